This is an optimization exercise on Yosys and OpenROAD, whose aim is small area and a short achievable clock period, not a production implementation.
Where RTL was checked, it was by simulation tests only, not by an equivalence proof against the original.
Runs are listed by start time; runs that overlapped did not see each other's results, and the first one shown may already differ from the original design.
The series may have gaps, and a smaller design here may also do less where the tests do not look.
Only the layout flow was run in runs 2 to 10, 13, 14, 21 to 24, 28 to 30 and 32 to 37; the RTL was not checked for function there.
No activity file was given, so power comes from the tool's default toggle rates.

--- flow/design.v ---
module half_adder(x,y,s,c);
   input x,y;
   output s,c;
   assign s=x^y;
   assign c=x&y;
endmodule  
module full_adder(x,y,c_in,s,c_out);
   input x,y,c_in;
   output s,c_out;
 assign s = (x^y) ^ c_in;
 assign c_out = (y&c_in)| (x&y) | (x&c_in);
endmodule  
module ha(a, b, sum, carry);
input a;
input b;
output sum;
output carry;
assign carry=a&b;
assign sum=a^b;
endmodule
module add_4_bit(input1,input2,answer);
parameter N=4;
input [N-1:0] input1,input2;
   output [N-1:0] answer;
   wire  carry_out;
  wire [N-1:0] carry;
   genvar i;
   generate 
   for(i=0;i<N;i=i+1)
     begin: generate_N_bit_Adder
   if(i==0) 
  half_adder f(input1[0],input2[0],answer[0],carry[0]);
   else
  full_adder f(input1[i],input2[i],carry[i-1],answer[i],carry[i]);
     end
  assign carry_out = carry[N-1];
   endgenerate
endmodule 
module add_6_bit(input1,input2,answer);
parameter N=6;
input [N-1:0] input1,input2;
   output [N-1:0] answer;
   wire  carry_out;
  wire [N-1:0] carry;
   genvar i;
   generate 
   for(i=0;i<N;i=i+1)
     begin: generate_N_bit_Adder
   if(i==0) 
  half_adder f(input1[0],input2[0],answer[0],carry[0]);
   else
  full_adder f(input1[i],input2[i],carry[i-1],answer[i],carry[i]);
     end
  assign carry_out = carry[N-1];
   endgenerate
endmodule 
module add_8_bit(input1,input2,answer);
parameter N=8;
input [N-1:0] input1,input2;
   output [N-1:0] answer;
   wire  carry_out;
  wire [N-1:0] carry;
   genvar i;
   generate 
   for(i=0;i<N;i=i+1)
     begin: generate_N_bit_Adder
   if(i==0) 
  half_adder f(input1[0],input2[0],answer[0],carry[0]);
   else
  full_adder f(input1[i],input2[i],carry[i-1],answer[i],carry[i]);
     end
  assign carry_out = carry[N-1];
   endgenerate
endmodule 
module add_12_bit(input1,input2,answer);
parameter N=12;
input [N-1:0] input1,input2;
   output [N-1:0] answer;
   wire  carry_out;
  wire [N-1:0] carry;
   genvar i;
   generate 
   for(i=0;i<N;i=i+1)
     begin: generate_N_bit_Adder
   if(i==0) 
  half_adder f(input1[0],input2[0],answer[0],carry[0]);
   else
  full_adder f(input1[i],input2[i],carry[i-1],answer[i],carry[i]);
     end
  assign carry_out = carry[N-1];
   endgenerate
endmodule 
module add_16_bit(input1,input2,answer);
parameter N=16;
input [N-1:0] input1,input2;
   output [N-1:0] answer;
   wire  carry_out;
  wire [N-1:0] carry;
   genvar i;
   generate 
   for(i=0;i<N;i=i+1)
     begin: generate_N_bit_Adder
   if(i==0) 
  half_adder f(input1[0],input2[0],answer[0],carry[0]);
   else
  full_adder f(input1[i],input2[i],carry[i-1],answer[i],carry[i]);
     end
  assign carry_out = carry[N-1];
   endgenerate
endmodule 
module sub_16_bit(input1,input2,answer);
parameter N=16;
input [N-1:0] input1,input2;
   output [N-1:0] answer;
   wire  carry_out;
   wire M;
   wire [N-1:0] temp;
  wire [N-1:0] carry;
   assign M = 1;
   genvar i;
   for(i=0; i<N; i=i+1)
   begin
       assign temp[i] = input2[i]^M; 
   end
   generate 
   for(i=0;i<N;i=i+1)
     begin: generate_N_bit_Adder
   if(i==0) 
        full_adder f(input1[0],temp[0],M,answer[0],carry[0]);
   else
        full_adder f(input1[i],temp[i],carry[i-1],answer[i],carry[i]);
     end
  assign carry_out = carry[N-1];
   endgenerate
endmodule 
module vedic_2x2(a,b,c);
input [1:0]a;
input [1:0]b;
output [3:0]c;
wire [3:0]c;
wire [3:0]temp;
assign c[0]=a[0]&b[0]; 
assign temp[0]=a[1]&b[0];
assign temp[1]=a[0]&b[1];
assign temp[2]=a[1]&b[1];
ha z1(temp[0],temp[1],c[1],temp[3]);
ha z2(temp[2],temp[3],c[2],c[3]);
endmodule
module vedic_4x4(a,b,c);
input [3:0]a;
input [3:0]b;
output [7:0]c;
wire [3:0]q0;	
wire [3:0]q1;	
wire [3:0]q2;
wire [3:0]q3;	
wire [7:0]c;
wire [3:0]temp1;
wire [5:0]temp2;
wire [5:0]temp3;
wire [5:0]temp4;
wire [3:0]q4;
wire [5:0]q5;
wire [5:0]q6;
vedic_2x2 z1(a[1:0],b[1:0],q0[3:0]);
vedic_2x2 z2(a[3:2],b[1:0],q1[3:0]);
vedic_2x2 z3(a[1:0],b[3:2],q2[3:0]);
vedic_2x2 z4(a[3:2],b[3:2],q3[3:0]);
assign temp1 ={2'b0,q0[3:2]};
add_4_bit z5(q1[3:0],temp1,q4);
assign temp2 ={2'b0,q2[3:0]};
assign temp3 ={q3[3:0],2'b0};
add_6_bit z6(temp2,temp3,q5);
assign temp4={2'b0,q4[3:0]};
add_6_bit z7(temp4,q5,q6);
assign c[1:0]=q0[1:0];
assign c[7:2]=q6[5:0];
endmodule
module vedic_8x8(a,b,c);
input [7:0]a;
input [7:0]b;
output [15:0]c;
wire [15:0]q0;	
wire [15:0]q1;	
wire [15:0]q2;
wire [15:0]q3;	
wire [15:0]c;
wire [7:0]temp1;
wire [11:0]temp2;
wire [11:0]temp3;
wire [11:0]temp4;
wire [7:0]q4;
wire [11:0]q5;
wire [11:0]q6;
vedic_4x4 z1(a[3:0],b[3:0],q0[7:0]);
vedic_4x4 z2(a[7:4],b[3:0],q1[7:0]);
vedic_4x4 z3(a[3:0],b[7:4],q2[7:0]);
vedic_4x4 z4(a[7:4],b[7:4],q3[7:0]);
assign temp1 ={4'b0,q0[7:4]};
add_8_bit z5(q1[7:0],temp1,q4);
assign temp2 ={4'b0,q2[7:0]};
assign temp3 ={q3[7:0],4'b0};
add_12_bit z6(temp2,temp3,q5);
assign temp4={4'b0,q4[7:0]};
add_12_bit z7(temp4,q5,q6);
assign c[3:0]=q0[3:0];
assign c[15:4]=q6[11:0];
endmodule
module complex(clk,a0,a1,b0,b1,im,re);
parameter N = 8;
input clk;
input [N-1:0] a0,a1,b0,b1;
output reg [15:0] im, re;
wire [15:0] im1, re1;
wire [15:0] q0, q1, q2, q3;
vedic_8x8 V1(a0,b0,q0);
vedic_8x8 V2(a1,b1,q1);
vedic_8x8 V3(a0,b1,q2);
vedic_8x8 V4(a1,b0,q3);
sub_16_bit A1(q0,q1,re1);
add_16_bit A2(q2,q3,im1);
always @(posedge clk) begin
    re <= re1;
    im <= im1;    
end
endmodule
--- flow/run.sh ---
#!/bin/bash
# synth_recipe.tcl (not shown) runs the flow's synth.tcl, then flattens the netlist and writes it again
# the make line also repeats each setting of config.mk as NAME=value (left out here)
make -C /OpenROAD-flow-scripts/flow DESIGN_CONFIG=/design/flow/config.mk WORK_HOME=/design/flow/orfs CLKGATE_MAP_FILE= SYNTH_SCRIPT=/design/flow/synth_recipe.tcl finish
--- flow/config.mk ---
export PLATFORM = sky130hd
export DESIGN_NAME = complex
export DESIGN_NICKNAME = complex
export VERILOG_FILES = /design/flow/design.v
export SDC_FILE = /design/flow/constraint.sdc
export NUM_CORES = 4
export LEC_CHECK = 0
export CAP_MARGIN = 20
export CORE_MARGIN = 2
export CORE_UTILIZATION = 40
export PLACE_DENSITY = 0.6
export SLEW_MARGIN = 20
--- flow/constraint.sdc ---
create_clock -name core_clock -period 10.0 [get_ports {clk}]
set_input_delay 2.0000 -clock core_clock [delete_from_list [all_inputs] [get_ports {clk}]]
set_output_delay 2.0000 -clock core_clock [all_outputs]
set_load 0.01 [all_outputs]
==> results.txt, run 1 <==
Avg Cell Area, Syn roughly 9.4 um^2; share of cells above drive strength 1 9.87%; slowest CP cell fa_2; die outline area 27300 um^2; Area contributors post-synth fa_1 (37%), ha_1 (25%), and2_1 (14%); Slew HR 50.8%; first-pass GRT wire length 36.3 mm; vias per cell 4.46; Num CTS Buffers 5; Least-Margin Pin Slew ~0.74 ns; Post-Synthesis Cells 1103; crit path max fanout 3; global-route usage over all layers 17.4%; crit end category flop; IO Pins 65; antenna violations before repair 0; Final WS setup 0.259 ns; core area 25300 um^2; Clock Sinks 32; First-pass DRT Iterations 4; routed vias 6761; status no timing/DRC/antenna violations; largest net degree at the start of global routing 17; fin area between 10000 and 15000 um^2; grt ovf 0; cell area after synthesis 10400 um^2; worst hold path type input pin to flop; Critical Path Max Stage Delay 0.53 ns; num rows 58; # DRC 0; die height 165 um; Yosys warnings 1; final setup fails 0; worst hold slack 2.12 ns; antenna-violating nets left 0; critical path class input pin to flop; Non-Filler Instances roughly 1500; vias in the first global route 7330; Crit path top cell by count fa_2; final cycle utilization of the critical path 97.4%; Pwr Total 2.30 mW; Die W roughly 170 um; Slew Viols, Final 0; Placer Congestion between 0.8 and 0.9; crit path DAT 9.93 ns; Initial DRC Count 182; DP Worst Slack -0.763 ns; leakage between 6 and 7 nW; CP required a little over 10 ns; DR WL/cell 14.0 um; pwr dens 192 nW/um^2; drt total wl between 20 and 25 mm; leading area contributor after synthesis fa_1; Yosys cell types 11; CTS tree yes; post-layout minimum cycle time 9.74 ns; Area Growth Syn to Fin 15.2%; maximum vdd drop approximately 0.00021 V; endpoints failing hold 0; PortBufs 64; achievable frequency between 0.1 and 0.15 GHz; Initial Utilization 41.0%; Post-DP Area 11700 um^2; Max-cap violations 0; unrepaired setup endpoints after global routing yes; Yosys top cell area share 37.0%; type of origin of the critical path input pin; # H-tree levels 2; fin nets 1621; diode count 0; sequential area share after synthesis 6.17%; post-synthesis register bit count 32; Clock Root Buffer clkbuf_16; dpl cells 1508; clk slew on worst S/H paths 0.06 ns; Clock Path Buffers 2; final HPWL from detailed placement 18.2 mm
Yosys cell counts:
master / number
and2_1: 225
xnor3_1: 2
nand2_1: 31
ha_1: 210
inv_1: 351
xor2_1: 13
dfxtp_1: 32
clkbuf_1: 32
xnor2_1: 13
xnor2_2: 2
fa_1: 192
worst paths after layout:
| path | startpoint | endpoint | cells past startpoint | slack, ns |
|---|---|---|---|---|
| max | a0[1] | im[15]$_DFF_P_ | 29 | 0.26 |
| min | b0[0] | re[0]$_DFF_P_ | 4 | 2.12 |
cell type report:
class | instances | area (um^2)
multi-input combinational | 688 | 8450
tap | 330 | 413
timing repair buffer | 108 | 981
clock buffer | 7 | 153
inverter | 351 | 1320
sequential | 32 | 641
fill | 2402 | 13400
flip-flops by register name (all words and copies together), names as in the netlist:
| name | flops |
|---|---|
| re | 16 |
| im | 16 |
layer usage:
metal	up-vias	part of all wire, %	wire [um]	GRT usage [%]
li1	3309	-	-	-
met4	0	0.88	187	2.92
met3	11	4.8	1020	1.67
met1	3334	48	10300	25.9
met2	107	46	9770	27.9
met5	-	0	0	0
per-stage QoR:
stage	setup TNS (ns)	util [%]
after detailed placement	-2.16	46.1
after floorplan	-0.0349	-
final	0	47.2
after CTS	-0.000289	46.9
after global routing	-0.00699	47.2
after global placement	-1.87	46.1
power by group:
| group | internal [mW] | switching (mW) | leakage [nW] | total (mW) |
|---|---|---|---|---|
| combinational | 0.905 | 0.963 | 5.88 | 1.87 |
| sequential | 0.236 | 0.0159 | 0.270 | 0.252 |
| clock | 0.105 | 0.0701 | 0.0760 | 0.175 |
| total | 1.25 | 1.05 | 6.22 | 2.30 |
worst max-delay path, delay by kind of cell:
family	cells	cell delay, ns
XOR/XNOR	3	0.51
adder cells (fa/ha/maj)	19	6.67
buffers and inverters	6	0.57
AND/OR/NAND/NOR	1	0.17
repair_timing:
item,CTS,global route
setup buffers,1,0
resized for setup,36,34
hold buffers,0,0
setup endpoints to repair,4,2
pin swaps,30,39
placed cells by master, fill, tap and decap left out, types with 13 or more instances in the layout:
cell	instances
xnor2_1	13
and2_1	221
inv_1	340
fa_2	43
nand2_1	31
xor2_1	13
ha_1	206
dfxtp_1	32
fa_1	149
clkdlybuf4s50_1	52
buf_4	42
logic make-up after synthesis:
family | after synthesis | share of synthesized area (%)
AND/OR/NAND/NOR | 256 | 14.7
buffers and inverters | 383 | 13.9
adder cells (fa/ha/maj) | 402 | 62.4
XOR/XNOR | 30 | 2.94
flip-flops | 32 | 6.17
--- run 2: outline of the changes from run 1 ---
flow/design.v: 226 -> 957 lines; modules unchanged: 0
  HA: new, 4 lines
  HAN: new, 4 lines
  FA: new, 4 lines
  FA1: new, 4 lines
  complex: edited, 18 -> 941 lines, not shown
  removed: half_adder, full_adder, ha, add_4_bit, add_6_bit, add_8_bit, add_12_bit, add_16_bit, sub_16_bit, vedic_2x2, vedic_4x4, vedic_8x8
==> module HA as of run 2 <==
module HA(input a, input b, output s, output co);
  assign s = a ^ b;
  assign co = a & b;
endmodule
==> module HAN as of run 2 <==
module HAN(input a, input b, output s, output co);
  assign s = ~(a ^ b);
  assign co = a | b;
endmodule
==> module FA as of run 2 <==
module FA(input a, input b, input c, output s, output co);
  assign s = a ^ b ^ c;
  assign co = (a & b) | (a & c) | (b & c);
endmodule
==> module FA1 as of run 2 <==
module FA1(input a, input b, output s, output co);
  assign s = ~(a ^ b);
  assign co = a | b;
endmodule
--- a/flow/config.mk
+++ b/flow/config.mk
@@ -10,3 +10,4 @@
 export CORE_UTILIZATION = 40
 export PLACE_DENSITY = 0.6
 export SLEW_MARGIN = 20
+export SYNTH_HIERARCHICAL = 1
==> run 2 against run 1 <==
Still clean on timing, DRC and antenna. Via count is 22% lower. Synthesized cell count shrank 30%. Clock power rose by 6%. Fmax increased by 37%. Worst hold slack gained 0.69 ns. First-iteration DRC count up 120%. Final area decreased by 29%. Sequential share of layout area increased by 2.2 points. Global-route usage increased by 0.84 points. Clock-buffer cell count fell by 1. Final cell count is 32% lower. Combinational power is 22% higher. Critical path type unchanged. Largest power group unchanged.
==> results.txt, run 2 <==
postcts setup bufs 0; XOR/XNOR share of the synthesized area under 10%; First-pass DRT Iterations 6; largest net degree at the start of global routing 17; Yosys cell types 28; Synth Area in Compound Gates 3.35%; routed vias about 5200; number of fillers in the final layout approximately 1800; Area Growth Syn to Fin 12.2%; antenna violations before repair 0; Clock Path Buffers 2; final HPWL from detailed placement 12.9 mm; largest family of logic cells by synthesized area adder cells; DP Worst Slack roughly 2.5 ns; Clock Root Buffer clkbuf_16; PortBufs 64; drt total wl 16.7 mm; first-pass GRT wire length ~29 mm; CTS tree yes; mux cell area share after synthesis 0%; die outline area 20000 um^2; most frequent cells in the layout nand2_1 (208), fa_1 (194), inv_1 (73); IO Pins 65; Yosys top cell area share 51.5%; Die W between 100 and 150 um; clk slew on worst S/H paths around 0.060 ns; type of origin of the critical path input pin; hold-fix buffers at CTS 0; leading area contributor after synthesis fa_1; final setup fails 0; setup tns final 0 ns; Clock Sinks 32; Slew HR 41.1%; unrepaired setup endpoints after global routing no; post-synthesis register bit count 32; status no timing/DRC/antenna violations; critical path class input pin to flop; crit path DAT 7.28 ns; maximum vdd drop about 0.00024 V; Post-CTS Resized 0; DR WL/cell 16.2 um; Max-cap violations 0; crit end category flop; Adder-Cell Fraction of Synth Area 62.9%; Post-synth EDFFs 0; Async SR Flop Fraction 0%; num rows 50; Pwr Total about 2.7 mW; Initial DRC Count 398; Yosys warnings 7; final core occ 45.5%; CP required 10.19 ns; Slew Viols, Final 0; # H-tree levels 2; post-layout minimum cycle time between 7 and 8 ns; Least-Margin Pin Slew 0.881 ns; vias per cell 5.11; endpoints failing hold 0; top-count cell post-synth nand2_1; sequential area share after synthesis approximately 8.5%; antenna-violating nets left 0; Most used DFF post-synth dfxtp_1; fin nets 1089; final cycle utilization of the critical path 71.0%; cell area after synthesis 7540 um^2; Synth top cells by count nand2_1 (208), fa_1 (194), inv_1 (73), ha_1 (69), and2_1 (64); share of cells above drive strength 1 1.89%; Placer Congestion 0.860; Area contributors post-synth fa_1 (51%), ha_1 (11%), nand2_1 (10%); global-route usage over all layers 18.2%; most common cell after layout, fill and taps aside nand2_1; crit path max fanout 16; largest registers im: 16 flops, re: 16 flops; vias in the first global route around 5700; leakage 3.54 nW; Avg Cell Area, Syn between 9 and 10 um^2; # DRC 0; grt ovf 0; Final WS setup a little under 3 ns; simple-gate share of the synthesized area 17.3%; Num CTS Buffers 5; die height 141 um; worst hold path type input pin to flop; Post-Synthesis Cells 770; core area 18600 um^2; Initial Utilization 40.6%; diode count 0; achievable frequency 0.141 GHz; pwr dens 324 nW/um^2
-- run 2: final timing paths --
| path | endpoint | cells past startpoint | start | slack, ns |
|---|---|---|---|---|
| hold / removal | im[0]$_DFF_P_ | 3 | a0[0] | 2.81 |
| setup / recovery | im[14]$_DFF_P_ | 16 | b1[4] | 2.90 |
-- run 2: per-module statistics from Yosys, one instance, submodules excluded --
module | cells | times used
complex | 461 | 1
FA1 | 5 | 6
HAN | 5 | 9
FA | 1 | 194
HA | 1 | 40
-- run 2: stage by stage --
stage	hold WS [ns]	cell area [um^2]	cells
after floorplan	2.30	7540	770
after global placement	2.73	8300	1020
after detailed placement	2.73	8300	1020
after CTS	2.83	8460	1028
after global routing	2.88	8460	1028
final	2.81	8460	1028
-- run 2: critical path: stages --
cell             delay (ns)
clkdlybuf4s50_1        0.93
nand2_1                0.17
fa_1                   0.48
fa_1                   0.47
fa_1                   0.46
fa_1                   0.39
fa_1                   0.51
fa_1                   0.41
ha_1                   0.33
inv_1                  0.05
o221ai_1               0.25
a21oi_1                0.11
o31ai_1                0.33
ha_1                   0.21
nor2_1                 0.05
xor2_1                 0.13
-- run 2: cell type report --
type / instances / area (um^2) / area share [%]
well taps: 234 / 293 / 3.46
multi-input cells: 616 / 6450 / 76.2
clock buffers: 6 / 129 / 1.52
flip-flops and latches: 32 / 641 / 7.57
inverters: 74 / 278 / 3.28
repair buffers: 64 / 641 / 7.57
clock inverters: 2 / 35.0 / 0.414
-- run 2: logic make-up (layout without fill, tap and decap cells) --
| group | after synthesis | count (layout) |
|---|---|---|
| flops | 32 | 32 |
| buf+inv | 122 | 146 |
| simple gates | 300 | 300 |
| fa+ha+maj | 263 | 263 |
| compound gates | 37 | 37 |
| xor+xnor | 16 | 16 |
-- run 2: report_power, final --
part	internal (mW)	leakage [nW]	switching, mW
clock	0.117	0.0808	0.0677
combinational	1.08	3.19	1.21
sequential	0.246	0.270	0.0140
total	1.45	3.54	1.29
-- run 2: routing by layer --
layer	wire, um	track usage [%]	vias up
li1	-	-	2361
met1	7340	25.5	2715
met2	8200	30.5	164
met3	997	2.97	9
met4	148	3.42	0
met5	0	0	-
## Run 3: large edit since run 2, in outline
flow/design.v: 957 -> 1005 lines; modules unchanged: 4
  complex: edited, 941 -> 989 lines, shown in part
==> module complex, changes in run 3, first 106 of 632 lines <==
@@ -278,38 +278,38 @@
   wire rap273;
   wire rag274;
   wire rag275;
-  wire rap276;
-  wire rag277;
-  wire rap278;
-  wire rag279;
-  wire rap280;
-  wire rag281;
+  wire rag276;
+  wire rap277;
+  wire rag278;
+  wire rap279;
+  wire rag280;
+  wire rap281;
   wire rag282;
   wire rap283;
   wire rag284;
-  wire rag285;
+  wire rap285;
   wire rag286;
-  wire rag287;
+  wire rap287;
   wire rag288;
   wire rag289;
   wire rag290;
   wire rag291;
   wire rag292;
-  wire rag293;
+  wire rap293;
   wire rag294;
-  wire rag295;
-  wire is296;
-  wire ic297;
-  wire is298;
-  wire ic299;
-  wire is300;
-  wire ic301;
-  wire is302;
-  wire ic303;
-  wire is304;
-  wire ic305;
-  wire is306;
-  wire ic307;
+  wire rap295;
+  wire rag296;
+  wire rap297;
+  wire rag298;
+  wire rap299;
+  wire rag300;
+  wire rag301;
+  wire rag302;
+  wire rag303;
+  wire rag304;
+  wire rag305;
+  wire rag306;
+  wire rag307;
   wire is308;
   wire ic309;
   wire is310;
@@ -508,18 +508,18 @@
   wire ic503;
   wire is504;
   wire ic505;
-  wire iahs506;
-  wire iahc507;
-  wire iahs508;
-  wire iahc509;
-  wire iahs510;
-  wire iahc511;
-  wire iahs512;
-  wire iahc513;
-  wire iahs514;
-  wire iahc515;
-  wire iahs516;
-  wire iahc517;
+  wire is506;
+  wire ic507;
+  wire is508;
+  wire ic509;
+  wire is510;
+  wire ic511;
+  wire is512;
+  wire ic513;
+  wire is514;
+  wire ic515;
+  wire is516;
+  wire ic517;
   wire iahs518;
   wire iahc519;
   wire iahs520;
@@ -540,43 +540,67 @@
   wire iahc535;
   wire iahs536;
   wire iahc537;
-  wire iag538;
-  wire iag539;
-  wire iap540;
-  wire iag541;
-  wire iap542;
-  wire iag543;
-  wire iap544;
-  wire iag545;
-  wire iap546;
-  wire iag547;
==> run 3 against run 2 <==
Routed wire length increased by 6.6%. Non-clock buffer count unchanged. Utilization increased by 0.25 points. First-iteration DRC count decreased by 30%. Worst hold slack improved by 0.089 ns. Final area increased by 1.6%. Final cell count increased by 2.7%. Largest cell class unchanged. Still clean.
==> results.txt, run 3 <==
final cycle utilization of the critical path 72.3%; worst path bufs/invs 2; Crit path top cell by count fa_1; postcts setup bufs 0; Yosys cell types 39; Num CTS Buffers 5; post-layout minimum cycle time 7.23 ns; Avg Cell Area, Syn a little under 10 um^2; met1 usage 27.2%; Post-CTS Resized 0; First-pass DRT Iterations 5; most frequent cells in the layout nand2_1 (204), fa_1 (194), inv_1 (73); Yosys warnings 7; die outline area 20400 um^2; crit path DAT ~7.4 ns; Die W 143 um; antenna violations before repair 0; routed vias 5500; Area contributors post-synth fa_1 (50%), nand2_1 (10%), ha_1 (9.9%); Initial Utilization 41.0%; drt total wl 17.8 mm; CP cell instances clkdlybuf4s50_1, nand2_1, fa_1, fa_1, fa_1, fa_1, fa_1, fa_1, ha_1, inv_1, o211ai_1, a211oi_1, o21ai_0, xnor2_1; Clock Root Buffer clkbuf_16; area of the multi-input gates approximately 6600 um^2; final HPWL from detailed placement 13.8 mm; DR WL/cell between 15 and 20 um; sequential area share after synthesis 8.33%; top-count cell post-synth nand2_1; type of origin of the critical path input pin; Slew Viols, Final 0; crit end category flop; Area Growth Syn to Fin 11.7%; vias in the first global route around 6000; critical path class input pin to flop; Clock Path Buffers 2; cell area after synthesis a little under 8000 um^2; PortBufs 64; final core occ 45.8%; slowest CP cell clkdlybuf4s50_1; global-route usage over all layers 19.3%; Critical Path Max Stage Delay 0.94 ns; CTS tree yes; worst hold path type input pin to flop; num rows 50; vias per cell 5.21; Post-synth EDFFs 0; antenna-violating nets left 0; crit path max fanout 16; achievable frequency approximately 0.14 GHz; Most used DFF post-synth dfxtp_1; Initial DRC Count 278; largest net degree at the start of global routing 17; Yosys top cell area share 50.5%; Placer Congestion 0.822; # DRC 0; DP Worst Slack 2.52 ns; most common cell after layout, fill and taps aside nand2_1; Max-cap violations 0; Top Usage Layer GRT met2; clk slew on worst S/H paths 0.05 ns; hold-fix buffers at CTS 0; share of cells above drive strength 1 between 1 and 1.5%; largest registers im: 16 flops, re: 16 flops; setup tns final 0 ns; unrepaired setup endpoints after global routing no; number of fillers in the final layout between 1500 and 2000; Post-Synthesis Cells 798; # H-tree levels 2; Synth top cells by count nand2_1 (204), fa_1 (194), inv_1 (73), and2_1 (63), ha_1 (61); diode count 0; Clock Sinks 32; worst hold slack 2.90 ns; endpoints failing hold 0; leading area contributor after synthesis fa_1; Async SR Flop Fraction 0%; final setup fails 0; post-synthesis register bit count 32; met3 Use GR 2.08%; Final WS setup 2.77 ns; Worst path top cell family by delay adder cells; core area 18800 um^2; die height 143 um; grt ovf 0; status no timing/DRC/antenna violations; met2 GRT Util 32.3%; Slew HR 46.8%; fin nets about 1100; IO Pins between 60 and 70; Least-Margin Pin Slew 0.796 ns; CP required 10.17 ns; first-pass GRT wire length 30.6 mm; Storage cell area 641 um^2
[run 3: Yosys stat by module, one instance, submodules excluded]
module | flops+latches | copies in the design
complex | 32 | 1
FA1 | 0 | 6
HAN | 0 | 9
FA | 0 | 194
HA | 0 | 40
[run 3: tightest hold or removal path: stages]
cell,delay (ns)
clkdlybuf4s50_1,0.74
nand2_1,0.19
ha_1,0.20
[run 3: per-stage QoR]
stage | instance area, um^2 | std cells
final | 8590 | 1056
after CTS | 8590 | 1056
after global placement | 8450 | 1048
after floorplan | 7690 | 798
after detailed placement | 8450 | 1048
after global routing | 8590 | 1056
[run 3: worst paths after layout]
check	startpoint	end	slack [ns]	cells past startpoint
setup / recovery	b1[1]	im[14]$_DFF_P_	2.77	14
hold / removal	a0[0]	im[0]$_DFF_P_	2.90	3
[run 3: cell type report]
class	count	share of cell area [%]
tap	234	3.41
sequential	32	7.45
timing repair buffer	64	7.45
multi-input combinational	645	76.8
clock buffer	8	1.70
inverter	73	3.19
[run 3: metal layers]
| layer | up-vias | part of all wire, % |
|---|---|---|
| li1 | 2495 | - |
| met1 | 2845 | 46 |
| met2 | 147 | 49 |
| met3 | 13 | 4.5 |
| met4 | 0 | 1.2 |
| met5 | - | 0 |
[run 3: cell families (layout without fill, tap and decap cells)]
logic type,count (synthesis),count (layout),synth area share [%]
and+or+nand+nor,317,317,18.3
adders and majority gates,255,255,60.4
buffers and inverters,121,145,5.90
AOI/OAI and AO/OA,55,55,5.06
DFF,32,32,8.33
xor gates and xnor gates,18,18,2.05
Power of run 3 is not shown: the default activity estimate is doubtful for this run.
--- run 4: outline of the changes from run 3 ---
flow/design.v: 1005 -> 960 lines; modules unchanged: 2
  HAN: edited, 4 -> 4 lines
  OR2: new, 3 lines
  FA1: edited, 4 -> 4 lines
  complex: edited, 989 -> 941 lines, shown in part
==> module HAN as of run 4 <==
module HAN(input a, input b, output s, output co);
  assign s = ~(a ^ b);
  OR2 o (a, b, co);
endmodule
==> module OR2 as of run 4 <==
module OR2(input a, input b, output y);
  assign y = a | b;
endmodule
==> module FA1 as of run 4 <==
module FA1(input a, input b, output s, output co);
  assign s = ~(a ^ b);
  OR2 o (a, b, co);
endmodule
==> module complex, changes in run 4, first 83 of 632 lines <==
@@ -278,38 +278,38 @@
   wire rap273;
   wire rag274;
   wire rag275;
-  wire rag276;
-  wire rap277;
-  wire rag278;
-  wire rap279;
-  wire rag280;
-  wire rap281;
+  wire rap276;
+  wire rag277;
+  wire rap278;
+  wire rag279;
+  wire rap280;
+  wire rag281;
   wire rag282;
   wire rap283;
   wire rag284;
-  wire rap285;
+  wire rag285;
   wire rag286;
-  wire rap287;
+  wire rag287;
   wire rag288;
   wire rag289;
   wire rag290;
   wire rag291;
   wire rag292;
-  wire rap293;
+  wire rag293;
   wire rag294;
-  wire rap295;
-  wire rag296;
-  wire rap297;
-  wire rag298;
-  wire rap299;
-  wire rag300;
-  wire rag301;
-  wire rag302;
-  wire rag303;
-  wire rag304;
-  wire rag305;
-  wire rag306;
-  wire rag307;
+  wire rag295;
+  wire is296;
+  wire ic297;
+  wire is298;
+  wire ic299;
+  wire is300;
+  wire ic301;
+  wire is302;
+  wire ic303;
+  wire is304;
+  wire ic305;
+  wire is306;
+  wire ic307;
   wire is308;
   wire ic309;
   wire is310;
@@ -508,18 +508,18 @@
   wire ic503;
   wire is504;
   wire ic505;
-  wire is506;
-  wire ic507;
-  wire is508;
-  wire ic509;
-  wire is510;
-  wire ic511;
-  wire is512;
-  wire ic513;
-  wire is514;
-  wire ic515;
-  wire is516;
-  wire ic517;
+  wire iahs506;
+  wire iahc507;
+  wire iahs508;
+  wire iahc509;
+  wire iahs510;
+  wire iahc511;
==> run 4 against run 3 <==
Synthesized cell count shrank 9.1%. Synthesized area is 4.4% lower. Sequential share of layout area up 0.33 points. Setup slack improved by 0.15 ns. Routed wire length is 5.3% lower. Worst hold slack lost 0.0089 ns. Final area shrank 4.3%. Critical path depth grew 2. Die area shrank 4.3%. Non-clock buffer count unchanged. First-iteration DRC count fell by 2.9%. Largest cell class unchanged.
==> results.txt, run 4 <==
maximum vdd drop around 0.00019 V; Slew Viols, Final 0; Most used DFF post-synth dfxtp_1; unrepaired setup endpoints after global routing no; vias in the first global route around 5900; # H-tree levels 2; leading area contributor after synthesis fa_1; num rows 49; number of fillers in the final layout roughly 1700; most common cell after layout, fill and taps aside nand2_1; final HPWL from detailed placement 13.3 mm; Critical Path Max Stage Delay 0.97 ns; First-pass DRT Iterations 4; post-layout minimum cycle time ~7 ns; sequential area share after synthesis 8.71%; # DRC 0; core area 18000 um^2; switching power of the nets 1.30 mW; vias per cell 5.26; die height 140 um; antenna-violating nets left 0; type of origin of the critical path input pin; grt ovf 0; clock group share of total power under 10%; Synth top cells by count nand2_1 (208), fa_1 (194), and2_1 (64), ha_1 (54), clkbuf_1 (48); status no timing/DRC/antenna violations; Placer Congestion 0.846; Area contributors post-synth fa_1 (53%), nand2_1 (11%), ha_1 (9.2%); Initial DRC Count 270; Final WS setup 2.92 ns; critical path class input pin to flop; Clock Sinks 32; area of the multi-input gates 6480 um^2; crit path DAT 7.30 ns; Worst path top cell family by delay adder cells; hold-fix buffers at CTS 0; Crit path top cell by count fa_1; Clock Path Buffers 2; crit end category flop; diode count 0; met1 wire length between 7 and 8 mm; Async SR Flop Fraction 0%; crit path max fanout 16; post-synthesis register bit count 32; top sig layer met4; IO Pins 65; Comb pwr share 85.0%; hold path depth 3; share of cells above drive strength 1 1.74%; Least-Margin Pin Slew 0.816 ns; DP Worst Slack about 2.6 ns; clk slew on worst S/H paths 0.05 ns; Clock Root Buffer clkbuf_16; DR WL met3 1.02 mm; DR WL/cell 17.3 um; dpl cells 970; met2 WL post-DR 8.56 mm; fin nets 1029; Yosys warnings 7; drt total wl 16.8 mm; Non-Filler Instances about 980; Num CTS Buffers 5; CTS tree yes; Post-synth EDFFs 0; leakage between 3 and 4 nW; slowest CP cell clkdlybuf4s50_1; worst hold slack between 2 and 3 ns; largest registers im: 16 flops, re: 16 flops; cell area after synthesis 7360 um^2; Yosys top cell area share 52.8%; P_int roughly 1.4 mW; Slew HR 45.4%; most frequent cells in the layout nand2_1 (208), fa_1 (194), and2_1 (64), clkdlybuf4s50_1 (64), ha_1 (54); CP cell instances clkdlybuf4s50_1, nand2_1, ha_1, fa_1, fa_1, fa_1, fa_1, fa_1, ha_1, a21oi_1, o221ai_1, nand2b_1, a41o_1, ha_1, nor2_1, xnor2_1; Post-Synthesis Cells roughly 730; antenna violations before repair 0; Area Growth Syn to Fin 11.9%; die outline area between 15000 and 20000 um^2; first-pass GRT wire length 29.3 mm; final setup fails 0; postcts setup bufs 0; Yosys cell types 29; global-route usage over all layers about a fifth; PortBufs 64; switch share between 40 and 50%; routed vias about 5100; Storage cell area 641 um^2; largest net degree at the start of global routing 17; worst hold path type input pin to flop; Reg power frac 9.6%; Post-CTS Resized 0; Avg Cell Area, Syn 10.1 um^2; crit path to re[14]$_DFF_P_; CP required 10.22 ns; Worst Setup SP a1[0]; Max-cap violations 0; Die W 140 um; final cycle utilization of the critical path 70.8%; achievable frequency 0.141 GHz; endpoints failing hold 0; Crit. path cell count 16; worst path bufs/invs 1; setup tns final 0 ns; pwr dens 330 nW/um^2; top-count cell post-synth nand2_1; Initial Utilization between 40 and 50%
[run 4: how the worst min path moves through the flow]
stage	start	endpoint
3_3_place_gp	re[4]$_DFF_P_	re[4]
3_5_place_dp	im[1]$_DFF_P_	im[1]
2_1_floorplan	im[0]$_DFF_P_	im[0]
6_report	b0[0]	im[0]$_DFF_P_
5_1_grt	b0[0]	im[0]$_DFF_P_
4_1_cts	b0[0]	im[0]$_DFF_P_
[run 4: area by class of cell]
| type | count | share of cell area, % |
|---|---|---|
| Inverter | 14 | 0.639 |
| Timing Repair Buffer | 64 | 7.78 |
| Multi-Input combinational cell | 631 | 78.8 |
| Sequential cell | 32 | 7.78 |
| Clock buffer | 5 | 1.52 |
| Tap cell | 229 | 3.48 |
[run 4: metal layers]
metal	vias up	track usage, %
li1	2274	-
met1	2678	25.3
met5	-	0
met2	165	32.6
met4	0	4.58
met3	12	2.92
[run 4: stage by stage]
step / instance area (um^2) / total power, mW / util [%]
floorplan: 7360 / 2.03 / -
global placement: 8100 / 2.58 / 45.0
detailed placement: 8100 / 2.62 / 45.0
CTS: 8230 / 2.79 / 45.7
global route: 8230 / 3.13 / 45.7
finish: 8230 / 2.72 / 45.7
[run 4: logic make-up after synthesis]
kind of cell | synth area share, %
fa+ha+maj | 62.0
buf+inv | 3.16
simple gates | 19.0
xor+xnor | 3.69
flops | 8.71
compound gates | 3.44
[run 4: per-module statistics from Yosys (local to each module, per instance)]
module,cell area (um^2),flops+latches
complex,2750,32
FA,20.0,0
HA,12.5,0
FA1,8.76,0
HAN,8.76,0
OR2,6.26,0
[run 4: power by group through the flow]
stage | Combinational [mW] | Sequential [mW] | Clock [mW]
2_1_floorplan | 1.73 | 0.299 | 0
3_3_place_gp | 2.32 | 0.266 | 0
3_5_place_dp | 2.36 | 0.265 | 0
4_1_cts | 2.37 | 0.263 | 0.153
5_1_grt | 2.71 | 0.267 | 0.158
6_report | 2.31 | 0.261 | 0.146
==> run 5, diff against run 4 <==
--- a/flow/config.mk
+++ b/flow/config.mk
@@ -9,5 +9,6 @@
 export CORE_MARGIN = 2
 export CORE_UTILIZATION = 40
 export PLACE_DENSITY = 0.6
+export SETUP_SLACK_MARGIN = 3.5
 export SLEW_MARGIN = 20
 export SYNTH_HIERARCHICAL = 1
==> run 5 against run 4 <==
Global-route usage hardly changed. Worst hold slack worse by 0.64 ns. Sequential share of layout area grew 0.099 points. Synthesized cell count did not move. Final area fell by 1.3%. Still clean. Sequential cell count stayed put. Critical endpoint unchanged. Clock-buffer cell count up 1. Final cell count increased by 0.31%.
==> results.txt, run 5 <==
status no timing/DRC/antenna violations; vias in the first global route 5807; Placer Congestion 0.832; IO Pins 65; Crit path top cell by count fa_1; crit path max fanout 16; post-synthesis register bit count 32; Area Growth Syn to Fin 10.4%; pwr dens between 300 and 400 nW/um^2; Yosys cell types 29; post-layout minimum cycle time 6.29 ns; Max-cap violations 0; share of cells above drive strength 1 around 6.3%; Most used DFF post-synth dfxtp_1; worst hold path type input pin to flop; achievable frequency between 0.15 and 0.2 GHz; maximum vdd drop 0.000232 V; # H-tree levels 2; grt ovf 0; fin nets 1029; global-route usage over all layers a little under a fifth; leakage between 3 and 4 nW; Post-DP Area 8100 um^2; number of fillers in the final layout roughly 1800; largest registers im: 16 flops, re: 16 flops; type of origin of the critical path input pin; First-pass DRT Iterations 4; postcts setup bufs 0; Area contributors post-synth fa_1 (53%), nand2_1 (11%), ha_1 (9.2%); vias per cell 5.32; most common cell after layout, fill and taps aside nand2_1; CP required 10.22 ns; Post-synth EDFFs 0; clock group share of total power 6.6%; Post-Synthesis Cells roughly 730; worst path bufs/invs 2; switch share 47.0%; antenna-violating nets left 0; slowest CP cell fa_1; clk slew on worst S/H paths 0.06 ns; switching power of the nets 1.29 mW; Initial DRC Count around 220; final core occ 45.1%; crit path DAT 6.51 ns; first-pass GRT wire length ~29 mm; Critical Path Max Stage Delay 0.50 ns; PortBufs 64; # DRC 0; Clock Root Buffer clkbuf_16; most frequent cells in the layout nand2_1 (208), fa_1 (194), and2_1 (64); core area approximately 18000 um^2; Clock Sinks 32; routed vias 5200; drt total wl 17.0 mm; critical path class input pin to flop; DR WL/cell 17.4 um; sequential area share after synthesis 8.71%; Clock Path Buffers 2; crit end category flop; P_int 1.45 mW; Initial Utilization 40.8%; cell area after synthesis around 7400 um^2; setup tns final 0 ns; Yosys warnings 7; final cycle utilization of the critical path a little over three fifths; Num CTS Buffers 5; die outline area between 15000 and 20000 um^2; largest net degree at the start of global routing 17; Slew Viols, Final 0; Synth top cells by count nand2_1 (208), fa_1 (194), and2_1 (64), ha_1 (54), clkbuf_1 (48); leading area contributor after synthesis fa_1; Least-Margin Pin Slew 0.424 ns; Die W approximately 140 um; Avg Cell Area, Syn 10.1 um^2; top-count cell post-synth nand2_1; diode count 0; Yosys top cell area share between 50% and 60%; final setup fails 0; CTS tree yes; CP cell instances buf_2, and2_1, fa_1, fa_1, fa_1, fa_1, fa_1, fa_1, ha_1, inv_1, o221ai_1, nand2b_1, a41o_1, ha_1, nor2_1, xnor2_1; unrepaired setup endpoints after global routing no; Comb pwr share 83.8%; Reg power frac 9.5%; antenna violations before repair 0; Async SR Flop Fraction 0%; Worst path top cell family by delay adder cells; Slew HR 71.7%; num rows 49; Post-CTS Resized 91; hold-fix buffers at CTS 0; endpoints failing hold 0; final HPWL from detailed placement roughly 13 mm; die height 140 um; fin area 8130 um^2
[run 5: cell counts after synthesis]
Identical to the previous run, type by type.
[run 5: layout make-up]
| cell class | instances | area (um^2) | share of cell area [%] |
|---|---|---|---|
| Clock buffer | 6 | 129 | 1.59 |
| Clock inverter | 2 | 35.0 | 0.431 |
| Inverter | 14 | 52.6 | 0.647 |
| Multi-Input combinational cell | 631 | 6480 | 79.8 |
| Sequential cell | 32 | 641 | 7.88 |
| Tap cell | 229 | 287 | 3.53 |
| Timing Repair Buffer | 64 | 498 | 6.13 |
[run 5: per-module statistics from Yosys (local to each module, per instance)]
module	times used	cells	area [um^2]	flops+latches
HAN	9	1	8.76	0
FA	194	1	20.0	0
OR2	15	1	6.26	0
HA	40	1	12.5	0
complex	1	461	2750	32
FA1	6	1	8.76	0
[run 5: cell families after synthesis]
family	synth area share (%)
xor gates and xnor gates	3.69
DFF	8.71
adders and majority gates	62.0
AOI/OAI and AO/OA	3.44
buffers and inverters	3.16
and+or+nand+nor	19.0
[run 5: power by group through the flow]
stage	logic, mW	clock network (mW)	registers [mW]
after floorplan	1.73	0	0.299
after global routing	2.68	0.193	0.267
after detailed placement	2.34	0	0.265
after global placement	2.31	0	0.266
after CTS	2.35	0.190	0.263
final	2.29	0.181	0.261
[run 5: path summary, 6_finish.rpt]
check	startpoint	endpoint	cells after the start
worst max-delay path	b0[4]	re[14]$_DFF_P_	16
worst min-delay path	b0[0]	im[0]$_DFF_P_	3
[run 5: metrics by stage]
step / hold WS [ns] / cells / total power [mW] / worst slack, ns
CTS: 2.41 / 978 / 2.80 / 3.50
floorplan: 2.30 / 725 / 2.03 / 3.52
finish: 2.25 / 978 / 2.74 / 3.71
detailed placement: 2.73 / 970 / 2.60 / 2.69
global placement: 2.74 / 970 / 2.58 / 2.79
global route: 2.28 / 978 / 3.14 / 3.50
[run 5: routing by layer]
layer / track usage [%] / wire (um) / share of wire (%) / up-vias
met3: 2.13 / 944 / 5.5 / 22
met4: 5.58 / 350 / 2.1 / 0
met2: 32.2 / 8410 / 49 / 169
li1: - / - / - / 2270
met5: 0 / 0 / 0 / -
met1: 25.9 / 7320 / 43 / 2739
==> run 6, diff against run 5 <==
--- a/flow/config.mk
+++ b/flow/config.mk
@@ -9,6 +9,6 @@
 export CORE_MARGIN = 2
 export CORE_UTILIZATION = 40
 export PLACE_DENSITY = 0.6
-export SETUP_SLACK_MARGIN = 3.5
+export SETUP_SLACK_MARGIN = 4.2
 export SLEW_MARGIN = 20
 export SYNTH_HIERARCHICAL = 1
==> run 6 against run 5 <==
Die area is the same. Synthesized area is the same. Synthesized cell count is the same. Final area grew 10%. Final cell count grew 1.7%. Critical endpoint unchanged. Largest cell class unchanged. Highest routed layer unchanged.
==> results.txt, run 6 <==
status no timing/DRC/antenna violations; setup tns final 0 ns; first-pass GRT wire length 30.6 mm; Avg Cell Area, Syn 10.1 um^2; sequential area share after synthesis 8.71%; final HPWL from detailed placement ~13 mm; area of the multi-input gates 6890 um^2; die height approximately 140 um; crit path DAT 6.06 ns; Placer Congestion 0.839; crit path max fanout 8; grt ovf 0; vias per cell 5.32; IO Pins 65; clk slew on worst S/H paths around 0.06 ns; PortBufs 64; Worst Setup SP b0[3]; number of fillers in the final layout 1636; unrepaired setup endpoints after global routing yes; Least-Margin Pin Slew 0.316 ns; die outline area 19500 um^2; Yosys top cell area share 52.8%; critical path class input pin to flop; Slew Viols, Final 0; endpoints failing hold 0; largest net degree at the start of global routing 17; fin nets 1046; global-route usage over all layers 19.8%; Most used DFF post-synth dfxtp_1; type of origin of the critical path input pin; Synth top cells by count nand2_1 (208), fa_1 (194), and2_1 (64), ha_1 (54), clkbuf_1 (48); slowest CP cell fa_1; cell area after synthesis ~7400 um^2; # DRC 0; most common cell after layout, fill and taps aside nand2_1; Num CTS Buffers 5; num rows 49; achievable frequency 0.171 GHz; Area Growth Syn to Fin 21.6%; core area 18000 um^2; Slew HR 78.9%; Initial Utilization 40.8%; Storage cell area about 640 um^2; post-layout minimum cycle time 5.83 ns; First-pass DRT Iterations 5; post-synthesis register bit count 32; final cycle utilization of the critical path 58.3%; Clock Path Buffers 2; crit path to re[14]$_DFF_P_; diode count 0; leading area contributor after synthesis fa_1; CTS tree yes; Post-synth EDFFs 0; hold-fix buffers at CTS 0; Clock Sinks 32; CP required 10.23 ns; share of cells above drive strength 1 a little under a fifth; Die W 140 um; # H-tree levels 2; Yosys warnings 7; drt total wl 18.0 mm; final setup fails 0; Max-cap violations 0; DR WL/cell 18.1 um; top-count cell post-synth nand2_1; largest registers im: 16 flops, re: 16 flops; CP cell instances buf_12, buf_4, and2_1, fa_1, fa_1, fa_1, fa_1, fa_1, ha_4, nor2_4, o221ai_4, nand2b_4, a41o_1, ha_4, nor2_2, xnor2_1; worst hold path type input pin to flop; Critical Path Max Stage Delay about 0.54 ns; Initial DRC Count 281; most frequent cells in the layout nand2_1 (201), fa_1 (164), and2_1 (50); routed vias 5296; Async SR Flop Fraction 0%; crit end category flop; Post-Synthesis Cells 725; vias in the first global route 6045; Yosys cell types 29; Crit path top cell by count fa_1; Clock Root Buffer clkbuf_16; antenna-violating nets left 0; Area contributors post-synth fa_1 (53%), nand2_1 (11%), ha_1 (9.2%); antenna violations before repair 0
-- run 6: metal layers --
layer	global-route usage (%)	wire length [um]
met1	26.5	7500
met2	34.1	9220
met3	2.89	1010
met4	5.11	226
met5	0	0
-- run 6: how the worst min path moves through the flow --
stage | from | depth (start not counted) | endpoint
finish | a1[0] | 3 | im[0]$_DFF_P_
global placement | re[1]$_DFF_P_ | 1 | re[1]
floorplan | im[0]$_DFF_P_ | 0 | im[0]
global route | a0[0] | 3 | im[0]$_DFF_P_
CTS | b1[0] | 3 | im[0]$_DFF_P_
detailed placement | re[11]$_DFF_P_ | 1 | re[11]
-- run 6: area by class of cell --
cell class,instances,share of cell area [%]
clock buffer,8,1.64
inverter,14,0.587
timing repair buffer,81,10.4
tap,229,3.20
multi-input combinational,631,77.0
sequential,32,7.16
-- run 6: modules after synthesis, one instance, submodules excluded --
module   flip-flops and latches  cell area, um^2  copies in the design
complex                      32             2750                     1
FA                            0             20.0                   194
HA                            0             12.5                    40
FA1                           0             8.76                     6
HAN                           0             8.76                     9
OR2                           0             6.26                    15
-- run 6: critical path: cells and delay by family --
family	cells	cell delay, ns
buf+inv	2	0.26
compound gates	2	0.32
simple gates	4	0.52
xor+xnor	1	0.11
fa+ha+maj	7	2.86
-- run 6: stage by stage --
stage	instance area, um^2	hold WS [ns]	util, %	setup slack (ns)	cells
floorplan	7910	2.30	-	3.93	725
global placement	8260	2.74	45.8	2.87	970
detailed placement	8260	2.74	45.8	2.76	970
CTS	8650	2.12	48.0	4.04	989
global route	8950	2.14	49.6	4.03	995
finish	8950	2.12	49.6	4.17	995
-- run 6: repair_timing --
action,CTS,global route
buffers inserted,11,6
pin swaps,17,30
endpoints found under the setup margin,19,13
hold endpoints to repair,0,0
gates resized for setup,250,56
-- run 6: cell families after synthesis --
| group | Yosys count | share of synthesized area, % |
|---|---|---|
| and+or+nand+nor | 315 | 19.0 |
| adders and majority gates | 248 | 62.0 |
| buffers and inverters | 62 | 3.16 |
| AOI/OAI and AO/OA | 37 | 3.44 |
| DFF | 32 | 8.71 |
| xor gates and xnor gates | 31 | 3.69 |
Power of run 6 is not shown: the default activity estimate is doubtful for this run.
==> run 7, diff against run 6 <==
--- a/flow/config.mk
+++ b/flow/config.mk
@@ -9,6 +9,6 @@
 export CORE_MARGIN = 2
 export CORE_UTILIZATION = 40
 export PLACE_DENSITY = 0.6
-export SETUP_SLACK_MARGIN = 4.2
+export SETUP_SLACK_MARGIN = 5.0
 export SLEW_MARGIN = 20
 export SYNTH_HIERARCHICAL = 1
==> run 7 against run 6 <==
Routed wire length is 6.8% higher. First-iteration DRC count decreased by 22%. Synthesized cell count unchanged. Worst hold slack gained 0.0060 ns. Clock-buffer cell count is the same. Via count up 3.5%. Fmax down 0.34%. Critical path depth is the same. Die area is the same. Final cell count up 3.6%. Global-route usage is 0.68 points higher. Non-clock buffer count increased by 36.
==> results.txt, run 7 <==
antenna violations before repair 0; dpl cells 970; unrepaired setup endpoints after global routing yes; Slew Viols, Final 0; IO Pins 65; Async SR Flop Fraction 0%; drt total wl around 19 mm; final cycle utilization of the critical path 58.5%; Max-cap violations 0; fin nets 1082; Critical Path Max Stage Delay 0.54 ns; Hold Path Origin b1[0]; DR WL/cell 18.6 um; Most used DFF post-synth dfxtp_1; vias in the first global route between 6000 and 7000; Slew HR roughly three quarters; CP cell instances buf_12, and2_4, fa_2, fa_2, fa_1, fa_2, fa_1, fa_1, ha_4, inv_2, o221ai_4, nand2b_4, a41o_1, ha_4, nor2_2, xnor2_1; vias per cell 5.32; antenna-violating nets left 0; hold-fix buffers at CTS 0; First-pass DRT Iterations 5; Area Growth Syn to Fin 32.8%; # H-tree levels 2; post-layout minimum cycle time 5.85 ns; Die W 140 um; Area contributors post-synth fa_1 (53%), nand2_1 (11%), ha_1 (9.2%); Least-Margin Pin Slew 0.367 ns; Synth top cells by count nand2_1 (208), fa_1 (194), and2_1 (64), ha_1 (54), clkbuf_1 (48); Min-Delay Endpoint im[0]$_DFF_P_; core area 18000 um^2; Yosys cell types 29; hold path depth 3; Clock Sinks 32; Num CTS Buffers 5; top-count cell post-synth nand2_1; Yosys warnings 7; Non-Filler Instances 1031; num rows just under 50; # DRC 0; largest net degree at the start of global routing 17; leading area contributor after synthesis fa_1; final setup fails 0; most frequent cells in the layout nand2_1 (179), fa_1 (142), and2_1 (53); status no timing/DRC/antenna violations; worst path bufs/invs 2; endpoints failing hold 0; CTS tree yes; largest registers im: 16 flops, re: 16 flops; Placer Congestion 0.849; final HPWL from detailed placement 13.5 mm; first-pass GRT wire length 31.4 mm; post-synthesis register bit count 32; cell area after synthesis 7360 um^2; achievable frequency 0.171 GHz; Clock Path Buffers 2; die outline area 19500 um^2; crit path DAT 6.07 ns; routed vias approximately 5500; Avg Cell Area, Syn 10.1 um^2; sequential area share after synthesis under 10%; type of origin of the critical path input pin; global-route usage over all layers 20.5%; Post-synth EDFFs 0; share of cells above drive strength 1 30.4%; Initial DRC Count 219; critical path class input pin to flop; die height 140 um; worst hold path type input pin to flop; Yosys top cell area share between 50% and 60%; Post-Synthesis Cells about 730; setup tns final 0 ns; crit path max fanout 9; clk slew on worst S/H paths ~0.050 ns; Clock Root Buffer clkbuf_16; CP required 10.22 ns; Initial Utilization ~41%; diode count 0; grt ovf 0; most common cell after layout, fill and taps aside nand2_1; slowest CP cell fa_1; PortBufs 64; Worst path top cell family by delay adder cells; crit end category flop
==> run 7: per-stage QoR <==
step           area, um^2  utilization (%)  setup WS (ns)  hold WS [ns]
6_report             9770             54.2           4.15          2.12
5_1_grt              9770             54.2           4.04          2.13
3_3_place_gp         8430             46.8           2.92          2.74
4_1_cts              9410             52.2           4.10          2.13
2_1_floorplan        8150                -           3.94          2.30
3_5_place_dp         8430             46.8           2.78          2.74
==> run 7: how the worst max path moves through the flow <==
stage | startpoint | end | slack [ns] | depth (start not counted)
2_1_floorplan | a1[0] | im[14]$_DFF_P_ | 3.94 | 17
3_3_place_gp | b1[3] | im[14]$_DFF_P_ | 2.92 | 16
3_5_place_dp | b1[4] | im[14]$_DFF_P_ | 2.78 | 16
4_1_cts | a0[6] | re[14]$_DFF_P_ | 4.10 | 16
5_1_grt | a0[6] | re[14]$_DFF_P_ | 4.04 | 16
6_report | a0[6] | re[14]$_DFF_P_ | 4.15 | 16
==> run 7: final cells by class <==
| cell class | count | area, um^2 |
|---|---|---|
| clock buffers | 8 | 146 |
| inverters | 14 | 56.3 |
| repair buffers | 117 | 1440 |
| well taps | 229 | 287 |
| multi-input cells | 631 | 7200 |
| flip-flops and latches | 32 | 641 |
| fillers | 1557 | 8250 |
==> run 7: cells by family after synthesis <==
family,after synthesis,share of synthesized area [%]
and+or+nand+nor,315,19.0
DFF,32,8.71
adders and majority gates,248,62.0
AOI/OAI and AO/OA,37,3.44
buffers and inverters,62,3.16
xor gates and xnor gates,31,3.69
==> run 7: per-module statistics from Yosys, one instance, submodules excluded <==
module | cell area, um^2 | flip-flops and latches | cells | copies in the design
HA | 12.5 | 0 | 1 | 40
FA | 20.0 | 0 | 1 | 194
FA1 | 8.76 | 0 | 1 | 6
complex | 2750 | 32 | 461 | 1
HAN | 8.76 | 0 | 1 | 9
OR2 | 6.26 | 0 | 1 | 15
==> run 7: what timing repair did <==
action / CTS / global route
resized for setup: 342 / 50
endpoints found under the setup margin: 25 / 19
buffers inserted: 36 / 17
pin swaps: 63 / 40
==> run 7: per-layer routing <==
metal / track usage (%) / wire [um] / vias up
met5: 0 / 0 / -
met4: 6.32 / 396 / 0
met3: 3.89 / 1280 / 25
met2: 35.4 / 9850 / 211
met1: 26.3 / 7660 / 2857
li1: - / - / 2388
Power of run 7 is not shown: the default activity estimate is doubtful for this run.
==> run 8, diff against run 7 <==
==> flow/flow/run.sh (new file) <==
#!/bin/bash
set -o pipefail
export BUFFER_PORTS_ARGS="-buffer_cell sky130_fd_sc_hd__buf_1"
cp standard.sh standard_sh.txt 2>/dev/null
bash standard.sh > standard.log 2>&1
==> flow/standard.sh (new file) <==
#!/bin/bash
# synth_recipe.tcl (not shown) runs the flow's synth.tcl, then flattens the netlist and writes it again
# the make line also repeats each setting of config.mk as NAME=value (left out here)
make -C /OpenROAD-flow-scripts/flow DESIGN_CONFIG=/design/flow/config.mk WORK_HOME=/design/flow/orfs CLKGATE_MAP_FILE= SYNTH_SCRIPT=/design/flow/synth_recipe.tcl "${@:-finish}"
--- a/flow/config.mk
+++ b/flow/config.mk
@@ -9,6 +9,6 @@
 export CORE_MARGIN = 2
 export CORE_UTILIZATION = 40
 export PLACE_DENSITY = 0.6
-export SETUP_SLACK_MARGIN = 5.0
+export SETUP_SLACK_MARGIN = 3.5
 export SLEW_MARGIN = 20
 export SYNTH_HIERARCHICAL = 1
removed: flow/run.sh
==> run 8 against run 7 <==
Still clean on timing, DRC and antenna. Setup slack got worse by 0.50 ns. Sequential cell count did not move. Final area is 19% lower. Clock-buffer cell count down 2. Final cell count is 4.8% lower. Die area unchanged. Utilization down 10 points. Sequential share of layout area up 1.5 points. Worst hold slack improved by 0.10 ns. First-iteration DRC count rose by 16%. Critical path type unchanged. Highest routed layer unchanged.
==> results.txt, run 8 <==
status no timing/DRC/antenna violations; vias in the first global route between 5000 and 6000; Die W 140 um; leading area contributor after synthesis fa_1; antenna-violating nets left 0; setup tns final 0 ns; Placer Congestion about 0.79; fin nets 1032; CP cell instances buf_2, nand2_1, fa_1, fa_1, fa_1, fa_1, fa_1, fa_1, ha_1, inv_1, o221ai_1, a21oi_1, o31ai_1, ha_1, nor2_1, xor2_1; worst path bufs/invs 2; Initial DRC Count 255; # H-tree levels 2; most frequent cells in the layout nand2_1 (208), fa_1 (194), and2_1 (64); # DRC 0; First-pass DRT Iterations 5; antenna violations before repair 0; top-count cell post-synth nand2_1; sequential area share after synthesis 8.71%; Clock Root Buffer clkbuf_16; Num CTS Buffers 5; post-layout minimum cycle time 6.36 ns; Worst path top cell family by delay adder cells; largest net degree at the start of global routing 17; Async SR Flop Fraction 0%; crit end category flop; clk slew on worst S/H paths 0.06 ns; final cycle utilization of the critical path 63.6%; critical path class input pin to flop; Storage cell area 641 um^2; final setup fails 0; Max-cap violations 0; final HPWL from detailed placement 12.7 mm; achievable frequency 0.157 GHz; area of the multi-input gates approximately 6500 um^2; Initial Utilization 40.8%; Synth top cells by count nand2_1 (208), fa_1 (194), and2_1 (64), ha_1 (54), clkbuf_1 (48); Post-Synthesis Cells 725; type of origin of the critical path input pin; worst hold path type input pin to flop; Crit path top cell by count fa_1; Slew HR 72.2%; core area between 15000 and 20000 um^2; routed vias 5079; Yosys cell types 29; DR WL/cell ~17 um; vias per cell slightly above 5; Post-synth EDFFs 0; diode count 0; die outline area 19500 um^2; grt ovf 0; Most used DFF post-synth dfxtp_1; cell area after synthesis around 7400 um^2; IO Pins 65; hold-fix buffers at CTS 0; Least-Margin Pin Slew 0.417 ns; Area Growth Syn to Fin 8.18%; num rows roughly 50; crit path DAT 6.54 ns; crit path max fanout 16; Avg Cell Area, Syn 10.1 um^2; slowest CP cell fa_1; post-synthesis register bit count 32; Clock Sinks 32; first-pass GRT wire length 28.1 mm; PortBufs 64; Clock Path Buffers 2; Area contributors post-synth fa_1 (53%), nand2_1 (11%), ha_1 (9.2%); die height about 140 um; CTS tree yes; number of fillers in the final layout 1781; largest registers im: 16 flops, re: 16 flops; Yosys top cell area share 52.8%; drt total wl 16.4 mm; global-route usage over all layers 18.1%; Critical Path Max Stage Delay 0.53 ns; CP required 10.18 ns; most common cell after layout, fill and taps aside nand2_1; Yosys warnings 7; share of cells above drive strength 1 6.25%; Slew Viols, Final 0; endpoints failing hold 0; unrepaired setup endpoints after global routing yes
[run 8: cell types whose count changed in the layout (fill, tap and decap cells not counted), sizes merged]
cell and change:
clkdlybuf4s18 +1, clkdlybuf4s50 -32, bufinv +1, clkinv +1
buf -32, clkbuf +11
[run 8: cell families (layout without fill, tap and decap cells)]
group,count (synthesis),count (layout),share of synthesized area (%)
flip-flops,32,32,8.71
buffers and inverters,62,89,3.16
adder cells (fa/ha/maj),248,248,62.0
AO/OA/AOI/OAI,37,37,3.44
XOR/XNOR,31,31,3.69
AND/OR/NAND/NOR,315,315,19.0
[run 8: per-stage QoR]
stage                     cell area [um^2]  worst slack [ns]  instances  hold slack [ns]  util, %
after CTS                             7960              3.50        981             2.20     44.1
after floorplan                       7360              3.52        725             2.30        -
final                                 7960              3.64        981             2.22     44.2
after detailed placement              7730              2.92        973             2.38     42.9
after global placement                7730              3.05        973             2.38     42.9
after global routing                  7960              3.38        981             2.24     44.2
[run 8: area by class of cell]
type                            count  area share [%]
Multi-Input combinational cell    631            81.5
Sequential cell                    32            8.05
Timing Repair Buffer               67            4.17
Tap cell                          229            3.60
Clock buffer                        6            1.62
Inverter                           14           0.660
Clock inverter                      2           0.440
[run 8: repair_timing]
item	4_1_cts	5_1_grt
cloned	0	0
resized for setup	32	22
endpoints found under the setup margin	7	7
setup buffers	0	0
[run 8: Yosys stat by module, one instance, submodules excluded]
module   copies in the design  area (um^2)  cells  flops+latches
OR2                        15         6.26      1              0
HA                         40         12.5      1              0
HAN                         9         8.76      1              0
FA1                         6         8.76      1              0
complex                     1         2750    461             32
FA                        194         20.0      1              0
[run 8: final timing paths]
check	startpoint	endpoint	slack [ns]	cells past startpoint
worst max-delay path	a0[4]	im[14]$_DFF_P_	3.64	16
worst min-delay path	b0[0]	im[0]$_DFF_P_	2.22	3
[run 8: per-layer routing]
metal  up-vias  global-route usage (%)  share of wire [%]
li1       2280                       -                  -
met2       135                    29.6                 49
met1      2657                    26.1                 45
met4         0                    3.95               0.91
met5         -                       0                  0
met3         7                    2.34                5.3
Power of run 8 is not shown: the default activity estimate is doubtful for this run.
==> run 9, diff against run 8 <==
==> flow/run.sh (new file) <==
#!/bin/bash
# synth_recipe.tcl (not shown) runs the flow's synth.tcl, then flattens the netlist and writes it again
# the make line also repeats each setting of config.mk as NAME=value (left out here)
make -C /OpenROAD-flow-scripts/flow DESIGN_CONFIG=/design/flow/config.mk WORK_HOME=/design/flow/orfs CLKGATE_MAP_FILE= SYNTH_SCRIPT=/design/flow/synth_recipe.tcl finish
--- a/flow/config.mk
+++ b/flow/config.mk
@@ -9,6 +9,6 @@
 export CORE_MARGIN = 2
 export CORE_UTILIZATION = 40
 export PLACE_DENSITY = 0.6
-export SETUP_SLACK_MARGIN = 3.5
+export SETUP_SLACK_MARGIN = 3.8
 export SLEW_MARGIN = 20
 export SYNTH_HIERARCHICAL = 1
removed: flow/flow/run.sh
removed: flow/standard.sh
==> run 9 against run 8 <==
Non-clock buffer count decreased by 3. Critical path depth unchanged. Fmax increased by 4.5%. Die area unchanged. Via count increased by 2.4%. Largest cell class unchanged. Synthesized cell count unchanged. Highest routed layer unchanged. First-iteration DRC count increased by 32%. Worst hold slack got worse by 0.071 ns. Synthesized area unchanged. Sequential share of layout area decreased by 0.30 points. Setup slack improved by 0.27 ns. Global-route usage increased by 0.95 points.
==> results.txt, run 9 <==
top-count cell post-synth nand2_1; First-pass DRT Iterations 5; IO Pins 65; Most used DFF post-synth dfxtp_1; Post-synth EDFFs 0; Synth top cells by count nand2_1 (208), fa_1 (194), and2_1 (64), ha_1 (54), clkbuf_1 (48); Max-cap violations 0; critical path class input pin to flop; Worst Setup SP b0[5]; type of origin of the critical path input pin; most common cell after layout, fill and taps aside nand2_1; setup tns final 0 ns; crit end category flop; unrepaired setup endpoints after global routing yes; most frequent cells in the layout nand2_1 (208), fa_1 (186), and2_1 (64); final HPWL from detailed placement between 10 and 15 mm; routed vias 5202; Yosys cell types 29; core area ~18000 um^2; crit path DAT 6.26 ns; Post-DP Area 8150 um^2; Least-Margin Pin Slew 0.331 ns; drt total wl 17.3 mm; fin nets 1029; cell area after synthesis 7360 um^2; CTS tree yes; die height 140 um; global-route usage over all layers 19.0%; diode count 0; antenna-violating nets left 0; Die W ~140 um; vias in the first global route 5740; Clock Path Buffers 2; Num CTS Buffers 5; crit path max fanout 16; # H-tree levels 2; clk slew on worst S/H paths 0.05 ns; Clock Root Buffer clkbuf_16; final cycle utilization of the critical path between 60% and 70%; num rows 49; final setup fails 0; status no timing/DRC/antenna violations; post-layout minimum cycle time 6.09 ns; post-synthesis register bit count 32; worst hold path type input pin to flop; Slew HR 77.9%; Slew Viols, Final 0; Yosys top cell area share about 53%; fin area 8270 um^2; share of cells above drive strength 1 8.42%; postcts setup bufs 0; Post-Synthesis Cells 725; largest net degree at the start of global routing 17; Placer Congestion 0.825; sequential area share after synthesis 8.71%; Yosys warnings 7; CP required approximately 10 ns; largest registers im: 16 flops, re: 16 flops; achievable frequency 0.164 GHz; Clock Sinks 32; vias per cell 5.32; antenna violations before repair 0; worst hold slack 2.15 ns; PortBufs 64; grt ovf 0; Hold Path Origin a0[0]; Area Growth Syn to Fin 12.4%; Initial DRC Count 336; DR WL/cell roughly 18 um; die outline area 19500 um^2; Area contributors post-synth fa_1 (53%), nand2_1 (11%), ha_1 (9.2%); Async SR Flop Fraction 0%; Avg Cell Area, Syn 10.1 um^2; first-pass GRT wire length around 29 mm; endpoints failing hold 0; # DRC 0; Initial Utilization 40.8%; leading area contributor after synthesis fa_1
-- run 9: area by class of cell --
| class | instances | area [um^2] |
|---|---|---|
| timing repair buffer | 64 | 582 |
| sequential | 32 | 641 |
| inverter | 14 | 52.6 |
| tap | 229 | 287 |
| fill | 1756 | 9750 |
| multi-input combinational | 631 | 6560 |
| clock buffer | 7 | 153 |
-- run 9: worst max-delay path: stages --
cell and delay, ns:
buf_2 0.26, nand2_1 0.13, fa_2 0.41, fa_1 0.40, fa_1 0.47, fa_2 0.35
fa_1 0.46, fa_1 0.51, ha_4 0.30, inv_1 0.05, o221ai_2 0.23, a21oi_2 0.09
o31ai_2 0.23, ha_2 0.21, nor2_1 0.05, xor2_1 0.13
-- run 9: cells by family after synthesis --
family | share of synthesized area, %
and+or+nand+nor | 19.0
adders and majority gates | 62.0
DFF | 8.71
AOI/OAI and AO/OA | 3.44
buffers and inverters | 3.16
xor gates and xnor gates | 3.69
-- run 9: final timing paths --
check        endpoint  slack (ns)  cells after the start
max    im[14]$_DFF_P_        3.91                     16
min     im[0]$_DFF_P_        2.15                      3
-- run 9: timing repair --
| item | in CTS | in global routing |
|---|---|---|
| pin swaps | 0 | 0 |
| resized for setup | 181 | 29 |
| endpoints found under the setup margin | 16 | 7 |
| hold buffers | 0 | 0 |
-- run 9: metal layers --
layer | part of all wire [%] | vias up | global-route usage, %
met5 | 0 | - | 0
met4 | 1.8 | 0 | 4.58
met3 | 6.2 | 19 | 2.96
met2 | 50 | 179 | 32.3
met1 | 42 | 2735 | 25.9
li1 | - | 2269 | -
-- run 9: metrics by stage --
step | std cells | setup WS, ns | utilization [%]
floorplan | 725 | 3.79 | -
global placement | 970 | 2.75 | 45.2
detailed placement | 970 | 2.68 | 45.2
CTS | 977 | 3.80 | 45.4
global route | 977 | 3.76 | 45.9
finish | 977 | 3.91 | 45.9
-- run 9: per-module statistics from Yosys (local to each module, per instance) --
module / cells / flip-flops and latches
complex: 461 / 32
OR2: 1 / 0
HAN: 1 / 0
FA: 1 / 0
FA1: 1 / 0
HA: 1 / 0
Power of run 9 is not shown: the default activity estimate is doubtful for this run.
## Run 10: large edit since run 9, in outline
flow/design.v: 960 -> 928 lines; modules unchanged: 5
  complex: edited, 941 -> 909 lines, shown in part
==> module complex, changes in run 10, first 57 of 608 lines <==
@@ -229,14 +229,14 @@
   wire rc224;
   wire rs225;
   wire rc226;
-  wire rahs227;
-  wire rahc228;
-  wire rahs229;
-  wire rahc230;
-  wire rahs231;
-  wire rahc232;
-  wire rahs233;
-  wire rahc234;
+  wire rars227;
+  wire rarc228;
+  wire rars229;
+  wire rarc230;
+  wire rars231;
+  wire rarc232;
+  wire rars233;
+  wire rarc234;
   wire rahs235;
   wire rahc236;
   wire rahs237;
@@ -273,31 +273,31 @@
   wire rag268;
   wire rap269;
   wire rag270;
-  wire rap271;
+  wire rag271;
   wire rag272;
   wire rap273;
   wire rag274;
-  wire rag275;
-  wire rap276;
-  wire rag277;
-  wire rap278;
-  wire rag279;
-  wire rap280;
+  wire rap275;
+  wire rag276;
+  wire rap277;
+  wire rag278;
+  wire rap279;
+  wire rag280;
   wire rag281;
   wire rag282;
-  wire rap283;
+  wire rag283;
   wire rag284;
   wire rag285;
   wire rag286;
   wire rag287;
-  wire rag288;
-  wire rag289;
-  wire rag290;
-  wire rag291;
-  wire rag292;
removed: flow/run.sh
==> flow/flow/run.sh (new file) <==
#!/bin/bash
set -o pipefail
export BUFFER_PORTS_ARGS="-buffer_cell sky130_fd_sc_hd__buf_1"
cp standard.sh standard_sh.txt 2>/dev/null
bash standard.sh > standard.log 2>&1
==> flow/standard.sh (new file) <==
#!/bin/bash
# synth_recipe.tcl (not shown) runs the flow's synth.tcl, then flattens the netlist and writes it again
# the make line also repeats each setting of config.mk as NAME=value (left out here)
make -C /OpenROAD-flow-scripts/flow DESIGN_CONFIG=/design/flow/config.mk WORK_HOME=/design/flow/orfs CLKGATE_MAP_FILE= SYNTH_SCRIPT=/design/flow/synth_recipe.tcl "${@:-finish}"
--- a/flow/config.mk
+++ b/flow/config.mk
@@ -9,6 +9,6 @@
 export CORE_MARGIN = 2
 export CORE_UTILIZATION = 40
 export PLACE_DENSITY = 0.6
-export SETUP_SLACK_MARGIN = 3.8
+export SETUP_SLACK_MARGIN = 3.5
 export SLEW_MARGIN = 20
 export SYNTH_HIERARCHICAL = 1
==> run 10 against run 9 <==
Still clean. Non-clock buffer count is 2 higher. Utilization decreased by 2.1 points. Synthesized area fell by 1.6%. Highest routed layer unchanged.
==> results.txt, run 10 <==
CP cell instances clkdlybuf4s15_2, nand2_1, fa_1, fa_1, fa_1, fa_1, fa_1, ha_1, a21o_1, a31o_2, a21oi_2, o21bai_1, ha_1, nor2_1, xor2_1; most common cell after layout, fill and taps aside fa_1; dpl cells 945; Num CTS Buffers 5; share of cells above drive strength 1 6.92%; Worst Setup SP a1[4]; met3 Use GR 2.87%; crit end category flop; die height roughly 140 um; most frequent cells in the layout fa_1 (202), nand2_1 (200), and2_1 (62); Placer Congestion approximately 0.8; grt ovf 0; vias per cell between 5 and 6; core area between 15000 and 20000 um^2; Die W 139 um; Post-Synthesis Cells 697; worst hold path type input pin to flop; Max-cap violations 0; die outline area about 19000 um^2; post-synthesis register bit count 32; crit path DAT 6.47 ns; antenna violations before repair 0; Avg Cell Area, Syn 10.4 um^2; fin nets 998; Clock Path Buffers 2; met1 usage about a quarter; sequential area share after synthesis 8.85%; routed vias just under 5000; Clock Sinks 32; # H-tree levels 2; Non-Filler Instances between 900 and 1000; cell area after synthesis 7240 um^2; # DRC 0; DR WL/cell 16.9 um; top-count cell post-synth fa_1; largest registers im: 16 flops, re: 16 flops; unrepaired setup endpoints after global routing yes; clk slew on worst S/H paths ~0.050 ns; met2 GRT Util 29.4%; Crit path top cell by count fa_1; IO Pins 65; global-route usage over all layers between 15 and 20%; maximum vdd drop around 0.00023 V; Area contributors post-synth fa_1 (56%), nand2_1 (10%), dfxtp_1 (8.8%); achievable frequency 0.160 GHz; final HPWL from detailed placement roughly 12 mm; PortBufs 64; diode count 0; Synth top cells by count fa_1 (202), nand2_1 (200), and2_1 (62), clkbuf_1 (48), ha_1 (40); first-pass GRT wire length 27.4 mm; Yosys top cell area share approximately 56%; Slew Viols, Final 0; final cycle utilization of the critical path around 62%; Top Usage Layer GRT met2; crit path to im[12]$_DFF_P_; crit path max fanout 16; slowest CP cell fa_1; num rows a little under 50; status no timing/DRC/antenna violations; Yosys warnings 7; Critical Path Max Stage Delay 0.50 ns; Clock Root Buffer clkbuf_16; type of origin of the critical path input pin; Post-synth EDFFs 0; CTS tree yes; Area Growth Syn to Fin 7.90%; drt total wl 16.1 mm; Async SR Flop Fraction 0%; postcts setup bufs 0; Most used DFF post-synth dfxtp_1; leading area contributor after synthesis fa_1; First-pass DRT Iterations 5; Yosys cell types 29; Initial Utilization around 41%; final setup fails 0; post-layout minimum cycle time 6.25 ns; critical path class input pin to flop; pwr dens around 330 nW/um^2; antenna-violating nets left 0; largest net degree at the start of global routing 17; vias in the first global route 5413; setup tns final 0 ns; Initial DRC Count around 350; leakage around 3 nW; CP required about 10 ns; endpoints failing hold 0
## run 10: changes by cell type after synthesis, moves of 3 or more
cell	change
xnor2_1	+3
nand3_1	+4
inv_1	+3
fa_1	+8
xor2_1	-3
a21oi_1	-5
nor3b_1	+4
nand2_1	-8
nor2_1	-11
ha_1	-14
nand2b_1	-4
## run 10: report_power, final
part           switching, mW  internal, mW
Combinational           1.14          1.01
Sequential            0.0144         0.246
Clock                 0.0584        0.0904
Total                   1.21          1.35
## run 10: kinds of logic after synthesis
kind of cell | count (synthesis) | synth area share [%]
simple gates | 301 | 18.8
other cells | 1 | 0.0518
flops | 32 | 8.85
fa+ha+maj | 242 | 62.8
compound gates | 26 | 2.47
buf+inv | 64 | 3.32
xor+xnor | 31 | 3.75
## run 10: repair_timing
item,in CTS,in global routing
resized for setup,16,33
endpoints found under the setup margin,6,10
hold buffers,0,0
## run 10: per-layer routing
| metal | part of all wire [%] | vias to the layer above |
|---|---|---|
| li1 | - | 2169 |
| met1 | 43 | 2622 |
| met2 | 49 | 157 |
| met3 | 6.6 | 13 |
| met4 | 1.4 | 0 |
| met5 | 0 | - |
## run 10: per-module statistics from Yosys, one instance, submodules excluded
module / cells / flops+latches / copies in the design / cell area (um^2)
complex: 433 / 32 / 1 / 2570
FA: 1 / 0 / 202 / 20.0
HA: 1 / 0 / 32 / 12.5
FA1: 1 / 0 / 6 / 8.76
HAN: 1 / 0 / 9 / 8.76
OR2: 1 / 0 / 15 / 6.26
## run 10: how the worst min path moves through the flow
stage,startpoint,endpoint,slack [ns],cells past startpoint
after floorplan,im[0]$_DFF_P_,im[0],2.30,0
after global placement,re[4]$_DFF_P_,re[4],2.39,1
after detailed placement,re[1]$_DFF_P_,re[1],2.38,1
after CTS,a1[0],re[0]$_DFF_P_,2.24,3
after global routing,a1[0],re[0]$_DFF_P_,2.30,3
final,a1[0],re[0]$_DFF_P_,2.25,3
## run 10: per-stage QoR
stage	setup WS [ns]	hold WS (ns)	instance area [um^2]	total power [mW]	utilization [%]
after floorplan	3.59	2.30	7240	2.02	-
after global placement	3.10	2.39	7600	2.43	42.6
after detailed placement	3.04	2.38	7600	2.45	42.6
after CTS	3.49	2.24	7780	2.61	43.6
after global routing	3.46	2.30	7810	2.93	43.8
final	3.75	2.25	7810	2.56	43.8
## run 10: worst max-delay path: cells and delay by family
kind / cells / cell delay, ns
compound gates: 4 / 0.72
buf+inv: 1 / 0.48
xor+xnor: 1 / 0.15
fa+ha+maj: 7 / 2.83
simple gates: 2 / 0.27
## run 10: final cells by class
type,instances,area (um^2)
multi-input cells,602,6370
clock inverters,1,5.00
clock buffers,6,129
repair buffers,66,318
inverters,16,60.1
well taps,229,287
flip-flops and latches,32,641
fillers,1713,10000
==> run 11, diff against run 10 <==
--- a/flow/design.v
+++ b/flow/design.v
@@ -256,10 +256,10 @@
   wire rarc232;
   wire rars233;
   wire rarc234;
-  wire rahs235;
-  wire rahc236;
-  wire rahs237;
-  wire rahc238;
+  wire rars235;
+  wire rarc236;
+  wire rars237;
+  wire rarc238;
   wire rahs239;
   wire rahc240;
   wire rahs241;
@@ -290,25 +290,25 @@
   wire rag266;
   wire rap267;
   wire rag268;
-  wire rap269;
-  wire rag270;
+  wire rag269;
+  wire rap270;
   wire rag271;
   wire rag272;
-  wire rap273;
+  wire rag273;
   wire rag274;
-  wire rap275;
+  wire rag275;
   wire rag276;
-  wire rap277;
-  wire rag278;
-  wire rap279;
-  wire rag280;
-  wire rag281;
-  wire rag282;
-  wire rag283;
-  wire rag284;
-  wire rag285;
-  wire rag286;
-  wire rag287;
+  wire rag277;
+  wire is278;
+  wire ic279;
+  wire is280;
+  wire ic281;
+  wire is282;
+  wire ic283;
+  wire is284;
+  wire ic285;
+  wire is286;
+  wire ic287;
   wire is288;
   wire ic289;
   wire is290;
@@ -509,24 +509,24 @@
   wire ic485;
   wire is486;
   wire ic487;
-  wire is488;
-  wire ic489;
-  wire is490;
-  wire ic491;
-  wire is492;
-  wire ic493;
-  wire is494;
-  wire ic495;
-  wire is496;
-  wire ic497;
+  wire iars488;
+  wire iarc489;
+  wire iars490;
+  wire iarc491;
+  wire iars492;
+  wire iarc493;
+  wire iars494;
+  wire iarc495;
+  wire iars496;
+  wire iarc497;
   wire iars498;
   wire iarc499;
-  wire iars500;
-  wire iarc501;
-  wire iars502;
-  wire iarc503;
-  wire iars504;
-  wire iarc505;
+  wire iahs500;
+  wire iahc501;
+  wire iahs502;
+  wire iahc503;
+  wire iahs504;
+  wire iahc505;
   wire iahs506;
   wire iahc507;
   wire iahs508;
@@ -541,45 +541,25 @@
   wire iahc517;
   wire iahs518;
   wire iahc519;
-  wire iahs520;
-  wire iahc521;
-  wire iahs522;
-  wire iahc523;
-  wire iahs524;
-  wire iahc525;
-  wire iahs526;
-  wire iahc527;
-  wire iahs528;
-  wire iahc529;
+  wire iag520;
+  wire iag521;
+  wire iap522;
+  wire iag523;
+  wire iap524;
+  wire iag525;
+  wire iap526;
+  wire iag527;
+  wire iap528;
+  wire iag529;
   wire iag530;
-  wire iag531;
-  wire iap532;
+  wire iap531;
+  wire iag532;
   wire iag533;
-  wire iap534;
+  wire iag534;
   wire iag535;
-  wire iap536;
+  wire iag536;
   wire iag537;
-  wire iap538;
-  wire iag539;
-  wire iap540;
-  wire iag541;
-  wire iag542;
-  wire iag543;
-  wire iap544;
-  wire iag545;
-  wire iap546;
-  wire iag547;
-  wire iap548;
-  wire iag549;
-  wire iap550;
-  wire iag551;
-  wire iag552;
-  wire iag553;
-  wire iag554;
-  wire iag555;
-  wire iag556;
-  wire iag557;
-  wire iag558;
+  wire iag538;
   FA1 ru2 ((a0[0] & b0[6]), (a0[1] & b0[5]), rs1, rc2);
   FA1 ru4 ((a0[0] & b0[7]), (a0[1] & b0[6]), rs3, rc4);
   FA ru6 ((a0[2] & b0[5]), (a0[3] & b0[4]), (a0[4] & b0[3]), rs5, rc6);
@@ -698,8 +678,8 @@
   FA raru230 (rs171, rs199, rarc228, rars229, rarc230);
   FA raru232 (rs173, rs201, rarc230, rars231, rarc232);
   FA raru234 (rs175, rs203, rarc232, rars233, rarc234);
-  HA rahu236 (rc204, rs205, rahs235, rahc236);
-  HA rahu238 (rc206, rs207, rahs237, rahc238);
+  FA raru236 (rc204, rs205, rarc234, rars235, rarc236);
+  FA raru238 (rc206, rs207, rarc236, rars237, rarc238);
   HA rahu240 (rc208, rs209, rahs239, rahc240);
   HA rahu242 (rc210, rs211, rahs241, rahc242);
   HA rahu244 (rc212, rs213, rahs243, rahc244);
@@ -710,217 +690,197 @@
   HA rahu254 (rc222, rs223, rahs253, rahc254);
   HA rahu256 (rc224, rs225, rahs255, rahc256);
   HA rahu258 (rc198, rc226, rahs257, rahc258);
-  assign rag259 = rahc236 | (rahs235 & rarc234);
-  assign rag260 = rahc240 | (rahs239 & rahc238);
-  assign rap261 = rahs239 & rahs237;
-  assign rag262 = rahc244 | (rahs243 & rahc242);
-  assign rap263 = rahs243 & rahs241;
-  assign rag264 = rahc248 | (rahs247 & rahc246);
-  assign rap265 = rahs247 & rahs245;
-  assign rag266 = rahc252 | (rahs251 & rahc250);
-  assign rap267 = rahs251 & rahs249;
-  assign rag268 = rahc256 | (rahs255 & rahc254);
-  assign rap269 = rahs255 & rahs253;
-  assign rag270 = rahc238 | (rahs237 & rag259);
-  assign rag271 = rag260 | (rap261 & rag259);
-  assign rag272 = rahc246 | (rahs245 & rag262);
-  assign rap273 = rahs245 & rap263;
-  assign rag274 = rag264 | (rap265 & rag262);
-  assign rap275 = rap265 & rap263;
-  assign rag276 = rahc254 | (rahs253 & rag266);
-  assign rap277 = rahs253 & rap267;
-  assign rag278 = rag268 | (rap269 & rag266);
-  assign rap279 = rap269 & rap267;
-  assign rag280 = rahc242 | (rahs241 & rag271);
-  assign rag281 = rag262 | (rap263 & rag271);
-  assign rag282 = rag272 | (rap273 & rag271);
-  assign rag283 = rag274 | (rap275 & rag271);
-  assign rag284 = rahc250 | (rahs249 & rag283);
-  assign rag285 = rag266 | (rap267 & rag283);
-  assign rag286 = rag276 | (rap277 & rag283);
-  assign rag287 = rag278 | (rap279 & rag283);
-  HAN iu289 (~(a0[0] & b1[6]), ~(a0[1] & b1[5]), is288, ic289);
-  FA iu291 (~(a0[0] & b1[7]), ~(a0[1] & b1[6]), ~(a0[2] & b1[5]), is290, ic291);
-  FA iu293 (~(a0[3] & b1[4]), ~(a0[4] & b1[3]), ~(a0[5] & b1[2]), is292, ic293);
-  FA iu295 (~(a0[1] & b1[7]), ~(a0[2] & b1[6]), ~(a0[3] & b1[5]), is294, ic295);
-  HAN iu297 (~(a0[4] & b1[4]), ~(a0[5] & b1[3]), is296, ic297);
-  HAN iu299 (~(a0[2] & b1[7]), ~(a0[3] & b1[6]), is298, ic299);
-  HAN iu301 (~(a0[0] & b1[4]), ~(a0[1] & b1[3]), is300, ic301);
-  FA iu303 (~(a0[0] & b1[5]), ~(a0[1] & b1[4]), ~(a0[2] & b1[3]), is302, ic303);
-  FA iu305 (~(a0[3] & b1[2]), ~(a0[4] & b1[1]), ~(a0[5] & b1[0]), is304, ic305);
-  FA iu307 (~(a0[2] & b1[4]), ~(a0[3] & b1[3]), ~(a0[4] & b1[2]), is306, ic307);
-  FA iu309 (~(a0[5] & b1[1]), ~(a0[6] & b1[0]), ~(a1[0] & b0[6]), is308, ic309);
-  FA iu311 (~(a1[1] & b0[5]), ~(a1[2] & b0[4]), ~(a1[3] & b0[3]), is310, ic311);
-  FA iu313 (~(a0[6] & b1[1]), ~(a0[7] & b1[0]), ~(a1[0] & b0[7]), is312, ic313);
-  FA iu315 (~(a1[1] & b0[6]), ~(a1[2] & b0[5]), ~(a1[3] & b0[4]), is314, ic315);
-  FA iu317 (~(a1[4] & b0[3]), ~(a1[5] & b0[2]), ~(a1[6] & b0[1]), is316, ic317);
-  HAN iu319 (~(a1[7] & b0[0]), ic289, is318, ic319);
-  FA iu321 (~(a0[6] & b1[2]), ~(a0[7] & b1[1]), ~(a1[1] & b0[7]), is320, ic321);
-  FA iu323 (~(a1[2] & b0[6]), ~(a1[3] & b0[5]), ~(a1[4] & b0[4]), is322, ic323);
-  FA iu325 (~(a1[5] & b0[3]), ~(a1[6] & b0[2]), ~(a1[7] & b0[1]), is324, ic325);
-  FA iu327 (is296, ic291, ic293, is326, ic327);
-  FA iu329 (~(a0[4] & b1[5]), ~(a0[5] & b1[4]), ~(a0[6] & b1[3]), is328, ic329);
-  FA iu331 (~(a0[7] & b1[2]), ~(a1[2] & b0[7]), ~(a1[3] & b0[6]), is330, ic331);
-  FA iu333 (~(a1[4] & b0[5]), ~(a1[5] & b0[4]), ~(a1[6] & b0[3]), is332, ic333);
-  FA iu335 (~(a1[7] & b0[2]), ic297, is298, is334, ic335);
-  FA iu337 (~(a0[3] & b1[7]), ~(a0[4] & b1[6]), ~(a0[5] & b1[5]), is336, ic337);
-  FA iu339 (~(a0[6] & b1[4]), ~(a0[7] & b1[3]), ~(a1[3] & b0[7]), is338, ic339);
-  FA iu341 (~(a1[4] & b0[6]), ~(a1[5] & b0[5]), ~(a1[6] & b0[4]), is340, ic341);
-  FA iu343 (~(a0[4] & b1[7]), ~(a0[5] & b1[6]), ~(a0[6] & b1[5]), is342, ic343);
-  FA iu345 (~(a0[0] & b1[3]), ~(a0[1] & b1[2]), ~(a0[2] & b1[1]), is344, ic345);
-  FA iu347 (~(a0[2] & b1[2]), ~(a0[3] & b1[1]), ~(a0[4] & b1[0]), is346, ic347);
-  FA iu349 (~(a1[0] & b0[4]), ~(a1[1] & b0[3]), ~(a1[2] & b0[2]), is348, ic349);
-  FA iu351 (~(a1[0] & b0[5]), ~(a1[1] & b0[4]), ~(a1[2] & b0[3]), is350, ic351);
-  FA iu353 (~(a1[3] & b0[2]), ~(a1[4] & b0[1]), ~(a1[5] & b0[0]), is352, ic353);
-  HAN iu355 (ic301, ic347, is354, ic355);
-  FA iu357 (~(a1[4] & b0[2]), ~(a1[5] & b0[1]), ~(a1[6] & b0[0]), is356, ic357);
-  FA iu359 (is288, ic303, ic305, is358, ic359);
-  FA iu361 (ic351, ic353, is306, is360, ic361);
-  FA iu363 (ic307, ic309, ic311, is362, ic363);
-  FA iu365 (ic357, is290, is292, is364, ic365);
-  FA iu367 (is312, is314, is316, is366, ic367);
-  FA iu369 (ic313, ic315, ic317, is368, ic369);
-  FA iu371 (is294, is320, is322, is370, ic371);
-  FA iu373 (is324, ic319, ic363, is372, ic373);
-  FA iu375 (ic295, ic321, ic323, is374, ic375);
-  FA iu377 (ic325, is328, is330, is376, ic377);
-  FA iu379 (is332, is334, ic327, is378, ic379);
-  FA iu381 (~(a1[7] & b0[3]), ic299, ic329, is380, ic381);
-  FA iu383 (ic331, ic333, is336, is382, ic383);
-  FA iu385 (is338, is340, ic335, is384, ic385);
-  FA iu387 (~(a0[7] & b1[4]), ~(a1[4] & b0[7]), ~(a1[5] & b0[6]), is386, ic387);
-  FA iu389 (~(a1[6] & b0[5]), ~(a1[7] & b0[4]), ic337, is388, ic389);
-  FA iu391 (ic339, ic341, is342, is390, ic391);
-  FA iu393 (~(a0[5] & b1[7]), ~(a0[6] & b1[6]), ~(a0[7] & b1[5]), is392, ic393);
-  FA iu395 (~(a1[5] & b0[7]), ~(a1[6] & b0[6]), ~(a1[7] & b0[5]), is394, ic395);
-  FA iu397 (~(a0[0] & b1[2]), ~(a0[1] & b1[1]), ~(a0[2] & b1[0]), is396, ic397);
-  FA iu399 (~(a0[3] & b1[0]), ~(a1[0] & b0[3]), ~(a1[1] & b0[2]), is398, ic399);
-  HAN iu401 (~(a1[2] & b0[1]), ~(a1[3] & b0[0]), is400, ic401);
-  FA iu403 (~(a1[3] & b0[1]), ~(a1[4] & b0[0]), is300, is402, ic403);
-  FA iu405 (ic401, ic345, ic399, is404, ic405);
-  FA iu407 (ic349, is302, is304, is406, ic407);
-  FA iu409 (is350, is352, is354, is408, ic409);
-  FA iu411 (is308, is310, is356, is410, ic411);
-  FA iu413 (ic355, is358, ic407, is412, ic413);
-  FA iu415 (is318, ic359, ic361, is414, ic415);
-  FA iu417 (is362, ic411, is364, is416, ic417);
-  FA iu419 (is326, ic365, ic367, is418, ic419);
-  FA iu421 (is368, is370, is372, is420, ic421);
-  FA iu423 (ic369, ic371, is374, is422, ic423);
-  FA iu425 (is376, ic373, is378, is424, ic425);
-  FA iu427 (ic375, ic377, is380, is426, ic427);
-  FA iu429 (is382, is384, ic379, is428, ic429);
-  FA iu431 (is386, ic381, ic383, is430, ic431);
-  FA iu433 (is388, is390, ic385, is432, ic433);
-  FA iu435 (ic343, ic387, is392, is434, ic435);
-  FA iu437 (is394, ic389, ic391, is436, ic437);
-  FA iu439 (~(a0[6] & b1[7]), ~(a0[7] & b1[6]), ~(a1[6] & b0[7]), is438, ic439);
-  FA iu441 (~(a1[7] & b0[6]), ic393, ic395, is440, ic441);
-  HAN iu443 (~(a0[0] & b1[1]), ~(a0[1] & b1[0]), is442, ic443);
-  FA iu445 (~(a1[0] & b0[2]), ~(a1[1] & b0[1]), ~(a1[2] & b0[0]), is444, ic445);
-  FA iu447 (is400, ic397, ic445, is446, ic447);
-  FA iu449 (is346, is348, is402, is448, ic449);
-  FA iu451 (ic403, ic405, is406, is450, ic451);
-  FA iu453 (is360, is410, ic409, is452, ic453);
-  FA iu455 (is366, ic413, is414, is454, ic455);
-  FA iu457 (ic415, ic417, is418, is456, ic457);
-  FA iu459 (ic419, is422, ic421, is458, ic459);
-  FA iu461 (ic423, is426, ic425, is460, ic461);
-  FA iu463 (ic427, is430, is432, is462, ic463);
-  FA iu465 (is434, ic431, is436, is464, ic465);
-  FA iu467 (is438, ic435, is440, is466, ic467);
-  FA iu469 (~(a0[7] & b1[7]), ~(a1[7] & b0[7]), ic439, is468, ic469);
-  HAN iu471 (~(a1[0] & b0[1]), ~(a1[1] & b0[0]), is470, ic471);
-  FA iu473 (ic443, ic471, is396, is472, ic473);
-  FA iu475 (is344, is398, is446, is474, ic475);
-  FA iu477 (ic447, is404, is448, is476, ic477);
-  FA iu479 (is408, ic449, is450, is478, ic479);
-  FA iu481 (is412, ic451, is452, is480, ic481);
-  FA iu483 (is416, ic453, is454, is482, ic483);
-  FA iu485 (is420, ic455, is456, is484, ic485);
-  FA iu487 (is424, ic457, is458, is486, ic487);
-  FA iu489 (is428, ic459, is460, is488, ic489);
-  FA iu491 (ic429, is462, ic461, is490, ic491);
-  FA iu493 (ic433, is464, ic463, is492, ic493);
-  FA iu495 (ic437, is466, ic465, is494, ic495);
-  FA iu497 (ic441, is468, ic467, is496, ic497);
-  FA iaru499 (~(a0[0] & b1[0]), ~(a1[0] & b0[0]), 1'b1, iars498, iarc499);
-  FA iaru501 (is442, is470, iarc499, iars500, iarc501);
-  FA iaru503 (is444, is472, iarc501, iars502, iarc503);
-  FA iaru505 (ic473, is474, iarc503, iars504, iarc505);
+  assign rag259 = rahc240 | (rahs239 & rarc238);
+  assign rag260 = rahc244 | (rahs243 & rahc242);
+  assign rap261 = rahs243 & rahs241;
+  assign rag262 = rahc248 | (rahs247 & rahc246);
+  assign rap263 = rahs247 & rahs245;
+  assign rag264 = rahc252 | (rahs251 & rahc250);
+  assign rap265 = rahs251 & rahs249;
+  assign rag266 = rahc256 | (rahs255 & rahc254);
+  assign rap267 = rahs255 & rahs253;
+  assign rag268 = rag260 | (rap261 & rag259);
+  assign rag269 = rag264 | (rap265 & rag262);
+  assign rap270 = rap265 & rap263;
+  assign rag271 = rag269 | (rap270 & rag268);
+  assign rag272 = rag262 | (rap263 & rag268);
+  assign rag273 = rag266 | (rap267 & rag271);
+  assign rag274 = rahc242 | (rahs241 & rag259);
+  assign rag275 = rahc246 | (rahs245 & rag268);
+  assign rag276 = rahc250 | (rahs249 & rag272);
+  assign rag277 = rahc254 | (rahs253 & rag271);
+  HAN iu279 (~(a0[0] & b1[6]), ~(a0[1] & b1[5]), is278, ic279);
+  FA iu281 (~(a0[0] & b1[7]), ~(a0[1] & b1[6]), ~(a0[2] & b1[5]), is280, ic281);
+  FA iu283 (~(a0[3] & b1[4]), ~(a0[4] & b1[3]), ~(a0[5] & b1[2]), is282, ic283);
+  FA iu285 (~(a0[1] & b1[7]), ~(a0[2] & b1[6]), ~(a0[3] & b1[5]), is284, ic285);
+  HAN iu287 (~(a0[4] & b1[4]), ~(a0[5] & b1[3]), is286, ic287);
+  HAN iu289 (~(a0[2] & b1[7]), ~(a0[3] & b1[6]), is288, ic289);
+  HAN iu291 (~(a0[0] & b1[4]), ~(a0[1] & b1[3]), is290, ic291);
+  FA iu293 (~(a0[0] & b1[5]), ~(a0[1] & b1[4]), ~(a0[2] & b1[3]), is292, ic293);
+  FA iu295 (~(a0[3] & b1[2]), ~(a0[4] & b1[1]), ~(a0[5] & b1[0]), is294, ic295);
+  FA iu297 (~(a0[2] & b1[4]), ~(a0[3] & b1[3]), ~(a0[4] & b1[2]), is296, ic297);
+  FA iu299 (~(a0[5] & b1[1]), ~(a0[6] & b1[0]), ~(a1[0] & b0[6]), is298, ic299);
+  FA iu301 (~(a1[1] & b0[5]), ~(a1[2] & b0[4]), ~(a1[3] & b0[3]), is300, ic301);
+  FA iu303 (~(a0[6] & b1[1]), ~(a0[7] & b1[0]), ~(a1[0] & b0[7]), is302, ic303);
+  FA iu305 (~(a1[1] & b0[6]), ~(a1[2] & b0[5]), ~(a1[3] & b0[4]), is304, ic305);
+  FA iu307 (~(a1[4] & b0[3]), ~(a1[5] & b0[2]), ~(a1[6] & b0[1]), is306, ic307);
+  HAN iu309 (~(a1[7] & b0[0]), ic279, is308, ic309);
+  FA iu311 (~(a0[6] & b1[2]), ~(a0[7] & b1[1]), ~(a1[1] & b0[7]), is310, ic311);
+  FA iu313 (~(a1[2] & b0[6]), ~(a1[3] & b0[5]), ~(a1[4] & b0[4]), is312, ic313);
+  FA iu315 (~(a1[5] & b0[3]), ~(a1[6] & b0[2]), ~(a1[7] & b0[1]), is314, ic315);
+  FA iu317 (is286, ic281, ic283, is316, ic317);
+  FA iu319 (~(a0[4] & b1[5]), ~(a0[5] & b1[4]), ~(a0[6] & b1[3]), is318, ic319);
+  FA iu321 (~(a0[7] & b1[2]), ~(a1[2] & b0[7]), ~(a1[3] & b0[6]), is320, ic321);
+  FA iu323 (~(a1[4] & b0[5]), ~(a1[5] & b0[4]), ~(a1[6] & b0[3]), is322, ic323);
+  FA iu325 (~(a1[7] & b0[2]), ic287, is288, is324, ic325);
+  FA iu327 (~(a0[3] & b1[7]), ~(a0[4] & b1[6]), ~(a0[5] & b1[5]), is326, ic327);
+  FA iu329 (~(a0[6] & b1[4]), ~(a0[7] & b1[3]), ~(a1[3] & b0[7]), is328, ic329);
+  FA iu331 (~(a1[4] & b0[6]), ~(a1[5] & b0[5]), ~(a1[6] & b0[4]), is330, ic331);
+  FA iu333 (~(a0[4] & b1[7]), ~(a0[5] & b1[6]), ~(a0[6] & b1[5]), is332, ic333);
+  FA iu335 (~(a0[0] & b1[3]), ~(a0[1] & b1[2]), ~(a0[2] & b1[1]), is334, ic335);
+  FA iu337 (~(a0[2] & b1[2]), ~(a0[3] & b1[1]), ~(a0[4] & b1[0]), is336, ic337);
+  FA iu339 (~(a1[0] & b0[4]), ~(a1[1] & b0[3]), ~(a1[2] & b0[2]), is338, ic339);
+  FA iu341 (~(a1[0] & b0[5]), ~(a1[1] & b0[4]), ~(a1[2] & b0[3]), is340, ic341);
+  FA iu343 (~(a1[3] & b0[2]), ~(a1[4] & b0[1]), ~(a1[5] & b0[0]), is342, ic343);
+  HAN iu345 (ic291, ic337, is344, ic345);
+  FA iu347 (~(a1[4] & b0[2]), ~(a1[5] & b0[1]), ~(a1[6] & b0[0]), is346, ic347);
+  FA iu349 (is278, ic293, ic295, is348, ic349);
+  FA iu351 (ic341, ic343, is296, is350, ic351);
+  FA iu353 (ic297, ic299, ic301, is352, ic353);
+  FA iu355 (ic347, is280, is282, is354, ic355);
+  FA iu357 (is302, is304, is306, is356, ic357);
+  FA iu359 (ic303, ic305, ic307, is358, ic359);
+  FA iu361 (is284, is310, is312, is360, ic361);
+  FA iu363 (is314, ic309, ic353, is362, ic363);
+  FA iu365 (ic285, ic311, ic313, is364, ic365);
+  FA iu367 (ic315, is318, is320, is366, ic367);
+  FA iu369 (is322, is324, ic317, is368, ic369);
+  FA iu371 (~(a1[7] & b0[3]), ic289, ic319, is370, ic371);
+  FA iu373 (ic321, ic323, is326, is372, ic373);
+  FA iu375 (is328, is330, ic325, is374, ic375);
+  FA iu377 (~(a0[7] & b1[4]), ~(a1[4] & b0[7]), ~(a1[5] & b0[6]), is376, ic377);
+  FA iu379 (~(a1[6] & b0[5]), ~(a1[7] & b0[4]), ic327, is378, ic379);
+  FA iu381 (ic329, ic331, is332, is380, ic381);
+  FA iu383 (~(a0[5] & b1[7]), ~(a0[6] & b1[6]), ~(a0[7] & b1[5]), is382, ic383);
+  FA iu385 (~(a1[5] & b0[7]), ~(a1[6] & b0[6]), ~(a1[7] & b0[5]), is384, ic385);
+  FA iu387 (~(a0[0] & b1[2]), ~(a0[1] & b1[1]), ~(a0[2] & b1[0]), is386, ic387);
+  FA iu389 (~(a0[3] & b1[0]), ~(a1[0] & b0[3]), ~(a1[1] & b0[2]), is388, ic389);
+  HAN iu391 (~(a1[2] & b0[1]), ~(a1[3] & b0[0]), is390, ic391);
+  FA iu393 (~(a1[3] & b0[1]), ~(a1[4] & b0[0]), is290, is392, ic393);
+  FA iu395 (ic391, ic335, ic389, is394, ic395);
+  FA iu397 (ic339, is292, is294, is396, ic397);
+  FA iu399 (is340, is342, is344, is398, ic399);
+  FA iu401 (is298, is300, is346, is400, ic401);
+  FA iu403 (ic345, is348, ic397, is402, ic403);
+  FA iu405 (is308, ic349, ic351, is404, ic405);
+  FA iu407 (is352, ic401, is354, is406, ic407);
+  FA iu409 (is316, ic355, ic357, is408, ic409);
+  FA iu411 (is358, is360, is362, is410, ic411);
+  FA iu413 (ic359, ic361, is364, is412, ic413);
+  FA iu415 (is366, ic363, is368, is414, ic415);
+  FA iu417 (ic365, ic367, is370, is416, ic417);
+  FA iu419 (is372, is374, ic369, is418, ic419);
+  FA iu421 (is376, ic371, ic373, is420, ic421);
+  FA iu423 (is378, is380, ic375, is422, ic423);
+  FA iu425 (ic333, ic377, is382, is424, ic425);
+  FA iu427 (is384, ic379, ic381, is426, ic427);
+  FA iu429 (~(a0[6] & b1[7]), ~(a0[7] & b1[6]), ~(a1[6] & b0[7]), is428, ic429);
+  FA iu431 (~(a1[7] & b0[6]), ic383, ic385, is430, ic431);
+  HAN iu433 (~(a0[0] & b1[1]), ~(a0[1] & b1[0]), is432, ic433);
+  FA iu435 (~(a1[0] & b0[2]), ~(a1[1] & b0[1]), ~(a1[2] & b0[0]), is434, ic435);
+  FA iu437 (is390, ic387, ic435, is436, ic437);
+  FA iu439 (is336, is338, is392, is438, ic439);
+  FA iu441 (ic393, ic395, is396, is440, ic441);
+  FA iu443 (is350, is400, ic399, is442, ic443);
+  FA iu445 (is356, ic403, is404, is444, ic445);
+  FA iu447 (ic405, ic407, is408, is446, ic447);
+  FA iu449 (ic409, is412, ic411, is448, ic449);
+  FA iu451 (ic413, is416, ic415, is450, ic451);
+  FA iu453 (ic417, is420, is422, is452, ic453);
+  FA iu455 (is424, ic421, is426, is454, ic455);
+  FA iu457 (is428, ic425, is430, is456, ic457);
+  FA iu459 (~(a0[7] & b1[7]), ~(a1[7] & b0[7]), ic429, is458, ic459);
+  HAN iu461 (~(a1[0] & b0[1]), ~(a1[1] & b0[0]), is460, ic461);
+  FA iu463 (ic433, ic461, is386, is462, ic463);
+  FA iu465 (is334, is388, is436, is464, ic465);
+  FA iu467 (ic437, is394, is438, is466, ic467);
+  FA iu469 (is398, ic439, is440, is468, ic469);
+  FA iu471 (is402, ic441, is442, is470, ic471);
+  FA iu473 (is406, ic443, is444, is472, ic473);
+  FA iu475 (is410, ic445, is446, is474, ic475);
+  FA iu477 (is414, ic447, is448, is476, ic477);
+  FA iu479 (is418, ic449, is450, is478, ic479);
+  FA iu481 (ic419, is452, ic451, is480, ic481);
+  FA iu483 (ic423, is454, ic453, is482, ic483);
+  FA iu485 (ic427, is456, ic455, is484, ic485);
+  FA iu487 (ic431, is458, ic457, is486, ic487);
+  FA iaru489 (~(a0[0] & b1[0]), ~(a1[0] & b0[0]), 1'b1, iars488, iarc489);
+  FA iaru491 (is432, is460, iarc489, iars490, iarc491);
+  FA iaru493 (is434, is462, iarc491, iars492, iarc493);
+  FA iaru495 (ic463, is464, iarc493, iars494, iarc495);
+  FA iaru497 (ic465, is466, iarc495, iars496, iarc497);
+  FA iaru499 (ic467, is468, iarc497, iars498, iarc499);
+  HA iahu501 (ic469, is470, iahs500, iahc501);
+  HA iahu503 (ic471, is472, iahs502, iahc503);
+  HA iahu505 (ic473, is474, iahs504, iahc505);
   HA iahu507 (ic475, is476, iahs506, iahc507);
   HA iahu509 (ic477, is478, iahs508, iahc509);
   HA iahu511 (ic479, is480, iahs510, iahc511);
   HA iahu513 (ic481, is482, iahs512, iahc513);
   HA iahu515 (ic483, is484, iahs514, iahc515);
   HA iahu517 (ic485, is486, iahs516, iahc517);
-  HA iahu519 (ic487, is488, iahs518, iahc519);
-  HA iahu521 (ic489, is490, iahs520, iahc521);
-  HA iahu523 (ic491, is492, iahs522, iahc523);
-  HA iahu525 (ic493, is494, iahs524, iahc525);
-  HA iahu527 (ic495, is496, iahs526, iahc527);
-  HA iahu529 (ic469, ic497, iahs528, iahc529);
-  assign iag530 = iahc507 | (iahs506 & iarc505);
-  assign iag531 = iahc511 | (iahs510 & iahc509);
-  assign iap532 = iahs510 & iahs508;
-  assign iag533 = iahc515 | (iahs514 & iahc513);
-  assign iap534 = iahs514 & iahs512;
-  assign iag535 = iahc519 | (iahs518 & iahc517);
-  assign iap536 = iahs518 & iahs516;
-  assign iag537 = iahc523 | (iahs522 & iahc521);
-  assign iap538 = iahs522 & iahs520;
-  assign iag539 = iahc527 | (iahs526 & iahc525);
-  assign iap540 = iahs526 & iahs524;
-  assign iag541 = iahc509 | (iahs508 & iag530);
-  assign iag542 = iag531 | (iap532 & iag530);
-  assign iag543 = iahc517 | (iahs516 & iag533);
-  assign iap544 = iahs516 & iap534;
-  assign iag545 = iag535 | (iap536 & iag533);
-  assign iap546 = iap536 & iap534;
-  assign iag547 = iahc525 | (iahs524 & iag537);
-  assign iap548 = iahs524 & iap538;
-  assign iag549 = iag539 | (iap540 & iag537);
-  assign iap550 = iap540 & iap538;
-  assign iag551 = iahc513 | (iahs512 & iag542);
-  assign iag552 = iag533 | (iap534 & iag542);
-  assign iag553 = iag543 | (iap544 & iag542);
-  assign iag554 = iag545 | (iap546 & iag542);
-  assign iag555 = iahc521 | (iahs520 & iag554);
-  assign iag556 = iag537 | (iap538 & iag554);
-  assign iag557 = iag547 | (iap548 & iag554);
-  assign iag558 = iag549 | (iap550 & iag554);
+  HA iahu519 (ic459, ic487, iahs518, iahc519);
+  assign iag520 = iahc501 | (iahs500 & iarc499);
+  assign iag521 = iahc505 | (iahs504 & iahc503);
+  assign iap522 = iahs504 & iahs502;
+  assign iag523 = iahc509 | (iahs508 & iahc507);
+  assign iap524 = iahs508 & iahs506;
+  assign iag525 = iahc513 | (iahs512 & iahc511);
+  assign iap526 = iahs512 & iahs510;
+  assign iag527 = iahc517 | (iahs516 & iahc515);
+  assign iap528 = iahs516 & iahs514;
+  assign iag529 = iag521 | (iap522 & iag520);
+  assign iag530 = iag525 | (iap526 & iag523);
+  assign iap531 = iap526 & iap524;
+  assign iag532 = iag530 | (iap531 & iag529);
+  assign iag533 = iag523 | (iap524 & iag529);
+  assign iag534 = iag527 | (iap528 & iag532);
+  assign iag535 = iahc503 | (iahs502 & iag520);
+  assign iag536 = iahc507 | (iahs506 & iag529);
+  assign iag537 = iahc511 | (iahs510 & iag533);
+  assign iag538 = iahc515 | (iahs514 & iag532);
   assign re_d[0] = rars227;
   assign re_d[1] = rars229;
   assign re_d[2] = rars231;
   assign re_d[3] = rars233;
-  assign re_d[4] = rahs235 ^ rarc234;
-  assign re_d[5] = rahs237 ^ rag259;
-  assign re_d[6] = rahs239 ^ rag270;
-  assign re_d[7] = rahs241 ^ rag271;
-  assign re_d[8] = rahs243 ^ rag280;
-  assign re_d[9] = rahs245 ^ rag281;
-  assign re_d[10] = rahs247 ^ rag282;
-  assign re_d[11] = rahs249 ^ rag283;
-  assign re_d[12] = rahs251 ^ rag284;
-  assign re_d[13] = rahs253 ^ rag285;
-  assign re_d[14] = rahs255 ^ rag286;
-  assign re_d[15] = rahs257 ^ rag287;
-  assign im_d[0] = ~(iars498);
-  assign im_d[1] = ~(iars500);
-  assign im_d[2] = ~(iars502);
-  assign im_d[3] = ~(iars504);
-  assign im_d[4] = ~(iahs506 ^ iarc505);
-  assign im_d[5] = ~(iahs508 ^ iag530);
-  assign im_d[6] = ~(iahs510 ^ iag541);
-  assign im_d[7] = ~(iahs512 ^ iag542);
-  assign im_d[8] = ~(iahs514 ^ iag551);
-  assign im_d[9] = ~(iahs516 ^ iag552);
-  assign im_d[10] = ~(iahs518 ^ iag553);
-  assign im_d[11] = ~(iahs520 ^ iag554);
-  assign im_d[12] = ~(iahs522 ^ iag555);
-  assign im_d[13] = ~(iahs524 ^ iag556);
-  assign im_d[14] = ~(iahs526 ^ iag557);
-  assign im_d[15] = ~(iahs528 ^ iag558);
+  assign re_d[4] = rars235;
+  assign re_d[5] = rars237;
+  assign re_d[6] = rahs239 ^ rarc238;
+  assign re_d[7] = rahs241 ^ rag259;
+  assign re_d[8] = rahs243 ^ rag274;
+  assign re_d[9] = rahs245 ^ rag268;
+  assign re_d[10] = rahs247 ^ rag275;
+  assign re_d[11] = rahs249 ^ rag272;
+  assign re_d[12] = rahs251 ^ rag276;
+  assign re_d[13] = rahs253 ^ rag271;
+  assign re_d[14] = rahs255 ^ rag277;
+  assign re_d[15] = rahs257 ^ rag273;
+  assign im_d[0] = ~(iars488);
+  assign im_d[1] = ~(iars490);
+  assign im_d[2] = ~(iars492);
+  assign im_d[3] = ~(iars494);
+  assign im_d[4] = ~(iars496);
+  assign im_d[5] = ~(iars498);
+  assign im_d[6] = ~(iahs500 ^ iarc499);
+  assign im_d[7] = ~(iahs502 ^ iag520);
+  assign im_d[8] = ~(iahs504 ^ iag535);
+  assign im_d[9] = ~(iahs506 ^ iag529);
+  assign im_d[10] = ~(iahs508 ^ iag536);
+  assign im_d[11] = ~(iahs510 ^ iag533);
+  assign im_d[12] = ~(iahs512 ^ iag537);
+  assign im_d[13] = ~(iahs514 ^ iag532);
+  assign im_d[14] = ~(iahs516 ^ iag538);
+  assign im_d[15] = ~(iahs518 ^ iag534);
   always @(posedge clk) begin
     re <= re_d;
     im <= im_d;
==> run 11 against run 10 <==
Clock power up 7%. Final cell count shrank 0.95%. Sequential cell count stayed put. Non-clock buffer count unchanged. Fmax hardly changed. Die area down 0.68%. Synthesized cell count shrank 1.3%. First-iteration DRC count is 3.2% lower. Synthesized area fell by 0.71%. Critical endpoint is now re[14]$_DFF_P_. Largest power group unchanged.
==> results.txt, run 11 <==
antenna violations before repair 0; pwr dens 303 nW/um^2; Post-synth EDFFs 0; die height 138 um; Final WS setup 3.75 ns; largest family of logic cells by synthesized area adder cells; CP cell instances buf_2, and2_1, fa_1, fa_1, fa_1, fa_1, fa_1, fa_1, ha_1, a21oi_2, o21ai_0, or2_1, ha_1, nor2_1, xnor2_1; endpoints failing hold 0; XOR/XNOR share of the synthesized area 2.92%; status no timing/DRC/antenna violations; Num CTS Buffers 5; critical path class input pin to flop; diode count 0; worst path bufs/invs 1; unrepaired setup endpoints after global routing no; clk slew on worst S/H paths about 0.050 ns; largest net degree at the start of global routing 17; crit end category flop; Crit path top cell by count fa_1; Area contributors post-synth fa_1 (57%), nand2_1 (11%), dfxtp_1 (8.9%); share of cells above drive strength 1 under 10%; Max-cap violations 0; maximum vdd drop between 0.0002 and 0.00025 V; type of origin of the critical path input pin; Yosys warnings 7; sequential area share after synthesis 8.91%; CTS tree yes; routed vias ~4900; post-layout minimum cycle time between 6 and 7 ns; final core occ around 44%; Adder-Cell Fraction of Synth Area a little under two thirds; Clock Path Buffers 2; Yosys cell types 27; # DRC 0; leakage 2.97 nW; setup tns final 0 ns; Critical Path Max Stage Delay 0.51 ns; IO Pins 65; post-synthesis register bit count 32; slowest CP cell fa_1; Pwr Total roughly 2.4 mW; vias in the first global route 5517; Placer Congestion 0.850; num rows 49; top-count cell post-synth fa_1; Synth Area in Compound Gates 1.93%; number of fillers in the final layout 1717; worst hold slack ~2.2 ns; drt total wl 15.9 mm; PortBufs 64; most common cell after layout, fill and taps aside fa_1; Clock Sinks 32; mux cell area share after synthesis 0.296%; DR WL/cell 16.8 um; achievable frequency 0.160 GHz; core area 17800 um^2; Die W 138 um; die outline area 19100 um^2; final cycle utilization of the critical path a little over three fifths; first-pass GRT wire length 27.7 mm; # H-tree levels 2; antenna-violating nets left 0; largest registers im: 16 flops, re: 16 flops; DP Worst Slack 2.95 ns; area of the multi-input gates ~6300 um^2; Slew Viols, Final 0; Yosys top cell area share 57.4%; cell area after synthesis between 7000 and 8000 um^2; final HPWL from detailed placement 12.2 mm; Area Growth Syn to Fin 7.95%; crit path DAT about 6.5 ns; worst hold path type input pin to flop; grt ovf 0; vias per cell roughly 5.1; Post-Synthesis Cells approximately 690; Most used DFF post-synth dfxtp_1; final setup fails 0; Initial Utilization 40.4%; CP required roughly 10 ns; Clock Root Buffer clkbuf_16; leading area contributor after synthesis fa_1; crit path max fanout 16; Synth top cells by count fa_1 (206), nand2_1 (205), and2_1 (62), clkbuf_1 (48), ha_1 (37); First-pass DRT Iterations 5; global-route usage over all layers 18.1%; Async SR Flop Fraction 0%; Avg Cell Area, Syn 10.4 um^2; Initial DRC Count 337; Storage cell area 641 um^2; simple-gate share of the synthesized area 18.7%; most frequent cells in the layout fa_1 (206), nand2_1 (205), and2_1 (62); Worst path top cell family by delay adder cells; fin nets 990
==> run 11: cells by family (layout without fill, tap and decap cells) <==
group,Yosys count,in the layout
buf+inv,64,89
other cells,1,2
fa+ha+maj,243,243
mux,2,2
compound gates,20,20
flops,32,32
simple gates,302,302
xor+xnor,24,24
==> run 11: Yosys stat by module (local to each module, per instance) <==
module,copies in the design,cells
complex,1,424
FA1,6,1
OR2,15,1
HA,28,1
FA,206,1
HAN,9,1
==> run 11: repair_timing <==
item,CTS,global route
hold buffers,0,0
gates resized for setup,32,24
gates cloned,0,0
buffers inserted,0,0
pin swaps,0,0
endpoints found under the setup margin,4,6
==> run 11: final timing paths <==
kind	cells after the start	slack, ns	endpoint	start
worst max-delay path	15	3.75	re[14]$_DFF_P_	b0[0]
worst min-delay path	3	2.25	re[0]$_DFF_P_	a1[0]
==> run 11: final cells by class <==
cell class	count	area share, %
clock buffer	7	1.97
sequential	32	8.26
timing repair buffer	66	3.93
inverter	16	0.774
tap	229	3.69
multi-input combinational	593	81.4
==> run 11: layer usage <==
metal | share of wire, % | up-vias | GRT usage, %
met5 | 0 | - | 0
met4 | 1.1 | 0 | 4.67
met3 | 7.6 | 8 | 3.64
met2 | 50 | 200 | 30.7
met1 | 41 | 2518 | 23.8
li1 | - | 2126 | -
==> run 11: where the power goes <==
group | total (mW) | leakage [nW] | internal [mW] | switching, mW
clock network | 0.160 | 0.0760 | 0.104 | 0.0555
logic | 1.93 | 2.62 | 0.894 | 1.04
registers | 0.259 | 0.270 | 0.245 | 0.0145
==> run 11: metrics by stage <==
stage	cell area [um^2]	instances
floorplan	7190	689
global placement	7550	936
detailed placement	7550	936
CTS	7780	943
global route	7760	943
finish	7760	943
==> run 12, diff against run 11 <==
--- a/flow/config.mk
+++ b/flow/config.mk
@@ -8,6 +8,7 @@
 export CAP_MARGIN = 20
 export CORE_MARGIN = 2
 export CORE_UTILIZATION = 40
+export CTS_BUF_LIST = sky130_fd_sc_hd__clkbuf_4
 export PLACE_DENSITY = 0.6
 export SETUP_SLACK_MARGIN = 3.5
 export SLEW_MARGIN = 20
==> run 12 against run 11 <==
Still clean on timing, DRC and antenna. Global-route usage about the same. Utilization decreased by 0.67 points. Worst hold slack got worse by 0.088 ns. Clock power down 55%. First-iteration DRC count decreased by 11%. Routed wire length fell by 0.32%. Die area is the same.
==> results.txt, run 12 <==
pwr dens 295 nW/um^2; worst hold path type input pin to flop; setup tns final 0 ns; Critical Path Max Stage Delay 0.51 ns; worst path bufs/invs 1; IO Pins 65; leakage 2.92 nW; switching power of the nets 1.10 mW; Clock Root Buffer clkbuf_4; status no timing/DRC/antenna violations; largest registers im: 16 flops, re: 16 flops; vias in the first global route approximately 5500; Final WS setup 3.76 ns; final setup fails 0; DR WL/cell 16.7 um; # DRC 0; most common cell after layout, fill and taps aside fa_1; Most used DFF post-synth dfxtp_1; type of origin of the critical path input pin; core area 17800 um^2; leading area contributor after synthesis fa_1; number of fillers in the final layout between 1500 and 2000; sequential area share after synthesis under 10%; crit path DAT 6.54 ns; Die W between 100 and 150 um; Post-synth EDFFs 0; PortBufs 64; Avg Cell Area, Syn between 10 and 15 um^2; Crit path top cell by count fa_1; final HPWL from detailed placement 12.2 mm; Initial Utilization 40.4%; Worst path top cell family by delay adder cells; unrepaired setup endpoints after global routing no; Worst Setup SP a0[2]; grt ovf 0; postcts setup bufs 0; crit path to re[14]$_DFF_P_; Yosys warnings 7; switch share 48.6%; Placer Congestion 0.850; vias per cell between 5 and 6; cell area after synthesis 7190 um^2; crit end category flop; CP required 10.30 ns; top-count cell post-synth fa_1; Num CTS Buffers 5; share of cells above drive strength 1 5.88%; crit path max fanout 16; CTS tree yes; Hold Path Origin a1[0]; Reg power frac roughly 12%; most frequent cells in the layout fa_1 (206), nand2_1 (205), and2_1 (62); slowest CP cell fa_1; post-layout minimum cycle time 6.24 ns; Clock Path Buffers 2; Clock Sinks 32; met1 usage roughly a quarter; num rows 49; Yosys top cell area share 57.4%; post-synthesis register bit count 32; global-route usage over all layers 18.0%; Async SR Flop Fraction 0%; clk slew on worst S/H paths 0.10 ns; fin nets approximately 1000; die height 138 um; critical path class input pin to flop; Comb pwr share between 80% and 90%; Area Growth Syn to Fin 6.30%; Crit. path cell count 15; achievable frequency approximately 0.16 GHz; routed vias 4836; antenna-violating nets left 0; endpoints failing hold 0; worst hold slack 2.16 ns; die outline area 19100 um^2; Max-cap violations 0; P_int 1.16 mW; First-pass DRT Iterations 7; Yosys cell types 27; Initial DRC Count 299; maximum vdd drop 0.000212 V; CP cell instances clkbuf_2, and2_1, fa_1, fa_1, fa_1, fa_1, fa_1, fa_1, ha_1, a21oi_1, o21ai_0, or2_1, ha_1, nor2_1, xnor2_1; drt total wl 15.8 mm; Post-Synthesis Cells 688; hold-fix buffers at CTS 0; clock group share of total power approximately 3.2%; largest net degree at the start of global routing 17; Slew Viols, Final 0; Synth top cells by count fa_1 (206), nand2_1 (205), and2_1 (62), clkbuf_1 (48), ha_1 (37); met2 GRT Util a little under a third; antenna violations before repair 1; Area contributors post-synth fa_1 (57%), nand2_1 (11%), dfxtp_1 (8.9%); DP Worst Slack roughly 3 ns; # H-tree levels 2; met3 Use GR between 3 and 4%; final cycle utilization of the critical path 62.4%; first-pass GRT wire length 27.6 mm; Top Usage Layer GRT met2
==> run 12: cell type report <==
type	count	area [um^2]	share of cell area [%]
Clock inverter	2	7.51	0.0982
Clock buffer	5	37.5	0.491
Tap cell	229	287	3.75
Timing Repair Buffer	66	295	3.86
Multi-Input combinational cell	593	6310	82.6
Inverter	16	60.1	0.786
Sequential cell	32	641	8.38
Antenna cell	1	2.50	0.0327
==> run 12: modules after synthesis, one instance, submodules excluded <==
module   area (um^2)  cells  flip-flops and latches
complex         2490    424                      32
FA              20.0      1                       0
HA              12.5      1                       0
FA1             8.76      1                       0
HAN             8.76      1                       0
OR2             6.26      1                       0
==> run 12: tightest hold or removal path: stages <==
cell and delay, ns:
clkbuf_4 0.22, nand2_1 0.13, fa_1 0.16
==> run 12: power groups by stage <==
stage          sequential (mW)  clock (mW)  combinational (mW)
2_1_floorplan            0.297           0                1.52
3_3_place_gp             0.263           0                1.96
3_5_place_dp             0.264           0                1.98
4_1_cts                  0.261      0.0785                1.99
5_1_grt                  0.264      0.0829                2.29
6_report                 0.259      0.0715                1.92
==> run 12: cell families after synthesis <==
kind of cell | Yosys count | synth area share, %
XOR/XNOR | 24 | 2.92
AO/OA/AOI/OAI | 20 | 1.93
buffers and inverters | 64 | 3.34
flip-flops | 32 | 8.91
other | 1 | 0.0522
multiplexers | 2 | 0.296
adder cells (fa/ha/maj) | 243 | 63.8
AND/OR/NAND/NOR | 302 | 18.7
==> run 12: per-layer routing <==
layer,part of all wire [%],vias to the layer above
li1,-,2127
met1,41,2522
met2,51,182
met3,6.8,5
met4,0.90,0
met5,0,-
==> run 12: worst min-delay path by stage <==
stage          slack (ns)  depth (start not counted)             to
6_report             2.16                          3  re[0]$_DFF_P_
2_1_floorplan        2.30                          0          im[0]
3_5_place_dp         2.39                          1          re[0]
4_1_cts              2.14                          3  re[0]$_DFF_P_
5_1_grt              2.18                          3  re[0]$_DFF_P_
3_3_place_gp         2.39                          1          re[4]
==> run 12: timing repair <==
| item | in CTS | in global routing |
|---|---|---|
| cloned | 0 | 0 |
| endpoints found under the setup margin | 3 | 8 |
| gates resized for setup | 16 | 42 |
==> run 12: per-stage QoR <==
step	power (mW)	cell area, um^2	cells	utilization, %
detailed placement	2.24	7550	936	42.5
CTS	2.33	7640	943	43.0
global placement	2.22	7550	936	42.5
floorplan	1.81	7190	689	-
finish	2.25	7640	944	43.0
global route	2.63	7640	944	43.0
==> run 13: too many edits to list; what changed since run 12 <==
flow/design.v: 888 -> 1101 lines; modules unchanged: 5
  G_NAND2: new, 3 lines
  G_NOR2: new, 3 lines
  G_XOR2: new, 3 lines
  G_XNOR2: new, 3 lines
  G_INV: new, 3 lines
  G_AOI21: new, 3 lines
  G_OAI21: new, 3 lines, not shown
  complex: edited, 869 -> 1061 lines, shown in part
==> module G_NAND2 as of run 13 <==
module G_NAND2(input a, input b, output y);
  assign y = ~(a & b);
endmodule
==> module G_NOR2 as of run 13 <==
module G_NOR2(input a, input b, output y);
  assign y = ~(a | b);
endmodule
==> module G_XOR2 as of run 13 <==
module G_XOR2(input a, input b, output y);
  assign y = a ^ b;
endmodule
==> module G_XNOR2 as of run 13 <==
module G_XNOR2(input a, input b, output y);
  assign y = ~(a ^ b);
endmodule
==> module G_INV as of run 13 <==
module G_INV(input a, output y);
  assign y = ~a;
endmodule
==> module G_AOI21 as of run 13 <==
module G_AOI21(input a1, input a2, input b1, output y);
  assign y = ~((a1 & a2) | b1);
endmodule
==> module complex as of run 13, first 41 of 1061 lines <==
module complex(clk, a0, a1, b0, b1, im, re);
  input clk;
  input [7:0] a0, a1, b0, b1;
  output reg [15:0] im, re;
  wire [15:0] re_d, im_d;
  wire rs1;
  wire rc2;
  wire rs3;
  wire rc4;
  wire rs5;
  wire rc6;
  wire rs7;
  wire rc8;
  wire rs9;
  wire rc10;
  wire rs11;
  wire rc12;
  wire rs13;
  wire rc14;
  wire rs15;
  wire rc16;
  wire rs17;
  wire rc18;
  wire rs19;
  wire rc20;
  wire rs21;
  wire rc22;
  wire rs23;
  wire rc24;
  wire rs25;
  wire rc26;
  wire rs27;
  wire rc28;
  wire rs29;
  wire rc30;
  wire rs31;
  wire rc32;
  wire rs33;
  wire rc34;
  wire rs35;
  wire rc36;
--- a/flow/config.mk
+++ b/flow/config.mk
@@ -8,8 +8,7 @@
 export CAP_MARGIN = 20
 export CORE_MARGIN = 2
 export CORE_UTILIZATION = 40
-export CTS_BUF_LIST = sky130_fd_sc_hd__clkbuf_4
 export PLACE_DENSITY = 0.6
-export SETUP_SLACK_MARGIN = 3.5
+export SETUP_SLACK_MARGIN = 4.1
 export SLEW_MARGIN = 20
 export SYNTH_HIERARCHICAL = 1
==> run 13 against run 12 <==
Global-route usage increased by 0.26 points. First-iteration DRC count shrank 4.3%. Synthesized cell count increased by 11%. Final area rose by 6.9%. Worst hold slack worse by 0.028 ns. Sequential cell count unchanged. Routed wire length increased by 6.9%. Largest cell class unchanged. Final cell count is 8.8% higher.
==> results.txt, run 13 <==
num rows 50; # DRC 0; area of the multi-input gates 6580 um^2; Max-cap violations 0; Critical Path Max Stage Delay 0.51 ns; top-count cell post-synth nand2_1; Slew HR 62.8%; Clock Path Buffers 2; unrepaired setup endpoints after global routing yes; crit end category flop; crit path max fanout 16; Synth top cells by count nand2_1 (224), fa_1 (204), and2_1 (64), nor2_1 (38); Post-synth EDFFs 0; First-pass DRT Iterations 5; Final WS setup roughly 4.2 ns; endpoints failing hold 0; final core occ 43.8%; DR WL/cell 16.4 um; final HPWL from detailed placement 13.1 mm; status no timing/DRC/antenna violations; post-layout minimum cycle time between 5 and 6 ns; worst hold path type input pin to flop; largest net degree at the start of global routing 19; worst hold slack 2.13 ns; grt ovf 0; fin nets 1037; worst path bufs/invs 2; DP Worst Slack 3.42 ns; Least-Margin Pin Slew 0.554 ns; sequential area share after synthesis around 8.4%; most common cell after layout, fill and taps aside nand2_1; core area 18600 um^2; final setup fails 0; Die W 142 um; Clock Sinks 32; drt total wl roughly 17 mm; type of origin of the critical path input pin; Clock Root Buffer clkbuf_16; crit path DAT 5.98 ns; cell area after synthesis 7590 um^2; Crit path top cell by count fa_1; antenna-violating nets left 0; most frequent cells in the layout nand2_1 (224), fa_1 (198), and2_1 (64); die outline area 20100 um^2; hold-fix buffers at CTS 0; Most used DFF post-synth dfxtp_1; Post-Synthesis Cells ~760; final cycle utilization of the critical path 57.9%; die height approximately 140 um; setup tns final 0 ns; vias per cell 5.13; critical path class input pin to flop; Yosys cell types 15; Worst path top cell family by delay adder cells; global-route usage over all layers a little under a fifth; Area Growth Syn to Fin 7.62%; largest registers im: 16 flops, re: 16 flops; Slew Viols, Final 0; Yosys top cell area share ~54%; Yosys warnings 7; Avg Cell Area, Syn 9.93 um^2; IO Pins 65; Placer Congestion 0.809; CP required 10.19 ns; number of fillers in the final layout 1826; vias in the first global route roughly 5700; post-synthesis register bit count 32; Initial DRC Count 286; Initial Utilization 40.7%; Area contributors post-synth fa_1 (54%), nand2_1 (11%), dfxtp_1 (8.4%); Storage cell area 641 um^2; achievable frequency around 0.17 GHz; share of cells above drive strength 1 a little over a tenth; leading area contributor after synthesis fa_1; # H-tree levels 2; PortBufs 64; antenna violations before repair 0; routed vias 5265; Async SR Flop Fraction 0%; diode count 0; clk slew on worst S/H paths approximately 0.05 ns; slowest CP cell fa_1; CTS tree yes; CP cell instances clkbuf_4, nand2_1, fa_1, fa_1, fa_1, fa_1, fa_1, fa_2, nor2_2, nor2_2, a21oi_2, o21ai_1, a21oi_2, xnor2_1, inv_1; first-pass GRT wire length between 20 and 30 mm; Num CTS Buffers 5
run 13: changes by cell type after synthesis, moves of 4 or more:
cell / before / now
clkbuf_1: 48 / 0
nand2_1: 205 / 224
xor2_1: 3 / 32
a21oi_1: 8 / 0
ha_1: 37 / 8
inv_1: 16 / 22
a21oi_2: 0 / 20
xnor2_1: 21 / 25
buf_4: 0 / 20
nor2_1: 13 / 38
clkbuf_2: 0 / 16
buf_6: 0 / 12
o21ai_1: 2 / 30
run 13: per-module statistics from Yosys (local to each module, per instance), a selection:
| module | cells inside | flip-flops and latches | copies in the design |
|---|---|---|---|
| G_OAI21 | 1 | 0 | 30 |
| G_XNOR2 | 1 | 0 | 8 |
| OR2 | 1 | 0 | 17 |
| FA | 1 | 0 | 204 |
| G_INV | 1 | 0 | 6 |
| G_NAND2 | 1 | 0 | 30 |
| complex | 354 | 32 | 1 |
| FA1 | 1 | 0 | 8 |
| G_XOR2 | 1 | 0 | 32 |
| HAN | 1 | 0 | 9 |
| G_NOR2 | 1 | 0 | 38 |
run 13: repair_timing:
| item | 4_1_cts | 5_1_grt |
|---|---|---|
| resized for setup | 33 | 67 |
| pin swaps | 0 | 4 |
| setup buffers | 0 | 0 |
| endpoints found under the setup margin | 15 | 11 |
run 13: layout make-up:
type                            count  area share (%)
Sequential cell                    32            7.85
Inverter                           22            1.01
Tap cell                          234            3.59
Clock buffer                        7            1.87
Clock inverter                      1           0.368
Timing Repair Buffer               69            4.70
Multi-Input combinational cell    662            80.6
run 13: kinds of logic after synthesis:
logic type / synth area share, %
xor+xnor: 6.58
buf+inv: 5.90
flops: 8.44
simple gates: 19.6
compound gates: 4.29
fa+ha+maj: 55.1
run 13: layer usage:
metal  GRT usage [%]  wire length [um]  vias up
li1                -                 -     2354
met1            26.1              7530     2733
met2            29.7              8200      163
met3            2.56               933       15
met4            4.53               225        0
met5               0                 0        -
run 13: path summary, 6_finish.rpt:
path | start | to | slack [ns] | cells past startpoint
worst max-delay path | a1[1] | im[15]$_DFF_P_ | 4.21 | 15
worst min-delay path | a0[0] | im[0]$_DFF_P_ | 2.13 | 4
run 13: per-stage QoR:
stage / instance area, um^2 / instances
2_1_floorplan: 7590 / 764
3_3_place_gp: 7790 / 1019
3_5_place_dp: 7790 / 1019
4_1_cts: 8020 / 1027
5_1_grt: 8170 / 1027
6_report: 8170 / 1027
Power of run 13 is not shown: the default activity estimate is doubtful for this run.
==> run 14, diff against run 13 <==
--- a/flow/design.v
+++ b/flow/design.v
@@ -573,100 +573,105 @@
   wire ic528;
   wire is529;
   wire ic530;
-  wire iars531;
-  wire iarc532;
+  wire iasw531;
+  wire iarw532;
   wire iars533;
   wire iarc534;
-  wire iars535;
-  wire iarc536;
-  wire iars537;
-  wire iarc538;
+  wire iaow535;
+  wire iars536;
+  wire iarc537;
+  wire iaow538;
   wire iars539;
   wire iarc540;
-  wire iars541;
-  wire iarc542;
-  wire iapw543;
-  wire iagw544;
-  wire iatw545;
-  wire iapw546;
-  wire iagw547;
-  wire iatw548;
-  wire iapw549;
-  wire iagw550;
-  wire iatw551;
-  wire iapw552;
-  wire iagw553;
-  wire iatw554;
-  wire iapw555;
-  wire iagw556;
-  wire iatw557;
-  wire iapw558;
-  wire iagw559;
-  wire iatw560;
-  wire iapw561;
-  wire iagw562;
-  wire iatw563;
-  wire iapw564;
-  wire iagw565;
-  wire iatw566;
-  wire iapw567;
-  wire iagw568;
-  wire iatw569;
-  wire iapw570;
-  wire iaiw571;
-  wire iaxw572;
-  wire iaxw573;
-  wire iayw574;
-  wire iaxw575;
-  wire iayw576;
+  wire iaow541;
+  wire iars542;
+  wire iarc543;
+  wire iaow544;
+  wire iars545;
+  wire iarc546;
+  wire iaow547;
+  wire iapw548;
+  wire iagw549;
+  wire iatw550;
+  wire iapw551;
+  wire iagw552;
+  wire iatw553;
+  wire iapw554;
+  wire iagw555;
+  wire iatw556;
+  wire iapw557;
+  wire iagw558;
+  wire iatw559;
+  wire iapw560;
+  wire iagw561;
+  wire iatw562;
+  wire iapw563;
+  wire iagw564;
+  wire iatw565;
+  wire iapw566;
+  wire iagw567;
+  wire iatw568;
+  wire iapw569;
+  wire iagw570;
+  wire iatw571;
+  wire iapw572;
+  wire iagw573;
+  wire iatw574;
+  wire iapw575;
+  wire iaiw576;
   wire iaxw577;
-  wire iayw578;
-  wire iaxw579;
-  wire iayw580;
-  wire iaxw581;
-  wire iayw582;
-  wire iaxw583;
-  wire iayw584;
-  wire iaxw585;
-  wire iayw586;
-  wire iaxw587;
-  wire iayw588;
-  wire iaxw589;
+  wire iaxw578;
+  wire iayw579;
+  wire iaxw580;
+  wire iayw581;
+  wire iaxw582;
+  wire iayw583;
+  wire iaxw584;
+  wire iayw585;
+  wire iaxw586;
+  wire iayw587;
+  wire iaxw588;
+  wire iayw589;
   wire iaxw590;
-  wire iaxw591;
-  wire iayw592;
-  wire iaxw593;
-  wire iayw594;
+  wire iayw591;
+  wire iaxw592;
+  wire iayw593;
+  wire iaxw594;
   wire iaxw595;
-  wire iayw596;
-  wire iaxw597;
-  wire iayw598;
-  wire iaxw599;
-  wire iayw600;
-  wire iaxw601;
-  wire iayw602;
-  wire iaiw603;
+  wire iaxw596;
+  wire iayw597;
+  wire iaxw598;
+  wire iayw599;
+  wire iaxw600;
+  wire iayw601;
+  wire iaxw602;
+  wire iayw603;
   wire iaxw604;
-  wire iaiw605;
+  wire iayw605;
   wire iaxw606;
-  wire iaxw607;
-  wire iaxw608;
+  wire iayw607;
+  wire iaiw608;
   wire iaxw609;
-  wire iayw610;
+  wire iaiw610;
   wire iaxw611;
-  wire iayw612;
+  wire iaxw612;
   wire iaxw613;
   wire iaxw614;
-  wire iasw615;
-  wire iasw616;
-  wire iasw617;
-  wire iasw618;
-  wire iasw619;
+  wire iayw615;
+  wire iaxw616;
+  wire iayw617;
+  wire iaxw618;
+  wire iaxw619;
   wire iasw620;
   wire iasw621;
   wire iasw622;
   wire iasw623;
   wire iasw624;
+  wire iasw625;
+  wire iasw626;
+  wire iasw627;
+  wire iasw628;
+  wire iasw629;
   FA1 ru2 ((a0[0] & b0[6]), (a0[1] & b0[5]), rs1, rc2);
   FA1 ru4 ((a0[0] & b0[7]), (a0[1] & b0[6]), rs3, rc4);
   FA ru6 ((a0[2] & b0[5]), (a0[3] & b0[4]), (a0[4] & b0[3]), rs5, rc6);
@@ -974,94 +979,100 @@
   FA iu526 (ic466, is497, ic496, is525, ic526);
   FA iu528 (ic470, is499, ic498, is527, ic528);
   FA iu530 (ic474, is501, ic500, is529, ic530);
-  FA1 iaru532 (~(a0[0] & b1[0]), ~(a1[0] & b0[0]), iars531, iarc532);
-  FA iaru534 (is475, is503, iarc532, iars533, iarc534);
-  FA iaru536 (is477, is505, iarc534, iars535, iarc536);
-  FA iaru538 (ic506, is507, iarc536, iars537, iarc538);
-  FA iaru540 (ic508, is509, iarc538, iars539, iarc540);
-  FA iaru542 (ic510, is511, iarc540, iars541, iarc542);
-  G_XOR2 iapu543 (ic512, is513, iapw543);
-  G_NAND2 iagu544 (ic512, is513, iagw544);
-  G_NOR2 iatu545 (ic512, is513, iatw545);
-  G_XOR2 iapu546 (ic514, is515, iapw546);
-  G_NAND2 iagu547 (ic514, is515, iagw547);
-  G_NOR2 iatu548 (ic514, is515, iatw548);
-  G_XOR2 iapu549 (ic516, is517, iapw549);
-  G_NAND2 iagu550 (ic516, is517, iagw550);
-  G_NOR2 iatu551 (ic516, is517, iatw551);
-  G_XOR2 iapu552 (ic518, is519, iapw552);
-  G_NAND2 iagu553 (ic518, is519, iagw553);
-  G_NOR2 iatu554 (ic518, is519, iatw554);
-  G_XOR2 iapu555 (ic520, is521, iapw555);
-  G_NAND2 iagu556 (ic520, is521, iagw556);
-  G_NOR2 iatu557 (ic520, is521, iatw557);
-  G_XOR2 iapu558 (ic522, is523, iapw558);
-  G_NAND2 iagu559 (ic522, is523, iagw559);
-  G_NOR2 iatu560 (ic522, is523, iatw560);
-  G_XOR2 iapu561 (ic524, is525, iapw561);
-  G_NAND2 iagu562 (ic524, is525, iagw562);
-  G_NOR2 iatu563 (ic524, is525, iatw563);
-  G_XOR2 iapu564 (ic526, is527, iapw564);
-  G_NAND2 iagu565 (ic526, is527, iagw565);
-  G_NOR2 iatu566 (ic526, is527, iatw566);
-  G_XOR2 iapu567 (ic528, is529, iapw567);
-  G_NAND2 iagu568 (ic528, is529, iagw568);
-  G_NOR2 iatu569 (ic528, is529, iatw569);
-  G_XOR2 iapu570 (ic502, ic530, iapw570);
-  G_INV iaiu571 (iarc542, iaiw571);
-  G_OAI21 iaxu572 (iatw545, iaiw571, iagw544, iaxw572);
-  G_OAI21 iaxu573 (iatw548, iagw544, iagw547, iaxw573);
-  G_NOR2 iayu574 (iatw548, iatw545, iayw574);
-  G_OAI21 iaxu575 (iatw551, iagw547, iagw550, iaxw575);
-  G_NOR2 iayu576 (iatw551, iatw548, iayw576);
-  G_OAI21 iaxu577 (iatw554, iagw550, iagw553, iaxw577);
-  G_NOR2 iayu578 (iatw554, iatw551, iayw578);
-  G_OAI21 iaxu579 (iatw557, iagw553, iagw556, iaxw579);
-  G_NOR2 iayu580 (iatw557, iatw554, iayw580);
-  G_OAI21 iaxu581 (iatw560, iagw556, iagw559, iaxw581);
-  G_NOR2 iayu582 (iatw560, iatw557, iayw582);
-  G_OAI21 iaxu583 (iatw563, iagw559, iagw562, iaxw583);
-  G_NOR2 iayu584 (iatw563, iatw560, iayw584);
-  G_OAI21 iaxu585 (iatw566, iagw562, iagw565, iaxw585);
-  G_NOR2 iayu586 (iatw566, iatw563, iayw586);
-  G_OAI21 iaxu587 (iatw569, iagw565, iagw568, iaxw587);
-  G_NOR2 iayu588 (iatw569, iatw566, iayw588);
-  G_AOI21 iaxu589 (iayw574, iarc542, iaxw573, iaxw589);
-  G_AOI21 iaxu590 (iayw576, iaxw572, iaxw575, iaxw590);
-  G_AOI21 iaxu591 (iayw578, iaxw573, iaxw577, iaxw591);
-  G_NAND2 iayu592 (iayw578, iayw574, iayw592);
-  G_AOI21 iaxu593 (iayw580, iaxw575, iaxw579, iaxw593);
-  G_NAND2 iayu594 (iayw580, iayw576, iayw594);
-  G_AOI21 iaxu595 (iayw582, iaxw577, iaxw581, iaxw595);
-  G_NAND2 iayu596 (iayw582, iayw578, iayw596);
-  G_AOI21 iaxu597 (iayw584, iaxw579, iaxw583, iaxw597);
-  G_NAND2 iayu598 (iayw584, iayw580, iayw598);
-  G_AOI21 iaxu599 (iayw586, iaxw581, iaxw585, iaxw599);
-  G_NAND2 iayu600 (iayw586, iayw582, iayw600);
-  G_AOI21 iaxu601 (iayw588, iaxw583, iaxw587, iaxw601);
-  G_NAND2 iayu602 (iayw588, iayw584, iayw602);
-  G_INV iaiu603 (iarc542, iaiw603);
-  G_OAI21 iaxu604 (iayw592, iaiw603, iaxw591, iaxw604);
-  G_INV iaiu605 (iaxw572, iaiw605);
-  G_OAI21 iaxu606 (iayw594, iaiw605, iaxw593, iaxw606);
-  G_OAI21 iaxu607 (iayw596, iaxw589, iaxw595, iaxw607);
-  G_OAI21 iaxu608 (iayw598, iaxw590, iaxw597, iaxw608);
-  G_OAI21 iaxu609 (iayw600, iaxw591, iaxw599, iaxw609);
-  G_NOR2 iayu610 (iayw600, iayw592, iayw610);
-  G_OAI21 iaxu611 (iayw602, iaxw593, iaxw601, iaxw611);
-  G_NOR2 iayu612 (iayw602, iayw594, iayw612);
-  G_AOI21 iaxu613 (iayw610, iarc542, iaxw609, iaxw613);
-  G_AOI21 iaxu614 (iayw612, iaxw572, iaxw611, iaxw614);
-  G_XOR2 iasu615 (iapw543, iarc542, iasw615);
-  G_XOR2 iasu616 (iapw546, iaxw572, iasw616);
-  G_XNOR2 iasu617 (iapw549, iaxw589, iasw617);
-  G_XNOR2 iasu618 (iapw552, iaxw590, iasw618);
-  G_XOR2 iasu619 (iapw555, iaxw604, iasw619);
-  G_XOR2 iasu620 (iapw558, iaxw606, iasw620);
-  G_XOR2 iasu621 (iapw561, iaxw607, iasw621);
-  G_XOR2 iasu622 (iapw564, iaxw608, iasw622);
-  G_XNOR2 iasu623 (iapw567, iaxw613, iasw623);
-  G_XNOR2 iasu624 (iapw570, iaxw614, iasw624);
+  G_XOR2 iasu531 (~(a0[0] & b1[0]), ~(a1[0] & b0[0]), iasw531);
+  OR2 iaru532 (~(a0[0] & b1[0]), ~(a1[0] & b0[0]), iarw532);
+  FA iaru534 (is475, is503, iarw532, iars533, iarc534);
+  G_INV iaou535 (iars533, iaow535);
+  FA iaru537 (is477, is505, iarc534, iars536, iarc537);
+  G_INV iaou538 (iars536, iaow538);
+  FA iaru540 (ic506, is507, iarc537, iars539, iarc540);
+  G_INV iaou541 (iars539, iaow541);
+  FA iaru543 (ic508, is509, iarc540, iars542, iarc543);
+  G_INV iaou544 (iars542, iaow544);
+  FA iaru546 (ic510, is511, iarc543, iars545, iarc546);
+  G_INV iaou547 (iars545, iaow547);
+  G_XOR2 iapu548 (ic512, is513, iapw548);
+  G_NAND2 iagu549 (ic512, is513, iagw549);
+  G_NOR2 iatu550 (ic512, is513, iatw550);
+  G_XOR2 iapu551 (ic514, is515, iapw551);
+  G_NAND2 iagu552 (ic514, is515, iagw552);
+  G_NOR2 iatu553 (ic514, is515, iatw553);
+  G_XOR2 iapu554 (ic516, is517, iapw554);
+  G_NAND2 iagu555 (ic516, is517, iagw555);
+  G_NOR2 iatu556 (ic516, is517, iatw556);
+  G_XOR2 iapu557 (ic518, is519, iapw557);
+  G_NAND2 iagu558 (ic518, is519, iagw558);
+  G_NOR2 iatu559 (ic518, is519, iatw559);
+  G_XOR2 iapu560 (ic520, is521, iapw560);
+  G_NAND2 iagu561 (ic520, is521, iagw561);
+  G_NOR2 iatu562 (ic520, is521, iatw562);
+  G_XOR2 iapu563 (ic522, is523, iapw563);
+  G_NAND2 iagu564 (ic522, is523, iagw564);
+  G_NOR2 iatu565 (ic522, is523, iatw565);
+  G_XOR2 iapu566 (ic524, is525, iapw566);
+  G_NAND2 iagu567 (ic524, is525, iagw567);
+  G_NOR2 iatu568 (ic524, is525, iatw568);
+  G_XOR2 iapu569 (ic526, is527, iapw569);
+  G_NAND2 iagu570 (ic526, is527, iagw570);
+  G_NOR2 iatu571 (ic526, is527, iatw571);
+  G_XOR2 iapu572 (ic528, is529, iapw572);
+  G_NAND2 iagu573 (ic528, is529, iagw573);
+  G_NOR2 iatu574 (ic528, is529, iatw574);
+  G_XOR2 iapu575 (ic502, ic530, iapw575);
+  G_INV iaiu576 (iarc546, iaiw576);
+  G_AOI21 iaxu577 (iagw549, iaiw576, iatw550, iaxw577);
+  G_AOI21 iaxu578 (iagw552, iatw550, iatw553, iaxw578);
+  G_NAND2 iayu579 (iagw552, iagw549, iayw579);
+  G_AOI21 iaxu580 (iagw555, iatw553, iatw556, iaxw580);
+  G_NAND2 iayu581 (iagw555, iagw552, iayw581);
+  G_AOI21 iaxu582 (iagw558, iatw556, iatw559, iaxw582);
+  G_NAND2 iayu583 (iagw558, iagw555, iayw583);
+  G_AOI21 iaxu584 (iagw561, iatw559, iatw562, iaxw584);
+  G_NAND2 iayu585 (iagw561, iagw558, iayw585);
+  G_AOI21 iaxu586 (iagw564, iatw562, iatw565, iaxw586);
+  G_NAND2 iayu587 (iagw564, iagw561, iayw587);
+  G_AOI21 iaxu588 (iagw567, iatw565, iatw568, iaxw588);
+  G_NAND2 iayu589 (iagw567, iagw564, iayw589);
+  G_AOI21 iaxu590 (iagw570, iatw568, iatw571, iaxw590);
+  G_NAND2 iayu591 (iagw570, iagw567, iayw591);
+  G_AOI21 iaxu592 (iagw573, iatw571, iatw574, iaxw592);
+  G_NAND2 iayu593 (iagw573, iagw570, iayw593);
+  G_OAI21 iaxu594 (iayw579, iarc546, iaxw578, iaxw594);
+  G_OAI21 iaxu595 (iayw581, iaxw577, iaxw580, iaxw595);
+  G_OAI21 iaxu596 (iayw583, iaxw578, iaxw582, iaxw596);
+  G_NOR2 iayu597 (iayw583, iayw579, iayw597);
+  G_OAI21 iaxu598 (iayw585, iaxw580, iaxw584, iaxw598);
+  G_NOR2 iayu599 (iayw585, iayw581, iayw599);
+  G_OAI21 iaxu600 (iayw587, iaxw582, iaxw586, iaxw600);
+  G_NOR2 iayu601 (iayw587, iayw583, iayw601);
+  G_OAI21 iaxu602 (iayw589, iaxw584, iaxw588, iaxw602);
+  G_NOR2 iayu603 (iayw589, iayw585, iayw603);
+  G_OAI21 iaxu604 (iayw591, iaxw586, iaxw590, iaxw604);
+  G_NOR2 iayu605 (iayw591, iayw587, iayw605);
+  G_OAI21 iaxu606 (iayw593, iaxw588, iaxw592, iaxw606);
+  G_NOR2 iayu607 (iayw593, iayw589, iayw607);
+  G_INV iaiu608 (iarc546, iaiw608);
+  G_AOI21 iaxu609 (iayw597, iaiw608, iaxw596, iaxw609);
+  G_INV iaiu610 (iaxw577, iaiw610);
+  G_AOI21 iaxu611 (iayw599, iaiw610, iaxw598, iaxw611);
+  G_AOI21 iaxu612 (iayw601, iaxw594, iaxw600, iaxw612);
+  G_AOI21 iaxu613 (iayw603, iaxw595, iaxw602, iaxw613);
+  G_AOI21 iaxu614 (iayw605, iaxw596, iaxw604, iaxw614);
+  G_NAND2 iayu615 (iayw605, iayw597, iayw615);
+  G_AOI21 iaxu616 (iayw607, iaxw598, iaxw606, iaxw616);
+  G_NAND2 iayu617 (iayw607, iayw599, iayw617);
+  G_OAI21 iaxu618 (iayw615, iarc546, iaxw614, iaxw618);
+  G_OAI21 iaxu619 (iayw617, iaxw577, iaxw616, iaxw619);
+  G_XNOR2 iasu620 (iapw548, iarc546, iasw620);
+  G_XNOR2 iasu621 (iapw551, iaxw577, iasw621);
+  G_XOR2 iasu622 (iapw554, iaxw594, iasw622);
+  G_XOR2 iasu623 (iapw557, iaxw595, iasw623);
+  G_XNOR2 iasu624 (iapw560, iaxw609, iasw624);
+  G_XNOR2 iasu625 (iapw563, iaxw611, iasw625);
+  G_XNOR2 iasu626 (iapw566, iaxw612, iasw626);
+  G_XNOR2 iasu627 (iapw569, iaxw613, iasw627);
+  G_XOR2 iasu628 (iapw572, iaxw618, iasw628);
+  G_XOR2 iasu629 (iapw575, iaxw619, iasw629);
   assign re_d[0] = rars227;
   assign re_d[1] = rars229;
   assign re_d[2] = rars231;
@@ -1078,22 +1089,22 @@
   assign re_d[13] = rasw318;
   assign re_d[14] = rasw319;
   assign re_d[15] = rasw320;
-  assign im_d[0] = ~iars531;
-  assign im_d[1] = ~iars533;
-  assign im_d[2] = ~iars535;
-  assign im_d[3] = ~iars537;
-  assign im_d[4] = ~iars539;
-  assign im_d[5] = ~iars541;
-  assign im_d[6] = ~iasw615;
-  assign im_d[7] = ~iasw616;
-  assign im_d[8] = ~iasw617;
-  assign im_d[9] = ~iasw618;
-  assign im_d[10] = ~iasw619;
-  assign im_d[11] = ~iasw620;
-  assign im_d[12] = ~iasw621;
-  assign im_d[13] = ~iasw622;
-  assign im_d[14] = ~iasw623;
-  assign im_d[15] = ~iasw624;
+  assign im_d[0] = iasw531;
+  assign im_d[1] = iaow535;
+  assign im_d[2] = iaow538;
+  assign im_d[3] = iaow541;
+  assign im_d[4] = iaow544;
+  assign im_d[5] = iaow547;
+  assign im_d[6] = iasw620;
+  assign im_d[7] = iasw621;
+  assign im_d[8] = iasw622;
+  assign im_d[9] = iasw623;
+  assign im_d[10] = iasw624;
+  assign im_d[11] = iasw625;
+  assign im_d[12] = iasw626;
+  assign im_d[13] = iasw627;
+  assign im_d[14] = iasw628;
+  assign im_d[15] = iasw629;
   always @(posedge clk) begin
     re <= re_d;
     im <= im_d;
==> run 14 against run 13 <==
Still clean on timing, DRC and antenna. Fmax increased by 0.49%. Sequential share of layout area about the same. Sequential cell count unchanged. Final cell count unchanged. Critical endpoint is now re[14]$_DFF_P_.
==> results.txt, run 14 <==
# H-tree levels 2; cell area after synthesis roughly 7600 um^2; Final WS setup 4.24 ns; Least-Margin Pin Slew 0.497 ns; Async SR Flop Fraction 0%; most common cell after layout, fill and taps aside nand2_1; vias in the first global route between 5000 and 6000; XOR/XNOR share of the synthesized area under 10%; crit path max fanout 17; Most used DFF post-synth dfxtp_1; setup tns final 0 ns; endpoints failing hold 0; Avg Cell Area, Syn 10.0 um^2; die height 142 um; critical path class input pin to flop; unrepaired setup endpoints after global routing yes; core area 18600 um^2; number of fillers in the final layout 1825; drt total wl 17.0 mm; achievable frequency 0.174 GHz; final setup fails 0; first-pass GRT wire length 28.5 mm; crit path DAT roughly 6 ns; Clock Root Buffer clkbuf_16; post-layout minimum cycle time 5.76 ns; Adder-Cell Fraction of Synth Area 55.3%; met3 Use GR 2.77%; Initial Utilization 40.6%; routed vias ~5300; met2 GRT Util 29.9%; clk slew on worst S/H paths 0.05 ns; final core occ between 40% and 50%; type of origin of the critical path input pin; Top Usage Layer GRT met2; IO Pins 65; Post-DP Area 7780 um^2; DP Worst Slack 3.48 ns; # DRC 0; Clock Path Buffers 2; Area Growth Syn to Fin 7.89%; antenna-violating nets left 0; final HPWL from detailed placement 12.9 mm; hold-fix buffers at CTS 0; Post-synth EDFFs 0; status no timing/DRC/antenna violations; final cycle utilization of the critical path 57.6%; worst hold path type input pin to flop; crit end category flop; Post-Synthesis Cells 753; PortBufs 64; DR WL/cell 16.6 um; largest registers im: 16 flops, re: 16 flops; met1 usage between 20 and 30%; Synth Area in Compound Gates around 4.5%; grt ovf 0; Yosys top cell area share 54.0%; Slew HR 66.6%; simple-gate share of the synthesized area 19.7%; Slew Viols, Final 0; CTS tree yes; Max-cap violations 0; Num CTS Buffers 5; CP required 10.18 ns; num rows 50; Synth top cells by count nand2_1 (228), fa_1 (204), and2_1 (64), nor2_1 (34), dfxtp_1 (32); Placer Congestion 0.847; Area contributors post-synth fa_1 (54%), nand2_1 (11%), dfxtp_1 (8.5%); fin area 8160 um^2; top-count cell post-synth nand2_1; most frequent cells in the layout nand2_1 (228), fa_1 (202), and2_1 (64); fin nets roughly 1000; First-pass DRT Iterations 5; die outline area 20000 um^2; post-synthesis register bit count 32; antenna violations before repair 0; Initial DRC Count 291; Clock Sinks 32; mux cell area share after synthesis 0%; largest family of logic cells by synthesized area adder cells; global-route usage over all layers 18.2%; Yosys cell types 15; leading area contributor after synthesis fa_1; Yosys warnings 7; share of cells above drive strength 1 10.5%; diode count 0; sequential area share after synthesis 8.47%; Die W about 140 um; vias per cell approximately 5.1; hold path depth 3; largest net degree at the start of global routing 19
run 14: changes by cell type after synthesis, sizes merged:
cell / before / now
nor2: 38 / 34
xor2: 32 / 31
inv: 22 / 11
nand2: 224 / 228
a21oi: 20 / 25
xnor2: 25 / 26
o21ai: 30 / 25
run 14: worst paths after layout:
kind / to / slack, ns / from
min: im[0]$_DFF_P_ / 2.06 / a0[0]
max: re[14]$_DFF_P_ / 4.24 / b0[1]
run 14: through the flow:
step,hold WS [ns],cells
6_report,2.06,1027
5_1_grt,2.07,1027
4_1_cts,2.15,1016
3_5_place_dp,2.38,1009
3_3_place_gp,2.39,1009
2_1_floorplan,2.23,753
run 14: Yosys stat by module, one instance, submodules excluded:
| module | cell area, um^2 | cells inside | times used | flip-flops and latches |
|---|---|---|---|---|
| G_OAI21 | 5.00 | 1 | 25 | 0 |
| HAN | 8.76 | 1 | 9 | 0 |
| OR2 | 6.26 | 1 | 17 | 0 |
| FA1 | 8.76 | 1 | 7 | 0 |
| FA | 20.0 | 1 | 204 | 0 |
| G_NOR2 | 3.75 | 1 | 34 | 0 |
| G_XNOR2 | 8.76 | 1 | 10 | 0 |
| G_XOR2 | 8.76 | 1 | 31 | 0 |
| G_INV | 3.75 | 1 | 11 | 0 |
| G_AOI21 | 8.76 | 1 | 25 | 0 |
| complex | 2130 | 338 | 1 | 32 |
| HA | 12.5 | 1 | 8 | 0 |
| G_NAND2 | 3.75 | 1 | 34 | 0 |
run 14: cells by family after synthesis:
logic type,count (synthesis)
DFF,32
and+or+nand+nor,343
xor gates and xnor gates,57
adders and majority gates,212
AOI/OAI and AO/OA,50
buffers and inverters,59
run 14: cell type report:
type,instances,area [um^2],share of cell area (%)
timing repair buffer,81,498,6.10
sequential,32,641,7.85
clock buffer,7,153,1.87
inverter,11,41.3,0.506
tap,234,293,3.59
multi-input combinational,662,6540,80.1
run 14: per-layer routing:
metal	share of wire [%]	vias up	routed length, um
met4	1.8	0	302
met5	0	-	0
met1	44	2714	7550
met3	6.0	20	1030
li1	-	2348	-
met2	48	173	8160
run 14: what timing repair did:
item,4_1_cts,5_1_grt
endpoints found under the hold margin,0,0
gates resized for setup,30,60
buffers inserted,0,10
endpoints found under the setup margin,14,11
pin swaps,0,1
cloned,0,1
run 14: critical path, stage by stage:
cell	delay, ns
buf_2	0.22
and2_1	0.23
fa_1	0.46
fa_1	0.41
fa_1	0.47
fa_1	0.39
fa_1	0.45
fa_1	0.56
nor2_2	0.08
nor2_1	0.20
nand2_1	0.12
nor2_1	0.15
a21oi_2	0.07
xnor2_1	0.12
Power of run 14 is not shown: the default activity estimate is doubtful for this run.
--- run 15: outline of the changes from run 14 ---
flow/design.v: 1112 -> 1048 lines; modules unchanged: 12
  complex: edited, 1072 -> 1008 lines, shown in part
==> module complex, changes in run 15, first 86 of 828 lines <==
@@ -279,50 +279,50 @@
   wire rayw274;
   wire raxw275;
   wire rayw276;
-  wire raxw277;
-  wire rayw278;
+  wire raiw277;
+  wire raxw278;
   wire raxw279;
-  wire rayw280;
-  wire raxw281;
-  wire rayw282;
-  wire raxw283;
-  wire rayw284;
-  wire raxw285;
+  wire raiw280;
+  wire raiw281;
+  wire raxw282;
+  wire rayw283;
+  wire raxw284;
+  wire rayw285;
   wire raxw286;
-  wire raxw287;
-  wire rayw288;
-  wire raxw289;
-  wire rayw290;
+  wire raiw287;
+  wire raxw288;
+  wire raiw289;
+  wire raxw290;
   wire raxw291;
-  wire rayw292;
+  wire raiw292;
   wire raxw293;
-  wire rayw294;
-  wire raxw295;
-  wire rayw296;
-  wire raxw297;
-  wire rayw298;
-  wire raiw299;
-  wire raxw300;
-  wire raiw301;
-  wire raxw302;
-  wire raxw303;
-  wire raxw304;
-  wire raxw305;
-  wire rayw306;
-  wire raxw307;
-  wire rayw308;
-  wire raxw309;
-  wire raxw310;
-  wire rasw311;
-  wire rasw312;
-  wire rasw313;
-  wire rasw314;
-  wire rasw315;
-  wire rasw316;
-  wire rasw317;
-  wire rasw318;
-  wire rasw319;
-  wire rasw320;
+  wire raxw294;
+  wire rasw295;
+  wire rasw296;
+  wire rasw297;
+  wire rasw298;
+  wire rasw299;
+  wire rasw300;
+  wire rasw301;
+  wire rasw302;
+  wire rasw303;
+  wire rasw304;
+  wire is305;
+  wire ic306;
+  wire is307;
+  wire ic308;
+  wire is309;
+  wire ic310;
+  wire is311;
+  wire ic312;
+  wire is313;
+  wire ic314;
+  wire is315;
+  wire ic316;
+  wire is317;
+  wire ic318;
--- a/flow/config.mk
+++ b/flow/config.mk
@@ -9,6 +9,6 @@
 export CORE_MARGIN = 2
 export CORE_UTILIZATION = 40
 export PLACE_DENSITY = 0.6
-export SETUP_SLACK_MARGIN = 4.1
+export SETUP_SLACK_MARGIN = 4.0
 export SLEW_MARGIN = 20
 export SYNTH_HIERARCHICAL = 1
==> run 15 against run 14 <==
Routed wire length shrank 9.6%. Utilization down 0.081 points. Highest routed layer unchanged. Via count shrank 7.6%. Final area fell by 3.5%. Die area decreased by 2.3%. Critical path type unchanged. Sequential share of layout area up 0.28 points.
==> results.txt, run 15 <==
Clock Sinks 32; worst path bufs/invs 2; hold-fix buffers at CTS 0; Crit path top cell by count fa_1; sequential area share after synthesis ~8.7%; met3 Use GR ~2.4%; CP required 10.18 ns; Critical Path Max Stage Delay 0.50 ns; setup tns final 0 ns; diode count 0; endpoints failing hold 0; antenna-violating nets left 0; Post-Synthesis Cells 721; Async SR Flop Fraction 0%; Area contributors post-synth fa_1 (55%), nand2_1 (11%), dfxtp_1 (8.7%); die height around 140 um; largest net degree at the start of global routing 19; Avg Cell Area, Syn 10.2 um^2; Area Growth Syn to Fin 6.69%; share of cells above drive strength 1 8.53%; First-pass DRT Iterations 5; routed vias 4857; slowest CP cell fa_1; Yosys warnings 7; leading area contributor after synthesis fa_1; Slew Viols, Final 0; Worst path top cell family by delay adder cells; Clock Root Buffer clkbuf_16; clk slew on worst S/H paths 0.06 ns; vias per cell 4.96; fin area 7880 um^2; # DRC 0; vias in the first global route 5355; Yosys cell types 15; top-count cell post-synth nand2_1; # H-tree levels 2; Post-DP Area 7570 um^2; crit end category flop; fin nets 994; post-synthesis register bit count 32; Initial DRC Count 226; achievable frequency 0.172 GHz; DR WL/cell roughly 16 um; Clock Path Buffers 2; largest registers im: 16 flops, re: 16 flops; status no timing/DRC/antenna violations; most common cell after layout, fill and taps aside nand2_1; unrepaired setup endpoints after global routing yes; met1 usage 24.3%; Least-Margin Pin Slew 0.391 ns; CP cell instances buf_2, and2_1, fa_1, fa_2, fa_1, fa_1, fa_1, fa_1, nor2_1, o21ai_4, a21oi_2, o21ai_2, buf_4, xor2_1; type of origin of the critical path input pin; Top Usage Layer GRT met2; crit path DAT 5.99 ns; Max-cap violations 0; Synth top cells by count nand2_1 (218), fa_1 (204), and2_1 (64), dfxtp_1 (32), xor2_1 (31); Die W between 100 and 150 um; critical path class input pin to flop; Num CTS Buffers 5; crit path max fanout 16; PortBufs 64; CTS tree yes; grt ovf 0; post-layout minimum cycle time 5.80 ns; Slew HR 73.9%; drt total wl 15.4 mm; Non-Filler Instances 979; Yosys top cell area share 55.3%; first-pass GRT wire length 26.9 mm; IO Pins 65; final core occ 43.7%; worst hold path type input pin to flop; Post-synth EDFFs 0; final cycle utilization of the critical path 58.0%; dpl cells 969; cell area after synthesis 7380 um^2; final setup fails 0; core area around 18000 um^2; met2 GRT Util around 29%; antenna violations before repair 0; die outline area 19600 um^2; num rows just under 50; final HPWL from detailed placement between 10 and 15 mm; most frequent cells in the layout nand2_1 (218), fa_1 (203), and2_1 (64); global-route usage over all layers 17.4%; Initial Utilization 41.0%; Placer Congestion approximately 0.80; Most used DFF post-synth dfxtp_1
-- run 15: changes by cell type after synthesis --
cell / change
inv_1: +8
nor2_1: -10
o21ai_1: -10
a21oi_2: -10
nand2_1: -10
-- run 15: timing repair --
action	4_1_cts	5_1_grt
hold endpoints to repair	0	0
pin swaps	0	2
buffers inserted	0	2
resized for setup	37	47
endpoints found under the setup margin	13	12
-- run 15: tightest hold or removal path, delay by kind of cell --
kind | cells | cell delay [ns]
XOR/XNOR | 1 | 0.06
AND/OR/NAND/NOR | 1 | 0.10
buffers and inverters | 1 | 0.18
-- run 15: per-module statistics from Yosys, one instance, submodules excluded, excerpt --
module	area, um^2	flip-flops and latches
G_NAND2	3.75	0
G_INV	3.75	0
HAN	8.76	0
G_XOR2	8.76	0
G_NOR2	3.75	0
FA	20.0	0
HA	12.5	0
OR2	6.26	0
complex	2130	32
G_XNOR2	8.76	0
G_OAI21	5.00	0
-- run 15: logic make-up (layout without fill, tap and decap cells) --
logic type	count (synthesis)	count (layout)	synth area share, %
AO/OA/AOI/OAI	30	30	2.80
buffers and inverters	67	96	5.92
adder cells (fa/ha/maj)	212	212	56.7
flip-flops	32	32	8.68
XOR/XNOR	57	57	6.76
AND/OR/NAND/NOR	323	323	19.2
-- run 15: metal layers --
| layer | part of all wire (%) | vias to the layer above |
|---|---|---|
| li1 | - | 2204 |
| met1 | 42 | 2489 |
| met2 | 51 | 151 |
| met3 | 6.3 | 13 |
| met4 | 1.4 | 0 |
| met5 | 0 | - |
-- run 15: worst paths after layout --
| check | start | endpoint | slack, ns | depth (start not counted) |
|---|---|---|---|---|
| min | a0[0] | im[0]$_DFF_P_ | 2.09 | 3 |
| max | a0[7] | re[13]$_DFF_P_ | 4.20 | 14 |
-- run 15: layout make-up --
class / instances / area [um^2]
clock buffers: 5 / 125
clock inverters: 3 / 42.5
fillers: 1758 / 10100
inverters: 19 / 71.3
multi-input cells: 622 / 6330
flip-flops and latches: 32 / 641
well taps: 229 / 287
repair buffers: 69 / 375
-- run 15: through the flow --
stage	worst slack, ns	hold slack (ns)
after CTS	3.96	2.14
after floorplan	4.02	2.23
final	4.20	2.09
after detailed placement	3.29	2.39
after global placement	3.40	2.39
after global routing	4.00	2.11
Power of run 15 is not shown: the default activity estimate is doubtful for this run.
==> run 16, diff against run 15 <==
--- a/flow/config.mk
+++ b/flow/config.mk
@@ -8,6 +8,9 @@
 export CAP_MARGIN = 20
 export CORE_MARGIN = 2
 export CORE_UTILIZATION = 40
+export CTS_BUF_LIST = sky130_fd_sc_hd__clkbuf_8
+export CTS_CLUSTER_DIAMETER = 200
+export CTS_CLUSTER_SIZE = 32
 export PLACE_DENSITY = 0.6
 export SETUP_SLACK_MARGIN = 4.0
 export SLEW_MARGIN = 20
==> run 16 against run 15 <==
Non-clock buffer count unchanged. Final cell count unchanged. Routed wire length decreased by 0.82%. Setup slack improved by 0.015 ns. Sequential share of layout area increased by 0.062 points. Utilization decreased by 0.33 points. Fmax increased by 0.26%. Sequential cell count unchanged. First-iteration DRC count increased by 2.7%. Clock-buffer cell count unchanged.
==> results.txt, run 16 <==
crit path DAT slightly above 6 ns; first-pass GRT wire length around 27 mm; post-layout minimum cycle time 5.79 ns; clk slew on worst S/H paths 0.08 ns; worst hold path type input pin to flop; critical path class input pin to flop; # H-tree levels 2; post-synthesis register bit count 32; Max-cap violations 0; leading area contributor after synthesis fa_1; final setup fails 0; num rows 49; sequential area share after synthesis between 8 and 9%; crit path max fanout 16; Post-synth EDFFs 0; top-count cell post-synth nand2_1; crit end category flop; CTS tree yes; PortBufs 64; die height around 140 um; unrepaired setup endpoints after global routing no; Async SR Flop Fraction 0%; Adder-Cell Fraction of Synth Area 56.7%; Area contributors post-synth fa_1 (55%), nand2_1 (11%), dfxtp_1 (8.7%); Placer Congestion 0.799; Most used DFF post-synth dfxtp_1; Initial Utilization 41.0%; IO Pins 65; Initial DRC Count 232; routed vias 4883; Slew Viols, Final 0; fin nets 994; share of cells above drive strength 1 8.53%; vias per cell 4.99; largest registers im: 16 flops, re: 16 flops; Yosys warnings 7; Post-Synthesis Cells 721; CP required 10.25 ns; global-route usage over all layers 17.5%; most common cell after layout, fill and taps aside nand2_1; largest family of logic cells by synthesized area adder cells; status no timing/DRC/antenna violations; antenna-violating nets left 0; Least-Margin Pin Slew approximately 0.41 ns; # DRC 0; type of origin of the critical path input pin; final HPWL from detailed placement 11.8 mm; simple-gate share of the synthesized area 19.2%; die outline area about 20000 um^2; Synth Area in Compound Gates around 2.8%; Slew HR 72.9%; mux cell area share after synthesis 0%; cell area after synthesis 7380 um^2; Yosys cell types 15; Yosys top cell area share 55.3%; Synth top cells by count nand2_1 (218), fa_1 (204), and2_1 (64), dfxtp_1 (32), xor2_1 (31); largest net degree at the start of global routing 19; Die W 140 um; Clock Path Buffers 2; vias in the first global route 5369; diode count 0; XOR/XNOR share of the synthesized area 6.76%; antenna violations before repair 0; final cycle utilization of the critical path 57.9%; most frequent cells in the layout nand2_1 (218), fa_1 (203), and2_1 (64); setup tns final 0 ns; Avg Cell Area, Syn ~10 um^2; Area Growth Syn to Fin 5.88%; Num CTS Buffers 5; First-pass DRT Iterations 5; drt total wl between 15 and 20 mm; core area 18000 um^2; Clock Root Buffer clkbuf_8; achievable frequency 0.173 GHz; number of fillers in the final layout 1767; Clock Sinks 32; endpoints failing hold 0; DR WL/cell 15.6 um; grt ovf 0
-- run 16: routing by layer --
metal	vias up	routed length, um	global-route usage (%)
li1	2201	-	-
met1	2522	6580	24.5
met2	152	7680	29.0
met3	8	867	2.34
met4	0	166	4.11
met5	-	0	0
-- run 16: worst max-delay path: stages --
cell and delay, ns:
clkbuf_4 0.24, nand2_1 0.11, fa_1 0.46, fa_1 0.47, fa_1 0.46, fa_1 0.40
fa_1 0.41, fa_1 0.57, nand2_1 0.10, a21oi_2 0.20, o21ai_1 0.10, a21oi_2 0.17
inv_1 0.07, a21oi_2 0.13, xnor2_1 0.12
-- run 16: cells by family after synthesis --
kind of cell | count (synthesis)
compound gates | 30
fa+ha+maj | 212
xor+xnor | 57
flops | 32
buf+inv | 67
simple gates | 323
-- run 16: repair_timing --
item | 4_1_cts | 5_1_grt
pin swaps | 0 | 2
resized for setup | 35 | 42
buffers inserted | 0 | 2
hold buffers | 0 | 0
hold endpoints to repair | 0 | 0
setup endpoints to repair | 10 | 12
cloned | 0 | 0
-- run 16: layout make-up --
type                    instances  area (um^2)  area share (%)
flip-flops and latches         32          641            8.20
clock inverters                 3         42.5           0.544
clock buffers                   5         68.8           0.880
multi-input cells             622         6330            81.0
well taps                     229          287            3.67
inverters                      19         71.3           0.912
repair buffers                 69          372            4.75
-- run 16: through the flow --
stage                     hold slack (ns)  cells  instance area (um^2)  setup WS [ns]  utilization (%)
after detailed placement             2.39    969                  7570           3.29             42.0
after global routing                 2.09    979                  7820           4.00             43.4
after floorplan                      2.23    721                  7380           4.02                -
after CTS                            2.10    977                  7730           3.94             42.9
final                                2.06    979                  7820           4.21             43.4
after global placement               2.39    969                  7570           3.40             42.0
-- run 16: modules after synthesis, one instance, submodules excluded, a selection --
module,times used,flops+latches,cell area [um^2],cells inside
FA,204,0,20.0,1
G_OAI21,15,0,5.00,1
HA,8,0,12.5,1
G_INV,19,0,3.75,1
complex,1,32,2130,338
FA1,7,0,8.76,1
G_NAND2,24,0,3.75,1
-- run 16: path summary, 6_finish.rpt --
| kind | start | to | slack [ns] | cells after the start |
|---|---|---|---|---|
| setup / recovery | b1[4] | im[14]$_DFF_P_ | 4.21 | 15 |
| hold / removal | b0[0] | im[0]$_DFF_P_ | 2.06 | 3 |
Power of run 16 is not shown: the default activity estimate is doubtful for this run.
==> run 17, diff against run 16 <==
--- a/flow/config.mk
+++ b/flow/config.mk
@@ -7,11 +7,11 @@
 export LEC_CHECK = 0
 export CAP_MARGIN = 20
 export CORE_MARGIN = 2
-export CORE_UTILIZATION = 40
+export CORE_UTILIZATION = 60
 export CTS_BUF_LIST = sky130_fd_sc_hd__clkbuf_8
 export CTS_CLUSTER_DIAMETER = 200
 export CTS_CLUSTER_SIZE = 32
-export PLACE_DENSITY = 0.6
+export PLACE_DENSITY = 0.75
 export SETUP_SLACK_MARGIN = 4.0
 export SLEW_MARGIN = 20
 export SYNTH_HIERARCHICAL = 1
==> run 17 against run 16 <==
First-iteration DRC count up 83%. Sequential share of layout area rose by 0.11 points. Sequential cell count did not move. Largest cell class unchanged. Highest routed layer unchanged.
==> results.txt, run 17 <==
routed vias 5054; status no timing/DRC/antenna violations; clk slew on worst S/H paths around 0.070 ns; IO Pins between 60 and 70; Synth top cells by count nand2_1 (218), fa_1 (204), and2_1 (64), dfxtp_1 (32), xor2_1 (31); unrepaired setup endpoints after global routing no; Avg Cell Area, Syn 10.2 um^2; Slew Viols, Final 0; Area Growth Syn to Fin 4.44%; Max-cap violations 0; Clock Root Buffer clkbuf_8; Post-Synthesis Cells 721; die height 115 um; leading area contributor after synthesis fa_1; final HPWL from detailed placement approximately 12 mm; largest net degree at the start of global routing 19; Non-Filler Instances 895; DR WL/cell 17.2 um; Most used DFF post-synth dfxtp_1; Die W 115 um; Async SR Flop Fraction 0%; fin area a little under 8000 um^2; dpl cells just under 900; top-count cell post-synth nand2_1; # H-tree levels 2; Num CTS Buffers 5; antenna-violating nets left 0; crit end category flop; Top Usage Layer GRT met2; Yosys top cell area share 55.3%; share of cells above drive strength 1 ~8.7%; antenna violations before repair 0; fin nets 992; CTS tree yes; Placer Congestion 0.888; most common cell after layout, fill and taps aside nand2_1; final cycle utilization of the critical path 59.2%; Clock Sinks 32; met3 Use GR 5.59%; most frequent cells in the layout nand2_1 (218), fa_1 (201), and2_1 (64); Area contributors post-synth fa_1 (55%), nand2_1 (11%), dfxtp_1 (8.7%); endpoints failing hold 0; drt total wl roughly 15 mm; cell area after synthesis 7380 um^2; hold-fix buffers at CTS 0; final setup fails 0; Post-DP Area roughly 7400 um^2; Initial DRC Count 424; vias per cell 5.65; First-pass DRT Iterations 5; grt ovf 0; crit path max fanout 16; PortBufs between 60 and 70; post-layout minimum cycle time between 5 and 6 ns; worst hold path type input pin to flop; met2 GRT Util 45.2%; # DRC 0; die outline area 13200 um^2; achievable frequency 0.169 GHz; sequential area share after synthesis 8.68%; Initial Utilization 61.5%; largest registers im: 16 flops, re: 16 flops; vias in the first global route 5751; post-synthesis register bit count 32; crit path DAT 6.16 ns; global-route usage over all layers 26.5%; type of origin of the critical path input pin; Yosys warnings 7; critical path class input pin to flop; met1 usage 34.1%; num rows 40; Yosys cell types 15; diode count 0; first-pass GRT wire length between 20 and 30 mm; Post-synth EDFFs 0; Least-Margin Pin Slew 0.382 ns; Slew HR approximately three quarters; setup tns final 0 ns; Clock Path Buffers 2; core area between 10000 and 15000 um^2; CP required just over 10 ns
-- run 17: cell count changes in the layout (fill, tap and decap cells not counted), moves of 2 or more --
cell	delta
buf_1	-3
clkbuf_4	+2
fa_1	-2
fa_2	+2
-- run 17: layout make-up --
type                       instances  area [um^2]
fill                            1002         4300
multi-input combinational        622         6340
tap                              147          184
clock buffer                       5         68.8
clock inverter                     3         38.8
sequential                        32          641
timing repair buffer              67          370
inverter                          19         71.3
-- run 17: Yosys stat by module (local to each module, per instance), excerpt --
module / cells / area (um^2)
HA: 1 / 12.5
G_INV: 1 / 3.75
G_OAI21: 1 / 5.00
FA1: 1 / 8.76
HAN: 1 / 8.76
G_NOR2: 1 / 3.75
G_XOR2: 1 / 8.76
-- run 17: kinds of logic after synthesis --
group           share of synthesized area (%)
flops                                    8.68
compound gates                           2.80
fa+ha+maj                                56.7
xor+xnor                                 6.76
buf+inv                                  5.92
simple gates                             19.2
-- run 17: what timing repair did --
item                       CTS  global route
pin swaps                    0             5
hold endpoints to repair     0             0
buffers inserted             0             3
setup endpoints to repair   12             6
gates resized for setup     34            39
-- run 17: metrics by stage --
step / hold WS [ns] / util [%] / setup WS, ns
final: 2.07 / 64.2 / 4.08
after global placement: 2.39 / 61.9 / 3.45
after global routing: 2.09 / 64.2 / 3.98
after detailed placement: 2.38 / 61.9 / 3.24
after floorplan: 2.23 / - / 4.02
after CTS: 2.11 / 63.2 / 4.07
-- run 17: worst paths after layout --
check	start	end	cells after the start
worst max-delay path	b0[5]	re[14]$_DFF_P_	15
worst min-delay path	b0[0]	im[0]$_DFF_P_	3
-- run 17: routing by layer --
metal / vias to the layer above / wire [um]
li1: 2197 / -
met1: 2598 / 5760
met2: 223 / 8160
met3: 36 / 1150
met4: 0 / 370
met5: - / 0
-- run 17: worst max-delay path, cell delays in order --
cell	delay (ns)
clkbuf_4	0.21
and2_1	0.19
fa_1	0.43
fa_1	0.38
fa_1	0.48
fa_2	0.36
fa_1	0.52
fa_2	0.61
nor2_1	0.08
nor2_2	0.17
nand2_1	0.10
o21ai_2	0.24
inv_1	0.06
o21ai_1	0.16
xor2_1	0.15
Power of run 17 is not shown: the default activity estimate is doubtful for this run.
==> run 18, diff against run 17 <==
--- a/flow/config.mk
+++ b/flow/config.mk
@@ -7,11 +7,11 @@
 export LEC_CHECK = 0
 export CAP_MARGIN = 20
 export CORE_MARGIN = 2
-export CORE_UTILIZATION = 60
+export CORE_UTILIZATION = 40
 export CTS_BUF_LIST = sky130_fd_sc_hd__clkbuf_8
 export CTS_CLUSTER_DIAMETER = 200
 export CTS_CLUSTER_SIZE = 32
-export PLACE_DENSITY = 0.75
-export SETUP_SLACK_MARGIN = 4.0
+export PLACE_DENSITY = 0.6
+export SETUP_SLACK_MARGIN = 4.7
 export SLEW_MARGIN = 20
 export SYNTH_HIERARCHICAL = 1
==> run 18 against run 17 <==
Still clean. Final cell count is 14% higher. Fmax is 6.8% higher. Setup slack better by 0.38 ns. Worst hold slack worse by 0.052 ns. Routed wire length is 11% higher. Synthesized cell count stayed put. Synthesized area stayed put. First-iteration DRC count is 39% lower. Utilization is 15 points lower. Sequential share of layout area is 1.0 points lower.
==> results.txt, run 18 <==
Die W 140 um; post-synthesis register bit count 32; Avg Cell Area, Syn 10.2 um^2; status no timing/DRC/antenna violations; clk slew on worst S/H paths approximately 0.070 ns; Post-synth EDFFs 0; CTS tree yes; final HPWL from detailed placement about 12 mm; sequential area share after synthesis 8.68%; Post-Synthesis Cells roughly 720; setup tns final 0 ns; Yosys warnings 7; vias in the first global route between 5000 and 6000; Num CTS Buffers 5; core area 18000 um^2; hold-fix buffers at CTS 0; largest family of logic cells by synthesized area adder cells; Clock Path Buffers 2; achievable frequency 0.181 GHz; first-pass GRT wire length ~29 mm; routed vias 5146; Yosys top cell area share 55.3%; Area contributors post-synth fa_1 (55%), nand2_1 (11%), dfxtp_1 (8.7%); leading area contributor after synthesis fa_1; worst hold path type input pin to flop; endpoints failing hold 0; Clock Root Buffer clkbuf_8; unrepaired setup endpoints after global routing yes; Async SR Flop Fraction 0%; final cycle utilization of the critical path a little under three fifths; top-count cell post-synth nand2_1; fin nets 1032; PortBufs 64; num rows 49; Area Growth Syn to Fin 19.5%; mux cell area share after synthesis 0%; global-route usage over all layers 18.8%; # DRC 0; die height 140 um; Min-Delay Endpoint re[0]$_DFF_P_; largest net degree at the start of global routing 19; Slew HR a little over four fifths; Synth top cells by count nand2_1 (218), fa_1 (204), and2_1 (64), dfxtp_1 (32), xor2_1 (31); DR WL/cell between 15 and 20 um; IO Pins 65; antenna-violating nets left 0; XOR/XNOR share of the synthesized area around 6.8%; crit end category flop; Most used DFF post-synth dfxtp_1; Synth Area in Compound Gates 2.80%; share of cells above drive strength 1 27.7%; die outline area a little under 20000 um^2; First-pass DRT Iterations 5; most frequent cells in the layout nand2_1 (198), fa_1 (141), fa_2 (63); crit path max fanout 6; Placer Congestion 0.785; largest registers im: 16 flops, re: 16 flops; Adder-Cell Fraction of Synth Area 56.7%; post-layout minimum cycle time 5.54 ns; vias per cell a little over 5; final setup fails 0; Hold Path Origin a1[0]; antenna violations before repair 0; Slew Viols, Final 0; hold path depth 3; Initial DRC Count 257; CP required 10.24 ns; # H-tree levels 2; diode count 0; simple-gate share of the synthesized area 19.2%; Least-Margin Pin Slew 0.244 ns; critical path class input pin to flop; grt ovf 0; most common cell after layout, fill and taps aside nand2_1; drt total wl 17.1 mm; crit path DAT 5.78 ns; Max-cap violations 0; cell area after synthesis 7380 um^2; Clock Sinks 32; type of origin of the critical path input pin; Initial Utilization just over 40%; Yosys cell types 15
## run 18: worst max path at each step
stage / from / end / cells after the start
global route: a0[6] / im[14]$_DFF_P_ / 17
CTS: b0[2] / re[14]$_DFF_P_ / 15
global placement: b1[4] / im[14]$_DFF_P_ / 15
floorplan: a1[0] / re[14]$_DFF_P_ / 16
finish: a0[6] / im[14]$_DFF_P_ / 17
detailed placement: a1[5] / re[14]$_DFF_P_ / 15
## run 18: routing by layer
layer	track usage [%]	routed length, um	vias up
li1	-	-	2280
met1	25.5	6930	2685
met2	31.8	8920	169
met3	3.54	1090	12
met4	3.95	190	0
met5	0	0	-
## run 18: final cells by class
cell class / instances / area (um^2)
Inverter: 19 / 71.3
Multi-Input combinational cell: 622 / 6700
Fill cell: 1696 / 9200
Clock inverter: 2 / 10.0
Clock buffer: 6 / 82.6
Sequential cell: 32 / 641
Timing Repair Buffer: 107 / 1030
Tap cell: 229 / 287
## run 18: worst max-delay path, stage by stage
cell	delay (ns)
buf_12	0.09
buf_8	0.11
buf_6	0.10
buf_8	0.12
nand2_4	0.05
fa_1	0.55
fa_2	0.46
fa_2	0.38
fa_1	0.50
fa_2	0.59
nand2_2	0.07
a21oi_2	0.17
o21ai_1	0.08
a21oi_2	0.16
inv_1	0.08
a21oi_2	0.14
xnor2_1	0.11
## run 18: through the flow
step	util, %	hold slack [ns]	worst slack [ns]	std cells	instance area, um^2
detailed placement	42.7	2.39	3.49	967	7690
finish	49.0	2.02	4.46	1017	8820
floorplan	-	2.23	4.26	721	7710
global route	49.0	2.02	4.29	1017	8820
global placement	42.7	2.39	3.52	967	7690
CTS	47.2	1.99	4.40	1004	8510
## run 18: timing repair
action                                  CTS  global route
gates cloned                              1             0
setup buffers                            28            13
pin swaps                                37            47
endpoints found under the setup margin   20            14
gates resized for setup                 198            64
## run 18: cell families (layout without fill, tap and decap cells)
group	after synthesis	after routing
flops	32	32
compound gates	30	30
fa+ha+maj	212	212
simple gates	323	323
xor+xnor	57	57
buf+inv	67	134
## run 18: Yosys stat by module (local to each module, per instance)
module   area, um^2  copies in the design
FA1            8.76                     7
complex        2130                     1
OR2            6.26                    17
G_XNOR2        8.76                    10
G_AOI21        8.76                    15
G_NOR2         3.75                    24
HAN            8.76                     9
G_INV          3.75                    19
G_XOR2         8.76                    31
HA             12.5                     8
FA             20.0                   204
G_NAND2        3.75                    24
G_OAI21        5.00                    15
Power of run 18 is not shown: the default activity estimate is doubtful for this run.
==> run 19, diff against run 18 <==
--- a/flow/config.mk
+++ b/flow/config.mk
@@ -12,6 +12,6 @@
 export CTS_CLUSTER_DIAMETER = 200
 export CTS_CLUSTER_SIZE = 32
 export PLACE_DENSITY = 0.6
-export SETUP_SLACK_MARGIN = 4.7
+export SETUP_SLACK_MARGIN = 5.0
 export SLEW_MARGIN = 20
 export SYNTH_HIERARCHICAL = 1
==> run 19 against run 18 <==
Largest cell class unchanged. Via count is essentially flat. Still clean. Clock-buffer cell count is the same. Fmax rose by 0.52%. Die area did not move.
==> results.txt, run 19 <==
die height 140 um; top-count cell post-synth nand2_1; final cycle utilization of the critical path between 50% and 60%; Max-cap violations 0; CP required approximately 10 ns; first-pass GRT wire length 28.4 mm; number of fillers in the final layout 1687; # H-tree levels 2; type of origin of the critical path input pin; Least-Margin Pin Slew 0.259 ns; Post-Synthesis Cells 721; status no timing/DRC/antenna violations; Yosys cell types 15; Most used DFF post-synth dfxtp_1; Final WS setup 4.49 ns; Placer Congestion roughly 0.8; Num CTS Buffers 5; vias per cell 5.02; most frequent cells in the layout nand2_1 (196), fa_1 (140), fa_2 (64); Synth top cells by count nand2_1 (218), fa_1 (204), and2_1 (64), dfxtp_1 (32), xor2_1 (31); sequential area share after synthesis 8.68%; worst hold slack about 2 ns; worst hold path type input pin to flop; critical path class input pin to flop; routed vias 5147; Slew Viols, Final 0; leading area contributor after synthesis fa_1; crit path DAT ~5.8 ns; hold-fix buffers at CTS 0; Clock Path Buffers 2; Yosys warnings 7; die outline area approximately 20000 um^2; Crit path top cell by count fa_2; share of cells above drive strength 1 28.9%; final core occ 49.2%; grt ovf 0; fin nets 1041; Initial Utilization about two fifths; unrepaired setup endpoints after global routing yes; area of the multi-input gates 6710 um^2; Clock Root Buffer clkbuf_8; Async SR Flop Fraction 0%; antenna-violating nets left 0; First-pass DRT Iterations 4; final setup fails 0; post-synthesis register bit count 32; Area Growth Syn to Fin 20.2%; Die W approximately 140 um; Area contributors post-synth fa_1 (55%), nand2_1 (11%), dfxtp_1 (8.7%); DP Worst Slack about 3.5 ns; CTS tree yes; core area between 15000 and 20000 um^2; Yosys top cell area share a little under three fifths; Avg Cell Area, Syn 10.2 um^2; crit end category flop; Initial DRC Count 300; CP cell instances buf_6, buf_6, buf_6, and2_4, fa_1, fa_2, fa_2, fa_2, fa_2, fa_2, inv_2, o21ai_4, a21oi_4, o21ai_2, buf_4, a21oi_2, xnor2_1; vias in the first global route 5656; diode count 0; PortBufs 64; largest registers im: 16 flops, re: 16 flops; achievable frequency between 0.15 and 0.2 GHz; final HPWL from detailed placement 12.2 mm; post-layout minimum cycle time about 5.5 ns; Clock Sinks 32; IO Pins 65; # DRC 0; global-route usage over all layers 18.4%; Storage cell area 641 um^2; drt total wl 17.1 mm; slowest CP cell fa_1; endpoints failing hold 0; setup tns final 0 ns; antenna violations before repair 0; DR WL/cell roughly 17 um; crit path max fanout 4; Critical Path Max Stage Delay around 0.53 ns; Post-synth EDFFs 0; most common cell after layout, fill and taps aside nand2_1; clk slew on worst S/H paths 0.07 ns; cell area after synthesis 7380 um^2; num rows 49; largest net degree at the start of global routing 18; Slew HR between 80% and 90%
-- run 19: cell counts after synthesis --
No cell type changed its count.
-- run 19: metrics by stage --
step                      cells  area, um^2
after detailed placement    970        7740
final                      1026        8870
after global routing       1026        8870
after CTS                  1007        8460
after global placement      970        7740
after floorplan             721        7740
-- run 19: kinds of logic (layout without fill, tap and decap cells) --
group / after synthesis / in the layout / synth area share, %
AND/OR/NAND/NOR: 323 / 323 / 19.2
XOR/XNOR: 57 / 57 / 6.76
AO/OA/AOI/OAI: 30 / 30 / 2.80
flip-flops: 32 / 32 / 8.68
buffers and inverters: 67 / 143 / 5.92
adder cells (fa/ha/maj): 212 / 212 / 56.7
-- run 19: worst paths after layout --
kind  start        endpoint  slack [ns]  cells after the start
max   b0[1]  re[15]$_DFF_P_        4.49                     17
min   b0[0]   im[0]$_DFF_P_        2.03                      3
-- run 19: repair_timing --
action,CTS,global route
gates cloned,3,2
endpoints found under the setup margin,22,18
pin swaps,57,41
gates resized for setup,172,63
buffers inserted,26,17
-- run 19: final cells by class --
| class | count | area share [%] |
|---|---|---|
| multi-input combinational | 622 | 75.6 |
| sequential | 32 | 7.22 |
| inverter | 19 | 0.804 |
| timing repair buffer | 116 | 12.1 |
| clock inverter | 2 | 0.113 |
| tap | 229 | 3.23 |
| clock buffer | 6 | 0.931 |
-- run 19: critical path, delay by kind of cell --
family | cells | cell delay (ns)
XOR/XNOR | 1 | 0.12
AND/OR/NAND/NOR | 1 | 0.15
adder cells (fa/ha/maj) | 6 | 2.41
buffers and inverters | 5 | 0.56
AO/OA/AOI/OAI | 4 | 0.53
-- run 19: per-module statistics from Yosys, one instance, submodules excluded, excerpt --
module	cells inside	flops+latches	times used	cell area (um^2)
HA	1	0	8	12.5
G_NOR2	1	0	24	3.75
G_OAI21	1	0	15	5.00
G_XNOR2	1	0	10	8.76
G_AOI21	1	0	15	8.76
G_INV	1	0	19	3.75
HAN	1	0	9	8.76
G_NAND2	1	0	24	3.75
OR2	1	0	17	6.26
G_XOR2	1	0	31	8.76
-- run 19: metal layers --
| metal | track usage, % | part of all wire, % | vias to the layer above |
|---|---|---|---|
| li1 | - | - | 2298 |
| met1 | 25.5 | 41 | 2649 |
| met2 | 31.1 | 51 | 180 |
| met3 | 2.44 | 6.7 | 20 |
| met4 | 4.00 | 1.5 | 0 |
| met5 | 0 | 0 | - |
Power of run 19 is not shown: the default activity estimate is doubtful for this run.
==> run 20, diff against run 19 <==
--- a/flow/config.mk
+++ b/flow/config.mk
@@ -12,6 +12,6 @@
 export CTS_CLUSTER_DIAMETER = 200
 export CTS_CLUSTER_SIZE = 32
 export PLACE_DENSITY = 0.6
-export SETUP_SLACK_MARGIN = 5.0
+export SETUP_SLACK_MARGIN = 4.4
 export SLEW_MARGIN = 20
 export SYNTH_HIERARCHICAL = 1
==> run 20 against run 19 <==
Still clean on timing, DRC and antenna. Clock-buffer cell count stayed put. Utilization is 4.1 points lower. First-iteration DRC count decreased by 34%. Setup slack got worse by 0.014 ns. Fmax down 0.25%. Synthesized cell count unchanged. Final area down 8.3%. Sequential cell count is the same. Critical path depth decreased by 2.
==> results.txt, run 20 <==
status no timing/DRC/antenna violations; post-layout minimum cycle time 5.52 ns; Initial DRC Count 197; crit path DAT 5.76 ns; fin nets approximately 1000; Async SR Flop Fraction 0%; crit end category flop; vias per cell 5.02; die outline area 19600 um^2; Worst Setup SP b0[4]; # H-tree levels 2; routed vias 4972; type of origin of the critical path input pin; critical path class input pin to flop; Yosys warnings 7; die height 140 um; PortBufs 64; Synth top cells by count nand2_1 (218), fa_1 (204), and2_1 (64), dfxtp_1 (32), xor2_1 (31); sequential area share after synthesis 8.68%; post-synthesis register bit count 32; worst hold path type input pin to flop; num rows 49; Critical Path Max Stage Delay 0.53 ns; cell area after synthesis 7380 um^2; Yosys cell types 15; drt total wl 16.4 mm; Max-cap violations 0; Clock Sinks 32; core area 18000 um^2; CP cell instances buf_6, and2_1, fa_2, fa_2, fa_1, fa_2, fa_1, fa_1, nor2_1, nor2_2, nand2_2, o21ai_4, inv_1, o21ai_1, xor2_1; Placer Congestion 0.786; area of the multi-input gates around 6500 um^2; endpoints failing hold 0; crit path max fanout 16; Area contributors post-synth fa_1 (55%), nand2_1 (11%), dfxtp_1 (8.7%); grt ovf 0; final setup fails 0; CP required approximately 10 ns; antenna violations before repair 0; IO Pins 65; Post-synth EDFFs 0; Yosys top cell area share 55.3%; most common cell after layout, fill and taps aside nand2_1; diode count 0; clk slew on worst S/H paths 0.07 ns; largest registers im: 16 flops, re: 16 flops; # DRC 0; final HPWL from detailed placement around 12 mm; Clock Path Buffers 2; Min-Delay Endpoint im[0]$_DFF_P_; Area Growth Syn to Fin 10.3%; achievable frequency 0.181 GHz; Clock Root Buffer clkbuf_8; setup tns final 0 ns; first-pass GRT wire length roughly 28 mm; global-route usage over all layers 18.1%; largest net degree at the start of global routing 19; worst path bufs/invs 2; Worst path top cell family by delay adder cells; Slew Viols, Final 0; unrepaired setup endpoints after global routing yes; Num CTS Buffers 5; DR WL/cell between 15 and 20 um; First-pass DRT Iterations 5; leading area contributor after synthesis fa_1; hold path depth 3; top-count cell post-synth nand2_1; vias in the first global route 5549; number of fillers in the final layout 1749; most frequent cells in the layout nand2_1 (214), fa_1 (175), and2_1 (61); Avg Cell Area, Syn 10.2 um^2; Storage cell area 641 um^2; antenna-violating nets left 0; final cycle utilization of the critical path 55.2%; CTS tree yes; Most used DFF post-synth dfxtp_1; Die W 140 um; Initial Utilization about two fifths; slowest CP cell fa_1; Hold Path Origin a0[0]; Slew HR slightly above 80%; Least-Margin Pin Slew between 0.2 and 0.3 ns; share of cells above drive strength 1 between 15 and 20%; Post-Synthesis Cells between 700 and 800
-- run 20: cell counts after synthesis --
Identical to the previous run, type by type.
-- run 20: cell type report --
class,count,area share [%]
clock inverter,2,0.123
inverter,19,0.876
timing repair buffer,80,7.29
multi-input combinational,622,79.3
clock buffer,6,1.01
sequential,32,7.87
tap,229,3.52
-- run 20: modules after synthesis (local to each module, per instance), excerpt --
module / flip-flops and latches / copies in the design
G_AOI21: 0 / 15
G_INV: 0 / 19
G_NOR2: 0 / 24
G_XOR2: 0 / 31
HA: 0 / 8
FA: 0 / 204
FA1: 0 / 7
OR2: 0 / 17
-- run 20: kinds of logic (layout without fill, tap and decap cells) --
group,after synthesis,after routing,synth area share [%]
compound gates,30,30,2.80
xor+xnor,57,57,6.76
fa+ha+maj,212,212,56.7
buf+inv,67,107,5.92
flops,32,32,8.68
simple gates,323,323,19.2
-- run 20: worst max path at each step --
stage                      to  slack (ns)  cells after the start
3_3_place_gp   im[14]$_DFF_P_        3.51                     15
5_1_grt        im[14]$_DFF_P_        4.32                     15
4_1_cts        re[14]$_DFF_P_        4.40                     15
6_report       re[14]$_DFF_P_        4.48                     15
3_5_place_dp   re[14]$_DFF_P_        3.45                     15
2_1_floorplan  re[14]$_DFF_P_        4.25                     16
-- run 20: layer usage --
layer / track usage, % / share of wire, %
met3: 3.10 / 7.0
met1: 24.8 / 41
met2: 30.4 / 51
met4: 3.74 / 1.0
met5: 0 / 0
-- run 20: timing repair --
action | 4_1_cts | 5_1_grt
hold buffers | 0 | 0
endpoints found under the hold margin | 0 | 0
pin swaps | 10 | 10
buffers inserted | 8 | 7
gates resized for setup | 105 | 39
cloned | 0 | 0
endpoints found under the setup margin | 16 | 12
-- run 20: metrics by stage --
step	worst slack [ns]	hold WS, ns	utilization, %	std cells	cell area, um^2
4_1_cts	4.40	2.06	44.1	983	7950
5_1_grt	4.32	2.04	45.2	990	8140
3_3_place_gp	3.51	2.39	42.3	967	7620
3_5_place_dp	3.45	2.39	42.3	967	7620
2_1_floorplan	4.25	2.23	-	721	7630
6_report	4.48	2.04	45.2	990	8140
Power of run 20 is not shown: the default activity estimate is doubtful for this run.
==> run 21: too many edits to list; what changed since run 20 <==
flow/design.v: 1048 -> 1113 lines; modules unchanged: 12
  G_AND2: new, 3 lines
  G_NAND2B: new, 3 lines
  G_NOR2B: new, 3 lines
  complex: edited, 1008 -> 1064 lines, shown in part
==> module G_AND2 as of run 21 <==
module G_AND2(input a, input b, output y);
  assign y = a & b;
endmodule
==> module G_NAND2B as of run 21 <==
module G_NAND2B(input a_n, input b, output y);
  assign y = ~(~a_n & b);
endmodule
==> module G_NOR2B as of run 21 <==
module G_NOR2B(input a, input b_n, output y);
  assign y = ~(a | ~b_n);
endmodule
==> module complex as of run 21, first 105 of 1064 lines <==
module complex(clk, a0, a1, b0, b1, im, re);
  input clk;
  input [7:0] a0, a1, b0, b1;
  output reg [15:0] im, re;
  wire [15:0] re_d, im_d;
  wire r1;
  wire r2;
  wire r3;
  wire r4;
  wire r5;
  wire r6;
  wire r7;
  wire r8;
  wire r9;
  wire r10;
  wire r11;
  wire r12;
  wire r13;
  wire r14;
  wire r15;
  wire r16;
  wire r17;
  wire r18;
  wire r19;
  wire r20;
  wire r21;
  wire r22;
  wire r23;
  wire r24;
  wire r25;
  wire r26;
  wire r27;
  wire r28;
  wire r29;
  wire r30;
  wire r31;
  wire r32;
  wire r33;
  wire r34;
  wire r35;
  wire r36;
  wire r37;
  wire r38;
  wire r39;
  wire r40;
  wire r41;
  wire r42;
  wire r43;
  wire r44;
  wire r45;
  wire r46;
  wire r47;
  wire r48;
  wire r49;
  wire r50;
  wire r51;
  wire r52;
  wire r53;
  wire r54;
  wire r55;
  wire r56;
  wire r57;
  wire r58;
  wire r59;
  wire r60;
  wire rn61;
  wire r62;
  wire r63;
  wire r64;
  wire r65;
  wire r66;
  wire r67;
  wire r68;
  wire r69;
  wire r70;
  wire r71;
  wire r72;
  wire r73;
  wire r74;
  wire r75;
  wire r76;
  wire r77;
  wire r78;
  wire r79;
  wire r80;
  wire r81;
  wire r82;
  wire r83;
  wire r84;
  wire r85;
  wire r86;
  wire r87;
  wire r88;
  wire r89;
  wire r90;
  wire r91;
  wire r92;
  wire r93;
  wire r94;
  wire r95;
  wire r96;
  wire r97;
  wire r98;
  wire r99;
  wire r100;
==> run 21 against run 20 <==
First-iteration DRC count is 71% higher. Final cell count is 11% higher. Critical path depth is 2 higher. Clock-buffer cell count unchanged. Largest cell class unchanged. Sequential cell count unchanged. Critical path type unchanged.
==> results.txt, run 21 <==
critical path class input pin to flop; most frequent cells in the layout nand2_1 (248), fa_1 (161), buf_4 (47); # DRC 0; Max-cap violations 0; type of origin of the critical path input pin; Avg Cell Area, Syn 10.2 um^2; global-route usage over all layers between 10% and 20%; Slew HR approximately four fifths; Clock Root Buffer clkbuf_8; post-layout minimum cycle time 5.78 ns; num rows 51; grt ovf 0; hold-fix buffers at CTS 0; Async SR Flop Fraction 0%; diode count 0; Area contributors post-synth fa_1 (52%), nand2_1 (13%), buf_6 (9.1%); Yosys warnings 7; final setup fails 0; first-pass GRT wire length 28.5 mm; Yosys top cell area share a little over half; Num CTS Buffers 5; status no timing/DRC/antenna violations; fin nets 1073; vias in the first global route 5842; setup tns final 0 ns; Clock Path Buffers 2; CP required 10.23 ns; core area 19300 um^2; Placer Congestion approximately 0.8; leading area contributor after synthesis fa_1; top-count cell post-synth nand2_1; most common cell after layout, fill and taps aside nand2_1; First-pass DRT Iterations 5; Area Growth Syn to Fin 14.7%; drt total wl about 17 mm; largest net degree at the start of global routing 17; Least-Margin Pin Slew 0.272 ns; cell area after synthesis 7810 um^2; crit path max fanout 16; worst hold path type input pin to flop; Initial DRC Count 337; Post-Synthesis Cells 769; vias per cell roughly 4.8; Synth top cells by count nand2_1 (266), fa_1 (204), buf_6 (63), inv_1 (49), xnor2_1 (41); Most used DFF post-synth dfxtp_1; crit path DAT approximately 6 ns; Clock Sinks 32; Die W 144 um; Worst Setup SP a1[4]; Post-synth EDFFs 0; final cycle utilization of the critical path 57.8%; IO Pins 65; met2 GRT Util 29.4%; achievable frequency 0.173 GHz; post-synthesis register bit count 32; antenna violations before repair 0; final HPWL from detailed placement 11.9 mm; die outline area a little over 20000 um^2; Crit path top cell by count fa_1; Initial Utilization approximately two fifths; Critical Path Max Stage Delay 0.57 ns; die height 144 um; Hold Path Origin b1[0]; PortBufs 64; Yosys cell types 16; routed vias 5304; clk slew on worst S/H paths 0.08 ns; crit end category flop; endpoints failing hold 0; DR WL/cell around 16 um; largest registers im: 16 flops, re: 16 flops; met3 Use GR 3.17%; Top Usage Layer GRT met2; slowest CP cell fa_2; share of cells above drive strength 1 25.5%; CTS tree yes; CP cell instances buf_12, nand2_1, fa_1, fa_1, inv_1, fa_1, fa_1, fa_2, fa_2, nor2b_4, nor2_4, inv_2, nor2_4, a21oi_4, inv_2, a21oi_2, xnor2_1; sequential area share after synthesis under 10%; met1 usage about 24%; number of fillers in the final layout 1807; unrepaired setup endpoints after global routing yes; Slew Viols, Final 0; # H-tree levels 2; antenna-violating nets left 0
==> run 21: logic make-up (layout without fill, tap and decap cells) <==
group | after synthesis | after routing | synth area share (%)
buf+inv | 113 | 177 | 11.7
xor+xnor | 61 | 61 | 6.84
flops | 32 | 32 | 8.20
fa+ha+maj | 208 | 208 | 52.9
simple gates | 325 | 325 | 17.6
compound gates | 30 | 30 | 2.74
==> run 21: Yosys stat by module, one instance, submodules excluded <==
module	cell area (um^2)	cells	flip-flops and latches	times used
HAN	8.76	1	0	14
G_AOI21	8.76	1	0	17
G_XNOR2	8.76	1	0	21
G_XOR2	8.76	1	0	20
G_NOR2B	13.8	1	0	7
G_OAI21	5.00	1	0	13
complex	2350	352	32	1
G_NAND2	3.75	1	0	17
HA	12.5	1	0	4
G_INV	3.75	1	0	49
OR2	6.26	1	0	21
FA	20.0	1	0	204
G_NOR2	3.75	1	0	17
G_NAND2B	6.26	1	0	7
FA1	8.76	1	0	6
==> run 21: per-layer routing <==
layer	share of wire, %	up-vias	wire length, um
met5	0	-	0
met4	1.5	0	255
met3	6.8	15	1170
met2	51	187	8800
met1	41	2744	6990
li1	-	2358	-
==> run 21: layout make-up <==
class	count	area [um^2]	share of cell area, %
clock buffers	6	82.6	0.921
clock inverters	2	10.0	0.112
inverters	49	184	2.05
multi-input cells	624	6590	73.6
flip-flops and latches	32	641	7.15
well taps	265	332	3.70
repair buffers	120	1120	12.5
==> run 21: timing repair <==
| action | in CTS | in global routing |
|---|---|---|
| pin swaps | 20 | 27 |
| endpoints found under the setup margin | 18 | 12 |
| resized for setup | 174 | 77 |
| buffers inserted | 34 | 18 |
==> run 21: worst max-delay path: cells and delay by family <==
kind            cells  cell delay (ns)
fa+ha+maj           6             2.88
simple gates        4             0.38
buf+inv             4             0.33
compound gates      2             0.29
xor+xnor            1             0.13
==> run 21: final timing paths <==
check | slack [ns] | end | cells after the start
setup / recovery | 4.22 | re[15]$_DFF_P_ | 17
hold / removal | 2.04 | im[0]$_DFF_P_ | 3
==> run 21: through the flow <==
step           area (um^2)  hold slack, ns  setup slack [ns]  std cells  utilization, %
2_1_floorplan         7900            2.29              3.95        769               -
6_report              8960            2.04              4.22       1098            46.4
4_1_cts               8540            2.00              4.23       1080            44.2
3_3_place_gp          7770            2.39              3.20       1038            40.2
5_1_grt               8960            2.05              4.09       1098            46.4
3_5_place_dp          7770            2.38              3.12       1038            40.2
Power of run 21 is not shown: the default activity estimate is doubtful for this run.
==> run 22: too many edits to list; what changed since run 21 <==
flow/design.v: 1113 -> 1085 lines; modules unchanged: 15
  complex: edited, 1064 -> 1036 lines, shown in part
==> module complex, changes in run 22, first 117 of 1267 lines <==
@@ -63,7 +63,7 @@
   wire r58;
   wire r59;
   wire r60;
-  wire rn61;
+  wire r61;
   wire r62;
   wire r63;
   wire r64;
@@ -148,7 +148,7 @@
   wire r143;
   wire r144;
   wire r145;
-  wire rn146;
+  wire r146;
   wire r147;
   wire r148;
   wire r149;
@@ -165,16 +165,16 @@
   wire r160;
   wire r161;
   wire r162;
-  wire rn163;
+  wire r163;
   wire r164;
   wire r165;
-  wire rn166;
+  wire r166;
   wire r167;
   wire r168;
-  wire rn169;
+  wire r169;
   wire r170;
   wire r171;
-  wire rn172;
+  wire r172;
   wire r173;
   wire r174;
   wire r175;
@@ -193,149 +193,149 @@
   wire r188;
   wire r189;
   wire r190;
-  wire r191;
+  wire rn191;
   wire r192;
   wire r193;
   wire r194;
-  wire rn195;
-  wire r196;
+  wire r195;
+  wire rn196;
   wire r197;
-  wire rn198;
+  wire r198;
   wire r199;
   wire r200;
-  wire rn201;
+  wire r201;
   wire r202;
   wire r203;
-  wire rn204;
+  wire r204;
   wire r205;
   wire r206;
   wire r207;
   wire r208;
-  wire r209;
+  wire rn209;
   wire r210;
   wire r211;
   wire r212;
   wire r213;
   wire r214;
   wire r215;
-  wire r216;
-  wire rn217;
+  wire rn216;
+  wire r217;
   wire r218;
   wire r219;
   wire r220;
   wire r221;
-  wire rn222;
-  wire r223;
+  wire r222;
+  wire rn223;
   wire r224;
   wire r225;
-  wire r226;
-  wire rn227;
+  wire rn226;
+  wire r227;
   wire r228;
-  wire r229;
-  wire rn230;
+  wire rn229;
+  wire r230;
   wire r231;
-  wire r232;
-  wire rn233;
-  wire r234;
-  wire r235;
-  wire rn236;
-  wire r237;
-  wire r238;
-  wire rn239;
-  wire r240;
-  wire r241;
-  wire ran242;
-  wire rar243;
-  wire rar244;
-  wire ran245;
-  wire ran246;
-  wire rar247;
-  wire rar248;
-  wire ran249;
==> run 22 against run 21 <==
Still clean on timing, DRC and antenna. Via count fell by 1.8%. Sequential share of layout area rose by 0.23 points. Utilization fell by 1.3 points.
==> results.txt, run 22 <==
unrepaired setup endpoints after global routing yes; top-count cell post-synth nand2_1; Min-Delay Endpoint im[0]$_DFF_P_; Post-Synthesis Cells 755; setup tns final 0 ns; fin nets 1049; leading area contributor after synthesis fa_1; # H-tree levels 2; Hold Path Origin a0[0]; Die W 143 um; Avg Cell Area, Syn 10.3 um^2; Least-Margin Pin Slew between 0.3 and 0.4 ns; vias in the first global route 5640; First-pass DRT Iterations 5; routed vias 5209; die outline area 20600 um^2; share of cells above drive strength 1 24.6%; Clock Sinks 32; Critical Path Max Stage Delay 0.56 ns; die height 143 um; final HPWL from detailed placement between 10 and 15 mm; sequential area share after synthesis 8.24%; Initial DRC Count roughly 220; post-synthesis register bit count 32; type of origin of the critical path input pin; DR WL/cell 15.2 um; first-pass GRT wire length 28.0 mm; hold-fix buffers at CTS 0; final cycle utilization of the critical path 62.8%; most frequent cells in the layout nand2_1 (244), fa_1 (156), fa_2 (48); Area contributors post-synth fa_1 (53%), nand2_1 (13%), buf_6 (9.1%); largest net degree at the start of global routing 17; global-route usage over all layers roughly 17%; Final WS setup between 3 and 4 ns; cell area after synthesis 7780 um^2; Clock Root Buffer clkbuf_8; dpl cells 1029; number of fillers in the final layout 1897; num rows 51; antenna-violating nets left 0; endpoints failing hold 0; worst hold path type input pin to flop; Initial Utilization between 40% and 50%; status no timing/DRC/antenna violations; Yosys warnings 7; Most used DFF post-synth dfxtp_1; drt total wl 16.3 mm; grt ovf 0; achievable frequency 0.159 GHz; final setup fails 0; Worst path top cell family by delay adder cells; worst path bufs/invs 3; CP cell instances buf_1, buf_6, nand2_4, fa_1, fa_1, fa_1, fa_2, fa_2, fa_2, fa_2, fa_2, nand2b_4, o21ai_1, a21oi_2, o21ai_2, buf_6, a21oi_4, xnor2_1; Yosys cell types 16; core area approximately 19000 um^2; CTS tree yes; diode count 0; Clock Path Buffers 2; clk slew on worst S/H paths 0.07 ns; critical path class input pin to flop; Slew Viols, Final 0; Num CTS Buffers 5; antenna violations before repair 0; crit path max fanout 5; hold path depth 3; Yosys top cell area share 52.5%; area of the multi-input gates roughly 6600 um^2; Placer Congestion 0.821; CP required 10.24 ns; vias per cell 4.85; Synth top cells by count nand2_1 (264), fa_1 (204), buf_6 (63), xnor2_1 (40), inv_1 (35); DP Worst Slack 2.67 ns; Storage cell area 641 um^2; Max-cap violations 0; Non-Filler Instances 1073; Area Growth Syn to Fin 11.6%; most common cell after layout, fill and taps aside nand2_1; post-layout minimum cycle time 6.28 ns; largest registers im: 16 flops, re: 16 flops; PortBufs 64; Crit path top cell by count fa_2; Post-synth EDFFs 0; crit end category flop; Async SR Flop Fraction 0%; slowest CP cell fa_2; Slew HR 74.7%; crit path DAT 6.52 ns; IO Pins 65; # DRC 0
==> run 22: cell types whose count changed after synthesis, sizes merged <==
cell / before / now
nand2: 273 / 271
inv: 49 / 35
nor2b: 7 / 9
nand2b: 7 / 9
nor2: 17 / 15
xnor2: 41 / 40
o21ai: 13 / 15
xor2: 20 / 21
a21oi: 17 / 15
==> run 22: cells by family after synthesis <==
kind of cell | count (synthesis) | synth area share, %
flip-flops | 32 | 8.24
XOR/XNOR | 61 | 6.87
AO/OA/AOI/OAI | 30 | 2.65
AND/OR/NAND/NOR | 325 | 18.0
buffers and inverters | 99 | 11.1
adder cells (fa/ha/maj) | 208 | 53.1
==> run 22: worst max path at each step <==
stage,cells past startpoint,slack [ns],from,to
final,18,3.72,b0[4],re[15]$_DFF_P_
after detailed placement,18,2.67,a0[3],re[14]$_DFF_P_
after global placement,18,2.75,a0[3],re[14]$_DFF_P_
after CTS,19,3.72,b0[4],re[15]$_DFF_P_
after floorplan,18,3.49,b0[4],re[14]$_DFF_P_
after global routing,19,3.57,b0[0],re[14]$_DFF_P_
==> run 22: modules after synthesis, one instance, submodules excluded, excerpt <==
module / flops+latches / cells / area (um^2) / copies in the design
complex: 32 / 352 / 2350 / 1
G_NOR2B: 0 / 1 / 13.8 / 9
HA: 0 / 1 / 12.5 / 4
G_XNOR2: 0 / 1 / 8.76 / 20
G_XOR2: 0 / 1 / 8.76 / 21
FA1: 0 / 1 / 8.76 / 6
G_NAND2B: 0 / 1 / 6.26 / 9
OR2: 0 / 1 / 6.26 / 21
G_OAI21: 0 / 1 / 5.00 / 15
G_NAND2: 0 / 1 / 3.75 / 15
G_NOR2: 0 / 1 / 3.75 / 15
==> run 22: layout make-up <==
class / count / share of cell area, %
Clock buffer: 7 / 1.11
Inverter: 35 / 1.51
Multi-Input combinational cell: 624 / 76.2
Sequential cell: 32 / 7.38
Tap cell: 265 / 3.82
Timing Repair Buffer: 110 / 10.0
==> run 22: stage by stage <==
step,area (um^2),utilization (%),hold WS (ns)
finish,8680,45.1,2.03
CTS,8470,43.9,2.01
global placement,7810,40.5,2.39
detailed placement,7810,40.5,2.39
floorplan,7910,-,2.29
global route,8680,45.1,2.03
==> run 22: per-layer routing <==
| layer | wire length (um) | up-vias | global-route usage [%] |
|---|---|---|---|
| met1 | 7230 | 2714 | 25.0 |
| met4 | 150 | 0 | 2.79 |
| li1 | - | 2315 | - |
| met2 | 7860 | 170 | 28.6 |
| met5 | 0 | - | 0 |
| met3 | 1030 | 10 | 2.90 |
==> run 22: repair_timing <==
item                                    4_1_cts  5_1_grt
endpoints found under the setup margin       18       15
pin swaps                                    30       29
buffers inserted                             31        6
endpoints found under the hold margin         0        0
resized for setup                           134       48
Power of run 22 is not shown: the default activity estimate is doubtful for this run.
==> run 23: too many edits to list; what changed since run 22 <==
flow/design.v: 1085 -> 1044 lines; modules unchanged: 12
  complex: edited, 1036 -> 1004 lines, shown in part
  removed: G_AND2, G_NAND2B, G_NOR2B
==> module complex as of run 23, first 124 of 1004 lines <==
module complex(clk, a0, a1, b0, b1, im, re);
  input clk;
  input [7:0] a0, a1, b0, b1;
  output reg [15:0] im, re;
  wire [15:0] re_d, im_d;
  wire rs1;
  wire rc2;
  wire rs3;
  wire rc4;
  wire rs5;
  wire rc6;
  wire rs7;
  wire rc8;
  wire rs9;
  wire rc10;
  wire rs11;
  wire rc12;
  wire rs13;
  wire rc14;
  wire rs15;
  wire rc16;
  wire rs17;
  wire rc18;
  wire rs19;
  wire rc20;
  wire rs21;
  wire rc22;
  wire rs23;
  wire rc24;
  wire rs25;
  wire rc26;
  wire rs27;
  wire rc28;
  wire rs29;
  wire rc30;
  wire rs31;
  wire rc32;
  wire rs33;
  wire rc34;
  wire rs35;
  wire rc36;
  wire rs37;
  wire rc38;
  wire rs39;
  wire rc40;
  wire rs41;
  wire rc42;
  wire rs43;
  wire rc44;
  wire rs45;
  wire rc46;
  wire rs47;
  wire rc48;
  wire rs49;
  wire rc50;
  wire rs51;
  wire rc52;
  wire rs53;
  wire rc54;
  wire rs55;
  wire rc56;
  wire rs57;
  wire rc58;
  wire rs59;
  wire rc60;
  wire rs61;
  wire rc62;
  wire rs63;
  wire rc64;
  wire rn65;
  wire rs66;
  wire rc67;
  wire rs68;
  wire rc69;
  wire rs70;
  wire rc71;
  wire rs72;
  wire rc73;
  wire rs74;
  wire rc75;
  wire rs76;
  wire rc77;
  wire rs78;
  wire rc79;
  wire rs80;
  wire rc81;
  wire rs82;
  wire rc83;
  wire rs84;
  wire rc85;
  wire rs86;
  wire rc87;
  wire rs88;
  wire rc89;
  wire rs90;
  wire rc91;
  wire rs92;
  wire rc93;
  wire rs94;
  wire rc95;
  wire rs96;
  wire rc97;
  wire rs98;
  wire rc99;
  wire rs100;
  wire rc101;
  wire rs102;
  wire rc103;
  wire rs104;
  wire rc105;
  wire rs106;
  wire rc107;
  wire rs108;
  wire rc109;
  wire rs110;
  wire rc111;
  wire rs112;
  wire rc113;
  wire rs114;
  wire rc115;
  wire rs116;
  wire rc117;
  wire rs118;
  wire rc119;
==> run 23 against run 22 <==
Still clean. First-iteration DRC count is 2.3% higher. Routed wire length grew 0.74%. Setup slack improved by 0.75 ns. Non-clock buffer count is 23 lower. Worst hold slack worse by 0.020 ns. Final cell count fell by 7.3%. Die area is 5.1% lower. Critical path depth fell by 2. Fmax is 14% higher. Final area is 3.7% lower.
==> results.txt, run 23 <==
PortBufs 64; Clock Root Buffer clkbuf_8; hold-fix buffers at CTS 0; met1 usage approximately a quarter; Least-Margin Pin Slew 0.259 ns; status no timing/DRC/antenna violations; Max-cap violations 0; top-count cell post-synth nand2_1; post-layout minimum cycle time 5.53 ns; CTS tree yes; worst path bufs/invs 3; Initial Utilization 40.9%; vias per cell 5.03; Initial DRC Count 227; Most used DFF post-synth dfxtp_1; most common cell after layout, fill and taps aside nand2_1; critical path class input pin to flop; first-pass GRT wire length between 20 and 30 mm; Post-synth EDFFs 0; slowest CP cell fa_2; met2 GRT Util 30.3%; met3 Use GR 2.79%; cell area after synthesis 7370 um^2; Num CTS Buffers 5; largest net degree at the start of global routing 19; First-pass DRT Iterations 5; unrepaired setup endpoints after global routing yes; IO Pins 65; crit end category flop; Yosys cell types 15; drt total wl 16.4 mm; Critical Path Max Stage Delay 0.59 ns; achievable frequency 0.181 GHz; most frequent cells in the layout nand2_1 (208), fa_1 (166), and2_1 (56); routed vias 5005; antenna violations before repair 0; Die W 140 um; largest registers im: 16 flops, re: 16 flops; antenna-violating nets left 0; num rows 49; leading area contributor after synthesis fa_1; Crit path top cell by count fa_2; diode count 0; Area contributors post-synth fa_1 (55%), nand2_1 (11%), dfxtp_1 (8.7%); die outline area 19500 um^2; endpoints failing hold 0; Slew HR between 80 and 90%; final cycle utilization of the critical path 55.3%; Placer Congestion 0.808; Slew Viols, Final 0; final HPWL from detailed placement 12.0 mm; clk slew on worst S/H paths 0.07 ns; worst hold path type input pin to flop; # DRC 0; core area 18000 um^2; Worst path top cell family by delay adder cells; Area Growth Syn to Fin 13.5%; global-route usage over all layers 17.9%; CP required 10.20 ns; setup tns final 0 ns; Synth top cells by count nand2_1 (218), fa_1 (204), and2_1 (64), dfxtp_1 (32), xor2_1 (31); type of origin of the critical path input pin; crit path max fanout 13; Avg Cell Area, Syn 10.3 um^2; Yosys warnings 7; vias in the first global route 5525; Async SR Flop Fraction 0%; Top Usage Layer GRT met2; Yosys top cell area share 55.4%; # H-tree levels 2; CP cell instances buf_12, buf_4, and2_1, fa_2, fa_2, fa_2, fa_2, fa_1, fa_2, nor2_2, nor2_2, nand2_1, o21ai_2, buf_4, a21oi_2, xnor2_1; die height 140 um; Post-Synthesis Cells roughly 700; DR WL/cell 16.5 um; crit path DAT 5.73 ns; post-synthesis register bit count 32; Clock Sinks 32; final setup fails 0; sequential area share after synthesis 8.69%; grt ovf 0; fin nets 1010; Clock Path Buffers 2; fin area 8370 um^2; Post-DP Area ~7600 um^2; share of cells above drive strength 1 19.3%
[run 23: cell count changes after synthesis, sizes merged]
cell    before  now
and2         0   64
nand2      271  218
buf         64   32
inv         35   17
clkbuf       0   16
xnor2       40   26
xor2        21   31
nand2b       9    0
nor2        15   24
nor2b        9    0
ha           4    8
or2         21   17
[run 23: worst paths after layout]
| check | from | to | slack (ns) | cells past startpoint |
|---|---|---|---|---|
| min | a0[0] | im[0]$_DFF_P_ | 2.01 | 3 |
| max | a0[4] | re[15]$_DFF_P_ | 4.47 | 16 |
[run 23: final cells by class]
cell class / instances / area (um^2)
fillers: 1748 / 9660
multi-input cells: 622 / 6520
repair buffers: 87 / 767
flip-flops and latches: 32 / 641
well taps: 229 / 287
clock buffers: 6 / 82.6
inverters: 17 / 63.8
clock inverters: 2 / 10.0
[run 23: kinds of logic after synthesis]
logic type                 synth area share, %
AOI/OAI and AO/OA                         2.80
xor gates and xnor gates                  6.77
adders and majority gates                 56.7
buffers and inverters                     5.82
DFF                                       8.69
and+or+nand+nor                           19.2
[run 23: per-layer routing]
| layer | vias up | wire length (um) |
|---|---|---|
| li1 | 2233 | - |
| met1 | 2598 | 6730 |
| met2 | 165 | 8420 |
| met3 | 9 | 1090 |
| met4 | 0 | 148 |
| met5 | - | 0 |
[run 23: timing repair]
item	4_1_cts	5_1_grt
pin swaps	18	32
setup buffers	6	16
setup endpoints to repair	17	11
resized for setup	132	71
[run 23: Yosys stat by module (local to each module, per instance), a selection]
module   area [um^2]  flops+latches
G_NAND2         3.75              0
G_OAI21         5.00              0
OR2             6.26              0
G_NOR2          3.75              0
FA              20.0              0
G_AOI21         8.76              0
G_INV           3.75              0
HAN             8.76              0
complex         2130             32
G_XNOR2         8.76              0
G_XOR2          8.76              0
HA              12.5              0
[run 23: metrics by stage]
stage / util, % / cells / hold slack [ns] / worst slack, ns
5_1_grt: 46.4 / 995 / 2.00 / 4.33
3_3_place_gp: 42.2 / 965 / 2.39 / 3.55
4_1_cts: 44.4 / 979 / 2.01 / 4.40
3_5_place_dp: 42.2 / 965 / 2.38 / 3.49
2_1_floorplan: - / 719 / 2.23 / 4.25
6_report: 46.4 / 995 / 2.01 / 4.47
Power of run 23 is not shown: the default activity estimate is doubtful for this run.
--- run 24: outline of the changes from run 23 ---
flow/design.v: 1044 -> 1072 lines; modules unchanged: 12
  complex: edited, 1004 -> 1032 lines, shown in part
==> module complex, changes in run 24, first 100 of 1298 lines <==
@@ -239,365 +239,378 @@
   wire rarc234;
   wire rars235;
   wire rarc236;
-  wire rars237;
-  wire rarc238;
-  wire rapw239;
-  wire ragw240;
-  wire ratw241;
-  wire rapw242;
-  wire ragw243;
-  wire ratw244;
-  wire rapw245;
-  wire ragw246;
-  wire ratw247;
-  wire rapw248;
-  wire ragw249;
-  wire ratw250;
-  wire rapw251;
-  wire ragw252;
-  wire ratw253;
-  wire rapw254;
-  wire ragw255;
-  wire ratw256;
-  wire rapw257;
-  wire ragw258;
-  wire ratw259;
-  wire rapw260;
-  wire ragw261;
-  wire ratw262;
-  wire rapw263;
-  wire ragw264;
-  wire ratw265;
-  wire rapw266;
-  wire raiw267;
-  wire raxw268;
+  wire rapw237;
+  wire ragw238;
+  wire ratw239;
+  wire rapw240;
+  wire ragw241;
+  wire ratw242;
+  wire rapw243;
+  wire ragw244;
+  wire ratw245;
+  wire rapw246;
+  wire ragw247;
+  wire ratw248;
+  wire rapw249;
+  wire ragw250;
+  wire ratw251;
+  wire rapw252;
+  wire ragw253;
+  wire ratw254;
+  wire rapw255;
+  wire ragw256;
+  wire ratw257;
+  wire rapw258;
+  wire ragw259;
+  wire ratw260;
+  wire rapw261;
+  wire ragw262;
+  wire ratw263;
+  wire rapw264;
+  wire ragw265;
+  wire ratw266;
+  wire rapw267;
+  wire raiw268;
   wire raxw269;
-  wire rayw270;
-  wire raxw271;
-  wire rayw272;
-  wire raxw273;
-  wire rayw274;
-  wire raxw275;
-  wire rayw276;
-  wire raiw277;
-  wire raxw278;
+  wire raxw270;
+  wire rayw271;
+  wire raxw272;
+  wire rayw273;
+  wire raxw274;
+  wire rayw275;
+  wire raxw276;
+  wire rayw277;
+  wire raiw278;
   wire raxw279;
-  wire raiw280;
+  wire raxw280;
   wire raiw281;
-  wire raxw282;
-  wire rayw283;
-  wire raxw284;
-  wire rayw285;
-  wire raxw286;
+  wire raiw282;
+  wire raxw283;
+  wire rayw284;
+  wire raxw285;
==> run 24 against run 23 <==
Still clean. Synthesized area increased by 0.76%. Clock-buffer cell count decreased by 1. Non-clock buffer count increased by 6. First-iteration DRC count increased by 22%. Fmax decreased by 1.3%. Critical path depth decreased by 1. Via count increased by 3.0%. Utilization increased by 1.3 points. Global-route usage decreased by 0.064 points. Highest routed layer unchanged.
==> results.txt, run 24 <==
Yosys warnings 7; Clock Sinks 32; antenna-violating nets left 0; endpoints failing hold 0; clk slew on worst S/H paths 0.07 ns; most common cell after layout, fill and taps aside nand2_1; Placer Congestion 0.806; Clock Root Buffer clkbuf_8; grt ovf 0; Hold Path Origin b1[0]; met1 usage around 24%; worst hold path type input pin to flop; Min-Delay Endpoint im[0]$_DFF_P_; vias per cell slightly above 5; critical path class input pin to flop; Avg Cell Area, Syn 10.1 um^2; First-pass DRT Iterations 5; Max-cap violations 0; Post-Synthesis Cells 734; Most used DFF post-synth dfxtp_1; largest net degree at the start of global routing 19; # H-tree levels 2; CTS tree yes; IO Pins 65; Area Growth Syn to Fin 16.2%; antenna violations before repair 0; Async SR Flop Fraction 0%; crit end category flop; crit path DAT slightly below 6 ns; Yosys cell types 15; Least-Margin Pin Slew 0.353 ns; leading area contributor after synthesis fa_1; share of cells above drive strength 1 18.4%; Slew Viols, Final 0; DR WL/cell 16.6 um; crit path max fanout 16; post-synthesis register bit count 32; drt total wl 16.9 mm; Initial DRC Count 278; most frequent cells in the layout nand2_1 (211), fa_1 (174), and2_1 (54); met3 Use GR under 10%; Num CTS Buffers 5; post-layout minimum cycle time 5.60 ns; hold path depth 3; achievable frequency 0.178 GHz; diode count 0; Slew HR 76.5%; final cycle utilization of the critical path 56.0%; CP required a little over 10 ns; PortBufs 64; Synth top cells by count nand2_1 (221), fa_1 (202), and2_1 (64), xor2_1 (34), dfxtp_1 (32); top-count cell post-synth nand2_1; num rows 49; status no timing/DRC/antenna violations; final setup fails 0; largest registers im: 16 flops, re: 16 flops; Clock Path Buffers 2; type of origin of the critical path input pin; final HPWL from detailed placement approximately 12 mm; # DRC 0; sequential area share after synthesis 8.62%; die outline area 19700 um^2; Initial Utilization 41.1%; first-pass GRT wire length 27.7 mm; Die W 140 um; die height 140 um; core area 18100 um^2; Post-synth EDFFs 0; setup tns final 0 ns; met2 GRT Util 29.9%; routed vias 5154; Top Usage Layer GRT met2; unrepaired setup endpoints after global routing yes; Yosys top cell area share roughly 54%; cell area after synthesis 7430 um^2; global-route usage over all layers 17.8%; vias in the first global route 5557; fin nets a little over 1000; Area contributors post-synth fa_1 (54%), nand2_1 (11%), dfxtp_1 (8.6%)
==> run 24: routing by layer <==
| metal | up-vias | part of all wire [%] |
|---|---|---|
| met2 | 183 | 52 |
| met3 | 12 | 6.7 |
| li1 | 2293 | - |
| met1 | 2666 | 40 |
| met4 | 0 | 1.0 |
| met5 | - | 0 |
==> run 24: worst max path at each step <==
| stage | startpoint | end | slack [ns] |
|---|---|---|---|
| finish | b0[5] | re[14]$_DFF_P_ | 4.40 |
| global route | b0[7] | re[13]$_DFF_P_ | 4.26 |
| CTS | b0[0] | re[13]$_DFF_P_ | 4.40 |
| detailed placement | a1[5] | re[13]$_DFF_P_ | 3.49 |
| global placement | a1[5] | re[13]$_DFF_P_ | 3.54 |
| floorplan | b0[5] | re[13]$_DFF_P_ | 4.25 |
==> run 24: modules after synthesis, one instance, submodules excluded <==
module / times used / flip-flops and latches / cell area, um^2
FA: 202 / 0 / 20.0
FA1: 7 / 0 / 8.76
G_AOI21: 17 / 0 / 8.76
G_INV: 20 / 0 / 3.75
G_NAND2: 27 / 0 / 3.75
G_NOR2: 27 / 0 / 3.75
G_OAI21: 17 / 0 / 5.00
G_XNOR2: 11 / 0 / 8.76
G_XOR2: 34 / 0 / 8.76
HA: 8 / 0 / 12.5
HAN: 9 / 0 / 8.76
OR2: 17 / 0 / 6.26
complex: 1 / 32 / 2130
==> run 24: through the flow <==
| step | cell area, um^2 | setup WS [ns] | utilization (%) | hold slack, ns | instances |
|---|---|---|---|---|---|
| global placement | 7670 | 3.54 | 42.4 | 2.39 | 979 |
| finish | 8640 | 4.40 | 47.8 | 2.01 | 1016 |
| global route | 8640 | 4.26 | 47.8 | 2.02 | 1016 |
| floorplan | 7690 | 4.25 | - | 2.23 | 734 |
| detailed placement | 7670 | 3.49 | 42.4 | 2.39 | 979 |
| CTS | 7940 | 4.40 | 43.9 | 2.06 | 990 |
==> run 24: logic make-up (layout without fill, tap and decap cells) <==
logic type	Yosys count	in the layout	synth area share (%)
flops	32	32	8.62
compound gates	34	34	3.15
simple gates	329	329	19.3
xor+xnor	61	61	7.19
buf+inv	68	121	5.93
fa+ha+maj	210	210	55.8
==> run 24: worst max-delay path, cell delays in order <==
cell and delay [ns]:
buf_6 0.14, and2_1 0.16, fa_1 0.44, fa_2 0.35, fa_1 0.46, fa_2 0.35, fa_1 0.50, fa_1 0.46
nor2_2 0.21, o21ai_1 0.10, a21oi_2 0.16, o21ai_4 0.11, buf_4 0.15, a21oi_2 0.13, xnor2_1 0.12
==> run 24: cell type report <==
cell class	count	area, um^2
fillers	1654	9450
well taps	229	287
multi-input cells	634	6550
flip-flops and latches	32	641
inverters	20	75.1
repair buffers	93	973
clock inverters	3	38.8
clock buffers	5	68.8
==> run 24: what timing repair did <==
action | 4_1_cts | 5_1_grt
setup endpoints to repair | 16 | 11
buffers inserted | 3 | 25
hold buffers | 0 | 0
gates cloned | 0 | 1
pin swaps | 5 | 38
gates resized for setup | 90 | 124
Power of run 24 is not shown: the default activity estimate is doubtful for this run.
==> run 25, diff against run 24 <==
==> flow/design.v: back to that of run 15 <==
--- a/flow/config.mk
+++ b/flow/config.mk
@@ -15,3 +15,4 @@
 export SETUP_SLACK_MARGIN = 4.4
 export SLEW_MARGIN = 20
 export SYNTH_HIERARCHICAL = 1
+export TNS_END_PERCENT = 0
==> run 25 against run 24 <==
Synthesized area fell by 0.66%. Via count fell by 3.8%. Die area shrank 0.64%. Worst hold slack better by 0.0064 ns. Critical endpoint unchanged.
==> results.txt, run 25 <==
cell area after synthesis 7380 um^2; Max-cap violations 0; # H-tree levels 2; final HPWL from detailed placement 11.9 mm; largest registers im: 16 flops, re: 16 flops; # DRC 0; top-count cell post-synth nand2_1; Placer Congestion 0.818; setup tns final 0 ns; CTS tree yes; type of origin of the critical path input pin; most common cell after layout, fill and taps aside nand2_1; endpoints failing hold 0; clk slew on worst S/H paths 0.08 ns; Clock Sinks 32; unrepaired setup endpoints after global routing yes; DR WL/cell 15.9 um; fin area 8190 um^2; post-synthesis register bit count 32; Yosys cell types 15; die height approximately 140 um; antenna violations before repair 0; fin nets 1000; IO Pins 65; number of fillers in the final layout between 1500 and 2000; diode count 0; PortBufs 64; status no timing/DRC/antenna violations; Avg Cell Area, Syn between 10 and 15 um^2; Most used DFF post-synth dfxtp_1; share of cells above drive strength 1 14.8%; worst hold path type input pin to flop; Post-Synthesis Cells 721; first-pass GRT wire length 26.8 mm; routed vias about 5000; leading area contributor after synthesis fa_1; achievable frequency between 0.15 and 0.2 GHz; Area Growth Syn to Fin 10.9%; core area 18000 um^2; vias per cell 5.03; final cycle utilization of the critical path between 50% and 60%; Initial DRC Count roughly 200; sequential area share after synthesis 8.68%; Initial Utilization 41.0%; Least-Margin Pin Slew 0.271 ns; Post-synth EDFFs 0; Synth top cells by count nand2_1 (218), fa_1 (204), and2_1 (64), dfxtp_1 (32), xor2_1 (31); area of the multi-input gates 6440 um^2; global-route usage over all layers 17.4%; Die W between 100 and 150 um; Num CTS Buffers 5; Clock Path Buffers 2; critical path class input pin to flop; largest net degree at the start of global routing 19; hold-fix buffers at CTS 0; vias in the first global route between 5000 and 6000; post-layout minimum cycle time 5.50 ns; Post-DP Area 7590 um^2; grt ovf 0; Async SR Flop Fraction 0%; Yosys top cell area share 55.3%; Clock Root Buffer clkbuf_8; CP required 10.25 ns; final setup fails 0; Area contributors post-synth fa_1 (55%), nand2_1 (11%), dfxtp_1 (8.7%); Storage cell area between 600 and 700 um^2; antenna-violating nets left 0; First-pass DRT Iterations 5; crit end category flop; crit path max fanout 16; final core occ 45.4%; most frequent cells in the layout nand2_1 (214), fa_1 (175), and2_1 (60); crit path DAT around 5.8 ns; die outline area between 15000 and 20000 um^2; num rows 49; Yosys warnings 7; Slew HR 81.8%; Slew Viols, Final 0; drt total wl 15.6 mm
## run 25: routing by layer
layer / share of wire, % / global-route usage [%] / up-vias
li1: - / - / 2207
met1: 42 / 24.1 / 2559
met2: 50 / 28.6 / 180
met3: 7.1 / 3.13 / 11
met4: 1.2 / 4.05 / 0
met5: 0 / 0 / -
## run 25: logic make-up after synthesis
family	synth area share (%)
xor+xnor	6.76
compound gates	2.80
simple gates	19.2
flops	8.68
buf+inv	5.92
fa+ha+maj	56.7
## run 25: timing repair
action                                  CTS  global route
resized for setup                        85            74
setup buffers                             6             5
endpoints found under the hold margin     0             0
endpoints found under the setup margin   16            12
pin swaps                                 8            22
## run 25: cell type report
class / count / share of cell area, %
clock inverter: 3 / 0.520
clock buffer: 5 / 0.841
tap: 229 / 3.50
inverter: 19 / 0.871
sequential: 32 / 7.83
timing repair buffer: 75 / 7.75
multi-input combinational: 622 / 78.7
## run 25: final timing paths
kind              start              to  slack, ns  cells after the start
setup / recovery  b0[0]  re[14]$_DFF_P_       4.50                     16
hold / removal    a1[0]   re[0]$_DFF_P_       2.02                      3
## run 25: through the flow
step           std cells  setup slack [ns]  hold slack (ns)
2_1_floorplan        721              4.24             2.23
3_3_place_gp         966              3.47             2.39
3_5_place_dp         966              3.40             2.39
4_1_cts              980              4.39             2.05
5_1_grt              985              4.33             2.04
6_report             985              4.50             2.02
## run 25: modules after synthesis, one instance, submodules excluded, excerpt
module   flip-flops and latches  cells inside  times used  area (um^2)
OR2                           0             1          17         6.26
HA                            0             1           8         12.5
FA                            0             1         204         20.0
HAN                           0             1           9         8.76
G_XOR2                        0             1          31         8.76
G_INV                         0             1          19         3.75
G_NOR2                        0             1          24         3.75
G_NAND2                       0             1          24         3.75
G_AOI21                       0             1          15         8.76
complex                      32           338           1         2130
G_XNOR2                       0             1          10         8.76
## run 25: worst max-delay path, stage by stage
cell and delay (ns):
buf_4 0.18, and2_1 0.17, ha_1 0.31, fa_2 0.37
fa_2 0.35, fa_2 0.38, fa_1 0.49, fa_1 0.61
nor2_1 0.08, o21ai_1 0.15, a21oi_2 0.05, buf_6 0.14
o21ai_4 0.16, inv_1 0.07, o21ai_2 0.12, xor2_1 0.13
Power of run 25 is not shown: the default activity estimate is doubtful for this run.
==> run 26, diff against run 25 <==
--- a/flow/config.mk
+++ b/flow/config.mk
@@ -15,4 +15,4 @@
 export SETUP_SLACK_MARGIN = 4.4
 export SLEW_MARGIN = 20
 export SYNTH_HIERARCHICAL = 1
-export TNS_END_PERCENT = 0
+export TNS_END_PERCENT = 20
==> run 26 against run 25 <==
Setup slack got worse by 0.029 ns. Sequential cell count unchanged. Final area up 0.40%. Critical path depth decreased by 1. Via count is 0.63% higher. First-iteration DRC count grew 5.0%. Sequential share of layout area hardly changed. Global-route usage up 0.57 points. Final cell count up 0.30%. Critical endpoint is now re[12]$_DFF_P_. Non-clock buffer count rose by 3. Worst hold slack lost 0.0067 ns. Utilization up 0.18 points.
==> results.txt, run 26 <==
Async SR Flop Fraction 0%; sequential area share after synthesis 8.68%; area of the multi-input gates 6490 um^2; Area Growth Syn to Fin 11.3%; crit path max fanout 16; Clock Root Buffer clkbuf_8; antenna-violating nets left 0; Area contributors post-synth fa_1 (55%), nand2_1 (11%), dfxtp_1 (8.7%); cell area after synthesis 7380 um^2; vias per cell between 5 and 6; Clock Sinks 32; Max-cap violations 0; largest net degree at the start of global routing 19; CTS tree yes; status no timing/DRC/antenna violations; achievable frequency about 0.18 GHz; Die W 140 um; IO Pins 65; worst hold path type input pin to flop; Yosys warnings 7; top-count cell post-synth nand2_1; crit path DAT 5.74 ns; Yosys cell types 15; Min-Delay Endpoint im[0]$_DFF_P_; DR WL/cell 16.2 um; Hold Path Origin a0[0]; Initial Utilization 41.0%; Initial DRC Count 209; Avg Cell Area, Syn about 10 um^2; antenna violations before repair 0; final HPWL from detailed placement 12.0 mm; Least-Margin Pin Slew 0.260 ns; post-layout minimum cycle time 5.53 ns; crit end category flop; most frequent cells in the layout nand2_1 (215), fa_1 (170), and2_1 (56); fin nets 1003; First-pass DRT Iterations 4; Placer Congestion 0.818; die outline area 19600 um^2; hold path depth 3; clk slew on worst S/H paths 0.07 ns; type of origin of the critical path input pin; unrepaired setup endpoints after global routing yes; core area about 18000 um^2; largest registers im: 16 flops, re: 16 flops; global-route usage over all layers 17.9%; # H-tree levels 2; Slew Viols, Final 0; number of fillers in the final layout 1725; Num CTS Buffers 5; Clock Path Buffers 2; Yosys top cell area share 55.3%; PortBufs 64; Post-synth EDFFs 0; Storage cell area around 640 um^2; drt total wl 16.0 mm; first-pass GRT wire length 27.8 mm; most common cell after layout, fill and taps aside nand2_1; share of cells above drive strength 1 17.0%; leading area contributor after synthesis fa_1; num rows 49; grt ovf 0; routed vias 4988; final cycle utilization of the critical path 55.3%; die height roughly 140 um; Post-Synthesis Cells 721; vias in the first global route 5460; hold-fix buffers at CTS 0; # DRC 0; Slew HR between 80 and 90%; setup tns final 0 ns; Most used DFF post-synth dfxtp_1; CP required 10.20 ns; diode count 0; endpoints failing hold 0; critical path class input pin to flop; post-synthesis register bit count 32; final setup fails 0; Synth top cells by count nand2_1 (218), fa_1 (204), and2_1 (64), dfxtp_1 (32), xor2_1 (31)
==> run 26: per-stage QoR <==
step / hold slack (ns) / instances / cell area, um^2 / util [%] / setup WS [ns]
5_1_grt: 2.04 / 988 / 8220 / 45.6 / 4.35
3_3_place_gp: 2.39 / 966 / 7600 / 42.1 / 3.51
6_report: 2.01 / 988 / 8220 / 45.6 / 4.47
3_5_place_dp: 2.38 / 966 / 7600 / 42.1 / 3.46
2_1_floorplan: 2.23 / 721 / 7610 / - / 4.24
4_1_cts: 2.00 / 981 / 7990 / 44.3 / 4.39
==> run 26: cell families after synthesis <==
logic type,synth area share [%]
simple gates,19.2
fa+ha+maj,56.7
buf+inv,5.92
xor+xnor,6.76
flops,8.68
compound gates,2.80
==> run 26: what timing repair did <==
action                     in CTS  in global routing
pin swaps                      20                 25
setup buffers                   7                  7
gates resized for setup       126                 50
setup endpoints to repair      16                 10
==> run 26: final cells by class <==
cell class / count / area share (%)
inverters: 19 / 0.868
well taps: 229 / 3.49
multi-input cells: 622 / 79.0
repair buffers: 78 / 7.70
flip-flops and latches: 32 / 7.80
clock inverters: 2 / 0.122
clock buffers: 6 / 1.00
==> run 26: how the worst max path moves through the flow <==
stage               startpoint              to
floorplan                a1[2]  re[14]$_DFF_P_
global placement         a1[2]  re[14]$_DFF_P_
detailed placement       a1[5]  re[14]$_DFF_P_
CTS                      b0[0]  re[12]$_DFF_P_
global route             b0[5]  re[13]$_DFF_P_
finish                   b0[3]  re[12]$_DFF_P_
==> run 26: critical path, cell delays in order <==
cell	delay, ns
buf_6	0.15
and2_4	0.18
fa_2	0.38
fa_2	0.39
fa_2	0.48
fa_2	0.35
fa_1	0.46
fa_2	0.57
nand2_1	0.09
o21ai_2	0.20
buf_4	0.15
inv_1	0.03
o21ai_1	0.13
a21oi_2	0.05
xnor2_1	0.12
==> run 26: per-module statistics from Yosys (local to each module, per instance), excerpt <==
| module | area [um^2] | times used |
|---|---|---|
| complex | 2130 | 1 |
| FA | 20.0 | 204 |
| HA | 12.5 | 8 |
| G_XNOR2 | 8.76 | 10 |
| G_AOI21 | 8.76 | 15 |
| FA1 | 8.76 | 7 |
| G_XOR2 | 8.76 | 31 |
| OR2 | 6.26 | 17 |
| G_NAND2 | 3.75 | 24 |
| G_NOR2 | 3.75 | 24 |
| G_INV | 3.75 | 19 |
==> run 26: layer usage <==
| metal | track usage (%) | vias up | part of all wire, % |
|---|---|---|---|
| li1 | - | 2222 | - |
| met1 | 25.7 | 2608 | 43 |
| met2 | 29.1 | 147 | 50 |
| met3 | 2.75 | 11 | 5.8 |
| met4 | 3.95 | 0 | 1.2 |
| met5 | 0 | - | 0 |
Power of run 26 is not shown: the default activity estimate is doubtful for this run.
==> run 27, diff against run 26 <==
==> flow/flow/run.sh (replaced) <==
#!/bin/bash
set -o pipefail
export BUFFER_PORTS_ARGS="-buffer_cell sky130_fd_sc_hd__buf_1"
export CTS_ARGS="-sink_clustering_enable -sink_clustering_size 32 -sink_clustering_max_diameter 200 -buf_list sky130_fd_sc_hd__clkbuf_8 -dont_use_dummy_load -repair_clock_nets"
cp standard.sh standard_sh.txt 2>/dev/null
bash standard.sh > standard.log 2>&1
--- a/flow/config.mk
+++ b/flow/config.mk
@@ -8,11 +8,8 @@
 export CAP_MARGIN = 20
 export CORE_MARGIN = 2
 export CORE_UTILIZATION = 40
-export CTS_BUF_LIST = sky130_fd_sc_hd__clkbuf_8
-export CTS_CLUSTER_DIAMETER = 200
-export CTS_CLUSTER_SIZE = 32
 export PLACE_DENSITY = 0.6
 export SETUP_SLACK_MARGIN = 4.4
 export SLEW_MARGIN = 20
 export SYNTH_HIERARCHICAL = 1
-export TNS_END_PERCENT = 20
+export TNS_END_PERCENT = 0
==> run 27 against run 26 <==
Global-route usage fell by 0.60 points. Sequential cell count stayed put. Synthesized cell count did not move. Fmax is 0.31% lower. Clock-buffer cell count is 1 lower. Utilization fell by 0.49 points. Critical path depth is the same. Final cell count is 0.61% lower. Final area is 1.1% lower. Highest routed layer unchanged.
==> results.txt, run 27 <==
share of cells above drive strength 1 approximately 14%; Placer Congestion 0.818; Area contributors post-synth fa_1 (55%), nand2_1 (11%), dfxtp_1 (8.7%); cell area after synthesis ~7400 um^2; type of origin of the critical path input pin; Post-DP Area 7590 um^2; core area 18000 um^2; met1 usage 24.1%; Most used DFF post-synth dfxtp_1; Top Usage Layer GRT met2; global-route usage over all layers 17.3%; Synth top cells by count nand2_1 (218), fa_1 (204), and2_1 (64), dfxtp_1 (32), xor2_1 (31); status no timing/DRC/antenna violations; met3 Use GR 3.13%; final core occ a little under half; Avg Cell Area, Syn 10.2 um^2; # DRC 0; antenna-violating nets left 0; post-synthesis register bit count 32; setup tns final 0 ns; routed vias 4942; unrepaired setup endpoints after global routing yes; final HPWL from detailed placement 11.9 mm; Hold Path Origin a1[0]; worst hold path type input pin to flop; achievable frequency 0.180 GHz; antenna violations before repair 0; vias in the first global route 5340; Clock Root Buffer clkbuf_8; crit path DAT roughly 5.8 ns; clk slew on worst S/H paths approximately 0.080 ns; first-pass GRT wire length 26.8 mm; Async SR Flop Fraction 0%; hold-fix buffers at CTS 0; dpl cells ~970; Least-Margin Pin Slew 0.270 ns; Clock Sinks 32; Initial Utilization 41.0%; Post-synth EDFFs 0; crit path max fanout 16; Area Growth Syn to Fin 10.1%; die outline area between 15000 and 20000 um^2; drt total wl 15.6 mm; sequential area share after synthesis 8.68%; DR WL/cell roughly 16 um; CTS tree yes; Post-Synthesis Cells 721; Num CTS Buffers 5; vias per cell 5.03; Slew Viols, Final 0; final cycle utilization of the critical path 55.5%; grt ovf 0; diode count 0; fin area 8130 um^2; met2 GRT Util between 20 and 30%; # H-tree levels 2; most frequent cells in the layout nand2_1 (215), fa_1 (177), and2_1 (60); First-pass DRT Iterations 4; largest net degree at the start of global routing 19; Max-cap violations 0; largest registers im: 16 flops, re: 16 flops; Worst Setup SP b0[0]; Non-Filler Instances 982; Initial DRC Count 230; critical path class input pin to flop; endpoints failing hold 0; leading area contributor after synthesis fa_1; crit path to re[14]$_DFF_P_; Slew HR around four fifths; Yosys cell types 15; top-count cell post-synth nand2_1; CP required 10.24 ns; post-layout minimum cycle time 5.55 ns; die height 140 um; final setup fails 0; Clock Path Buffers 2; Yosys top cell area share 55.3%; Die W approximately 140 um; most common cell after layout, fill and taps aside nand2_1; PortBufs between 60 and 70; IO Pins between 60 and 70; Yosys warnings 7; num rows 49; crit end category flop; fin nets 1000
-- run 27: cell counts after synthesis --
No cell type changed its count.
-- run 27: through the flow --
step	setup WS (ns)	hold slack [ns]
floorplan	4.24	2.23
global placement	3.47	2.39
detailed placement	3.40	2.39
CTS	4.38	2.05
global route	4.31	2.04
finish	4.45	2.02
-- run 27: routing by layer --
metal | share of wire, % | vias to the layer above
met4 | 1.2 | 0
met3 | 6.6 | 11
met5 | 0 | -
met1 | 42 | 2557
met2 | 50 | 169
li1 | - | 2205
-- run 27: how the worst min path moves through the flow --
| stage | depth (start not counted) | to | slack (ns) |
|---|---|---|---|
| 2_1_floorplan | 2 | re[0]$_DFF_P_ | 2.23 |
| 3_3_place_gp | 1 | re[8] | 2.39 |
| 3_5_place_dp | 1 | im[1] | 2.39 |
| 4_1_cts | 3 | im[0]$_DFF_P_ | 2.05 |
| 5_1_grt | 3 | re[0]$_DFF_P_ | 2.04 |
| 6_report | 3 | re[0]$_DFF_P_ | 2.02 |
-- run 27: Yosys stat by module, one instance, submodules excluded, a selection --
module   cell area (um^2)  cells inside
G_NAND2              3.75             1
FA                   20.0             1
complex              2130           338
HA                   12.5             1
G_XOR2               8.76             1
G_XNOR2              8.76             1
OR2                  6.26             1
-- run 27: final cells by class --
class                   count  area, um^2
clock buffers               5        68.8
well taps                 229         287
repair buffers             75         631
fillers                  1747        9900
multi-input cells         622        6430
inverters                  19        71.3
flip-flops and latches     32         641
-- run 27: what timing repair did --
| item | 4_1_cts | 5_1_grt |
|---|---|---|
| pin swaps | 8 | 17 |
| setup endpoints to repair | 16 | 12 |
| buffers inserted | 6 | 5 |
| gates resized for setup | 84 | 69 |
| gates cloned | 0 | 0 |
-- run 27: cell families (layout without fill, tap and decap cells) --
| group | count (synthesis) | after routing | synth area share [%] |
|---|---|---|---|
| buffers and inverters | 67 | 99 | 5.92 |
| DFF | 32 | 32 | 8.68 |
| adders and majority gates | 212 | 212 | 56.7 |
| AOI/OAI and AO/OA | 30 | 30 | 2.80 |
| and+or+nand+nor | 323 | 323 | 19.2 |
| xor gates and xnor gates | 57 | 57 | 6.76 |
-- run 27: worst max-delay path, cell delays in order --
cell,delay [ns]
buf_4,0.18
and2_1,0.19
fa_2,0.40
fa_2,0.40
fa_2,0.43
fa_2,0.34
fa_1,0.45
fa_2,0.57
nor2_2,0.06
nor2_2,0.13
nand2_1,0.11
o21ai_4,0.20
inv_1,0.07
o21ai_2,0.12
xor2_1,0.13
Power of run 27 is not shown: the default activity estimate is doubtful for this run.
==> run 28: too many edits to list; what changed since run 27 <==
flow/design.v: 1048 -> 1024 lines; modules unchanged: 12
  complex: edited, 1008 -> 984 lines, shown in part
==> module complex, changes in run 28, first 66 of 791 lines <==
@@ -241,72 +241,72 @@
   wire rarc236;
   wire rars237;
   wire rarc238;
-  wire rapw239;
-  wire ragw240;
-  wire ratw241;
-  wire rapw242;
-  wire ragw243;
-  wire ratw244;
-  wire rapw245;
-  wire ragw246;
-  wire ratw247;
-  wire rapw248;
-  wire ragw249;
-  wire ratw250;
-  wire rapw251;
-  wire ragw252;
-  wire ratw253;
-  wire rapw254;
-  wire ragw255;
-  wire ratw256;
-  wire rapw257;
-  wire ragw258;
-  wire ratw259;
-  wire rapw260;
-  wire ragw261;
-  wire ratw262;
-  wire rapw263;
-  wire ragw264;
-  wire ratw265;
-  wire rapw266;
-  wire raiw267;
+  wire rars239;
+  wire rarc240;
+  wire rapw241;
+  wire ragw242;
+  wire ratw243;
+  wire rapw244;
+  wire ragw245;
+  wire ratw246;
+  wire rapw247;
+  wire ragw248;
+  wire ratw249;
+  wire rapw250;
+  wire ragw251;
+  wire ratw252;
+  wire rapw253;
+  wire ragw254;
+  wire ratw255;
+  wire rapw256;
+  wire ragw257;
+  wire ratw258;
+  wire rapw259;
+  wire ragw260;
+  wire ratw261;
+  wire rapw262;
+  wire ragw263;
+  wire ratw264;
+  wire rapw265;
+  wire raiw266;
+  wire raxw267;
   wire raxw268;
-  wire raxw269;
-  wire rayw270;
-  wire raxw271;
==> flow/flow/run.sh (replaced) <==
#!/bin/bash
set -o pipefail
export BUFFER_PORTS_ARGS="-buffer_cell sky130_fd_sc_hd__buf_1"
cp standard.sh standard_sh.txt 2>/dev/null
bash standard.sh > standard.log 2>&1
--- a/flow/config.mk
+++ b/flow/config.mk
@@ -8,8 +8,10 @@
 export CAP_MARGIN = 20
 export CORE_MARGIN = 2
 export CORE_UTILIZATION = 40
+export CTS_BUF_LIST = sky130_fd_sc_hd__clkbuf_8
+export CTS_CLUSTER_DIAMETER = 200
+export CTS_CLUSTER_SIZE = 32
 export PLACE_DENSITY = 0.6
 export SETUP_SLACK_MARGIN = 4.4
 export SLEW_MARGIN = 20
 export SYNTH_HIERARCHICAL = 1
-export TNS_END_PERCENT = 0
==> run 28 against run 27 <==
Non-clock buffer count rose by 18. Critical path depth did not move. Worst hold slack improved by 0.020 ns. Final area rose by 2.7%. Synthesized area fell by 0.66%. Clock-buffer cell count rose by 1. Global-route usage rose by 0.70 points. Via count rose by 1.6%. Setup slack got worse by 0.084 ns. Final cell count rose by 0.81%. Critical path type unchanged. Critical endpoint is now re[15]$_DFF_P_. Highest routed layer unchanged.
==> results.txt, run 28 <==
achievable frequency 0.177 GHz; Post-synth EDFFs 0; Avg Cell Area, Syn 10.4 um^2; Clock Path Buffers 2; PortBufs 64; # DRC 0; Num CTS Buffers 5; most common cell after layout, fill and taps aside nand2_1; grt ovf 0; hold-fix buffers at CTS 0; share of cells above drive strength 1 between 10% and 20%; Slew HR 83.7%; routed vias approximately 5000; unrepaired setup endpoints after global routing yes; Synth top cells by count nand2_1 (215), fa_1 (206), and2_1 (64), dfxtp_1 (32), xor2_1 (28); Area Growth Syn to Fin 13.8%; largest net degree at the start of global routing 19; vias in the first global route 5406; sequential area share after synthesis 8.74%; critical path class input pin to flop; global-route usage over all layers 18.0%; Clock Sinks 32; setup tns final 0 ns; Most used DFF post-synth dfxtp_1; clk slew on worst S/H paths 0.07 ns; Die W ~140 um; Clock Root Buffer clkbuf_8; # H-tree levels 2; die outline area around 20000 um^2; Yosys warnings 7; Non-Filler Instances approximately 1000; Placer Congestion 0.776; dpl cells approximately 960; Yosys top cell area share 56.2%; worst hold path type input pin to flop; final HPWL from detailed placement 11.9 mm; endpoints failing hold 0; Post-Synthesis Cells 708; Initial DRC Count 212; drt total wl 16.2 mm; first-pass GRT wire length 27.8 mm; largest registers im: 16 flops, re: 16 flops; post-layout minimum cycle time between 5 and 6 ns; fin nets 1007; IO Pins 65; top-count cell post-synth nand2_1; crit path to re[15]$_DFF_P_; final cycle utilization of the critical path 56.3%; crit path DAT 5.88 ns; Least-Margin Pin Slew 0.243 ns; number of fillers in the final layout 1736; num rows 49; Yosys cell types 15; core area about 18000 um^2; Slew Viols, Final 0; leading area contributor after synthesis fa_1; Initial Utilization 40.8%; post-synthesis register bit count 32; crit path max fanout 16; Worst Setup SP b0[5]; First-pass DRT Iterations 5; diode count 0; antenna violations before repair 0; crit end category flop; vias per cell a little over 5; Storage cell area 641 um^2; CTS tree yes; status no timing/DRC/antenna violations; most frequent cells in the layout nand2_1 (208), fa_1 (173), and2_1 (53); die height 139 um; area of the multi-input gates 6500 um^2; DR WL/cell around 16 um; type of origin of the critical path input pin; Async SR Flop Fraction 0%; cell area after synthesis 7330 um^2; final setup fails 0; Area contributors post-synth fa_1 (56%), nand2_1 (11%), dfxtp_1 (8.7%); CP required approximately 10 ns; antenna-violating nets left 0; Max-cap violations 0
[run 28: cell types whose count changed in the layout (fill, tap and decap cells not counted), moves of 3 or more]
cell | before | now
nand2_1 | 215 | 208
buf_6 | 8 | 19
o21ai_1 | 10 | 6
a21oi_2 | 15 | 11
xor2_1 | 31 | 28
buf_12 | 6 | 2
buf_4 | 16 | 24
nor2_1 | 21 | 16
inv_2 | 0 | 4
inv_1 | 19 | 16
fa_2 | 27 | 33
and2_1 | 60 | 53
fa_1 | 177 | 173
and2_4 | 4 | 11
[run 28: area by class of cell]
class	instances	area share [%]
clock buffer	6	0.989
clock inverter	2	0.0899
inverter	18	0.809
multi-input combinational	610	77.8
sequential	32	7.68
tap	229	3.43
timing repair buffer	93	9.16
[run 28: how the worst min path moves through the flow]
stage	start	end	depth (start not counted)
global placement	re[3]$_DFF_P_	re[3]	1
finish	a0[0]	im[0]$_DFF_P_	3
floorplan	a0[0]	re[0]$_DFF_P_	2
CTS	b0[0]	im[0]$_DFF_P_	3
global route	a1[0]	re[0]$_DFF_P_	3
detailed placement	im[1]$_DFF_P_	im[1]	1
[run 28: cells by family after synthesis]
kind of cell,after synthesis,synth area share [%]
simple gates,317,19.0
buf+inv,66,5.90
xor+xnor,53,6.33
fa+ha+maj,214,57.6
compound gates,26,2.44
flops,32,8.74
[run 28: metrics by stage]
| stage | hold WS [ns] | instance area, um^2 | worst slack, ns | utilization [%] |
|---|---|---|---|---|
| final | 2.04 | 8350 | 4.37 | 46.5 |
| after global routing | 2.04 | 8350 | 4.24 | 46.5 |
| after CTS | 2.03 | 8070 | 4.34 | 44.9 |
| after detailed placement | 2.39 | 7660 | 3.36 | 42.7 |
| after global placement | 2.39 | 7660 | 3.45 | 42.7 |
| after floorplan | 2.23 | 7640 | 4.14 | - |
[run 28: timing repair]
action	CTS	global route
resized for setup	125	41
gates cloned	1	1
buffers inserted	7	16
endpoints found under the setup margin	20	10
pin swaps	24	18
[run 28: layer usage]
metal  GRT usage (%)  part of all wire (%)  vias up
met5               0                     0        -
met4            3.24                   1.1        0
met3            2.34                   5.3       15
met2            31.0                    51      153
met1            24.9                    42     2653
li1                -                     -     2201
[run 28: per-module statistics from Yosys (local to each module, per instance), excerpt]
module	cells	flip-flops and latches	copies in the design	cell area [um^2]
FA	1	0	206	20.0
G_AOI21	1	0	13	8.76
G_INV	1	0	18	3.75
G_NAND2	1	0	21	3.75
G_XOR2	1	0	28	8.76
HAN	1	0	9	8.76
OR2	1	0	17	6.26
[run 28: worst max-delay path, stage by stage]
cell	delay, ns
buf_4	0.19
and2_1	0.18
fa_1	0.44
fa_1	0.39
fa_1	0.46
fa_1	0.39
fa_1	0.46
fa_2	0.58
nor2_2	0.06
nor2_2	0.15
nand2_1	0.08
o21ai_2	0.14
inv_1	0.06
o21ai_1	0.15
xor2_1	0.14
Power of run 28 is not shown: the default activity estimate is doubtful for this run.
==> run 29: too many edits to list; what changed since run 28 <==
flow/design.v: 1024 -> 1108 lines; modules unchanged: 12
  complex: edited, 984 -> 1068 lines, shown in part
==> module complex, changes in run 29, first 100 of 1305 lines <==
@@ -241,314 +241,314 @@
   wire rarc236;
   wire rars237;
   wire rarc238;
-  wire rars239;
-  wire rarc240;
-  wire rapw241;
-  wire ragw242;
-  wire ratw243;
-  wire rapw244;
-  wire ragw245;
-  wire ratw246;
-  wire rapw247;
-  wire ragw248;
-  wire ratw249;
-  wire rapw250;
-  wire ragw251;
-  wire ratw252;
-  wire rapw253;
-  wire ragw254;
-  wire ratw255;
-  wire rapw256;
-  wire ragw257;
-  wire ratw258;
-  wire rapw259;
-  wire ragw260;
-  wire ratw261;
-  wire rapw262;
-  wire ragw263;
-  wire ratw264;
-  wire rapw265;
-  wire raiw266;
-  wire raxw267;
+  wire rapw239;
+  wire ragw240;
+  wire ratw241;
+  wire rapw242;
+  wire ragw243;
+  wire ratw244;
+  wire rapw245;
+  wire ragw246;
+  wire ratw247;
+  wire rapw248;
+  wire ragw249;
+  wire ratw250;
+  wire rapw251;
+  wire ragw252;
+  wire ratw253;
+  wire rapw254;
+  wire ragw255;
+  wire ratw256;
+  wire rapw257;
+  wire ragw258;
+  wire ratw259;
+  wire rapw260;
+  wire ragw261;
+  wire ratw262;
+  wire rapw263;
+  wire ragw264;
+  wire ratw265;
+  wire rapw266;
+  wire raiw267;
   wire raxw268;
-  wire rayw269;
-  wire raxw270;
-  wire rayw271;
-  wire raxw272;
-  wire rayw273;
-  wire raiw274;
+  wire raxw269;
+  wire rayw270;
+  wire raxw271;
+  wire rayw272;
+  wire raxw273;
+  wire rayw274;
   wire raxw275;
-  wire raxw276;
-  wire raiw277;
-  wire raiw278;
+  wire rayw276;
+  wire raxw277;
+  wire rayw278;
   wire raxw279;
   wire rayw280;
   wire raxw281;
   wire rayw282;
   wire raxw283;
-  wire raiw284;
+  wire rayw284;
   wire raxw285;
   wire raxw286;
   wire raxw287;
-  wire raiw288;
+  wire rayw288;
   wire raxw289;
-  wire rasw290;
-  wire rasw291;
-  wire rasw292;
-  wire rasw293;
-  wire rasw294;
==> run 29 against run 28 <==
Utilization shrank 0.089 points. Critical path depth unchanged. Die area rose by 3.0%. Sequential share of layout area fell by 0.27 points. Global-route usage up 0.85 points. Via count increased by 4.5%. Synthesized area rose by 3.1%. Critical path type unchanged.
==> results.txt, run 29 <==
status no timing/DRC/antenna violations; endpoints failing hold 0; type of origin of the critical path input pin; Async SR Flop Fraction 0%; sequential area share after synthesis between 8 and 9%; Yosys cell types 15; die outline area 20000 um^2; share of cells above drive strength 1 19.2%; leading area contributor after synthesis fa_1; Post-synth EDFFs 0; DR WL met3 919 um; Avg Cell Area, Syn 10.1 um^2; largest net degree at the start of global routing 19; CP cell instances buf_12, buf_4, nand2_1, fa_1, fa_2, fa_1, fa_2, fa_1, fa_2, nor2_2, a21oi_2, o21ai_2, a21oi_2, o21ai_1, xor2_1; Critical Path Max Stage Delay 0.59 ns; setup tns final 0 ns; Num CTS Buffers 5; Max-cap violations 0; worst hold path type input pin to flop; met2 WL post-DR ~8.6 mm; met1 wire length 7.69 mm; cell area after synthesis 7560 um^2; final HPWL from detailed placement 13.3 mm; grt ovf 0; DR WL/cell 16.8 um; # DRC 0; Worst path top cell family by delay adder cells; drt total wl 17.4 mm; die height 141 um; most common cell after layout, fill and taps aside nand2_1; Placer Congestion ~0.82; num rows 50; Die W 141 um; antenna-violating nets left 0; core area 18600 um^2; Synth top cells by count nand2_1 (228), fa_1 (204), and2_1 (64), nor2_1 (34), dfxtp_1 (32); hold-fix buffers at CTS 0; PortBufs 64; Yosys warnings 7; antenna violations before repair 0; crit path DAT 5.72 ns; top-count cell post-synth nand2_1; # H-tree levels 2; Storage cell area 641 um^2; first-pass GRT wire length between 20 and 30 mm; CTS tree yes; Yosys top cell area share about 54%; Area contributors post-synth fa_1 (54%), nand2_1 (11%), dfxtp_1 (8.5%); number of fillers in the final layout between 1500 and 2000; vias in the first global route about 5700; Clock Sinks 32; crit path max fanout 10; Initial DRC Count a little under 300; final cycle utilization of the critical path 55.3%; Clock Path Buffers 2; crit path to im[15]$_DFF_P_; clk slew on worst S/H paths around 0.070 ns; post-layout minimum cycle time 5.53 ns; IO Pins 65; First-pass DRT Iterations 5; final setup fails 0; worst path bufs/invs 2; routed vias 5249; Least-Margin Pin Slew roughly 0.33 ns; slowest CP cell fa_2; most frequent cells in the layout nand2_1 (219), fa_1 (176), and2_1 (59); Initial Utilization about two fifths; largest registers im: 16 flops, re: 16 flops; crit end category flop; Clock Root Buffer clkbuf_8; Most used DFF post-synth dfxtp_1; Worst Setup SP a0[4]; Crit. path cell count 15; CP required about 10 ns; critical path class input pin to flop; Slew HR 78.1%; unrepaired setup endpoints after global routing yes; vias per cell 5.07; Area Growth Syn to Fin 14.4%; diode count 0; area of the multi-input gates 6710 um^2; top sig layer met4; Post-Synthesis Cells 751; post-synthesis register bit count 32; global-route usage over all layers 18.9%; Slew Viols, Final 0; achievable frequency 0.181 GHz; fin nets 1047
[run 29: cell types whose count changed after synthesis, sizes merged]
cell   delta
nand2    +13
xor2      +3
o21ai    +12
nor2     +13
xnor2     +1
a21oi    +12
fa        -2
inv       -9
[run 29: logic make-up after synthesis]
logic type | Yosys count | synth area share, %
fa+ha+maj | 212 | 55.4
xor+xnor | 57 | 6.61
simple gates | 343 | 19.7
buf+inv | 57 | 5.28
flops | 32 | 8.48
compound gates | 50 | 4.55
[run 29: timing repair]
item                                    4_1_cts  5_1_grt
pin swaps                                     6       21
gates resized for setup                      82      114
hold endpoints to repair                      0        0
endpoints found under the setup margin       18       11
buffers inserted                              3       25
[run 29: modules after synthesis (local to each module, per instance), a selection]
module	area, um^2	flops+latches	cells	copies in the design
G_NAND2	3.75	0	1	34
HAN	8.76	0	1	9
G_OAI21	5.00	0	1	25
G_NOR2	3.75	0	1	34
FA1	8.76	0	1	7
G_XOR2	8.76	0	1	31
G_XNOR2	8.76	0	1	10
complex	2130	32	338	1
OR2	6.26	0	1	17
FA	20.0	0	1	204
[run 29: per-layer routing]
metal	up-vias	GRT usage (%)
met4	0	3.63
li1	2372	-
met2	158	30.7
met3	9	2.60
met5	-	0
met1	2710	27.4
[run 29: cell type report]
class	count	share of cell area [%]
clock buffers	7	1.11
well taps	234	3.39
repair buffers	92	10.1
inverters	9	0.391
flip-flops and latches	32	7.41
multi-input cells	662	77.6
[run 29: stage by stage]
stage / worst slack, ns / cells / util, % / hold WS (ns) / area, um^2
floorplan: 4.34 / 751 / - / 2.23 / 7830
global placement: 3.62 / 1001 / 42.0 / 2.39 / 7830
global route: 4.35 / 1036 / 46.4 / 2.00 / 8650
CTS: 4.40 / 1011 / 43.2 / 2.06 / 8060
finish: 4.47 / 1036 / 46.4 / 2.00 / 8650
detailed placement: 3.57 / 1001 / 42.0 / 2.38 / 7830
[run 29: how the worst min path moves through the flow]
stage | from | endpoint | slack [ns] | depth (start not counted)
after global routing | b1[0] | im[0]$_DFF_P_ | 2.00 | 3
after global placement | re[3]$_DFF_P_ | re[3] | 2.39 | 1
after floorplan | a0[0] | re[0]$_DFF_P_ | 2.23 | 2
after detailed placement | im[4]$_DFF_P_ | im[4] | 2.38 | 1
after CTS | a0[0] | im[0]$_DFF_P_ | 2.06 | 3
final | b1[0] | im[0]$_DFF_P_ | 2.00 | 3
Power of run 29 is not shown: the default activity estimate is doubtful for this run.
==> run 30: too many edits to list; what changed since run 29 <==
flow/design.v: 1108 -> 1048 lines; modules unchanged: 12
  complex: edited, 1068 -> 1008 lines, shown in part
==> module complex, changes in run 30, first 105 of 1391 lines <==
@@ -279,276 +279,276 @@
   wire rayw274;
   wire raxw275;
   wire rayw276;
-  wire raxw277;
-  wire rayw278;
+  wire raiw277;
+  wire raxw278;
   wire raxw279;
-  wire rayw280;
-  wire raxw281;
-  wire rayw282;
-  wire raxw283;
-  wire rayw284;
-  wire raxw285;
+  wire raiw280;
+  wire raiw281;
+  wire raxw282;
+  wire rayw283;
+  wire raxw284;
+  wire rayw285;
   wire raxw286;
-  wire raxw287;
-  wire rayw288;
-  wire raxw289;
-  wire rayw290;
+  wire raiw287;
+  wire raxw288;
+  wire raiw289;
+  wire raxw290;
   wire raxw291;
-  wire rayw292;
+  wire raiw292;
   wire raxw293;
-  wire rayw294;
-  wire raxw295;
-  wire rayw296;
-  wire raxw297;
-  wire rayw298;
-  wire raxw299;
-  wire raiw300;
-  wire raxw301;
-  wire raxw302;
-  wire raxw303;
-  wire raxw304;
-  wire rayw305;
-  wire raxw306;
-  wire rayw307;
-  wire raxw308;
-  wire raxw309;
-  wire rasw310;
-  wire rasw311;
-  wire rasw312;
-  wire rasw313;
-  wire rasw314;
-  wire rasw315;
-  wire rasw316;
-  wire rasw317;
-  wire rasw318;
-  wire rasw319;
-  wire is320;
-  wire ic321;
-  wire is322;
-  wire ic323;
-  wire is324;
-  wire ic325;
-  wire is326;
-  wire ic327;
-  wire is328;
-  wire ic329;
-  wire is330;
-  wire ic331;
-  wire is332;
-  wire ic333;
-  wire is334;
-  wire ic335;
-  wire is336;
-  wire ic337;
-  wire is338;
-  wire ic339;
-  wire is340;
-  wire ic341;
-  wire is342;
-  wire ic343;
-  wire is344;
-  wire ic345;
-  wire is346;
-  wire ic347;
-  wire is348;
-  wire ic349;
-  wire is350;
-  wire ic351;
-  wire is352;
-  wire ic353;
-  wire is354;
-  wire ic355;
-  wire is356;
-  wire ic357;
-  wire is358;
-  wire ic359;
-  wire is360;
-  wire ic361;
-  wire is362;
-  wire ic363;
-  wire is364;
==> run 30 against run 29 <==
Global-route usage decreased by 0.89 points. Die area down 1.2%. Synthesized cell count fell by 4.0%. Non-clock buffer count up 7. Clock-buffer cell count down 1. Final cell count fell by 2.6%. Critical path type unchanged. Largest cell class unchanged.
==> results.txt, run 30 <==
status no timing/DRC/antenna violations; Initial DRC Count 253; unrepaired setup endpoints after global routing yes; simple-gate share of the synthesized area 19.0%; num rows 49; drt total wl about 17 mm; DP Worst Slack 3.39 ns; routed vias just over 5000; final setup fails 0; worst hold path type input pin to flop; most frequent cells in the layout nand2_1 (204), fa_1 (165), and2_1 (66); Final WS setup between 4 and 5 ns; Synth Area in Compound Gates 2.77%; crit path max fanout 6; vias per cell between 5 and 6; Max-cap violations 0; antenna-violating nets left 0; post-layout minimum cycle time approximately 5.6 ns; Async SR Flop Fraction 0%; mux cell area share after synthesis 0%; # H-tree levels 2; IO Pins 65; PortBufs 64; Slew Viols, Final 0; endpoints failing hold 0; Least-Margin Pin Slew 0.336 ns; diode count 0; leading area contributor after synthesis fa_1; Adder-Cell Fraction of Synth Area 56.1%; core area 18100 um^2; largest registers im: 16 flops, re: 16 flops; clk slew on worst S/H paths roughly 0.07 ns; Area contributors post-synth fa_1 (55%), nand2_1 (11%), dfxtp_1 (8.6%); Placer Congestion about 0.77; Storage cell area about 640 um^2; Post-synth EDFFs 0; number of fillers in the final layout 1758; XOR/XNOR share of the synthesized area approximately 6.7%; Num CTS Buffers 5; area of the multi-input gates 6540 um^2; crit end category flop; global-route usage over all layers 18.0%; First-pass DRT Iterations 5; die outline area 19800 um^2; met3 Use GR 3.26%; final core occ 45.9%; final cycle utilization of the critical path a little under three fifths; vias in the first global route 5592; cell area after synthesis approximately 7500 um^2; Clock Sinks 32; CP required 10.20 ns; dpl cells 972; # DRC 0; antenna violations before repair 0; met2 GRT Util 30.1%; final HPWL from detailed placement between 10 and 15 mm; first-pass GRT wire length between 20 and 30 mm; Synth top cells by count nand2_1 (216), fa_1 (204), and2_1 (66), dfxtp_1 (32); sequential area share after synthesis between 8 and 9%; Clock Root Buffer clkbuf_8; crit path DAT a little under 6 ns; critical path class input pin to flop; Top Usage Layer GRT met2; Non-Filler Instances 1009; fin nets 1024; Area Growth Syn to Fin 11.8%; largest net degree at the start of global routing 18; met1 usage 24.8%; achievable frequency 0.177 GHz; type of origin of the critical path input pin; top-count cell post-synth nand2_1; largest family of logic cells by synthesized area adder cells; setup tns final 0 ns; Post-Synthesis Cells just over 700; grt ovf 0; CTS tree yes; Die W 141 um; Avg Cell Area, Syn 10.3 um^2; die height between 100 and 150 um; Yosys warnings 7; Slew HR 77.6%; Yosys cell types 16; Clock Path Buffers 2; most common cell after layout, fill and taps aside nand2_1; Yosys top cell area share 54.7%; share of cells above drive strength 1 19.5%; Initial Utilization between 40 and 50%; DR WL/cell between 15 and 20 um; post-synthesis register bit count 32; Most used DFF post-synth dfxtp_1
==> run 30: layout make-up <==
class	count	area share, %
Tap cell	229	3.44
Multi-Input combinational cell	622	78.4
Inverter	19	0.855
Clock buffer	6	0.990
Clock inverter	2	0.120
Sequential cell	32	7.68
Timing Repair Buffer	99	8.48
==> run 30: per-layer routing <==
layer,up-vias,wire length [um]
li1,2265,-
met2,172,8200
met3,19,1260
met4,0,259
met1,2614,6840
met5,-,0
==> run 30: what timing repair did <==
item,CTS,global route
endpoints found under the hold margin,0,0
pin swaps,14,20
gates cloned,0,2
resized for setup,92,54
setup endpoints to repair,17,11
hold buffers,0,0
setup buffers,21,6
==> run 30: kinds of logic after synthesis <==
| group | count (synthesis) |
|---|---|
| xor+xnor | 57 |
| compound gates | 30 |
| flops | 32 |
| fa+ha+maj | 212 |
| buf+inv | 67 |
| simple gates | 323 |
==> run 30: per-stage QoR <==
stage | cell area, um^2 | hold WS [ns]
global route | 8340 | 2.03
CTS | 8110 | 2.06
finish | 8340 | 2.03
floorplan | 7680 | 2.24
global placement | 7680 | 2.39
detailed placement | 7680 | 2.39
==> run 30: path summary, 6_finish.rpt <==
path	slack (ns)	cells past startpoint	start	end
worst max-delay path	4.36	16	a1[3]	im[12]$_DFF_P_
worst min-delay path	2.03	3	b1[0]	im[0]$_DFF_P_
==> run 30: critical path, stage by stage <==
cell and delay, ns:
buf_1 0.09, buf_6 0.16, buf_4 0.15, nand2_1 0.07, fa_2 0.36, fa_1 0.52, fa_1 0.61, fa_2 0.47
fa_2 0.65, nor2_4 0.05, a21oi_2 0.19, buf_4 0.14, inv_1 0.04, a21oi_2 0.12, o21ai_1 0.08, xor2_1 0.14
==> run 30: modules after synthesis (local to each module, per instance), a selection <==
module / flops+latches / cells inside / area [um^2] / copies in the design
G_NOR2: 0 / 1 / 3.75 / 24
FA1: 0 / 1 / 8.76 / 7
G_NAND2: 0 / 1 / 3.75 / 24
OR2: 0 / 1 / 6.26 / 17
G_AOI21: 0 / 1 / 8.76 / 15
G_INV: 0 / 1 / 3.75 / 19
HAN: 0 / 1 / 8.76 / 9
G_XNOR2: 0 / 1 / 8.76 / 10
FA: 0 / 1 / 20.0 / 204
G_OAI21: 0 / 1 / 5.00 / 15
Power of run 30 is not shown: the default activity estimate is doubtful for this run.
==> run 31, diff against run 30 <==
==> flow/design.v: back to that of run 15 <==
--- a/flow/config.mk
+++ b/flow/config.mk
@@ -12,6 +12,6 @@
 export CTS_CLUSTER_DIAMETER = 200
 export CTS_CLUSTER_SIZE = 32
 export PLACE_DENSITY = 0.6
-export SETUP_SLACK_MARGIN = 4.4
+export SETUP_SLACK_MARGIN = 4.2
 export SLEW_MARGIN = 20
 export SYNTH_HIERARCHICAL = 1
==> run 31 against run 30 <==
Sequential cell count unchanged. Final cell count down 2.5%. Critical path depth down 1. Via count down 2.2%. Global-route usage down 0.83 points. First-iteration DRC count down 5.5%. Routed wire length down 6.8%. Final area down 4.7%. Critical endpoint is now re[15]$_DFF_P_. Utilization down 1.9 points. Highest routed layer unchanged. Sequential share of layout area up 0.38 points. Non-clock buffer count down 25. Worst hold slack about the same.
==> results.txt, run 31 <==
status no timing/DRC/antenna violations; critical path class input pin to flop; top sig layer met4; CP required 10.20 ns; clk slew on worst S/H paths approximately 0.07 ns; Post-DP Area roughly 7600 um^2; Post-synth EDFFs 0; fin nets about 1000; Clock Root Buffer clkbuf_8; post-synthesis register bit count 32; setup tns final 0 ns; Yosys top cell area share between 50 and 60%; Post-Synthesis Cells 721; Yosys warnings 7; crit end category flop; die outline area 19600 um^2; Initial DRC Count 239; die height between 100 and 150 um; top-count cell post-synth nand2_1; Most used DFF post-synth dfxtp_1; antenna-violating nets left 0; Slew Viols, Final 0; fin area 7950 um^2; IO Pins 65; Min-Delay Endpoint im[0]$_DFF_P_; Clock Path Buffers 2; crit path DAT 5.90 ns; Worst path top cell family by delay adder cells; unrepaired setup endpoints after global routing no; first-pass GRT wire length 26.7 mm; num rows between 40 and 50; final cycle utilization of the critical path a little under three fifths; antenna violations before repair 0; type of origin of the critical path input pin; # H-tree levels 2; most common cell after layout, fill and taps aside nand2_1; final setup fails 0; achievable frequency around 0.18 GHz; Initial Utilization 41.0%; hold path depth 3; share of cells above drive strength 1 about an eighth; crit path max fanout 17; leading area contributor after synthesis fa_1; grt ovf 0; Area Growth Syn to Fin 7.64%; cell area after synthesis 7380 um^2; Least-Margin Pin Slew 0.253 ns; Async SR Flop Fraction 0%; Clock Sinks 32; met1 wire length 6.38 mm; core area between 15000 and 20000 um^2; Slew HR 83.0%; Yosys cell types 15; met2 WL post-DR 7.84 mm; global-route usage over all layers 17.2%; # DRC 0; post-layout minimum cycle time 5.70 ns; PortBufs 64; vias in the first global route between 5000 and 6000; CP cell instances buf_4, and2_4, fa_2, fa_2, fa_1, fa_2, fa_1, fa_1, nor2_1, nor2_2, nand2_1, o21ai_2, buf_4, a21oi_2, xnor2_1; Max-cap violations 0; Avg Cell Area, Syn 10.2 um^2; most frequent cells in the layout nand2_1 (218), fa_1 (189), and2_1 (61); CTS tree yes; worst path bufs/invs 2; largest net degree at the start of global routing 19; drt total wl 15.4 mm; routed vias 4960; hold-fix buffers at CTS 0; First-pass DRT Iterations 4; Area contributors post-synth fa_1 (55%), nand2_1 (11%), dfxtp_1 (8.7%); vias per cell between 5 and 6; Die W between 100 and 150 um; DR WL met3 1.04 mm; Critical Path Max Stage Delay 0.60 ns; worst hold path type input pin to flop; Placer Congestion ~0.82; Synth top cells by count nand2_1 (218), fa_1 (204), and2_1 (64), dfxtp_1 (32), xor2_1 (31); diode count 0; final HPWL from detailed placement around 12 mm; number of fillers in the final layout about 1800; DR WL/cell 15.7 um; Hold Path Origin a0[0]; slowest CP cell fa_1; endpoints failing hold 0; sequential area share after synthesis 8.68%; Num CTS Buffers 5; largest registers im: 16 flops, re: 16 flops
## run 31: cell count changes after synthesis, sizes merged
cell | before | now
nand2 | 216 | 218
clkbuf | 13 | 16
buf | 35 | 32
and2 | 66 | 64
## run 31: Yosys stat by module, one instance, submodules excluded
module	cell area [um^2]	cells
G_XOR2	8.76	1
G_NOR2	3.75	1
FA1	8.76	1
HAN	8.76	1
FA	20.0	1
HA	12.5	1
G_XNOR2	8.76	1
G_INV	3.75	1
G_NAND2	3.75	1
G_AOI21	8.76	1
complex	2130	338
OR2	6.26	1
G_OAI21	5.00	1
## run 31: cell families (layout without fill, tap and decap cells)
kind of cell	Yosys count	after routing	share of synthesized area, %
AOI/OAI and AO/OA	30	30	2.80
xor gates and xnor gates	57	57	6.76
adders and majority gates	212	212	56.7
buffers and inverters	67	101	5.92
DFF	32	32	8.68
and+or+nand+nor	323	323	19.2
## run 31: final cells by class
type	count	area, um^2	share of cell area (%)
well taps	229	287	3.61
flip-flops and latches	32	641	8.06
inverters	19	71.3	0.897
clock inverters	2	10.0	0.126
clock buffers	6	82.6	1.04
multi-input cells	622	6390	80.4
repair buffers	74	469	5.90
## run 31: metal layers
layer  vias up  global-route usage (%)
met3        10                    2.27
met1      2581                    24.5
met4         0                    3.32
met5         -                       0
met2       159                    28.4
li1       2210                       -
## run 31: stage by stage
step / utilization, % / hold WS (ns) / setup WS [ns] / cells
2_1_floorplan: - / 2.23 / 4.18 / 721
3_3_place_gp: 42.1 / 2.39 / 3.45 / 969
3_5_place_dp: 42.1 / 2.39 / 3.41 / 969
4_1_cts: 43.0 / 2.07 / 4.20 / 978
5_1_grt: 44.1 / 2.03 / 4.17 / 984
6_report: 44.1 / 2.03 / 4.30 / 984
## run 31: worst max path at each step
stage / startpoint / to / slack [ns] / cells after the start
after floorplan: a1[5] / re[14]$_DFF_P_ / 4.18 / 16
after global placement: b1[2] / im[15]$_DFF_P_ / 3.45 / 14
after detailed placement: b1[2] / im[15]$_DFF_P_ / 3.41 / 14
after CTS: a0[3] / im[15]$_DFF_P_ / 4.20 / 14
after global routing: b0[1] / re[14]$_DFF_P_ / 4.17 / 15
final: b0[1] / re[15]$_DFF_P_ / 4.30 / 15
## run 31: what timing repair did
item	in CTS	in global routing
setup endpoints to repair	14	8
setup buffers	1	6
pin swaps	2	9
gates resized for setup	47	69
## run 31: tightest hold or removal path: stages
cell and delay, ns:
buf_6 0.14, nand2_1 0.09, xor2_1 0.06
Power of run 31 is not shown: the default activity estimate is doubtful for this run.
--- run 32: outline of the changes from run 31 ---
flow/design.v: 1048 -> 1032 lines; modules unchanged: 12
  complex: edited, 1008 -> 992 lines, shown in part
==> module complex, changes in run 32, first 101 of 729 lines <==
@@ -273,19 +273,19 @@
   wire raxw268;
   wire raxw269;
   wire rayw270;
-  wire raxw271;
-  wire rayw272;
+  wire raiw271;
+  wire raxw272;
   wire raxw273;
-  wire rayw274;
+  wire raxw274;
   wire raxw275;
   wire rayw276;
-  wire raiw277;
-  wire raxw278;
-  wire raxw279;
-  wire raiw280;
-  wire raiw281;
-  wire raxw282;
-  wire rayw283;
+  wire raxw277;
+  wire rayw278;
+  wire raiw279;
+  wire raxw280;
+  wire raxw281;
+  wire raiw282;
+  wire raiw283;
   wire raxw284;
   wire rayw285;
   wire raxw286;
@@ -293,20 +293,20 @@
   wire raxw288;
   wire raiw289;
   wire raxw290;
-  wire raxw291;
-  wire raiw292;
-  wire raxw293;
-  wire raxw294;
+  wire rasw291;
+  wire rasw292;
+  wire rasw293;
+  wire rasw294;
   wire rasw295;
   wire rasw296;
   wire rasw297;
   wire rasw298;
   wire rasw299;
   wire rasw300;
-  wire rasw301;
-  wire rasw302;
-  wire rasw303;
-  wire rasw304;
+  wire is301;
+  wire ic302;
+  wire is303;
+  wire ic304;
   wire is305;
   wire ic306;
   wire is307;
@@ -513,93 +513,85 @@
   wire ic508;
   wire is509;
   wire ic510;
-  wire is511;
-  wire ic512;
-  wire is513;
-  wire ic514;
-  wire iasw515;
-  wire iarw516;
-  wire iars517;
-  wire iarc518;
-  wire iaow519;
-  wire iars520;
-  wire iarc521;
-  wire iaow522;
-  wire iars523;
-  wire iarc524;
-  wire iaow525;
-  wire iars526;
-  wire iarc527;
-  wire iaow528;
-  wire iars529;
-  wire iarc530;
-  wire iaow531;
-  wire iapw532;
-  wire iagw533;
-  wire iatw534;
-  wire iapw535;
-  wire iagw536;
-  wire iatw537;
-  wire iapw538;
-  wire iagw539;
-  wire iatw540;
-  wire iapw541;
-  wire iagw542;
-  wire iatw543;
-  wire iapw544;
-  wire iagw545;
-  wire iatw546;
-  wire iapw547;
-  wire iagw548;
==> run 32 against run 31 <==
Via count rose by 0.28%. Non-clock buffer count rose by 26. Setup slack improved by 0.033 ns. Die area fell by 0.56%. First-iteration DRC count rose by 18%. Clock-buffer cell count fell by 1. Utilization rose by 1.4 points. Fmax rose by 0.58%. Final cell count rose by 1.8%. Sequential share of layout area fell by 0.22 points. Sequential cell count did not move. Critical endpoint is now re[13]$_DFF_P_. Highest routed layer unchanged.
==> results.txt, run 32 <==
status no timing/DRC/antenna violations; Avg Cell Area, Syn around 10 um^2; pwr dens 325 nW/um^2; DR WL/cell around 16 um; maximum vdd drop approximately 0.00026 V; fin nets 1017; Yosys cell types 15; Clock Path Buffers 2; sequential area share after synthesis 8.73%; first-pass GRT wire length 27.1 mm; top-count cell post-synth nand2_1; DR WL met3 approximately 960 um; antenna violations before repair 0; top sig layer met4; Yosys warnings 7; Yosys top cell area share 55.6%; leakage roughly 3.1 nW; vias per cell 4.96; Initial DRC Count 283; Die W 139 um; crit path max fanout 16; Initial Utilization 40.9%; final setup fails 0; grt ovf 0; slowest CP cell fa_1; Area Growth Syn to Fin 11.3%; largest net degree at the start of global routing 19; CP cell instances buf_4, and2_1, fa_1, fa_1, fa_1, fa_1, fa_1, fa_1, nor2_1, o21ai_2, a21oi_4, o21ai_1, xor2_1; # H-tree levels 2; Placer Congestion 0.797; worst path bufs/invs 1; Num CTS Buffers 5; Most used DFF post-synth dfxtp_1; DP Worst Slack 3.43 ns; IO Pins 65; Post-synth EDFFs 0; number of fillers in the final layout 1723; Synth top cells by count nand2_1 (216), fa_1 (204), and2_1 (64), dfxtp_1 (32), xor2_1 (31); Async SR Flop Fraction 0%; vias in the first global route 5365; Clock Root Buffer clkbuf_8; drt total wl roughly 16 mm; # DRC 0; diode count 0; CTS tree yes; most frequent cells in the layout nand2_1 (216), fa_1 (196), and2_1 (64); First-pass DRT Iterations 4; Max-cap violations 0; Worst path top cell family by delay adder cells; worst hold slack 2.03 ns; Least-Margin Pin Slew 0.257 ns; antenna-violating nets left 0; cell area after synthesis 7340 um^2; num rows 49; Clock Sinks 32; crit end category flop; setup tns final 0 ns; most common cell after layout, fill and taps aside nand2_1; Area contributors post-synth fa_1 (56%), nand2_1 (11%), dfxtp_1 (8.7%); unrepaired setup endpoints after global routing no; Crit path top cell by count fa_1; post-layout minimum cycle time 5.67 ns; clk slew on worst S/H paths about 0.08 ns; routed vias 4974; met1 wire length 6.62 mm; CP required just over 10 ns; die outline area 19400 um^2; PortBufs 64; achievable frequency 0.176 GHz; Final WS setup roughly 4.3 ns; Crit. path cell count 13; Slew HR 82.8%; Critical Path Max Stage Delay around 0.55 ns; worst hold path type input pin to flop; crit path DAT 5.91 ns; met2 WL post-DR 8.37 mm; hold-fix buffers at CTS 0; endpoints failing hold 0; global-route usage over all layers 17.6%; leading area contributor after synthesis fa_1; hold path depth 3; type of origin of the critical path input pin; final HPWL from detailed placement 11.9 mm; core area 18000 um^2; Post-Synthesis Cells 713; share of cells above drive strength 1 12.8%; Slew Viols, Final 0; post-synthesis register bit count 32; final cycle utilization of the critical path between 50 and 60%; die height roughly 140 um; largest registers im: 16 flops, re: 16 flops; critical path class input pin to flop
-- run 32: logic make-up (layout without fill, tap and decap cells) --
kind of cell	count (synthesis)	count (layout)	synth area share, %
simple gates	319	319	19.1
buf+inv	67	127	5.95
flops	32	32	8.73
xor+xnor	57	57	6.80
compound gates	26	26	2.44
fa+ha+maj	212	212	57.0
-- run 32: worst paths after layout --
path	slack (ns)	startpoint	end
max	4.33	b0[4]	re[13]$_DFF_P_
min	2.03	a0[0]	im[0]$_DFF_P_
-- run 32: what timing repair did --
item,4_1_cts,5_1_grt
setup endpoints to repair,11,10
pin swaps,0,14
buffers inserted,0,29
gates resized for setup,48,73
-- run 32: power breakdown --
| part | internal, mW | total (mW) | leakage [nW] | switching [mW] |
|---|---|---|---|---|
| clock network | 0.0730 | 0.132 | 0.0593 | 0.0592 |
| logic | 1.07 | 2.27 | 2.78 | 1.20 |
| registers | 0.240 | 0.255 | 0.270 | 0.0145 |
-- run 32: modules after synthesis, one instance, submodules excluded, excerpt --
| module | flops+latches | copies in the design |
|---|---|---|
| G_AOI21 | 0 | 13 |
| FA | 0 | 204 |
| complex | 32 | 1 |
| G_XNOR2 | 0 | 10 |
| FA1 | 0 | 7 |
| G_NOR2 | 0 | 22 |
| G_XOR2 | 0 | 31 |
-- run 32: per-layer routing --
layer	global-route usage, %	vias up
met1	24.3	2576
met4	3.56	0
li1	-	2228
met2	29.9	153
met5	0	-
met3	2.51	17
-- run 32: through the flow --
step | instance area, um^2 | power (mW) | instances | util, %
5_1_grt | 8170 | 3.00 | 1002 | 45.5
3_5_place_dp | 7570 | 2.34 | 965 | 42.1
2_1_floorplan | 7370 | 2.02 | 713 | -
3_3_place_gp | 7570 | 2.30 | 965 | 42.1
6_report | 8170 | 2.66 | 1002 | 45.5
4_1_cts | 7740 | 2.49 | 973 | 43.1
-- run 32: layout make-up --
class                      instances  area (um^2)  share of cell area, %
inverter                          19         71.3                  0.873
tap                              229          287                   3.51
multi-input combinational        614         6340                   77.6
timing repair buffer             100          722                   8.84
clock buffer                       5         68.8                  0.842
clock inverter                     3         38.8                  0.475
sequential                        32          641                   7.84
## Run 33: large edit since run 32, in outline
flow/design.v: 1032 -> 1016 lines; modules unchanged: 12
  complex: edited, 992 -> 976 lines, shown in part
==> module complex, changes in run 33, first 101 of 670 lines <==
@@ -277,32 +277,32 @@
   wire raxw272;
   wire raxw273;
   wire raxw274;
-  wire raxw275;
-  wire rayw276;
+  wire raiw275;
+  wire raxw276;
   wire raxw277;
   wire rayw278;
-  wire raiw279;
-  wire raxw280;
-  wire raxw281;
-  wire raiw282;
-  wire raiw283;
+  wire raxw279;
+  wire rayw280;
+  wire raiw281;
+  wire raxw282;
+  wire raxw283;
   wire raxw284;
-  wire rayw285;
+  wire raiw285;
   wire raxw286;
-  wire raiw287;
-  wire raxw288;
-  wire raiw289;
-  wire raxw290;
+  wire rasw287;
+  wire rasw288;
+  wire rasw289;
+  wire rasw290;
   wire rasw291;
   wire rasw292;
   wire rasw293;
   wire rasw294;
   wire rasw295;
   wire rasw296;
-  wire rasw297;
-  wire rasw298;
-  wire rasw299;
-  wire rasw300;
+  wire is297;
+  wire ic298;
+  wire is299;
+  wire ic300;
   wire is301;
   wire ic302;
   wire is303;
@@ -509,89 +509,81 @@
   wire ic504;
   wire is505;
   wire ic506;
-  wire is507;
-  wire ic508;
-  wire is509;
-  wire ic510;
-  wire iasw511;
-  wire iarw512;
-  wire iars513;
-  wire iarc514;
-  wire iaow515;
-  wire iars516;
-  wire iarc517;
-  wire iaow518;
-  wire iars519;
-  wire iarc520;
-  wire iaow521;
-  wire iars522;
-  wire iarc523;
-  wire iaow524;
-  wire iars525;
-  wire iarc526;
-  wire iaow527;
-  wire iapw528;
-  wire iagw529;
-  wire iatw530;
-  wire iapw531;
-  wire iagw532;
-  wire iatw533;
-  wire iapw534;
-  wire iagw535;
-  wire iatw536;
-  wire iapw537;
-  wire iagw538;
-  wire iatw539;
-  wire iapw540;
-  wire iagw541;
-  wire iatw542;
-  wire iapw543;
-  wire iagw544;
-  wire iatw545;
-  wire iapw546;
-  wire iagw547;
-  wire iatw548;
-  wire iapw549;
-  wire iagw550;
-  wire iatw551;
-  wire iapw552;
-  wire iagw553;
-  wire iatw554;
==> run 33 against run 32 <==
Synthesized area fell by 0.49%. Clock power about the same. Utilization shrank 0.36 points. Fmax down 0.39%. Sequential cell count did not move. Clock-buffer cell count unchanged.
==> results.txt, run 33 <==
status no timing/DRC/antenna violations; worst hold slack 2.03 ns; critical path class input pin to flop; CP required 10.24 ns; PortBufs 64; type of origin of the critical path input pin; Post-DP Area between 7000 and 8000 um^2; Avg Cell Area, Syn 10.4 um^2; most common cell after layout, fill and taps aside nand2_1; Synth top cells by count nand2_1 (215), fa_1 (204), and2_1 (64), dfxtp_1 (32), xor2_1 (31); Placer Congestion 0.795; largest registers im: 16 flops, re: 16 flops; core area 18000 um^2; Area contributors post-synth fa_1 (56%), nand2_1 (11%), dfxtp_1 (8.8%); drt total wl 15.7 mm; First-pass DRT Iterations 5; Die W between 100 and 150 um; global-route usage over all layers 17.1%; Storage cell area 641 um^2; Yosys warnings 7; # H-tree levels 2; Num CTS Buffers 5; routed vias 4924; Pwr Total between 2 and 3 mW; switching power of the nets about 1.2 mW; Area Growth Syn to Fin 11.0%; vias per cell ~5; Post-synth EDFFs 0; Clock Sinks 32; final setup fails 0; P_int 1.41 mW; worst path bufs/invs 2; leakage 3.04 nW; num rows 49; diode count 0; Crit path top cell by count fa_1; DR WL/cell 16.0 um; die outline area 19400 um^2; maximum vdd drop 0.000364 V; grt ovf 0; share of cells above drive strength 1 around 15%; Yosys top cell area share 55.9%; Initial DRC Count 291; Post-Synthesis Cells 705; CTS tree yes; post-synthesis register bit count 32; achievable frequency 0.176 GHz; largest net degree at the start of global routing 19; vias in the first global route 5404; clock group share of total power 5.0%; switch share 46.5%; # DRC 0; number of fillers in the final layout approximately 1700; sequential area share after synthesis 8.77%; unrepaired setup endpoints after global routing yes; Initial Utilization 40.7%; Clock Root Buffer clkbuf_8; crit end category flop; most frequent cells in the layout nand2_1 (212), fa_1 (181), and2_1 (62); CP cell instances buf_6, and2_1, fa_1, fa_1, fa_1, fa_1, fa_2, nor2_4, o21ai_1, a21oi_2, o21ai_2, inv_1, o21ai_2, a21oi_2, o21ai_1, xor2_1; Slew Viols, Final 0; crit path DAT 5.93 ns; leading area contributor after synthesis fa_1; Comb pwr share 85.3%; area of the multi-input gates around 6400 um^2; Most used DFF post-synth dfxtp_1; Least-Margin Pin Slew roughly 0.25 ns; first-pass GRT wire length 26.2 mm; crit path max fanout 16; antenna violations before repair 0; Reg power frac approximately 9.7%; Critical Path Max Stage Delay 0.59 ns; Slew HR 83.2%; final HPWL from detailed placement between 10 and 15 mm; slowest CP cell fa_2; worst hold path type input pin to flop; Worst path top cell family by delay adder cells; cell area after synthesis 7300 um^2; fin nets 1000; fin area 8110 um^2; pwr dens between 300 and 400 nW/um^2; Yosys cell types 15; Async SR Flop Fraction 0%; antenna-violating nets left 0; setup tns final 0 ns; Clock Path Buffers 2; post-layout minimum cycle time 5.69 ns; final cycle utilization of the critical path around 57%; Max-cap violations 0; endpoints failing hold 0; clk slew on worst S/H paths 0.07 ns; top-count cell post-synth nand2_1; die height 139 um; IO Pins 65
[run 33: metrics by stage]
step	setup slack, ns	instances	utilization, %
finish	4.31	985	45.1
detailed placement	3.30	956	42.1
CTS	4.19	970	43.8
global placement	3.39	956	42.1
floorplan	4.10	705	-
global route	4.17	985	45.1
[run 33: cell families (layout without fill, tap and decap cells)]
group	count (synthesis)	count (layout)	synth area share, %
xor gates and xnor gates	57	57	6.84
and+or+nand+nor	317	317	19.1
DFF	32	32	8.77
adders and majority gates	212	212	57.3
buffers and inverters	63	114	5.77
AOI/OAI and AO/OA	24	24	2.26
[run 33: modules after synthesis, one instance, submodules excluded]
| module | flip-flops and latches | cell area (um^2) | cells | times used |
|---|---|---|---|---|
| complex | 32 | 2130 | 338 | 1 |
| FA | 0 | 20.0 | 1 | 204 |
| HA | 0 | 12.5 | 1 | 8 |
| FA1 | 0 | 8.76 | 1 | 7 |
| G_AOI21 | 0 | 8.76 | 1 | 12 |
| G_XNOR2 | 0 | 8.76 | 1 | 10 |
| G_XOR2 | 0 | 8.76 | 1 | 31 |
| HAN | 0 | 8.76 | 1 | 9 |
| OR2 | 0 | 6.26 | 1 | 17 |
| G_OAI21 | 0 | 5.00 | 1 | 12 |
| G_INV | 0 | 3.75 | 1 | 15 |
| G_NAND2 | 0 | 3.75 | 1 | 21 |
| G_NOR2 | 0 | 3.75 | 1 | 21 |
[run 33: metal layers]
metal  GRT usage (%)  part of all wire (%)
met4            4.31                   1.0
met5               0                     0
met2            28.4                    50
met1            23.1                    42
met3            3.49                   6.9
[run 33: what timing repair did]
action,4_1_cts,5_1_grt
pin swaps,4,22
gates cloned,0,2
hold buffers,0,0
buffers inserted,6,13
resized for setup,79,44
setup endpoints to repair,10,7
[run 33: area by class of cell]
cell class | count | area share, %
tap | 229 | 3.54
sequential | 32 | 7.90
clock inverter | 3 | 0.479
timing repair buffer | 91 | 8.06
inverter | 15 | 0.695
clock buffer | 5 | 0.849
multi-input combinational | 610 | 78.5
[run 33: final timing paths]
check | cells past startpoint | slack (ns) | from | end
worst max-delay path | 16 | 4.31 | a0[4] | re[14]$_DFF_P_
worst min-delay path | 3 | 2.03 | a0[0] | im[0]$_DFF_P_
[run 33: power groups by stage]
stage,Combinational [mW],Sequential (mW),Clock [mW]
3_5_place_dp,2.03,0.259,0
3_3_place_gp,2.00,0.261,0
6_report,2.25,0.255,0.132
4_1_cts,2.12,0.257,0.142
5_1_grt,2.54,0.261,0.144
2_1_floorplan,1.70,0.292,0
==> run 34, diff against run 33 <==
==> flow/design.v: back to that of run 32 <==
--- a/flow/config.mk
+++ b/flow/config.mk
@@ -12,6 +12,6 @@
 export CTS_CLUSTER_DIAMETER = 200
 export CTS_CLUSTER_SIZE = 32
 export PLACE_DENSITY = 0.6
-export SETUP_SLACK_MARGIN = 4.2
+export SETUP_SLACK_MARGIN = 4.4
 export SLEW_MARGIN = 20
 export SYNTH_HIERARCHICAL = 1
==> run 34 against run 33 <==
Still clean. Fmax up 3.0%. Critical path depth unchanged. Synthesized cell count grew 1.1%. Routed wire length rose by 6.5%. Clock power is essentially flat. Global-route usage is 1.5 points higher.
==> results.txt, run 34 <==
status no timing/DRC/antenna violations; Clock Path Buffers 2; crit path max fanout 16; share of cells above drive strength 1 23.8%; Post-DP Area 7640 um^2; Least-Margin Pin Slew 0.252 ns; First-pass DRT Iterations 5; crit path DAT 5.76 ns; worst hold slack 2.01 ns; CP required 10.24 ns; cell area after synthesis between 7000 and 8000 um^2; Post-Synthesis Cells 713; routed vias between 5000 and 6000; Yosys top cell area share between 50 and 60%; antenna violations before repair 0; clk slew on worst S/H paths around 0.08 ns; largest registers im: 16 flops, re: 16 flops; setup tns final 0 ns; Synth top cells by count nand2_1 (216), fa_1 (204), and2_1 (64), dfxtp_1 (32), xor2_1 (31); Min-Delay Endpoint im[0]$_DFF_P_; Pwr Total approximately 2.9 mW; global-route usage over all layers 18.5%; Slew Viols, Final 0; CP cell instances buf_8, nand2_2, ha_4, fa_1, fa_1, fa_1, fa_2, fa_2, inv_2, o21ai_4, a21oi_2, o21ai_2, a21oi_4, inv_2, a21oi_2, xnor2_1; Critical Path Max Stage Delay 0.57 ns; DR WL/cell 16.5 um; worst hold path type input pin to flop; first-pass GRT wire length about 28 mm; Final WS setup 4.48 ns; final core occ 48.2%; final setup fails 0; Most used DFF post-synth dfxtp_1; maximum vdd drop approximately 0.00030 V; Non-Filler Instances 1015; Hold Path Origin b0[0]; Slew HR between 80% and 90%; Max-cap violations 0; CTS tree yes; drt total wl 16.7 mm; Crit path top cell by count fa_1; leading area contributor after synthesis fa_1; Die W 139 um; Yosys cell types 15; PortBufs 64; DP Worst Slack between 3 and 4 ns; IO Pins 65; unrepaired setup endpoints after global routing yes; pwr dens 337 nW/um^2; Placer Congestion slightly above 0.8; Async SR Flop Fraction 0%; Initial Utilization 40.9%; Worst path top cell family by delay adder cells; dpl cells 965; slowest CP cell fa_1; Yosys warnings 7; worst path bufs/invs 3; die outline area slightly below 20000 um^2; grt ovf 0; die height 139 um; Initial DRC Count 264; vias in the first global route 5683; sequential area share after synthesis 8.73%; Storage cell area 641 um^2; post-synthesis register bit count 32; critical path class input pin to flop; post-layout minimum cycle time between 5 and 6 ns; vias per cell about 5.0; endpoints failing hold 0; most frequent cells in the layout nand2_1 (203), fa_1 (164), and2_1 (54); type of origin of the critical path input pin; Post-synth EDFFs 0; final cycle utilization of the critical path 55.2%; Area Growth Syn to Fin 18.0%; final HPWL from detailed placement ~12 mm; hold path depth 3; crit end category flop; Clock Sinks 32; diode count 0; Area contributors post-synth fa_1 (56%), nand2_1 (11%), dfxtp_1 (8.7%); Clock Root Buffer clkbuf_8; achievable frequency ~0.18 GHz; Avg Cell Area, Syn 10.3 um^2; core area 18000 um^2; fin nets 1030; fin area around 8700 um^2; # DRC 0; num rows between 40 and 50; leakage 3.27 nW; top-count cell post-synth nand2_1; most common cell after layout, fill and taps aside nand2_1; # H-tree levels 2; antenna-violating nets left 0; Num CTS Buffers 5; largest net degree at the start of global routing 19; area of the multi-input gates ~6600 um^2; number of fillers in the final layout 1668
[run 34: cell types whose count changed in the layout (fill, tap and decap cells not counted), moves of 7 or more]
cell,delta
and2_1,-8
and2_4,+8
buf_12,+9
buf_4,+17
buf_6,-19
buf_8,+14
fa_1,-17
fa_2,+17
nand2_1,-9
nand2_2,+7
[run 34: logic make-up after synthesis]
kind of cell,share of synthesized area (%)
simple gates,19.1
fa+ha+maj,57.0
buf+inv,5.95
xor+xnor,6.80
flops,8.73
compound gates,2.44
[run 34: where the power goes]
part,switching (mW),internal (mW)
registers,0.0140,0.240
logic,1.30,1.23
clock network,0.0577,0.0730
total,1.37,1.55
[run 34: timing repair]
item / 4_1_cts / 5_1_grt
resized for setup: 122 / 93
cloned: 2 / 0
hold buffers: 0 / 0
endpoints found under the setup margin: 14 / 9
pin swaps: 33 / 57
buffers inserted: 29 / 11
hold endpoints to repair: 0 / 0
[run 34: area by class of cell]
type / count / share of cell area (%)
clock inverters: 3 / 0.448
inverters: 19 / 0.823
repair buffers: 113 / 11.4
multi-input cells: 614 / 75.9
clock buffers: 5 / 0.794
flip-flops and latches: 32 / 7.40
well taps: 229 / 3.31
[run 34: worst max-delay path by stage]
stage / to / from / slack [ns] / cells past startpoint
finish: re[14]$_DFF_P_ / a1[3] / 4.48 / 16
global route: im[15]$_DFF_P_ / b1[7] / 4.34 / 16
CTS: im[14]$_DFF_P_ / a0[5] / 4.40 / 17
detailed placement: im[15]$_DFF_P_ / b1[2] / 3.45 / 16
global placement: im[14]$_DFF_P_ / b1[2] / 3.49 / 16
floorplan: im[15]$_DFF_P_ / a1[0] / 4.28 / 16
[run 34: Yosys stat by module, one instance, submodules excluded]
module / flip-flops and latches / copies in the design / cell area [um^2] / cells
HAN: 0 / 9 / 8.76 / 1
G_NAND2: 0 / 22 / 3.75 / 1
G_OAI21: 0 / 13 / 5.00 / 1
G_AOI21: 0 / 13 / 8.76 / 1
HA: 0 / 8 / 12.5 / 1
G_XOR2: 0 / 31 / 8.76 / 1
G_INV: 0 / 19 / 3.75 / 1
OR2: 0 / 17 / 6.26 / 1
complex: 32 / 1 / 2130 / 338
G_NOR2: 0 / 22 / 3.75 / 1
G_XNOR2: 0 / 10 / 8.76 / 1
FA1: 0 / 7 / 8.76 / 1
FA: 0 / 204 / 20.0 / 1
[run 34: metal layers]
metal | GRT usage, % | wire [um] | vias to the layer above
li1 | - | - | 2265
met2 | 32.2 | 8490 | 165
met3 | 3.06 | 1150 | 10
met5 | 0 | 0 | -
met4 | 3.67 | 155 | 0
met1 | 24.7 | 6930 | 2652
==> run 35, diff against run 34 <==
==> flow/design.v: back to that of run 33 <==
==> run 35 against run 34 <==
Sequential share of layout area down 0.15 points. Final cell count is 0.49% higher. Combinational power rose by 6%. Utilization grew 1.0 points. Synthesized area decreased by 0.49%. Sequential power about the same. Final area up 2.1%. Via count grew 1.8%. Routed wire length is 3.8% higher. Critical path type unchanged. Largest cell class unchanged. Largest power group unchanged.
==> results.txt, run 35 <==
Non-Filler Instances 1020; Yosys warnings 7; Initial Utilization 40.7%; Slew Viols, Final 0; Most used DFF post-synth dfxtp_1; cell area after synthesis 7300 um^2; pwr dens 347 nW/um^2; fin area 8840 um^2; CTS tree yes; top-count cell post-synth nand2_1; core area about 18000 um^2; hold path depth 3; die outline area a little under 20000 um^2; Post-DP Area between 7000 and 8000 um^2; routed vias 5185; # DRC 0; share of cells above drive strength 1 23.6%; Initial DRC Count 290; CP cell instances buf_1, buf_6, nand2_4, fa_1, fa_2, fa_1, fa_1, fa_2, nand2_2, a21oi_2, o21ai_2, a21oi_2, inv_2, a21oi_4, o21ai_4, buf_4, xor2_1; dpl cells 956; vias in the first global route 5693; Min-Delay Endpoint re[0]$_DFF_P_; DR WL/cell 17.0 um; Critical Path Max Stage Delay just over 0.6 ns; hold-fix buffers at CTS 0; Least-Margin Pin Slew roughly 0.28 ns; Final WS setup between 4 and 5 ns; slowest CP cell fa_2; leakage ~3.3 nW; top sig layer met4; Worst Setup SP b1[7]; Hold Path Origin a1[0]; drt total wl 17.4 mm; final core occ 49.2%; Synth top cells by count nand2_1 (215), fa_1 (204), and2_1 (64), dfxtp_1 (32), xor2_1 (31); Clock Sinks 32; DR WL met3 1.24 mm; vias per cell 5.08; num rows 49; Crit path top cell by count fa_1; Post-synth EDFFs 0; Clock Path Buffers 2; Max-cap violations 0; post-synthesis register bit count 32; Async SR Flop Fraction 0%; setup tns final 0 ns; leading area contributor after synthesis fa_1; worst hold path type input pin to flop; post-layout minimum cycle time 5.69 ns; type of origin of the critical path input pin; maximum vdd drop 0.000356 V; Num CTS Buffers 5; die height 139 um; Slew HR 81.4%; status no timing/DRC/antenna violations; worst path bufs/invs 4; crit path DAT between 5 and 6 ns; met1 wire length 7.23 mm; first-pass GRT wire length 27.9 mm; endpoints failing hold 0; Yosys cell types 15; achievable frequency 0.176 GHz; Area contributors post-synth fa_1 (56%), nand2_1 (11%), dfxtp_1 (8.8%); antenna-violating nets left 0; Pwr Total between 3 and 4 mW; DP Worst Slack 3.29 ns; fin nets 1035; largest registers im: 16 flops, re: 16 flops; Area Growth Syn to Fin 21.1%; met2 WL post-DR a little under 9 mm; unrepaired setup endpoints after global routing yes; PortBufs 64; Avg Cell Area, Syn between 10 and 15 um^2; clk slew on worst S/H paths ~0.080 ns; antenna violations before repair 0; grt ovf 0; critical path class input pin to flop; worst hold slack 2.02 ns; CP required 10.20 ns; final HPWL from detailed placement 11.7 mm; global-route usage over all layers 18.2%; IO Pins between 60 and 70; diode count 0; most common cell after layout, fill and taps aside nand2_1; First-pass DRT Iterations 5; final cycle utilization of the critical path 56.9%; Placer Congestion 0.799; Worst path top cell family by delay adder cells; crit path max fanout 6; Yosys top cell area share 55.9%; final setup fails 0; # H-tree levels 2; largest net degree at the start of global routing 19; crit end category flop; Clock Root Buffer clkbuf_8; most frequent cells in the layout nand2_1 (201), fa_1 (166), and2_1 (61); sequential area share after synthesis between 8 and 9%; Die W 139 um; Post-Synthesis Cells 705
## run 35: worst max path at each step
stage,to,cells past startpoint
floorplan,im[15]$_DFF_P_,18
global placement,im[15]$_DFF_P_,18
detailed placement,im[15]$_DFF_P_,18
CTS,im[15]$_DFF_P_,18
global route,im[13]$_DFF_P_,17
finish,im[13]$_DFF_P_,17
## run 35: per-layer routing
| layer | track usage (%) | up-vias |
|---|---|---|
| met4 | 4.63 | 0 |
| li1 | - | 2264 |
| met3 | 3.11 | 20 |
| met5 | 0 | - |
| met1 | 25.1 | 2704 |
| met2 | 30.3 | 197 |
## run 35: repair_timing
item                       4_1_cts  5_1_grt
setup buffers                   29       20
hold endpoints to repair         0        0
setup endpoints to repair       14       11
pin swaps                       34       36
resized for setup              129       74
cloned                           2        5
## run 35: where the power goes
group	switching [mW]	internal [mW]
registers	0.0147	0.240
logic	1.28	1.40
clock network	0.0595	0.0730
## run 35: cell families (layout without fill, tap and decap cells)
family,Yosys count,in the layout,share of synthesized area (%)
buf+inv,63,149,5.77
flops,32,32,8.77
simple gates,317,317,19.1
xor+xnor,57,57,6.84
compound gates,24,24,2.26
fa+ha+maj,212,212,57.3
## run 35: modules after synthesis, one instance, submodules excluded, a selection
module / flops+latches / times used / area, um^2 / cells inside
HA: 0 / 8 / 12.5 / 1
G_AOI21: 0 / 12 / 8.76 / 1
complex: 32 / 1 / 2130 / 338
FA1: 0 / 7 / 8.76 / 1
HAN: 0 / 9 / 8.76 / 1
G_INV: 0 / 15 / 3.75 / 1
G_OAI21: 0 / 12 / 5.00 / 1
## run 35: worst min-delay path, cell delays in order
cell,delay [ns]
buf_12,0.13
nand2_1,0.09
xnor2_1,0.07
## run 35: layout make-up
cell class,instances,area [um^2]
clock buffer,5,68.8
timing repair buffer,126,1220
tap,229,287
fill,1638,9120
sequential,32,641
multi-input combinational,610,6530
clock inverter,3,38.8
inverter,15,56.3
==> run 36, diff against run 35 <==
==> flow/design.v: back to that of run 32 <==
--- a/flow/config.mk
+++ b/flow/config.mk
@@ -12,6 +12,6 @@
 export CTS_CLUSTER_DIAMETER = 200
 export CTS_CLUSTER_SIZE = 32
 export PLACE_DENSITY = 0.6
-export SETUP_SLACK_MARGIN = 4.4
+export SETUP_SLACK_MARGIN = 4.6
 export SLEW_MARGIN = 20
 export SYNTH_HIERARCHICAL = 1
==> run 36 against run 35 <==
Via count increased by 0.42%. Non-clock buffer count unchanged. Final cell count increased by 0.78%. Worst hold slack got worse by 0.0014 ns. Clock-buffer cell count increased by 1. Global-route usage increased by 0.32 points. Sequential share of layout area increased by 0.068 points. Utilization decreased by 0.46 points. Setup slack improved by 0.11 ns. Sequential cell count unchanged. Critical path type unchanged.
==> results.txt, run 36 <==
status no timing/DRC/antenna violations; largest registers im: 16 flops, re: 16 flops; vias per cell 5.07; hold-fix buffers at CTS 0; Post-synth EDFFs 0; share of cells above drive strength 1 26.2%; unrepaired setup endpoints after global routing yes; most common cell after layout, fill and taps aside nand2_1; # H-tree levels 2; Slew Viols, Final 0; die height approximately 140 um; Post-Synthesis Cells 713; Yosys warnings 7; Async SR Flop Fraction 0%; Avg Cell Area, Syn around 10 um^2; leading area contributor after synthesis fa_1; fin area 8760 um^2; post-layout minimum cycle time 5.58 ns; crit path DAT 5.83 ns; die outline area 19400 um^2; antenna-violating nets left 0; CP required 10.25 ns; final setup fails 0; clk slew on worst S/H paths about 0.08 ns; DR WL/cell around 17 um; sequential area share after synthesis just under 9%; largest net degree at the start of global routing 19; Area Growth Syn to Fin 19.4%; CTS tree yes; top-count cell post-synth nand2_1; dpl cells between 900 and 1000; num rows 49; First-pass DRT Iterations 5; drt total wl roughly 17 mm; crit path max fanout 5; fin nets approximately 1000; crit path to re[14]$_DFF_P_; global-route usage over all layers 18.6%; Non-Filler Instances about 1000; IO Pins 65; crit end category flop; achievable frequency between 0.15 and 0.2 GHz; diode count 0; Slew HR 79.9%; Clock Root Buffer clkbuf_8; Most used DFF post-synth dfxtp_1; cell area after synthesis 7340 um^2; routed vias 5207; setup tns final 0 ns; Initial DRC Count 307; most frequent cells in the layout nand2_1 (203), fa_1 (156), and2_1 (57); antenna violations before repair 0; type of origin of the critical path input pin; Area contributors post-synth fa_1 (56%), nand2_1 (11%), dfxtp_1 (8.7%); grt ovf 0; Die W 139 um; number of fillers in the final layout 1663; # DRC 0; Synth top cells by count nand2_1 (216), fa_1 (204), and2_1 (64), dfxtp_1 (32), xor2_1 (31); final cycle utilization of the critical path 55.8%; Clock Path Buffers 2; Worst Setup SP a1[4]; critical path class input pin to flop; post-synthesis register bit count 32; Placer Congestion 0.807; Post-DP Area between 7000 and 8000 um^2; core area ~18000 um^2; Least-Margin Pin Slew ~0.3 ns; first-pass GRT wire length 28.4 mm; Clock Sinks 32; PortBufs 64; Max-cap violations 0; Initial Utilization 40.9%; Yosys top cell area share 55.6%; final HPWL from detailed placement 12.0 mm; vias in the first global route 5528; worst hold path type input pin to flop; Num CTS Buffers 5; Yosys cell types 15; endpoints failing hold 0
## run 36: critical path, stage by stage
cell and delay (ns):
buf_4 0.13, buf_8 0.13, buf_12 0.12, nand2_1 0.09
ha_4 0.21, fa_1 0.49, fa_1 0.44, fa_1 0.49
fa_2 0.35, fa_2 0.36, inv_2 0.08, o21ai_4 0.07
a21oi_2 0.23, o21ai_4 0.09, a21oi_4 0.21, inv_2 0.05
a21oi_2 0.14, xnor2_1 0.12
## run 36: worst min-delay path by stage
| stage | endpoint | depth (start not counted) | start | slack [ns] |
|---|---|---|---|---|
| 2_1_floorplan | re[0]$_DFF_P_ | 2 | a0[0] | 2.23 |
| 3_3_place_gp | re[3] | 1 | re[3]$_DFF_P_ | 2.39 |
| 3_5_place_dp | im[1] | 1 | im[1]$_DFF_P_ | 2.38 |
| 4_1_cts | re[0]$_DFF_P_ | 3 | a1[0] | 2.00 |
| 5_1_grt | im[0]$_DFF_P_ | 3 | a1[0] | 2.01 |
| 6_report | im[0]$_DFF_P_ | 3 | a1[0] | 2.02 |
## run 36: final cells by class
class / count / area, um^2 / area share, %
well taps: 229 / 287 / 3.27
multi-input cells: 614 / 6610 / 75.5
flip-flops and latches: 32 / 641 / 7.31
clock inverters: 2 / 10.0 / 0.114
inverters: 19 / 71.3 / 0.814
clock buffers: 6 / 82.6 / 0.942
repair buffers: 126 / 1060 / 12.1
## run 36: Yosys stat by module, one instance, submodules excluded, a selection
module,flip-flops and latches,cells inside
OR2,0,1
FA1,0,1
G_AOI21,0,1
HA,0,1
HAN,0,1
G_NOR2,0,1
G_OAI21,0,1
G_XNOR2,0,1
FA,0,1
G_INV,0,1
## run 36: layer usage
metal  up-vias  wire length, um  global-route usage (%)
met4         0              202                    3.62
met2       167             9010                    31.6
li1       2285                -                       -
met1      2744             7070                    24.9
met5         -                0                       0
met3        11             1090                    3.72
## run 36: kinds of logic (layout without fill, tap and decap cells)
logic type	Yosys count	count (layout)	synth area share, %
AOI/OAI and AO/OA	26	26	2.44
xor gates and xnor gates	57	57	6.80
adders and majority gates	212	212	57.0
buffers and inverters	67	153	5.95
DFF	32	32	8.73
and+or+nand+nor	319	319	19.1
## run 36: repair_timing
| item | CTS | global route |
|---|---|---|
| gates resized for setup | 132 | 80 |
| buffers inserted | 30 | 21 |
| setup endpoints to repair | 18 | 11 |
| pin swaps | 33 | 49 |
| gates cloned | 1 | 2 |
## run 36: stage by stage
| step | utilization (%) | setup slack [ns] | hold WS, ns |
|---|---|---|---|
| floorplan | - | 4.28 | 2.23 |
| global placement | 42.6 | 3.51 | 2.39 |
| detailed placement | 42.6 | 3.44 | 2.38 |
| CTS | 46.2 | 4.37 | 2.00 |
| global route | 48.8 | 4.25 | 2.01 |
| finish | 48.8 | 4.42 | 2.02 |
Power of run 36 is not shown: the default activity estimate is doubtful for this run.
==> run 37, diff against run 36 <==
==> flow/design.v: back to that of run 33 <==
==> run 37 against run 36 <==
Still clean on timing, DRC and antenna. Highest routed layer unchanged. Largest cell class unchanged. Critical endpoint is now im[15]$_DFF_P_. Worst hold slack improved by 0.012 ns. Fmax fell by 2.0%. Synthesized area fell by 0.49%. Critical path type unchanged.
==> results.txt, run 37 <==
status no timing/DRC/antenna violations; die outline area 19400 um^2; Worst Setup SP a0[6]; First-pass DRT Iterations 5; CTS tree yes; achievable frequency 0.176 GHz; Num CTS Buffers 5; Initial Utilization 40.7%; hold-fix buffers at CTS 0; Clock Sinks 32; Initial DRC Count 368; vias per cell ~5; Post-Synthesis Cells 705; # H-tree levels 2; crit path to im[15]$_DFF_P_; Most used DFF post-synth dfxtp_1; Slew Viols, Final 0; Critical Path Max Stage Delay 0.54 ns; CP required 10.20 ns; setup tns final 0 ns; Clock Path Buffers 2; endpoints failing hold 0; cell area after synthesis 7300 um^2; Area contributors post-synth fa_1 (56%), nand2_1 (11%), dfxtp_1 (8.8%); most frequent cells in the layout nand2_1 (205), fa_1 (171), and2_1 (55); core area ~18000 um^2; worst hold path type input pin to flop; final setup fails 0; IO Pins 65; vias in the first global route ~5600; crit path DAT 5.90 ns; final core occ a little under half; maximum vdd drop 0.000338 V; type of origin of the critical path input pin; share of cells above drive strength 1 21.6%; top-count cell post-synth nand2_1; Least-Margin Pin Slew 0.292 ns; DR WL/cell 16.7 um; Max-cap violations 0; Worst path top cell family by delay adder cells; global-route usage over all layers a little under a fifth; diode count 0; final cycle utilization of the critical path 56.9%; antenna-violating nets left 0; num rows 49; largest registers im: 16 flops, re: 16 flops; most common cell after layout, fill and taps aside nand2_1; leading area contributor after synthesis fa_1; Synth top cells by count nand2_1 (215), fa_1 (204), and2_1 (64), dfxtp_1 (32), xor2_1 (31); Clock Root Buffer clkbuf_8; die height between 100 and 150 um; DP Worst Slack 3.32 ns; Final WS setup 4.31 ns; Die W 139 um; CP cell instances buf_1, buf_6, buf_4, buf_4, nand2_1, fa_1, fa_1, fa_1, fa_1, fa_1, nand2_1, a21oi_2, inv_2, a21oi_4, o21ai_4, inv_2, o21ai_2, xor2_1; fin nets between 1000 and 1500; worst path bufs/invs 6; unrepaired setup endpoints after global routing yes; clk slew on worst S/H paths approximately 0.07 ns; Placer Congestion between 0.7 and 0.8; sequential area share after synthesis 8.77%; first-pass GRT wire length 28.1 mm; leakage 3.23 nW; grt ovf 0; Slew HR 80.4%; slowest CP cell fa_1; post-synthesis register bit count 32; crit end category flop; Crit. path cell count 18; critical path class input pin to flop; # DRC 0; post-layout minimum cycle time between 5 and 6 ns; Crit path top cell by count fa_1; pwr dens 327 nW/um^2; antenna violations before repair 0; Yosys cell types 15; PortBufs 64; Avg Cell Area, Syn around 10 um^2; largest net degree at the start of global routing 19; Area Growth Syn to Fin 17.4%; Yosys warnings 7; Post-synth EDFFs 0; drt total wl around 17 mm; Async SR Flop Fraction 0%; crit path max fanout 7; Yosys top cell area share 55.9%; routed vias slightly above 5000; final HPWL from detailed placement around 12 mm; worst hold slack ~2.0 ns
-- run 37: cell count changes in the layout (fill, tap and decap cells not counted), moves of 3 or more --
| cell | previous run | this run |
|---|---|---|
| nor2_2 | 7 | 4 |
| fa_2 | 48 | 33 |
| buf_6 | 26 | 21 |
| nor2_1 | 13 | 17 |
| nand2_2 | 11 | 7 |
| buf_4 | 42 | 36 |
| fa_1 | 156 | 171 |
-- run 37: cells by family (layout without fill, tap and decap cells) --
| group | after synthesis | in the layout | share of synthesized area [%] |
|---|---|---|---|
| xor gates and xnor gates | 57 | 57 | 6.84 |
| buffers and inverters | 63 | 137 | 5.77 |
| and+or+nand+nor | 317 | 317 | 19.1 |
| adders and majority gates | 212 | 212 | 57.3 |
| AOI/OAI and AO/OA | 24 | 24 | 2.26 |
| DFF | 32 | 32 | 8.77 |
-- run 37: final cells by class --
type,count,area [um^2]
fillers,1660,9390
multi-input cells,610,6500
repair buffers,114,983
flip-flops and latches,32,641
well taps,229,287
clock buffers,5,68.8
inverters,15,56.3
clock inverters,3,38.8
-- run 37: repair_timing --
action                     4_1_cts  5_1_grt
gates cloned                     1        0
resized for setup              143       28
setup endpoints to repair       17       11
setup buffers                   34        8
hold endpoints to repair         0        0
pin swaps                       52       37
-- run 37: tightest hold or removal path, delay by kind of cell --
family / cells / cell delay (ns)
XOR/XNOR: 1 / 0.07
buffers and inverters: 1 / 0.14
AND/OR/NAND/NOR: 1 / 0.09
-- run 37: stage by stage --
step,instance area (um^2),power (mW),instances
6_report,8570,2.80,1008
5_1_grt,8570,3.13,1008
4_1_cts,8380,2.71,1000
3_5_place_dp,7610,2.32,957
3_3_place_gp,7610,2.28,957
2_1_floorplan,7580,2.01,705
-- run 37: per-layer routing --
metal | track usage (%) | part of all wire [%] | wire, um | vias up
met4 | 3.30 | 0.93 | 157 | 0
met5 | 0 | 0 | 0 | -
met3 | 3.97 | 7.1 | 1200 | 13
met2 | 30.6 | 50 | 8450 | 148
met1 | 25.5 | 42 | 7050 | 2641
li1 | - | - | - | 2248
-- run 37: report_power, final --
group	internal (mW)	switching [mW]
clock	0.0730	0.0598
sequential	0.240	0.0148
combinational	1.19	1.22
total	1.50	1.30
-- run 37: how the worst min path moves through the flow --
stage | cells past startpoint | end | slack (ns) | start
global placement | 1 | re[1] | 2.39 | re[1]$_DFF_P_
detailed placement | 1 | im[2] | 2.38 | im[2]$_DFF_P_
finish | 3 | re[0]$_DFF_P_ | 2.03 | a1[0]
CTS | 3 | im[0]$_DFF_P_ | 1.99 | b0[0]
global route | 3 | re[0]$_DFF_P_ | 2.05 | a1[0]
floorplan | 2 | re[0]$_DFF_P_ | 2.23 | a0[0]
-- run 37: Yosys stat by module (local to each module, per instance), a selection --
module	cell area [um^2]	cells inside	flip-flops and latches
G_XNOR2	8.76	1	0
G_XOR2	8.76	1	0
G_INV	3.75	1	0
FA1	8.76	1	0
G_NOR2	3.75	1	0
complex	2130	338	32
HAN	8.76	1	0
G_AOI21	8.76	1	0
FA	20.0	1	0
OR2	6.26	1	0
HA	12.5	1	0
G_OAI21	5.00	1	0
==> run 38, diff against run 37 <==
==> flow/design.v: back to that of run 15 <==
==> run 38 against run 37 <==
Via count shrank 0.79%. Largest cell class unchanged. Routed wire length shrank 2.3%. Critical path type unchanged. Sequential cell count is the same. Synthesized area grew 1.1%. Clock-buffer cell count grew 1. Worst hold slack lost 0.014 ns. First-iteration DRC count shrank 17%. Global-route usage shrank 0.69 points. Utilization shrank 0.22 points. Die area grew 1.1%. Synthesized cell count grew 2.3%. Final area shrank 0.12%.
==> results.txt, run 38 <==
status no timing/DRC/antenna violations; crit path max fanout 16; Async SR Flop Fraction 0%; Crit path top cell by count fa_2; clk slew on worst S/H paths 0.07 ns; type of origin of the critical path input pin; PortBufs 64; fin nets around 1000; most frequent cells in the layout nand2_1 (203), fa_1 (156), and2_1 (57); Critical Path Max Stage Delay 0.50 ns; global-route usage over all layers 17.8%; Avg Cell Area, Syn 10.2 um^2; Hold Path Origin a0[0]; Area contributors post-synth fa_1 (55%), nand2_1 (11%), dfxtp_1 (8.7%); area of the multi-input gates 6640 um^2; First-pass DRT Iterations 4; die outline area between 15000 and 20000 um^2; Clock Root Buffer clkbuf_8; CP cell instances buf_8, nand2_1, fa_2, fa_2, fa_1, fa_2, fa_1, fa_2, nor2_4, o21ai_4, a21oi_2, o21ai_2, buf_4, a21oi_2, xnor2_1; Slew Viols, Final 0; Min-Delay Endpoint im[0]$_DFF_P_; final HPWL from detailed placement 11.9 mm; diode count 0; Area Growth Syn to Fin 16.0%; Yosys warnings 7; largest registers im: 16 flops, re: 16 flops; final cycle utilization of the critical path a little over half; Die W 140 um; post-synthesis register bit count 32; Slew HR 81.6%; Worst path top cell family by delay adder cells; share of cells above drive strength 1 22.6%; IO Pins 65; Num CTS Buffers 5; CP required 10.25 ns; Clock Sinks 32; Initial DRC Count 305; number of fillers in the final layout 1696; Storage cell area around 640 um^2; final setup fails 0; first-pass GRT wire length 27.4 mm; post-layout minimum cycle time approximately 5.5 ns; drt total wl 16.5 mm; achievable frequency 0.182 GHz; Least-Margin Pin Slew around 0.28 ns; antenna violations before repair 0; crit end category flop; Initial Utilization 41.0%; slowest CP cell fa_1; core area 18000 um^2; die height 140 um; DR WL/cell 16.5 um; unrepaired setup endpoints after global routing yes; Most used DFF post-synth dfxtp_1; antenna-violating nets left 0; endpoints failing hold 0; Max-cap violations 0; Yosys top cell area share a little under three fifths; leading area contributor after synthesis fa_1; top-count cell post-synth nand2_1; # DRC 0; Clock Path Buffers 2; routed vias 5010; crit path DAT between 5 and 6 ns; vias in the first global route approximately 5400; hold path depth 3; Post-synth EDFFs 0; Synth top cells by count nand2_1 (218), fa_1 (204), and2_1 (64), dfxtp_1 (32), xor2_1 (31); sequential area share after synthesis 8.68%; grt ovf 0; cell area after synthesis roughly 7400 um^2; Placer Congestion between 0.8 and 0.9; Post-Synthesis Cells approximately 720; # H-tree levels 2; worst hold path type input pin to flop; Yosys cell types 15; critical path class input pin to flop; num rows 49; largest net degree at the start of global routing 19; vias per cell about 5.0; CTS tree yes; worst path bufs/invs 2; most common cell after layout, fill and taps aside nand2_1; setup tns final 0 ns
-- run 38: changes by cell type after synthesis, sizes merged --
cell | before | now
a21oi | 12 | 15
nor2 | 21 | 24
nand2 | 215 | 218
inv | 15 | 19
o21ai | 12 | 15
-- run 38: how the worst max path moves through the flow --
stage,endpoint,depth (start not counted),startpoint,slack (ns)
after floorplan,re[14]$_DFF_P_,16,a1[0],4.26
after global placement,im[14]$_DFF_P_,15,b1[4],3.55
after detailed placement,im[15]$_DFF_P_,14,b1[4],3.51
after CTS,re[14]$_DFF_P_,15,a0[3],4.44
after global routing,im[14]$_DFF_P_,16,a0[3],4.38
final,re[15]$_DFF_P_,15,b1[2],4.50
-- run 38: cells by family (layout without fill, tap and decap cells) --
kind of cell / count (synthesis) / in the layout / share of synthesized area (%)
AO/OA/AOI/OAI: 30 / 30 / 2.80
XOR/XNOR: 57 / 57 / 6.76
adder cells (fa/ha/maj): 212 / 212 / 56.7
buffers and inverters: 67 / 115 / 5.92
flip-flops: 32 / 32 / 8.68
AND/OR/NAND/NOR: 323 / 323 / 19.2
-- run 38: area by class of cell --
class / instances / area share, %
clock buffer: 6 / 0.964
clock inverter: 2 / 0.117
inverter: 19 / 0.833
multi-input combinational: 622 / 77.6
sequential: 32 / 7.48
tap: 229 / 3.35
timing repair buffer: 88 / 9.70
-- run 38: metal layers --
| layer | GRT usage, % | share of wire, % | vias up |
|---|---|---|---|
| met5 | 0 | 0 | - |
| met4 | 5.32 | 1.8 | 0 |
| met3 | 2.24 | 5.7 | 19 |
| met2 | 29.5 | 51 | 147 |
| met1 | 24.6 | 42 | 2605 |
| li1 | - | - | 2239 |
-- run 38: stage by stage --
stage | hold WS (ns) | area [um^2] | instances | util [%] | setup slack [ns]
2_1_floorplan | 2.23 | 7710 | 721 | - | 4.26
5_1_grt | 2.03 | 8560 | 998 | 47.5 | 4.38
3_3_place_gp | 2.39 | 7690 | 967 | 42.7 | 3.55
4_1_cts | 2.01 | 8220 | 992 | 45.6 | 4.44
6_report | 2.02 | 8560 | 998 | 47.5 | 4.50
3_5_place_dp | 2.38 | 7690 | 967 | 42.7 | 3.51
-- run 38: what timing repair did --
item	in CTS	in global routing
endpoints found under the hold margin	0	0
buffers inserted	17	5
endpoints found under the setup margin	17	14
hold buffers	0	0
gates resized for setup	133	88
cloned	0	1
pin swaps	32	36
-- run 38: modules after synthesis (local to each module, per instance), excerpt --
module | times used | flip-flops and latches | area (um^2)
OR2 | 17 | 0 | 6.26
G_OAI21 | 15 | 0 | 5.00
HAN | 9 | 0 | 8.76
G_XNOR2 | 10 | 0 | 8.76
HA | 8 | 0 | 12.5
G_NOR2 | 24 | 0 | 3.75
G_XOR2 | 31 | 0 | 8.76
G_INV | 19 | 0 | 3.75
G_AOI21 | 15 | 0 | 8.76
FA | 204 | 0 | 20.0
G_NAND2 | 24 | 0 | 3.75
FA1 | 7 | 0 | 8.76
Power of run 38 is not shown: the default activity estimate is doubtful for this run.
==> run 39, diff against run 38 <==
==> flow/flow/run.sh (replaced) <==
#!/bin/bash
set -o pipefail
export BUFFER_PORTS_ARGS="-buffer_cell sky130_fd_sc_hd__buf_1"
export CTS_ARGS="-sink_clustering_enable -sink_clustering_size 32 -sink_clustering_max_diameter 200 -buf_list sky130_fd_sc_hd__clkbuf_8 -dont_use_dummy_load -repair_clock_nets"
cp standard.sh standard_sh.txt 2>/dev/null
bash standard.sh > standard.log 2>&1
--- a/flow/config.mk
+++ b/flow/config.mk
@@ -8,10 +8,8 @@
 export CAP_MARGIN = 20
 export CORE_MARGIN = 2
 export CORE_UTILIZATION = 40
-export CTS_BUF_LIST = sky130_fd_sc_hd__clkbuf_8
-export CTS_CLUSTER_DIAMETER = 200
-export CTS_CLUSTER_SIZE = 32
 export PLACE_DENSITY = 0.6
-export SETUP_SLACK_MARGIN = 4.6
+export SETUP_SLACK_MARGIN = 4.4
 export SLEW_MARGIN = 20
 export SYNTH_HIERARCHICAL = 1
+export TNS_END_PERCENT = 0.0
==> run 39 against run 38 <==
Critical path type unchanged. Critical endpoint is now re[14]$_DFF_P_. Worst hold slack hardly changed. Synthesized area stayed put. Via count is 1.4% lower. Global-route usage is 0.44 points lower. Highest routed layer unchanged. Final area is 5.1% lower. Routed wire length is 5.4% lower. Largest cell class unchanged.
==> results.txt, run 39 <==
status no timing/DRC/antenna violations; most common cell after layout, fill and taps aside nand2_1; XOR/XNOR share of the synthesized area about 6.8%; unrepaired setup endpoints after global routing yes; Slew Viols, Final 0; final core occ a little under half; Post-Synthesis Cells around 720; sequential area share after synthesis 8.68%; vias in the first global route 5340; leading area contributor after synthesis fa_1; Area Growth Syn to Fin 10.1%; crit end category flop; largest registers im: 16 flops, re: 16 flops; Area contributors post-synth fa_1 (55%), nand2_1 (11%), dfxtp_1 (8.7%); antenna violations before repair 0; Initial DRC Count 230; Clock Root Buffer clkbuf_8; Max-cap violations 0; Yosys top cell area share about 55%; diode count 0; Synth top cells by count nand2_1 (218), fa_1 (204), and2_1 (64), dfxtp_1 (32), xor2_1 (31); routed vias 4942; setup tns final 0 ns; Post-DP Area 7590 um^2; fin area roughly 8100 um^2; Num CTS Buffers 5; # H-tree levels 2; CTS tree yes; Crit path top cell by count fa_2; crit path to re[14]$_DFF_P_; antenna-violating nets left 0; Adder-Cell Fraction of Synth Area 56.7%; slowest CP cell fa_2; cell area after synthesis 7380 um^2; num rows 49; Post-synth EDFFs 0; vias per cell 5.03; mux cell area share after synthesis 0%; global-route usage over all layers 17.3%; CP cell instances buf_4, and2_1, fa_2, fa_2, fa_2, fa_2, fa_1, fa_2, nor2_2, nor2_2, nand2_1, o21ai_4, inv_1, o21ai_2, xor2_1; Most used DFF post-synth dfxtp_1; Async SR Flop Fraction 0%; worst hold slack 2.02 ns; Placer Congestion 0.818; post-synthesis register bit count 32; die outline area 19600 um^2; CP required 10.24 ns; die height 140 um; Synth Area in Compound Gates between 2 and 3%; final setup fails 0; Critical Path Max Stage Delay 0.57 ns; hold-fix buffers at CTS 0; largest net degree at the start of global routing 19; Slew HR 81.8%; largest family of logic cells by synthesized area adder cells; First-pass DRT Iterations 4; DR WL/cell 15.9 um; Yosys warnings 7; post-layout minimum cycle time 5.55 ns; Initial Utilization about two fifths; endpoints failing hold 0; simple-gate share of the synthesized area 19.2%; fin nets 1000; crit path DAT about 5.8 ns; type of origin of the critical path input pin; crit path max fanout 16; final cycle utilization of the critical path about 55%; clk slew on worst S/H paths 0.08 ns; Least-Margin Pin Slew between 0.2 and 0.3 ns; share of cells above drive strength 1 approximately 14%; Die W 140 um; achievable frequency 0.180 GHz; # DRC 0; final HPWL from detailed placement 11.9 mm; Worst Setup SP b0[0]; critical path class input pin to flop; top-count cell post-synth nand2_1; most frequent cells in the layout nand2_1 (215), fa_1 (177), and2_1 (60); worst hold path type input pin to flop; Yosys cell types 15; Clock Sinks 32; core area 18000 um^2; Avg Cell Area, Syn 10.2 um^2; Clock Path Buffers 2; PortBufs 64; first-pass GRT wire length roughly 27 mm; grt ovf 0; IO Pins 65; drt total wl 15.6 mm
==> run 39: cell count changes in the layout (fill, tap and decap cells not counted), moves of 4 or more <==
cell	change
a21oi_2	+4
inv_1	+4
inv_2	-4
fa_1	+21
buf_6	-8
nor2_1	+7
nand2_1	+12
nand2_2	-11
a21oi_4	-4
nor2_4	-4
fa_2	-21
buf_12	-6
==> run 39: repair_timing <==
| item | in CTS | in global routing |
|---|---|---|
| setup endpoints to repair | 16 | 12 |
| resized for setup | 84 | 69 |
| setup buffers | 6 | 5 |
| pin swaps | 8 | 17 |
==> run 39: modules after synthesis, one instance, submodules excluded, excerpt <==
module | flops+latches | area (um^2) | times used | cells inside
G_AOI21 | 0 | 8.76 | 15 | 1
OR2 | 0 | 6.26 | 17 | 1
HA | 0 | 12.5 | 8 | 1
G_NOR2 | 0 | 3.75 | 24 | 1
FA | 0 | 20.0 | 204 | 1
complex | 32 | 2130 | 1 | 338
G_XNOR2 | 0 | 8.76 | 10 | 1
FA1 | 0 | 8.76 | 7 | 1
HAN | 0 | 8.76 | 9 | 1
G_OAI21 | 0 | 5.00 | 15 | 1
G_XOR2 | 0 | 8.76 | 31 | 1
==> run 39: final cells by class <==
type                            instances  area, um^2
Clock buffer                            5        68.8
Fill cell                            1747        9900
Inverter                               19        71.3
Multi-Input combinational cell        622        6430
Sequential cell                        32         641
Tap cell                              229         287
Timing Repair Buffer                   75         631
==> run 39: layer usage <==
layer,vias up,GRT usage [%],wire [um]
li1,2205,-,-
met1,2557,24.1,6590
met2,169,28.4,7760
met3,11,3.13,1020
met4,0,4.05,189
met5,-,0,0
==> run 39: through the flow <==
stage	worst slack, ns	instances
after floorplan	4.24	721
after global placement	3.47	966
after detailed placement	3.40	966
after CTS	4.38	977
after global routing	4.31	982
final	4.45	982
==> run 39: cells by family (layout without fill, tap and decap cells) <==
kind of cell	count (synthesis)	count (layout)
AND/OR/NAND/NOR	323	323
adder cells (fa/ha/maj)	212	212
buffers and inverters	67	99
XOR/XNOR	57	57
flip-flops	32	32
AO/OA/AOI/OAI	30	30
==> run 39: worst min path at each step <==
stage,startpoint,end,slack (ns),cells past startpoint
6_report,a1[0],re[0]$_DFF_P_,2.02,3
5_1_grt,a1[0],re[0]$_DFF_P_,2.04,3
4_1_cts,b0[0],im[0]$_DFF_P_,2.05,3
3_5_place_dp,im[1]$_DFF_P_,im[1],2.39,1
3_3_place_gp,re[8]$_DFF_P_,re[8],2.39,1
2_1_floorplan,a0[0],re[0]$_DFF_P_,2.23,2
==> run 39: critical path: cells and delay by family <==
kind	cells	cell delay (ns)
fa+ha+maj	6	2.59
simple gates	4	0.49
compound gates	2	0.32
buf+inv	2	0.25
xor+xnor	1	0.13
Power of run 39 is not shown: the default activity estimate is doubtful for this run.
==> run 40, diff against run 39 <==
--- a/flow/config.mk
+++ b/flow/config.mk
@@ -9,7 +9,7 @@
 export CORE_MARGIN = 2
 export CORE_UTILIZATION = 40
 export PLACE_DENSITY = 0.6
-export SETUP_SLACK_MARGIN = 4.4
+export SETUP_SLACK_MARGIN = 4.2
 export SLEW_MARGIN = 20
 export SYNTH_HIERARCHICAL = 1
 export TNS_END_PERCENT = 0.0
==> run 40 against run 39 <==
Still clean on timing, DRC and antenna. Final area down 2.4%. Critical path depth unchanged. Utilization down 1.1 points. Sequential share of layout area up 0.20 points. Final cell count down 0.10%. Fmax down 2.4%. Die area unchanged. Setup slack worse by 0.14 ns. Sequential cell count unchanged. First-iteration DRC count unchanged. Worst hold slack better by 0.015 ns. Largest cell class unchanged. Highest routed layer unchanged.
==> results.txt, run 40 <==
PortBufs 64; Area Growth Syn to Fin 7.46%; final core occ 44.0%; achievable frequency 0.176 GHz; antenna violations before repair 0; Slew HR roughly 83%; crit path max fanout 17; final cycle utilization of the critical path 56.9%; # H-tree levels 2; sequential area share after synthesis under 10%; antenna-violating nets left 0; cell area after synthesis 7380 um^2; fin nets ~1000; most common cell after layout, fill and taps aside nand2_1; critical path class input pin to flop; hold-fix buffers at CTS 0; Yosys top cell area share 55.3%; # DRC 0; most frequent cells in the layout nand2_1 (218), fa_1 (188), and2_1 (61); Num CTS Buffers 5; Clock Path Buffers 2; First-pass DRT Iterations 4; Worst Setup SP b0[2]; vias per cell 5.02; Slew Viols, Final 0; crit path to re[15]$_DFF_P_; crit end category flop; worst hold path type input pin to flop; diode count 0; core area 18000 um^2; die outline area 19600 um^2; unrepaired setup endpoints after global routing yes; Area contributors post-synth fa_1 (55%), nand2_1 (11%), dfxtp_1 (8.7%); global-route usage over all layers 17.1%; DR WL/cell 15.6 um; status no timing/DRC/antenna violations; Least-Margin Pin Slew roughly 0.25 ns; endpoints failing hold 0; final setup fails 0; largest registers im: 16 flops, re: 16 flops; Post-Synthesis Cells 721; Placer Congestion 0.819; Avg Cell Area, Syn 10.2 um^2; setup tns final 0 ns; Most used DFF post-synth dfxtp_1; Initial Utilization 41.0%; Async SR Flop Fraction 0%; share of cells above drive strength 1 11.6%; num rows 49; Die W 140 um; Yosys warnings 7; clk slew on worst S/H paths roughly 0.070 ns; Max-cap violations 0; Initial DRC Count between 200 and 250; Clock Sinks 32; die height 140 um; hold path depth 3; Yosys cell types 15; Synth top cells by count nand2_1 (218), fa_1 (204), and2_1 (64), dfxtp_1 (32), xor2_1 (31); Post-synth EDFFs 0; CTS tree yes; top-count cell post-synth nand2_1; vias in the first global route 5291; routed vias 4922; number of fillers in the final layout 1793; Clock Root Buffer clkbuf_8; IO Pins 65; largest net degree at the start of global routing 19; crit path DAT between 5 and 6 ns; post-synthesis register bit count 32; drt total wl 15.3 mm; type of origin of the critical path input pin; first-pass GRT wire length 26.6 mm; grt ovf 0; leading area contributor after synthesis fa_1; CP required 10.19 ns; post-layout minimum cycle time roughly 5.7 ns; final HPWL from detailed placement 11.8 mm
## run 40: per-module statistics from Yosys, one instance, submodules excluded
module,copies in the design,flops+latches
HAN,9,0
HA,8,0
G_NAND2,24,0
G_AOI21,15,0
complex,1,32
OR2,17,0
G_XNOR2,10,0
G_INV,19,0
G_OAI21,15,0
G_NOR2,24,0
FA,204,0
G_XOR2,31,0
FA1,7,0
## run 40: how the worst min path moves through the flow
| stage | from | endpoint | slack (ns) |
|---|---|---|---|
| after floorplan | a0[0] | re[0]$_DFF_P_ | 2.23 |
| after global placement | im[3]$_DFF_P_ | im[3] | 2.39 |
| after detailed placement | im[2]$_DFF_P_ | im[2] | 2.39 |
| after CTS | a1[0] | re[0]$_DFF_P_ | 2.07 |
| after global routing | a0[0] | im[0]$_DFF_P_ | 2.03 |
| final | a0[0] | im[0]$_DFF_P_ | 2.03 |
## run 40: what timing repair did
item	in CTS	in global routing
setup endpoints to repair	14	9
buffers inserted	1	6
gates resized for setup	47	73
pin swaps	2	10
## run 40: cell families after synthesis
logic type,after synthesis,share of synthesized area [%]
buffers and inverters,67,5.92
AOI/OAI and AO/OA,30,2.80
DFF,32,8.68
adders and majority gates,212,56.7
xor gates and xnor gates,57,6.76
and+or+nand+nor,323,19.2
## run 40: critical path, cell delays in order
cell     delay [ns]
buf_4          0.18
and2_1         0.19
fa_2           0.34
fa_2           0.37
fa_1           0.50
fa_2           0.36
fa_1           0.48
fa_1           0.60
nor2_1         0.09
nor2_2         0.17
nand2_1        0.09
o21ai_2        0.20
buf_4          0.14
a21oi_2        0.05
xnor2_1        0.11
## run 40: area by class of cell
| cell class | count | area (um^2) | area share, % |
|---|---|---|---|
| Clock buffer | 5 | 68.8 | 0.868 |
| Multi-Input combinational cell | 622 | 6390 | 80.5 |
| Tap cell | 229 | 287 | 3.61 |
| Timing Repair Buffer | 74 | 477 | 6.01 |
| Sequential cell | 32 | 641 | 8.08 |
| Inverter | 19 | 71.3 | 0.899 |
## run 40: layer usage
metal  vias to the layer above  wire length [um]  GRT usage (%)
li1                       2204                 -              -
met1                      2573              6690           24.4
met2                       140              7590           28.3
met3                         5               881           2.17
met4                         0               138           3.32
met5                         -                 0              0
## run 40: through the flow
step	hold WS [ns]	cells	instance area, um^2	setup slack [ns]
after floorplan	2.23	721	7570	4.18
after global placement	2.39	969	7590	3.45
after detailed placement	2.39	969	7590	3.41
after CTS	2.07	975	7730	4.19
after global routing	2.03	981	7930	4.16
final	2.03	981	7930	4.31
Power of run 40 is not shown: the default activity estimate is doubtful for this run.
==> run 41, diff against run 40 <==
--- a/flow/config.mk
+++ b/flow/config.mk
@@ -9,7 +9,7 @@
 export CORE_MARGIN = 2
 export CORE_UTILIZATION = 40
 export PLACE_DENSITY = 0.6
-export SETUP_SLACK_MARGIN = 4.2
+export SETUP_SLACK_MARGIN = 4.5
 export SLEW_MARGIN = 20
 export SYNTH_HIERARCHICAL = 1
 export TNS_END_PERCENT = 0.0
==> run 41 against run 40 <==
Die area did not move. Non-clock buffer count rose by 13. Final area rose by 6.6%. Synthesized area did not move. Fmax rose by 3.9%. Final cell count rose by 1.3%. Clock-buffer cell count did not move. Sequential cell count did not move. First-iteration DRC count rose by 26%.
==> results.txt, run 41 <==
DP Worst Slack 3.40 ns; Clock Path Buffers 2; Clock Root Buffer clkbuf_8; critical path class input pin to flop; simple-gate share of the synthesized area 19.2%; setup tns final 0 ns; DR WL/cell 16.1 um; antenna-violating nets left 0; most common cell after layout, fill and taps aside nand2_1; Initial Utilization 41.0%; endpoints failing hold 0; Area Growth Syn to Fin 14.5%; unrepaired setup endpoints after global routing yes; Final WS setup between 4 and 5 ns; Synth Area in Compound Gates 2.80%; largest net degree at the start of global routing 19; crit path DAT 5.71 ns; clk slew on worst S/H paths 0.08 ns; first-pass GRT wire length between 20 and 30 mm; Avg Cell Area, Syn 10.2 um^2; Non-Filler Instances between 900 and 1000; Yosys warnings 7; Worst Setup SP a1[7]; Yosys cell types 15; Num CTS Buffers 5; global-route usage over all layers 17.6%; Crit. path cell count 15; Critical Path Max Stage Delay 0.58 ns; cell area after synthesis 7380 um^2; worst path bufs/invs 2; type of origin of the critical path input pin; core area 18000 um^2; IO Pins 65; crit path to re[14]$_DFF_P_; sequential area share after synthesis 8.68%; Adder-Cell Fraction of Synth Area between 50 and 60%; most frequent cells in the layout nand2_1 (207), fa_1 (166), and2_1 (55); Post-Synthesis Cells 721; Least-Margin Pin Slew between 0.2 and 0.3 ns; PortBufs 64; vias in the first global route 5407; crit path max fanout 16; Max-cap violations 0; Die W approximately 140 um; mux cell area share after synthesis 0%; antenna violations before repair 0; Clock Sinks 32; Placer Congestion 0.818; leading area contributor after synthesis fa_1; final HPWL from detailed placement 11.9 mm; fin nets 1012; crit end category flop; Yosys top cell area share 55.3%; worst hold path type input pin to flop; routed vias 4993; num rows 49; # DRC 0; Crit path top cell by count fa_2; dpl cells 966; CTS tree yes; vias per cell 5.02; CP cell instances buf_12, nand2_2, fa_2, fa_2, fa_2, fa_2, fa_1, fa_2, nor2_2, nor2_2, nand2_2, o21ai_4, inv_2, o21ai_2, xor2_1; post-layout minimum cycle time approximately 5.5 ns; top-count cell post-synth nand2_1; drt total wl 16.0 mm; status no timing/DRC/antenna violations; final cycle utilization of the critical path between 50% and 60%; XOR/XNOR share of the synthesized area 6.76%; die height 140 um; diode count 0; Post-synth EDFFs 0; Slew HR 81.0%; Async SR Flop Fraction 0%; slowest CP cell fa_2; Synth top cells by count nand2_1 (218), fa_1 (204), and2_1 (64), dfxtp_1 (32), xor2_1 (31); share of cells above drive strength 1 19.2%; Most used DFF post-synth dfxtp_1; CP required a little over 10 ns; largest family of logic cells by synthesized area adder cells; achievable frequency 0.183 GHz; die outline area 19600 um^2; Slew Viols, Final 0; # H-tree levels 2; largest registers im: 16 flops, re: 16 flops; First-pass DRT Iterations 5; grt ovf 0; final setup fails 0; Initial DRC Count ~290; Worst path top cell family by delay adder cells; Area contributors post-synth fa_1 (55%), nand2_1 (11%), dfxtp_1 (8.7%); post-synthesis register bit count 32
## run 41: cell types whose count changed in the layout (fill, tap and decap cells not counted), moves of 3 or more
| cell | delta |
|---|---|
| nand2_2 | +11 |
| fa_1 | -22 |
| nand2_1 | -11 |
| buf_1 | -3 |
| and2_4 | +6 |
| buf_6 | -11 |
| buf_8 | +14 |
| and2_1 | -6 |
| buf_4 | -3 |
| fa_2 | +22 |
| buf_12 | +18 |
## run 41: worst min-delay path: stages
cell	delay, ns
buf_12	0.13
nand2_1	0.09
xnor2_1	0.07
## run 41: worst min-delay path by stage
stage / end / slack, ns / depth (start not counted) / start
5_1_grt: re[0]$_DFF_P_ / 2.03 / 3 / b1[0]
6_report: re[0]$_DFF_P_ / 2.01 / 3 / b1[0]
2_1_floorplan: re[0]$_DFF_P_ / 2.23 / 2 / a0[0]
4_1_cts: im[0]$_DFF_P_ / 1.98 / 3 / b0[0]
3_5_place_dp: im[1] / 2.39 / 1 / im[1]$_DFF_P_
3_3_place_gp: re[8] / 2.39 / 1 / re[8]$_DFF_P_
## run 41: final cells by class
class | count | area [um^2]
multi-input cells | 622 | 6510
well taps | 229 | 287
inverters | 19 | 71.3
repair buffers | 87 | 875
fillers | 1711 | 9570
flip-flops and latches | 32 | 641
clock buffers | 5 | 68.8
## run 41: cell families (layout without fill, tap and decap cells)
family	Yosys count	count (layout)
buf+inv	67	111
fa+ha+maj	212	212
flops	32	32
simple gates	323	323
compound gates	30	30
xor+xnor	57	57
## run 41: timing repair
item,in CTS,in global routing
buffers inserted,18,5
resized for setup,144,70
hold buffers,0,0
setup endpoints to repair,18,10
gates cloned,0,0
pin swaps,26,40
## run 41: metrics by stage
stage | area, um^2 | util, % | hold WS (ns)
floorplan | 7600 | - | 2.23
global placement | 7590 | 42.1 | 2.39
detailed placement | 7590 | 42.1 | 2.39
CTS | 8170 | 45.3 | 1.98
global route | 8450 | 46.9 | 2.03
finish | 8450 | 46.9 | 2.01
## run 41: Yosys stat by module (local to each module, per instance)
module,cells inside,cell area (um^2)
G_INV,1,3.75
G_XNOR2,1,8.76
complex,338,2130
FA1,1,8.76
HA,1,12.5
OR2,1,6.26
G_XOR2,1,8.76
FA,1,20.0
G_OAI21,1,5.00
G_AOI21,1,8.76
HAN,1,8.76
G_NAND2,1,3.75
G_NOR2,1,3.75
## run 41: metal layers
metal	global-route usage [%]	share of wire [%]	vias up
met5	0	0	-
met4	4.00	1.1	0
met3	3.23	5.9	9
met2	29.4	51	150
met1	23.9	42	2605
li1	-	-	2229
Power of run 41 is not shown: the default activity estimate is doubtful for this run.
==> run 42, diff against run 41 <==
--- a/flow/config.mk
+++ b/flow/config.mk
@@ -9,7 +9,7 @@
 export CORE_MARGIN = 2
 export CORE_UTILIZATION = 40
 export PLACE_DENSITY = 0.6
-export SETUP_SLACK_MARGIN = 4.5
+export SETUP_SLACK_MARGIN = 4.3
 export SLEW_MARGIN = 20
 export SYNTH_HIERARCHICAL = 1
 export TNS_END_PERCENT = 0.0
==> run 42 against run 41 <==
Final cell count shrank 1.5%. Critical path depth is the same. Setup slack lost 0.093 ns. Final area shrank 5.8%. Highest routed layer unchanged.
==> results.txt, run 42 <==
status no timing/DRC/antenna violations; global-route usage over all layers 17.3%; core area 18000 um^2; Area contributors post-synth fa_1 (55%), nand2_1 (11%), dfxtp_1 (8.7%); Die W 140 um; type of origin of the critical path input pin; post-layout minimum cycle time 5.57 ns; Least-Margin Pin Slew 0.270 ns; CP required between 10 and 15 ns; achievable frequency 0.180 GHz; # DRC 0; clk slew on worst S/H paths 0.08 ns; First-pass DRT Iterations 4; diode count 0; endpoints failing hold 0; num rows between 40 and 50; sequential area share after synthesis under 10%; Placer Congestion 0.818; largest net degree at the start of global routing 19; final setup fails 0; # H-tree levels 2; largest registers im: 16 flops, re: 16 flops; PortBufs between 60 and 70; cell area after synthesis 7380 um^2; routed vias roughly 5000; CTS tree yes; die height 140 um; Area Growth Syn to Fin 7.90%; DR WL/cell 15.8 um; Yosys top cell area share 55.3%; IO Pins 65; first-pass GRT wire length 26.8 mm; top-count cell post-synth nand2_1; final cycle utilization of the critical path 55.7%; die outline area 19600 um^2; Initial DRC Count 222; leading area contributor after synthesis fa_1; unrepaired setup endpoints after global routing yes; final HPWL from detailed placement around 12 mm; grt ovf 0; number of fillers in the final layout 1759; critical path class input pin to flop; vias per cell 4.98; share of cells above drive strength 1 about an eighth; crit path DAT 5.81 ns; post-synthesis register bit count 32; Async SR Flop Fraction 0%; antenna violations before repair 0; Yosys warnings 7; Num CTS Buffers 5; crit end category flop; Clock Sinks 32; Slew HR 81.9%; Yosys cell types 15; Initial Utilization 41.0%; Max-cap violations 0; Post-Synthesis Cells 721; most frequent cells in the layout nand2_1 (218), fa_1 (180), and2_1 (62); most common cell after layout, fill and taps aside nand2_1; drt total wl 15.5 mm; fin nets 997; Most used DFF post-synth dfxtp_1; Clock Path Buffers 2; vias in the first global route 5363; antenna-violating nets left 0; Post-synth EDFFs 0; Slew Viols, Final 0; Avg Cell Area, Syn 10.2 um^2; setup tns final 0 ns; worst hold path type input pin to flop; crit path max fanout 16; Synth top cells by count nand2_1 (218), fa_1 (204), and2_1 (64), dfxtp_1 (32), xor2_1 (31); Clock Root Buffer clkbuf_8
[run 42: logic make-up after synthesis]
| logic type | Yosys count | share of synthesized area, % |
|---|---|---|
| AND/OR/NAND/NOR | 323 | 19.2 |
| adder cells (fa/ha/maj) | 212 | 56.7 |
| buffers and inverters | 67 | 5.92 |
| XOR/XNOR | 57 | 6.76 |
| flip-flops | 32 | 8.68 |
| AO/OA/AOI/OAI | 30 | 2.80 |
[run 42: layout make-up]
class / count / area [um^2] / area share, %
inverter: 19 / 71.3 / 0.895
timing repair buffer: 72 / 484 / 6.08
multi-input combinational: 622 / 6410 / 80.5
tap: 229 / 287 / 3.60
sequential: 32 / 641 / 8.04
clock buffer: 5 / 68.8 / 0.864
[run 42: through the flow]
| step | setup WS, ns | hold slack (ns) | area (um^2) | cells | util (%) |
|---|---|---|---|---|---|
| detailed placement | 3.40 | 2.39 | 7590 | 966 | 42.1 |
| global route | 4.27 | 2.06 | 7970 | 979 | 44.2 |
| global placement | 3.47 | 2.39 | 7590 | 966 | 42.1 |
| finish | 4.43 | 2.02 | 7970 | 979 | 44.2 |
| CTS | 4.30 | 2.06 | 7790 | 976 | 43.2 |
| floorplan | 4.24 | 2.23 | 7600 | 721 | - |
[run 42: what timing repair did]
item,in CTS,in global routing
endpoints found under the setup margin,14,12
hold buffers,0,0
buffers inserted,5,3
resized for setup,64,59
pin swaps,5,12
[run 42: routing by layer]
layer	track usage (%)	up-vias	part of all wire (%)
li1	-	2194	-
met1	23.8	2506	42
met2	28.8	161	49
met3	3.17	13	6.9
met4	4.05	0	1.4
met5	0	-	0
[run 42: path summary, 6_finish.rpt]
path / start / endpoint / slack [ns] / depth (start not counted)
max: b0[0] / re[14]$_DFF_P_ / 4.43 / 15
min: a0[0] / im[0]$_DFF_P_ / 2.02 / 3
[run 42: critical path, cell delays in order]
cell     delay (ns)
buf_4          0.18
and2_4         0.18
fa_2           0.39
fa_2           0.40
fa_2           0.35
fa_1           0.40
fa_1           0.46
fa_1           0.59
nor2_2         0.08
nor2_2         0.14
nand2_1        0.11
o21ai_4        0.20
inv_1          0.07
o21ai_2        0.12
xor2_1         0.13
[run 42: modules after synthesis, one instance, submodules excluded, excerpt]
module	flops+latches	cells inside	times used	area (um^2)
complex	32	338	1	2130
FA	0	1	204	20.0
HAN	0	1	9	8.76
G_XOR2	0	1	31	8.76
FA1	0	1	7	8.76
G_AOI21	0	1	15	8.76
G_XNOR2	0	1	10	8.76
OR2	0	1	17	6.26
G_OAI21	0	1	15	5.00
G_NAND2	0	1	24	3.75
G_INV	0	1	19	3.75
G_NOR2	0	1	24	3.75
Power of run 42 is not shown: the default activity estimate is doubtful for this run.
==> run 43, diff against run 42 <==
--- a/flow/config.mk
+++ b/flow/config.mk
@@ -7,8 +7,8 @@
 export LEC_CHECK = 0
 export CAP_MARGIN = 20
 export CORE_MARGIN = 2
-export CORE_UTILIZATION = 40
-export PLACE_DENSITY = 0.6
+export CORE_UTILIZATION = 40.0
+export PLACE_DENSITY = 0.5
 export SETUP_SLACK_MARGIN = 4.3
 export SLEW_MARGIN = 20
 export SYNTH_HIERARCHICAL = 1
==> run 43 against run 42 <==
First-iteration DRC count grew 42%. Setup slack lost 0.039 ns. Critical path depth is the same. Synthesized area is the same. Fmax shrank 0.70%.
==> results.txt, run 43 <==
Async SR Flop Fraction 0%; final setup fails 0; post-layout minimum cycle time 5.61 ns; DR WL/cell about 17 um; DR WL met3 1.16 mm; simple-gate share of the synthesized area 19.2%; final HPWL from detailed placement ~12 mm; Yosys top cell area share 55.3%; clk slew on worst S/H paths 0.08 ns; Post-synth EDFFs 0; Initial DRC Count 315; antenna violations before repair 0; most frequent cells in the layout nand2_1 (217), fa_1 (171), and2_1 (62); crit path max fanout 16; largest registers im: 16 flops, re: 16 flops; met2 WL post-DR 8.52 mm; Synth top cells by count nand2_1 (218), fa_1 (204), and2_1 (64), dfxtp_1 (32), xor2_1 (31); Yosys cell types 15; hold-fix buffers at CTS 0; Die W 140 um; Post-Synthesis Cells just over 700; Synth Area in Compound Gates 2.80%; core area approximately 18000 um^2; Max-cap violations 0; vias per cell between 5 and 6; CP required 10.23 ns; antenna-violating nets left 0; largest net degree at the start of global routing 19; diode count 0; first-pass GRT wire length 28.3 mm; largest family of logic cells by synthesized area adder cells; slowest CP cell fa_1; # DRC 0; critical path class input pin to flop; most common cell after layout, fill and taps aside nand2_1; die outline area around 20000 um^2; Adder-Cell Fraction of Synth Area between 50% and 60%; share of cells above drive strength 1 15.3%; Yosys warnings 7; leading area contributor after synthesis fa_1; Placer Congestion 0.834; # H-tree levels 2; Area Growth Syn to Fin 9.41%; final cycle utilization of the critical path 56.1%; die height 140 um; Slew Viols, Final 0; Avg Cell Area, Syn 10.2 um^2; IO Pins between 60 and 70; worst hold path type input pin to flop; Initial Utilization 41.0%; Slew HR 83.1%; top-count cell post-synth nand2_1; XOR/XNOR share of the synthesized area 6.76%; CP cell instances buf_4, and2_1, fa_2, fa_2, fa_2, fa_2, fa_1, fa_1, nor2_2, nor2_2, nand2_1, o21ai_2, inv_1, o21ai_2, xor2_1; CTS tree yes; mux cell area share after synthesis 0%; post-synthesis register bit count 32; worst hold slack 2.02 ns; sequential area share after synthesis roughly 8.7%; Critical Path Max Stage Delay 0.57 ns; PortBufs 64; Clock Sinks 32; cell area after synthesis 7380 um^2; crit end category flop; Crit path top cell by count fa_2; achievable frequency 0.178 GHz; drt total wl 16.7 mm; endpoints failing hold 0; grt ovf 0; status no timing/DRC/antenna violations; crit path DAT 5.84 ns; Num CTS Buffers 5; Clock Path Buffers 2; fin nets 1001; Least-Margin Pin Slew roughly 0.25 ns; unrepaired setup endpoints after global routing yes; met1 wire length 6.81 mm; Area contributors post-synth fa_1 (55%), nand2_1 (11%), dfxtp_1 (8.7%); type of origin of the critical path input pin; global-route usage over all layers 18.3%; top sig layer met4; setup tns final 0 ns; vias in the first global route 5669; Most used DFF post-synth dfxtp_1; First-pass DRT Iterations 7; Clock Root Buffer clkbuf_8; num rows 49; routed vias 5073
run 43: cell counts after synthesis:
Identical to the previous run, type by type.
run 43: path summary, 6_finish.rpt:
check	startpoint	to	slack [ns]	depth (start not counted)
setup / recovery	b0[3]	re[14]$_DFF_P_	4.39	15
hold / removal	a0[0]	im[0]$_DFF_P_	2.02	3
run 43: area by class of cell:
cell class,instances,area (um^2)
clock buffers,5,68.8
multi-input cells,622,6470
fillers,1767,9950
well taps,229,287
inverters,19,71.3
repair buffers,76,537
flip-flops and latches,32,641
run 43: worst max-delay path: cells and delay by family:
family | cells | cell delay [ns]
buffers and inverters | 2 | 0.27
and+or+nand+nor | 4 | 0.47
AOI/OAI and AO/OA | 2 | 0.33
xor gates and xnor gates | 1 | 0.16
adders and majority gates | 6 | 2.60
run 43: Yosys stat by module (local to each module, per instance), excerpt:
| module | cells | cell area (um^2) | flops+latches | copies in the design |
|---|---|---|---|---|
| FA | 1 | 20.0 | 0 | 204 |
| FA1 | 1 | 8.76 | 0 | 7 |
| G_INV | 1 | 3.75 | 0 | 19 |
| G_NAND2 | 1 | 3.75 | 0 | 24 |
| G_NOR2 | 1 | 3.75 | 0 | 24 |
| G_OAI21 | 1 | 5.00 | 0 | 15 |
| G_XNOR2 | 1 | 8.76 | 0 | 10 |
| HA | 1 | 12.5 | 0 | 8 |
| HAN | 1 | 8.76 | 0 | 9 |
| OR2 | 1 | 6.26 | 0 | 17 |
| complex | 338 | 2130 | 32 | 1 |
run 43: kinds of logic (layout without fill, tap and decap cells):
logic type / Yosys count / count (layout)
XOR/XNOR: 57 / 57
flip-flops: 32 / 32
AO/OA/AOI/OAI: 30 / 30
AND/OR/NAND/NOR: 323 / 323
adder cells (fa/ha/maj): 212 / 212
buffers and inverters: 67 / 100
run 43: what timing repair did:
item | in CTS | in global routing
pin swaps | 7 | 23
buffers inserted | 5 | 7
gates resized for setup | 101 | 57
setup endpoints to repair | 15 | 9
run 43: metal layers:
metal  vias up  GRT usage (%)
met4         0           4.53
li1       2212              -
met2       173           30.5
met3        13           3.85
met5         -              0
met1      2675           24.7
run 43: metrics by stage:
step / cells / util (%) / instance area [um^2] / setup slack, ns
3_3_place_gp: 966 / 42.1 / 7590 / 3.42
4_1_cts: 976 / 43.5 / 7840 / 4.29
2_1_floorplan: 721 / - / 7600 / 4.24
5_1_grt: 983 / 44.8 / 8080 / 4.26
3_5_place_dp: 966 / 42.1 / 7590 / 3.32
6_report: 983 / 44.8 / 8080 / 4.39
Power of run 43 is not shown: the default activity estimate is doubtful for this run.
==> run 44, diff against run 43 <==
--- a/flow/config.mk
+++ b/flow/config.mk
@@ -8,7 +8,7 @@
 export CAP_MARGIN = 20
 export CORE_MARGIN = 2
 export CORE_UTILIZATION = 40.0
-export PLACE_DENSITY = 0.5
+export PLACE_DENSITY = 0.7
 export SETUP_SLACK_MARGIN = 4.3
 export SLEW_MARGIN = 20
 export SYNTH_HIERARCHICAL = 1
==> run 44 against run 43 <==
Highest routed layer unchanged. Die area unchanged. Routed wire length down 4.0%. Final area up 1.6%. Critical path depth unchanged. Global-route usage down 1.1 points. Still clean on timing, DRC and antenna. Setup slack worse by 0.036 ns.
==> results.txt, run 44 <==
status no timing/DRC/antenna violations; Yosys cell types 15; Area Growth Syn to Fin 11.2%; achievable frequency 0.177 GHz; met1 wire length 6.38 mm; crit end category flop; Most used DFF post-synth dfxtp_1; diode count 0; Yosys top cell area share 55.3%; # DRC 0; Clock Sinks 32; antenna-violating nets left 0; setup tns final 0 ns; CP cell instances buf_12, and2_4, fa_2, fa_2, fa_1, fa_2, fa_1, fa_2, nand2_2, o21ai_4, a21oi_2, o21ai_2, inv_1, o21ai_2, xor2_1; endpoints failing hold 0; fin nets between 1000 and 1500; die height 140 um; Avg Cell Area, Syn ~10 um^2; hold-fix buffers at CTS 0; Critical Path Max Stage Delay ~0.65 ns; critical path class input pin to flop; die outline area 19600 um^2; vias per cell 5.11; num rows 49; global-route usage over all layers 17.2%; Placer Congestion 0.820; most frequent cells in the layout nand2_1 (217), fa_1 (180), and2_1 (54); routed vias 5052; Initial Utilization 41.0%; final core occ between 40% and 50%; most common cell after layout, fill and taps aside nand2_1; IO Pins 65; final setup fails 0; CP required 10.23 ns; worst hold path type input pin to flop; Synth top cells by count nand2_1 (218), fa_1 (204), and2_1 (64), dfxtp_1 (32), xor2_1 (31); Clock Root Buffer clkbuf_8; first-pass GRT wire length 26.9 mm; top sig layer met4; slowest CP cell fa_2; Num CTS Buffers 5; Storage cell area approximately 640 um^2; Area contributors post-synth fa_1 (55%), nand2_1 (11%), dfxtp_1 (8.7%); antenna violations before repair 0; largest registers im: 16 flops, re: 16 flops; Yosys warnings 7; Die W 140 um; largest net degree at the start of global routing 19; share of cells above drive strength 1 15.3%; Slew Viols, Final 0; CTS tree yes; Clock Path Buffers 2; PortBufs 64; met2 WL post-DR 8.09 mm; Crit path top cell by count fa_2; crit path DAT 5.88 ns; vias in the first global route 5432; top-count cell post-synth nand2_1; core area 18000 um^2; DR WL/cell 16.2 um; drt total wl 16.0 mm; Least-Margin Pin Slew 0.264 ns; sequential area share after synthesis 8.68%; post-layout minimum cycle time 5.64 ns; leading area contributor after synthesis fa_1; crit path max fanout 17; number of fillers in the final layout about 1700; post-synthesis register bit count 32; Max-cap violations 0; Initial DRC Count roughly 260; type of origin of the critical path input pin; Async SR Flop Fraction 0%; Post-Synthesis Cells between 700 and 800; First-pass DRT Iterations 5; unrepaired setup endpoints after global routing yes; final HPWL from detailed placement 11.9 mm; # H-tree levels 2; grt ovf 0; area of the multi-input gates between 6000 and 7000 um^2; DR WL met3 1.31 mm; Post-synth EDFFs 0; Slew HR 82.4%; final cycle utilization of the critical path 56.4%; cell area after synthesis between 7000 and 8000 um^2; clk slew on worst S/H paths roughly 0.07 ns
-- run 44: cell count changes in the layout (fill, tap and decap cells not counted), moves of 3 or more --
cell / previous run / this run
nor2_2: 7 / 3
o21ai_2: 7 / 4
buf_8: 4 / 1
and2_1: 62 / 54
and2_4: 2 / 10
fa_2: 33 / 24
buf_12: 0 / 7
fa_1: 171 / 180
-- run 44: cell families (layout without fill, tap and decap cells) --
group	count (synthesis)	in the layout	share of synthesized area (%)
compound gates	30	30	2.80
flops	32	32	8.68
simple gates	323	323	19.2
xor+xnor	57	57	6.76
buf+inv	67	106	5.92
fa+ha+maj	212	212	56.7
-- run 44: area by class of cell --
cell class	count	share of cell area, %
clock buffer	5	0.839
multi-input combinational	622	78.7
tap	229	3.49
timing repair buffer	82	8.26
inverter	19	0.869
sequential	32	7.81
-- run 44: path summary, 6_finish.rpt --
| path | start | endpoint | slack (ns) | cells past startpoint |
|---|---|---|---|---|
| worst min-delay path | a1[0] | re[0]$_DFF_P_ | 2.04 | 3 |
| worst max-delay path | b0[1] | re[14]$_DFF_P_ | 4.36 | 15 |
-- run 44: per-module statistics from Yosys (local to each module, per instance) --
| module | cell area [um^2] | times used | flip-flops and latches |
|---|---|---|---|
| G_NOR2 | 3.75 | 24 | 0 |
| G_INV | 3.75 | 19 | 0 |
| complex | 2130 | 1 | 32 |
| G_OAI21 | 5.00 | 15 | 0 |
| HA | 12.5 | 8 | 0 |
| G_AOI21 | 8.76 | 15 | 0 |
| HAN | 8.76 | 9 | 0 |
| OR2 | 6.26 | 17 | 0 |
| FA1 | 8.76 | 7 | 0 |
| G_NAND2 | 3.75 | 24 | 0 |
| G_XOR2 | 8.76 | 31 | 0 |
| G_XNOR2 | 8.76 | 10 | 0 |
| FA | 20.0 | 204 | 0 |
-- run 44: timing repair --
| action | in CTS | in global routing |
|---|---|---|
| buffers inserted | 4 | 12 |
| pin swaps | 5 | 30 |
| gates cloned | 0 | 2 |
| resized for setup | 75 | 77 |
| endpoints found under the setup margin | 14 | 11 |
-- run 44: per-stage QoR --
| stage | hold slack, ns | area, um^2 | worst slack, ns | cells |
|---|---|---|---|---|
| 2_1_floorplan | 2.23 | 7600 | 4.24 | 721 |
| 3_3_place_gp | 2.39 | 7590 | 3.48 | 966 |
| 3_5_place_dp | 2.39 | 7590 | 3.38 | 966 |
| 4_1_cts | 2.07 | 7810 | 4.29 | 975 |
| 5_1_grt | 2.06 | 8210 | 4.22 | 989 |
| 6_report | 2.04 | 8210 | 4.36 | 989 |
-- run 44: layer usage --
metal | GRT usage [%] | up-vias
met3 | 3.48 | 18
met4 | 3.89 | 0
met5 | 0 | -
met1 | 23.4 | 2598
li1 | - | 2222
met2 | 28.7 | 214
-- run 44: critical path: cells and delay by family --
kind                       cells  cell delay, ns
buffers and inverters          2            0.21
xor gates and xnor gates       1            0.13
AOI/OAI and AO/OA              4            0.52
and+or+nand+nor                2            0.26
adders and majority gates      6            2.76
Power of run 44 is not shown: the default activity estimate is doubtful for this run.
==> run 45, diff against run 44 <==
--- a/flow/config.mk
+++ b/flow/config.mk
@@ -7,8 +7,8 @@
 export LEC_CHECK = 0
 export CAP_MARGIN = 20
 export CORE_MARGIN = 2
-export CORE_UTILIZATION = 40.0
-export PLACE_DENSITY = 0.7
+export CORE_UTILIZATION = 50.0
+export PLACE_DENSITY = 0.65
 export SETUP_SLACK_MARGIN = 4.3
 export SLEW_MARGIN = 20
 export SYNTH_HIERARCHICAL = 1
==> run 45 against run 44 <==
Synthesized cell count unchanged. Clock-buffer cell count unchanged. First-iteration DRC count up 5.1%. Highest routed layer unchanged.
==> results.txt, run 45 <==
leading area contributor after synthesis fa_1; Yosys warnings 7; Placer Congestion ~0.85; crit end category flop; Slew HR 76.7%; Most used DFF post-synth dfxtp_1; Slew Viols, Final 0; Num CTS Buffers 5; Avg Cell Area, Syn 10.2 um^2; clk slew on worst S/H paths 0.07 ns; Yosys cell types 15; Clock Sinks 32; die outline area 15800 um^2; Max-cap violations 0; DR WL/cell approximately 17 um; type of origin of the critical path input pin; Post-Synthesis Cells 721; most frequent cells in the layout nand2_1 (217), fa_1 (173), and2_1 (64); Async SR Flop Fraction 0%; sequential area share after synthesis 8.68%; post-synthesis register bit count 32; vias in the first global route 5518; final setup fails 0; achievable frequency 0.179 GHz; Clock Root Buffer clkbuf_8; CTS tree yes; most common cell after layout, fill and taps aside nand2_1; Initial DRC Count 268; antenna-violating nets left 0; core area 14500 um^2; endpoints failing hold 0; Clock Path Buffers 2; crit path max fanout 16; First-pass DRT Iterations 5; crit path DAT between 5 and 6 ns; fin nets 999; worst hold path type input pin to flop; Area contributors post-synth fa_1 (55%), nand2_1 (11%), dfxtp_1 (8.7%); dpl cells around 920; PortBufs 64; Non-Filler Instances ~940; routed vias roughly 5000; post-layout minimum cycle time 5.59 ns; largest net degree at the start of global routing 19; DP Worst Slack 3.37 ns; die height 126 um; largest registers im: 16 flops, re: 16 flops; antenna violations before repair 0; status no timing/DRC/antenna violations; Die W 126 um; grt ovf 0; CP required 10.23 ns; share of cells above drive strength 1 between 10% and 20%; Initial Utilization 51.0%; # DRC 0; global-route usage over all layers 21.3%; final HPWL from detailed placement 11.8 mm; # H-tree levels 2; vias per cell 5.38; cell area after synthesis 7380 um^2; final cycle utilization of the critical path a little under three fifths; Yosys top cell area share 55.3%; Area Growth Syn to Fin 8.12%; unrepaired setup endpoints after global routing yes; drt total wl 15.6 mm; Least-Margin Pin Slew 0.350 ns; IO Pins 65; num rows 44; first-pass GRT wire length between 20 and 30 mm; Final WS setup 4.41 ns; top-count cell post-synth nand2_1; Synth top cells by count nand2_1 (218), fa_1 (204), and2_1 (64), dfxtp_1 (32), xor2_1 (31); Post-synth EDFFs 0; setup tns final 0 ns; critical path class input pin to flop; diode count 0
-- run 45: cell counts after synthesis --
Identical to the previous run, type by type.
-- run 45: worst max-delay path, stage by stage --
cell and delay, ns:
buf_8 0.14, and2_1 0.18, fa_1 0.44, fa_1 0.39, fa_1 0.45, fa_1 0.38, fa_1 0.51, fa_2 0.48
nor2_4 0.13, nor2_2 0.06, a21oi_2 0.18, o21ai_4 0.09, buf_4 0.14, a21oi_2 0.13, xnor2_1 0.12
-- run 45: cells by family after synthesis --
kind of cell / after synthesis / share of synthesized area [%]
buffers and inverters: 67 / 5.92
adders and majority gates: 212 / 56.7
xor gates and xnor gates: 57 / 6.76
DFF: 32 / 8.68
and+or+nand+nor: 323 / 19.2
AOI/OAI and AO/OA: 30 / 2.80
-- run 45: metrics by stage --
| stage | utilization, % | hold slack (ns) | instance area, um^2 |
|---|---|---|---|
| 2_1_floorplan | - | 2.23 | 7600 |
| 4_1_cts | 53.5 | 2.05 | 7750 |
| 3_5_place_dp | 52.0 | 2.38 | 7530 |
| 5_1_grt | 55.1 | 2.06 | 7980 |
| 6_report | 55.1 | 2.03 | 7980 |
| 3_3_place_gp | 52.0 | 2.39 | 7530 |
-- run 45: cell type report --
type | instances | area (um^2)
Tap cell | 184 | 230
Multi-Input combinational cell | 622 | 6450
Fill cell | 1285 | 6500
Inverter | 19 | 71.3
Sequential cell | 32 | 641
Timing Repair Buffer | 74 | 519
Clock buffer | 5 | 68.8
-- run 45: path summary, 6_finish.rpt --
| check | slack [ns] | cells after the start | end | startpoint |
|---|---|---|---|---|
| max | 4.41 | 15 | re[15]$_DFF_P_ | a0[3] |
| min | 2.03 | 3 | im[0]$_DFF_P_ | a0[0] |
-- run 45: routing by layer --
| metal | wire length [um] | global-route usage (%) | share of wire [%] | vias up |
|---|---|---|---|---|
| li1 | - | - | - | 2207 |
| met1 | 6080 | 28.9 | 39 | 2614 |
| met2 | 8220 | 36.1 | 52 | 202 |
| met3 | 1160 | 3.94 | 7.4 | 15 |
| met4 | 201 | 5.03 | 1.3 | 0 |
| met5 | 0 | 0 | 0 | - |
-- run 45: what timing repair did --
action                     4_1_cts  5_1_grt
pin swaps                        5       22
setup endpoints to repair       14        9
resized for setup               62       66
buffers inserted                 5        5
hold buffers                     0        0
-- run 45: Yosys stat by module (local to each module, per instance), a selection --
module / times used / cell area [um^2] / flops+latches
complex: 1 / 2130 / 32
FA: 204 / 20.0 / 0
HA: 8 / 12.5 / 0
FA1: 7 / 8.76 / 0
G_NAND2: 24 / 3.75 / 0
G_XNOR2: 10 / 8.76 / 0
G_XOR2: 31 / 8.76 / 0
HAN: 9 / 8.76 / 0
G_INV: 19 / 3.75 / 0
Power of run 45 is not shown: the default activity estimate is doubtful for this run.
==> run 46, diff against run 45 <==
--- a/flow/config.mk
+++ b/flow/config.mk
@@ -7,9 +7,9 @@
 export LEC_CHECK = 0
 export CAP_MARGIN = 20
 export CORE_MARGIN = 2
-export CORE_UTILIZATION = 50.0
-export PLACE_DENSITY = 0.65
-export SETUP_SLACK_MARGIN = 4.3
+export CORE_UTILIZATION = 40.0
+export PLACE_DENSITY = 0.6
+export SETUP_SLACK_MARGIN = 4.35
 export SLEW_MARGIN = 20
 export SYNTH_HIERARCHICAL = 1
 export TNS_END_PERCENT = 0.0
==> run 46 against run 45 <==
Still clean. Critical path depth is the same. Final cell count grew 4.9%. First-iteration DRC count shrank 20%. Worst hold slack lost 0.0051 ns. Via count shrank 1.9%.
==> results.txt, run 46 <==
Yosys warnings 7; Async SR Flop Fraction 0%; CP required 10.24 ns; PortBufs 64; first-pass GRT wire length 26.8 mm; share of cells above drive strength 1 approximately 14%; post-layout minimum cycle time 5.52 ns; vias in the first global route 5348; Clock Root Buffer clkbuf_8; unrepaired setup endpoints after global routing yes; Area contributors post-synth fa_1 (55%), nand2_1 (11%), dfxtp_1 (8.7%); worst hold path type input pin to flop; Slew Viols, Final 0; routed vias a little under 5000; Num CTS Buffers 5; setup tns final 0 ns; num rows 49; diode count 0; crit end category flop; crit path DAT 5.76 ns; status no timing/DRC/antenna violations; final core occ about 45%; largest net degree at the start of global routing 19; final HPWL from detailed placement 11.9 mm; Placer Congestion a little over 0.8; drt total wl 15.6 mm; cell area after synthesis between 7000 and 8000 um^2; Clock Sinks 32; Avg Cell Area, Syn 10.2 um^2; DR WL/cell approximately 16 um; # H-tree levels 2; crit path max fanout 16; dpl cells 966; top-count cell post-synth nand2_1; die height about 140 um; leading area contributor after synthesis fa_1; hold-fix buffers at CTS 0; grt ovf 0; CP cell instances buf_6, and2_1, fa_1, fa_2, fa_2, fa_2, fa_1, fa_2, nor2_2, nor2_2, nand2_2, o21ai_4, inv_1, o21ai_2, xor2_1; most frequent cells in the layout nand2_1 (217), fa_1 (176), and2_1 (59); Initial Utilization 41.0%; Critical Path Max Stage Delay 0.57 ns; Max-cap violations 0; Initial DRC Count 215; Clock Path Buffers 2; die outline area 19600 um^2; most common cell after layout, fill and taps aside nand2_1; critical path class input pin to flop; First-pass DRT Iterations 5; Synth top cells by count nand2_1 (218), fa_1 (204), and2_1 (64), dfxtp_1 (32), xor2_1 (31); achievable frequency 0.181 GHz; Area Growth Syn to Fin 8.95%; largest registers im: 16 flops, re: 16 flops; core area 18000 um^2; Least-Margin Pin Slew 0.268 ns; Yosys cell types 15; area of the multi-input gates between 6000 and 7000 um^2; DP Worst Slack approximately 3.4 ns; Final WS setup 4.48 ns; Yosys top cell area share 55.3%; vias per cell 5.03; slowest CP cell fa_2; IO Pins 65; Storage cell area 641 um^2; clk slew on worst S/H paths 0.08 ns; final cycle utilization of the critical path between 50% and 60%; sequential area share after synthesis 8.68%; number of fillers in the final layout roughly 1800; endpoints failing hold 0; Most used DFF post-synth dfxtp_1; final setup fails 0; antenna violations before repair 0; antenna-violating nets left 0; Post-Synthesis Cells 721; fin nets 1000; Post-synth EDFFs 0; Crit path top cell by count fa_2; type of origin of the critical path input pin; CTS tree yes; global-route usage over all layers about 17%; post-synthesis register bit count 32; Non-Filler Instances 982; Slew HR 82.0%; # DRC 0; Die W 140 um
[run 46: worst max-delay path: cells and delay by family]
kind                       cells  cell delay, ns
and+or+nand+nor                4            0.49
AOI/OAI and AO/OA              2            0.30
buffers and inverters          2            0.22
adders and majority gates      6            2.61
xor gates and xnor gates       1            0.13
[run 46: logic make-up after synthesis]
| family | after synthesis | synth area share (%) |
|---|---|---|
| simple gates | 323 | 19.2 |
| fa+ha+maj | 212 | 56.7 |
| buf+inv | 67 | 5.92 |
| xor+xnor | 57 | 6.76 |
| flops | 32 | 8.68 |
| compound gates | 30 | 2.80 |
[run 46: what timing repair did]
action,in CTS,in global routing
resized for setup,78,57
setup buffers,6,5
pin swaps,7,17
setup endpoints to repair,15,11
[run 46: per-module statistics from Yosys, one instance, submodules excluded, a selection]
| module | area [um^2] | cells | flops+latches |
|---|---|---|---|
| complex | 2130 | 338 | 32 |
| HA | 12.5 | 1 | 0 |
| G_XOR2 | 8.76 | 1 | 0 |
| G_AOI21 | 8.76 | 1 | 0 |
| FA1 | 8.76 | 1 | 0 |
| HAN | 8.76 | 1 | 0 |
| OR2 | 6.26 | 1 | 0 |
| G_OAI21 | 5.00 | 1 | 0 |
[run 46: metal layers]
metal  share of wire [%]  vias up  wire length [um]  global-route usage [%]
li1                    -     2202                 -                       -
met1                  42     2564              6570                    24.0
met2                  50      163              7780                    28.5
met3                 6.5       12              1010                    3.13
met4                 1.2        0               189                    4.05
met5                   0        -                 0                       0
[run 46: cell type report]
type                    count  area share [%]
clock buffers               5           0.856
inverters                  19           0.887
multi-input cells         622            80.0
flip-flops and latches     32            7.97
well taps                 229            3.56
repair buffers             75            6.77
[run 46: final timing paths]
path                  startpoint  depth (start not counted)  slack [ns]        endpoint
worst max-delay path       b0[5]                         15        4.48  re[14]$_DFF_P_
worst min-delay path       b0[0]                          3        2.02   im[0]$_DFF_P_
[run 46: through the flow]
stage | hold WS [ns] | area, um^2
6_report | 2.02 | 8040
5_1_grt | 2.05 | 8040
4_1_cts | 2.05 | 7840
3_5_place_dp | 2.39 | 7590
3_3_place_gp | 2.39 | 7590
2_1_floorplan | 2.23 | 7600
Power of run 46 is not shown: the default activity estimate is doubtful for this run.

-- afterwards: timing with drivers on the ports --
The flow's constraints put no driver on any port. The routed layouts listed below were extracted and timed again, unchanged, in two steps.
Step 1, drivers: a clkbuf_16 drives clk and a buf_2 each remaining input, both assumed.
Step 2 also shifts input and output timing later by t, the mid clock arrival at the registers, as if the neighbouring blocks saw the same clock.
a / b / c = ideal / step 1 / step 2; a / b = the first two.
run	t, ns	setup WS [ns]	pins driven straight from the clock port
run 1	0.342	0.259 / 0.285 / -0.057	1
run 2	0.335	2.904 / 2.918 / 2.583	1
run 3	0.330	2.773 / 2.793 / 2.463	1
run 4	0.330	2.922 / 2.935 / 2.605	1
run 5	0.333	3.715 / 3.735 / 3.402	1
run 6	0.336	4.166 / 4.162 / 3.826	1
run 7	0.330	4.146 / 4.135 / 3.806	1
run 8	0.332	3.643 / 3.665 / 3.333	1
run 9	0.329	3.915 / 3.916 / 3.587	1
run 10	0.335	3.751 / 3.769 / 3.434	1
run 11	0.329	3.753 / 3.773 / 3.444	1
run 12	0.405	3.760 / 3.777 / 3.371	1
run 13	0.329	4.211 / 4.226 / 3.897	1
run 14	0.331	4.239 / 4.259 / 3.929	1
run 15	0.338	4.197 / 4.220 / 3.882	1
run 16	0.352	4.212 / 4.213 / 3.861	1
run 17	0.351	4.083 / 4.094 / 3.743	1
run 18	0.343	4.461 / 4.435 / 4.092	1
run 19	0.351	4.490 / 4.463 / 4.112	1
run 20	0.341	4.476 / 4.476 / 4.135	1
run 21	0.341	4.222 / 4.174 / 3.833	1
run 22	0.341	3.722 / 3.735 / 3.394	1
run 23	0.344	4.471 / 4.457 / 4.114	1
run 24	0.345	4.396 / 4.362 / 4.017	1
run 25	0.344	4.496 / 4.470 / 4.126	1
run 26	0.351	4.467 / 4.475 / 4.124	1
run 27	0.339	4.450 / 4.451 / 4.113	1
run 28	0.341	4.366 / 4.377 / 4.036	1
run 29	0.344	4.469 / 4.449 / 4.106	1
run 30	0.346	4.356 / 4.363 / 4.017	1
run 31	0.343	4.301 / 4.309 / 3.966	1
run 32	0.344	4.334 / 4.339 / 3.995	1
run 33	0.347	4.312 / 4.311 / 3.963	1
run 34	0.343	4.475 / 4.446 / 4.103	1
run 35	0.350	4.307 / 4.256 / 3.905	1
run 36	0.342	4.421 / 4.410 / 4.068	1
run 37	0.354	4.308 / 4.278 / 3.924	1
run 38	0.348	4.502 / 4.479 / 4.130	1
run 39	0.339	4.450 / 4.451 / 4.113	1
run 40	0.336	4.313 / 4.319 / 3.983	1
run 41	0.339	4.525 / 4.497 / 4.158	1
run 42	0.338	4.432 / 4.434 / 4.096	1
run 43	0.342	4.393 / 4.404 / 4.063	1
run 44	0.337	4.357 / 4.338 / 4.001	1
run 45	0.335	4.411 / 4.407 / 4.072	1
run 46	0.340	4.480 / 4.481 / 4.141	1
With both steps, setup timing fails in run 1, where it was met with ideal ports. For run 35, which loses most, drivers alone change the setup slack by -0.051 ns; drivers and shift together by -0.402 ns.
